What follows belongs to an exercise in optimizing a design on an open flow for small area, a short achievable clock period and few clock cycles; a production flow would make more cautious choices. RTL that was checked went through simulation tests only; none was proved equivalent to the original. Runs are listed by start time; runs that overlapped did not see each other's results, and the first one shown may already differ from the original design. The series may have gaps, and a smaller design here may also do less where the tests do not look. Function not checked in run 1: the RTL went through the layout flow alone. Power and IR drop assume default switching activity.

`flow/config.mk`:
```
export PLATFORM = sky130hd
export DESIGN_NAME = systolic_mm
export DESIGN_NICKNAME = systolic_mm
export VERILOG_FILES = /design/flow/design.v
export SDC_FILE = /design/flow/constraint.sdc
export NUM_CORES = 4
export LEC_CHECK = 0
export CAP_MARGIN = 20
export CORE_MARGIN = 2
export CORE_UTILIZATION = 40
export SLEW_MARGIN = 20
```
`flow/constraint.sdc`:
```
create_clock -name core_clock -period 7.5 [get_ports {clk}]
set_input_delay 1.5000 -clock core_clock [delete_from_list [all_inputs] [get_ports {clk}]]
set_output_delay 1.5000 -clock core_clock [all_outputs]
set_load 0.01 [all_outputs]
```
`flow/run.sh`:
```
#!/bin/bash
# synth_recipe.tcl (not shown) runs the flow's synth.tcl, then flattens the netlist and writes it again
# the make line also repeats each setting of config.mk as NAME=value (left out here)
make -C /OpenROAD-flow-scripts/flow DESIGN_CONFIG=/design/flow/config.mk WORK_HOME=/design/flow/orfs CLKGATE_MAP_FILE= SYNTH_SCRIPT=/design/flow/synth_recipe.tcl finish
```
`flow/design.v`:
```
module mod_mult_m_14 (
  input  wire        clk,
  input  wire        rst,
  input  wire [13:0] input_data0,
  input  wire [13:0] input_data1,
  output reg  [13:0] output_data
);
  localparam [15:0] modulus = 16'd12289;
  reg [27:0] product;                
  reg [13:0] q_est;                 
  reg [29:0] r_partial0, r_partial1, r_partial2, r_partial3, r_partial4, r_partial5, r_est;  
  reg [24:0] y_partial0, y_partial1, y_term;  
  reg [15:0] diff;                 
  reg [13:0] q_d1, q_d2, q_d3, q_d4, q_d5, q_d6;
  reg [14:0] h_d1, h_d2;
  reg [15:0] p_low [0:10];
  integer k;
  always @(posedge clk or negedge rst) begin
    if (!rst)
      product <= 0;
    else
      product <= input_data0 * input_data1;
  end
  always @(posedge clk or negedge rst) begin
    if (!rst)
      q_est <= 0;
    else
      q_est <= product[27:14];
  end
  always @(posedge clk or negedge rst) begin
    if (!rst) begin
      for (k = 0; k < 11; k = k + 1)
        p_low[k] <= 0;
    end else begin
      p_low[0] <= product[15:0];
      for (k = 1; k < 11; k = k + 1)
        p_low[k] <= p_low[k-1];
    end
  end
  always @(posedge clk or negedge rst) begin
    if (!rst) begin
      r_partial0 <= 0;
      r_partial1 <= 0;
      r_partial2 <= 0;
      r_partial3 <= 0;
      r_partial4 <= 0;
      r_partial5 <= 0;
      r_est      <= 0;
      q_d1 <= 0;
      q_d2 <= 0;
      q_d3 <= 0;
      q_d4 <= 0;
      q_d5 <= 0;
      q_d6 <= 0;
    end else begin
      r_partial0 <= (q_est << 14);                
      r_partial1 <= r_partial0 + (q_d1 << 12);    
      r_partial2 <= r_partial1 + (q_d2 << 10);    
      r_partial3 <= r_partial2 + (q_d3 << 8);     
      r_partial4 <= r_partial3 + (q_d4 << 6);     
      r_partial5 <= r_partial4 + (q_d5 << 4);     
      r_est      <= r_partial5 + (q_d6 << 1) + q_d6;  
      q_d1 <= q_est;
      q_d2 <= q_d1;
      q_d3 <= q_d2;
      q_d4 <= q_d3;
      q_d5 <= q_d4;
      q_d6 <= q_d5;
    end
  end
  always @(posedge clk or negedge rst) begin
    if (!rst) begin
      y_partial0 <= 0;
      y_partial1 <= 0;
      y_term     <= 0;
      h_d1 <= 0;
      h_d2 <= 0;
    end else begin
      y_partial0 <= (r_est[28:14] << 13);
      y_partial1 <= y_partial0 + (h_d1 << 12);
      y_term     <= y_partial1 + h_d2;
      h_d1 <= r_est[28:14];
      h_d2 <= h_d1;
    end
  end
  always @(posedge clk or negedge rst) begin
    if (!rst)
      diff <= 0;
    else
      diff <= p_low[10] - y_term[15:0];
  end
  always @(posedge clk or negedge rst) begin
    if (!rst)
      output_data <= 0;
    else if (diff >= (modulus << 1))
      output_data <= diff - (modulus << 1);
    else if (diff >= modulus)
      output_data <= diff - modulus;
    else
      output_data <= diff;
  end
endmodule
module systolic_mm #(
    parameter ARRAY_ROWS = 4,
    parameter ARRAY_COLUMNS = 4,
    parameter DATA_WIDTH = 14,
    parameter MUL_DELAY = 14
)(
    input clk,
    input rst_n,
    input in_valid,
    input in_last,
    input [ARRAY_ROWS*DATA_WIDTH-1:0] a_col,
    input [ARRAY_COLUMNS*DATA_WIDTH-1:0] b_row,
    output reg out_valid,
    output reg [ARRAY_COLUMNS*DATA_WIDTH-1:0] out_data
);
localparam [DATA_WIDTH-1:0] MODULUS = 14'd12289;
reg [DATA_WIDTH-1:0] A_shift [0:ARRAY_ROWS-1][0:ARRAY_ROWS-1];
reg [1:0]            C_shift [0:ARRAY_ROWS-1][0:ARRAY_ROWS-1];    
reg [DATA_WIDTH-1:0] B_shift [0:ARRAY_COLUMNS-1][0:ARRAY_COLUMNS-1];
reg [DATA_WIDTH-1:0] a_pipe [0:ARRAY_ROWS-1][0:ARRAY_COLUMNS-1];
reg [1:0]            c_pipe [0:ARRAY_ROWS-1][0:ARRAY_COLUMNS-1];
reg [DATA_WIDTH-1:0] b_pipe [0:ARRAY_ROWS-1][0:ARRAY_COLUMNS-1];
reg [1:0]            mode_pipeline [0:MUL_DELAY-1][0:ARRAY_ROWS-1][0:ARRAY_COLUMNS-1];
wire [DATA_WIDTH-1:0] pe_result [0:ARRAY_ROWS-1][0:ARRAY_COLUMNS-1];
reg [DATA_WIDTH-1:0] mac [0:ARRAY_ROWS-1][0:ARRAY_COLUMNS-1];
reg                  mac_clear [0:ARRAY_ROWS-1][0:ARRAY_COLUMNS-1];
reg [DATA_WIDTH-1:0] out_buffer [0:ARRAY_ROWS-1][0:ARRAY_COLUMNS-1];
reg                  row_done [0:ARRAY_ROWS-1];
integer ii, jj, l;
genvar gr, gc;
generate
    for (gr = 0; gr < ARRAY_ROWS; gr = gr + 1) begin : gen_row
        for (gc = 0; gc < ARRAY_COLUMNS; gc = gc + 1) begin : gen_col
            mod_mult_m_14 u_mod_mult_m_14 (
                .clk(clk),
                .rst(rst_n),
                .input_data0(a_pipe[gr][gc]),
                .input_data1(b_pipe[gr][gc]),
                .output_data(pe_result[gr][gc])
            );
        end
    end
endgenerate
function [DATA_WIDTH-1:0] mod_add;
    input [DATA_WIDTH-1:0] x;
    input [DATA_WIDTH-1:0] y;
    reg [DATA_WIDTH:0] s;
    begin
        s = x + y;
        if (s >= MODULUS)
            mod_add = s - MODULUS;
        else
            mod_add = s[DATA_WIDTH-1:0];
    end
endfunction
reg [DATA_WIDTH-1:0] sum_tmp;
always @(posedge clk or negedge rst_n) begin
    if (!rst_n) begin
        for (ii = 0; ii < ARRAY_ROWS; ii = ii + 1)
            for (jj = 0; jj < ARRAY_ROWS; jj = jj + 1) begin
                A_shift[ii][jj] <= 0;
                C_shift[ii][jj] <= 0;
            end
        for (ii = 0; ii < ARRAY_COLUMNS; ii = ii + 1)
            for (jj = 0; jj < ARRAY_COLUMNS; jj = jj + 1)
                B_shift[ii][jj] <= 0;
        for (ii = 0; ii < ARRAY_ROWS; ii = ii + 1) begin
            row_done[ii] <= 0;
            for (jj = 0; jj < ARRAY_COLUMNS; jj = jj + 1) begin
                a_pipe[ii][jj] <= 0;
                b_pipe[ii][jj] <= 0;
                c_pipe[ii][jj] <= 0;
                mac[ii][jj] <= 0;
                mac_clear[ii][jj] <= 1;
                out_buffer[ii][jj] <= 0;
                for (l = 0; l < MUL_DELAY; l = l + 1)
                    mode_pipeline[l][ii][jj] <= 0;
            end
        end
        out_valid <= 0;
        out_data <= 0;
    end else begin
        for (ii = 0; ii < ARRAY_ROWS; ii = ii + 1) begin
            A_shift[ii][0] <= a_col[ii*DATA_WIDTH +: DATA_WIDTH];
            C_shift[ii][0] <= {in_last & in_valid, in_valid};
            for (jj = 1; jj < ARRAY_ROWS; jj = jj + 1) begin
                A_shift[ii][jj] <= A_shift[ii][jj-1];
                C_shift[ii][jj] <= C_shift[ii][jj-1];
            end
        end
        for (ii = 0; ii < ARRAY_COLUMNS; ii = ii + 1) begin
            B_shift[ii][0] <= b_row[ii*DATA_WIDTH +: DATA_WIDTH];
            for (jj = 1; jj < ARRAY_COLUMNS; jj = jj + 1)
                B_shift[ii][jj] <= B_shift[ii][jj-1];
        end
        for (ii = 0; ii < ARRAY_ROWS; ii = ii + 1) begin
            a_pipe[ii][0] <= A_shift[ii][ii];
            c_pipe[ii][0] <= C_shift[ii][ii];
            for (jj = 1; jj < ARRAY_COLUMNS; jj = jj + 1) begin
                a_pipe[ii][jj] <= a_pipe[ii][jj-1];
                c_pipe[ii][jj] <= c_pipe[ii][jj-1];
            end
        end
        for (jj = 0; jj < ARRAY_COLUMNS; jj = jj + 1) begin
            b_pipe[0][jj] <= B_shift[jj][jj];
            for (ii = 1; ii < ARRAY_ROWS; ii = ii + 1)
                b_pipe[ii][jj] <= b_pipe[ii-1][jj];
        end
        for (ii = 0; ii < ARRAY_ROWS; ii = ii + 1)
            for (jj = 0; jj < ARRAY_COLUMNS; jj = jj + 1) begin
                mode_pipeline[0][ii][jj] <= c_pipe[ii][jj];
                for (l = 1; l < MUL_DELAY; l = l + 1)
                    mode_pipeline[l][ii][jj] <= mode_pipeline[l-1][ii][jj];
                if (mode_pipeline[MUL_DELAY-1][ii][jj][0]) begin
                    sum_tmp = mod_add(mac_clear[ii][jj] ? {DATA_WIDTH{1'b0}} : mac[ii][jj],
                                      pe_result[ii][jj]);
                    mac[ii][jj] <= sum_tmp;
                    mac_clear[ii][jj] <= mode_pipeline[MUL_DELAY-1][ii][jj][1];
                    if (mode_pipeline[MUL_DELAY-1][ii][jj][1])
                        out_buffer[ii][jj] <= sum_tmp;
                end
            end
        for (ii = 0; ii < ARRAY_ROWS; ii = ii + 1)
            row_done[ii] <= mode_pipeline[MUL_DELAY-1][ii][ARRAY_COLUMNS-1] == 2'b11;
        out_valid <= 0;
        for (ii = 0; ii < ARRAY_ROWS; ii = ii + 1)
            if (row_done[ii]) begin
                out_valid <= 1;
                for (jj = 0; jj < ARRAY_COLUMNS; jj = jj + 1)
                    out_data[jj*DATA_WIDTH +: DATA_WIDTH] <= out_buffer[ii][jj];
            end
    end
end
endmodule
```
==> results of run 1 <==
[registers in the layout (all words and copies together) (netlist names), 256 cells and up]
signal	count
gen_row.gen_col.u_mod_mult_m_14.product	448
gen_row.gen_col.u_mod_mult_m_14.r_partial3	304
gen_row.gen_col.u_mod_mult_m_14.p_low	2672
gen_row.gen_col.u_mod_mult_m_14.r_est	256
gen_row.gen_col.u_mod_mult_m_14.diff	256
gen_row.gen_col.u_mod_mult_m_14.r_partial2	272
gen_row.gen_col.u_mod_mult_m_14.r_partial4	336
gen_row.gen_col.u_mod_mult_m_14.r_partial5	368
gen_row.gen_col.u_mod_mult_m_14.y_term	256
[path summary, 6_finish.rpt]
check,cells after the start,from,to,slack [ns]
setup / recovery,22,b_pipe[6][2]$_DFF_PN0_,gen_row[1].gen_col[2].u_mod_mult_m_14.product[24]$_DFF_PN0_,0.43
hold / removal,0,gen_row[0].gen_col[0].u_mod_mult_m_14.h_d1[6]$_DFF_PN0_,gen_row[0].gen_col[0].u_mod_mult_m_14.h_d2[6]$_DFF_PN0_,0.27
setup reg to reg,22,b_pipe[6][2]$_DFF_PN0_,gen_row[1].gen_col[2].u_mod_mult_m_14.product[24]$_DFF_PN0_,0.43
hold reg to reg,0,gen_row[0].gen_col[0].u_mod_mult_m_14.h_d1[6]$_DFF_PN0_,gen_row[0].gen_col[0].u_mod_mult_m_14.h_d2[6]$_DFF_PN0_,0.27
max in group asynchronous,5,rst_n,out_buffer[5][11]$_DFFE_PN0P_,4.84
min in group asynchronous,2,rst_n,gen_row[0].gen_col[1].u_mod_mult_m_14.q_est[6]$_DFF_PN0_,0.57
[critical path, cell delays in order (launching register included)]
cell       delay (ns)
dfrtp_1          0.62
and2_1           0.31
fa_1             0.55
inv_1            0.05
fa_1             0.48
inv_1            0.05
fa_1             0.48
fa_1             0.51
fa_1             0.50
inv_1            0.05
fa_1             0.49
inv_1            0.05
ha_1             0.31
and3_1           0.24
and3_1           0.21
or3b_2           0.49
a31oi_1          0.36
o2111ai_1        0.22
a31o_2           0.27
a21oi_1          0.28
o21bai_1         0.11
a21oi_1          0.19
xnor2_1          0.16
[cell usage in the layout, fill, tap and decap left out, drive strengths merged, types with 443 or more instances in the layout]
cell type,count
nand3,478
xnor2,1758
fa,2560
nor3,443
inv,4035
dfrtp,8913
ha,3328
and2,1559
nor2,1789
o21ai,1293
a21oi,1283
clkbuf,1235
nor2b,538
nand2,2869
xor2,711
[routing by layer]
layer	global-route usage (%)	part of all wire, %
met3	2.42	4.5
met2	27.9	46
met1	24.2	46
met5	0	0.0099
met4	5.23	3.2
[logic make-up after synthesis]
group / synth area share, %
AO/OA/AOI/OAI: 6.68
adder cells (fa/ha/maj): 21.6
flip-flops: 52.0
XOR/XNOR: 5.03
buffers and inverters: 4.08
AND/OR/NAND/NOR: 10.1
multiplexers: 0.482
[metrics by stage]
stage               worst slack (ns)  utilization [%]  hold slack, ns
floorplan                       1.11                -           0.331
global placement               0.379             42.0           0.331
detailed placement             0.423             42.0           0.335
CTS                            0.413             45.0           0.256
global route                  0.0398             45.1           0.257
finish                         0.432             45.1           0.270
[final cells by class]
type	count	area, um^2
inverters	3978	14900
repair buffers	468	4510
flip-flops and latches	8920	223000
clock buffers	1235	25900
clock inverters	464	6840
well taps	14300	17900
diodes	32	80.1
fillers	96300	588000
multi-input cells	22000	189000
==> flow_summary_export.csv, run 1 <==
group,metric,value,unit
status,outcome,"timing/DRC/antenna clean",
sta,tns,0,ns
synthesis,synth_nets,41600,
global_routing,gr-usage-all-layers,17.2,%
synthesis,ys_ff_latch,8920,
run,drv_cap,0,
sta,timing.final.crit_period,7.07,ns
drt,drt-initial-drc-count,14900,
die,dieArea,1.08,mm^2
clocking,insertion_delay,1.22,ns
clocking,htree_num_levels,6,
synthesis,synth_area,0.429,mm^2
clocking,numCtsBuffers,915,
setup_path,crit_type,"reg2reg",
clocking,post-cts-setup-buffer-count,0,
drt,drtPass1Iterations,9,
synthesis,yosys-top-cells-area,"dfrtp_1 52%, fa_1 12%, ha_1 9.7%",
die,initial_utilization,40.1,%
global_routing,antenna_found_initial,96,
clocking,cts_root_buffer,"clkbuf_16",
clocking,cts_tree,"yes",
synthesis,synth_edf_count,0,
synthesis,ys_async_sr_fraction,100,%
die,die_h,1.04,mm
clocking,clock_path_buffers,5,
placement,dp_hpwl,699,mm
placement,routabilityCongestion,0.875,
synthesis,avgSynthCellArea,12.1,um^2
placement,placed_cell_area,0.449,mm^2
synthesis,synth_cell_types,99,
global_routing,overflow,0,
setup_path,cp_max_fo,15,
die,die_w,1.04,mm
drt,drc,0,
clocking,ctsResizeCount,0,
drt,ant_nets,0,
clocking,clkSinkCount,8920,
placement,dp_cells,49700,
drt,via_per_inst,4.86,
sta,fmax,141,MHz
layout,drive_gt1_share,5.74,%
global_routing,grt_pass1_wl,1490,mm
die,rows,380,
hold_path,hold_class,"reg2reg",
synthesis,synth.most_common_cell,"dfrtp_1",
synthesis,yosysWarnings,25,
synthesis,synth_seq_area_share,52.0,%
global_routing,grt_max_degree,201,
drt,vias,250000,
drt,drt-wirelength-per-cell,17.8,um
synthesis,synth_top_area_share,51.9,%
sta,finalSetupViolCount,0,
layout,fin_nets,42300,
sta,period_share,94.2,%
setup_path,critPathArrivalTime,8.12,ns
clocking,path_clk_slew,0.06,ns
die,num_io_pins,173,
synthesis,netlist_instances,35600,
sta,slew_violations,0,
synthesis,synth_top_area_cell,"dfrtp_1",
sta,worst_pin_slew,1.25,ns
synthesis,ys_top_cells_by_count,"8,913 x dfrtp_1, 3,975 x inv_1, 3,328 x ha_1, 2,868 x nand2_1, 2,560 x fa_1",
setup_path,worstPathRequired,8.55,ns
drt,drt_wl_total,917,mm
die,core_area,1.07,mm^2
clocking,cts_hold_buf,0,
layout,area_delta_synth_final,12.3,%
synthesis,ys.flop_type,"dfrtp_1",
sta,hold_viol,0,
sta,rsz0062_at_grt,"false",
setup_path,crit_path_end_kind,"flop",
placement,io_buffer_count,172,
layout,design_area,0.482,mm^2
layout,finalNonFillerCells,51400,
global_routing,grt_pass1_vias,268000,
sta,maxSlewHeadroom,16.9,%
setup_path,worst_setup_path_start_kind,"flop",
sta,fin_skew,0.150,ns
Power of run 1 is not shown: the default activity estimate is doubtful for this run.
==> run 2: changes to the inputs <==
==> flow/design.v (replaced) <==
module mod_mult_m_14 (
    input  wire        clk,
    input  wire        clr,
    input  wire [21:0] e,
    input  wire [13:0] b,
    output reg  [33:0] acc_s,
    output reg  [33:0] acc_c
);
wire [6:0] neg = e[6:0];
wire [6:0] one = e[13:7];
wire [6:0] two = e[20:14];
wire [14:0] b1 = {1'b0, b};         
wire [14:0] b2 = {b, 1'b0};         
wire [14:0] pp0 = (({15{one[0]}} & b1) | ({15{two[0]}} & b2)) ^ {15{neg[0]}};
wire [14:0] pp1 = (({15{one[1]}} & b1) | ({15{two[1]}} & b2)) ^ {15{neg[1]}};
wire [14:0] pp2 = (({15{one[2]}} & b1) | ({15{two[2]}} & b2)) ^ {15{neg[2]}};
wire [14:0] pp3 = (({15{one[3]}} & b1) | ({15{two[3]}} & b2)) ^ {15{neg[3]}};
wire [14:0] pp4 = (({15{one[4]}} & b1) | ({15{two[4]}} & b2)) ^ {15{neg[4]}};
wire [14:0] pp5 = (({15{one[5]}} & b1) | ({15{two[5]}} & b2)) ^ {15{neg[5]}};
wire [14:0] pp6 = (({15{one[6]}} & b1) | ({15{two[6]}} & b2)) ^ {15{neg[6]}};
wire [13:0] pp7 = {14{e[21]}} & b;
wire [33:0] gs = clr ? 34'd0 : acc_s;
wire [33:0] gc = clr ? 34'd0 : acc_c;
wire n1 = gs[12] ^ gc[12];
wire n2 = gs[12] & gc[12];
wire n3 = gs[13] ^ gc[13];
wire n4 = gs[13] & gc[13];
wire n5, n6;
fa_cell u_n5 (.a(gs[14]), .b(gc[14]), .c(pp7[0]), .s(n5), .co(n6));
wire n7 = ~(gs[15] ^ gc[15]);
wire n8 = gs[15] | gc[15];
wire n9 = ~neg[0] ^ pp7[1];
wire n10 = ~neg[0] & pp7[1];
wire n11 = ~(gs[16] ^ gc[16]);
wire n12 = gs[16] | gc[16];
wire n13 = pp7[2] ^ pp1[14];
wire n14 = pp7[2] & pp1[14];
wire n15, n16;
fa_cell u_n15 (.a(gs[17]), .b(gc[17]), .c(~neg[1]), .s(n15), .co(n16));
wire n17 = ~gs[18];
wire n18 = gs[6] ^ gc[6];
wire n19 = gs[6] & gc[6];
wire n20 = gs[7] ^ gc[7];
wire n21 = gs[7] & gc[7];
wire n22, n23;
fa_cell u_n22 (.a(gs[8]), .b(gc[8]), .c(neg[4]), .s(n22), .co(n23));
wire n24 = pp0[8] ^ pp1[6];
wire n25 = pp0[8] & pp1[6];
wire n26, n27;
fa_cell u_n26 (.a(gs[9]), .b(gc[9]), .c(pp0[9]), .s(n26), .co(n27));
wire n28 = pp1[7] ^ pp2[5];
wire n29 = pp1[7] & pp2[5];
wire n30, n31;
fa_cell u_n30 (.a(gs[10]), .b(gc[10]), .c(neg[5]), .s(n30), .co(n31));
wire n32, n33;
fa_cell u_n32 (.a(pp0[10]), .b(pp1[8]), .c(pp2[6]), .s(n32), .co(n33));
wire n34 = pp3[4] ^ pp4[2];
wire n35 = pp3[4] & pp4[2];
wire n36, n37;
fa_cell u_n36 (.a(gs[11]), .b(gc[11]), .c(pp0[11]), .s(n36), .co(n37));
wire n38, n39;
fa_cell u_n38 (.a(pp1[9]), .b(pp2[7]), .c(pp3[5]), .s(n38), .co(n39));
wire n40 = pp4[3] ^ pp5[1];
wire n41 = pp4[3] & pp5[1];
wire n42, n43;
fa_cell u_n42 (.a(neg[6]), .b(n1), .c(pp0[12]), .s(n42), .co(n43));
wire n44, n45;
fa_cell u_n44 (.a(pp1[10]), .b(pp2[8]), .c(pp3[6]), .s(n44), .co(n45));
wire n46, n47;
fa_cell u_n46 (.a(pp4[4]), .b(pp5[2]), .c(pp6[0]), .s(n46), .co(n47));
wire n48, n49;
fa_cell u_n48 (.a(n2), .b(n3), .c(pp0[13]), .s(n48), .co(n49));
wire n50, n51;
fa_cell u_n50 (.a(pp1[11]), .b(pp2[9]), .c(pp3[7]), .s(n50), .co(n51));
wire n52, n53;
fa_cell u_n52 (.a(pp4[5]), .b(pp5[3]), .c(pp6[1]), .s(n52), .co(n53));
wire n54, n55;
fa_cell u_n54 (.a(n4), .b(pp0[14]), .c(pp1[12]), .s(n54), .co(n55));
wire n56, n57;
fa_cell u_n56 (.a(pp2[10]), .b(pp3[8]), .c(pp4[6]), .s(n56), .co(n57));
wire n58, n59;
fa_cell u_n58 (.a(pp5[4]), .b(pp6[2]), .c(n5), .s(n58), .co(n59));
wire n60, n61;
fa_cell u_n60 (.a(n7), .b(pp1[13]), .c(pp2[11]), .s(n60), .co(n61));
wire n62, n63;
fa_cell u_n62 (.a(pp3[9]), .b(pp4[7]), .c(pp5[5]), .s(n62), .co(n63));
wire n64, n65;
fa_cell u_n64 (.a(pp6[3]), .b(n9), .c(n6), .s(n64), .co(n65));
wire n66, n67;
fa_cell u_n66 (.a(n11), .b(n8), .c(pp2[12]), .s(n66), .co(n67));
wire n68, n69;
fa_cell u_n68 (.a(pp3[10]), .b(pp4[8]), .c(pp5[6]), .s(n68), .co(n69));
wire n70, n71;
fa_cell u_n70 (.a(pp6[4]), .b(n10), .c(n13), .s(n70), .co(n71));
wire n72, n73;
fa_cell u_n72 (.a(n12), .b(pp7[3]), .c(pp2[13]), .s(n72), .co(n73));
wire n74, n75;
fa_cell u_n74 (.a(pp3[11]), .b(pp4[9]), .c(pp5[7]), .s(n74), .co(n75));
wire n76, n77;
fa_cell u_n76 (.a(pp6[5]), .b(n15), .c(n14), .s(n76), .co(n77));
wire n78, n79;
fa_cell u_n78 (.a(gc[18]), .b(n17), .c(pp7[4]), .s(n78), .co(n79));
wire n80, n81;
fa_cell u_n80 (.a(pp2[14]), .b(pp3[12]), .c(pp4[10]), .s(n80), .co(n81));
wire n82, n83;
fa_cell u_n82 (.a(pp5[8]), .b(pp6[6]), .c(n16), .s(n82), .co(n83));
wire n84, n85;
fa_cell u_n84 (.a(gs[19]), .b(gc[19]), .c(gs[18]), .s(n84), .co(n85));
wire n86, n87;
fa_cell u_n86 (.a(~neg[2]), .b(pp7[5]), .c(pp3[13]), .s(n86), .co(n87));
wire n88, n89;
fa_cell u_n88 (.a(pp4[11]), .b(pp5[9]), .c(pp6[7]), .s(n88), .co(n89));
wire n90 = ~(gs[20] ^ gc[20]);
wire n91 = gs[20] | gc[20];
wire n92, n93;
fa_cell u_n92 (.a(pp7[6]), .b(pp3[14]), .c(pp4[12]), .s(n92), .co(n93));
wire n94 = pp5[10] ^ pp6[8];
wire n95 = pp5[10] & pp6[8];
wire n96, n97;
fa_cell u_n96 (.a(gs[21]), .b(gc[21]), .c(~neg[3]), .s(n96), .co(n97));
wire n98, n99;
fa_cell u_n98 (.a(pp7[7]), .b(pp4[13]), .c(pp5[11]), .s(n98), .co(n99));
wire n100 = ~(gs[22] ^ gc[22]);
wire n101 = gs[22] | gc[22];
wire n102 = pp7[8] ^ pp4[14];
wire n103 = pp7[8] & pp4[14];
wire n104, n105;
fa_cell u_n104 (.a(gs[23]), .b(gc[23]), .c(~neg[4]), .s(n104), .co(n105));
wire n106 = ~gs[24];
wire n107 = gs[2] ^ gc[2];
wire n108 = gs[2] & gc[2];
wire n109 = gs[3] ^ gc[3];
wire n110 = gs[3] & gc[3];
wire n111, n112;
fa_cell u_n111 (.a(gs[4]), .b(gc[4]), .c(neg[2]), .s(n111), .co(n112));
wire n113 = pp0[4] ^ pp1[2];
wire n114 = pp0[4] & pp1[2];
wire n115, n116;
fa_cell u_n115 (.a(gs[5]), .b(gc[5]), .c(pp0[5]), .s(n115), .co(n116));
wire n117 = pp1[3] ^ pp2[1];
wire n118 = pp1[3] & pp2[1];
wire n119, n120;
fa_cell u_n119 (.a(neg[3]), .b(n18), .c(pp0[6]), .s(n119), .co(n120));
wire n121, n122;
fa_cell u_n121 (.a(pp1[4]), .b(pp2[2]), .c(pp3[0]), .s(n121), .co(n122));
wire n123, n124;
fa_cell u_n123 (.a(n19), .b(n20), .c(pp0[7]), .s(n123), .co(n124));
wire n125, n126;
fa_cell u_n125 (.a(pp1[5]), .b(pp2[3]), .c(pp3[1]), .s(n125), .co(n126));
wire n127, n128;
fa_cell u_n127 (.a(n21), .b(pp2[4]), .c(pp3[2]), .s(n127), .co(n128));
wire n129, n130;
fa_cell u_n129 (.a(pp4[0]), .b(n22), .c(n24), .s(n129), .co(n130));
wire n131, n132;
fa_cell u_n131 (.a(pp3[3]), .b(pp4[1]), .c(n23), .s(n131), .co(n132));
wire n133, n134;
fa_cell u_n133 (.a(n25), .b(n28), .c(n26), .s(n133), .co(n134));
wire n135, n136;
fa_cell u_n135 (.a(pp5[0]), .b(n30), .c(n29), .s(n135), .co(n136));
wire n137, n138;
fa_cell u_n137 (.a(n34), .b(n27), .c(n32), .s(n137), .co(n138));
wire n139, n140;
fa_cell u_n139 (.a(n31), .b(n35), .c(n40), .s(n139), .co(n140));
wire n141, n142;
fa_cell u_n141 (.a(n33), .b(n36), .c(n38), .s(n141), .co(n142));
wire n143, n144;
fa_cell u_n143 (.a(n41), .b(n37), .c(n39), .s(n143), .co(n144));
wire n145, n146;
fa_cell u_n145 (.a(n42), .b(n44), .c(n46), .s(n145), .co(n146));
wire n147, n148;
fa_cell u_n147 (.a(n43), .b(n45), .c(n47), .s(n147), .co(n148));
wire n149, n150;
fa_cell u_n149 (.a(n48), .b(n50), .c(n52), .s(n149), .co(n150));
wire n151, n152;
fa_cell u_n151 (.a(n49), .b(n51), .c(n53), .s(n151), .co(n152));
wire n153, n154;
fa_cell u_n153 (.a(n54), .b(n56), .c(n58), .s(n153), .co(n154));
wire n155, n156;
fa_cell u_n155 (.a(n55), .b(n57), .c(n60), .s(n155), .co(n156));
wire n157, n158;
fa_cell u_n157 (.a(n62), .b(n59), .c(n64), .s(n157), .co(n158));
wire n159, n160;
fa_cell u_n159 (.a(n61), .b(n63), .c(n66), .s(n159), .co(n160));
wire n161, n162;
fa_cell u_n161 (.a(n68), .b(n65), .c(n70), .s(n161), .co(n162));
wire n163, n164;
fa_cell u_n163 (.a(n67), .b(n69), .c(n72), .s(n163), .co(n164));
wire n165, n166;
fa_cell u_n165 (.a(n74), .b(n76), .c(n71), .s(n165), .co(n166));
wire n167, n168;
fa_cell u_n167 (.a(n78), .b(n73), .c(n75), .s(n167), .co(n168));
wire n169, n170;
fa_cell u_n169 (.a(n80), .b(n82), .c(n77), .s(n169), .co(n170));
wire n171, n172;
fa_cell u_n171 (.a(n84), .b(n79), .c(n81), .s(n171), .co(n172));
wire n173, n174;
fa_cell u_n173 (.a(n86), .b(n88), .c(n83), .s(n173), .co(n174));
wire n175, n176;
fa_cell u_n175 (.a(n90), .b(n85), .c(n94), .s(n175), .co(n176));
wire n177, n178;
fa_cell u_n177 (.a(n87), .b(n89), .c(n92), .s(n177), .co(n178));
wire n179, n180;
fa_cell u_n179 (.a(n91), .b(pp6[9]), .c(n96), .s(n179), .co(n180));
wire n181, n182;
fa_cell u_n181 (.a(n95), .b(n93), .c(n98), .s(n181), .co(n182));
wire n183, n184;
fa_cell u_n183 (.a(n100), .b(pp5[12]), .c(pp6[10]), .s(n183), .co(n184));
wire n185, n186;
fa_cell u_n185 (.a(n97), .b(n102), .c(n99), .s(n185), .co(n186));
wire n187, n188;
fa_cell u_n187 (.a(n101), .b(pp7[9]), .c(pp5[13]), .s(n187), .co(n188));
wire n189, n190;
fa_cell u_n189 (.a(pp6[11]), .b(n104), .c(n103), .s(n189), .co(n190));
wire n191, n192;
fa_cell u_n191 (.a(gc[24]), .b(n106), .c(pp7[10]), .s(n191), .co(n192));
wire n193, n194;
fa_cell u_n193 (.a(pp5[14]), .b(pp6[12]), .c(n105), .s(n193), .co(n194));
wire n195, n196;
fa_cell u_n195 (.a(gs[25]), .b(gc[25]), .c(gs[24]), .s(n195), .co(n196));
wire n197, n198;
fa_cell u_n197 (.a(~neg[5]), .b(pp7[11]), .c(pp6[13]), .s(n197), .co(n198));
wire n199 = ~(gs[26] ^ gc[26]);
wire n200 = gs[26] | gc[26];
wire n201 = pp7[12] ^ pp6[14];
wire n202 = pp7[12] & pp6[14];
wire n203, n204;
fa_cell u_n203 (.a(gs[27]), .b(gc[27]), .c(~neg[6]), .s(n203), .co(n204));
wire n205 = gs[0] ^ gc[0];
wire n206 = gs[0] & gc[0];
wire n207 = gs[1] ^ gc[1];
wire n208 = gs[1] & gc[1];
wire n209, n210;
fa_cell u_n209 (.a(neg[1]), .b(n107), .c(pp0[2]), .s(n209), .co(n210));
wire n211, n212;
fa_cell u_n211 (.a(n108), .b(n109), .c(pp0[3]), .s(n211), .co(n212));
wire n213, n214;
fa_cell u_n213 (.a(n110), .b(pp2[0]), .c(n111), .s(n213), .co(n214));
wire n215, n216;
fa_cell u_n215 (.a(n112), .b(n114), .c(n117), .s(n215), .co(n216));
wire n217, n218;
fa_cell u_n217 (.a(n118), .b(n116), .c(n119), .s(n217), .co(n218));
wire n219, n220;
fa_cell u_n219 (.a(n120), .b(n122), .c(n123), .s(n219), .co(n220));
wire n221, n222;
fa_cell u_n221 (.a(n124), .b(n126), .c(n127), .s(n221), .co(n222));
wire n223, n224;
fa_cell u_n223 (.a(n128), .b(n131), .c(n130), .s(n223), .co(n224));
wire n225, n226;
fa_cell u_n225 (.a(n132), .b(n135), .c(n134), .s(n225), .co(n226));
wire n227, n228;
fa_cell u_n227 (.a(n136), .b(n139), .c(n138), .s(n227), .co(n228));
wire n229, n230;
fa_cell u_n229 (.a(n140), .b(n143), .c(n142), .s(n229), .co(n230));
wire n231, n232;
fa_cell u_n231 (.a(n144), .b(n147), .c(n146), .s(n231), .co(n232));
wire n233, n234;
fa_cell u_n233 (.a(n148), .b(n151), .c(n150), .s(n233), .co(n234));
wire n235, n236;
fa_cell u_n235 (.a(n152), .b(n155), .c(n154), .s(n235), .co(n236));
wire n237, n238;
fa_cell u_n237 (.a(n156), .b(n159), .c(n158), .s(n237), .co(n238));
wire n239, n240;
fa_cell u_n239 (.a(n160), .b(n163), .c(n165), .s(n239), .co(n240));
wire n241, n242;
fa_cell u_n241 (.a(n167), .b(n164), .c(n169), .s(n241), .co(n242));
wire n243, n244;
fa_cell u_n243 (.a(n168), .b(n171), .c(n173), .s(n243), .co(n244));
wire n245, n246;
fa_cell u_n245 (.a(n175), .b(n172), .c(n174), .s(n245), .co(n246));
wire n247, n248;
fa_cell u_n247 (.a(n179), .b(n176), .c(n178), .s(n247), .co(n248));
wire n249, n250;
fa_cell u_n249 (.a(n183), .b(n180), .c(n185), .s(n249), .co(n250));
wire n251, n252;
fa_cell u_n251 (.a(n184), .b(n187), .c(n189), .s(n251), .co(n252));
wire n253, n254;
fa_cell u_n253 (.a(n191), .b(n188), .c(n193), .s(n253), .co(n254));
wire n255, n256;
fa_cell u_n255 (.a(n195), .b(n192), .c(n197), .s(n255), .co(n256));
wire n257, n258;
fa_cell u_n257 (.a(n199), .b(n196), .c(n201), .s(n257), .co(n258));
wire n259, n260;
fa_cell u_n259 (.a(n200), .b(pp7[13]), .c(n203), .s(n259), .co(n260));
wire n261 = ~(gs[28] ^ gc[28]);
wire n262 = gs[28] | gc[28];
wire n263 = ~gs[29];
wire n264 = ~gs[30];
wire n265 = ~gs[31];
wire n266 = ~gs[32];
wire n267 = ~gs[33];
wire n268 = neg[0] ^ n205;
wire n269 = neg[0] & n205;
wire n270, n271;
fa_cell u_n270 (.a(n206), .b(n207), .c(pp0[1]), .s(n270), .co(n271));
wire n272, n273;
fa_cell u_n272 (.a(n208), .b(pp1[0]), .c(n209), .s(n272), .co(n273));
wire n274, n275;
fa_cell u_n274 (.a(pp1[1]), .b(n210), .c(n211), .s(n274), .co(n275));
wire n276, n277;
fa_cell u_n276 (.a(n113), .b(n212), .c(n213), .s(n276), .co(n277));
wire n278, n279;
fa_cell u_n278 (.a(n115), .b(n214), .c(n215), .s(n278), .co(n279));
wire n280, n281;
fa_cell u_n280 (.a(n121), .b(n216), .c(n217), .s(n280), .co(n281));
wire n282, n283;
fa_cell u_n282 (.a(n125), .b(n218), .c(n219), .s(n282), .co(n283));
wire n284, n285;
fa_cell u_n284 (.a(n129), .b(n220), .c(n221), .s(n284), .co(n285));
wire n286, n287;
fa_cell u_n286 (.a(n222), .b(n133), .c(n223), .s(n286), .co(n287));
wire n288, n289;
fa_cell u_n288 (.a(n137), .b(n224), .c(n225), .s(n288), .co(n289));
wire n290, n291;
fa_cell u_n290 (.a(n141), .b(n226), .c(n227), .s(n290), .co(n291));
wire n292, n293;
fa_cell u_n292 (.a(n145), .b(n228), .c(n229), .s(n292), .co(n293));
wire n294, n295;
fa_cell u_n294 (.a(n149), .b(n230), .c(n231), .s(n294), .co(n295));
wire n296, n297;
fa_cell u_n296 (.a(n153), .b(n232), .c(n233), .s(n296), .co(n297));
wire n298, n299;
fa_cell u_n298 (.a(n157), .b(n234), .c(n235), .s(n298), .co(n299));
wire n300, n301;
fa_cell u_n300 (.a(n161), .b(n236), .c(n237), .s(n300), .co(n301));
wire n302, n303;
fa_cell u_n302 (.a(n162), .b(n238), .c(n239), .s(n302), .co(n303));
wire n304, n305;
fa_cell u_n304 (.a(n166), .b(n241), .c(n240), .s(n304), .co(n305));
wire n306, n307;
fa_cell u_n306 (.a(n170), .b(n243), .c(n242), .s(n306), .co(n307));
wire n308, n309;
fa_cell u_n308 (.a(n177), .b(n244), .c(n245), .s(n308), .co(n309));
wire n310, n311;
fa_cell u_n310 (.a(n181), .b(n246), .c(n247), .s(n310), .co(n311));
wire n312, n313;
fa_cell u_n312 (.a(n182), .b(n248), .c(n249), .s(n312), .co(n313));
wire n314, n315;
fa_cell u_n314 (.a(n186), .b(n251), .c(n250), .s(n314), .co(n315));
wire n316, n317;
fa_cell u_n316 (.a(n190), .b(n253), .c(n252), .s(n316), .co(n317));
wire n318, n319;
fa_cell u_n318 (.a(n194), .b(n255), .c(n254), .s(n318), .co(n319));
wire n320, n321;
fa_cell u_n320 (.a(n198), .b(n257), .c(n256), .s(n320), .co(n321));
wire n322, n323;
fa_cell u_n322 (.a(n202), .b(n259), .c(n258), .s(n322), .co(n323));
wire n324, n325;
fa_cell u_n324 (.a(n261), .b(n204), .c(n260), .s(n324), .co(n325));
wire n326, n327;
fa_cell u_n326 (.a(gc[29]), .b(n263), .c(n262), .s(n326), .co(n327));
wire n328, n329;
fa_cell u_n328 (.a(gc[30]), .b(gs[29]), .c(n264), .s(n328), .co(n329));
wire n330, n331;
fa_cell u_n330 (.a(gc[31]), .b(gs[30]), .c(n265), .s(n330), .co(n331));
wire n332, n333;
fa_cell u_n332 (.a(gc[32]), .b(gs[31]), .c(n266), .s(n332), .co(n333));
wire n334, n335;
fa_cell u_n334 (.a(gc[33]), .b(gs[32]), .c(n267), .s(n334), .co(n335));
always @(posedge clk) begin
    acc_s <= {n334, n332, n330, n328, n326, n324, n322, n320, n318, n316, n314, n312, n310, n308, n306, n304, n302, n300, n298, n296, n294, n292, n290, n288, n286, n284, n282, n280, n278, n276, n274, n272, n270, n268};
    acc_c <= {n333, n331, n329, n327, n325, n323, n321, n319, n317, n315, n313, n311, n309, n307, n305, n303, n301, n299, n297, n295, n293, n291, n289, n287, n285, n283, n281, n279, n277, n275, n273, n271, n269, pp0[0]};
end
endmodule
module fa_cell (
    input  wire a,
    input  wire b,
    input  wire c,
    output wire s,
    output wire co
);
    assign s  = a ^ b ^ c;
    assign co = (a & b) | (a & c) | (b & c);
endmodule
module systolic_mm (
    input clk,
    input rst_n,
    input in_valid,
    input in_last,
    input [55:0] a_col,
    input [55:0] b_row,
    output reg out_valid,
    output reg [55:0] out_data
);
function [21:0] booth_enc;
    input [13:0] a;
    reg [15:0] x;
    integer k;
    begin
        x = {1'b0, a, 1'b0};           
        for (k = 0; k < 7; k = k + 1) begin
            booth_enc[k]      = x[2*k+2];                                    
            booth_enc[7 + k]  = x[2*k+1] ^ x[2*k];                           
            booth_enc[14 + k] = (x[2*k+2] & ~x[2*k+1] & ~x[2*k]) |
                                (~x[2*k+2] & x[2*k+1] & x[2*k]);             
        end
        booth_enc[21] = a[13];
    end
endfunction
wire [55:0] a_in = in_valid ? a_col : 56'd0;
reg  [21:0] e0_d0, e1_d0, e2_d0, e3_d0;    
reg  [21:0] e1_d1, e2_d1, e2_d2, e3_d1, e3_d2, e3_d3;
reg  [55:0] b_d0, b_d1, b_d2, b_d3;            
reg         in_tile;        
reg  [3:0]  st_d;           
reg  [3:0]  ls_d;           
reg  [3:0]  fin;            
always @(posedge clk) begin
    e0_d0 <= booth_enc(a_in[13:0]);
    e1_d0 <= booth_enc(a_in[27:14]);
    e2_d0 <= booth_enc(a_in[41:28]);
    e3_d0 <= booth_enc(a_in[55:42]);
    e1_d1 <= e1_d0;
    e2_d1 <= e2_d0;
    e2_d2 <= e2_d1;
    e3_d1 <= e3_d0;
    e3_d2 <= e3_d1;
    e3_d3 <= e3_d2;
    b_d0  <= b_row;
    b_d1  <= b_d0;
    b_d2  <= b_d1;
    b_d3  <= b_d2;
end
always @(posedge clk or negedge rst_n) begin
    if (!rst_n) begin
        in_tile <= 1'b0;
        st_d    <= 4'd0;
        ls_d    <= 4'd0;
        fin     <= 4'd0;
    end else begin
        if (in_valid)
            in_tile <= !in_last;
        st_d <= {st_d[2:0], in_valid & !in_tile};
        ls_d <= {ls_d[2:0], in_valid & in_last};
        fin  <= ls_d;
    end
end
wire [21:0] e_row [0:3];
assign e_row[0] = e0_d0;
assign e_row[1] = e1_d1;
assign e_row[2] = e2_d2;
assign e_row[3] = e3_d3;
wire [55:0] b_row_d [0:3];
assign b_row_d[0] = b_d0;
assign b_row_d[1] = b_d1;
assign b_row_d[2] = b_d2;
assign b_row_d[3] = b_d3;
wire [33:0] acc_s [0:3][0:3];
wire [33:0] acc_c [0:3][0:3];
genvar gi, gj;
generate
    for (gi = 0; gi < 4; gi = gi + 1) begin : g_row
        for (gj = 0; gj < 4; gj = gj + 1) begin : g_col
            mod_mult_m_14 u_mac (
                .clk(clk),
                .clr(st_d[gi]),
                .e(e_row[gi]),
                .b(b_row_d[gi][gj*14 +: 14]),
                .acc_s(acc_s[gi][gj]),
                .acc_c(acc_c[gi][gj])
            );
        end
    end
endgenerate
function [13:0] lut0;       
    input [3:0] v;
    reg [223:0] tbl;
    begin
        tbl = {14'd12269, 14'd8174, 14'd4079, 14'd12273, 14'd8178, 14'd4083, 14'd12277, 14'd8182, 14'd4087, 14'd12281, 14'd8186, 14'd4091, 14'd12285, 14'd8190, 14'd4095, 14'd0};
        lut0 = tbl[v * 14 +: 14];
    end
endfunction
function [13:0] lut1;       
    input [3:0] v;
    reg [223:0] tbl;
    begin
        tbl = {14'd11969, 14'd7894, 14'd3819, 14'd12033, 14'd7958, 14'd3883, 14'd12097, 14'd8022, 14'd3947, 14'd12161, 14'd8086, 14'd4011, 14'd12225, 14'd8150, 14'd4075, 14'd0};
        lut1 = tbl[v * 14 +: 14];
    end
endfunction
function [13:0] lut2;       
    input [3:0] v;
    reg [223:0] tbl;
    begin
        tbl = {14'd7169, 14'd3414, 14'd11948, 14'd8193, 14'd4438, 14'd683, 14'd9217, 14'd5462, 14'd1707, 14'd10241, 14'd6486, 14'd2731, 14'd11265, 14'd7510, 14'd3755, 14'd0};
        lut2 = tbl[v * 14 +: 14];
    end
endfunction
function [13:0] lut3;       
    input [3:0] v;
    reg [223:0] tbl;
    begin
        tbl = {14'd4103, 14'd5468, 14'd6833, 14'd8198, 14'd9563, 14'd10928, 14'd4, 14'd1369, 14'd2734, 14'd4099, 14'd5464, 14'd6829, 14'd8194, 14'd9559, 14'd10924, 14'd0};
        lut3 = tbl[v * 14 +: 14];
    end
endfunction
function [13:0] lut4;       
    input [3:0] v;
    reg [223:0] tbl;
    begin
        tbl = {14'd4203, 14'd1465, 14'd11016, 14'd8278, 14'd5540, 14'd2802, 14'd64, 14'd9615, 14'd6877, 14'd4139, 14'd1401, 14'd10952, 14'd8214, 14'd5476, 14'd2738, 14'd0};
        lut4 = tbl[v * 14 +: 14];
    end
endfunction
function [13:0] luth;       
    input [2:0] v;
    reg [111:0] tbl;
    begin
        tbl = {14'd4087, 14'd12281, 14'd8186, 14'd4091, 14'd12285, 14'd8190, 14'd4095, 14'd0};
        luth = tbl[v * 14 +: 14];
    end
endfunction
function [13:0] fold3;           
    input [14:0] u;
    begin
        if (u >= 15'd24578)
            fold3 = u - 15'd24578;
        else if (u >= 15'd12289)
            fold3 = u - 15'd12289;
        else
            fold3 = u[13:0];
    end
endfunction
reg [3:0] rv;                    
always @(posedge clk or negedge rst_n) begin
    if (!rst_n) begin
        rv <= 4'd0;
        out_valid <= 1'b0;
    end else begin
        rv <= {rv[2:0], |fin};
        out_valid <= rv[3];
    end
end
genvar gc;
generate
    for (gc = 0; gc < 4; gc = gc + 1) begin : g_red
        wire [33:0] xs = ({34{fin[0]}} & acc_s[0][gc]) | ({34{fin[1]}} & acc_s[1][gc]) |
                         ({34{fin[2]}} & acc_s[2][gc]) | ({34{fin[3]}} & acc_s[3][gc]);
        wire [33:0] xc = ({34{fin[0]}} & acc_c[0][gc]) | ({34{fin[1]}} & acc_c[1][gc]) |
                         ({34{fin[2]}} & acc_c[2][gc]) | ({34{fin[3]}} & acc_c[3][gc]);
        reg  [33:0] x_r;
        wire [13:0] l0 = lut0(x_r[17:14]);
        wire [13:0] l1 = lut1(x_r[21:18]);
        wire [13:0] l2 = lut2(x_r[25:22]);
        wire [13:0] l3 = lut3(x_r[29:26]);
        wire [13:0] l4 = lut4(x_r[33:30]);
        wire f1, f2;
        fa_cell u_f1 (.a(x_r[0]), .b(l0[0]), .c(l1[0]), .s(f1), .co(f2));
        wire f3, f4;
        fa_cell u_f3 (.a(x_r[1]), .b(l0[1]), .c(l1[1]), .s(f3), .co(f4));
        wire f5 = l2[1] ^ l3[1];
        wire f6 = l2[1] & l3[1];
        wire f7, f8;
        fa_cell u_f7 (.a(x_r[2]), .b(l0[2]), .c(l1[2]), .s(f7), .co(f8));
        wire f9, f10;
        fa_cell u_f9 (.a(l2[2]), .b(l3[2]), .c(l4[2]), .s(f9), .co(f10));
        wire f11, f12;
        fa_cell u_f11 (.a(x_r[3]), .b(l0[3]), .c(l1[3]), .s(f11), .co(f12));
        wire f13, f14;
        fa_cell u_f13 (.a(l2[3]), .b(l3[3]), .c(l4[3]), .s(f13), .co(f14));
        wire f15, f16;
        fa_cell u_f15 (.a(x_r[4]), .b(l0[4]), .c(l1[4]), .s(f15), .co(f16));
        wire f17, f18;
        fa_cell u_f17 (.a(l2[4]), .b(l3[4]), .c(l4[4]), .s(f17), .co(f18));
        wire f19, f20;
        fa_cell u_f19 (.a(x_r[5]), .b(l0[5]), .c(l1[5]), .s(f19), .co(f20));
        wire f21, f22;
        fa_cell u_f21 (.a(l2[5]), .b(l3[5]), .c(l4[5]), .s(f21), .co(f22));
        wire f23, f24;
        fa_cell u_f23 (.a(x_r[6]), .b(l0[6]), .c(l1[6]), .s(f23), .co(f24));
        wire f25, f26;
        fa_cell u_f25 (.a(l2[6]), .b(l3[6]), .c(l4[6]), .s(f25), .co(f26));
        wire f27, f28;
        fa_cell u_f27 (.a(x_r[7]), .b(l0[7]), .c(l1[7]), .s(f27), .co(f28));
        wire f29, f30;
        fa_cell u_f29 (.a(l2[7]), .b(l3[7]), .c(l4[7]), .s(f29), .co(f30));
        wire f31, f32;
        fa_cell u_f31 (.a(x_r[8]), .b(l0[8]), .c(l1[8]), .s(f31), .co(f32));
        wire f33, f34;
        fa_cell u_f33 (.a(l2[8]), .b(l3[8]), .c(l4[8]), .s(f33), .co(f34));
        wire f35, f36;
        fa_cell u_f35 (.a(x_r[9]), .b(l0[9]), .c(l1[9]), .s(f35), .co(f36));
        wire f37, f38;
        fa_cell u_f37 (.a(l2[9]), .b(l3[9]), .c(l4[9]), .s(f37), .co(f38));
        wire f39, f40;
        fa_cell u_f39 (.a(x_r[10]), .b(l0[10]), .c(l1[10]), .s(f39), .co(f40));
        wire f41, f42;
        fa_cell u_f41 (.a(l2[10]), .b(l3[10]), .c(l4[10]), .s(f41), .co(f42));
        wire f43, f44;
        fa_cell u_f43 (.a(x_r[11]), .b(l0[11]), .c(l1[11]), .s(f43), .co(f44));
        wire f45, f46;
        fa_cell u_f45 (.a(l2[11]), .b(l3[11]), .c(l4[11]), .s(f45), .co(f46));
        wire f47, f48;
        fa_cell u_f47 (.a(x_r[12]), .b(l0[12]), .c(l1[12]), .s(f47), .co(f48));
        wire f49, f50;
        fa_cell u_f49 (.a(l2[12]), .b(l3[12]), .c(l4[12]), .s(f49), .co(f50));
        wire f51, f52;
        fa_cell u_f51 (.a(x_r[13]), .b(l0[13]), .c(l1[13]), .s(f51), .co(f52));
        wire f53, f54;
        fa_cell u_f53 (.a(l2[13]), .b(l3[13]), .c(l4[13]), .s(f53), .co(f54));
        wire f55 = l2[0] ^ l3[0];
        wire f56 = l2[0] & l3[0];
        wire f57, f58;
        fa_cell u_f57 (.a(l4[1]), .b(f5), .c(f2), .s(f57), .co(f58));
        wire f59, f60;
        fa_cell u_f59 (.a(f6), .b(f4), .c(f7), .s(f59), .co(f60));
        wire f61, f62;
        fa_cell u_f61 (.a(f8), .b(f10), .c(f11), .s(f61), .co(f62));
        wire f63, f64;
        fa_cell u_f63 (.a(f12), .b(f14), .c(f15), .s(f63), .co(f64));
        wire f65, f66;
        fa_cell u_f65 (.a(f16), .b(f18), .c(f19), .s(f65), .co(f66));
        wire f67, f68;
        fa_cell u_f67 (.a(f20), .b(f22), .c(f23), .s(f67), .co(f68));
        wire f69, f70;
        fa_cell u_f69 (.a(f24), .b(f26), .c(f27), .s(f69), .co(f70));
        wire f71, f72;
        fa_cell u_f71 (.a(f28), .b(f30), .c(f31), .s(f71), .co(f72));
        wire f73, f74;
        fa_cell u_f73 (.a(f32), .b(f34), .c(f35), .s(f73), .co(f74));
        wire f75, f76;
        fa_cell u_f75 (.a(f36), .b(f38), .c(f39), .s(f75), .co(f76));
        wire f77, f78;
        fa_cell u_f77 (.a(f40), .b(f42), .c(f43), .s(f77), .co(f78));
        wire f79, f80;
        fa_cell u_f79 (.a(f44), .b(f46), .c(f47), .s(f79), .co(f80));
        wire f81, f82;
        fa_cell u_f81 (.a(f48), .b(f50), .c(f51), .s(f81), .co(f82));
        wire f83 = l4[0] ^ f55;
        wire f84 = l4[0] & f55;
        wire f85, f86;
        fa_cell u_f85 (.a(f56), .b(f3), .c(f57), .s(f85), .co(f86));
        wire f87, f88;
        fa_cell u_f87 (.a(f9), .b(f58), .c(f59), .s(f87), .co(f88));
        wire f89, f90;
        fa_cell u_f89 (.a(f13), .b(f60), .c(f61), .s(f89), .co(f90));
        wire f91, f92;
        fa_cell u_f91 (.a(f17), .b(f62), .c(f63), .s(f91), .co(f92));
        wire f93, f94;
        fa_cell u_f93 (.a(f21), .b(f64), .c(f65), .s(f93), .co(f94));
        wire f95, f96;
        fa_cell u_f95 (.a(f25), .b(f66), .c(f67), .s(f95), .co(f96));
        wire f97, f98;
        fa_cell u_f97 (.a(f29), .b(f68), .c(f69), .s(f97), .co(f98));
        wire f99, f100;
        fa_cell u_f99 (.a(f33), .b(f70), .c(f71), .s(f99), .co(f100));
        wire f101, f102;
        fa_cell u_f101 (.a(f37), .b(f72), .c(f73), .s(f101), .co(f102));
        wire f103, f104;
        fa_cell u_f103 (.a(f41), .b(f74), .c(f75), .s(f103), .co(f104));
        wire f105, f106;
        fa_cell u_f105 (.a(f45), .b(f76), .c(f77), .s(f105), .co(f106));
        wire f107, f108;
        fa_cell u_f107 (.a(f49), .b(f78), .c(f79), .s(f107), .co(f108));
        wire f109, f110;
        fa_cell u_f109 (.a(f53), .b(f80), .c(f81), .s(f109), .co(f110));
        wire f111, f112;
        fa_cell u_f111 (.a(f52), .b(f54), .c(f82), .s(f111), .co(f112));
        reg  [16:0] f0_r, f1_r;
        reg  [16:0] t_r;
        reg  [14:0] u_r;
        always @(posedge clk) begin
            x_r  <= xs + xc;
            f0_r <= {1'b0, f112, f111, f109, f107, f105, f103, f101, f99, f97, f95, f93, f91, f89, f87, f85, f83};
            f1_r <= {1'b0, 1'b0, f110, f108, f106, f104, f102, f100, f98, f96, f94, f92, f90, f88, f86, f84, f1};
            t_r  <= f0_r + f1_r;
            u_r  <= {1'b0, t_r[13:0]} + {1'b0, luth(t_r[16:14])};
            out_data[gc*14 +: 14] <= fold3(u_r);
        end
    end
endgenerate
endmodule
--- a/flow/config.mk
+++ b/flow/config.mk
@@ -5,7 +5,11 @@
 export SDC_FILE = /design/flow/constraint.sdc
 export NUM_CORES = 4
 export LEC_CHECK = 0
+export ABC_CLOCK_PERIOD_IN_PS = 3000
 export CAP_MARGIN = 20
 export CORE_MARGIN = 2
-export CORE_UTILIZATION = 40
+export CORE_UTILIZATION = 50
+export SETUP_SLACK_MARGIN = 4.2
 export SLEW_MARGIN = 20
+export SYNTH_HIERARCHICAL = 1
+export SYNTH_MINIMUM_KEEP_SIZE = 0
==> run 2 against run 1 <==
- clock skew is 0.093 ns lower
- register-to-register slack gained 3.4 ns
- non-clock buffer count rose by 503
- cell count is 62% lower
- critical path type unchanged
- critical endpoint is now g_red[2].x_r[33]$_DFF_P_
==> flow_summary_export.csv, run 2 <==
group,metric,value,unit
status,outcome,"timing/DRC/antenna clean",
die,die_w,571,um
pwr,powerDensity,498,mW/mm^2
hold_path,hold_class,"reg2reg",
setup_path,startpoint,"fin[1]$_DFF_PN0_",
synthesis,synth-compound-area-share,13.0,%
global_routing,antenna_found_initial,45,
run,drv_cap,0,
synthesis,synth_edf_count,0,
setup_path,crit_slowest_cell,"dfrtp_4",
setup_path,r2r_start,"fin[1]$_DFF_PN0_",
layout,drive_gt1_share,22.5,%
setup_path,worstPathRequired,8.34,ns
clocking,cts_hold_buf,0,
layout,nFillCells,25600,
synthesis,avgSynthCellArea,11.0,um^2
setup_path,critPathBufInv,2,
die,dieArea,0.327,mm^2
layout,area_delta_synth_final,19.9,%
clocking,clock_path_buffers,4,
synthesis,ys_async_sr_fraction,0.757,%
drt,drtPass1Iterations,8,
global_routing,overflow,0,
layout,fin_nets,18200,
global_routing,grt_pass1_vias,128000,
clocking,cts_tree,"yes",
sta,fmax,271,MHz
setup_path,worst_setup_path_start_kind,"flop",
setup_path,crit_type,"reg2reg",
die,rows,208,
layout,finalNonFillerCells,19300,
hold_path,min_from,"e2_d0[19]$_DFF_P_",
placement,io_buffer_count,172,
sta,finalSetupViolCount,0,
pwr,p_leak,75.6,nW
placement,routabilityCongestion,0.958,
drt,drt_wl_total,598,mm
sta,fin_hold_ws,0.307,ns
setup_path,critPathMaxStageDelay,0.53,ns
sta,rsz0062_at_grt,"true",
synthesis,ys_ff_latch,1981,
synthesis,synth-xor-area-share,10.7,%
sta,slew_violations,0,
die,initial_utilization,50.2,%
layout,layout_commonest_cell,"xnor2_1",
die,num_io_pins,173,
pwr,total_power,96.1,mW
synthesis,synth_cell_types,83,
drt,vias,120000,
pwr,peakVddDrop,327,uV
synthesis,synth.most_common_cell,"fa_1",
setup_path,path_delay_family,"compound AO/OA/AOI/OAI gates",
sta,maxSlewHeadroom,31.6,%
global_routing,grt_max_degree,84,
synthesis,synthMuxAreaShare,0.350,%
layout,utilization,60.2,%
drt,drt-wirelength-per-cell,30.9,um
global_routing,grt_pass1_wl,857,mm
clocking,htree_num_levels,4,
sta,fin_skew,0.0567,ns
synthesis,synth_top_area_share,30.2,%
synthesis,yosys.area_share.adder,36.9,%
drt,ant_nets,0,
synthesis,ys.flop_type,"dfxtp_1",
layout,reg_top3,"g_row.g_col.u_mac.acc_c x544, g_row.g_col.u_mac.acc_s x544, g_red.x_r x136",
sta,period_share,49.3,%
synthesis,netlist_instances,14600,
sta,worst_pin_slew,1.03,ns
sta,timing.final.crit_period,3.69,ns
global_routing,gr-usage-all-layers,35.8,%
sta,tns,0,ns
clocking,clkSinkCount,1981,
synthesis,synth_seq_area_share,24.7,%
synthesis,yosys-top-cells-area,"fa_1 30%, dfxtp_1 24%, xnor2_1 10%",
clocking,numCtsBuffers,237,
setup_path,path_cells,"buf_12, buf_16, a22oi_1, nand2_1, ha_4, a211oi_4, o21ai_2, a41o_1, a211oi_2, nand3b_1, o31a_1, nor3_2, a311oi_2, xnor2_1",
die,core_area,0.321,mm^2
setup_path,cp_max_fo,30,
setup_path,critPathArrivalTime,4.53,ns
synthesis,synth_top_area_cell,"fa_1",
synthesis,synth_nets,18000,
die,die_h,571,um
drt,drt-initial-drc-count,12700,
layout,final_cell_mix,"1,846 x xnor2_1, 1,806 x fa_1, 1,756 x a22oi_1, 1,677 x dfxtp_1, 700 x ha_1",
setup_path,crit_path_end_kind,"flop",
placement,dp_cells,18200,
synthesis,synth-simple-area-share,9.36,%
synthesis,synth_area,0.161,mm^2
drt,via_per_inst,6.21,
clocking,cts_root_buffer,"clkbuf_16",
placement,dp_hpwl,369,mm
synthesis,yosysWarnings,8,
sta,hold_viol,0,
clocking,path_clk_slew,0.06,ns
clocking,insertion_delay,0.99,ns
synthesis,synth_top_family_by_area,"adder cells",
drt,drc,0,
synthesis,ys_top_cells_by_count,"2,432 x fa_1, 1,987 x a22oi_1, 1,966 x dfxtp_1, 1,864 x xnor2_1, 860 x ha_1",
==> run 2: through the flow <==
step	worst slack, ns	cell area (um^2)
6_report	3.81	193000
5_1_grt	3.72	193000
4_1_cts	3.79	186000
3_5_place_dp	2.70	164000
3_3_place_gp	2.62	164000
2_1_floorplan	4.12	161000
==> run 2: kinds of logic after synthesis <==
group / count (synthesis)
muxes: 47
adders and majority gates: 3292
and+or+nand+nor: 2783
DFF: 1981
AOI/OAI and AO/OA: 2945
buffers and inverters: 1587
xor gates and xnor gates: 1969
==> run 2: layout make-up <==
cell class              count  area [um^2]  share of cell area [%]
diodes                     35         87.6                  0.0454
well taps                4305         5390                    2.79
repair buffers            971        14500                    7.52
clock inverters           132         1800                   0.934
multi-input cells       11000       122000                    63.3
clock buffers             307         6530                    3.38
inverters                 579         2170                    1.13
flip-flops and latches   1981        40300                    20.9
==> run 2: modules after synthesis (local to each module, per instance) <==
module         area (um^2)  flip-flops and latches
systolic_mm          44300                     893
fa_cell               20.0                       0
mod_mult_m_14         4260                      68
==> run 2: repair_timing <==
| item | in CTS | in global routing |
|---|---|---|
| gates resized for setup | 1864 | 1167 |
| pin swaps | 658 | 708 |
| gates cloned | 86 | 35 |
| setup endpoints to repair | 879 | 585 |
| buffers inserted | 384 | 158 |
==> run 2: path summary, 6_finish.rpt <==
kind / to / slack (ns) / depth (start not counted)
max: g_red[2].x_r[33]$_DFF_P_ / 3.81 / 14
min: e2_d1[19]$_DFF_P_ / 0.31 / 0
max reg2reg: g_red[2].x_r[33]$_DFF_P_ / 3.81 / 14
min reg2reg: e2_d1[19]$_DFF_P_ / 0.31 / 0
max in group asynchronous: fin[0]$_DFF_PN0_ / 6.38 / 1
min in group asynchronous: rv[3]$_DFF_PN0_ / 0.57 / 1
==> run 2: worst register-to-register path, cell delays in order (launching register included) <==
cell and delay [ns]:
dfrtp_4 0.53, buf_12 0.18, buf_16 0.22, a22oi_1 0.27
nand2_1 0.14, ha_4 0.28, a211oi_4 0.33, o21ai_2 0.12
a41o_1 0.26, a211oi_2 0.22, nand3b_1 0.23, o31a_1 0.27
nor3_2 0.08, a311oi_2 0.30, xnor2_1 0.10
==> run 2: per-layer routing <==
| layer | wire (um) | global-route usage, % |
|---|---|---|
| met1 | 217000 | 43.2 |
| met2 | 266000 | 55.5 |
| met3 | 68200 | 11.4 |
| met4 | 46000 | 21.9 |
| met5 | 681 | 0.397 |
==> run 2: where the power goes <==
group | leakage [nW] | switching, mW | internal (mW) | total (mW)
Combinational | 54.9 | 32.1 | 29.8 | 61.9
Clock | 4.02 | 5.16 | 7.37 | 12.5
Sequential | 16.7 | 4.93 | 16.8 | 21.7
Total | 75.6 | 42.1 | 54.0 | 96.1
Testbench counts for the RTL of run 2, summed over its fixed seeds: cycles 6,224.
==> run 3: changes to the inputs <==
==> flow/design.v (replaced) <==
module mod_mult_m_14 (
    input  wire        clk,
    input  wire        clr,
    input  wire [13:0] e,
    input  wire [13:0] b,
    output reg  [33:0] acc_s,
    output reg  [33:0] acc_c
);
wire [13:0] pp0 = {14{e[0]}} & b;
wire [13:0] pp1 = {14{e[1]}} & b;
wire [13:0] pp2 = {14{e[2]}} & b;
wire [13:0] pp3 = {14{e[3]}} & b;
wire [13:0] pp4 = {14{e[4]}} & b;
wire [13:0] pp5 = {14{e[5]}} & b;
wire [13:0] pp6 = {14{e[6]}} & b;
wire [13:0] pp7 = {14{e[7]}} & b;
wire [13:0] pp8 = {14{e[8]}} & b;
wire [13:0] pp9 = {14{e[9]}} & b;
wire [13:0] pp10 = {14{e[10]}} & b;
wire [13:0] pp11 = {14{e[11]}} & b;
wire [13:0] pp12 = {14{e[12]}} & b;
wire [13:0] pp13 = {14{e[13]}} & b;
wire [33:0] gs = clr ? 34'd0 : acc_s;
wire [33:0] gc = clr ? 34'd0 : acc_c;
wire n1 = gs[11] ^ gc[11];
wire n2 = gs[11] & gc[11];
wire n3, n4;
fa_cell u_n3 (.a(gs[12]), .b(gc[12]), .c(pp0[12]), .s(n3), .co(n4));
wire n5 = pp1[11] ^ pp2[10];
wire n6 = pp1[11] & pp2[10];
wire n7, n8;
fa_cell u_n7 (.a(gs[13]), .b(gc[13]), .c(pp0[13]), .s(n7), .co(n8));
wire n9, n10;
fa_cell u_n9 (.a(pp1[12]), .b(pp2[11]), .c(pp3[10]), .s(n9), .co(n10));
wire n11 = pp4[9] ^ pp5[8];
wire n12 = pp4[9] & pp5[8];
wire n13, n14;
fa_cell u_n13 (.a(gs[14]), .b(gc[14]), .c(pp1[13]), .s(n13), .co(n14));
wire n15, n16;
fa_cell u_n15 (.a(pp2[12]), .b(pp3[11]), .c(pp4[10]), .s(n15), .co(n16));
wire n17 = pp5[9] ^ pp6[8];
wire n18 = pp5[9] & pp6[8];
wire n19, n20;
fa_cell u_n19 (.a(gs[15]), .b(gc[15]), .c(pp2[13]), .s(n19), .co(n20));
wire n21, n22;
fa_cell u_n21 (.a(pp3[12]), .b(pp4[11]), .c(pp5[10]), .s(n21), .co(n22));
wire n23, n24;
fa_cell u_n23 (.a(gs[16]), .b(gc[16]), .c(pp3[13]), .s(n23), .co(n24));
wire n25 = gs[7] ^ gc[7];
wire n26 = gs[7] & gc[7];
wire n27, n28;
fa_cell u_n27 (.a(gs[8]), .b(gc[8]), .c(pp0[8]), .s(n27), .co(n28));
wire n29 = pp1[7] ^ pp2[6];
wire n30 = pp1[7] & pp2[6];
wire n31, n32;
fa_cell u_n31 (.a(gs[9]), .b(gc[9]), .c(pp0[9]), .s(n31), .co(n32));
wire n33, n34;
fa_cell u_n33 (.a(pp1[8]), .b(pp2[7]), .c(pp3[6]), .s(n33), .co(n34));
wire n35 = pp4[5] ^ pp5[4];
wire n36 = pp4[5] & pp5[4];
wire n37, n38;
fa_cell u_n37 (.a(gs[10]), .b(gc[10]), .c(pp0[10]), .s(n37), .co(n38));
wire n39, n40;
fa_cell u_n39 (.a(pp1[9]), .b(pp2[8]), .c(pp3[7]), .s(n39), .co(n40));
wire n41, n42;
fa_cell u_n41 (.a(pp4[6]), .b(pp5[5]), .c(pp6[4]), .s(n41), .co(n42));
wire n43 = pp7[3] ^ pp8[2];
wire n44 = pp7[3] & pp8[2];
wire n45, n46;
fa_cell u_n45 (.a(n1), .b(pp0[11]), .c(pp1[10]), .s(n45), .co(n46));
wire n47, n48;
fa_cell u_n47 (.a(pp2[9]), .b(pp3[8]), .c(pp4[7]), .s(n47), .co(n48));
wire n49, n50;
fa_cell u_n49 (.a(pp5[6]), .b(pp6[5]), .c(pp7[4]), .s(n49), .co(n50));
wire n51, n52;
fa_cell u_n51 (.a(pp8[3]), .b(pp9[2]), .c(pp10[1]), .s(n51), .co(n52));
wire n53, n54;
fa_cell u_n53 (.a(n2), .b(pp3[9]), .c(pp4[8]), .s(n53), .co(n54));
wire n55, n56;
fa_cell u_n55 (.a(pp5[7]), .b(pp6[6]), .c(pp7[5]), .s(n55), .co(n56));
wire n57, n58;
fa_cell u_n57 (.a(pp8[4]), .b(pp9[3]), .c(pp10[2]), .s(n57), .co(n58));
wire n59, n60;
fa_cell u_n59 (.a(pp11[1]), .b(pp12[0]), .c(n5), .s(n59), .co(n60));
wire n61, n62;
fa_cell u_n61 (.a(pp6[7]), .b(pp7[6]), .c(pp8[5]), .s(n61), .co(n62));
wire n63, n64;
fa_cell u_n63 (.a(pp9[4]), .b(pp10[3]), .c(pp11[2]), .s(n63), .co(n64));
wire n65, n66;
fa_cell u_n65 (.a(pp12[1]), .b(pp13[0]), .c(n6), .s(n65), .co(n66));
wire n67, n68;
fa_cell u_n67 (.a(n11), .b(n4), .c(n7), .s(n67), .co(n68));
wire n69, n70;
fa_cell u_n69 (.a(pp7[7]), .b(pp8[6]), .c(pp9[5]), .s(n69), .co(n70));
wire n71, n72;
fa_cell u_n71 (.a(pp10[4]), .b(pp11[3]), .c(pp12[2]), .s(n71), .co(n72));
wire n73, n74;
fa_cell u_n73 (.a(pp13[1]), .b(n12), .c(n17), .s(n73), .co(n74));
wire n75, n76;
fa_cell u_n75 (.a(n8), .b(n10), .c(n13), .s(n75), .co(n76));
wire n77, n78;
fa_cell u_n77 (.a(pp6[9]), .b(pp7[8]), .c(pp8[7]), .s(n77), .co(n78));
wire n79, n80;
fa_cell u_n79 (.a(pp9[6]), .b(pp10[5]), .c(pp11[4]), .s(n79), .co(n80));
wire n81, n82;
fa_cell u_n81 (.a(pp12[3]), .b(pp13[2]), .c(n18), .s(n81), .co(n82));
wire n83, n84;
fa_cell u_n83 (.a(n14), .b(n16), .c(n19), .s(n83), .co(n84));
wire n85, n86;
fa_cell u_n85 (.a(pp4[12]), .b(pp5[11]), .c(pp6[10]), .s(n85), .co(n86));
wire n87, n88;
fa_cell u_n87 (.a(pp7[9]), .b(pp8[8]), .c(pp9[7]), .s(n87), .co(n88));
wire n89, n90;
fa_cell u_n89 (.a(pp10[6]), .b(pp11[5]), .c(pp12[4]), .s(n89), .co(n90));
wire n91, n92;
fa_cell u_n91 (.a(pp13[3]), .b(n20), .c(n22), .s(n91), .co(n92));
wire n93, n94;
fa_cell u_n93 (.a(gs[17]), .b(gc[17]), .c(pp4[13]), .s(n93), .co(n94));
wire n95, n96;
fa_cell u_n95 (.a(pp5[12]), .b(pp6[11]), .c(pp7[10]), .s(n95), .co(n96));
wire n97, n98;
fa_cell u_n97 (.a(pp8[9]), .b(pp9[8]), .c(pp10[7]), .s(n97), .co(n98));
wire n99, n100;
fa_cell u_n99 (.a(pp11[6]), .b(pp12[5]), .c(pp13[4]), .s(n99), .co(n100));
wire n101, n102;
fa_cell u_n101 (.a(gs[18]), .b(gc[18]), .c(pp5[13]), .s(n101), .co(n102));
wire n103, n104;
fa_cell u_n103 (.a(pp6[12]), .b(pp7[11]), .c(pp8[10]), .s(n103), .co(n104));
wire n105, n106;
fa_cell u_n105 (.a(pp9[9]), .b(pp10[8]), .c(pp11[7]), .s(n105), .co(n106));
wire n107, n108;
fa_cell u_n107 (.a(gs[19]), .b(gc[19]), .c(pp6[13]), .s(n107), .co(n108));
wire n109, n110;
fa_cell u_n109 (.a(pp7[12]), .b(pp8[11]), .c(pp9[10]), .s(n109), .co(n110));
wire n111, n112;
fa_cell u_n111 (.a(gs[20]), .b(gc[20]), .c(pp7[13]), .s(n111), .co(n112));
wire n113 = gs[4] ^ gc[4];
wire n114 = gs[4] & gc[4];
wire n115, n116;
fa_cell u_n115 (.a(gs[5]), .b(gc[5]), .c(pp0[5]), .s(n115), .co(n116));
wire n117 = pp1[4] ^ pp2[3];
wire n118 = pp1[4] & pp2[3];
wire n119, n120;
fa_cell u_n119 (.a(gs[6]), .b(gc[6]), .c(pp0[6]), .s(n119), .co(n120));
wire n121, n122;
fa_cell u_n121 (.a(pp1[5]), .b(pp2[4]), .c(pp3[3]), .s(n121), .co(n122));
wire n123 = pp4[2] ^ pp5[1];
wire n124 = pp4[2] & pp5[1];
wire n125, n126;
fa_cell u_n125 (.a(n25), .b(pp0[7]), .c(pp1[6]), .s(n125), .co(n126));
wire n127, n128;
fa_cell u_n127 (.a(pp2[5]), .b(pp3[4]), .c(pp4[3]), .s(n127), .co(n128));
wire n129, n130;
fa_cell u_n129 (.a(pp5[2]), .b(pp6[1]), .c(pp7[0]), .s(n129), .co(n130));
wire n131, n132;
fa_cell u_n131 (.a(n26), .b(pp3[5]), .c(pp4[4]), .s(n131), .co(n132));
wire n133, n134;
fa_cell u_n133 (.a(pp5[3]), .b(pp6[2]), .c(pp7[1]), .s(n133), .co(n134));
wire n135, n136;
fa_cell u_n135 (.a(pp8[0]), .b(n29), .c(n27), .s(n135), .co(n136));
wire n137, n138;
fa_cell u_n137 (.a(pp6[3]), .b(pp7[2]), .c(pp8[1]), .s(n137), .co(n138));
wire n139, n140;
fa_cell u_n139 (.a(pp9[0]), .b(n30), .c(n35), .s(n139), .co(n140));
wire n141, n142;
fa_cell u_n141 (.a(n28), .b(n31), .c(n33), .s(n141), .co(n142));
wire n143, n144;
fa_cell u_n143 (.a(pp9[1]), .b(pp10[0]), .c(n36), .s(n143), .co(n144));
wire n145, n146;
fa_cell u_n145 (.a(n43), .b(n32), .c(n34), .s(n145), .co(n146));
wire n147, n148;
fa_cell u_n147 (.a(n37), .b(n39), .c(n41), .s(n147), .co(n148));
wire n149, n150;
fa_cell u_n149 (.a(pp11[0]), .b(n44), .c(n38), .s(n149), .co(n150));
wire n151, n152;
fa_cell u_n151 (.a(n40), .b(n42), .c(n45), .s(n151), .co(n152));
wire n153, n154;
fa_cell u_n153 (.a(n47), .b(n49), .c(n51), .s(n153), .co(n154));
wire n155, n156;
fa_cell u_n155 (.a(n46), .b(n48), .c(n50), .s(n155), .co(n156));
wire n157, n158;
fa_cell u_n157 (.a(n52), .b(n53), .c(n55), .s(n157), .co(n158));
wire n159, n160;
fa_cell u_n159 (.a(n57), .b(n3), .c(n59), .s(n159), .co(n160));
wire n161, n162;
fa_cell u_n161 (.a(n54), .b(n56), .c(n58), .s(n161), .co(n162));
wire n163, n164;
fa_cell u_n163 (.a(n61), .b(n63), .c(n9), .s(n163), .co(n164));
wire n165, n166;
fa_cell u_n165 (.a(n65), .b(n60), .c(n67), .s(n165), .co(n166));
wire n167, n168;
fa_cell u_n167 (.a(n62), .b(n64), .c(n69), .s(n167), .co(n168));
wire n169, n170;
fa_cell u_n169 (.a(n71), .b(n15), .c(n66), .s(n169), .co(n170));
wire n171, n172;
fa_cell u_n171 (.a(n73), .b(n68), .c(n75), .s(n171), .co(n172));
wire n173, n174;
fa_cell u_n173 (.a(n70), .b(n72), .c(n77), .s(n173), .co(n174));
wire n175, n176;
fa_cell u_n175 (.a(n79), .b(n21), .c(n81), .s(n175), .co(n176));
wire n177, n178;
fa_cell u_n177 (.a(n74), .b(n76), .c(n83), .s(n177), .co(n178));
wire n179, n180;
fa_cell u_n179 (.a(n78), .b(n80), .c(n85), .s(n179), .co(n180));
wire n181, n182;
fa_cell u_n181 (.a(n87), .b(n89), .c(n23), .s(n181), .co(n182));
wire n183, n184;
fa_cell u_n183 (.a(n82), .b(n84), .c(n91), .s(n183), .co(n184));
wire n185, n186;
fa_cell u_n185 (.a(n24), .b(n86), .c(n88), .s(n185), .co(n186));
wire n187, n188;
fa_cell u_n187 (.a(n90), .b(n93), .c(n95), .s(n187), .co(n188));
wire n189, n190;
fa_cell u_n189 (.a(n97), .b(n99), .c(n92), .s(n189), .co(n190));
wire n191, n192;
fa_cell u_n191 (.a(pp12[6]), .b(pp13[5]), .c(n94), .s(n191), .co(n192));
wire n193, n194;
fa_cell u_n193 (.a(n96), .b(n98), .c(n100), .s(n193), .co(n194));
wire n195, n196;
fa_cell u_n195 (.a(n101), .b(n103), .c(n105), .s(n195), .co(n196));
wire n197, n198;
fa_cell u_n197 (.a(pp10[9]), .b(pp11[8]), .c(pp12[7]), .s(n197), .co(n198));
wire n199, n200;
fa_cell u_n199 (.a(pp13[6]), .b(n102), .c(n104), .s(n199), .co(n200));
wire n201, n202;
fa_cell u_n201 (.a(n106), .b(n107), .c(n109), .s(n201), .co(n202));
wire n203, n204;
fa_cell u_n203 (.a(pp8[12]), .b(pp9[11]), .c(pp10[10]), .s(n203), .co(n204));
wire n205, n206;
fa_cell u_n205 (.a(pp11[9]), .b(pp12[8]), .c(pp13[7]), .s(n205), .co(n206));
wire n207, n208;
fa_cell u_n207 (.a(n108), .b(n110), .c(n111), .s(n207), .co(n208));
wire n209, n210;
fa_cell u_n209 (.a(gs[21]), .b(gc[21]), .c(pp8[13]), .s(n209), .co(n210));
wire n211, n212;
fa_cell u_n211 (.a(pp9[12]), .b(pp10[11]), .c(pp11[10]), .s(n211), .co(n212));
wire n213, n214;
fa_cell u_n213 (.a(pp12[9]), .b(pp13[8]), .c(n112), .s(n213), .co(n214));
wire n215, n216;
fa_cell u_n215 (.a(gs[22]), .b(gc[22]), .c(pp9[13]), .s(n215), .co(n216));
wire n217, n218;
fa_cell u_n217 (.a(pp10[12]), .b(pp11[11]), .c(pp12[10]), .s(n217), .co(n218));
wire n219, n220;
fa_cell u_n219 (.a(gs[23]), .b(gc[23]), .c(pp10[13]), .s(n219), .co(n220));
wire n221 = gs[2] ^ gc[2];
wire n222 = gs[2] & gc[2];
wire n223, n224;
fa_cell u_n223 (.a(gs[3]), .b(gc[3]), .c(pp0[3]), .s(n223), .co(n224));
wire n225 = pp1[2] ^ pp2[1];
wire n226 = pp1[2] & pp2[1];
wire n227, n228;
fa_cell u_n227 (.a(n113), .b(pp0[4]), .c(pp1[3]), .s(n227), .co(n228));
wire n229, n230;
fa_cell u_n229 (.a(pp2[2]), .b(pp3[1]), .c(pp4[0]), .s(n229), .co(n230));
wire n231, n232;
fa_cell u_n231 (.a(n114), .b(pp3[2]), .c(pp4[1]), .s(n231), .co(n232));
wire n233, n234;
fa_cell u_n233 (.a(pp5[0]), .b(n117), .c(n115), .s(n233), .co(n234));
wire n235, n236;
fa_cell u_n235 (.a(pp6[0]), .b(n118), .c(n123), .s(n235), .co(n236));
wire n237, n238;
fa_cell u_n237 (.a(n116), .b(n119), .c(n121), .s(n237), .co(n238));
wire n239, n240;
fa_cell u_n239 (.a(n124), .b(n120), .c(n122), .s(n239), .co(n240));
wire n241, n242;
fa_cell u_n241 (.a(n125), .b(n127), .c(n129), .s(n241), .co(n242));
wire n243, n244;
fa_cell u_n243 (.a(n126), .b(n128), .c(n130), .s(n243), .co(n244));
wire n245, n246;
fa_cell u_n245 (.a(n131), .b(n133), .c(n135), .s(n245), .co(n246));
wire n247, n248;
fa_cell u_n247 (.a(n132), .b(n134), .c(n137), .s(n247), .co(n248));
wire n249, n250;
fa_cell u_n249 (.a(n139), .b(n136), .c(n141), .s(n249), .co(n250));
wire n251, n252;
fa_cell u_n251 (.a(n138), .b(n143), .c(n140), .s(n251), .co(n252));
wire n253, n254;
fa_cell u_n253 (.a(n142), .b(n145), .c(n147), .s(n253), .co(n254));
wire n255, n256;
fa_cell u_n255 (.a(n144), .b(n146), .c(n148), .s(n255), .co(n256));
wire n257, n258;
fa_cell u_n257 (.a(n149), .b(n151), .c(n153), .s(n257), .co(n258));
wire n259, n260;
fa_cell u_n259 (.a(n150), .b(n152), .c(n154), .s(n259), .co(n260));
wire n261, n262;
fa_cell u_n261 (.a(n155), .b(n157), .c(n159), .s(n261), .co(n262));
wire n263, n264;
fa_cell u_n263 (.a(n156), .b(n158), .c(n161), .s(n263), .co(n264));
wire n265, n266;
fa_cell u_n265 (.a(n163), .b(n160), .c(n165), .s(n265), .co(n266));
wire n267, n268;
fa_cell u_n267 (.a(n162), .b(n164), .c(n167), .s(n267), .co(n268));
wire n269, n270;
fa_cell u_n269 (.a(n169), .b(n166), .c(n171), .s(n269), .co(n270));
wire n271, n272;
fa_cell u_n271 (.a(n168), .b(n173), .c(n170), .s(n271), .co(n272));
wire n273, n274;
fa_cell u_n273 (.a(n175), .b(n172), .c(n177), .s(n273), .co(n274));
wire n275, n276;
fa_cell u_n275 (.a(n174), .b(n179), .c(n181), .s(n275), .co(n276));
wire n277, n278;
fa_cell u_n277 (.a(n176), .b(n178), .c(n183), .s(n277), .co(n278));
wire n279, n280;
fa_cell u_n279 (.a(n180), .b(n182), .c(n185), .s(n279), .co(n280));
wire n281, n282;
fa_cell u_n281 (.a(n187), .b(n189), .c(n184), .s(n281), .co(n282));
wire n283, n284;
fa_cell u_n283 (.a(n186), .b(n188), .c(n191), .s(n283), .co(n284));
wire n285, n286;
fa_cell u_n285 (.a(n193), .b(n195), .c(n190), .s(n285), .co(n286));
wire n287, n288;
fa_cell u_n287 (.a(n197), .b(n192), .c(n194), .s(n287), .co(n288));
wire n289, n290;
fa_cell u_n289 (.a(n196), .b(n199), .c(n201), .s(n289), .co(n290));
wire n291, n292;
fa_cell u_n291 (.a(n198), .b(n203), .c(n205), .s(n291), .co(n292));
wire n293, n294;
fa_cell u_n293 (.a(n200), .b(n202), .c(n207), .s(n293), .co(n294));
wire n295, n296;
fa_cell u_n295 (.a(n204), .b(n206), .c(n209), .s(n295), .co(n296));
wire n297, n298;
fa_cell u_n297 (.a(n211), .b(n208), .c(n213), .s(n297), .co(n298));
wire n299, n300;
fa_cell u_n299 (.a(pp13[9]), .b(n210), .c(n212), .s(n299), .co(n300));
wire n301, n302;
fa_cell u_n301 (.a(n215), .b(n217), .c(n214), .s(n301), .co(n302));
wire n303, n304;
fa_cell u_n303 (.a(pp11[12]), .b(pp12[11]), .c(pp13[10]), .s(n303), .co(n304));
wire n305, n306;
fa_cell u_n305 (.a(n216), .b(n218), .c(n219), .s(n305), .co(n306));
wire n307, n308;
fa_cell u_n307 (.a(gs[24]), .b(gc[24]), .c(pp11[13]), .s(n307), .co(n308));
wire n309, n310;
fa_cell u_n309 (.a(pp12[12]), .b(pp13[11]), .c(n220), .s(n309), .co(n310));
wire n311, n312;
fa_cell u_n311 (.a(gs[25]), .b(gc[25]), .c(pp12[13]), .s(n311), .co(n312));
wire n313 = gs[1] ^ gc[1];
wire n314 = gs[1] & gc[1];
wire n315, n316;
fa_cell u_n315 (.a(n221), .b(pp0[2]), .c(pp1[1]), .s(n315), .co(n316));
wire n317, n318;
fa_cell u_n317 (.a(n222), .b(pp3[0]), .c(n225), .s(n317), .co(n318));
wire n319, n320;
fa_cell u_n319 (.a(n226), .b(n224), .c(n227), .s(n319), .co(n320));
wire n321, n322;
fa_cell u_n321 (.a(n228), .b(n230), .c(n231), .s(n321), .co(n322));
wire n323, n324;
fa_cell u_n323 (.a(n232), .b(n235), .c(n234), .s(n323), .co(n324));
wire n325, n326;
fa_cell u_n325 (.a(n236), .b(n238), .c(n239), .s(n325), .co(n326));
wire n327, n328;
fa_cell u_n327 (.a(n240), .b(n242), .c(n243), .s(n327), .co(n328));
wire n329, n330;
fa_cell u_n329 (.a(n244), .b(n247), .c(n246), .s(n329), .co(n330));
wire n331, n332;
fa_cell u_n331 (.a(n248), .b(n251), .c(n250), .s(n331), .co(n332));
wire n333, n334;
fa_cell u_n333 (.a(n252), .b(n255), .c(n254), .s(n333), .co(n334));
wire n335, n336;
fa_cell u_n335 (.a(n256), .b(n259), .c(n258), .s(n335), .co(n336));
wire n337, n338;
fa_cell u_n337 (.a(n260), .b(n263), .c(n262), .s(n337), .co(n338));
wire n339, n340;
fa_cell u_n339 (.a(n264), .b(n267), .c(n266), .s(n339), .co(n340));
wire n341, n342;
fa_cell u_n341 (.a(n268), .b(n271), .c(n270), .s(n341), .co(n342));
wire n343, n344;
fa_cell u_n343 (.a(n272), .b(n275), .c(n274), .s(n343), .co(n344));
wire n345, n346;
fa_cell u_n345 (.a(n276), .b(n279), .c(n281), .s(n345), .co(n346));
wire n347, n348;
fa_cell u_n347 (.a(n280), .b(n283), .c(n285), .s(n347), .co(n348));
wire n349, n350;
fa_cell u_n349 (.a(n287), .b(n284), .c(n289), .s(n349), .co(n350));
wire n351, n352;
fa_cell u_n351 (.a(n291), .b(n288), .c(n290), .s(n351), .co(n352));
wire n353, n354;
fa_cell u_n353 (.a(n292), .b(n295), .c(n294), .s(n353), .co(n354));
wire n355, n356;
fa_cell u_n355 (.a(n296), .b(n299), .c(n301), .s(n355), .co(n356));
wire n357, n358;
fa_cell u_n357 (.a(n303), .b(n300), .c(n305), .s(n357), .co(n358));
wire n359, n360;
fa_cell u_n359 (.a(n304), .b(n307), .c(n306), .s(n359), .co(n360));
wire n361, n362;
fa_cell u_n361 (.a(pp13[12]), .b(n308), .c(n311), .s(n361), .co(n362));
wire n363, n364;
fa_cell u_n363 (.a(gs[26]), .b(gc[26]), .c(pp13[13]), .s(n363), .co(n364));
wire n365 = gs[0] ^ gc[0];
wire n366 = gs[0] & gc[0];
wire n367, n368;
fa_cell u_n367 (.a(n313), .b(pp0[1]), .c(pp1[0]), .s(n367), .co(n368));
wire n369, n370;
fa_cell u_n369 (.a(n314), .b(pp2[0]), .c(n315), .s(n369), .co(n370));
wire n371, n372;
fa_cell u_n371 (.a(n316), .b(n223), .c(n317), .s(n371), .co(n372));
wire n373, n374;
fa_cell u_n373 (.a(n229), .b(n318), .c(n319), .s(n373), .co(n374));
wire n375, n376;
fa_cell u_n375 (.a(n320), .b(n321), .c(n233), .s(n375), .co(n376));
wire n377, n378;
fa_cell u_n377 (.a(n322), .b(n237), .c(n323), .s(n377), .co(n378));
wire n379, n380;
fa_cell u_n379 (.a(n241), .b(n324), .c(n325), .s(n379), .co(n380));
wire n381, n382;
fa_cell u_n381 (.a(n326), .b(n327), .c(n245), .s(n381), .co(n382));
wire n383, n384;
fa_cell u_n383 (.a(n328), .b(n249), .c(n329), .s(n383), .co(n384));
wire n385, n386;
fa_cell u_n385 (.a(n253), .b(n330), .c(n331), .s(n385), .co(n386));
wire n387, n388;
fa_cell u_n387 (.a(n257), .b(n332), .c(n333), .s(n387), .co(n388));
wire n389, n390;
fa_cell u_n389 (.a(n261), .b(n334), .c(n335), .s(n389), .co(n390));
wire n391, n392;
fa_cell u_n391 (.a(n336), .b(n265), .c(n337), .s(n391), .co(n392));
wire n393, n394;
fa_cell u_n393 (.a(n269), .b(n338), .c(n339), .s(n393), .co(n394));
wire n395, n396;
fa_cell u_n395 (.a(n273), .b(n340), .c(n341), .s(n395), .co(n396));
wire n397, n398;
fa_cell u_n397 (.a(n277), .b(n342), .c(n343), .s(n397), .co(n398));
wire n399, n400;
fa_cell u_n399 (.a(n278), .b(n344), .c(n345), .s(n399), .co(n400));
wire n401, n402;
fa_cell u_n401 (.a(n282), .b(n347), .c(n346), .s(n401), .co(n402));
wire n403, n404;
fa_cell u_n403 (.a(n286), .b(n349), .c(n348), .s(n403), .co(n404));
wire n405, n406;
fa_cell u_n405 (.a(n293), .b(n351), .c(n350), .s(n405), .co(n406));
wire n407, n408;
fa_cell u_n407 (.a(n297), .b(n352), .c(n353), .s(n407), .co(n408));
wire n409, n410;
fa_cell u_n409 (.a(n298), .b(n354), .c(n355), .s(n409), .co(n410));
wire n411, n412;
fa_cell u_n411 (.a(n302), .b(n357), .c(n356), .s(n411), .co(n412));
wire n413, n414;
fa_cell u_n413 (.a(n309), .b(n359), .c(n358), .s(n413), .co(n414));
wire n415, n416;
fa_cell u_n415 (.a(n310), .b(n361), .c(n360), .s(n415), .co(n416));
wire n417, n418;
fa_cell u_n417 (.a(n312), .b(n363), .c(n362), .s(n417), .co(n418));
wire n419, n420;
fa_cell u_n419 (.a(gs[27]), .b(gc[27]), .c(n364), .s(n419), .co(n420));
wire n421 = gs[28] ^ gc[28];
wire n422 = gs[28] & gc[28];
wire n423 = gs[29] ^ gc[29];
wire n424 = gs[29] & gc[29];
wire n425 = gs[30] ^ gc[30];
wire n426 = gs[30] & gc[30];
wire n427 = gs[31] ^ gc[31];
wire n428 = gs[31] & gc[31];
wire n429 = gs[32] ^ gc[32];
wire n430 = gs[32] & gc[32];
wire n431 = gs[33] ^ gc[33];
wire n432 = gs[33] & gc[33];
always @(posedge clk) begin
    acc_s <= {n431, n429, n427, n425, n423, n421, n419, n417, n415, n413, n411, n409, n407, n405, n403, n401, n399, n397, n395, n393, n391, n389, n387, n385, n383, n381, n379, n377, n375, n373, n371, n369, n367, n365};
    acc_c <= {n430, n428, n426, n424, n422, n420, n418, n416, n414, n412, n410, n408, n406, n404, n402, n400, n398, n396, n394, n392, n390, n388, n386, n384, n382, n380, n378, n376, n374, n372, n370, n368, n366, pp0[0]};
end
endmodule
module fa_cell (
    input  wire a,
    input  wire b,
    input  wire c,
    output wire s,
    output wire co
);
    assign s  = a ^ b ^ c;
    assign co = (a & b) | (a & c) | (b & c);
endmodule
module systolic_mm (
    input clk,
    input rst_n,
    input in_valid,
    input in_last,
    input [55:0] a_col,
    input [55:0] b_row,
    output reg out_valid,
    output reg [55:0] out_data
);
wire [55:0] a_in = in_valid ? a_col : 56'd0;
reg  [13:0] e0_d0, e1_d0, e2_d0, e3_d0;    
reg  [13:0] e1_d1, e2_d1, e2_d2, e3_d1, e3_d2, e3_d3;
reg  [55:0] b_d0, b_d1, b_d2, b_d3;            
reg         in_tile;        
reg  [3:0]  st_d;           
reg  [3:0]  ls_d;           
reg  [3:0]  fin;            
always @(posedge clk) begin
    e0_d0 <= (a_in[13:0]);
    e1_d0 <= (a_in[27:14]);
    e2_d0 <= (a_in[41:28]);
    e3_d0 <= (a_in[55:42]);
    e1_d1 <= e1_d0;
    e2_d1 <= e2_d0;
    e2_d2 <= e2_d1;
    e3_d1 <= e3_d0;
    e3_d2 <= e3_d1;
    e3_d3 <= e3_d2;
    b_d0  <= b_row;
    b_d1  <= b_d0;
    b_d2  <= b_d1;
    b_d3  <= b_d2;
end
always @(posedge clk or negedge rst_n) begin
    if (!rst_n) begin
        in_tile <= 1'b0;
        st_d    <= 4'd0;
        ls_d    <= 4'd0;
        fin     <= 4'd0;
    end else begin
        if (in_valid)
            in_tile <= !in_last;
        st_d <= {st_d[2:0], in_valid & !in_tile};
        ls_d <= {ls_d[2:0], in_valid & in_last};
        fin  <= ls_d;
    end
end
wire [13:0] e_row [0:3];
assign e_row[0] = e0_d0;
assign e_row[1] = e1_d1;
assign e_row[2] = e2_d2;
assign e_row[3] = e3_d3;
wire [55:0] b_row_d [0:3];
assign b_row_d[0] = b_d0;
assign b_row_d[1] = b_d1;
assign b_row_d[2] = b_d2;
assign b_row_d[3] = b_d3;
wire [33:0] acc_s [0:3][0:3];
wire [33:0] acc_c [0:3][0:3];
genvar gi, gj;
generate
    for (gi = 0; gi < 4; gi = gi + 1) begin : g_row
        for (gj = 0; gj < 4; gj = gj + 1) begin : g_col
            mod_mult_m_14 u_mac (
                .clk(clk),
                .clr(st_d[gi]),
                .e(e_row[gi]),
                .b(b_row_d[gi][gj*14 +: 14]),
                .acc_s(acc_s[gi][gj]),
                .acc_c(acc_c[gi][gj])
            );
        end
    end
endgenerate
function [13:0] lut0;       
    input [3:0] v;
    reg [223:0] tbl;
    begin
        tbl = {14'd12269, 14'd8174, 14'd4079, 14'd12273, 14'd8178, 14'd4083, 14'd12277, 14'd8182, 14'd4087, 14'd12281, 14'd8186, 14'd4091, 14'd12285, 14'd8190, 14'd4095, 14'd0};
        lut0 = tbl[v * 14 +: 14];
    end
endfunction
function [13:0] lut1;       
    input [3:0] v;
    reg [223:0] tbl;
    begin
        tbl = {14'd11969, 14'd7894, 14'd3819, 14'd12033, 14'd7958, 14'd3883, 14'd12097, 14'd8022, 14'd3947, 14'd12161, 14'd8086, 14'd4011, 14'd12225, 14'd8150, 14'd4075, 14'd0};
        lut1 = tbl[v * 14 +: 14];
    end
endfunction
function [13:0] lut2;       
    input [3:0] v;
    reg [223:0] tbl;
    begin
        tbl = {14'd7169, 14'd3414, 14'd11948, 14'd8193, 14'd4438, 14'd683, 14'd9217, 14'd5462, 14'd1707, 14'd10241, 14'd6486, 14'd2731, 14'd11265, 14'd7510, 14'd3755, 14'd0};
        lut2 = tbl[v * 14 +: 14];
    end
endfunction
function [13:0] lut3;       
    input [3:0] v;
    reg [223:0] tbl;
    begin
        tbl = {14'd4103, 14'd5468, 14'd6833, 14'd8198, 14'd9563, 14'd10928, 14'd4, 14'd1369, 14'd2734, 14'd4099, 14'd5464, 14'd6829, 14'd8194, 14'd9559, 14'd10924, 14'd0};
        lut3 = tbl[v * 14 +: 14];
    end
endfunction
function [13:0] lut4;       
    input [3:0] v;
    reg [223:0] tbl;
    begin
        tbl = {14'd4203, 14'd1465, 14'd11016, 14'd8278, 14'd5540, 14'd2802, 14'd64, 14'd9615, 14'd6877, 14'd4139, 14'd1401, 14'd10952, 14'd8214, 14'd5476, 14'd2738, 14'd0};
        lut4 = tbl[v * 14 +: 14];
    end
endfunction
function [13:0] luth;       
    input [2:0] v;
    reg [111:0] tbl;
    begin
        tbl = {14'd4087, 14'd12281, 14'd8186, 14'd4091, 14'd12285, 14'd8190, 14'd4095, 14'd0};
        luth = tbl[v * 14 +: 14];
    end
endfunction
function [13:0] fold3;           
    input [14:0] u;
    begin
        if (u >= 15'd24578)
            fold3 = u - 15'd24578;
        else if (u >= 15'd12289)
            fold3 = u - 15'd12289;
        else
            fold3 = u[13:0];
    end
endfunction
reg [3:0] rv;                    
always @(posedge clk or negedge rst_n) begin
    if (!rst_n) begin
        rv <= 4'd0;
        out_valid <= 1'b0;
    end else begin
        rv <= {rv[2:0], |fin};
        out_valid <= rv[3];
    end
end
genvar gc;
generate
    for (gc = 0; gc < 4; gc = gc + 1) begin : g_red
        wire [33:0] xs = ({34{fin[0]}} & acc_s[0][gc]) | ({34{fin[1]}} & acc_s[1][gc]) |
                         ({34{fin[2]}} & acc_s[2][gc]) | ({34{fin[3]}} & acc_s[3][gc]);
        wire [33:0] xc = ({34{fin[0]}} & acc_c[0][gc]) | ({34{fin[1]}} & acc_c[1][gc]) |
                         ({34{fin[2]}} & acc_c[2][gc]) | ({34{fin[3]}} & acc_c[3][gc]);
        reg  [33:0] x_r;
        wire [13:0] l0 = lut0(x_r[17:14]);
        wire [13:0] l1 = lut1(x_r[21:18]);
        wire [13:0] l2 = lut2(x_r[25:22]);
        wire [13:0] l3 = lut3(x_r[29:26]);
        wire [13:0] l4 = lut4(x_r[33:30]);
        wire f1, f2;
        fa_cell u_f1 (.a(x_r[0]), .b(l0[0]), .c(l1[0]), .s(f1), .co(f2));
        wire f3, f4;
        fa_cell u_f3 (.a(x_r[1]), .b(l0[1]), .c(l1[1]), .s(f3), .co(f4));
        wire f5 = l2[1] ^ l3[1];
        wire f6 = l2[1] & l3[1];
        wire f7, f8;
        fa_cell u_f7 (.a(x_r[2]), .b(l0[2]), .c(l1[2]), .s(f7), .co(f8));
        wire f9, f10;
        fa_cell u_f9 (.a(l2[2]), .b(l3[2]), .c(l4[2]), .s(f9), .co(f10));
        wire f11, f12;
        fa_cell u_f11 (.a(x_r[3]), .b(l0[3]), .c(l1[3]), .s(f11), .co(f12));
        wire f13, f14;
        fa_cell u_f13 (.a(l2[3]), .b(l3[3]), .c(l4[3]), .s(f13), .co(f14));
        wire f15, f16;
        fa_cell u_f15 (.a(x_r[4]), .b(l0[4]), .c(l1[4]), .s(f15), .co(f16));
        wire f17, f18;
        fa_cell u_f17 (.a(l2[4]), .b(l3[4]), .c(l4[4]), .s(f17), .co(f18));
        wire f19, f20;
        fa_cell u_f19 (.a(x_r[5]), .b(l0[5]), .c(l1[5]), .s(f19), .co(f20));
        wire f21, f22;
        fa_cell u_f21 (.a(l2[5]), .b(l3[5]), .c(l4[5]), .s(f21), .co(f22));
        wire f23, f24;
        fa_cell u_f23 (.a(x_r[6]), .b(l0[6]), .c(l1[6]), .s(f23), .co(f24));
        wire f25, f26;
        fa_cell u_f25 (.a(l2[6]), .b(l3[6]), .c(l4[6]), .s(f25), .co(f26));
        wire f27, f28;
        fa_cell u_f27 (.a(x_r[7]), .b(l0[7]), .c(l1[7]), .s(f27), .co(f28));
        wire f29, f30;
        fa_cell u_f29 (.a(l2[7]), .b(l3[7]), .c(l4[7]), .s(f29), .co(f30));
        wire f31, f32;
        fa_cell u_f31 (.a(x_r[8]), .b(l0[8]), .c(l1[8]), .s(f31), .co(f32));
        wire f33, f34;
        fa_cell u_f33 (.a(l2[8]), .b(l3[8]), .c(l4[8]), .s(f33), .co(f34));
        wire f35, f36;
        fa_cell u_f35 (.a(x_r[9]), .b(l0[9]), .c(l1[9]), .s(f35), .co(f36));
        wire f37, f38;
        fa_cell u_f37 (.a(l2[9]), .b(l3[9]), .c(l4[9]), .s(f37), .co(f38));
        wire f39, f40;
        fa_cell u_f39 (.a(x_r[10]), .b(l0[10]), .c(l1[10]), .s(f39), .co(f40));
        wire f41, f42;
        fa_cell u_f41 (.a(l2[10]), .b(l3[10]), .c(l4[10]), .s(f41), .co(f42));
        wire f43, f44;
        fa_cell u_f43 (.a(x_r[11]), .b(l0[11]), .c(l1[11]), .s(f43), .co(f44));
        wire f45, f46;
        fa_cell u_f45 (.a(l2[11]), .b(l3[11]), .c(l4[11]), .s(f45), .co(f46));
        wire f47, f48;
        fa_cell u_f47 (.a(x_r[12]), .b(l0[12]), .c(l1[12]), .s(f47), .co(f48));
        wire f49, f50;
        fa_cell u_f49 (.a(l2[12]), .b(l3[12]), .c(l4[12]), .s(f49), .co(f50));
        wire f51, f52;
        fa_cell u_f51 (.a(x_r[13]), .b(l0[13]), .c(l1[13]), .s(f51), .co(f52));
        wire f53, f54;
        fa_cell u_f53 (.a(l2[13]), .b(l3[13]), .c(l4[13]), .s(f53), .co(f54));
        wire f55 = l2[0] ^ l3[0];
        wire f56 = l2[0] & l3[0];
        wire f57, f58;
        fa_cell u_f57 (.a(l4[1]), .b(f5), .c(f2), .s(f57), .co(f58));
        wire f59, f60;
        fa_cell u_f59 (.a(f6), .b(f4), .c(f7), .s(f59), .co(f60));
        wire f61, f62;
        fa_cell u_f61 (.a(f8), .b(f10), .c(f11), .s(f61), .co(f62));
        wire f63, f64;
        fa_cell u_f63 (.a(f12), .b(f14), .c(f15), .s(f63), .co(f64));
        wire f65, f66;
        fa_cell u_f65 (.a(f16), .b(f18), .c(f19), .s(f65), .co(f66));
        wire f67, f68;
        fa_cell u_f67 (.a(f20), .b(f22), .c(f23), .s(f67), .co(f68));
        wire f69, f70;
        fa_cell u_f69 (.a(f24), .b(f26), .c(f27), .s(f69), .co(f70));
        wire f71, f72;
        fa_cell u_f71 (.a(f28), .b(f30), .c(f31), .s(f71), .co(f72));
        wire f73, f74;
        fa_cell u_f73 (.a(f32), .b(f34), .c(f35), .s(f73), .co(f74));
        wire f75, f76;
        fa_cell u_f75 (.a(f36), .b(f38), .c(f39), .s(f75), .co(f76));
        wire f77, f78;
        fa_cell u_f77 (.a(f40), .b(f42), .c(f43), .s(f77), .co(f78));
        wire f79, f80;
        fa_cell u_f79 (.a(f44), .b(f46), .c(f47), .s(f79), .co(f80));
        wire f81, f82;
        fa_cell u_f81 (.a(f48), .b(f50), .c(f51), .s(f81), .co(f82));
        wire f83 = l4[0] ^ f55;
        wire f84 = l4[0] & f55;
        wire f85, f86;
        fa_cell u_f85 (.a(f56), .b(f3), .c(f57), .s(f85), .co(f86));
        wire f87, f88;
        fa_cell u_f87 (.a(f9), .b(f58), .c(f59), .s(f87), .co(f88));
        wire f89, f90;
        fa_cell u_f89 (.a(f13), .b(f60), .c(f61), .s(f89), .co(f90));
        wire f91, f92;
        fa_cell u_f91 (.a(f17), .b(f62), .c(f63), .s(f91), .co(f92));
        wire f93, f94;
        fa_cell u_f93 (.a(f21), .b(f64), .c(f65), .s(f93), .co(f94));
        wire f95, f96;
        fa_cell u_f95 (.a(f25), .b(f66), .c(f67), .s(f95), .co(f96));
        wire f97, f98;
        fa_cell u_f97 (.a(f29), .b(f68), .c(f69), .s(f97), .co(f98));
        wire f99, f100;
        fa_cell u_f99 (.a(f33), .b(f70), .c(f71), .s(f99), .co(f100));
        wire f101, f102;
        fa_cell u_f101 (.a(f37), .b(f72), .c(f73), .s(f101), .co(f102));
        wire f103, f104;
        fa_cell u_f103 (.a(f41), .b(f74), .c(f75), .s(f103), .co(f104));
        wire f105, f106;
        fa_cell u_f105 (.a(f45), .b(f76), .c(f77), .s(f105), .co(f106));
        wire f107, f108;
        fa_cell u_f107 (.a(f49), .b(f78), .c(f79), .s(f107), .co(f108));
        wire f109, f110;
        fa_cell u_f109 (.a(f53), .b(f80), .c(f81), .s(f109), .co(f110));
        wire f111, f112;
        fa_cell u_f111 (.a(f52), .b(f54), .c(f82), .s(f111), .co(f112));
        reg  [16:0] f0_r, f1_r;
        reg  [16:0] t_r;
        reg  [14:0] u_r;
        always @(posedge clk) begin
            x_r  <= xs + xc;
            f0_r <= {1'b0, f112, f111, f109, f107, f105, f103, f101, f99, f97, f95, f93, f91, f89, f87, f85, f83};
            f1_r <= {1'b0, 1'b0, f110, f108, f106, f104, f102, f100, f98, f96, f94, f92, f90, f88, f86, f84, f1};
            t_r  <= f0_r + f1_r;
            u_r  <= {1'b0, t_r[13:0]} + {1'b0, luth(t_r[16:14])};
            out_data[gc*14 +: 14] <= fold3(u_r);
        end
    end
endgenerate
endmodule
==> run 3 against run 2 <==
- synthesized cell count fell by 3.3%
- wire length fell by 6.0%
- highest routed layer unchanged
- non-clock buffer count rose by 14
- worst setup slack got worse by 0.28 ns
- critical path depth fell by 4
- area after synthesis rose by 1.7%
- clock power barely moved
- count of clock-buffer cells in the layout rose by 6
==> flow_summary_export.csv, run 3 <==
group,metric,value,unit
status,outcome,"timing/DRC/antenna clean",
global_routing,antenna_found_initial,49,
hold_path,hold_path_depth,0,
synthesis,synth-simple-area-share,19.3,%
synthesis,avgSynthCellArea,11.6,um^2
sta,tns,0,ns
layout,finalNonFillerCells,19200,
global_routing,grt_max_degree,69,
synthesis,netlist_instances,14100,
die,core_area,0.327,mm^2
setup_path,crit_path_frequent_cell,"fa_2",
layout,final_cell_mix,"3,205 x and2_1, 2,246 x fa_1, 1,742 x dfxtp_1, 1,098 x fa_2, 650 x ha_1",
drt,drc,0,
sta,rsz0062_at_grt,"true",
setup_path,worst_setup_path_start_kind,"flop",
die,rows,210,
setup_path,critPathArrivalTime,4.82,ns
setup_path,cp_max_fo,5,
synthesis,synth_top_area_share,40.9,%
sta,finalSetupViolCount,0,
synthesis,synth-compound-area-share,6.10,%
drt,vias,111000,
clocking,cts_root_buffer,"clkbuf_16",
synthesis,synth_cell_types,82,
placement,routabilityCongestion,0.930,
pwr,peakVddDrop,429,uV
layout,reg_top3,"g_row.g_col.u_mac.acc_c x544, g_row.g_col.u_mac.acc_s x544, g_red.x_r x136",
synthesis,synth_edf_count,0,
sta,hold_viol,0,
synthesis,synth-xor-area-share,1.52,%
synthesis,synth_top_area_cell,"fa_1",
synthesis,yosys-top-cells-area,"fa_1 41%, dfxtp_1 23%, and2_1 12%",
clocking,htree_num_levels,4,
pwr,p_leak,87.6,nW
layout,drive_gt1_share,25.2,%
setup_path,critPathMaxStageDelay,0.56,ns
synthesis,synth_nets,18300,
die,die_w,576,um
layout,fin_nets,18800,
placement,io_buffer_count,172,
sta,timing.final.crit_period,3.98,ns
clocking,clock_path_buffers,4,
drt,ant_nets,0,
setup_path,path_delay_family,"adder cells",
global_routing,grt_pass1_wl,828,mm
clocking,clkSinkCount,1911,
setup_path,critical_path_depth,10,
hold_path,hold_class,"reg2reg",
layout,area_delta_synth_final,21.8,%
synthesis,ys.flop_type,"dfxtp_1",
synthesis,yosysWarnings,8,
sta,worst_pin_slew,0.910,ns
drt,wl_met2,262,mm
synthesis,synth_seq_area_share,23.4,%
sta,fmax,251,MHz
placement,dp_hpwl,370,mm
sta,period_share,53.0,%
drt,met3_length,48.2,mm
clocking,cts_hold_buf,0,
drt,via_per_inst,5.82,
global_routing,overflow,0,
setup_path,path_cells,"buf_12, buf_12, buf_16, nor2b_4, fa_2, fa_2, fa_2, fa_2, fa_2, fa_1",
clocking,insertion_delay,0.99,ns
drt,drt_wl_total,562,mm
die,num_io_pins,173,
synthesis,synthMuxAreaShare,0.409,%
synthesis,ys_async_sr_fraction,0.785,%
drt,m1WireLength,211,mm
synthesis,synth_area,0.164,mm^2
global_routing,grt_pass1_vias,124000,
setup_path,crit_slowest_cell,"fa_2",
die,dieArea,0.332,mm^2
drt,highest_layer,"met5",
synthesis,ys_ff_latch,1911,
layout,layout_commonest_cell,"and2_1",
die,die_h,576,um
drt,drtPass1Iterations,7,
pwr,powerDensity,382,mW/mm^2
sta,fin_skew,0.0544,ns
global_routing,gr-usage-all-layers,34.0,%
synthesis,synth.most_common_cell,"fa_1",
sta,slew_violations,0,
sta,maxSlewHeadroom,39.2,%
layout,utilization,61.1,%
setup_path,critPathBufInv,3,
run,drv_cap,0,
die,initial_utilization,50.1,%
setup_path,crit_path_end_kind,"flop",
clocking,cts_tree,"yes",
placement,dp_cells,18000,
pwr,total_power,76.3,mW
setup_path,worstPathRequired,8.34,ns
setup_path,crit_type,"reg2reg",
synthesis,ys_top_cells_by_count,"3,344 x fa_1, 3,209 x and2_1, 1,896 x dfxtp_1, 1,126 x nor2b_1, 764 x ha_1",
clocking,path_clk_slew,0.06,ns
setup_path,reg2regPathDepth,10,
synthesis,synth_top_family_by_area,"adder cells",
clocking,numCtsBuffers,233,
drt,drt-wirelength-per-cell,29.3,um
synthesis,yosys.area_share.adder,46.7,%
drt,drt-initial-drc-count,9032,
layout,nFillCells,25200,
## run 3: worst register-to-register path: cells and delay by family, from the launching register on
family / cells / cell delay [ns]
fa+ha+maj: 6 / 2.77
buf+inv: 3 / 0.47
flops: 1 / 0.51
simple gates: 1 / 0.12
## run 3: metal layers
metal	global-route usage, %	vias to the layer above
met3	7.39	1495
met4	20.4	10
met2	54.7	5177
met5	0	-
met1	42.3	58500
li1	-	46200
## run 3: per-module statistics from Yosys (local to each module, per instance)
module | cell area (um^2) | flip-flops and latches | cells | copies in the design
fa_cell | 20.0 | 0 | 1 | 3332
mod_mult_m_14 | 3430 | 68 | 387 | 16
systolic_mm | 42200 | 823 | 4598 | 1
## run 3: final timing paths
path                                       from                                         to  slack [ns]
max                           st_d[0]$_DFF_PN0_  g_row[0].g_col[3].u_mac.acc_s[15]$_DFF_P_        3.52
min reg2reg                e1_d0[12]$_SDFF_PN0_                          e1_d1[12]$_DFF_P_        0.28
max reg2reg                   st_d[0]$_DFF_PN0_  g_row[0].g_col[3].u_mac.acc_s[15]$_DFF_P_        3.52
min in group asynchronous                 rst_n                            rv[0]$_DFF_PN0_        0.56
max in group asynchronous                 rst_n                           fin[2]$_DFF_PN0_        6.44
min                        e1_d0[12]$_SDFF_PN0_                          e1_d1[12]$_DFF_P_        0.28
## run 3: power by group
part | internal, mW | total, mW | switching [mW]
Combinational | 22.0 | 45.1 | 23.1
Clock | 7.64 | 12.7 | 5.07
Sequential | 14.6 | 18.5 | 3.81
Total | 44.3 | 76.3 | 32.0
## run 3: cells by family (layout without fill, tap and decap cells)
kind of cell / count (synthesis) / in the layout
simple gates: 5338 / 5338
fa+ha+maj: 4108 / 4108
flops: 1911 / 1911
compound gates: 1475 / 1475
buf+inv: 949 / 1600
xor+xnor: 284 / 284
mux: 57 / 57
other cells: 0 / 39
## run 3: area by class of cell
| type | instances | area [um^2] | area share [%] |
|---|---|---|---|
| multi-input combinational | 11300 | 132000 | 66.1 |
| clock inverter | 120 | 1890 | 0.946 |
| timing repair buffer | 985 | 14300 | 7.17 |
| tap | 4346 | 5440 | 2.73 |
| inverter | 182 | 688 | 0.345 |
| clock buffer | 313 | 6640 | 3.33 |
| sequential | 1911 | 38700 | 19.4 |
| antenna | 39 | 97.6 | 0.0489 |
## run 3: through the flow
stage               hold slack (ns)  setup slack (ns)  area (um^2)
floorplan                     0.310              3.91       165000
global placement              0.312              2.66       170000
detailed placement            0.312              2.68       170000
CTS                           0.281              3.52       194000
global route                  0.292              3.47       199000
finish                        0.283              3.52       200000
## run 3: timing repair
item / CTS / global route
buffers inserted: 417 / 149
cloned: 106 / 12
hold endpoints to repair: 0 / 0
resized for setup: 2585 / 845
setup endpoints to repair: 859 / 793
pin swaps: 783 / 662
Testbench counts for the RTL of run 3, summed over its fixed seeds: cycles 6,224.
==> run 4: changes to the inputs <==
==> flow/design.v (replaced) <==
module mod_mult_m_14 (
    input  wire        clk,
    input  wire        rst_n,
    input  wire        st,           
    input  wire [20:0] e,
    input  wire [13:0] b,
    output reg  [33:0] acc_s,
    output reg  [33:0] acc_c
);
reg clr;
always @(posedge clk or negedge rst_n) begin
    if (!rst_n)
        clr <= 1'b0;
    else
        clr <= st;
end
wire [6:0] neg = e[6:0];
wire [6:0] one = e[13:7];
wire [6:0] two = e[20:14];
wire [14:0] b1 = {1'b0, b};         
wire [14:0] b2 = {b, 1'b0};         
wire [14:0] pp0 = (({15{one[0]}} & b1) | ({15{two[0]}} & b2)) ^ {15{neg[0]}};
wire [14:0] pp1 = (({15{one[1]}} & b1) | ({15{two[1]}} & b2)) ^ {15{neg[1]}};
wire [14:0] pp2 = (({15{one[2]}} & b1) | ({15{two[2]}} & b2)) ^ {15{neg[2]}};
wire [14:0] pp3 = (({15{one[3]}} & b1) | ({15{two[3]}} & b2)) ^ {15{neg[3]}};
wire [14:0] pp4 = (({15{one[4]}} & b1) | ({15{two[4]}} & b2)) ^ {15{neg[4]}};
wire [14:0] pp5 = (({15{one[5]}} & b1) | ({15{two[5]}} & b2)) ^ {15{neg[5]}};
wire [14:0] pp6 = (({15{one[6]}} & b1) | ({15{two[6]}} & b2)) ^ {15{neg[6]}};
wire [33:0] gs = clr ? 34'd0 : acc_s;
wire [33:0] gc = clr ? 34'd0 : acc_c;
wire n1 = neg[6] ^ gs[12];
wire n2 = neg[6] & gs[12];
wire n3 = gs[13] ^ gc[13];
wire n4 = gs[13] & gc[13];
wire n5 = gs[14] ^ gc[14];
wire n6 = gs[14] & gc[14];
wire n7 = ~(~neg[0] ^ gs[15]);
wire n8 = ~neg[0] | gs[15];
wire n9 = ~gs[16];
wire n10 = neg[3] ^ gs[6];
wire n11 = neg[3] & gs[6];
wire n12 = gs[7] ^ gc[7];
wire n13 = gs[7] & gc[7];
wire n14, n15;
fa_cell u_n14 (.a(neg[4]), .b(gs[8]), .c(gc[8]), .s(n14), .co(n15));
wire n16 = pp0[8] ^ pp1[6];
wire n17 = pp0[8] & pp1[6];
wire n18, n19;
fa_cell u_n18 (.a(gs[9]), .b(gc[9]), .c(pp0[9]), .s(n18), .co(n19));
wire n20 = pp1[7] ^ pp2[5];
wire n21 = pp1[7] & pp2[5];
wire n22, n23;
fa_cell u_n22 (.a(neg[5]), .b(gs[10]), .c(gc[10]), .s(n22), .co(n23));
wire n24, n25;
fa_cell u_n24 (.a(pp0[10]), .b(pp1[8]), .c(pp2[6]), .s(n24), .co(n25));
wire n26 = pp3[4] ^ pp4[2];
wire n27 = pp3[4] & pp4[2];
wire n28, n29;
fa_cell u_n28 (.a(gs[11]), .b(gc[11]), .c(pp0[11]), .s(n28), .co(n29));
wire n30, n31;
fa_cell u_n30 (.a(pp1[9]), .b(pp2[7]), .c(pp3[5]), .s(n30), .co(n31));
wire n32 = pp4[3] ^ pp5[1];
wire n33 = pp4[3] & pp5[1];
wire n34, n35;
fa_cell u_n34 (.a(gc[12]), .b(pp0[12]), .c(pp1[10]), .s(n34), .co(n35));
wire n36, n37;
fa_cell u_n36 (.a(pp2[8]), .b(pp3[6]), .c(pp4[4]), .s(n36), .co(n37));
wire n38, n39;
fa_cell u_n38 (.a(pp5[2]), .b(pp6[0]), .c(n1), .s(n38), .co(n39));
wire n40, n41;
fa_cell u_n40 (.a(pp0[13]), .b(pp1[11]), .c(pp2[9]), .s(n40), .co(n41));
wire n42, n43;
fa_cell u_n42 (.a(pp3[7]), .b(pp4[5]), .c(pp5[3]), .s(n42), .co(n43));
wire n44, n45;
fa_cell u_n44 (.a(pp6[1]), .b(n2), .c(n3), .s(n44), .co(n45));
wire n46, n47;
fa_cell u_n46 (.a(pp0[14]), .b(pp1[12]), .c(pp2[10]), .s(n46), .co(n47));
wire n48, n49;
fa_cell u_n48 (.a(pp3[8]), .b(pp4[6]), .c(pp5[4]), .s(n48), .co(n49));
wire n50, n51;
fa_cell u_n50 (.a(pp6[2]), .b(n4), .c(n5), .s(n50), .co(n51));
wire n52, n53;
fa_cell u_n52 (.a(gc[15]), .b(pp1[13]), .c(pp2[11]), .s(n52), .co(n53));
wire n54, n55;
fa_cell u_n54 (.a(pp3[9]), .b(pp4[7]), .c(pp5[5]), .s(n54), .co(n55));
wire n56, n57;
fa_cell u_n56 (.a(pp6[3]), .b(n6), .c(n7), .s(n56), .co(n57));
wire n58, n59;
fa_cell u_n58 (.a(gc[16]), .b(n9), .c(pp1[14]), .s(n58), .co(n59));
wire n60, n61;
fa_cell u_n60 (.a(pp2[12]), .b(pp3[10]), .c(pp4[8]), .s(n60), .co(n61));
wire n62, n63;
fa_cell u_n62 (.a(pp5[6]), .b(pp6[4]), .c(n8), .s(n62), .co(n63));
wire n64, n65;
fa_cell u_n64 (.a(~neg[1]), .b(gs[17]), .c(gc[17]), .s(n64), .co(n65));
wire n66, n67;
fa_cell u_n66 (.a(gs[16]), .b(pp2[13]), .c(pp3[11]), .s(n66), .co(n67));
wire n68, n69;
fa_cell u_n68 (.a(pp4[9]), .b(pp5[7]), .c(pp6[5]), .s(n68), .co(n69));
wire n70 = ~(gs[18] ^ gc[18]);
wire n71 = gs[18] | gc[18];
wire n72, n73;
fa_cell u_n72 (.a(pp2[14]), .b(pp3[12]), .c(pp4[10]), .s(n72), .co(n73));
wire n74 = pp5[8] ^ pp6[6];
wire n75 = pp5[8] & pp6[6];
wire n76, n77;
fa_cell u_n76 (.a(~neg[2]), .b(gs[19]), .c(gc[19]), .s(n76), .co(n77));
wire n78, n79;
fa_cell u_n78 (.a(pp3[13]), .b(pp4[11]), .c(pp5[9]), .s(n78), .co(n79));
wire n80 = ~(gs[20] ^ gc[20]);
wire n81 = gs[20] | gc[20];
wire n82 = pp3[14] ^ pp4[12];
wire n83 = pp3[14] & pp4[12];
wire n84, n85;
fa_cell u_n84 (.a(~neg[3]), .b(gs[21]), .c(gc[21]), .s(n84), .co(n85));
wire n86 = ~gs[22];
wire n87 = neg[1] ^ gs[2];
wire n88 = neg[1] & gs[2];
wire n89 = gs[3] ^ gc[3];
wire n90 = gs[3] & gc[3];
wire n91, n92;
fa_cell u_n91 (.a(neg[2]), .b(gs[4]), .c(gc[4]), .s(n91), .co(n92));
wire n93 = pp0[4] ^ pp1[2];
wire n94 = pp0[4] & pp1[2];
wire n95, n96;
fa_cell u_n95 (.a(gs[5]), .b(gc[5]), .c(pp0[5]), .s(n95), .co(n96));
wire n97 = pp1[3] ^ pp2[1];
wire n98 = pp1[3] & pp2[1];
wire n99, n100;
fa_cell u_n99 (.a(gc[6]), .b(pp0[6]), .c(pp1[4]), .s(n99), .co(n100));
wire n101, n102;
fa_cell u_n101 (.a(pp2[2]), .b(pp3[0]), .c(n10), .s(n101), .co(n102));
wire n103, n104;
fa_cell u_n103 (.a(pp0[7]), .b(pp1[5]), .c(pp2[3]), .s(n103), .co(n104));
wire n105, n106;
fa_cell u_n105 (.a(pp3[1]), .b(n11), .c(n12), .s(n105), .co(n106));
wire n107, n108;
fa_cell u_n107 (.a(pp2[4]), .b(pp3[2]), .c(pp4[0]), .s(n107), .co(n108));
wire n109, n110;
fa_cell u_n109 (.a(n13), .b(n14), .c(n16), .s(n109), .co(n110));
wire n111, n112;
fa_cell u_n111 (.a(pp3[3]), .b(pp4[1]), .c(n17), .s(n111), .co(n112));
wire n113, n114;
fa_cell u_n113 (.a(n15), .b(n20), .c(n18), .s(n113), .co(n114));
wire n115, n116;
fa_cell u_n115 (.a(pp5[0]), .b(n21), .c(n22), .s(n115), .co(n116));
wire n117, n118;
fa_cell u_n117 (.a(n26), .b(n19), .c(n24), .s(n117), .co(n118));
wire n119, n120;
fa_cell u_n119 (.a(n27), .b(n23), .c(n32), .s(n119), .co(n120));
wire n121, n122;
fa_cell u_n121 (.a(n25), .b(n28), .c(n30), .s(n121), .co(n122));
wire n123, n124;
fa_cell u_n123 (.a(n33), .b(n29), .c(n31), .s(n123), .co(n124));
wire n125, n126;
fa_cell u_n125 (.a(n34), .b(n36), .c(n38), .s(n125), .co(n126));
wire n127, n128;
fa_cell u_n127 (.a(n35), .b(n37), .c(n40), .s(n127), .co(n128));
wire n129, n130;
fa_cell u_n129 (.a(n42), .b(n39), .c(n44), .s(n129), .co(n130));
wire n131, n132;
fa_cell u_n131 (.a(n41), .b(n43), .c(n46), .s(n131), .co(n132));
wire n133, n134;
fa_cell u_n133 (.a(n48), .b(n45), .c(n50), .s(n133), .co(n134));
wire n135, n136;
fa_cell u_n135 (.a(n47), .b(n49), .c(n52), .s(n135), .co(n136));
wire n137, n138;
fa_cell u_n137 (.a(n54), .b(n51), .c(n56), .s(n137), .co(n138));
wire n139, n140;
fa_cell u_n139 (.a(n53), .b(n55), .c(n57), .s(n139), .co(n140));
wire n141, n142;
fa_cell u_n141 (.a(n58), .b(n60), .c(n62), .s(n141), .co(n142));
wire n143, n144;
fa_cell u_n143 (.a(n64), .b(n59), .c(n61), .s(n143), .co(n144));
wire n145, n146;
fa_cell u_n145 (.a(n63), .b(n66), .c(n68), .s(n145), .co(n146));
wire n147, n148;
fa_cell u_n147 (.a(n70), .b(n65), .c(n74), .s(n147), .co(n148));
wire n149, n150;
fa_cell u_n149 (.a(n67), .b(n69), .c(n72), .s(n149), .co(n150));
wire n151, n152;
fa_cell u_n151 (.a(pp6[7]), .b(n71), .c(n75), .s(n151), .co(n152));
wire n153, n154;
fa_cell u_n153 (.a(n76), .b(n73), .c(n78), .s(n153), .co(n154));
wire n155, n156;
fa_cell u_n155 (.a(pp5[10]), .b(pp6[8]), .c(n80), .s(n155), .co(n156));
wire n157, n158;
fa_cell u_n157 (.a(n77), .b(n82), .c(n79), .s(n157), .co(n158));
wire n159, n160;
fa_cell u_n159 (.a(pp4[13]), .b(pp5[11]), .c(pp6[9]), .s(n159), .co(n160));
wire n161, n162;
fa_cell u_n161 (.a(n81), .b(n83), .c(n84), .s(n161), .co(n162));
wire n163, n164;
fa_cell u_n163 (.a(gc[22]), .b(n86), .c(pp4[14]), .s(n163), .co(n164));
wire n165, n166;
fa_cell u_n165 (.a(pp5[12]), .b(pp6[10]), .c(n85), .s(n165), .co(n166));
wire n167, n168;
fa_cell u_n167 (.a(~neg[4]), .b(gs[23]), .c(gc[23]), .s(n167), .co(n168));
wire n169, n170;
fa_cell u_n169 (.a(gs[22]), .b(pp5[13]), .c(pp6[11]), .s(n169), .co(n170));
wire n171 = ~(gs[24] ^ gc[24]);
wire n172 = gs[24] | gc[24];
wire n173 = pp5[14] ^ pp6[12];
wire n174 = pp5[14] & pp6[12];
wire n175, n176;
fa_cell u_n175 (.a(~neg[5]), .b(gs[25]), .c(gc[25]), .s(n175), .co(n176));
wire n177 = ~gs[26];
wire n178 = neg[0] ^ gs[0];
wire n179 = neg[0] & gs[0];
wire n180 = gs[1] ^ gc[1];
wire n181 = gs[1] & gc[1];
wire n182, n183;
fa_cell u_n182 (.a(gc[2]), .b(pp0[2]), .c(pp1[0]), .s(n182), .co(n183));
wire n184, n185;
fa_cell u_n184 (.a(pp0[3]), .b(pp1[1]), .c(n88), .s(n184), .co(n185));
wire n186, n187;
fa_cell u_n186 (.a(pp2[0]), .b(n90), .c(n91), .s(n186), .co(n187));
wire n188, n189;
fa_cell u_n188 (.a(n94), .b(n92), .c(n97), .s(n188), .co(n189));
wire n190, n191;
fa_cell u_n190 (.a(n98), .b(n96), .c(n99), .s(n190), .co(n191));
wire n192, n193;
fa_cell u_n192 (.a(n100), .b(n103), .c(n102), .s(n192), .co(n193));
wire n194, n195;
fa_cell u_n194 (.a(n104), .b(n107), .c(n106), .s(n194), .co(n195));
wire n196, n197;
fa_cell u_n196 (.a(n108), .b(n111), .c(n110), .s(n196), .co(n197));
wire n198, n199;
fa_cell u_n198 (.a(n112), .b(n115), .c(n114), .s(n198), .co(n199));
wire n200, n201;
fa_cell u_n200 (.a(n116), .b(n119), .c(n118), .s(n200), .co(n201));
wire n202, n203;
fa_cell u_n202 (.a(n120), .b(n123), .c(n122), .s(n202), .co(n203));
wire n204, n205;
fa_cell u_n204 (.a(n124), .b(n127), .c(n126), .s(n204), .co(n205));
wire n206, n207;
fa_cell u_n206 (.a(n128), .b(n131), .c(n130), .s(n206), .co(n207));
wire n208, n209;
fa_cell u_n208 (.a(n132), .b(n135), .c(n134), .s(n208), .co(n209));
wire n210, n211;
fa_cell u_n210 (.a(n136), .b(n139), .c(n138), .s(n210), .co(n211));
wire n212, n213;
fa_cell u_n212 (.a(n140), .b(n143), .c(n142), .s(n212), .co(n213));
wire n214, n215;
fa_cell u_n214 (.a(n147), .b(n144), .c(n146), .s(n214), .co(n215));
wire n216, n217;
fa_cell u_n216 (.a(n151), .b(n148), .c(n150), .s(n216), .co(n217));
wire n218, n219;
fa_cell u_n218 (.a(n155), .b(n152), .c(n157), .s(n218), .co(n219));
wire n220, n221;
fa_cell u_n220 (.a(n156), .b(n159), .c(n161), .s(n220), .co(n221));
wire n222, n223;
fa_cell u_n222 (.a(n160), .b(n163), .c(n162), .s(n222), .co(n223));
wire n224, n225;
fa_cell u_n224 (.a(n167), .b(n164), .c(n169), .s(n224), .co(n225));
wire n226, n227;
fa_cell u_n226 (.a(n171), .b(n168), .c(n173), .s(n226), .co(n227));
wire n228, n229;
fa_cell u_n228 (.a(pp6[13]), .b(n172), .c(n174), .s(n228), .co(n229));
wire n230, n231;
fa_cell u_n230 (.a(gc[26]), .b(n177), .c(pp6[14]), .s(n230), .co(n231));
wire n232, n233;
fa_cell u_n232 (.a(~neg[6]), .b(gs[27]), .c(gc[27]), .s(n232), .co(n233));
wire n234 = ~gs[28];
wire n235 = ~gs[29];
wire n236 = ~gs[30];
wire n237 = ~gs[31];
wire n238 = ~gs[32];
wire n239 = ~gs[33];
wire n240 = gc[0] ^ pp0[0];
wire n241 = gc[0] & pp0[0];
wire n242, n243;
fa_cell u_n242 (.a(pp0[1]), .b(n179), .c(n180), .s(n242), .co(n243));
wire n244, n245;
fa_cell u_n244 (.a(n181), .b(n87), .c(n182), .s(n244), .co(n245));
wire n246, n247;
fa_cell u_n246 (.a(n89), .b(n183), .c(n184), .s(n246), .co(n247));
wire n248, n249;
fa_cell u_n248 (.a(n93), .b(n185), .c(n186), .s(n248), .co(n249));
wire n250, n251;
fa_cell u_n250 (.a(n95), .b(n187), .c(n188), .s(n250), .co(n251));
wire n252, n253;
fa_cell u_n252 (.a(n101), .b(n189), .c(n190), .s(n252), .co(n253));
wire n254, n255;
fa_cell u_n254 (.a(n105), .b(n191), .c(n192), .s(n254), .co(n255));
wire n256, n257;
fa_cell u_n256 (.a(n109), .b(n193), .c(n194), .s(n256), .co(n257));
wire n258, n259;
fa_cell u_n258 (.a(n195), .b(n113), .c(n196), .s(n258), .co(n259));
wire n260, n261;
fa_cell u_n260 (.a(n117), .b(n197), .c(n198), .s(n260), .co(n261));
wire n262, n263;
fa_cell u_n262 (.a(n121), .b(n199), .c(n200), .s(n262), .co(n263));
wire n264, n265;
fa_cell u_n264 (.a(n125), .b(n201), .c(n202), .s(n264), .co(n265));
wire n266, n267;
fa_cell u_n266 (.a(n129), .b(n203), .c(n204), .s(n266), .co(n267));
wire n268, n269;
fa_cell u_n268 (.a(n133), .b(n205), .c(n206), .s(n268), .co(n269));
wire n270, n271;
fa_cell u_n270 (.a(n137), .b(n207), .c(n208), .s(n270), .co(n271));
wire n272, n273;
fa_cell u_n272 (.a(n141), .b(n209), .c(n210), .s(n272), .co(n273));
wire n274, n275;
fa_cell u_n274 (.a(n145), .b(n211), .c(n212), .s(n274), .co(n275));
wire n276, n277;
fa_cell u_n276 (.a(n149), .b(n213), .c(n214), .s(n276), .co(n277));
wire n278, n279;
fa_cell u_n278 (.a(n153), .b(n215), .c(n216), .s(n278), .co(n279));
wire n280, n281;
fa_cell u_n280 (.a(n154), .b(n217), .c(n218), .s(n280), .co(n281));
wire n282, n283;
fa_cell u_n282 (.a(n158), .b(n220), .c(n219), .s(n282), .co(n283));
wire n284, n285;
fa_cell u_n284 (.a(n165), .b(n222), .c(n221), .s(n284), .co(n285));
wire n286, n287;
fa_cell u_n286 (.a(n166), .b(n224), .c(n223), .s(n286), .co(n287));
wire n288, n289;
fa_cell u_n288 (.a(n170), .b(n226), .c(n225), .s(n288), .co(n289));
wire n290, n291;
fa_cell u_n290 (.a(n175), .b(n228), .c(n227), .s(n290), .co(n291));
wire n292, n293;
fa_cell u_n292 (.a(n176), .b(n230), .c(n229), .s(n292), .co(n293));
wire n294, n295;
fa_cell u_n294 (.a(gs[26]), .b(n232), .c(n231), .s(n294), .co(n295));
wire n296, n297;
fa_cell u_n296 (.a(gc[28]), .b(n234), .c(n233), .s(n296), .co(n297));
wire n298, n299;
fa_cell u_n298 (.a(gc[29]), .b(gs[28]), .c(n235), .s(n298), .co(n299));
wire n300, n301;
fa_cell u_n300 (.a(gc[30]), .b(gs[29]), .c(n236), .s(n300), .co(n301));
wire n302, n303;
fa_cell u_n302 (.a(gc[31]), .b(gs[30]), .c(n237), .s(n302), .co(n303));
wire n304, n305;
fa_cell u_n304 (.a(gc[32]), .b(gs[31]), .c(n238), .s(n304), .co(n305));
wire n306, n307;
fa_cell u_n306 (.a(gc[33]), .b(gs[32]), .c(n239), .s(n306), .co(n307));
always @(posedge clk) begin
    acc_s <= {n306, n304, n302, n300, n298, n296, n294, n292, n290, n288, n286, n284, n282, n280, n278, n276, n274, n272, n270, n268, n266, n264, n262, n260, n258, n256, n254, n252, n250, n248, n246, n244, n242, n240};
    acc_c <= {n305, n303, n301, n299, n297, n295, n293, n291, n289, n287, n285, n283, n281, n279, n277, n275, n273, n271, n269, n267, n265, n263, n261, n259, n257, n255, n253, n251, n249, n247, n245, n243, n241, n178};
end
endmodule
module fa_cell (
    input  wire a,
    input  wire b,
    input  wire c,
    output wire s,
    output wire co
);
    assign s  = a ^ b ^ c;
    assign co = (a & b) | (a & c) | (b & c);
endmodule
module pfx34 (
    input  wire [33:0] g,
    input  wire [33:0] p,
    output wire [33:0] c
);
wire G0_1 = g[1] | (p[1] & g[0]);
wire P0_1 = p[1] & p[0];
wire G0_3 = g[3] | (p[3] & g[2]);
wire P0_3 = p[3] & p[2];
wire G0_5 = g[5] | (p[5] & g[4]);
wire P0_5 = p[5] & p[4];
wire G0_7 = g[7] | (p[7] & g[6]);
wire P0_7 = p[7] & p[6];
wire G0_9 = g[9] | (p[9] & g[8]);
wire P0_9 = p[9] & p[8];
wire G0_11 = g[11] | (p[11] & g[10]);
wire P0_11 = p[11] & p[10];
wire G0_13 = g[13] | (p[13] & g[12]);
wire P0_13 = p[13] & p[12];
wire G0_15 = g[15] | (p[15] & g[14]);
wire P0_15 = p[15] & p[14];
wire G0_17 = g[17] | (p[17] & g[16]);
wire P0_17 = p[17] & p[16];
wire G0_19 = g[19] | (p[19] & g[18]);
wire P0_19 = p[19] & p[18];
wire G0_21 = g[21] | (p[21] & g[20]);
wire P0_21 = p[21] & p[20];
wire G0_23 = g[23] | (p[23] & g[22]);
wire P0_23 = p[23] & p[22];
wire G0_25 = g[25] | (p[25] & g[24]);
wire P0_25 = p[25] & p[24];
wire G0_27 = g[27] | (p[27] & g[26]);
wire P0_27 = p[27] & p[26];
wire G0_29 = g[29] | (p[29] & g[28]);
wire P0_29 = p[29] & p[28];
wire G0_31 = g[31] | (p[31] & g[30]);
wire P0_31 = p[31] & p[30];
wire G0_33 = g[33] | (p[33] & g[32]);
wire P0_33 = p[33] & p[32];
wire G1_2 = g[2] | (p[2] & G0_1);
wire P1_2 = p[2] & P0_1;
wire G1_3 = G0_3 | (P0_3 & G0_1);
wire P1_3 = P0_3 & P0_1;
wire G1_6 = g[6] | (p[6] & G0_5);
wire P1_6 = p[6] & P0_5;
wire G1_7 = G0_7 | (P0_7 & G0_5);
wire P1_7 = P0_7 & P0_5;
wire G1_10 = g[10] | (p[10] & G0_9);
wire P1_10 = p[10] & P0_9;
wire G1_11 = G0_11 | (P0_11 & G0_9);
wire P1_11 = P0_11 & P0_9;
wire G1_14 = g[14] | (p[14] & G0_13);
wire P1_14 = p[14] & P0_13;
wire G1_15 = G0_15 | (P0_15 & G0_13);
wire P1_15 = P0_15 & P0_13;
wire G1_18 = g[18] | (p[18] & G0_17);
wire P1_18 = p[18] & P0_17;
wire G1_19 = G0_19 | (P0_19 & G0_17);
wire P1_19 = P0_19 & P0_17;
wire G1_22 = g[22] | (p[22] & G0_21);
wire P1_22 = p[22] & P0_21;
wire G1_23 = G0_23 | (P0_23 & G0_21);
wire P1_23 = P0_23 & P0_21;
wire G1_26 = g[26] | (p[26] & G0_25);
wire P1_26 = p[26] & P0_25;
wire G1_27 = G0_27 | (P0_27 & G0_25);
wire P1_27 = P0_27 & P0_25;
wire G1_30 = g[30] | (p[30] & G0_29);
wire P1_30 = p[30] & P0_29;
wire G1_31 = G0_31 | (P0_31 & G0_29);
wire P1_31 = P0_31 & P0_29;
wire G2_4 = g[4] | (p[4] & G1_3);
wire P2_4 = p[4] & P1_3;
wire G2_5 = G0_5 | (P0_5 & G1_3);
wire P2_5 = P0_5 & P1_3;
wire G2_6 = G1_6 | (P1_6 & G1_3);
wire P2_6 = P1_6 & P1_3;
wire G2_7 = G1_7 | (P1_7 & G1_3);
wire P2_7 = P1_7 & P1_3;
wire G2_12 = g[12] | (p[12] & G1_11);
wire P2_12 = p[12] & P1_11;
wire G2_13 = G0_13 | (P0_13 & G1_11);
wire P2_13 = P0_13 & P1_11;
wire G2_14 = G1_14 | (P1_14 & G1_11);
wire P2_14 = P1_14 & P1_11;
wire G2_15 = G1_15 | (P1_15 & G1_11);
wire P2_15 = P1_15 & P1_11;
wire G2_20 = g[20] | (p[20] & G1_19);
wire P2_20 = p[20] & P1_19;
wire G2_21 = G0_21 | (P0_21 & G1_19);
wire P2_21 = P0_21 & P1_19;
wire G2_22 = G1_22 | (P1_22 & G1_19);
wire P2_22 = P1_22 & P1_19;
wire G2_23 = G1_23 | (P1_23 & G1_19);
wire P2_23 = P1_23 & P1_19;
wire G2_28 = g[28] | (p[28] & G1_27);
wire P2_28 = p[28] & P1_27;
wire G2_29 = G0_29 | (P0_29 & G1_27);
wire P2_29 = P0_29 & P1_27;
wire G2_30 = G1_30 | (P1_30 & G1_27);
wire P2_30 = P1_30 & P1_27;
wire G2_31 = G1_31 | (P1_31 & G1_27);
wire P2_31 = P1_31 & P1_27;
wire G3_8 = g[8] | (p[8] & G2_7);
wire P3_8 = p[8] & P2_7;
wire G3_9 = G0_9 | (P0_9 & G2_7);
wire P3_9 = P0_9 & P2_7;
wire G3_10 = G1_10 | (P1_10 & G2_7);
wire P3_10 = P1_10 & P2_7;
wire G3_11 = G1_11 | (P1_11 & G2_7);
wire P3_11 = P1_11 & P2_7;
wire G3_12 = G2_12 | (P2_12 & G2_7);
wire P3_12 = P2_12 & P2_7;
wire G3_13 = G2_13 | (P2_13 & G2_7);
wire P3_13 = P2_13 & P2_7;
wire G3_14 = G2_14 | (P2_14 & G2_7);
wire P3_14 = P2_14 & P2_7;
wire G3_15 = G2_15 | (P2_15 & G2_7);
wire P3_15 = P2_15 & P2_7;
wire G3_24 = g[24] | (p[24] & G2_23);
wire P3_24 = p[24] & P2_23;
wire G3_25 = G0_25 | (P0_25 & G2_23);
wire P3_25 = P0_25 & P2_23;
wire G3_26 = G1_26 | (P1_26 & G2_23);
wire P3_26 = P1_26 & P2_23;
wire G3_27 = G1_27 | (P1_27 & G2_23);
wire P3_27 = P1_27 & P2_23;
wire G3_28 = G2_28 | (P2_28 & G2_23);
wire P3_28 = P2_28 & P2_23;
wire G3_29 = G2_29 | (P2_29 & G2_23);
wire P3_29 = P2_29 & P2_23;
wire G3_30 = G2_30 | (P2_30 & G2_23);
wire P3_30 = P2_30 & P2_23;
wire G3_31 = G2_31 | (P2_31 & G2_23);
wire P3_31 = P2_31 & P2_23;
wire G4_16 = g[16] | (p[16] & G3_15);
wire P4_16 = p[16] & P3_15;
wire G4_17 = G0_17 | (P0_17 & G3_15);
wire P4_17 = P0_17 & P3_15;
wire G4_18 = G1_18 | (P1_18 & G3_15);
wire P4_18 = P1_18 & P3_15;
wire G4_19 = G1_19 | (P1_19 & G3_15);
wire P4_19 = P1_19 & P3_15;
wire G4_20 = G2_20 | (P2_20 & G3_15);
wire P4_20 = P2_20 & P3_15;
wire G4_21 = G2_21 | (P2_21 & G3_15);
wire P4_21 = P2_21 & P3_15;
wire G4_22 = G2_22 | (P2_22 & G3_15);
wire P4_22 = P2_22 & P3_15;
wire G4_23 = G2_23 | (P2_23 & G3_15);
wire P4_23 = P2_23 & P3_15;
wire G4_24 = G3_24 | (P3_24 & G3_15);
wire P4_24 = P3_24 & P3_15;
wire G4_25 = G3_25 | (P3_25 & G3_15);
wire P4_25 = P3_25 & P3_15;
wire G4_26 = G3_26 | (P3_26 & G3_15);
wire P4_26 = P3_26 & P3_15;
wire G4_27 = G3_27 | (P3_27 & G3_15);
wire P4_27 = P3_27 & P3_15;
wire G4_28 = G3_28 | (P3_28 & G3_15);
wire P4_28 = P3_28 & P3_15;
wire G4_29 = G3_29 | (P3_29 & G3_15);
wire P4_29 = P3_29 & P3_15;
wire G4_30 = G3_30 | (P3_30 & G3_15);
wire P4_30 = P3_30 & P3_15;
wire G4_31 = G3_31 | (P3_31 & G3_15);
wire P4_31 = P3_31 & P3_15;
wire G5_32 = g[32] | (p[32] & G4_31);
wire P5_32 = p[32] & P4_31;
wire G5_33 = G0_33 | (P0_33 & G4_31);
wire P5_33 = P0_33 & P4_31;
assign c = {G5_33, G5_32, G4_31, G4_30, G4_29, G4_28, G4_27, G4_26, G4_25, G4_24, G4_23, G4_22, G4_21, G4_20, G4_19, G4_18, G4_17, G4_16, G3_15, G3_14, G3_13, G3_12, G3_11, G3_10, G3_9, G3_8, G2_7, G2_6, G2_5, G2_4, G1_3, G1_2, G0_1, g[0]};
endmodule
module pfx17 (
    input  wire [16:0] g,
    input  wire [16:0] p,
    output wire [16:0] c
);
wire G0_1 = g[1] | (p[1] & g[0]);
wire P0_1 = p[1] & p[0];
wire G0_3 = g[3] | (p[3] & g[2]);
wire P0_3 = p[3] & p[2];
wire G0_5 = g[5] | (p[5] & g[4]);
wire P0_5 = p[5] & p[4];
wire G0_7 = g[7] | (p[7] & g[6]);
wire P0_7 = p[7] & p[6];
wire G0_9 = g[9] | (p[9] & g[8]);
wire P0_9 = p[9] & p[8];
wire G0_11 = g[11] | (p[11] & g[10]);
wire P0_11 = p[11] & p[10];
wire G0_13 = g[13] | (p[13] & g[12]);
wire P0_13 = p[13] & p[12];
wire G0_15 = g[15] | (p[15] & g[14]);
wire P0_15 = p[15] & p[14];
wire G1_2 = g[2] | (p[2] & G0_1);
wire P1_2 = p[2] & P0_1;
wire G1_3 = G0_3 | (P0_3 & G0_1);
wire P1_3 = P0_3 & P0_1;
wire G1_6 = g[6] | (p[6] & G0_5);
wire P1_6 = p[6] & P0_5;
wire G1_7 = G0_7 | (P0_7 & G0_5);
wire P1_7 = P0_7 & P0_5;
wire G1_10 = g[10] | (p[10] & G0_9);
wire P1_10 = p[10] & P0_9;
wire G1_11 = G0_11 | (P0_11 & G0_9);
wire P1_11 = P0_11 & P0_9;
wire G1_14 = g[14] | (p[14] & G0_13);
wire P1_14 = p[14] & P0_13;
wire G1_15 = G0_15 | (P0_15 & G0_13);
wire P1_15 = P0_15 & P0_13;
wire G2_4 = g[4] | (p[4] & G1_3);
wire P2_4 = p[4] & P1_3;
wire G2_5 = G0_5 | (P0_5 & G1_3);
wire P2_5 = P0_5 & P1_3;
wire G2_6 = G1_6 | (P1_6 & G1_3);
wire P2_6 = P1_6 & P1_3;
wire G2_7 = G1_7 | (P1_7 & G1_3);
wire P2_7 = P1_7 & P1_3;
wire G2_12 = g[12] | (p[12] & G1_11);
wire P2_12 = p[12] & P1_11;
wire G2_13 = G0_13 | (P0_13 & G1_11);
wire P2_13 = P0_13 & P1_11;
wire G2_14 = G1_14 | (P1_14 & G1_11);
wire P2_14 = P1_14 & P1_11;
wire G2_15 = G1_15 | (P1_15 & G1_11);
wire P2_15 = P1_15 & P1_11;
wire G3_8 = g[8] | (p[8] & G2_7);
wire P3_8 = p[8] & P2_7;
wire G3_9 = G0_9 | (P0_9 & G2_7);
wire P3_9 = P0_9 & P2_7;
wire G3_10 = G1_10 | (P1_10 & G2_7);
wire P3_10 = P1_10 & P2_7;
wire G3_11 = G1_11 | (P1_11 & G2_7);
wire P3_11 = P1_11 & P2_7;
wire G3_12 = G2_12 | (P2_12 & G2_7);
wire P3_12 = P2_12 & P2_7;
wire G3_13 = G2_13 | (P2_13 & G2_7);
wire P3_13 = P2_13 & P2_7;
wire G3_14 = G2_14 | (P2_14 & G2_7);
wire P3_14 = P2_14 & P2_7;
wire G3_15 = G2_15 | (P2_15 & G2_7);
wire P3_15 = P2_15 & P2_7;
wire G4_16 = g[16] | (p[16] & G3_15);
wire P4_16 = p[16] & P3_15;
assign c = {G4_16, G3_15, G3_14, G3_13, G3_12, G3_11, G3_10, G3_9, G3_8, G2_7, G2_6, G2_5, G2_4, G1_3, G1_2, G0_1, g[0]};
endmodule
module systolic_mm (
    input clk,
    input rst_n,
    input in_valid,
    input in_last,
    input [55:0] a_col,
    input [55:0] b_row,
    output reg out_valid,
    output reg [55:0] out_data
);
function [20:0] booth_enc;
    input [13:0] a;
    reg [13:0] s;
    reg [14:0] x;
    integer k;
    begin
        s = a[13] ? a + 14'd4095 : a;     
        x = {s, 1'b0};
        for (k = 0; k < 7; k = k + 1) begin
            booth_enc[k]      = x[2*k+2];                                    
            booth_enc[7 + k]  = x[2*k+1] ^ x[2*k];                           
            booth_enc[14 + k] = (x[2*k+2] & ~x[2*k+1] & ~x[2*k]) |
                                (~x[2*k+2] & x[2*k+1] & x[2*k]);             
        end
    end
endfunction
wire [55:0] a_in = in_valid ? a_col : 56'd0;
reg  [20:0] e0_d0, e1_d1, e2_d2, e3_d3;    
reg  [13:0] a1_d0, a2_d0, a2_d1, a3_d0, a3_d1, a3_d2;    
reg  [55:0] b_d0, b_d1, b_d2, b_d3;        
reg         in_tile;        
reg  [3:0]  st_d;           
reg  [3:0]  ls_d;           
reg  [3:0]  rv;             
always @(posedge clk) begin
    e0_d0 <= booth_enc(a_in[13:0]);
    a1_d0 <= a_in[27:14];
    a2_d0 <= a_in[41:28];
    a3_d0 <= a_in[55:42];
    e1_d1 <= booth_enc(a1_d0);
    a2_d1 <= a2_d0;
    e2_d2 <= booth_enc(a2_d1);
    a3_d1 <= a3_d0;
    a3_d2 <= a3_d1;
    e3_d3 <= booth_enc(a3_d2);
    b_d0  <= b_row;
    b_d1  <= b_d0;
    b_d2  <= b_d1;
    b_d3  <= b_d2;
end
wire st_in = in_valid & !in_tile;
always @(posedge clk or negedge rst_n) begin
    if (!rst_n) begin
        in_tile   <= 1'b0;
        st_d      <= 4'd0;
        ls_d      <= 4'd0;
        rv        <= 4'd0;
        out_valid <= 1'b0;
    end else begin
        if (in_valid)
            in_tile <= !in_last;
        st_d      <= {st_d[2:0], st_in};
        ls_d      <= {ls_d[2:0], in_valid & in_last};
        rv        <= {rv[2:0], |ls_d};
        out_valid <= rv[3];
    end
end
wire [20:0] e_row [0:3];
assign e_row[0] = e0_d0;
assign e_row[1] = e1_d1;
assign e_row[2] = e2_d2;
assign e_row[3] = e3_d3;
wire [55:0] b_row_d [0:3];
assign b_row_d[0] = b_d0;
assign b_row_d[1] = b_d1;
assign b_row_d[2] = b_d2;
assign b_row_d[3] = b_d3;
wire [3:0] st_pe = {st_d[2:0], st_in};
wire [33:0] acc_s [0:3][0:3];
wire [33:0] acc_c [0:3][0:3];
genvar gi, gj;
generate
    for (gi = 0; gi < 4; gi = gi + 1) begin : g_row
        for (gj = 0; gj < 4; gj = gj + 1) begin : g_col
            mod_mult_m_14 u_mac (
                .clk(clk),
                .rst_n(rst_n),
                .st(st_pe[gi]),
                .e(e_row[gi]),
                .b(b_row_d[gi][gj*14 +: 14]),
                .acc_s(acc_s[gi][gj]),
                .acc_c(acc_c[gi][gj])
            );
        end
    end
endgenerate
wire [13:0] res [0:3];
generate
    for (gj = 0; gj < 4; gj = gj + 1) begin : g_red
        mod_red u_red (
            .clk(clk),
            .rst_n(rst_n),
            .ls(ls_d),
            .acc_s({acc_s[3][gj], acc_s[2][gj], acc_s[1][gj], acc_s[0][gj]}),
            .acc_c({acc_c[3][gj], acc_c[2][gj], acc_c[1][gj], acc_c[0][gj]}),
            .res(res[gj])
        );
    end
endgenerate
always @(*) out_data = {res[3], res[2], res[1], res[0]};
endmodule
module mod_red (
    input  wire         clk,
    input  wire         rst_n,
    input  wire [3:0]   ls,           
    input  wire [135:0] acc_s,        
    input  wire [135:0] acc_c,
    output reg  [13:0]  res
);
reg [3:0] fin;
always @(posedge clk or negedge rst_n) begin
    if (!rst_n)
        fin <= 4'd0;
    else
        fin <= ls;
end
function [13:0] lut0;       
    input [3:0] v;
    reg [223:0] tbl;
    begin
        tbl = {14'd12269, 14'd8174, 14'd4079, 14'd12273, 14'd8178, 14'd4083, 14'd12277, 14'd8182, 14'd4087, 14'd12281, 14'd8186, 14'd4091, 14'd12285, 14'd8190, 14'd4095, 14'd0};
        lut0 = tbl[v * 14 +: 14];
    end
endfunction
function [13:0] lut1;       
    input [3:0] v;
    reg [223:0] tbl;
    begin
        tbl = {14'd11969, 14'd7894, 14'd3819, 14'd12033, 14'd7958, 14'd3883, 14'd12097, 14'd8022, 14'd3947, 14'd12161, 14'd8086, 14'd4011, 14'd12225, 14'd8150, 14'd4075, 14'd0};
        lut1 = tbl[v * 14 +: 14];
    end
endfunction
function [13:0] lut2;       
    input [3:0] v;
    reg [223:0] tbl;
    begin
        tbl = {14'd7169, 14'd3414, 14'd11948, 14'd8193, 14'd4438, 14'd683, 14'd9217, 14'd5462, 14'd1707, 14'd10241, 14'd6486, 14'd2731, 14'd11265, 14'd7510, 14'd3755, 14'd0};
        lut2 = tbl[v * 14 +: 14];
    end
endfunction
function [13:0] lut3;       
    input [3:0] v;
    reg [223:0] tbl;
    begin
        tbl = {14'd4103, 14'd5468, 14'd6833, 14'd8198, 14'd9563, 14'd10928, 14'd4, 14'd1369, 14'd2734, 14'd4099, 14'd5464, 14'd6829, 14'd8194, 14'd9559, 14'd10924, 14'd0};
        lut3 = tbl[v * 14 +: 14];
    end
endfunction
function [13:0] lut4;       
    input [3:0] v;
    reg [223:0] tbl;
    begin
        tbl = {14'd9551, 14'd6813, 14'd4075, 14'd1337, 14'd10888, 14'd8150, 14'd5412, 14'd2674, 14'd6877, 14'd4139, 14'd1401, 14'd10952, 14'd8214, 14'd5476, 14'd2738, 14'd0};
        lut4 = tbl[v * 14 +: 14];
    end
endfunction
function [15:0] cconst;          
    input [2:0] h;
    input [1:0] k;
    reg [127:0] tbl0, tbl1, tbl2;
    begin
        tbl0 = {16'd4087, 16'd12281, 16'd8186, 16'd4091, 16'd12285, 16'd8190, 16'd4095, 16'd0};
        tbl1 = {16'd57334, 16'd65528, 16'd61433, 16'd57338, 16'd65532, 16'd61437, 16'd57342, 16'd53247};
        tbl2 = {16'd45045, 16'd53239, 16'd49144, 16'd45049, 16'd53243, 16'd49148, 16'd45053, 16'd40958};
        case (k)
            2'd0: cconst = tbl0[h * 16 +: 16];
            2'd1: cconst = tbl1[h * 16 +: 16];
            default: cconst = tbl2[h * 16 +: 16];
        endcase
    end
endfunction
function [13:0] final_red;
    input [16:0] t;
    reg [15:0] c0, c1, c2;
    begin
        c0 = {2'b00, t[13:0]} + cconst(t[16:14], 2'd0);
        c1 = {2'b00, t[13:0]} + cconst(t[16:14], 2'd1);
        c2 = {2'b00, t[13:0]} + cconst(t[16:14], 2'd2);
        if (!c2[15])
            final_red = c2[13:0];
        else if (!c1[15])
            final_red = c1[13:0];
        else
            final_red = c0[13:0];
    end
endfunction
wire [33:0] xs = ({34{fin[0]}} & acc_s[33:0])   | ({34{fin[1]}} & acc_s[67:34]) |
                 ({34{fin[2]}} & acc_s[101:68]) | ({34{fin[3]}} & acc_s[135:102]);
wire [33:0] xc = ({34{fin[0]}} & acc_c[33:0])   | ({34{fin[1]}} & acc_c[67:34]) |
                 ({34{fin[2]}} & acc_c[101:68]) | ({34{fin[3]}} & acc_c[135:102]);
wire [33:0] xa_p = xs ^ xc;
wire [33:0] xa_g = xs & xc;
wire [33:0] xa_c;
pfx34 u_xa (.g(xa_g), .p(xa_p), .c(xa_c));
wire [33:0] xa = xa_p ^ {xa_c[32:0], 1'b0};
reg [33:0] x_r;
wire [13:0] l0 = lut0(x_r[17:14]);
wire [13:0] l1 = lut1(x_r[21:18]);
wire [13:0] l2 = lut2(x_r[25:22]);
wire [13:0] l3 = lut3(x_r[29:26]);
wire [13:0] l4 = lut4(x_r[33:30]);
wire f1, f2;
fa_cell u_f1 (.a(x_r[0]), .b(l0[0]), .c(l1[0]), .s(f1), .co(f2));
wire f3, f4;
fa_cell u_f3 (.a(x_r[1]), .b(l0[1]), .c(l1[1]), .s(f3), .co(f4));
wire f5 = l2[1] ^ l3[1];
wire f6 = l2[1] & l3[1];
wire f7, f8;
fa_cell u_f7 (.a(x_r[2]), .b(l0[2]), .c(l1[2]), .s(f7), .co(f8));
wire f9, f10;
fa_cell u_f9 (.a(l2[2]), .b(l3[2]), .c(l4[2]), .s(f9), .co(f10));
wire f11, f12;
fa_cell u_f11 (.a(x_r[3]), .b(l0[3]), .c(l1[3]), .s(f11), .co(f12));
wire f13, f14;
fa_cell u_f13 (.a(l2[3]), .b(l3[3]), .c(l4[3]), .s(f13), .co(f14));
wire f15, f16;
fa_cell u_f15 (.a(x_r[4]), .b(l0[4]), .c(l1[4]), .s(f15), .co(f16));
wire f17, f18;
fa_cell u_f17 (.a(l2[4]), .b(l3[4]), .c(l4[4]), .s(f17), .co(f18));
wire f19, f20;
fa_cell u_f19 (.a(x_r[5]), .b(l0[5]), .c(l1[5]), .s(f19), .co(f20));
wire f21, f22;
fa_cell u_f21 (.a(l2[5]), .b(l3[5]), .c(l4[5]), .s(f21), .co(f22));
wire f23, f24;
fa_cell u_f23 (.a(x_r[6]), .b(l0[6]), .c(l1[6]), .s(f23), .co(f24));
wire f25, f26;
fa_cell u_f25 (.a(l2[6]), .b(l3[6]), .c(l4[6]), .s(f25), .co(f26));
wire f27, f28;
fa_cell u_f27 (.a(x_r[7]), .b(l0[7]), .c(l1[7]), .s(f27), .co(f28));
wire f29, f30;
fa_cell u_f29 (.a(l2[7]), .b(l3[7]), .c(l4[7]), .s(f29), .co(f30));
wire f31, f32;
fa_cell u_f31 (.a(x_r[8]), .b(l0[8]), .c(l1[8]), .s(f31), .co(f32));
wire f33, f34;
fa_cell u_f33 (.a(l2[8]), .b(l3[8]), .c(l4[8]), .s(f33), .co(f34));
wire f35, f36;
fa_cell u_f35 (.a(x_r[9]), .b(l0[9]), .c(l1[9]), .s(f35), .co(f36));
wire f37, f38;
fa_cell u_f37 (.a(l2[9]), .b(l3[9]), .c(l4[9]), .s(f37), .co(f38));
wire f39, f40;
fa_cell u_f39 (.a(x_r[10]), .b(l0[10]), .c(l1[10]), .s(f39), .co(f40));
wire f41, f42;
fa_cell u_f41 (.a(l2[10]), .b(l3[10]), .c(l4[10]), .s(f41), .co(f42));
wire f43, f44;
fa_cell u_f43 (.a(x_r[11]), .b(l0[11]), .c(l1[11]), .s(f43), .co(f44));
wire f45, f46;
fa_cell u_f45 (.a(l2[11]), .b(l3[11]), .c(l4[11]), .s(f45), .co(f46));
wire f47, f48;
fa_cell u_f47 (.a(x_r[12]), .b(l0[12]), .c(l1[12]), .s(f47), .co(f48));
wire f49, f50;
fa_cell u_f49 (.a(l2[12]), .b(l3[12]), .c(l4[12]), .s(f49), .co(f50));
wire f51, f52;
fa_cell u_f51 (.a(x_r[13]), .b(l0[13]), .c(l1[13]), .s(f51), .co(f52));
wire f53, f54;
fa_cell u_f53 (.a(l2[13]), .b(l3[13]), .c(l4[13]), .s(f53), .co(f54));
wire f55 = l2[0] ^ l3[0];
wire f56 = l2[0] & l3[0];
wire f57, f58;
fa_cell u_f57 (.a(l4[1]), .b(f5), .c(f2), .s(f57), .co(f58));
wire f59, f60;
fa_cell u_f59 (.a(f6), .b(f4), .c(f7), .s(f59), .co(f60));
wire f61, f62;
fa_cell u_f61 (.a(f8), .b(f10), .c(f11), .s(f61), .co(f62));
wire f63, f64;
fa_cell u_f63 (.a(f12), .b(f14), .c(f15), .s(f63), .co(f64));
wire f65, f66;
fa_cell u_f65 (.a(f16), .b(f18), .c(f19), .s(f65), .co(f66));
wire f67, f68;
fa_cell u_f67 (.a(f20), .b(f22), .c(f23), .s(f67), .co(f68));
wire f69, f70;
fa_cell u_f69 (.a(f24), .b(f26), .c(f27), .s(f69), .co(f70));
wire f71, f72;
fa_cell u_f71 (.a(f28), .b(f30), .c(f31), .s(f71), .co(f72));
wire f73, f74;
fa_cell u_f73 (.a(f32), .b(f34), .c(f35), .s(f73), .co(f74));
wire f75, f76;
fa_cell u_f75 (.a(f36), .b(f38), .c(f39), .s(f75), .co(f76));
wire f77, f78;
fa_cell u_f77 (.a(f40), .b(f42), .c(f43), .s(f77), .co(f78));
wire f79, f80;
fa_cell u_f79 (.a(f44), .b(f46), .c(f47), .s(f79), .co(f80));
wire f81, f82;
fa_cell u_f81 (.a(f48), .b(f50), .c(f51), .s(f81), .co(f82));
wire f83 = l4[0] ^ f55;
wire f84 = l4[0] & f55;
wire f85, f86;
fa_cell u_f85 (.a(f56), .b(f3), .c(f57), .s(f85), .co(f86));
wire f87, f88;
fa_cell u_f87 (.a(f9), .b(f58), .c(f59), .s(f87), .co(f88));
wire f89, f90;
fa_cell u_f89 (.a(f13), .b(f60), .c(f61), .s(f89), .co(f90));
wire f91, f92;
fa_cell u_f91 (.a(f17), .b(f62), .c(f63), .s(f91), .co(f92));
wire f93, f94;
fa_cell u_f93 (.a(f21), .b(f64), .c(f65), .s(f93), .co(f94));
wire f95, f96;
fa_cell u_f95 (.a(f25), .b(f66), .c(f67), .s(f95), .co(f96));
wire f97, f98;
fa_cell u_f97 (.a(f29), .b(f68), .c(f69), .s(f97), .co(f98));
wire f99, f100;
fa_cell u_f99 (.a(f33), .b(f70), .c(f71), .s(f99), .co(f100));
wire f101, f102;
fa_cell u_f101 (.a(f37), .b(f72), .c(f73), .s(f101), .co(f102));
wire f103, f104;
fa_cell u_f103 (.a(f41), .b(f74), .c(f75), .s(f103), .co(f104));
wire f105, f106;
fa_cell u_f105 (.a(f45), .b(f76), .c(f77), .s(f105), .co(f106));
wire f107, f108;
fa_cell u_f107 (.a(f49), .b(f78), .c(f79), .s(f107), .co(f108));
wire f109, f110;
fa_cell u_f109 (.a(f53), .b(f80), .c(f81), .s(f109), .co(f110));
wire f111, f112;
fa_cell u_f111 (.a(f52), .b(f54), .c(f82), .s(f111), .co(f112));
reg [16:0] f0_r, f1_r;
wire [16:0] ta_p = f0_r ^ f1_r;
wire [16:0] ta_g = f0_r & f1_r;
wire [16:0] ta_c;
pfx17 u_ta (.g(ta_g), .p(ta_p), .c(ta_c));
wire [16:0] ta = ta_p ^ {ta_c[15:0], 1'b0};
reg [16:0] t_r;
always @(posedge clk) begin
    x_r  <= xa;
    f0_r <= {1'b0, f112, f111, f109, f107, f105, f103, f101, f99, f97, f95, f93, f91, f89, f87, f85, f83};
    f1_r <= {1'b0, 1'b0, f110, f108, f106, f104, f102, f100, f98, f96, f94, f92, f90, f88, f86, f84, f1};
    t_r  <= ta;
    res  <= final_red(t_r);
end
endmodule
==> run 4 against run 3 <==
- critical endpoint is now g_red[3].u_red.x_r[33]$_DFF_P_
- largest cell class unchanged
- clock skew rose by 0.0013 ns
- worst setup slack improved by 0.61 ns
- count of clock-buffer cells in the layout fell by 21
- sequential share of layout area rose by 2.8 points
- non-clock buffer count fell by 349
- maximum frequency rose by 18%
==> flow_summary_export.csv, run 4 <==
group,metric,value,unit
global_routing,overflow,0,
clocking,path_clk_slew,0.06,ns
global_routing,grt_pass1_vias,124000,
layout,final_cell_mix,"2,240 x fa_1, 1,849 x a22oi_1, 1,774 x xnor2_1, 1,572 x dfxtp_1, 799 x ha_1",
die,rows,207,
sta,timing.final.crit_period,3.37,ns
clocking,clock_path_buffers,4,
global_routing,grt_max_degree,69,
setup_path,reg2regPathDepth,11,
setup_path,worst_setup_path_start_kind,"flop",
placement,place_ws,3.41,ns
sta,maxSlewHeadroom,33.0,%
status,outcome,"timing/DRC/antenna clean",
sta,finalSetupViolCount,0,
placement,dp_hpwl,364,mm
global_routing,grt_util_met1,41.7,%
clocking,cts_root_buffer,"clkbuf_16",
global_routing,antenna_found_initial,26,
setup_path,critPathMaxStageDelay,0.57,ns
die,die_h,569,um
drt,drt-wirelength-per-cell,29.8,um
drt,drt-initial-drc-count,11900,
layout,seqCellArea,0.0391,mm^2
die,num_io_pins,173,
die,core_area,0.318,mm^2
setup_path,worstPathRequired,8.29,ns
global_routing,busiest_layer,"met2",
sta,fmax,297,MHz
clocking,cts_tree,"yes",
layout,reg_top3,"g_row.g_col.u_mac.acc_c x544, g_row.g_col.u_mac.acc_s x544, g_red.u_red.x_r x136",
sta,period_share,44.9,%
clocking,htree_num_levels,4,
layout,drive_gt1_share,11.9,%
die,initial_utilization,50.2,%
hold_path,hold_path_depth,0,
sta,worst_pin_slew,0.998,ns
sta,slew_violations,0,
sta,hold_viol,0,
drt,drtPass1Iterations,7,
global_routing,grt_pass1_wl,816,mm
setup_path,cp_max_fo,24,
placement,io_buffer_count,172,
clocking,clkSinkCount,1909,
clocking,cts_hold_buf,0,
synthesis,avgSynthCellArea,10.9,um^2
layout,area_delta_synth_final,10.5,%
setup_path,critPathArrivalTime,4.16,ns
run,drv_cap,0,
setup_path,crit_path_end_kind,"flop",
global_routing,grtUsageMet3,7.40,%
layout,nFillCells,27000,
die,dieArea,0.323,mm^2
global_routing,gr-usage-all-layers,33.8,%
global_routing,met2_usage,53.4,%
die,die_w,569,um
drt,drt_wl_total,555,mm
setup_path,crit_type,"reg2reg",
placement,routabilityCongestion,0.938,
layout,fin_nets,17500,
drt,drc,0,
synthesis,synth_nets,17800,
clocking,insertion_delay,0.95,ns
setup_path,path_cells,"bufbuf_16, a22oi_1, nand2_1, ha_1, a21oi_1, o21ai_0, inv_1, o21ai_4, o41a_4, a21o_1, xor2_1",
layout,layout_commonest_cell,"fa_1",
synthesis,yosysWarnings,9,
drt,via_per_inst,6.23,
sta,fin_skew,0.0558,ns
synthesis,netlist_instances,14600,
layout,multi_input_area,0.113,mm^2
sta,tns,0,ns
setup_path,crit_slowest_cell,"dfrtp_4",
synthesis,synth_area,0.159,mm^2
drt,ant_nets,0,
sta,rsz0062_at_grt,"true",
clocking,numCtsBuffers,229,
sta,worst_slack,4.13,ns
drt,vias,116000,
hold_path,hold_class,"reg2reg",
==> run 4: cell types whose count changed in the layout (fill, tap and decap cells not counted), moves of 170 or more <==
cell,previous run,this run
nand2b_1,74,344
nor2b_4,452,0
nand2_1,439,731
fa_2,1098,0
inv_1,177,524
xnor2_1,167,1774
and2_1,3205,62
dfxtp_1,1742,1572
nor2b_1,567,776
a22oi_1,308,1849
==> run 4: per-stage QoR <==
step	util [%]	std cells	hold WS (ns)	area [um^2]
3_5_place_dp	50.3	17900	0.312	160000
3_3_place_gp	50.3	17900	0.310	160000
6_report	55.5	18600	0.324	176000
5_1_grt	55.5	18600	0.331	176000
2_1_floorplan	-	14600	0.310	159000
4_1_cts	54.7	18600	0.326	174000
==> run 4: final timing paths <==
check                                                startpoint                              end  slack [ns]
worst min register to register                 a3_d1[5]$_DFF_P_                 a3_d2[5]$_DFF_P_        0.32
min in group asynchronous                                 rst_n              in_tile$_DFFE_PN0P_        0.72
worst max-delay path            g_red[3].u_red.fin[0]$_DFF_PN0_   g_red[3].u_red.x_r[33]$_DFF_P_        4.13
worst min-delay path                           a3_d1[5]$_DFF_P_                 a3_d2[5]$_DFF_P_        0.32
max in group asynchronous                                 rst_n  g_red[2].u_red.fin[1]$_DFF_PN0_        6.10
worst max register to register  g_red[3].u_red.fin[0]$_DFF_PN0_   g_red[3].u_red.x_r[33]$_DFF_P_        4.13
==> run 4: final cells by class <==
cell class              instances  share of cell area, %
diodes                         10                 0.0142
clock inverters               135                   1.07
multi-input cells           11000                   64.2
flip-flops and latches       1909                   22.2
repair buffers                636                   4.84
well taps                    4180                   2.97
clock buffers                 292                   3.59
inverters                     526                   1.12
==> run 4: routing by layer <==
metal	share of wire, %	vias up
li1	-	48700
met1	37	58900
met2	45	6616
met3	9.6	1912
met4	8.2	12
met5	0.016	-
==> run 4: worst max-delay path, delay by kind of cell, from the launching register on <==
kind	cells	cell delay [ns]
buf+inv	2	0.50
fa+ha+maj	1	0.27
xor+xnor	1	0.15
simple gates	1	0.20
flops	1	0.57
compound gates	6	1.52
==> run 4: repair_timing <==
| action | CTS | global route |
|---|---|---|
| endpoints found under the setup margin | 822 | 396 |
| pin swaps | 41 | 104 |
| gates resized for setup | 602 | 401 |
| setup buffers | 247 | 58 |
| gates cloned | 9 | 18 |
Testbench counts for the RTL of run 4, summed over its fixed seeds: cycles 6,216.
Power of run 4 is not shown: the default activity estimate is doubtful for this run.
==> run 5: changes to the inputs <==
--- a/flow/design.v
+++ b/flow/design.v
@@ -8,12 +8,8 @@
     output reg  [33:0] acc_c
 );
 reg clr;
-always @(posedge clk or negedge rst_n) begin
-    if (!rst_n)
-        clr <= 1'b0;
-    else
-        clr <= st;
-end
+always @(posedge clk)
+    clr <= st;
 wire [6:0] neg = e[6:0];
 wire [6:0] one = e[13:7];
 wire [6:0] two = e[20:14];
@@ -716,12 +712,8 @@
     output reg  [13:0]  res
 );
 reg [3:0] fin;
-always @(posedge clk or negedge rst_n) begin
-    if (!rst_n)
-        fin <= 4'd0;
-    else
-        fin <= ls;
-end
+always @(posedge clk)
+    fin <= ls;
 function [13:0] lut0;       
     input [3:0] v;
     reg [223:0] tbl;
==> run 5 against run 4 <==
- first-iteration DRC count rose by 1.1%
- synthesized cell count did not move
- flip-flop and latch count did not move
- design area fell by 1.4%
- worst hold slack got worse by 0.021 ns
- die area barely moved
- count of clock-buffer cells in the layout rose by 16
- non-clock buffer count fell by 77
- global-route usage fell by 0.60 points
- maximum frequency rose by 1.2%
- worst setup slack improved by 0.040 ns
- sequential share of layout area rose by 0.20 points
==> flow_summary_export.csv, run 5 <==
group,metric,value,unit
clocking,cts_root_buffer,"clkbuf_16",
sta,rsz0062_at_grt,"true",
global_routing,grt_pass1_vias,122000,
hold_path,hold_class,"reg2reg",
synthesis,synth_area,0.159,mm^2
hold_path,min_to,"a2_d1[4]$_DFF_P_",
global_routing,grt_pass1_wl,802,mm
sta,fmax,300,MHz
drt,drt_wl_total,544,mm
die,die_w,568,um
synthesis,yosysWarnings,9,
drt,vias,115000,
drt,met3_length,53.8,mm
placement,dp_hpwl,366,mm
synthesis,avgSynthCellArea,10.9,um^2
global_routing,gr-usage-all-layers,33.2,%
drt,m1WireLength,207,mm
setup_path,r2r_start,"g_red[1].u_red.fin[0]$_DFF_P_",
die,core_area,0.318,mm^2
die,die_h,568,um
die,initial_utilization,50.2,%
setup_path,crit_type,"reg2reg",
sta,tns,0,ns
die,num_io_pins,173,
drt,drt-initial-drc-count,12000,
die,dieArea,0.323,mm^2
sta,hold_viol,0,
sta,finalSetupViolCount,0,
hold_path,min_from,"a2_d0[4]$_SDFF_PN0_",
clocking,numCtsBuffers,229,
layout,final_cell_mix,"2,238 x fa_1, 1,909 x a22oi_1, 1,773 x xnor2_1, 1,562 x dfxtp_1, 821 x ha_1",
placement,routabilityCongestion,0.959,
setup_path,worstPathRequired,8.32,ns
global_routing,overflow,0,
placement,io_buffer_count,172,
sta,maxSlewHeadroom,12.6,%
setup_path,worst_setup_path_start_kind,"flop",
synthesis,netlist_instances,14600,
layout,area_delta_synth_final,9.04,%
status,outcome,"timing/DRC/antenna clean",
placement,place_ws,3.03,ns
setup_path,critPathArrivalTime,4.15,ns
drt,highest_layer,"met5",
drt,drtPass1Iterations,7,
drt,via_per_inst,6.17,
sta,worst_slack,4.17,ns
drt,drc,0,
drt,ant_nets,0,
layout,fin_nets,17400,
sta,fin_skew,0.0666,ns
sta,worst_pin_slew,1.31,ns
clocking,cts_tree,"yes",
global_routing,grt_max_degree,69,
run,drv_cap,0,
setup_path,rrSetupSlack,4.17,ns
layout,layout_commonest_cell,"fa_1",
clocking,clock_path_buffers,4,
setup_path,cp_max_fo,68,
clocking,path_clk_slew,0.06,ns
clocking,htree_num_levels,4,
setup_path,reg2regPathDepth,11,
sta,period_share,44.4,%
sta,fin_hold_ws,0.303,ns
drt,drt-wirelength-per-cell,29.3,um
setup_path,r2r-end,"g_red[1].u_red.x_r[33]$_DFF_P_",
sta,slew_violations,0,
clocking,clkSinkCount,1909,
sta,timing.final.crit_period,3.33,ns
synthesis,synth_nets,17800,
hold_path,hold_path_depth,0,
clocking,insertion_delay,0.99,ns
die,rows,207,
setup_path,crit_path_end_kind,"flop",
layout,drive_gt1_share,10.5,%
layout,reg_top3,"g_row.g_col.u_mac.acc_c x544, g_row.g_col.u_mac.acc_s x544, g_red.u_red.x_r x136",
global_routing,antenna_found_initial,21,
drt,wl_met2,241,mm
[run 5: per-layer routing]
layer / track usage, % / vias up
met5: 0.238 / -
met4: 21.4 / 12
met3: 7.95 / 1590
met2: 51.0 / 6343
met1: 42.1 / 58200
li1: - / 48600
[run 5: critical path: stages, from the launching register on]
cell,delay (ns)
dfxtp_2,0.33
buf_12,0.19
a22oi_1,0.63
nand2_1,0.14
ha_1,0.38
a21oi_1,0.16
o21ai_0,0.17
inv_1,0.17
o21ai_4,0.10
o41a_4,0.46
a21o_1,0.20
xor2_1,0.14
[run 5: layout make-up]
cell class / instances / area [um^2]
fill: 27200 / 144000
multi-input combinational: 11000 / 112000
sequential: 1909 / 38900
timing repair buffer: 559 / 7250
clock buffer: 308 / 6430
tap: 4180 / 5230
inverter: 526 / 1970
clock inverter: 114 / 1450
antenna: 40 / 100
[run 5: repair_timing]
action | 4_1_cts | 5_1_grt
pin swaps | 12 | 45
hold buffers | 0 | 0
setup endpoints to repair | 786 | 413
gates cloned | 1 | 7
setup buffers | 191 | 65
gates resized for setup | 527 | 345
[run 5: worst max path at each step]
stage | from | to | slack [ns] | depth (start not counted)
2_1_floorplan | in_valid | e0_d0[16]$_DFF_P_ | 4.23 | 10
3_3_place_gp | a_col[13] | e0_d0[10]$_DFF_P_ | 3.09 | 6
3_5_place_dp | a_col[13] | e0_d0[10]$_DFF_P_ | 3.03 | 6
4_1_cts | g_red[2].u_red.t_r[14]$_DFF_P_ | g_red[2].u_red.res[9]$_DFF_P_ | 4.20 | 12
5_1_grt | g_red[0].u_red.t_r[14]$_DFF_P_ | g_red[0].u_red.res[13]$_DFF_P_ | 4.14 | 11
6_report | g_red[1].u_red.fin[0]$_DFF_P_ | g_red[1].u_red.x_r[33]$_DFF_P_ | 4.17 | 11
[run 5: through the flow]
stage	cells	area (um^2)	util, %
global placement	17900	160000	50.2
CTS	18500	172000	54.1
floorplan	14600	159000	-
detailed placement	17900	160000	50.2
global route	18600	174000	54.7
finish	18600	174000	54.7
Testbench counts for the RTL of run 5, summed over its fixed seeds: cycles 6,216.
Power of run 5 is not shown: the default activity estimate is doubtful for this run.
==> run 6: changes to the inputs <==
--- a/flow/design.v
+++ b/flow/design.v
@@ -1,15 +1,14 @@
 module mod_mult_m_14 (
     input  wire        clk,
-    input  wire        rst_n,
     input  wire        st,           
     input  wire [20:0] e,
     input  wire [13:0] b,
     output reg  [33:0] acc_s,
     output reg  [33:0] acc_c
 );
-reg clr;
-always @(posedge clk)
-    clr <= st;
+wire clr_s, clr_c;
+flag_reg #(.W(1)) u_clr_s (.clk(clk), .d(st), .q(clr_s));
+flag_reg #(.W(1)) u_clr_c (.clk(clk), .d(st), .q(clr_c));
 wire [6:0] neg = e[6:0];
 wire [6:0] one = e[13:7];
 wire [6:0] two = e[20:14];
@@ -22,8 +21,8 @@
 wire [14:0] pp4 = (({15{one[4]}} & b1) | ({15{two[4]}} & b2)) ^ {15{neg[4]}};
 wire [14:0] pp5 = (({15{one[5]}} & b1) | ({15{two[5]}} & b2)) ^ {15{neg[5]}};
 wire [14:0] pp6 = (({15{one[6]}} & b1) | ({15{two[6]}} & b2)) ^ {15{neg[6]}};
-wire [33:0] gs = clr ? 34'd0 : acc_s;
-wire [33:0] gc = clr ? 34'd0 : acc_c;
+wire [33:0] gs = clr_s ? 34'd0 : acc_s;
+wire [33:0] gc = clr_c ? 34'd0 : acc_c;
 wire n1 = neg[6] ^ gs[12];
 wire n2 = neg[6] & gs[12];
 wire n3 = gs[13] ^ gc[13];
@@ -336,6 +335,14 @@
     acc_c <= {n305, n303, n301, n299, n297, n295, n293, n291, n289, n287, n285, n283, n281, n279, n277, n275, n273, n271, n269, n267, n265, n263, n261, n259, n257, n255, n253, n251, n249, n247, n245, n243, n241, n178};
 end
 endmodule
+module flag_reg #(parameter W = 1) (
+    input  wire         clk,
+    input  wire [W-1:0] d,
+    output reg  [W-1:0] q
+);
+    always @(posedge clk)
+        q <= d;
+endmodule
 module fa_cell (
     input  wire a,
     input  wire b,
@@ -678,7 +685,6 @@
         for (gj = 0; gj < 4; gj = gj + 1) begin : g_col
             mod_mult_m_14 u_mac (
                 .clk(clk),
-                .rst_n(rst_n),
                 .st(st_pe[gi]),
                 .e(e_row[gi]),
                 .b(b_row_d[gi][gj*14 +: 14]),
@@ -693,7 +699,6 @@
     for (gj = 0; gj < 4; gj = gj + 1) begin : g_red
         mod_red u_red (
             .clk(clk),
-            .rst_n(rst_n),
             .ls(ls_d),
             .acc_s({acc_s[3][gj], acc_s[2][gj], acc_s[1][gj], acc_s[0][gj]}),
             .acc_c({acc_c[3][gj], acc_c[2][gj], acc_c[1][gj], acc_c[0][gj]}),
@@ -705,15 +710,14 @@
 endmodule
 module mod_red (
     input  wire         clk,
-    input  wire         rst_n,
     input  wire [3:0]   ls,           
     input  wire [135:0] acc_s,        
     input  wire [135:0] acc_c,
     output reg  [13:0]  res
 );
-reg [3:0] fin;
-always @(posedge clk)
-    fin <= ls;
+wire [3:0] fin_s, fin_c;
+flag_reg #(.W(4)) u_fin_s (.clk(clk), .d(ls), .q(fin_s));
+flag_reg #(.W(4)) u_fin_c (.clk(clk), .d(ls), .q(fin_c));
 function [13:0] lut0;       
     input [3:0] v;
     reg [223:0] tbl;
@@ -784,10 +788,10 @@
             final_red = c0[13:0];
     end
 endfunction
-wire [33:0] xs = ({34{fin[0]}} & acc_s[33:0])   | ({34{fin[1]}} & acc_s[67:34]) |
-                 ({34{fin[2]}} & acc_s[101:68]) | ({34{fin[3]}} & acc_s[135:102]);
-wire [33:0] xc = ({34{fin[0]}} & acc_c[33:0])   | ({34{fin[1]}} & acc_c[67:34]) |
-                 ({34{fin[2]}} & acc_c[101:68]) | ({34{fin[3]}} & acc_c[135:102]);
+wire [33:0] xs = ({34{fin_s[0]}} & acc_s[33:0])   | ({34{fin_s[1]}} & acc_s[67:34]) |
+                 ({34{fin_s[2]}} & acc_s[101:68]) | ({34{fin_s[3]}} & acc_s[135:102]);
+wire [33:0] xc = ({34{fin_c[0]}} & acc_c[33:0])   | ({34{fin_c[1]}} & acc_c[67:34]) |
+                 ({34{fin_c[2]}} & acc_c[101:68]) | ({34{fin_c[3]}} & acc_c[135:102]);
 wire [33:0] xa_p = xs ^ xc;
 wire [33:0] xa_g = xs & xc;
 wire [33:0] xa_c;
==> run 6 against run 5 <==
- flip-flop and latch count rose by 32
- global-route usage up 0.45 points
- design area increased by 0.85%
- maximum frequency increased by 0.48%
- first-iteration DRC count is 3.2% lower
- cell count increased by 0.30%
- critical endpoint is now g_red[1].u_red.x_r[19]$_DFF_P_
- largest cell class unchanged
- highest routed layer unchanged
==> flow_summary_export.csv, run 6 <==
group,metric,value,unit
clocking,htree_num_levels,4,
clocking,path_clk_slew,0.06,ns
synthesis,synth_area,0.160,mm^2
setup_path,cp_max_fo,34,
sta,timing.final.crit_period,3.31,ns
synthesis,yosysWarnings,11,
die,dieArea,0.325,mm^2
clocking,cts_root_buffer,"clkbuf_16",
clocking,cts_hold_buf,0,
drt,ant_nets,0,
layout,seqCellArea,0.0395,mm^2
run,drv_cap,0,
layout,fin_nets,17400,
sta,maxSlewHeadroom,28.0,%
layout,multi_input_area,0.112,mm^2
clocking,cts_tree,"yes",
layout,design_area,0.175,mm^2
setup_path,worst_setup_path_start_kind,"flop",
layout,reg_top3,"g_row.g_col.u_mac.acc_c x544, g_row.g_col.u_mac.acc_s x544, g_red.u_red.x_r x136",
global_routing,grt_pass1_vias,125000,
global_routing,antenna_found_initial,39,
setup_path,crit_path_end_kind,"flop",
clocking,clkSinkCount,1941,
die,die_w,570,um
sta,fmax,302,MHz
global_routing,gr-usage-all-layers,33.7,%
die,initial_utilization,50.3,%
sta,hold_viol,0,
placement,routabilityCongestion,0.983,
drt,drt-initial-drc-count,11600,
hold_path,hold_class,"reg2reg",
sta,worst_pin_slew,1.08,ns
drt,drt_wl_total,557,mm
placement,placed_cell_area,0.161,mm^2
clocking,numCtsBuffers,238,
global_routing,overflow,0,
die,core_area,0.318,mm^2
synthesis,synth_nets,17800,
sta,slew_violations,0,
synthesis,netlist_instances,14600,
layout,layout_commonest_cell,"fa_1",
drt,via_per_inst,6.22,
sta,period_share,44.2,%
setup_path,critPathArrivalTime,4.13,ns
drt,drc,0,
setup_path,crit_type,"reg2reg",
sta,rsz0062_at_grt,"true",
status,outcome,"timing/DRC/antenna clean",
sta,fin_skew,0.0675,ns
layout,area_delta_synth_final,9.47,%
synthesis,avgSynthCellArea,10.9,um^2
die,rows,207,
clocking,insertion_delay,0.98,ns
drt,drt-wirelength-per-cell,29.9,um
die,num_io_pins,173,
setup_path,worstPathRequired,8.32,ns
global_routing,grt_max_degree,65,
layout,drive_gt1_share,10.6,%
placement,io_buffer_count,172,
layout,final_cell_mix,"2,240 x fa_1, 1,928 x a22oi_1, 1,791 x xnor2_1, 1,626 x dfxtp_1, 830 x ha_1",
die,die_h,570,um
sta,tns,0,ns
drt,drtPass1Iterations,8,
placement,dp_hpwl,370,mm
global_routing,grt_pass1_wl,814,mm
sta,finalSetupViolCount,0,
layout,nFillCells,27000,
clocking,clock_path_buffers,4,
drt,vias,116000,
## run 6: metrics by stage
step	util [%]	std cells	hold WS, ns	worst slack, ns
floorplan	-	14600	0.310	4.23
global placement	50.4	17900	0.314	3.10
detailed placement	50.4	17900	0.312	3.13
CTS	54.4	18500	0.318	4.20
global route	55.0	18600	0.328	4.11
finish	55.0	18700	0.316	4.19
## run 6: cell type report
type / count / area share, %
diodes: 35 / 0.0500
clock buffers: 310 / 3.84
clock inverters: 134 / 1.10
inverters: 526 / 1.13
multi-input cells: 10900 / 64.1
flip-flops and latches: 1941 / 22.6
well taps: 4180 / 2.99
repair buffers: 578 / 4.26
## run 6: worst paths after layout
check	from	slack [ns]	to	depth (start not counted)
max reg2reg	g_red[1].u_red.u_fin_s.q[1]$_DFF_P_	4.19	g_red[1].u_red.x_r[19]$_DFF_P_	11
min in group asynchronous	rst_n	1.10	ls_d[1]$_DFF_PN0_	1
max in group asynchronous	rst_n	5.76	st_d[1]$_DFF_PN0_	1
max	g_red[1].u_red.u_fin_s.q[1]$_DFF_P_	4.19	g_red[1].u_red.x_r[19]$_DFF_P_	11
min	a3_d1[7]$_DFF_P_	0.32	a3_d2[7]$_DFF_P_	0
min reg2reg	a3_d1[7]$_DFF_P_	0.32	a3_d2[7]$_DFF_P_	0
## run 6: critical path, cell delays in order (launching register included)
cell     delay [ns]
dfxtp_1        0.30
buf_4          0.28
a22oi_2        0.40
nand2_1        0.12
ha_1           0.38
and4_4         0.28
nand4_1        0.12
o32a_4         0.40
nand2_2        0.14
a21o_1         0.18
a31o_2         0.17
xor2_1         0.36
## run 6: layer usage
| metal | up-vias | GRT usage, % | routed length (um) |
|---|---|---|---|
| li1 | 48700 | - | - |
| met1 | 59100 | 40.7 | 204000 |
| met2 | 6318 | 53.9 | 254000 |
| met3 | 1861 | 7.78 | 54200 |
| met4 | 8 | 22.4 | 44600 |
| met5 | - | 0 | 82 |
## run 6: what timing repair did
| action | 4_1_cts | 5_1_grt |
|---|---|---|
| resized for setup | 467 | 284 |
| buffers inserted | 168 | 74 |
| pin swaps | 8 | 44 |
| setup endpoints to repair | 740 | 357 |
| gates cloned | 1 | 12 |
Testbench counts for the RTL of run 6, summed over its fixed seeds: cycles 6,216.
Power of run 6 is not shown: the default activity estimate is doubtful for this run.
==> run 7: changes to the inputs <==
--- a/flow/design.v
+++ b/flow/design.v
@@ -758,34 +758,25 @@
         lut4 = tbl[v * 14 +: 14];
     end
 endfunction
-function [15:0] cconst;          
-    input [2:0] h;
-    input [1:0] k;
-    reg [127:0] tbl0, tbl1, tbl2;
-    begin
-        tbl0 = {16'd4087, 16'd12281, 16'd8186, 16'd4091, 16'd12285, 16'd8190, 16'd4095, 16'd0};
-        tbl1 = {16'd57334, 16'd65528, 16'd61433, 16'd57338, 16'd65532, 16'd61437, 16'd57342, 16'd53247};
-        tbl2 = {16'd45045, 16'd53239, 16'd49144, 16'd45049, 16'd53243, 16'd49148, 16'd45053, 16'd40958};
-        case (k)
-            2'd0: cconst = tbl0[h * 16 +: 16];
-            2'd1: cconst = tbl1[h * 16 +: 16];
-            default: cconst = tbl2[h * 16 +: 16];
-        endcase
-    end
-endfunction
 function [13:0] final_red;
     input [16:0] t;
-    reg [15:0] c0, c1, c2;
+    reg [159:0] rk_tbl;
+    reg [111:0] neg_tbl;
+    reg [4:0] rk;               
+    reg [3:0] lo;               
+    reg [8:0] mid;              
+    reg [1:0] hi;               
     begin
-        c0 = {2'b00, t[13:0]} + cconst(t[16:14], 2'd0);
-        c1 = {2'b00, t[13:0]} + cconst(t[16:14], 2'd1);
-        c2 = {2'b00, t[13:0]} + cconst(t[16:14], 2'd2);
-        if (!c2[15])
-            final_red = c2[13:0];
-        else if (!c1[15])
-            final_red = c1[13:0];
+        rk_tbl = {5'd10, 5'd10, 5'd25, 5'd9, 5'd9, 5'd24, 5'd8, 5'd8, 5'd23, 5'd15, 5'd7, 5'd22, 5'd14, 5'd6, 5'd21, 5'd13, 5'd5, 5'd20, 5'd12, 5'd4, 5'd19, 5'd11, 5'd3, 5'd18, 5'd10, 5'd2, 5'd17, 5'd9, 5'd1, 5'd16, 5'd8, 5'd0};
+        neg_tbl = {14'd12288, 14'd12287, 14'd12286, 14'd12285, 14'd12284, 14'd12283, 14'd0, 14'd0};
+        rk = rk_tbl[t[16:12] * 5 +: 5];
+        lo = {1'b0, t[2:0]} - {1'b0, rk[2:0]};
+        mid = lo[3] ? t[11:3] - 9'd1 : t[11:3];
+        hi = (lo[3] && t[11:3] == 9'd0) ? rk[4:3] - 2'd1 : rk[4:3];
+        if (lo[3] && t[11:3] == 9'd0 && rk[4:3] == 2'd0)
+            final_red = neg_tbl[lo[2:0] * 14 +: 14];     
         else
-            final_red = c0[13:0];
+            final_red = {hi, mid, lo[2:0]};
     end
 endfunction
 wire [33:0] xs = ({34{fin_s[0]}} & acc_s[33:0])   | ({34{fin_s[1]}} & acc_s[67:34]) |
--- a/flow/config.mk
+++ b/flow/config.mk
@@ -8,7 +8,8 @@
 export ABC_CLOCK_PERIOD_IN_PS = 3000
 export CAP_MARGIN = 20
 export CORE_MARGIN = 2
-export CORE_UTILIZATION = 50
+export CORE_UTILIZATION = 65
+export PLACE_DENSITY = 0.72
 export SETUP_SLACK_MARGIN = 4.2
 export SLEW_MARGIN = 20
 export SYNTH_HIERARCHICAL = 1
==> run 7 against run 6 <==
- flip-flop and latch count did not move
- wire length fell by 2.6%
- worst setup slack worse by 0.045 ns
- first-iteration DRC count increased by 17%
- clock skew is 0.0067 ns lower
- die area down 25%
- cell count fell by 8.5%
- maximum frequency is 1.3% lower
- global-route usage rose by 9.0 points
- still clean
- non-clock buffer count fell by 31
- design area decreased by 3.7%
- via count down 1.5%
==> flow_summary_export.csv, run 7 <==
group,metric,value,unit
sta,worst_pin_slew,1.21,ns
clocking,clock_path_buffers,3,
placement,dp_cells,16400,
placement,io_buffer_count,172,
setup_path,crit_slowest_cell,"xor2_1",
layout,layout_commonest_cell,"fa_1",
layout,reg_top3,"g_row.g_col.u_mac.acc_c x544, g_row.g_col.u_mac.acc_s x544, g_red.u_red.x_r x136",
sta,slew_violations,0,
synthesis,synth_area,0.156,mm^2
hold_path,hold_class,"reg2reg",
clocking,numCtsBuffers,215,
clocking,clkSinkCount,1941,
clocking,path_clk_slew,0.06,ns
synthesis,avgSynthCellArea,11.1,um^2
synthesis,yosysWarnings,11,
sta,finalSetupViolCount,0,
clocking,insertion_delay,0.91,ns
global_routing,grt_pass1_vias,121000,
setup_path,crit_type,"reg2reg",
sta,maxSlewHeadroom,19.5,%
run,drv_cap,0,
layout,drive_gt1_share,10.3,%
setup_path,critPathMaxStageDelay,0.59,ns
synthesis,netlist_instances,14100,
setup_path,path_cells,"buf_6, a22oi_1, nand2_1, ha_1, a21oi_1, o21ai_1, a221oi_4, nand2_2, a221o_1, xor2_1",
clocking,htree_num_levels,4,
setup_path,reg2regPathDepth,10,
drt,drt-initial-drc-count,13500,
drt,drtPass1Iterations,9,
die,rows,179,
sta,period_share,44.8,%
drt,drt-wirelength-per-cell,31.8,um
placement,routabilityCongestion,1.03,
synthesis,synth_nets,17200,
layout,multi_input_area,0.108,mm^2
setup_path,worstPathRequired,8.19,ns
drt,via_per_inst,6.69,
placement,dp_hpwl,349,mm
sta,timing.final.crit_period,3.36,ns
clocking,cts_tree,"yes",
layout,nFillCells,17100,
sta,tns,0,ns
global_routing,antenna_found_initial,22,
sta,hold_viol,0,
global_routing,grt_pass1_wl,774,mm
sta,fin_skew,0.0608,ns
setup_path,critPathBufInv,1,
setup_path,worst_setup_path_start_kind,"flop",
die,initial_utilization,65.5,%
status,outcome,"timing/DRC/antenna clean",
drt,drt_wl_total,543,mm
die,die_h,494,um
setup_path,path_delay_family,"compound AO/OA/AOI/OAI gates",
global_routing,overflow,0,
global_routing,grt_max_degree,63,
setup_path,critPathArrivalTime,4.05,ns
sta,fmax,298,MHz
drt,drc,0,
layout,seqCellArea,0.0395,mm^2
clocking,cts_hold_buf,0,
layout,area_delta_synth_final,8.05,%
setup_path,crit_path_end_kind,"flop",
clocking,cts_root_buffer,"clkbuf_16",
global_routing,gr-usage-all-layers,42.7,%
die,num_io_pins,173,
layout,final_cell_mix,"2,232 x fa_1, 1,915 x a22oi_1, 1,734 x xnor2_1, 1,626 x dfxtp_1, 766 x nand2_1",
die,die_w,494,um
die,core_area,0.238,mm^2
drt,ant_nets,0,
drt,vias,114000,
die,dieArea,0.244,mm^2
setup_path,cp_max_fo,34,
setup_path,critical_path_depth,10,
sta,rsz0062_at_grt,"true",
layout,finalNonFillerCells,17100,
hold_path,hold_path_depth,0,
layout,fin_nets,16800,
run 7: timing repair:
item,in CTS,in global routing
cloned,1,30
setup buffers,118,78
pin swaps,5,28
resized for setup,383,326
endpoints found under the setup margin,628,361
run 7: worst paths after layout:
kind / from / end / slack, ns
max in group asynchronous: rst_n / ls_d[1]$_DFF_PN0_ / 5.79
min in group asynchronous: rst_n / rv[2]$_DFF_PN0_ / 1.09
hold reg to reg: a3_d1[5]$_DFF_P_ / a3_d2[5]$_DFF_P_ / 0.30
hold / removal: a3_d1[5]$_DFF_P_ / a3_d2[5]$_DFF_P_ / 0.30
setup reg to reg: g_red[2].u_red.u_fin_s.q[1]$_DFF_P_ / g_red[2].u_red.x_r[21]$_DFF_P_ / 4.14
setup / recovery: g_red[2].u_red.u_fin_s.q[1]$_DFF_P_ / g_red[2].u_red.x_r[21]$_DFF_P_ / 4.14
run 7: per-stage QoR:
step / hold WS, ns / setup slack, ns / utilization [%] / area, um^2
2_1_floorplan: 0.310 / 4.23 / - / 156000
3_3_place_gp: 0.310 / 3.57 / 65.2 / 155000
3_5_place_dp: 0.312 / 3.47 / 65.2 / 155000
4_1_cts: 0.318 / 4.14 / 69.7 / 166000
5_1_grt: 0.316 / 4.16 / 70.7 / 169000
6_report: 0.303 / 4.14 / 70.8 / 169000
run 7: per-layer routing:
metal | track usage, % | part of all wire, %
met5 | 0 | 0.017
met1 | 52.7 | 35
met3 | 16.5 | 15
met2 | 62.6 | 42
met4 | 27.4 | 8.7
run 7: layout make-up:
class | count | share of cell area [%]
Antenna cell | 35 | 0.0519
Multi-Input combinational cell | 10400 | 64.2
Clock buffer | 286 | 3.61
Clock inverter | 118 | 0.932
Inverter | 518 | 1.15
Timing Repair Buffer | 547 | 4.28
Tap cell | 3167 | 2.35
Sequential cell | 1941 | 23.4
Testbench counts for the RTL of run 7, summed over its fixed seeds: cycles 6,216.
Power of run 7 is not shown: the default activity estimate is doubtful for this run.
==> run 8: changes to the inputs <==
--- a/flow/config.mk
+++ b/flow/config.mk
@@ -8,9 +8,10 @@
 export ABC_CLOCK_PERIOD_IN_PS = 3000
 export CAP_MARGIN = 20
 export CORE_MARGIN = 2
-export CORE_UTILIZATION = 65
-export PLACE_DENSITY = 0.72
-export SETUP_SLACK_MARGIN = 4.2
+export CORE_UTILIZATION = 50
+export CTS_CLUSTER_DIAMETER = 80
+export CTS_CLUSTER_SIZE = 30
+export SETUP_SLACK_MARGIN = 4.3
 export SLEW_MARGIN = 20
 export SYNTH_HIERARCHICAL = 1
 export SYNTH_MINIMUM_KEEP_SIZE = 0
==> run 8 against run 7 <==
- die area rose by 30%
- clock skew decreased by 0.0035 ns
- register-to-register slack improved by 0.11 ns
- global-route usage fell by 8.9 points
- utilization decreased by 16 points
- maximum frequency increased by 3.5%
- wire length rose by 3.7%
- flip-flop and latch count stayed put
- worst setup slack improved by 0.11 ns
- design area increased by 1.4%
- count of clock-buffer cells in the layout is 123 lower
- cell count up 5.5%
- critical path type unchanged
==> flow_summary_export.csv, run 8 <==
group,metric,value,unit
placement,io_buffer_count,172,
setup_path,critical_path_depth,11,
setup_path,crit_path_end,"g_red[0].u_red.x_r[23]$_DFF_P_",
layout,layout_commonest_cell,"fa_1",
sta,fmax,308,MHz
die,rows,205,
synthesis,netlist_instances,14100,
clocking,numCtsBuffers,143,
die,dieArea,0.317,mm^2
setup_path,critPathArrivalTime,4.06,ns
hold_path,min_from,"a2_d0[4]$_SDFF_PN0_",
global_routing,busiest_layer,"met2",
clocking,cts_hold_buf,0,
layout,drive_gt1_share,12.4,%
layout,reg_top3,"g_row.g_col.u_mac.acc_c x544, g_row.g_col.u_mac.acc_s x544, g_red.u_red.x_r x136",
sta,slew_violations,0,
layout,nFillCells,26300,
setup_path,path_cells,"buf_6, a22oi_1, nand2_1, ha_1, and4_4, nand4_1, o32a_4, nand2_2, a221o_1, a31o_1, xor2_2",
placement,placed_cell_area,0.157,mm^2
global_routing,antenna_found_initial,30,
drt,drtPass1Iterations,12,
die,die_h,563,um
layout,design_area,0.171,mm^2
clocking,htree_num_levels,4,
sta,worst_pin_slew,1.01,ns
setup_path,worstPathRequired,8.32,ns
setup_path,crit_path_end_kind,"flop",
setup_path,path_delay_family,"compound AO/OA/AOI/OAI gates",
synthesis,synth_nets,17200,
synthesis,synth_area,0.156,mm^2
setup_path,critPathBufInv,1,
setup_path,rrSetupSlack,4.26,ns
sta,tns,0,ns
clocking,clock_path_buffers,4,
clocking,clkSinkCount,1941,
global_routing,gr-usage-all-layers,33.8,%
placement,routabilityCongestion,0.959,
hold_path,hold_class,"reg2reg",
sta,fin_hold_ws,0.322,ns
global_routing,overflow,0,
status,outcome,"timing/DRC/antenna clean",
setup_path,cp_max_fo,34,
clocking,insertion_delay,0.92,ns
clocking,path_clk_slew,0.10,ns
placement,place_ws,3.46,ns
sta,period_share,43.3,%
setup_path,r2r_start,"g_red[0].u_red.u_fin_c.q[2]$_DFF_P_",
global_routing,grtUsageMet3,8.62,%
global_routing,grt_max_degree,57,
setup_path,critPathMaxStageDelay,0.45,ns
setup_path,crit_slowest_cell,"a22oi_1",
drt,drt_wl_total,563,mm
global_routing,grt_util_met1,43.2,%
sta,timing.final.crit_period,3.24,ns
setup_path,worst_setup_path_start_kind,"flop",
global_routing,met2_usage,51.6,%
sta,maxSlewHeadroom,32.1,%
drt,ant_nets,0,
clocking,cts_tree,"yes",
drt,drt-initial-drc-count,13100,
clocking,cts_root_buffer,"clkbuf_16",
sta,rsz0062_at_grt,"true",
synthesis,yosysWarnings,11,
setup_path,crit_type,"reg2reg",
global_routing,grt_pass1_wl,792,mm
sta,worst_slack,4.26,ns
sta,fin_skew,0.0573,ns
global_routing,grt_pass1_vias,118000,
run,drv_cap,0,
drt,drc,0,
die,die_w,563,um
die,initial_utilization,50.2,%
drt,drt-wirelength-per-cell,31.2,um
sta,finalSetupViolCount,0,
drt,vias,112000,
placement,dp_hpwl,357,mm
die,core_area,0.311,mm^2
setup_path,startpoint,"g_red[0].u_red.u_fin_c.q[2]$_DFF_P_",
setup_path,r2r-end,"g_red[0].u_red.x_r[23]$_DFF_P_",
setup_path,reg2regPathDepth,11,
synthesis,avgSynthCellArea,11.1,um^2
layout,final_cell_mix,"2,178 x fa_1, 1,791 x a22oi_1, 1,714 x xnor2_1, 1,594 x dfxtp_1, 751 x nand2_1",
layout,fin_nets,16900,
die,num_io_pins,173,
layout,area_delta_synth_final,9.58,%
sta,hold_viol,0,
drt,via_per_inst,6.24,
## run 8: routing by layer
metal,wire (um),vias up
li1,-,46600
met1,210000,57000
met2,244000,6867
met3,64900,1859
met4,43800,14
met5,314,-
## run 8: stage by stage
| stage | std cells | util, % |
|---|---|---|
| floorplan | 14100 | - |
| global placement | 17400 | 50.3 |
| detailed placement | 17400 | 50.3 |
| CTS | 17900 | 53.7 |
| global route | 18000 | 55.0 |
| finish | 18000 | 55.0 |
## run 8: how the worst min path moves through the flow
stage | end | cells past startpoint
final | a2_d1[4]$_DFF_P_ | 0
after global routing | a2_d1[4]$_DFF_P_ | 0
after CTS | a2_d1[4]$_DFF_P_ | 0
after detailed placement | a3_d2[9]$_DFF_P_ | 0
after global placement | a3_d2[9]$_DFF_P_ | 0
after floorplan | a2_d1[0]$_DFF_P_ | 0
## run 8: area by class of cell
type / instances / area [um^2] / area share, %
clock inverter: 92 / 1260 / 0.738
inverter: 518 / 1940 / 1.14
antenna: 11 / 27.5 / 0.0161
tap: 4140 / 5180 / 3.03
timing repair buffer: 693 / 9780 / 5.72
clock buffer: 163 / 3840 / 2.25
sequential: 1941 / 39600 / 23.2
multi-input combinational: 10400 / 109000 / 64.0
## run 8: repair_timing
item / CTS / global route
cloned: 11 / 42
pin swaps: 15 / 221
endpoints found under the setup margin: 804 / 316
setup buffers: 246 / 72
gates resized for setup: 636 / 486
Power of run 8 is not shown: the default activity estimate is doubtful for this run.
==> run 9: changes to the inputs <==
--- a/flow/design.v
+++ b/flow/design.v
@@ -599,6 +599,150 @@
 wire P4_16 = p[16] & P3_15;
 assign c = {G4_16, G3_15, G3_14, G3_13, G3_12, G3_11, G3_10, G3_9, G3_8, G2_7, G2_6, G2_5, G2_4, G1_3, G1_2, G0_1, g[0]};
 endmodule
+module pfx14 (
+    input  wire [13:0] g,
+    input  wire [13:0] p,
+    output wire [13:0] c
+);
+wire G0_1 = g[1] | (p[1] & g[0]);
+wire P0_1 = p[1] & p[0];
+wire G0_3 = g[3] | (p[3] & g[2]);
+wire P0_3 = p[3] & p[2];
+wire G0_5 = g[5] | (p[5] & g[4]);
+wire P0_5 = p[5] & p[4];
+wire G0_7 = g[7] | (p[7] & g[6]);
+wire P0_7 = p[7] & p[6];
+wire G0_9 = g[9] | (p[9] & g[8]);
+wire P0_9 = p[9] & p[8];
+wire G0_11 = g[11] | (p[11] & g[10]);
+wire P0_11 = p[11] & p[10];
+wire G0_13 = g[13] | (p[13] & g[12]);
+wire P0_13 = p[13] & p[12];
+wire G1_2 = g[2] | (p[2] & G0_1);
+wire P1_2 = p[2] & P0_1;
+wire G1_3 = G0_3 | (P0_3 & G0_1);
+wire P1_3 = P0_3 & P0_1;
+wire G1_6 = g[6] | (p[6] & G0_5);
+wire P1_6 = p[6] & P0_5;
+wire G1_7 = G0_7 | (P0_7 & G0_5);
+wire P1_7 = P0_7 & P0_5;
+wire G1_10 = g[10] | (p[10] & G0_9);
+wire P1_10 = p[10] & P0_9;
+wire G1_11 = G0_11 | (P0_11 & G0_9);
+wire P1_11 = P0_11 & P0_9;
+wire G2_4 = g[4] | (p[4] & G1_3);
+wire P2_4 = p[4] & P1_3;
+wire G2_5 = G0_5 | (P0_5 & G1_3);
+wire P2_5 = P0_5 & P1_3;
+wire G2_6 = G1_6 | (P1_6 & G1_3);
+wire P2_6 = P1_6 & P1_3;
+wire G2_7 = G1_7 | (P1_7 & G1_3);
+wire P2_7 = P1_7 & P1_3;
+wire G2_12 = g[12] | (p[12] & G1_11);
+wire P2_12 = p[12] & P1_11;
+wire G2_13 = G0_13 | (P0_13 & G1_11);
+wire P2_13 = P0_13 & P1_11;
+wire G3_8 = g[8] | (p[8] & G2_7);
+wire P3_8 = p[8] & P2_7;
+wire G3_9 = G0_9 | (P0_9 & G2_7);
+wire P3_9 = P0_9 & P2_7;
+wire G3_10 = G1_10 | (P1_10 & G2_7);
+wire P3_10 = P1_10 & P2_7;
+wire G3_11 = G1_11 | (P1_11 & G2_7);
+wire P3_11 = P1_11 & P2_7;
+wire G3_12 = G2_12 | (P2_12 & G2_7);
+wire P3_12 = P2_12 & P2_7;
+wire G3_13 = G2_13 | (P2_13 & G2_7);
+wire P3_13 = P2_13 & P2_7;
+assign c = {G3_13, G3_12, G3_11, G3_10, G3_9, G3_8, G2_7, G2_6, G2_5, G2_4, G1_3, G1_2, G0_1, g[0]};
+endmodule
+module pfx20 (
+    input  wire [19:0] g,
+    input  wire [19:0] p,
+    output wire [19:0] c
+);
+wire G0_1 = g[1] | (p[1] & g[0]);
+wire P0_1 = p[1] & p[0];
+wire G0_3 = g[3] | (p[3] & g[2]);
+wire P0_3 = p[3] & p[2];
+wire G0_5 = g[5] | (p[5] & g[4]);
+wire P0_5 = p[5] & p[4];
+wire G0_7 = g[7] | (p[7] & g[6]);
+wire P0_7 = p[7] & p[6];
+wire G0_9 = g[9] | (p[9] & g[8]);
+wire P0_9 = p[9] & p[8];
+wire G0_11 = g[11] | (p[11] & g[10]);
+wire P0_11 = p[11] & p[10];
+wire G0_13 = g[13] | (p[13] & g[12]);
+wire P0_13 = p[13] & p[12];
+wire G0_15 = g[15] | (p[15] & g[14]);
+wire P0_15 = p[15] & p[14];
+wire G0_17 = g[17] | (p[17] & g[16]);
+wire P0_17 = p[17] & p[16];
+wire G0_19 = g[19] | (p[19] & g[18]);
+wire P0_19 = p[19] & p[18];
+wire G1_2 = g[2] | (p[2] & G0_1);
+wire P1_2 = p[2] & P0_1;
+wire G1_3 = G0_3 | (P0_3 & G0_1);
+wire P1_3 = P0_3 & P0_1;
+wire G1_6 = g[6] | (p[6] & G0_5);
+wire P1_6 = p[6] & P0_5;
+wire G1_7 = G0_7 | (P0_7 & G0_5);
+wire P1_7 = P0_7 & P0_5;
+wire G1_10 = g[10] | (p[10] & G0_9);
+wire P1_10 = p[10] & P0_9;
+wire G1_11 = G0_11 | (P0_11 & G0_9);
+wire P1_11 = P0_11 & P0_9;
+wire G1_14 = g[14] | (p[14] & G0_13);
+wire P1_14 = p[14] & P0_13;
+wire G1_15 = G0_15 | (P0_15 & G0_13);
+wire P1_15 = P0_15 & P0_13;
+wire G1_18 = g[18] | (p[18] & G0_17);
+wire P1_18 = p[18] & P0_17;
+wire G1_19 = G0_19 | (P0_19 & G0_17);
+wire P1_19 = P0_19 & P0_17;
+wire G2_4 = g[4] | (p[4] & G1_3);
+wire P2_4 = p[4] & P1_3;
+wire G2_5 = G0_5 | (P0_5 & G1_3);
+wire P2_5 = P0_5 & P1_3;
+wire G2_6 = G1_6 | (P1_6 & G1_3);
+wire P2_6 = P1_6 & P1_3;
+wire G2_7 = G1_7 | (P1_7 & G1_3);
+wire P2_7 = P1_7 & P1_3;
+wire G2_12 = g[12] | (p[12] & G1_11);
+wire P2_12 = p[12] & P1_11;
+wire G2_13 = G0_13 | (P0_13 & G1_11);
+wire P2_13 = P0_13 & P1_11;
+wire G2_14 = G1_14 | (P1_14 & G1_11);
+wire P2_14 = P1_14 & P1_11;
+wire G2_15 = G1_15 | (P1_15 & G1_11);
+wire P2_15 = P1_15 & P1_11;
+wire G3_8 = g[8] | (p[8] & G2_7);
+wire P3_8 = p[8] & P2_7;
+wire G3_9 = G0_9 | (P0_9 & G2_7);
+wire P3_9 = P0_9 & P2_7;
+wire G3_10 = G1_10 | (P1_10 & G2_7);
+wire P3_10 = P1_10 & P2_7;
+wire G3_11 = G1_11 | (P1_11 & G2_7);
+wire P3_11 = P1_11 & P2_7;
+wire G3_12 = G2_12 | (P2_12 & G2_7);
+wire P3_12 = P2_12 & P2_7;
+wire G3_13 = G2_13 | (P2_13 & G2_7);
+wire P3_13 = P2_13 & P2_7;
+wire G3_14 = G2_14 | (P2_14 & G2_7);
+wire P3_14 = P2_14 & P2_7;
+wire G3_15 = G2_15 | (P2_15 & G2_7);
+wire P3_15 = P2_15 & P2_7;
+wire G4_16 = g[16] | (p[16] & G3_15);
+wire P4_16 = p[16] & P3_15;
+wire G4_17 = G0_17 | (P0_17 & G3_15);
+wire P4_17 = P0_17 & P3_15;
+wire G4_18 = G1_18 | (P1_18 & G3_15);
+wire P4_18 = P1_18 & P3_15;
+wire G4_19 = G1_19 | (P1_19 & G3_15);
+wire P4_19 = P1_19 & P3_15;
+assign c = {G4_19, G4_18, G4_17, G4_16, G3_15, G3_14, G3_13, G3_12, G3_11, G3_10, G3_9, G3_8, G2_7, G2_6, G2_5, G2_4, G1_3, G1_2, G0_1, g[0]};
+endmodule
 module systolic_mm (
     input clk,
     input rst_n,
@@ -626,7 +770,19 @@
     end
 endfunction
 wire [55:0] a_in = in_valid ? a_col : 56'd0;
-reg  [20:0] e0_d0, e1_d1, e2_d2, e3_d3;    
+wire [20:0] e0_d0a, e1_d1a, e2_d2a, e3_d3a, e0_d0b, e1_d1b, e2_d2b, e3_d3b;
+wire [20:0] enc0 = booth_enc(a_in[13:0]);
+wire [20:0] enc1 = booth_enc(a1_d0);
+wire [20:0] enc2 = booth_enc(a2_d1);
+wire [20:0] enc3 = booth_enc(a3_d2);
+flag_reg #(.W(21)) u_e0_d0a (.clk(clk), .d(enc0), .q(e0_d0a));
+flag_reg #(.W(21)) u_e0_d0b (.clk(clk), .d(enc0), .q(e0_d0b));
+flag_reg #(.W(21)) u_e1_d1a (.clk(clk), .d(enc1), .q(e1_d1a));
+flag_reg #(.W(21)) u_e1_d1b (.clk(clk), .d(enc1), .q(e1_d1b));
+flag_reg #(.W(21)) u_e2_d2a (.clk(clk), .d(enc2), .q(e2_d2a));
+flag_reg #(.W(21)) u_e2_d2b (.clk(clk), .d(enc2), .q(e2_d2b));
+flag_reg #(.W(21)) u_e3_d3a (.clk(clk), .d(enc3), .q(e3_d3a));
+flag_reg #(.W(21)) u_e3_d3b (.clk(clk), .d(enc3), .q(e3_d3b));
 reg  [13:0] a1_d0, a2_d0, a2_d1, a3_d0, a3_d1, a3_d2;    
 reg  [55:0] b_d0, b_d1, b_d2, b_d3;        
 reg         in_tile;        
@@ -634,16 +790,12 @@
 reg  [3:0]  ls_d;           
 reg  [3:0]  rv;             
 always @(posedge clk) begin
-    e0_d0 <= booth_enc(a_in[13:0]);
     a1_d0 <= a_in[27:14];
     a2_d0 <= a_in[41:28];
     a3_d0 <= a_in[55:42];
-    e1_d1 <= booth_enc(a1_d0);
     a2_d1 <= a2_d0;
-    e2_d2 <= booth_enc(a2_d1);
     a3_d1 <= a3_d0;
     a3_d2 <= a3_d1;
-    e3_d3 <= booth_enc(a3_d2);
     b_d0  <= b_row;
     b_d1  <= b_d0;
     b_d2  <= b_d1;
@@ -666,11 +818,16 @@
         out_valid <= rv[3];
     end
 end
-wire [20:0] e_row [0:3];
-assign e_row[0] = e0_d0;
-assign e_row[1] = e1_d1;
-assign e_row[2] = e2_d2;
-assign e_row[3] = e3_d3;
+wire [20:0] e_row_a [0:3];
+wire [20:0] e_row_b [0:3];
+assign e_row_a[0] = e0_d0a;
+assign e_row_a[1] = e1_d1a;
+assign e_row_a[2] = e2_d2a;
+assign e_row_a[3] = e3_d3a;
+assign e_row_b[0] = e0_d0b;
+assign e_row_b[1] = e1_d1b;
+assign e_row_b[2] = e2_d2b;
+assign e_row_b[3] = e3_d3b;
 wire [55:0] b_row_d [0:3];
 assign b_row_d[0] = b_d0;
 assign b_row_d[1] = b_d1;
@@ -686,7 +843,7 @@
             mod_mult_m_14 u_mac (
                 .clk(clk),
                 .st(st_pe[gi]),
-                .e(e_row[gi]),
+                .e(gj < 2 ? e_row_a[gi] : e_row_b[gi]),
                 .b(b_row_d[gi][gj*14 +: 14]),
                 .acc_s(acc_s[gi][gj]),
                 .acc_c(acc_c[gi][gj])
@@ -715,9 +872,18 @@
     input  wire [135:0] acc_c,
     output reg  [13:0]  res
 );
-wire [3:0] fin_s, fin_c;
-flag_reg #(.W(4)) u_fin_s (.clk(clk), .d(ls), .q(fin_s));
-flag_reg #(.W(4)) u_fin_c (.clk(clk), .d(ls), .q(fin_c));
+wire [3:0] fin_sl, fin_sh, fin_cl, fin_ch;
+flag_reg #(.W(4)) u_fin_sl (.clk(clk), .d(ls), .q(fin_sl));
+flag_reg #(.W(4)) u_fin_sh (.clk(clk), .d(ls), .q(fin_sh));
+flag_reg #(.W(4)) u_fin_cl (.clk(clk), .d(ls), .q(fin_cl));
+flag_reg #(.W(4)) u_fin_ch (.clk(clk), .d(ls), .q(fin_ch));
+function [16:0] sel4;            
+    input [3:0] f;
+    input [16:0] r0, r1, r2, r3;
+    begin
+        sel4 = ({17{f[0]}} & r0) | ({17{f[1]}} & r1) | ({17{f[2]}} & r2) | ({17{f[3]}} & r3);
+    end
+endfunction
 function [13:0] lut0;       
     input [3:0] v;
     reg [223:0] tbl;
@@ -768,7 +934,7 @@
     reg [1:0] hi;               
     begin
         rk_tbl = {5'd10, 5'd10, 5'd25, 5'd9, 5'd9, 5'd24, 5'd8, 5'd8, 5'd23, 5'd15, 5'd7, 5'd22, 5'd14, 5'd6, 5'd21, 5'd13, 5'd5, 5'd20, 5'd12, 5'd4, 5'd19, 5'd11, 5'd3, 5'd18, 5'd10, 5'd2, 5'd17, 5'd9, 5'd1, 5'd16, 5'd8, 5'd0};
-        neg_tbl = {14'd12288, 14'd12287, 14'd12286, 14'd12285, 14'd12284, 14'd12283, 14'd0, 14'd0};
+        neg_tbl = {14'd12288, 14'd12287, 14'd12286, 14'd12285, 14'd12284, 14'd12283, 14'd12282, 14'd0};
         rk = rk_tbl[t[16:12] * 5 +: 5];
         lo = {1'b0, t[2:0]} - {1'b0, rk[2:0]};
         mid = lo[3] ? t[11:3] - 9'd1 : t[11:3];
@@ -779,15 +945,23 @@
             final_red = {hi, mid, lo[2:0]};
     end
 endfunction
-wire [33:0] xs = ({34{fin_s[0]}} & acc_s[33:0])   | ({34{fin_s[1]}} & acc_s[67:34]) |
-                 ({34{fin_s[2]}} & acc_s[101:68]) | ({34{fin_s[3]}} & acc_s[135:102]);
-wire [33:0] xc = ({34{fin_c[0]}} & acc_c[33:0])   | ({34{fin_c[1]}} & acc_c[67:34]) |
-                 ({34{fin_c[2]}} & acc_c[101:68]) | ({34{fin_c[3]}} & acc_c[135:102]);
-wire [33:0] xa_p = xs ^ xc;
-wire [33:0] xa_g = xs & xc;
-wire [33:0] xa_c;
-pfx34 u_xa (.g(xa_g), .p(xa_p), .c(xa_c));
-wire [33:0] xa = xa_p ^ {xa_c[32:0], 1'b0};
+wire [33:0] xs = {sel4(fin_sh, acc_s[33:17], acc_s[67:51], acc_s[101:85], acc_s[135:119]),
+                  sel4(fin_sl, acc_s[16:0], acc_s[50:34], acc_s[84:68], acc_s[118:102])};
+wire [33:0] xc = {sel4(fin_ch, acc_c[33:17], acc_c[67:51], acc_c[101:85], acc_c[135:119]),
+                  sel4(fin_cl, acc_c[16:0], acc_c[50:34], acc_c[84:68], acc_c[118:102])};
+wire [13:0] xa0_p = xs[13:0] ^ xc[13:0];
+wire [13:0] xa0_g = xs[13:0] & xc[13:0];
+wire [13:0] xa0_c;
+pfx14 u_xa0 (.g(xa0_g), .p(xa0_p), .c(xa0_c));
+wire [13:0] xa0 = xa0_p ^ {xa0_c[12:0], 1'b0};
+wire [19:0] xa14_p = xs[33:14] ^ xc[33:14];
+wire [19:0] xa14_g = xs[33:14] & xc[33:14];
+wire [19:0] xa14_c;
+pfx20 u_xa14 (.g(xa14_g), .p(xa14_p), .c(xa14_c));
+wire [19:0] xa14 = xa14_p ^ {xa14_c[18:0], 1'b0};
+wire [33:0] xa = {xa14, xa0};
+wire [0:0] xcy = xa0_c[13];      
+reg [0:0] cy_r;
 reg [33:0] x_r;
 wire [13:0] l0 = lut0(x_r[17:14]);
 wire [13:0] l1 = lut1(x_r[21:18]);
@@ -876,36 +1050,38 @@
 fa_cell u_f79 (.a(f44), .b(f46), .c(f47), .s(f79), .co(f80));
 wire f81, f82;
 fa_cell u_f81 (.a(f48), .b(f50), .c(f51), .s(f81), .co(f82));
-wire f83 = l4[0] ^ f55;
-wire f84 = l4[0] & f55;
-wire f85, f86;
-fa_cell u_f85 (.a(f56), .b(f3), .c(f57), .s(f85), .co(f86));
+wire f83 = cy_r[0] ^ f52;
+wire f84 = cy_r[0] & f52;
+wire f85 = l4[0] ^ f55;
+wire f86 = l4[0] & f55;
 wire f87, f88;
-fa_cell u_f87 (.a(f9), .b(f58), .c(f59), .s(f87), .co(f88));
+fa_cell u_f87 (.a(f56), .b(f3), .c(f57), .s(f87), .co(f88));
 wire f89, f90;
-fa_cell u_f89 (.a(f13), .b(f60), .c(f61), .s(f89), .co(f90));
+fa_cell u_f89 (.a(f9), .b(f58), .c(f59), .s(f89), .co(f90));
 wire f91, f92;
-fa_cell u_f91 (.a(f17), .b(f62), .c(f63), .s(f91), .co(f92));
+fa_cell u_f91 (.a(f13), .b(f60), .c(f61), .s(f91), .co(f92));
 wire f93, f94;
-fa_cell u_f93 (.a(f21), .b(f64), .c(f65), .s(f93), .co(f94));
+fa_cell u_f93 (.a(f17), .b(f62), .c(f63), .s(f93), .co(f94));
 wire f95, f96;
-fa_cell u_f95 (.a(f25), .b(f66), .c(f67), .s(f95), .co(f96));
+fa_cell u_f95 (.a(f21), .b(f64), .c(f65), .s(f95), .co(f96));
 wire f97, f98;
-fa_cell u_f97 (.a(f29), .b(f68), .c(f69), .s(f97), .co(f98));
+fa_cell u_f97 (.a(f25), .b(f66), .c(f67), .s(f97), .co(f98));
 wire f99, f100;
-fa_cell u_f99 (.a(f33), .b(f70), .c(f71), .s(f99), .co(f100));
+fa_cell u_f99 (.a(f29), .b(f68), .c(f69), .s(f99), .co(f100));
 wire f101, f102;
-fa_cell u_f101 (.a(f37), .b(f72), .c(f73), .s(f101), .co(f102));
+fa_cell u_f101 (.a(f33), .b(f70), .c(f71), .s(f101), .co(f102));
 wire f103, f104;
-fa_cell u_f103 (.a(f41), .b(f74), .c(f75), .s(f103), .co(f104));
+fa_cell u_f103 (.a(f37), .b(f72), .c(f73), .s(f103), .co(f104));
 wire f105, f106;
-fa_cell u_f105 (.a(f45), .b(f76), .c(f77), .s(f105), .co(f106));
+fa_cell u_f105 (.a(f41), .b(f74), .c(f75), .s(f105), .co(f106));
 wire f107, f108;
-fa_cell u_f107 (.a(f49), .b(f78), .c(f79), .s(f107), .co(f108));
+fa_cell u_f107 (.a(f45), .b(f76), .c(f77), .s(f107), .co(f108));
 wire f109, f110;
-fa_cell u_f109 (.a(f53), .b(f80), .c(f81), .s(f109), .co(f110));
+fa_cell u_f109 (.a(f49), .b(f78), .c(f79), .s(f109), .co(f110));
 wire f111, f112;
-fa_cell u_f111 (.a(f52), .b(f54), .c(f82), .s(f111), .co(f112));
+fa_cell u_f111 (.a(f53), .b(f80), .c(f81), .s(f111), .co(f112));
+wire f113, f114;
+fa_cell u_f113 (.a(f54), .b(f83), .c(f82), .s(f113), .co(f114));
 reg [16:0] f0_r, f1_r;
 wire [16:0] ta_p = f0_r ^ f1_r;
 wire [16:0] ta_g = f0_r & f1_r;
@@ -915,8 +1091,9 @@
 reg [16:0] t_r;
 always @(posedge clk) begin
     x_r  <= xa;
-    f0_r <= {1'b0, f112, f111, f109, f107, f105, f103, f101, f99, f97, f95, f93, f91, f89, f87, f85, f83};
-    f1_r <= {1'b0, 1'b0, f110, f108, f106, f104, f102, f100, f98, f96, f94, f92, f90, f88, f86, f84, f1};
+    cy_r <= xcy;
+    f0_r <= {1'b0, f84, f113, f111, f109, f107, f105, f103, f101, f99, f97, f95, f93, f91, f89, f87, f85};
+    f1_r <= {1'b0, f114, f112, f110, f108, f106, f104, f102, f100, f98, f96, f94, f92, f90, f88, f86, f1};
     t_r  <= ta;
     res  <= final_red(t_r);
 end
--- a/flow/config.mk
+++ b/flow/config.mk
@@ -9,9 +9,7 @@
 export CAP_MARGIN = 20
 export CORE_MARGIN = 2
 export CORE_UTILIZATION = 50
-export CTS_CLUSTER_DIAMETER = 80
-export CTS_CLUSTER_SIZE = 30
-export SETUP_SLACK_MARGIN = 4.3
+export SETUP_SLACK_MARGIN = 4.25
 export SLEW_MARGIN = 20
 export SYNTH_HIERARCHICAL = 1
 export SYNTH_MINIMUM_KEEP_SIZE = 0
==> run 9 against run 8 <==
- synthesized cell count down 0.23%
- flip-flop and latch count up 124
- via count down 4.3%
- critical path depth down 3
- non-clock buffer count down 313
- maximum frequency down 2.0%
- design area down 1.3%
- utilization down 1.3 points
- cell count down 0.74%
- count of clock-buffer cells in the layout up 145
- still clean
- sequential share of layout area up 1.7 points
==> flow_summary_export.csv, run 9 <==
group,metric,value,unit
setup_path,critPathArrivalTime,4.07,ns
sta,period_share,44.1,%
clocking,cts_tree,"yes",
die,die_h,566,um
drt,via_per_inst,6.02,
clocking,numCtsBuffers,239,
die,die_w,566,um
synthesis,yosysWarnings,12,
hold_path,min_to,"a2_d1[13]$_DFF_P_",
drt,drt_wl_total,500,mm
sta,finalSetupViolCount,0,
die,rows,206,
sta,tns,0,ns
synthesis,avgSynthCellArea,11.2,um^2
setup_path,worst_setup_path_start_kind,"flop",
setup_path,rrSetupSlack,4.19,ns
sta,fmax,302,MHz
layout,area_delta_synth_final,6.89,%
placement,routabilityCongestion,0.965,
die,core_area,0.314,mm^2
global_routing,gr-usage-all-layers,30.9,%
drt,drtPass1Iterations,7,
sta,rsz0062_at_grt,"true",
clocking,clock_path_buffers,4,
layout,fin_nets,16600,
setup_path,crit_path_end_kind,"flop",
layout,reg_top3,"g_row.g_col.u_mac.acc_c x544, g_row.g_col.u_mac.acc_s x544, g_red.u_red.x_r x136",
global_routing,grt_pass1_vias,114000,
drt,drt-initial-drc-count,11600,
synthesis,synth_area,0.158,mm^2
drt,drt-wirelength-per-cell,28.0,um
drt,ant_nets,0,
hold_path,hold_path_depth,0,
sta,maxSlewHeadroom,21.7,%
placement,dp_hpwl,363,mm
clocking,cts_hold_buf,0,
clocking,cts_root_buffer,"clkbuf_16",
setup_path,worstPathRequired,8.26,ns
sta,timing.final.crit_period,3.31,ns
setup_path,r2r-end,"g_red[0].u_red.x_r[26]$_DFF_P_",
placement,io_buffer_count,172,
global_routing,grt_max_degree,65,
die,initial_utilization,50.2,%
synthesis,netlist_instances,14100,
hold_path,min_from,"a2_d0[13]$_SDFF_PN0_",
clocking,clkSinkCount,2065,
clocking,insertion_delay,0.96,ns
sta,fin_skew,0.0713,ns
clocking,htree_num_levels,4,
sta,worst_pin_slew,1.17,ns
hold_path,hold_class,"reg2reg",
drt,drc,0,
global_routing,overflow,0,
clocking,path_clk_slew,0.07,ns
drt,vias,108000,
global_routing,grt_pass1_wl,747,mm
die,dieArea,0.320,mm^2
layout,drive_gt1_share,9.83,%
sta,hold_viol,0,
global_routing,antenna_found_initial,40,
run,drv_cap,0,
synthesis,synth_nets,17200,
setup_path,cp_max_fo,17,
status,outcome,"timing/DRC/antenna clean",
die,num_io_pins,173,
layout,layout_commonest_cell,"fa_1",
setup_path,r2r_start,"g_red[0].u_red.u_fin_cl.q[0]$_DFF_P_",
setup_path,reg2regPathDepth,8,
sta,slew_violations,0,
setup_path,crit_type,"reg2reg",
layout,final_cell_mix,"2,231 x fa_1, 1,937 x a22oi_1, 1,754 x xnor2_1, 1,690 x dfxtp_1, 772 x ha_1",
run 9: cell count changes in the layout (fill, tap and decap cells not counted), sizes merged, moves of 24 or more:
cell	before	now
buf	478	208
dfxtp	1928	2052
clkbuf	204	309
nand2	772	692
inv	577	523
o21ai	255	215
bufinv	5	41
clkinv	23	53
a21oi	222	198
nor3	48	24
run 9: worst max-delay path by stage:
stage	startpoint	to	cells past startpoint
floorplan	a_col[13]	u_e0_d0a.q[19]$_DFF_P_	7
global placement	a_col[13]	u_e0_d0a.q[19]$_DFF_P_	6
detailed placement	a_col[13]	u_e0_d0a.q[19]$_DFF_P_	6
CTS	b_d2[37]$_DFF_P_	g_row[2].g_col[2].u_mac.acc_s[16]$_DFF_P_	6
global route	g_red[1].u_red.u_fin_sl.q[0]$_DFF_P_	g_red[1].u_red.x_r[13]$_DFF_P_	8
finish	g_red[0].u_red.u_fin_cl.q[0]$_DFF_P_	g_red[0].u_red.x_r[26]$_DFF_P_	8
run 9: stage by stage:
stage | hold slack (ns) | cell area, um^2 | util (%) | setup WS, ns | std cells
final | 0.278 | 169000 | 53.7 | 4.19 | 17900
after global placement | 0.313 | 159000 | 50.4 | 3.46 | 17400
after CTS | 0.284 | 168000 | 53.3 | 4.24 | 17800
after floorplan | 0.310 | 158000 | - | 4.28 | 14100
after detailed placement | 0.312 | 159000 | 50.4 | 3.47 | 17400
after global routing | 0.303 | 169000 | 53.7 | 4.22 | 17900
run 9: area by class of cell:
cell class	instances	area (um^2)
Antenna cell	14	35.0
Clock buffer	308	6700
Clock inverter	131	1960
Fill cell	27100	146000
Inverter	510	1910
Multi-Input combinational cell	10300	107000
Sequential cell	2065	41900
Tap cell	4160	5200
Timing Repair Buffer	380	3650
run 9: per-layer routing:
metal / part of all wire, % / vias to the layer above / global-route usage, % / routed length, um
li1: - / 46000 / - / -
met5: 0.069 / - / 0.104 / 345
met3: 13 / 845 / 12.8 / 65900
met4: 2.7 / 28 / 8.20 / 13300
met2: 40 / 5569 / 42.1 / 201000
met1: 44 / 55100 / 44.7 / 220000
run 9: repair_timing:
| item | in CTS | in global routing |
|---|---|---|
| endpoints found under the setup margin | 404 | 314 |
| cloned | 0 | 0 |
| buffers inserted | 13 | 1 |
| gates resized for setup | 288 | 312 |
| pin swaps | 3 | 2 |
run 9: critical path, stage by stage (launching register included):
cell and delay, ns:
dfxtp_1 0.55, a22oi_1 0.61, nand2_1 0.11, ha_1 0.35, and3_1 0.17, a22oi_1 0.28, o21bai_1 0.19, a21o_1 0.24
xor2_1 0.60
Testbench counts for the RTL of run 9, summed over its fixed seeds: cycles 6,216.
Power of run 9 is not shown: the default activity estimate is doubtful for this run.
==> run 10: changes to the inputs <==
==> flow/flow/run.sh (new file) <==
#!/bin/bash
set -euo pipefail
export BUFFER_PORTS_ARGS="-buffer_cell sky130_fd_sc_hd__buf_4"
bash standard.sh finish > standard_flow.log 2>&1
==> flow/standard.sh (new file) <==
#!/bin/bash
# synth_recipe.tcl (not shown) runs the flow's synth.tcl, then flattens the netlist and writes it again
# the make line also repeats each setting of config.mk as NAME=value (left out here)
make -C /OpenROAD-flow-scripts/flow DESIGN_CONFIG=/design/flow/config.mk WORK_HOME=/design/flow/orfs CLKGATE_MAP_FILE= SYNTH_SCRIPT=/design/flow/synth_recipe.tcl "${@:-finish}"
removed: flow/run.sh
==> run 10 against run 9 <==
- flip-flop and latch count unchanged
- count of clock-buffer cells in the layout is 11 lower
- clock skew rose by 0.013 ns
- first-iteration DRC count up 4.9%
- design area shrank 0.31%
- die area unchanged
- register-to-register slack about the same
- maximum frequency rose by 0.36%
- critical endpoint is now g_red[3].u_red.x_r[11]$_DFF_P_
- non-clock buffer count increased by 7
- area after synthesis unchanged
- global-route usage barely moved
- synthesized cell count unchanged
==> flow_summary_export.csv, run 10 <==
group,metric,value,unit
setup_path,worstPathRequired,8.27,ns
drt,vias,108000,
hold_path,min_to,"a2_d1[6]$_DFF_P_",
global_routing,overflow,0,
sta,worst_slack,4.20,ns
setup_path,r2r_start,"g_red[3].u_red.u_fin_cl.q[0]$_DFF_P_",
hold_path,min_from,"a2_d0[6]$_SDFF_PN0_",
drt,wl_met2,199,mm
sta,maxSlewHeadroom,23.1,%
sta,finalSetupViolCount,0,
sta,tns,0,ns
die,num_io_pins,173,
drt,highest_layer,"met5",
drt,drtPass1Iterations,9,
setup_path,r2r-end,"g_red[3].u_red.x_r[11]$_DFF_P_",
placement,dp_hpwl,363,mm
setup_path,crit_type,"reg2reg",
clocking,path_clk_slew,0.07,ns
global_routing,grt_pass1_vias,115000,
die,initial_utilization,50.2,%
setup_path,cp_max_fo,17,
drt,drt-wirelength-per-cell,27.9,um
drt,drt-initial-drc-count,12100,
synthesis,netlist_instances,14100,
clocking,cts_root_buffer,"clkbuf_16",
layout,layout_commonest_cell,"fa_1",
global_routing,antenna_found_initial,28,
layout,nFillCells,27100,
synthesis,avgSynthCellArea,11.2,um^2
sta,fin_skew,0.0843,ns
layout,final_cell_mix,"2,228 x fa_1, 1,951 x a22oi_1, 1,755 x xnor2_1, 1,713 x dfxtp_1, 772 x ha_1",
sta,period_share,44.0,%
global_routing,grt_pass1_wl,749,mm
drt,ant_nets,0,
setup_path,rrSetupSlack,4.20,ns
die,core_area,0.314,mm^2
status,outcome,"timing/DRC/antenna clean",
drt,drc,0,
sta,rsz0062_at_grt,"true",
sta,worst_pin_slew,1.15,ns
setup_path,critPathArrivalTime,4.07,ns
global_routing,grt_max_degree,65,
hold_path,hold_class,"reg2reg",
placement,routabilityCongestion,0.977,
drt,via_per_inst,6.06,
die,die_w,566,um
sta,fin_hold_ws,0.319,ns
drt,drt_wl_total,499,mm
setup_path,reg2regPathDepth,8,
global_routing,gr-usage-all-layers,30.9,%
placement,io_buffer_count,172,
layout,reg_top3,"g_row.g_col.u_mac.acc_c x544, g_row.g_col.u_mac.acc_s x544, g_red.u_red.x_r x136",
die,rows,206,
die,die_h,566,um
synthesis,synth_nets,17200,
drt,m1WireLength,218,mm
synthesis,yosysWarnings,12,
synthesis,synth_area,0.158,mm^2
die,dieArea,0.320,mm^2
sta,slew_violations,0,
clocking,clkSinkCount,2065,
sta,hold_viol,0,
layout,area_delta_synth_final,6.56,%
clocking,htree_num_levels,4,
run,drv_cap,0,
clocking,insertion_delay,0.96,ns
setup_path,worst_setup_path_start_kind,"flop",
hold_path,hold_path_depth,0,
layout,drive_gt1_share,10.9,%
placement,place_ws,3.92,ns
clocking,numCtsBuffers,239,
clocking,cts_tree,"yes",
setup_path,crit_path_end_kind,"flop",
sta,timing.final.crit_period,3.30,ns
sta,fmax,303,MHz
clocking,clock_path_buffers,4,
layout,fin_nets,16600,
drt,met3_length,68.4,mm
## run 10: how the worst max path moves through the flow
stage / startpoint / end / slack [ns] / cells past startpoint
final: g_red[3].u_red.u_fin_cl.q[0]$_DFF_P_ / g_red[3].u_red.x_r[11]$_DFF_P_ / 4.20 / 8
after global routing: g_red[3].u_red.u_fin_sl.q[0]$_DFF_P_ / g_red[3].u_red.x_r[13]$_DFF_P_ / 4.05 / 8
after CTS: b_d1[47]$_DFF_P_ / g_row[1].g_col[3].u_mac.acc_s[14]$_DFF_P_ / 4.25 / 6
after detailed placement: a_col[2] / u_e0_d0b.q[19]$_DFF_P_ / 3.92 / 6
after global placement: a_col[2] / u_e0_d0a.q[19]$_DFF_P_ / 3.99 / 6
after floorplan: a_col[13] / u_e0_d0a.q[19]$_DFF_P_ / 4.28 / 7
## run 10: per-stage QoR
stage                     utilization (%)  cells  cell area [um^2]
final                                53.5  17900            168000
after global routing                 53.5  17900            168000
after CTS                            53.2  17900            167000
after detailed placement             50.3  17400            158000
after global placement               50.3  17400            158000
after floorplan                         -  14100            158000
## run 10: repair_timing
action                                  4_1_cts  5_1_grt
gates cloned                                  0        1
setup buffers                                15        0
endpoints found under the setup margin      319      305
pin swaps                                     4        2
hold buffers                                  0        0
gates resized for setup                     216      306
## run 10: cell type report
cell class,count,area [um^2],share of cell area [%]
Antenna cell,20,50.0,0.0297
Tap cell,4160,5200,3.09
Multi-Input combinational cell,10300,107000,63.8
Inverter,510,1910,1.14
Clock inverter,145,1860,1.10
Sequential cell,2065,41900,24.9
Clock buffer,297,6620,3.94
Timing Repair Buffer,387,3440,2.05
## run 10: critical path, cell delays in order (launching register included)
cell	delay [ns]
dfxtp_1	0.54
a22oi_1	0.92
nand2_1	0.17
ha_1	0.29
a21oi_2	0.24
o22ai_2	0.14
a41o_1	0.31
a31o_1	0.23
xor2_1	0.24
## run 10: layer usage
| layer | vias to the layer above | track usage, % |
|---|---|---|
| met5 | - | 0 |
| met4 | 22 | 8.73 |
| met3 | 854 | 12.6 |
| met2 | 5861 | 41.8 |
| met1 | 55500 | 44.9 |
| li1 | 46100 | - |
Power of run 10 is not shown: the default activity estimate is doubtful for this run.
==> run 11: changes to the inputs <==
--- a/flow/config.mk
+++ b/flow/config.mk
@@ -9,7 +9,9 @@
 export CAP_MARGIN = 20
 export CORE_MARGIN = 2
 export CORE_UTILIZATION = 50
-export SETUP_SLACK_MARGIN = 4.25
+export CTS_CLUSTER_DIAMETER = 80
+export CTS_CLUSTER_SIZE = 30
+export SETUP_SLACK_MARGIN = 4.45
 export SLEW_MARGIN = 20
 export SYNTH_HIERARCHICAL = 1
 export SYNTH_MINIMUM_KEEP_SIZE = 0
==> run 11 against run 10 <==
- flip-flop and latch count is the same
- sequential share of layout area shrank 0.063 points
- area after synthesis is the same
- utilization grew 1.3 points
- first-iteration DRC count grew 6.5%
- wire length grew 6.3%
- worst setup slack gained 0.17 ns
- cell count is essentially flat
- count of clock-buffer cells in the layout shrank 143
- worst hold slack gained 0.0025 ns
- synthesized cell count is the same
- critical path type unchanged
==> flow_summary_export.csv, run 11 <==
group,metric,value,unit
setup_path,path_cells,"a22oi_1, nand2_1, ha_1, a21o_1, a22oi_1, nand2b_1, a21o_1, a21o_1, xor2_1",
layout,layout_commonest_cell,"fa_1",
placement,routabilityCongestion,0.997,
global_routing,overflow,0,
die,core_area,0.314,mm^2
layout,reg_top3,"g_row.g_col.u_mac.acc_c x544, g_row.g_col.u_mac.acc_s x544, g_red.u_red.x_r x136",
synthesis,netlist_instances,14100,
layout,seqCellArea,0.0428,mm^2
setup_path,crit_type,"reg2reg",
clocking,clock_path_buffers,4,
setup_path,startpoint,"g_red[0].u_red.u_fin_sl.q[0]$_DFF_P_",
clocking,htree_num_levels,4,
synthesis,synth_nets,17200,
setup_path,cp_max_fo,17,
drt,vias,110000,
global_routing,antenna_found_initial,42,
clocking,cts_root_buffer,"clkbuf_16",
die,die_h,566,um
synthesis,avgSynthCellArea,11.2,um^2
global_routing,grt_max_degree,65,
die,num_io_pins,173,
drt,drt_wl_total,531,mm
placement,io_buffer_count,172,
placement,dp_hpwl,368,mm
sta,maxSlewHeadroom,33.7,%
drt,ant_nets,0,
sta,worst_pin_slew,0.991,ns
clocking,numCtsBuffers,144,
setup_path,crit_path_end,"g_red[0].u_red.x_r[21]$_DFF_P_",
sta,period_share,41.7,%
sta,tns,0,ns
clocking,cts_tree,"yes",
clocking,insertion_delay,0.90,ns
drt,via_per_inst,6.16,
synthesis,synth_area,0.158,mm^2
sta,hold_viol,0,
synthesis,yosysWarnings,12,
global_routing,gr-usage-all-layers,31.2,%
layout,area_delta_synth_final,9.06,%
drt,drc,0,
drt,drt-initial-drc-count,12900,
layout,multi_input_area,0.108,mm^2
setup_path,worstPathRequired,8.24,ns
die,initial_utilization,50.2,%
setup_path,critPathArrivalTime,3.87,ns
setup_path,worst_setup_path_start_kind,"flop",
setup_path,r2r_start,"g_red[0].u_red.u_fin_sl.q[0]$_DFF_P_",
drt,drtPass1Iterations,6,
sta,fmax,319,MHz
sta,timing.final.crit_period,3.13,ns
layout,drive_gt1_share,14.0,%
clocking,clkSinkCount,2065,
sta,rsz0062_at_grt,"true",
sta,fin_skew,0.0534,ns
clocking,path_clk_slew,0.10,ns
sta,finalSetupViolCount,0,
setup_path,crit_slowest_cell,"a22oi_1",
sta,slew_violations,0,
die,rows,206,
status,outcome,"timing/DRC/antenna clean",
setup_path,r2r-end,"g_red[0].u_red.x_r[21]$_DFF_P_",
global_routing,grt_pass1_wl,752,mm
die,dieArea,0.320,mm^2
layout,nFillCells,26600,
placement,placed_cell_area,0.158,mm^2
setup_path,crit_path_end_kind,"flop",
global_routing,grt_pass1_vias,114000,
drt,drt-wirelength-per-cell,29.7,um
layout,final_cell_mix,"2,156 x fa_1, 1,825 x a22oi_1, 1,727 x xnor2_1, 1,562 x dfxtp_1, 770 x ha_1",
layout,fin_nets,16700,
layout,design_area,0.172,mm^2
setup_path,rrSetupSlack,4.37,ns
die,die_w,566,um
hold_path,hold_class,"reg2reg",
layout,utilization,54.8,%
setup_path,crit_path_frequent_cell,"a21o_1",
run,drv_cap,0,
setup_path,reg2regPathDepth,9,
setup_path,critPathMaxStageDelay,0.53,ns
==> run 11: critical path, delay by kind of cell, from the launching register on <==
family | cells | cell delay (ns)
AO/OA/AOI/OAI | 5 | 1.46
flip-flops | 1 | 0.49
XOR/XNOR | 1 | 0.45
adder cells (fa/ha/maj) | 1 | 0.33
AND/OR/NAND/NOR | 2 | 0.26
==> run 11: how the worst min path moves through the flow <==
stage	end	cells past startpoint	startpoint	slack (ns)
2_1_floorplan	a2_d1[0]$_DFF_P_	0	a2_d0[0]$_SDFF_PN0_	0.31
4_1_cts	a3_d2[7]$_DFF_P_	0	a3_d1[7]$_DFF_P_	0.33
3_5_place_dp	a3_d2[0]$_DFF_P_	0	a3_d1[0]$_DFF_P_	0.31
5_1_grt	a3_d2[7]$_DFF_P_	0	a3_d1[7]$_DFF_P_	0.33
6_report	a3_d2[7]$_DFF_P_	0	a3_d1[7]$_DFF_P_	0.32
3_3_place_gp	a3_d1[11]$_DFF_P_	0	a3_d0[11]$_SDFF_PN0_	0.31
==> run 11: layout make-up <==
type	count	share of cell area, %
Clock inverter	105	0.957
Clock buffer	154	2.23
Multi-Input combinational cell	10300	63.0
Antenna cell	15	0.0218
Inverter	510	1.11
Timing Repair Buffer	564	4.84
Sequential cell	2065	24.8
Tap cell	4160	3.02
==> run 11: what timing repair did <==
action,in CTS,in global routing
gates resized for setup,656,1006
gates cloned,1,95
hold buffers,0,0
pin swaps,6,186
buffers inserted,20,75
endpoints found under the setup margin,611,406
==> run 11: metrics by stage <==
stage               setup WS [ns]  std cells  hold WS, ns
floorplan                    4.33      14100        0.310
global placement             3.94      17400        0.313
detailed placement           3.86      17400        0.312
CTS                          4.38      17700        0.328
global route                 4.34      17900        0.326
finish                       4.37      17900        0.322
==> run 11: metal layers <==
metal	up-vias	global-route usage [%]	wire [um]
met2	6350	42.4	217000
li1	46200	-	-
met5	-	0	93
met3	887	12.8	73800
met1	56600	45.6	224000
met4	16	7.83	15900
Power of run 11 is not shown: the default activity estimate is doubtful for this run.
==> run 12: changes to the inputs <==
--- a/flow/config.mk
+++ b/flow/config.mk
@@ -8,9 +8,10 @@
 export ABC_CLOCK_PERIOD_IN_PS = 3000
 export CAP_MARGIN = 20
 export CORE_MARGIN = 2
-export CORE_UTILIZATION = 50
+export CORE_UTILIZATION = 60
 export CTS_CLUSTER_DIAMETER = 80
 export CTS_CLUSTER_SIZE = 30
+export PLACE_DENSITY = 0.68
 export SETUP_SLACK_MARGIN = 4.45
 export SLEW_MARGIN = 20
 export SYNTH_HIERARCHICAL = 1
==> run 12 against run 11 <==
- maximum frequency is 2.0% higher
- highest routed layer unchanged
- wire length is 0.14% lower
- design area is 0.85% lower
- clock skew is 0.014 ns lower
- flip-flop and latch count stayed put
- sequential share of layout area is 0.20 points higher
- area after synthesis stayed put
- largest cell class unchanged
- critical path depth is 1 lower
- worst setup slack better by 0.060 ns
==> flow_summary_export.csv, run 12 <==
group,metric,value,unit
layout,design_area,0.171,mm^2
sta,period_share,40.9,%
status,outcome,"timing/DRC/antenna clean",
sta,fin_skew,0.0398,ns
setup_path,crit_path_end_kind,"flop",
die,die_h,517,um
layout,layout_commonest_cell,"fa_1",
clocking,cts_root_buffer,"clkbuf_16",
drt,ant_nets,0,
drt,drt-wirelength-per-cell,30.8,um
layout,drive_gt1_share,13.9,%
placement,dp_hpwl,366,mm
sta,finalSetupViolCount,0,
clocking,numCtsBuffers,134,
die,dieArea,0.267,mm^2
die,initial_utilization,60.3,%
placement,placed_cell_area,0.157,mm^2
placement,routabilityCongestion,1.05,
synthesis,synth_area,0.158,mm^2
sta,fmax,326,MHz
run,drv_cap,0,
global_routing,grt_pass1_vias,113000,
layout,final_cell_mix,"2,164 x fa_1, 1,805 x a22oi_1, 1,738 x xnor2_1, 1,553 x dfxtp_1, 770 x ha_1",
sta,timing.final.crit_period,3.07,ns
drt,drt-initial-drc-count,13900,
clocking,clkSinkCount,2065,
drt,drt_wl_total,530,mm
sta,slew_violations,0,
placement,place_ws,3.88,ns
drt,drtPass1Iterations,10,
layout,fin_nets,16700,
drt,vias,112000,
setup_path,cp_max_fo,17,
clocking,cts_tree,"yes",
synthesis,synth_nets,17200,
die,rows,188,
layout,area_delta_synth_final,8.13,%
drt,via_per_inst,6.48,
sta,rsz0062_at_grt,"true",
global_routing,grt_pass1_wl,746,mm
sta,tns,0,ns
sta,hold_viol,0,
synthesis,yosysWarnings,12,
placement,io_buffer_count,172,
clocking,path_clk_slew,0.10,ns
die,num_io_pins,173,
clocking,insertion_delay,0.85,ns
setup_path,critPathArrivalTime,3.72,ns
layout,reg_top3,"g_row.g_col.u_mac.acc_c x544, g_row.g_col.u_mac.acc_s x544, g_red.u_red.x_r x136",
sta,maxSlewHeadroom,26.9,%
synthesis,avgSynthCellArea,11.2,um^2
global_routing,antenna_found_initial,44,
clocking,htree_num_levels,4,
sta,worst_slack,4.43,ns
setup_path,crit_type,"reg2reg",
setup_path,worstPathRequired,8.15,ns
hold_path,hold_class,"reg2reg",
global_routing,overflow,0,
synthesis,netlist_instances,14100,
clocking,clock_path_buffers,3,
global_routing,grt_max_degree,65,
global_routing,gr-usage-all-layers,37.7,%
sta,worst_pin_slew,1.10,ns
die,core_area,0.262,mm^2
die,die_w,517,um
setup_path,worst_setup_path_start_kind,"flop",
layout,nFillCells,20100,
drt,drc,0,
sta,fin_hold_ws,0.323,ns
run 12: final cells by class:
type / instances / area (um^2) / share of cell area [%]
Antenna cell: 26 / 65.1 / 0.0381
Clock inverter: 90 / 1200 / 0.706
Tap cell: 3515 / 4400 / 2.58
Sequential cell: 2065 / 42700 / 25.0
Clock buffer: 155 / 3700 / 2.16
Inverter: 510 / 1910 / 1.12
Timing Repair Buffer: 562 / 8220 / 4.81
Multi-Input combinational cell: 10300 / 108000 / 63.6
run 12: worst max-delay path: stages, from the launching register on:
cell and delay (ns):
dfxtp_2 0.48, a22oi_1 0.37, nand2_1 0.11, ha_1 0.39
a21o_1 0.23, a21o_1 0.21, a221oi_1 0.36, nand3_1 0.16
xor2_1 0.57
run 12: worst paths after layout:
kind	from	endpoint	slack, ns	cells after the start
max	g_red[1].u_red.u_fin_sh.q[2]$_DFF_P_	g_red[1].u_red.x_r[30]$_DFF_P_	4.43	8
min	a2_d0[11]$_SDFF_PN0_	a2_d1[11]$_DFF_P_	0.32	0
max reg2reg	g_red[1].u_red.u_fin_sh.q[2]$_DFF_P_	g_red[1].u_red.x_r[30]$_DFF_P_	4.43	8
min reg2reg	a2_d0[11]$_SDFF_PN0_	a2_d1[11]$_DFF_P_	0.32	0
max in group asynchronous	rst_n	in_tile$_DFFE_PN0P_	6.73	1
min in group asynchronous	rst_n	out_valid$_DFF_PN0_	0.53	1
run 12: metal layers:
layer	vias up	part of all wire [%]	GRT usage (%)
met3	1155	17	19.3
met4	26	3.6	9.89
met2	7561	40	50.2
li1	46200	-	-
met1	56700	40	53.5
met5	-	0.031	0
run 12: per-stage QoR:
stage,instances,utilization [%]
2_1_floorplan,14100,-
3_3_place_gp,16800,60.1
6_report,17200,65.2
3_5_place_dp,16800,60.1
5_1_grt,17200,65.1
4_1_cts,17000,62.7
run 12: what timing repair did:
item / in CTS / in global routing
gates cloned: 1 / 90
resized for setup: 628 / 1013
setup endpoints to repair: 625 / 416
setup buffers: 19 / 87
hold buffers: 0 / 0
pin swaps: 5 / 152
Power of run 12 is not shown: the default activity estimate is doubtful for this run.
==> run 13: changes to the inputs <==
--- a/flow/config.mk
+++ b/flow/config.mk
@@ -8,11 +8,10 @@
 export ABC_CLOCK_PERIOD_IN_PS = 3000
 export CAP_MARGIN = 20
 export CORE_MARGIN = 2
-export CORE_UTILIZATION = 60
+export CORE_UTILIZATION = 50
 export CTS_CLUSTER_DIAMETER = 80
 export CTS_CLUSTER_SIZE = 30
-export PLACE_DENSITY = 0.68
-export SETUP_SLACK_MARGIN = 4.45
+export SETUP_SLACK_MARGIN = 4.5
 export SLEW_MARGIN = 20
 export SYNTH_HIERARCHICAL = 1
 export SYNTH_MINIMUM_KEEP_SIZE = 0
==> run 13 against run 12 <==
- worst setup slack got worse by 0.044 ns
- utilization decreased by 8.1 points
- register-to-register slack lost 0.04 ns
- sequential share of layout area fell by 1.0 points
- flip-flop and latch count is the same
- via count rose by 1.5%
- wire length grew 6.7%
- critical path type unchanged
- maximum frequency down 1.4%
- cell count is 5.5% higher
- highest routed layer unchanged
- die area up 20%
==> flow_summary_export.csv, run 13 <==
group,metric,value,unit
setup_path,crit_type,"reg2reg",
sta,timing.final.crit_period,3.11,ns
drt,drtPass1Iterations,7,
sta,worst_pin_slew,1.10,ns
die,die_w,566,um
placement,routabilityCongestion,0.990,
placement,dp_hpwl,374,mm
drt,drt-wirelength-per-cell,31.1,um
clocking,insertion_delay,0.91,ns
clocking,numCtsBuffers,146,
synthesis,netlist_instances,14100,
clocking,cts_hold_buf,0,
setup_path,critPathBufInv,0,
sta,hold_viol,0,
setup_path,path_cells,"a22oi_1, nand2_1, ha_1, and4_1, and4_1, a21oi_1, a21boi_1, xor2_2",
global_routing,antenna_found_initial,54,
placement,placed_cell_area,0.158,mm^2
sta,tns,0,ns
setup_path,path_delay_family,"compound AO/OA/AOI/OAI gates",
sta,rsz0062_at_grt,"true",
setup_path,worstPathRequired,8.23,ns
drt,via_per_inst,6.23,
status,outcome,"timing/DRC/antenna clean",
sta,fmax,321,MHz
die,initial_utilization,50.2,%
global_routing,overflow,0,
sta,fin_skew,0.0763,ns
layout,layout_commonest_cell,"fa_1",
drt,vias,113000,
placement,io_buffer_count,172,
drt,drc,0,
global_routing,grt_pass1_vias,114000,
die,die_h,566,um
clocking,clock_path_buffers,4,
layout,utilization,57.1,%
run,drv_cap,0,
setup_path,cp_max_fo,17,
synthesis,synth_area,0.158,mm^2
setup_path,critPathMaxStageDelay,0.61,ns
global_routing,grt_pass1_wl,782,mm
layout,area_delta_synth_final,13.7,%
die,rows,206,
layout,reg_top3,"g_row.g_col.u_mac.acc_c x544, g_row.g_col.u_mac.acc_s x544, g_red.u_red.x_r x136",
global_routing,gr-usage-all-layers,32.7,%
clocking,clkSinkCount,2065,
synthesis,yosysWarnings,12,
setup_path,crit_path_frequent_cell,"and4_1",
drt,ant_nets,0,
global_routing,grt_max_degree,65,
layout,design_area,0.179,mm^2
drt,drt-initial-drc-count,14700,
setup_path,worst_setup_path_start_kind,"flop",
synthesis,avgSynthCellArea,11.2,um^2
sta,slew_violations,0,
placement,dp_cells,17400,
sta,period_share,41.5,%
layout,finalNonFillerCells,18200,
clocking,cts_tree,"yes",
setup_path,rrSetupSlack,4.39,ns
sta,maxSlewHeadroom,26.3,%
layout,fin_nets,17000,
die,dieArea,0.320,mm^2
layout,drive_gt1_share,20.7,%
clocking,htree_num_levels,4,
clocking,path_clk_slew,0.10,ns
drt,drt_wl_total,565,mm
setup_path,critPathArrivalTime,3.84,ns
hold_path,hold_class,"reg2reg",
sta,finalSetupViolCount,0,
synthesis,synth_nets,17200,
die,core_area,0.314,mm^2
setup_path,crit_slowest_cell,"a22oi_1",
layout,final_cell_mix,"1,948 x fa_1, 1,640 x xnor2_1, 1,535 x a22oi_1, 1,504 x dfxtp_1, 752 x ha_1",
clocking,cts_root_buffer,"clkbuf_16",
setup_path,crit_path_end_kind,"flop",
die,num_io_pins,173,
## run 13: per-layer routing
metal / GRT usage [%] / vias up / wire length, um
met4: 9.74 / 46 / 24300
met2: 44.4 / 7290 / 229000
met5: 0 / - / 316
met1: 47.5 / 57900 / 230000
li1: - / 46800 / -
met3: 12.9 / 1221 / 81700
## run 13: area by class of cell
cell class | instances | area [um^2]
clock buffers | 157 | 3830
inverters | 510 | 1920
multi-input cells | 10300 | 112000
diodes | 42 | 105
flip-flops and latches | 2065 | 43100
repair buffers | 830 | 12200
fillers | 25800 | 135000
clock inverters | 104 | 1610
well taps | 4160 | 5200
## run 13: timing repair
item | in CTS | in global routing
cloned | 46 | 113
endpoints found under the setup margin | 685 | 473
gates resized for setup | 1148 | 1332
setup buffers | 56 | 244
pin swaps | 63 | 589
## run 13: worst reg2reg max path: stages, from the launching register on
cell and delay, ns:
dfxtp_2 0.48, a22oi_1 0.62, nand2_1 0.13, ha_1 0.42, and4_1 0.27, and4_1 0.26, a21oi_1 0.08, a21boi_1 0.26
xor2_2 0.41
## run 13: per-stage QoR
step / hold WS [ns] / worst slack [ns]
floorplan: 0.310 / 4.33
global placement: 0.311 / 3.84
detailed placement: 0.313 / 3.83
CTS: 0.336 / 4.43
global route: 0.340 / 4.35
finish: 0.334 / 4.39
## run 13: path summary, 6_finish.rpt
check,from,to,cells after the start
worst max-delay path,g_red[0].u_red.u_fin_cl.q[0]$_DFF_P_,g_red[0].u_red.x_r[13]$_DFF_P_,8
worst min-delay path,a3_d1[4]$_DFF_P_,a3_d2[4]$_DFF_P_,0
worst max register to register,g_red[0].u_red.u_fin_cl.q[0]$_DFF_P_,g_red[0].u_red.x_r[13]$_DFF_P_,8
max in group asynchronous,rst_n,out_valid$_DFF_PN0_,1
worst min register to register,a3_d1[4]$_DFF_P_,a3_d2[4]$_DFF_P_,0
min in group asynchronous,rst_n,st_d[2]$_DFF_PN0_,1
Power of run 13 is not shown: the default activity estimate is doubtful for this run.
==> run 14: changes to the inputs <==
--- a/flow/config.mk
+++ b/flow/config.mk
@@ -8,10 +8,11 @@
 export ABC_CLOCK_PERIOD_IN_PS = 3000
 export CAP_MARGIN = 20
 export CORE_MARGIN = 2
-export CORE_UTILIZATION = 50
+export CORE_UTILIZATION = 70
 export CTS_CLUSTER_DIAMETER = 80
 export CTS_CLUSTER_SIZE = 30
-export SETUP_SLACK_MARGIN = 4.5
+export PLACE_DENSITY = 0.78
+export SETUP_SLACK_MARGIN = 4.45
 export SLEW_MARGIN = 20
 export SYNTH_HIERARCHICAL = 1
 export SYNTH_MINIMUM_KEEP_SIZE = 0
==> run 14 against run 13 <==
- global-route usage is 9.7 points higher
- sequential share of layout area is 1.1 points higher
- flip-flop and latch count stayed put
- area after synthesis stayed put
- cell count is 8.2% lower
- critical path depth is 1 lower
- die area is 28% lower
- synthesized cell count stayed put
- largest cell class unchanged
- highest routed layer unchanged
==> flow_summary_export.csv, run 14 <==
group,metric,value,unit
setup_path,path_cells,"buf_12, a22oi_1, xnor2_1, fa_1, fa_1, fa_1, fa_1",
die,rows,174,
placement,place_ws,3.85,ns
status,outcome,"timing/DRC/antenna clean",
setup_path,critical_path_depth,7,
die,num_io_pins,173,
die,die_w,479,um
global_routing,grt_pass1_vias,117000,
run,drv_cap,0,
sta,slew_violations,0,
setup_path,cp_max_fo,14,
placement,dp_hpwl,350,mm
drt,drt_wl_total,520,mm
drt,drt-wirelength-per-cell,31.2,um
layout,drive_gt1_share,14.0,%
setup_path,critPathMaxStageDelay,0.52,ns
die,dieArea,0.229,mm^2
global_routing,grt_pass1_wl,732,mm
drt,drc,0,
layout,layout_commonest_cell,"fa_1",
global_routing,gr-usage-all-layers,42.4,%
sta,rsz0062_at_grt,"true",
drt,drtPass1Iterations,9,
setup_path,worst_setup_path_start_kind,"flop",
clocking,numCtsBuffers,117,
drt,drt-initial-drc-count,16400,
drt,vias,114000,
setup_path,rrSetupSlack,4.35,ns
global_routing,met2_usage,59.0,%
sta,period_share,42.0,%
setup_path,crit_path_end,"g_row[1].g_col[1].u_mac.acc_s[16]$_DFF_P_",
global_routing,grtUsageMet3,21.9,%
hold_path,hold_class,"reg2reg",
setup_path,r2r_start,"u_e1_d1a.q[12]$_DFF_P_",
synthesis,synth_nets,17200,
placement,routabilityCongestion,1.05,
sta,worst_pin_slew,1.15,ns
clocking,clock_path_buffers,3,
layout,reg_top3,"g_row.g_col.u_mac.acc_c x544, g_row.g_col.u_mac.acc_s x544, g_red.u_red.x_r x136",
sta,timing.final.crit_period,3.15,ns
setup_path,critPathArrivalTime,3.90,ns
global_routing,busiest_layer,"met2",
synthesis,netlist_instances,14100,
setup_path,r2r-end,"g_row[1].g_col[1].u_mac.acc_s[16]$_DFF_P_",
clocking,cts_hold_buf,0,
drt,ant_nets,0,
die,core_area,0.224,mm^2
clocking,clkSinkCount,2065,
setup_path,critPathBufInv,1,
global_routing,grt_util_met1,57.6,%
layout,design_area,0.170,mm^2
sta,fin_skew,0.0529,ns
die,initial_utilization,70.3,%
placement,placed_cell_area,0.157,mm^2
layout,fin_nets,16700,
clocking,cts_root_buffer,"clkbuf_16",
sta,finalSetupViolCount,0,
clocking,insertion_delay,0.86,ns
sta,hold_viol,0,
setup_path,crit_path_end_kind,"flop",
sta,maxSlewHeadroom,23.5,%
setup_path,path_delay_family,"adder cells",
die,die_h,479,um
global_routing,overflow,0,
drt,via_per_inst,6.83,
sta,fmax,317,MHz
global_routing,antenna_found_initial,41,
placement,io_buffer_count,172,
layout,final_cell_mix,"2,146 x fa_1, 1,814 x a22oi_1, 1,720 x xnor2_1, 1,570 x dfxtp_1, 768 x ha_1",
setup_path,crit_slowest_cell,"fa_1",
synthesis,yosysWarnings,12,
setup_path,reg2regPathDepth,7,
sta,worst_slack,4.35,ns
setup_path,crit_type,"reg2reg",
clocking,htree_num_levels,3,
synthesis,synth_area,0.158,mm^2
setup_path,startpoint,"u_e1_d1a.q[12]$_DFF_P_",
clocking,path_clk_slew,0.11,ns
setup_path,worstPathRequired,8.24,ns
clocking,cts_tree,"yes",
global_routing,grt_max_degree,65,
synthesis,avgSynthCellArea,11.2,um^2
setup_path,crit_path_frequent_cell,"fa_1",
layout,area_delta_synth_final,7.72,%
sta,tns,0,ns
==> run 14: how the worst min path moves through the flow <==
stage | start | end | slack, ns | cells after the start
6_report | a3_d1[12]$_DFF_P_ | a3_d2[12]$_DFF_P_ | 0.34 | 0
5_1_grt | a3_d1[12]$_DFF_P_ | a3_d2[12]$_DFF_P_ | 0.34 | 0
4_1_cts | a3_d1[0]$_DFF_P_ | a3_d2[0]$_DFF_P_ | 0.34 | 0
3_5_place_dp | a3_d1[4]$_DFF_P_ | a3_d2[4]$_DFF_P_ | 0.32 | 0
3_3_place_gp | a3_d0[9]$_SDFF_PN0_ | a3_d1[9]$_DFF_P_ | 0.31 | 0
2_1_floorplan | a2_d0[0]$_SDFF_PN0_ | a2_d1[0]$_DFF_P_ | 0.31 | 0
==> run 14: metal layers <==
metal,vias up,part of all wire (%)
li1,46200,-
met4,26,5.1
met3,1787,17
met5,-,0.090
met1,57100,37
met2,8792,41
==> run 14: timing repair <==
item,in CTS,in global routing
setup buffers,20,76
cloned,3,94
endpoints found under the setup margin,612,416
pin swaps,6,196
gates resized for setup,649,1053
==> run 14: cell type report <==
| cell class | count | area [um^2] |
|---|---|---|
| fill | 14400 | 54400 |
| clock inverter | 90 | 1360 |
| tap | 2992 | 3740 |
| inverter | 510 | 1910 |
| sequential | 2065 | 42700 |
| multi-input combinational | 10300 | 109000 |
| antenna | 20 | 50.0 |
| timing repair buffer | 563 | 8450 |
| clock buffer | 130 | 3110 |
==> run 14: metrics by stage <==
step	util, %	cells	hold slack, ns
after detailed placement	69.9	16200	0.316
after global routing	75.8	16700	0.344
after global placement	69.9	16200	0.315
after floorplan	-	14100	0.310
after CTS	72.8	16500	0.340
final	75.8	16700	0.337
==> run 14: worst reg2reg max path: cells and delay by family (launching register included) <==
kind	cells	cell delay, ns
xor+xnor	1	0.22
flops	1	0.41
fa+ha+maj	4	1.90
compound gates	1	0.33
buf+inv	1	0.17
Power of run 14 is not shown: the default activity estimate is doubtful for this run.
==> run 15: changes to the inputs <==
--- a/flow/config.mk
+++ b/flow/config.mk
@@ -8,11 +8,11 @@
 export ABC_CLOCK_PERIOD_IN_PS = 3000
 export CAP_MARGIN = 20
 export CORE_MARGIN = 2
-export CORE_UTILIZATION = 70
+export CORE_UTILIZATION = 65
 export CTS_CLUSTER_DIAMETER = 80
 export CTS_CLUSTER_SIZE = 30
-export PLACE_DENSITY = 0.78
-export SETUP_SLACK_MARGIN = 4.45
+export PLACE_DENSITY = 0.72
+export SETUP_SLACK_MARGIN = 4.4
 export SLEW_MARGIN = 20
 export SYNTH_HIERARCHICAL = 1
 export SYNTH_MINIMUM_KEEP_SIZE = 0
==> run 15 against run 14 <==
- first-iteration DRC count is 14% lower
- sequential share of layout area is 0.20 points higher
- flip-flop and latch count stayed put
- wire length is 2.1% lower
- cell count is 0.55% higher
- clock skew is 0.0060 ns lower
- register-to-register slack worse by 0.097 ns
- maximum frequency is 3.0% lower
- global-route usage is 2.2 points lower
- critical path type unchanged
- worst hold slack worse by 0.0084 ns
- design area is 1.7% lower
- count of clock-buffer cells in the layout is 21 higher
==> flow_summary_export.csv, run 15 <==
group,metric,value,unit
status,outcome,"timing/DRC/antenna clean",
clocking,cts_hold_buf,0,
global_routing,grt_max_degree,65,
die,dieArea,0.247,mm^2
placement,io_buffer_count,172,
global_routing,busiest_layer,"met1",
global_routing,gr-usage-all-layers,40.2,%
clocking,cts_root_buffer,"clkbuf_16",
die,rows,180,
clocking,path_clk_slew,0.12,ns
clocking,clock_path_buffers,3,
drt,via_per_inst,6.58,
sta,slew_violations,0,
setup_path,path_cells,"a22oi_1, nand2_1, ha_1, nand3_1, o22ai_2, a41o_1, a31o_1, xor2_1",
layout,drive_gt1_share,11.5,%
sta,maxSlewHeadroom,26.1,%
sta,period_share,43.3,%
setup_path,crit_type,"reg2reg",
drt,vias,110000,
clocking,insertion_delay,0.87,ns
drt,drt-wirelength-per-cell,30.4,um
setup_path,worstPathRequired,8.22,ns
synthesis,netlist_instances,14100,
sta,tns,0,ns
sta,worst_pin_slew,1.11,ns
setup_path,critPathBufInv,0,
drt,drt_wl_total,509,mm
layout,fin_nets,16600,
clocking,htree_num_levels,4,
synthesis,avgSynthCellArea,11.2,um^2
die,num_io_pins,173,
die,die_w,497,um
drt,drtPass1Iterations,10,
global_routing,antenna_found_initial,33,
run,drv_cap,0,
synthesis,yosysWarnings,12,
setup_path,worst_setup_path_start_kind,"flop",
clocking,cts_tree,"yes",
die,initial_utilization,65.5,%
global_routing,overflow,0,
global_routing,grt_util_met1,55.8,%
global_routing,met2_usage,53.5,%
sta,fmax,308,MHz
clocking,clkSinkCount,2065,
drt,ant_nets,0,
layout,layout_commonest_cell,"fa_1",
setup_path,cp_max_fo,17,
die,die_h,497,um
setup_path,path_delay_family,"compound AO/OA/AOI/OAI gates",
layout,final_cell_mix,"2,206 x fa_1, 1,885 x a22oi_1, 1,751 x xnor2_1, 1,639 x dfxtp_1, 771 x ha_1",
layout,reg_top3,"g_row.g_col.u_mac.acc_c x544, g_row.g_col.u_mac.acc_s x544, g_red.u_red.x_r x136",
drt,drc,0,
die,core_area,0.241,mm^2
hold_path,hold_class,"reg2reg",
synthesis,synth_area,0.158,mm^2
sta,rsz0062_at_grt,"true",
setup_path,critPathMaxStageDelay,0.94,ns
setup_path,crit_slowest_cell,"a22oi_1",
clocking,numCtsBuffers,137,
sta,fin_skew,0.0469,ns
placement,dp_hpwl,367,mm
global_routing,grt_pass1_vias,114000,
sta,finalSetupViolCount,0,
setup_path,critPathArrivalTime,3.97,ns
drt,drt-initial-drc-count,14100,
synthesis,synth_nets,17200,
sta,timing.final.crit_period,3.25,ns
global_routing,grt_pass1_wl,742,mm
placement,routabilityCongestion,1.06,
layout,area_delta_synth_final,5.89,%
sta,hold_viol,0,
setup_path,crit_path_end_kind,"flop",
global_routing,grtUsageMet3,23.0,%
-- run 15: timing repair --
action,4_1_cts,5_1_grt
setup buffers,14,21
endpoints found under the setup margin,577,380
pin swaps,5,62
cloned,0,33
resized for setup,526,714
-- run 15: worst reg2reg max path, delay by kind of cell (launching register included) --
| family | cells | cell delay (ns) |
|---|---|---|
| XOR/XNOR | 1 | 0.30 |
| flip-flops | 1 | 0.53 |
| AO/OA/AOI/OAI | 4 | 1.63 |
| adder cells (fa/ha/maj) | 1 | 0.40 |
| AND/OR/NAND/NOR | 2 | 0.26 |
-- run 15: path summary, 6_finish.rpt --
path / from / slack [ns] / depth (start not counted) / end
min reg2reg: a3_d1[7]$_DFF_P_ / 0.33 / 0 / a3_d2[7]$_DFF_P_
max in group asynchronous: rst_n / 6.80 / 1 / ls_d[0]$_DFF_PN0_
min in group asynchronous: rst_n / 0.48 / 1 / st_d[0]$_DFF_PN0_
min: a3_d1[7]$_DFF_P_ / 0.33 / 0 / a3_d2[7]$_DFF_P_
max: g_red[1].u_red.u_fin_cl.q[1]$_DFF_P_ / 4.25 / 8 / g_red[1].u_red.x_r[11]$_DFF_P_
max reg2reg: g_red[1].u_red.u_fin_cl.q[1]$_DFF_P_ / 4.25 / 8 / g_red[1].u_red.x_r[11]$_DFF_P_
-- run 15: metal layers --
layer | up-vias | part of all wire, % | wire length (um)
li1 | 45900 | - | -
met1 | 55900 | 39 | 200000
met2 | 7293 | 40 | 201000
met3 | 1110 | 18 | 91300
met4 | 28 | 3.1 | 15600
met5 | - | 0.086 | 437
-- run 15: layout make-up --
type | instances | area (um^2)
multi-input combinational | 10300 | 108000
fill | 17600 | 73800
sequential | 2065 | 42400
timing repair buffer | 434 | 5720
tap | 3185 | 3990
clock buffer | 151 | 3680
inverter | 510 | 1910
clock inverter | 97 | 1580
antenna | 20 | 50.0
-- run 15: through the flow --
stage | worst slack [ns] | util [%] | hold slack [ns] | instance area [um^2] | instances
after global placement | 3.83 | 65.2 | 0.312 | 157000 | 16400
after global routing | 4.20 | 69.4 | 0.344 | 167000 | 16700
after CTS | 4.33 | 68.0 | 0.330 | 164000 | 16700
after detailed placement | 3.90 | 65.2 | 0.312 | 157000 | 16400
after floorplan | 4.33 | - | 0.310 | 158000 | 14100
final | 4.25 | 69.4 | 0.328 | 167000 | 16800
Power of run 15 is not shown: the default activity estimate is doubtful for this run.
==> run 16: changes to the inputs <==
--- a/flow/config.mk
+++ b/flow/config.mk
@@ -8,10 +8,10 @@
 export ABC_CLOCK_PERIOD_IN_PS = 3000
 export CAP_MARGIN = 20
 export CORE_MARGIN = 2
-export CORE_UTILIZATION = 65
+export CORE_UTILIZATION = 60
 export CTS_CLUSTER_DIAMETER = 80
 export CTS_CLUSTER_SIZE = 30
-export PLACE_DENSITY = 0.72
+export PLACE_DENSITY = 0.68
 export SETUP_SLACK_MARGIN = 4.4
 export SLEW_MARGIN = 20
 export SYNTH_HIERARCHICAL = 1
==> run 16 against run 15 <==
- non-clock buffer count rose by 45
- sequential share of layout area decreased by 0.11 points
- utilization fell by 5.2 points
- global-route usage decreased by 3.1 points
- highest routed layer unchanged
==> flow_summary_export.csv, run 16 <==
group,metric,value,unit
setup_path,worstPathRequired,8.14,ns
die,num_io_pins,173,
layout,final_cell_mix,"2,198 x fa_1, 1,887 x a22oi_1, 1,750 x xnor2_1, 1,615 x dfxtp_1, 770 x ha_1",
clocking,clkSinkCount,2065,
global_routing,grt_max_degree,65,
synthesis,synth_nets,17200,
clocking,cts_tree,"yes",
setup_path,worst_setup_path_start_kind,"flop",
drt,via_per_inst,6.44,
clocking,cts_hold_buf,0,
sta,rsz0062_at_grt,"true",
die,rows,188,
clocking,path_clk_slew,0.10,ns
placement,routabilityCongestion,1.02,
setup_path,cp_max_fo,17,
clocking,clock_path_buffers,3,
setup_path,crit_path_end_kind,"flop",
status,outcome,"timing/DRC/antenna clean",
sta,fmax,321,MHz
sta,finalSetupViolCount,0,
drt,drc,0,
global_routing,overflow,0,
die,die_w,517,um
placement,dp_cells,16800,
layout,fin_nets,16600,
global_routing,busiest_layer,"met1",
layout,drive_gt1_share,12.1,%
global_routing,antenna_found_initial,35,
layout,finalNonFillerCells,17100,
drt,drt-wirelength-per-cell,29.8,um
synthesis,yosysWarnings,12,
layout,area_delta_synth_final,6.47,%
setup_path,crit_type,"reg2reg",
sta,worst_pin_slew,1.06,ns
global_routing,grt_pass1_wl,739,mm
global_routing,met2_usage,50.8,%
sta,tns,0,ns
clocking,cts_root_buffer,"clkbuf_16",
global_routing,grtUsageMet3,16.8,%
layout,layout_commonest_cell,"fa_1",
drt,drt_wl_total,510,mm
drt,drtPass1Iterations,7,
die,core_area,0.262,mm^2
layout,reg_top3,"g_row.g_col.u_mac.acc_c x544, g_row.g_col.u_mac.acc_s x544, g_red.u_red.x_r x136",
placement,dp_hpwl,361,mm
clocking,numCtsBuffers,136,
hold_path,hold_class,"reg2reg",
sta,period_share,41.6,%
sta,maxSlewHeadroom,29.1,%
global_routing,gr-usage-all-layers,37.1,%
global_routing,grt_pass1_vias,115000,
sta,slew_violations,0,
run,drv_cap,0,
die,die_h,517,um
drt,drt-initial-drc-count,14100,
sta,fin_skew,0.0537,ns
clocking,htree_num_levels,4,
sta,timing.final.crit_period,3.12,ns
die,dieArea,0.267,mm^2
setup_path,critPathArrivalTime,3.76,ns
sta,hold_viol,0,
sta,fin_hold_ws,0.330,ns
clocking,insertion_delay,0.88,ns
placement,io_buffer_count,172,
die,initial_utilization,60.3,%
drt,ant_nets,0,
synthesis,avgSynthCellArea,11.2,um^2
synthesis,netlist_instances,14100,
global_routing,grt_util_met1,52.5,%
synthesis,synth_area,0.158,mm^2
drt,vias,110000,
## run 16: what timing repair did
item	CTS	global route
cloned	0	50
setup buffers	12	39
gates resized for setup	520	765
pin swaps	3	66
endpoints found under the setup margin	541	367
## run 16: worst paths after layout
check | startpoint | end | slack [ns] | cells after the start
max | g_red[3].u_red.u_fin_sl.q[2]$_DFF_P_ | g_red[3].u_red.x_r[22]$_DFF_P_ | 4.38 | 7
min | a2_d0[11]$_SDFF_PN0_ | a2_d1[11]$_DFF_P_ | 0.33 | 0
max reg2reg | g_red[3].u_red.u_fin_sl.q[2]$_DFF_P_ | g_red[3].u_red.x_r[22]$_DFF_P_ | 4.38 | 7
min reg2reg | a2_d0[11]$_SDFF_PN0_ | a2_d1[11]$_DFF_P_ | 0.33 | 0
max in group asynchronous | rst_n | ls_d[2]$_DFF_PN0_ | 6.69 | 1
min in group asynchronous | rst_n | ls_d[1]$_DFF_PN0_ | 0.53 | 1
## run 16: stage by stage
| step | instance area, um^2 | utilization, % | worst slack (ns) |
|---|---|---|---|
| 6_report | 168000 | 64.1 | 4.38 |
| 4_1_cts | 164000 | 62.6 | 4.37 |
| 3_3_place_gp | 158000 | 60.1 | 3.98 |
| 3_5_place_dp | 158000 | 60.1 | 3.85 |
| 5_1_grt | 168000 | 64.1 | 4.35 |
| 2_1_floorplan | 158000 | - | 4.33 |
## run 16: layer usage
metal	share of wire (%)	up-vias	routed length (um)
met5	0.13	-	648
met4	3.0	24	15500
met3	15	974	78900
met2	41	7013	209000
met1	40	56300	206000
li1	-	45900	-
## run 16: layout make-up
type | count | area [um^2]
Antenna cell | 12 | 30.0
Inverter | 510 | 1910
Multi-Input combinational cell | 10300 | 108000
Clock inverter | 100 | 1420
Fill cell | 20400 | 94000
Clock buffer | 152 | 3640
Timing Repair Buffer | 479 | 6390
Sequential cell | 2065 | 42400
Tap cell | 3515 | 4400
## run 16: critical path: stages (launching register included)
cell and delay [ns]:
dfxtp_2 0.47, a22oi_1 0.48, nand2_1 0.13, ha_1 0.35
and3_1 0.18, a22oi_1 0.31, o21bai_1 0.21, xor2_1 0.77
Power of run 16 is not shown: the default activity estimate is doubtful for this run.
==> run 17: changes to the inputs <==
--- a/flow/config.mk
+++ b/flow/config.mk
@@ -8,11 +8,11 @@
 export ABC_CLOCK_PERIOD_IN_PS = 3000
 export CAP_MARGIN = 20
 export CORE_MARGIN = 2
-export CORE_UTILIZATION = 60
+export CORE_UTILIZATION = 55
 export CTS_CLUSTER_DIAMETER = 80
 export CTS_CLUSTER_SIZE = 30
-export PLACE_DENSITY = 0.68
-export SETUP_SLACK_MARGIN = 4.4
+export PLACE_DENSITY = 0.64
+export SETUP_SLACK_MARGIN = 4.45
 export SLEW_MARGIN = 20
 export SYNTH_HIERARCHICAL = 1
 export SYNTH_MINIMUM_KEEP_SIZE = 0
==> run 17 against run 16 <==
- still clean on timing, DRC and antenna
- global-route usage fell by 2.9 points
- via count rose by 0.16%
- count of clock-buffer cells in the layout rose by 8
- die area rose by 9.0%
- wire length rose by 3.4%
- area after synthesis did not move
- sequential share of layout area fell by 0.38 points
- register-to-register slack barely moved
- critical path depth rose by 1
- design area rose by 2.4%
- clock skew rose by 0.022 ns
- maximum frequency barely moved
- critical path type unchanged
==> flow_summary_export.csv, run 17 <==
group,metric,value,unit
status,outcome,"timing/DRC/antenna clean",
global_routing,antenna_found_initial,49,
setup_path,path_delay_family,"compound AO/OA/AOI/OAI gates",
layout,design_area,0.172,mm^2
global_routing,grt_max_degree,65,
drt,drc,0,
sta,worst_pin_slew,1.25,ns
synthesis,synth_nets,17200,
layout,final_cell_mix,"2,153 x fa_1, 1,781 x a22oi_1, 1,735 x xnor2_1, 1,551 x dfxtp_1, 766 x ha_1",
hold_path,hold_class,"reg2reg",
clocking,clock_path_buffers,4,
global_routing,gr-usage-all-layers,34.2,%
global_routing,overflow,0,
drt,ant_nets,0,
setup_path,path_cells,"a22oi_1, nand2_1, ha_1, a21oi_2, o22ai_2, a41o_1, a21o_1, xor2_1",
synthesis,avgSynthCellArea,11.2,um^2
clocking,clkSinkCount,2065,
die,initial_utilization,55.3,%
setup_path,worstPathRequired,8.26,ns
setup_path,critPathBufInv,0,
clocking,htree_num_levels,4,
synthesis,yosysWarnings,12,
sta,period_share,41.5,%
setup_path,worst_setup_path_start_kind,"flop",
die,die_w,540,um
sta,fmax,321,MHz
sta,slew_violations,0,
placement,dp_hpwl,365,mm
drt,drt-wirelength-per-cell,30.2,um
global_routing,grt_pass1_vias,114000,
sta,fin_skew,0.0756,ns
clocking,cts_root_buffer,"clkbuf_16",
drt,drt-initial-drc-count,13000,
die,num_io_pins,173,
sta,maxSlewHeadroom,16.3,%
placement,io_buffer_count,172,
setup_path,crit_slowest_cell,"a22oi_1",
layout,fin_nets,16700,
drt,drtPass1Iterations,8,
clocking,path_clk_slew,0.10,ns
setup_path,critPathMaxStageDelay,0.79,ns
sta,tns,0,ns
sta,worst_slack,4.39,ns
die,dieArea,0.291,mm^2
die,rows,196,
sta,rsz0062_at_grt,"true",
synthesis,synth_area,0.158,mm^2
sta,timing.final.crit_period,3.11,ns
clocking,cts_tree,"yes",
layout,utilization,60.3,%
die,die_h,540,um
setup_path,reg2regPathDepth,8,
sta,hold_viol,0,
die,core_area,0.285,mm^2
run,drv_cap,0,
setup_path,critical_path_depth,8,
synthesis,netlist_instances,14100,
setup_path,crit_type,"reg2reg",
clocking,insertion_delay,0.93,ns
setup_path,crit_path_end_kind,"flop",
global_routing,grt_pass1_wl,746,mm
clocking,numCtsBuffers,146,
setup_path,cp_max_fo,17,
layout,area_delta_synth_final,9.00,%
drt,vias,110000,
drt,via_per_inst,6.31,
sta,finalSetupViolCount,0,
clocking,cts_hold_buf,0,
placement,placed_cell_area,0.158,mm^2
layout,drive_gt1_share,14.6,%
hold_path,hold_path_depth,0,
drt,drt_wl_total,528,mm
layout,layout_commonest_cell,"fa_1",
placement,place_ws,3.83,ns
placement,routabilityCongestion,1.03,
setup_path,critPathArrivalTime,3.88,ns
layout,reg_top3,"g_row.g_col.u_mac.acc_c x544, g_row.g_col.u_mac.acc_s x544, g_red.u_red.x_r x136",
-- run 17: final timing paths --
kind	start	to	slack, ns
max	g_red[0].u_red.u_fin_cl.q[0]$_DFF_P_	g_red[0].u_red.x_r[9]$_DFF_P_	4.39
min	a3_d1[0]$_DFF_P_	a3_d2[0]$_DFF_P_	0.32
max reg2reg	g_red[0].u_red.u_fin_cl.q[0]$_DFF_P_	g_red[0].u_red.x_r[9]$_DFF_P_	4.39
min reg2reg	a3_d1[0]$_DFF_P_	a3_d2[0]$_DFF_P_	0.32
max in group asynchronous	rst_n	st_d[0]$_DFF_PN0_	6.80
min in group asynchronous	rst_n	ls_d[1]$_DFF_PN0_	0.44
-- run 17: final cells by class --
type,count,area [um^2]
fill,22900,113000
inverter,510,1910
timing repair buffer,577,8450
clock inverter,102,1540
tap,3762,4710
clock buffer,160,3880
sequential,2065,42800
multi-input combinational,10300,109000
antenna,20,50.0
-- run 17: metrics by stage --
step | std cells | hold WS (ns)
detailed placement | 17000 | 0.312
global route | 17500 | 0.325
global placement | 17000 | 0.315
floorplan | 14100 | 0.310
CTS | 17300 | 0.331
finish | 17500 | 0.325
-- run 17: timing repair --
| action | 4_1_cts | 5_1_grt |
|---|---|---|
| setup endpoints to repair | 649 | 430 |
| cloned | 9 | 83 |
| pin swaps | 7 | 171 |
| buffers inserted | 19 | 94 |
| gates resized for setup | 737 | 988 |
| endpoints found under the hold margin | 0 | 0 |
-- run 17: metal layers --
layer  wire, um  vias to the layer above  GRT usage, %
li1           -                    46200             -
met4      18700                       24          9.25
met2     214000                     6777          46.3
met1     214000                    56400          48.6
met5        386                        -         0.806
met3      80800                     1031          15.8
-- run 17: worst reg2reg max path, stage by stage (launching register included) --
cell and delay [ns]:
dfxtp_2 0.46, a22oi_1 0.79, nand2_1 0.13, ha_1 0.28, a21oi_2 0.27, o22ai_2 0.16, a41o_1 0.32, a21o_1 0.21
xor2_1 0.34
Power of run 17 is not shown: the default activity estimate is doubtful for this run.
==> run 18: changes to the inputs <==
--- a/flow/config.mk
+++ b/flow/config.mk
@@ -8,11 +8,11 @@
 export ABC_CLOCK_PERIOD_IN_PS = 3000
 export CAP_MARGIN = 20
 export CORE_MARGIN = 2
-export CORE_UTILIZATION = 55
+export CORE_UTILIZATION = 60
 export CTS_CLUSTER_DIAMETER = 80
 export CTS_CLUSTER_SIZE = 30
-export PLACE_DENSITY = 0.64
-export SETUP_SLACK_MARGIN = 4.45
+export PLACE_DENSITY = 0.68
+export SETUP_SLACK_MARGIN = 4.35
 export SLEW_MARGIN = 20
 export SYNTH_HIERARCHICAL = 1
 export SYNTH_MINIMUM_KEEP_SIZE = 0
==> run 18 against run 17 <==
- global-route usage is 2.5 points higher
- design area fell by 3.5%
- sequential share of layout area is 0.48 points higher
==> flow_summary_export.csv, run 18 <==
group,metric,value,unit
layout,fin_nets,16600,
drt,drtPass1Iterations,6,
setup_path,rrSetupSlack,4.36,ns
clocking,htree_num_levels,4,
setup_path,crit_type,"reg2reg",
layout,drive_gt1_share,10.5,%
drt,vias,109000,
placement,io_buffer_count,172,
sta,fmax,319,MHz
hold_path,min_from,"a3_d0[5]$_SDFF_PN0_",
placement,routabilityCongestion,1.00,
clocking,clock_path_buffers,3,
global_routing,overflow,0,
global_routing,grt_pass1_vias,115000,
setup_path,worstPathRequired,8.29,ns
run,drv_cap,0,
drt,via_per_inst,6.40,
die,initial_utilization,60.3,%
layout,final_cell_mix,"2,228 x fa_1, 1,947 x a22oi_1, 1,754 x xnor2_1, 1,664 x dfxtp_1, 772 x ha_1",
setup_path,r2r_start,"g_red[3].u_red.u_fin_sh.q[0]$_DFF_P_",
global_routing,grt_pass1_wl,733,mm
layout,layout_commonest_cell,"fa_1",
sta,hold_viol,0,
setup_path,crit_path_end_kind,"flop",
die,dieArea,0.267,mm^2
hold_path,hold_class,"reg2reg",
status,outcome,"timing/DRC/antenna clean",
clocking,numCtsBuffers,139,
setup_path,startpoint,"g_red[3].u_red.u_fin_sh.q[0]$_DFF_P_",
die,die_w,517,um
sta,finalSetupViolCount,0,
setup_path,reg2regPathDepth,9,
sta,slew_violations,0,
die,num_io_pins,173,
drt,ant_nets,0,
drt,drt-initial-drc-count,12700,
global_routing,grt_max_degree,65,
synthesis,synth_nets,17200,
global_routing,antenna_found_initial,24,
drt,drc,0,
sta,tns,0,ns
drt,drt_wl_total,500,mm
setup_path,cp_max_fo,17,
placement,placed_cell_area,0.157,mm^2
sta,worst_slack,4.36,ns
die,core_area,0.262,mm^2
sta,rsz0062_at_grt,"true",
sta,fin_skew,0.0410,ns
synthesis,synth_area,0.158,mm^2
synthesis,netlist_instances,14100,
synthesis,avgSynthCellArea,11.2,um^2
die,rows,188,
sta,period_share,41.8,%
setup_path,critPathArrivalTime,3.93,ns
layout,area_delta_synth_final,5.23,%
clocking,cts_tree,"yes",
sta,timing.final.crit_period,3.14,ns
drt,drt-wirelength-per-cell,29.2,um
setup_path,worst_setup_path_start_kind,"flop",
hold_path,min_to,"a3_d1[5]$_DFF_P_",
clocking,cts_root_buffer,"clkbuf_16",
clocking,path_clk_slew,0.10,ns
clocking,insertion_delay,0.89,ns
placement,dp_hpwl,355,mm
sta,maxSlewHeadroom,30.3,%
sta,worst_pin_slew,1.05,ns
layout,reg_top3,"g_row.g_col.u_mac.acc_c x544, g_row.g_col.u_mac.acc_s x544, g_red.u_red.x_r x136",
global_routing,gr-usage-all-layers,36.6,%
synthesis,yosysWarnings,12,
layout,design_area,0.166,mm^2
hold_path,hold_path_depth,0,
die,die_h,517,um
setup_path,r2r-end,"g_red[3].u_red.x_r[33]$_DFF_P_",
clocking,clkSinkCount,2065,
placement,place_ws,3.84,ns
## run 18: cell count changes in the layout (fill, tap and decap cells not counted), moves of 23 or more
cell       before   now
dfxtp_4       290    70
fa_1         2153  2228
dfxtp_2       211   318
a22oi_1      1781  1947
clkbuf_16     236   161
a22oi_2       231    65
buf_4         264   215
dfxtp_1      1551  1664
fa_2           79     4
buf_12        164    76
buf_6          13    58
clkbuf_8        6    29
## run 18: critical path: stages, from the launching register on
cell	delay (ns)
dfxtp_2	0.48
a22oi_1	0.66
nand2_1	0.21
ha_1	0.40
and4_1	0.20
and2_1	0.14
or3b_1	0.37
a31o_2	0.27
a21boi_2	0.13
xor2_1	0.19
## run 18: routing by layer
layer,track usage [%],wire length [um],part of all wire (%)
met5,0.469,405,0.081
met4,12.0,18100,3.6
met3,16.1,73500,15
met2,51.9,209000,42
met1,50.1,199000,40
## run 18: area by class of cell
class	instances	area, um^2
clock inverter	100	1390
sequential	2065	42100
timing repair buffer	433	5250
clock buffer	156	3760
inverter	510	1910
fill	20600	95900
tap	3515	4400
multi-input combinational	10300	107000
antenna	16	40.0
## run 18: stage by stage
step / utilization (%) / cells / hold slack [ns]
final: 63.4 / 17100 / 0.312
after global placement: 60.1 / 16800 / 0.311
after global routing: 63.4 / 17100 / 0.310
after detailed placement: 60.1 / 16800 / 0.312
after CTS: 62.5 / 17000 / 0.320
after floorplan: - / 14100 / 0.310
## run 18: worst max path at each step
stage	to	slack [ns]	depth (start not counted)
after global placement	u_e0_d0a.q[16]$_DFF_P_	3.74	8
after detailed placement	u_e0_d0a.q[16]$_DFF_P_	3.84	8
after CTS	g_row[3].g_col[2].u_mac.acc_s[17]$_DFF_P_	4.35	6
final	g_red[3].u_red.x_r[33]$_DFF_P_	4.36	9
after global routing	g_row[0].g_col[3].u_mac.acc_s[14]$_DFF_P_	4.28	6
after floorplan	u_e0_d0a.q[17]$_DFF_P_	4.33	7
## run 18: what timing repair did
action	4_1_cts	5_1_grt
hold buffers	0	0
resized for setup	443	458
cloned	0	15
endpoints found under the setup margin	487	320
setup buffers	15	35
pin swaps	3	17
Power of run 18 is not shown: the default activity estimate is doubtful for this run.
==> run 19: changes to the inputs <==
--- a/flow/config.mk
+++ b/flow/config.mk
@@ -8,11 +8,11 @@
 export ABC_CLOCK_PERIOD_IN_PS = 3000
 export CAP_MARGIN = 20
 export CORE_MARGIN = 2
-export CORE_UTILIZATION = 60
+export CORE_UTILIZATION = 62
 export CTS_CLUSTER_DIAMETER = 80
 export CTS_CLUSTER_SIZE = 30
-export PLACE_DENSITY = 0.68
-export SETUP_SLACK_MARGIN = 4.35
+export PLACE_DENSITY = 0.7
+export SETUP_SLACK_MARGIN = 4.42
 export SLEW_MARGIN = 20
 export SYNTH_HIERARCHICAL = 1
 export SYNTH_MINIMUM_KEEP_SIZE = 0
==> run 19 against run 18 <==
- still clean
- clock skew is 0.013 ns higher
- flip-flop and latch count stayed put
- worst hold slack better by 0.022 ns
- via count is 1.4% higher
- die area is 3.2% lower
- non-clock buffer count is 86 higher
- count of clock-buffer cells in the layout is 7 lower
- worst setup slack better by 0.036 ns
- maximum frequency is 1.2% higher
- synthesized cell count stayed put
- sequential share of layout area is 0.19 points lower
==> flow_summary_export.csv, run 19 <==
group,metric,value,unit
placement,io_buffer_count,172,
hold_path,hold_class,"reg2reg",
clocking,cts_tree,"yes",
clocking,numCtsBuffers,138,
placement,routabilityCongestion,1.03,
setup_path,worst_setup_path_start_kind,"flop",
run,drv_cap,0,
layout,fin_nets,16700,
setup_path,critPathArrivalTime,3.82,ns
layout,final_cell_mix,"2,188 x fa_1, 1,843 x a22oi_1, 1,748 x xnor2_1, 1,588 x dfxtp_1, 770 x ha_1",
global_routing,grt_max_degree,65,
layout,reg_top3,"g_row.g_col.u_mac.acc_c x544, g_row.g_col.u_mac.acc_s x544, g_red.u_red.x_r x136",
setup_path,crit_path_frequent_cell,"fa_1",
sta,fin_skew,0.0540,ns
drt,drt-initial-drc-count,14100,
sta,slew_violations,0,
placement,dp_hpwl,362,mm
drt,vias,111000,
clocking,path_clk_slew,0.10,ns
setup_path,rrSetupSlack,4.40,ns
setup_path,path_cells,"buf_6, nor2b_1, ha_1, fa_1, fa_1, fa_1, fa_1",
die,rows,185,
setup_path,crit_path_end_kind,"flop",
drt,m1WireLength,204,mm
synthesis,yosysWarnings,12,
layout,layout_commonest_cell,"fa_1",
drt,highest_layer,"met5",
die,die_h,509,um
drt,ant_nets,0,
synthesis,avgSynthCellArea,11.2,um^2
drt,drt_wl_total,516,mm
global_routing,overflow,0,
setup_path,cp_max_fo,34,
sta,tns,0,ns
global_routing,antenna_found_initial,24,
global_routing,grt_pass1_wl,735,mm
setup_path,crit_type,"reg2reg",
clocking,cts_hold_buf,0,
setup_path,crit_slowest_cell,"fa_1",
global_routing,grt_pass1_vias,114000,
drt,drtPass1Iterations,7,
die,dieArea,0.259,mm^2
status,outcome,"timing/DRC/antenna clean",
layout,drive_gt1_share,13.0,%
global_routing,gr-usage-all-layers,38.1,%
sta,period_share,41.3,%
sta,maxSlewHeadroom,18.2,%
layout,area_delta_synth_final,7.36,%
sta,rsz0062_at_grt,"true",
drt,drt-wirelength-per-cell,30.3,um
die,die_w,509,um
drt,wl_met2,210,mm
sta,timing.final.crit_period,3.10,ns
die,initial_utilization,62.2,%
clocking,cts_root_buffer,"clkbuf_16",
hold_path,hold_path_depth,0,
synthesis,synth_nets,17200,
sta,finalSetupViolCount,0,
synthesis,synth_area,0.158,mm^2
clocking,clock_path_buffers,3,
clocking,clkSinkCount,2065,
setup_path,critPathMaxStageDelay,0.53,ns
sta,worst_pin_slew,1.22,ns
die,core_area,0.254,mm^2
drt,via_per_inst,6.52,
sta,fmax,323,MHz
setup_path,reg2regPathDepth,7,
die,num_io_pins,173,
sta,hold_viol,0,
drt,drc,0,
setup_path,worstPathRequired,8.22,ns
synthesis,netlist_instances,14100,
drt,met3_length,82.6,mm
clocking,htree_num_levels,4,
clocking,insertion_delay,0.87,ns
run 19: what timing repair did:
action | in CTS | in global routing
endpoints found under the setup margin | 574 | 401
pin swaps | 3 | 110
setup buffers | 14 | 65
gates cloned | 1 | 64
gates resized for setup | 583 | 906
run 19: worst paths after layout:
kind	startpoint	endpoint
worst min-delay path	a2_d0[0]$_SDFF_PN0_	a2_d1[0]$_DFF_P_
min in group asynchronous	rst_n	rv[3]$_DFF_PN0_
worst max-delay path	g_row[2].g_col[1].u_mac.u_clr_s.q$_DFF_P_	g_row[2].g_col[1].u_mac.acc_s[15]$_DFF_P_
max in group asynchronous	rst_n	ls_d[0]$_DFF_PN0_
worst min register to register	a2_d0[0]$_SDFF_PN0_	a2_d1[0]$_DFF_P_
worst max register to register	g_row[2].g_col[1].u_mac.u_clr_s.q$_DFF_P_	g_row[2].g_col[1].u_mac.acc_s[15]$_DFF_P_
run 19: through the flow:
step	hold slack (ns)	instance area (um^2)	cells	setup WS (ns)	utilization (%)
6_report	0.334	170000	17000	4.40	66.8
5_1_grt	0.343	169000	17000	4.31	66.8
4_1_cts	0.337	164000	16900	4.37	64.8
3_5_place_dp	0.312	157000	16600	3.93	62.0
3_3_place_gp	0.314	157000	16600	3.92	62.0
2_1_floorplan	0.310	158000	14100	4.33	-
run 19: area by class of cell:
class                           instances  area (um^2)
Tap cell                             3366         4210
Sequential cell                      2065        42600
Antenna cell                           10         25.0
Clock inverter                        106         1630
Fill cell                           19100        84200
Clock buffer                          149         3660
Multi-Input combinational cell      10300       108000
Timing Repair Buffer                  519         7320
Inverter                              510         1910
run 19: critical path: cells and delay by family (launching register included):
family / cells / cell delay, ns
buffers and inverters: 1 / 0.29
flip-flops: 1 / 0.34
adder cells (fa/ha/maj): 5 / 2.21
AND/OR/NAND/NOR: 1 / 0.11
run 19: layer usage:
layer  vias to the layer above  track usage, %
li1                      46100               -
met1                     56500            53.8
met2                      7393            51.5
met3                      1072            18.4
met4                        12            11.3
met5                         -          0.0370
Power of run 19 is not shown: the default activity estimate is doubtful for this run.

## re-timing with driven ports
The flow's constraints put no driver on any port. The routed layouts listed below were extracted and timed again, unchanged, in two steps.
Step 1, drivers: a clkbuf_16 drives clk and a buf_2 each remaining input, both assumed.
Step 2 times the ports against the registers' clock, not the clock port: input delays grow and output delays shrink by t, the midpoint of the rising clock arrivals with the driver on.
a / b / c = ideal ports / drivers / drivers and shift; a / b = the first two.
run | t, ns | setup slack, ns | hold WS [ns] | worst setup path at the end | worst data-port slew with drivers (ns)
run 1 | 1.282 | 0.432 / 0.432 / 0.432 | 0.270 / 0.270 / 0.270 | register to register | 0.08
run 2 | 1.076 | 3.806 / 3.806 / 3.806 | 0.307 / 0.307 / 0.307 | register to register | 0.10
run 3 | 1.076 | 3.522 / 3.522 / 3.522 | 0.283 / 0.283 / 0.283 | register to register | 0.07
run 4 | 1.038 | 4.129 / 4.129 / 3.385 | 0.324 / 0.324 / 0.324 | input to register | 0.33
run 5 | 1.067 | 4.169 / 4.168 / 3.246 | 0.303 / 0.303 / 0.303 | input to register | 0.09
run 6 | 1.059 | 4.185 / 4.048 / 2.988 | 0.316 / 0.316 / 0.316 | input to register | 0.48
run 7 | 0.984 | 4.141 / 4.141 / 3.451 | 0.303 / 0.303 / 0.303 | input to register | 0.06
run 8 | 0.996 | 4.255 / 4.255 / 3.576 | 0.322 / 0.322 / 0.322 | input to register | 0.21
run 9 | 1.014 | 4.189 / 4.189 / 3.436 | 0.278 / 0.278 / 0.278 | input to register | 0.08
run 10 | 1.014 | 4.201 / 4.201 / 3.876 | 0.319 / 0.319 / 0.319 | input to register | 0.08
run 11 | 0.985 | 4.369 / 4.369 / 4.108 | 0.322 / 0.322 / 0.322 | input to register | 0.06
run 12 | 0.921 | 4.430 / 4.430 / 3.969 | 0.323 / 0.323 / 0.323 | input to register | 0.07
run 13 | 0.974 | 4.386 / 4.386 / 4.106 | 0.334 / 0.334 / 0.334 | input to register | 0.07
run 14 | 0.945 | 4.348 / 4.348 / 3.961 | 0.337 / 0.337 / 0.337 | input to register | 0.05
run 15 | 0.949 | 4.251 / 4.251 / 3.989 | 0.328 / 0.328 / 0.328 | input to register | 0.08
run 16 | 0.946 | 4.383 / 4.383 / 4.028 | 0.330 / 0.330 / 0.330 | input to register | 0.06
run 17 | 0.982 | 4.385 / 4.350 / 4.010 | 0.325 / 0.325 / 0.325 | input to register | 0.07
run 18 | 0.964 | 4.365 / 4.365 / 3.820 | 0.312 / 0.312 / 0.312 | input to register | 0.07
run 19 | 0.949 | 4.400 / 4.400 / 3.970 | 0.334 / 0.334 / 0.334 | input to register | 0.10
After both steps every run listed still meets setup and hold. For run 6, which loses most, drivers alone change the setup slack by -0.137 ns; drivers and shift together by -1.197 ns.
